From an optimization exercise on the open Yosys and OpenROAD flow, aimed at small area, a short achievable clock period and few clock cycles; shortcuts taken in it are not production practice.
RTL that was checked went through simulation tests only; none was proved equivalent to the original.
Order is by start time. A run may have started before the one above it ended, and the first run may already hold edits.
Some runs may be left out. An edit can pass the tests and still lose a function that they never use.
Function not checked in runs 2 to 16, 20 to 23, 25, 27 to 29, 34 to 36 and 43: the RTL went through the layout flow alone.
The clock port is modelled as an ideal driver; clocking choices that lean on that would not hold on a real chip.
Power and IR drop assume default switching activity.

==> design.v <==
module counter #(parameter N=4)(input clock,input load, input en,input[N-1:0] par_load,output logic[N-1:0] count);
always @(posedge clock) begin
   if(load)begin
        count<=par_load;
   end
   else if(en)begin
         count<=count+1;
   end
end
endmodule
module n_register #(parameter N=8)(input logic clock,input logic reset, input logic enable,input logic [N-1:0] data_in,output logic [N-1:0] data_out );
    always @(posedge clock or posedge reset) begin
        if (reset)
         begin
            data_out <= 0; 
        end 
        else if (enable)
         begin
            data_out <= data_in; 
        end
    end
endmodule
module multiplier(input signed [7:0] x,input signed [7:0] y,output signed [15:0] multiplier_result);
       assign multiplier_result =x*y;
endmodule
module multiplier2 (input signed [15:0] x,input signed [7:0] y,output signed [15:0] multiplier_result);
       assign multiplier_result =x*y;
endmodule
module adder(input signed [15:0] a, input signed [15:0] b, output signed [15:0] result);
    assign result = a + b; 
endmodule
module subtractor(input signed [15:0] a, input signed [15:0] b, output signed [15:0] result);
    assign result = a - b; 
endmodule
module determinant_calculator2_2_datapath(input clock,input reset,input [1:7] en,input[7:0] data_in,input s1,
input cload,input cen ,output logic [2:0]z, output logic[15:0] out_put );
logic [7:0] a;
logic [7:0] b;
logic [7:0] c;
logic [7:0] d;
logic [15:0] ad;
logic [15:0] bc;
logic [15:0] ad_bc;
logic [7:0] x;
logic [7:0] y;
logic [15:0] multiplier_result;
counter #(3) count0to3(clock,cload,cen,3'b000,z);
n_register #(8) ra(clock,reset,en[1],data_in,a);
n_register #(8) rb(clock,reset,en[2],data_in,b);
n_register #(8) rc(clock,reset,en[3],data_in,c);
n_register #(8) rd(clock,reset,en[4],data_in,d);
n_register #(16) rad(clock,reset,en[5],multiplier_result,ad);
n_register #(16) rbc(clock,reset,en[6],multiplier_result,bc);
n_register #(16) rad_bc(clock,reset,en[7],ad_bc,out_put);
assign x= s1? b:a;
assign y= s1? c:d;
multiplier mult(x,y,multiplier_result);
subtractor subt(ad,bc,ad_bc);
endmodule
module determinant_calculator2_2_controller(input clock,input reset,input start,input [2:0]z,
output logic [1:7] en,output logic s1, output logic cload,output logic cen,output logic done );
parameter [2:0] idle=0 ,loading=1,first_multiplier=2,second_multiplier=3,subtraction=4;
logic [2:0] p_state,n_state;
always @(*)begin
    done=0;
    cload=0;
    cen=0;
    en = '0;
    s1=0;
    n_state=idle;
    case(p_state)
     idle:begin
        done=1;
        cload=1;
        n_state=(start)?loading: idle;
     end
      loading:begin
        cen=1;
        if(z<4) en[z+1]=1;
        n_state=(z==4)?first_multiplier: loading;
      end
       first_multiplier:begin
          s1=0;
          en[5]=1;
          n_state=second_multiplier;
       end
       second_multiplier:begin
         s1=1;
         en[6]=1;
         n_state=subtraction;
       end
       subtraction:begin
         en[7]=1;
         n_state=idle;
       end
       default: n_state=idle;
    endcase
end
always @( posedge clock or posedge reset)begin
  if(reset)begin
    p_state<=idle;
  end
  else begin
     p_state<=n_state;
  end
end
endmodule
 module top_module1_updated (input [7:0]data_in , input clock , input start,input reset,
  output logic [15:0] out_put,output logic done);
    logic [1:7] en;
    logic s1;
    logic [2:0]z;
    logic cload,cen;
    determinant_calculator2_2_datapath dp(clock,reset,en,data_in,s1,cload,cen,z,out_put);
    determinant_calculator2_2_controller cont(clock,reset,start,z,en,s1,cload,cen,done);
 endmodule
module determinant_calculator3_3_datapath(input clock,input reset,input [15:0] out_put_det2,input [1:13] en,input[7:0] data_in,
input[1:0] s,input[3:0] select,input [3:0] start_adress,input cload,input cen,output logic [15:0] out_put_det3,output logic[3:0] adress,
output logic [3:0]flag,output logic[7:0] k);
logic [7:0] a,b,c,d,e,f,g,h,i;
logic[15:0] multiplier_result,term1,term2,term3,sub_result,final_result;
logic [7:0] A;
counter #(4) countadresses2 (clock,cload,cen,start_adress,adress);
counter #(4) countf(clock,cload,cen,4'b0000,flag);
n_register #(8) ra(clock,reset,en[1],data_in,a);
n_register #(8) rb(clock,reset,en[2],data_in,b);
n_register #(8) rc(clock,reset,en[3],data_in,c);
n_register #(8) rd(clock,reset,en[4],data_in,d);
n_register #(8) re(clock,reset,en[5],data_in,e);
n_register #(8) rf(clock,reset,en[6],data_in,f);
n_register #(8) rg(clock,reset,en[7],data_in,g);
n_register #(8) rh(clock,reset,en[8],data_in,h);
n_register #(8) ri(clock,reset,en[9],data_in,i);
assign A= (s== 2'b00) ? a:  
        (s== 2'b01) ?b:  
        (s== 2'b10) ?c:  
        1'b0;                    
multiplier2 mult2(out_put_det2,A,multiplier_result);
n_register #(16) t1(clock,reset,en[10],multiplier_result,term1);
n_register #(16) t2(clock,reset,en[11],multiplier_result,term2);
n_register #(16) t3(clock,reset,en[12],multiplier_result,term3);
n_register #(16) t4(clock,reset,en[13],final_result,out_put_det3);
subtractor sub2(term1,term2,sub_result);
adder add(sub_result,term3,final_result);
always @(*) begin
        case (select)
            0: k =a; 
            1: k =b; 
            2: k =c; 
            3: k =d; 
            4: k =e; 
            5: k =f; 
            6: k =g; 
            7: k =h; 
            8: k =i; 
            default: k = 8'b00000000; 
        endcase
    end
endmodule
module determinant_calculator3_3_controller(input clock,input reset,input done,output logic start,input Start,input [3:0]flag,
output logic [1:13] en,output logic[1:0] s,output logic [3:0] select,output logic cload,output logic cen,output logic Done );
logic first;
parameter [2:0] idle=0 ,loading=1,det1=2, det2=3, det3=4 ,last=5;
parameter [2:0] init=0 ,E=1,F=2, H=3, I=4 ,G=5, D=6;
logic [2:0] p_state,n_state, p_state_prim , n_state_prim;
logic [1:0]x;
always @(*)begin
    Done=0;
    start=0;
    cload=0;
    cen=0;
    en = '0;
    s=2'b00;
    x=2'b00;
    n_state=idle;
    case(p_state)
     idle:begin
        Done=1;
        cload=1;
        n_state=(Start)?loading: idle;
     end
      loading:begin
        cen=1;
        if(flag<9) en[flag+1]=1;
        n_state=(flag==9)? det1: loading;
      end
       det1:begin
          s=2'b00;
          en[10]=1;
          x=2'b01;
          start=first;
          n_state=(!first && done)?det2:det1;
       end
       det2:begin
          s=2'b01;
          en[11]=1;
          x=2'b10;
          start=first;
          n_state=(!first && done)?det3:det2;
       end
       det3:begin
          s=2'b10;
          en[12]=1;
          x=2'b11;
          start=first;
          n_state=(!first && done)?last:det3;
       end
        last:begin
         en[13]=1;
         n_state=idle;
       end
       default: n_state=idle;
    endcase
end
always @(*)begin
    select=4'b0000;
    n_state_prim=init;
    case(p_state_prim)
     init:begin
         n_state_prim=(!start)?init:
           (x==2'b01)?E:
           (x==2'b10 )?D:
           (x==2'b11 )?D:
           init;
     end
      E:begin
            select=4'b0100;
            n_state_prim=(x==2'b01)?F:
           (x==2'b11 )?G:
            init;
     end
      F:begin
         select=4'b0101;
       n_state_prim=(x==2'b01)?H:
           (x==2'b10 )?G:
            init;
     end
      H:begin
          select=4'b0111;
          n_state_prim=(x==2'b01)?I:init;
     end
       I:begin
          select=4'b1000;
          n_state_prim=init;
     end
     G:begin
       select=4'b0110;
     n_state_prim=(x==2'b10)?I:
           (x==2'b11 )?H:
           init;
     end
      D:begin
          select=4'b0011;
     n_state_prim=(x==2'b10)?F:
           (x==2'b11 )?E:
           init;
     end
     default: n_state_prim=init;
    endcase
end
always @( posedge clock or posedge reset)begin
  if(reset)begin
    p_state<=idle;
    p_state_prim<=init;
    first<=0;
  end
  else begin
     p_state<=n_state;
     p_state_prim<=n_state_prim;
     first<=(n_state!=p_state) && (n_state==det1 || n_state==det2 || n_state==det3);
  end
end
endmodule
 module top_module2 (input [3:0] start_adress,input [7:0]data_in , input clock , input Start,input reset,
  output logic [15:0] out_put_det3,output logic Done,output logic [3:0] adress);
    logic [1:13] en;
    logic [1:0]s;
    logic [3:0] select,flag;
    logic cload,cen;
    logic start;
    logic [15:0] out_put_det2;
    logic [7:0] k;
    logic done;
    determinant_calculator3_3_datapath dp2(clock,reset,out_put_det2 ,en,data_in,s,select,start_adress,cload,cen,out_put_det3,adress,flag,k);
    determinant_calculator3_3_controller cont2(clock,reset,done,start,Start,flag,en,s,select,cload,cen,Done);
    top_module1_updated dc(k,clock,start,reset,out_put_det2,done);
 endmodule
==> run.sh <==
#!/bin/bash
# synth_recipe.tcl (not shown) runs the flow's synth.tcl, then flattens the netlist and writes it again
# the make line also repeats each setting of config.mk as NAME=value (left out here)
make -C /OpenROAD-flow-scripts/flow DESIGN_CONFIG=/design/flow/config.mk WORK_HOME=/design/flow/orfs CLKGATE_MAP_FILE= SYNTH_SCRIPT=/design/flow/synth_recipe.tcl finish
==> config.mk <==
export PLATFORM = sky130hd
export DESIGN_NAME = top_module2
export DESIGN_NICKNAME = top_module2
export VERILOG_FILES = /design/flow/design.v
export SDC_FILE = /design/flow/constraint.sdc
export NUM_CORES = 4
export LEC_CHECK = 0
export CAP_MARGIN = 20
export CORE_MARGIN = 2
export CORE_UTILIZATION = 40
export SLEW_MARGIN = 20
==> constraint.sdc <==
create_clock -name core_clock -period 7.0 [get_ports {clock}]
set_input_delay 1.4000 -clock core_clock [delete_from_list [all_inputs] [get_ports {clock}]]
set_output_delay 1.4000 -clock core_clock [all_outputs]
set_load 0.01 [all_outputs]
==> impl_metrics.toml, run 1 <==
[run_status]
status = "timing/DRC/antenna clean"

[sta]
period_minus_slack_ns = 6.23
fin_hold_ws_ns = 0.480
fmax_mhz = 160
drv_slew = 0
worst_pin_slew_ns = 1.04
finClkSkew_ns = 0.0171
slew_headroom_pct = 30.7
tns_ns = 0
hold_viol_final = 0
final-setup-viol-count = 0
finalCritPeriodShare_pct = 89.1
rsz0062_at_grt = "no"

[clock_tree]
clockRootBuffer = "clkbuf_16"
post_cts_buffers = 0
clock_path_buffers = 3
ctsHoldBuffers = 0
htree_num_levels = 1
cts-buffers-inserted = 28
worstSkewPairLatency_ns = 0.57
clkSlewWorstSetupHoldPaths_ns = 0.05
cts_tree = "done"
cts_resized = 0
cts_num_sinks = 237

[drt]
final_antenna_net_count = 0
drtIter0Drc = 552
wl_per_cell_um = 15.3
viasPerCell = 5.01
drc = 0
totalWireLength_um = 35900
drt-pass1-iter-count = 6
vias = 11700

[grt]
gr-total-overflow = 0
grt_max_degree = 170
gr-usage-all-layers_pct = 16.7
grt_pass1_wl_um = 62000
grt_pass1_vias = 12200
antenna_found_initial = 0

[critical_path]
r2r_cells = 19
cp.required_ns = 7.42
arrival_ns = 6.66
regToRegEndpoint = "dp2.t1.data_out[14]"
r2r_start = "cont2.p_state[2]"
worstPathMaxFanout = 16
cp-start-kind = "register"
reg2reg_slack_ns = 0.77
critical_path_class = "reg -> reg"
end_kind = "register"

[finish]
final_core_util_pct = 45.3
n_antenna_cell = 0
syn_to_final_growth_pct = 11.3
drive_above_1_share_pct = 10.4
regArea_sq_um = 5920
multiInputGateArea_sq_um = 10700
fillers = 4112
final_cell_mix = "inv_1, dfrtp_1, nand2_1"
final_common_cell = "inv_1"
fin_cells = 2343
nNetsFinal = 1995

[synth]
synth-edff-count = 4
syn-cell-area_sq_um = 17600
synth_warnings = 7
syn-num-nets = 1958
synth_area_leaders = "dfrtp_1, fa_1, ha_1"
yosys.area.top_type = "dfrtp_1"
syn_area_per_cell_sq_um = 10.3
synth_flop_cell = "dfrtp_1"
yosysSeqAreaShare_pct = 33.6
synth_cell_types = 69
synth-seq-cells = 237
syn_inst = 1701
yosys.area.top_type_share_pct = 32.1
synthArstFlopShare_pct = 95.4

[placed_design]
gp_congestion = 0.827
dp_hpwl_um = 27200
dp.cells = 2293
io_buffer_count = 35

[floorplanning]
ios = 36
chipWidth_um = 214
die_area_sq_um = 45700
core_area_sq_um = 43300
initial_utilization_pct = 40.7
die_h_um = 214
placementRows = 76

[min_path]
min_path_cells = 2
min_to = "dp2.t4.data_out[7]"
hold_path.startpoint = "dp2.t4.data_out[7]"
hp-class = "reg -> reg"

[run]
maxCapViolations = 0
sequential cells by signal, indices dropped and copies added (netlist names), 8 cells and up:
signal,count
dc.dp.ra.data_out,8
dp2.rf.data_out,8
dc.dp.rbc.data_out,16
dp2.rb.data_out,8
dp2.ra.data_out,8
dp2.rd.data_out,8
dp2.ri.data_out,8
dc.dp.rad.data_out,16
dc.dp.rad_bc.data_out,16
dp2.t4.data_out,16
dp2.rg.data_out,8
dc.dp.rb.data_out,8
dp2.rc.data_out,8
dc.dp.rd.data_out,8
dp2.t1.data_out,16
dc.dp.rc.data_out,8
dp2.re.data_out,8
dp2.t3.data_out,16
dp2.t2.data_out,16
dp2.rh.data_out,8
stage by stage:
stage                     setup WS (ns)  area (sq um)
after floorplan                    1.30         17600
after global placement            0.860         18700
after detailed placement          0.721         18700
after CTS                         0.747         19600
after global routing              0.286         19600
final                             0.765         19600
cells by family (layout without fill, tap and decap cells):
kind of cell / count (synthesis) / count (layout) / synth area share, %
compound gates: 210 / 210 / 7.87
flops: 237 / 237 / 33.6
simple gates: 456 / 456 / 12.8
xor+xnor: 64 / 64 / 3.26
buf+inv: 279 / 336 / 6.04
mux: 213 / 213 / 13.5
fa+ha+maj: 242 / 242 / 22.9
synth_stat cells (6+ instances only):
cell	n
fa_1	133
dfrtp_1	226
mux2_1	96
buf_2	7
inv_1	232
ha_1	109
a21o_1	8
nand3_1	16
xor2_1	21
and3_1	7
o21ai_0	46
a31oi_1	14
o31ai_1	11
mux2i_1	31
or2_2	23
nand2b_1	25
o21ai_1	23
nand2_1	142
nor2b_1	21
xnor2_1	42
and2_1	66
clkbuf_1	33
nor3_1	14
a221o_1	6
a22oi_1	6
a311oi_1	7
o211ai_1	7
or3_1	9
nand4_1	6
mux2_2	84
a21oi_1	39
nor2_1	103
dfxtp_1	7
routing by layer:
layer	part of all wire, %	GRT usage (%)
met1	48	22.6
met2	48	28.6
met3	2.4	2.04
met4	2.0	3.86
met5	0	0
final cells by class:
cell class              instances  share of cell area [%]
multi-input cells            1185                    54.4
flip-flops and latches        237                    30.2
inverters                     233                    4.49
clock buffers                  39                    4.15
well taps                     585                    3.74
repair buffers                 53                    2.54
clock inverters                11                   0.486
worst max-delay path by stage:
| stage | from | endpoint | slack (ns) | cells past startpoint |
|---|---|---|---|---|
| after floorplan | dc.cont.p_state[0] | dc.dp.rbc.data_out[12] | 1.30 | 22 |
| after global placement | cont2.p_state[2] | dp2.t3.data_out[15] | 0.86 | 18 |
| after detailed placement | cont2.p_state[2] | dp2.t1.data_out[14] | 0.72 | 19 |
| after CTS | cont2.p_state[2] | dp2.t1.data_out[14] | 0.75 | 19 |
| after global routing | cont2.p_state[2] | dp2.t1.data_out[14] | 0.29 | 19 |
| final | cont2.p_state[2] | dp2.t1.data_out[14] | 0.77 | 19 |
worst max-delay path: stages, from the launching register on:
cell      delay, ns
dfrtp_1        0.64
nand3b_1       0.61
nand2_1        0.32
o21a_1         0.43
and2_1         0.26
fa_1           0.41
inv_1          0.10
fa_1           0.42
fa_1           0.47
fa_1           0.54
inv_1          0.04
ha_1           0.33
nor2b_1        0.15
o21ai_1        0.16
a21boi_1       0.11
o21ai_1        0.16
a21boi_1       0.12
o211ai_1       0.31
nand2_1        0.14
o311ai_0       0.38
Testbench counts, summed over its fixed seeds: cycles 67,200.
Power of run 1 is left out: the tool's default activity adds up to more than one toggle a clock period on the data nets, which glitch-free logic cannot reach.
==> inputs of run 2 (changes only) <==
==> design.v (replaced) <==
module top_module2 (input [3:0] start_adress, input [7:0] data_in, input clock, input Start, input reset,
  output logic [15:0] out_put_det3, output logic Done, output logic [3:0] adress);
  logic [3:0] cnt;             
  logic [3:0] addr;
  logic [7:0] q0, q1, q2;      
  logic [7:0] dr;              
  logic [15:0] x2n, x3;
  wire go = Done & Start;
  wire t4 = cnt == 4'd4, t5 = cnt == 4'd5, t6 = cnt == 4'd6;
  wire t7 = cnt == 4'd7, t8 = cnt == 4'd8, t9 = cnt == 4'd9;
  assign adress = Done ? start_adress : addr;
  always @(posedge clock or posedge reset) begin
    if (reset) begin
      Done <= 1'b1;
      cnt  <= 4'd0;
    end else if (go) begin
      Done <= 1'b0;
      cnt  <= 4'd1;
    end else if (!Done) begin
      Done <= t9;
      cnt  <= t9 ? 4'd0 : cnt + 4'd1;
    end
  end
  wire signed [15:0] s_prod = $signed(q0) * $signed(dr);
  wire [15:0] s_res = (t6 ? x2n : 16'd0) - s_prod;
  wire [15:0] b_m = (t7) ? out_put_det3 : t8 ? x2n : t9 ? x3 : {{8{q1[7]}}, q1};
  wire [15:0] b_add = t5 ? x3 : (t6 | t8 | t9) ? out_put_det3 : 16'd0;
  wire signed [15:0] b_prod = $signed(b_m) * $signed(dr);
  wire [15:0] b_res = b_add + b_prod;
  always @(posedge clock) begin
    addr <= go ? start_adress + 4'd1 : addr + 4'd1;
    dr <= data_in;
    q0 <= q1;
    q1 <= q2;
    q2 <= (go || cnt == 4'd1 || cnt == 4'd2) ? data_in : q0;
    if (t4) x2n <= b_res;
    else if (t6) x2n <= s_res;
    if (t4) x3 <= s_res;
    else if (t5) x3 <= b_res;
    if (t5) out_put_det3 <= s_res;
    else if (t6 | t7 | t8 | t9) out_put_det3 <= b_res;
  end
endmodule
==> run 2 against run 1 <==
Net effect: sequential share of layout area decreased by 9.9 points; cell count decreased by 40%; global-route usage increased by 2.7 points; core utilization decreased by 0.38 points; hold slack got worse by 0.15 ns; via count decreased by 39%; critical endpoint is now out_put_det3[15].
==> impl_metrics.toml, run 2 <==
[finish]
fillers = 2426
reg.largest.list = "out_put_det3 (16), x2n (16), x3 (16)"
final_cell_mix = "fa_1, inv_1, nand2_1"
final_common_cell = "fa_1"
drive_above_1_share_pct = 7.26
fin_cells = 1404
nNetsFinal = 1293
syn_to_final_growth_pct = 10.6
n_antenna_cell = 0

[placed_design]
gp_congestion = 0.823
dp.cells = 1388
io_buffer_count = 35
dp_slack_ns = 0.583
dp_hpwl_um = 20300

[synth]
syn_inst = 1037
synth_top_family_by_area = "adder cells"
synth-edff-count = 48
synthMuxAreaShare_pct = 3.75
synth_area_leaders = "fa_1, edfxtp_1, ha_1"
yosys.area.top_type = "fa_1"
yosys.area.top_type_share_pct = 27.1
synth-seq-cells = 89
synth_flop_cell = "edfxtp_1"
yosys-top-cells-count = "fa_1, inv_1, nand2_1"
synthMostInstantiatedCell = "fa_1"
synth-adder-area-share_pct = 35.8
synthArstFlopShare_pct = 5.62
syn_area_per_cell_sq_um = 9.82
synth_xor_area_share_pct = 4.26
yosysSeqAreaShare_pct = 22.5
syn-cell-area_sq_um = 10200
synth_warnings = 1
synth_simple_gate_area_share_pct = 16.9
synth_compound_area_share_pct = 9.89
synth_cell_types = 67
syn-num-nets = 1261

[drt]
vias = 7118
totalWireLength_um = 24500
drt-pass1-iter-count = 5
drc = 0
viasPerCell = 5.07
final_antenna_net_count = 0
wl_per_cell_um = 17.4
drtIter0Drc = 445

[grt]
gr-usage-all-layers_pct = 19.4
grt_pass1_vias = 7336
gr-total-overflow = 0
grt_pass1_wl_um = 40300
grt_max_degree = 37
antenna_found_initial = 1

[floorplanning]
die_h_um = 164
ios = 36
chipWidth_um = 164
placementRows = 58
core_area_sq_um = 25100
die_area_sq_um = 26800
initial_utilization_pct = 40.6

[sta]
worst_pin_slew_ns = 0.895
timing.final.ws_setup_ns = 0.546
tns_ns = 0
slew_headroom_pct = 40.3
finClkSkew_ns = 0.0103
final-setup-viol-count = 0
drv_slew = 0
finalCritPeriodShare_pct = 92.2
fin_hold_ws_ns = 0.327
hold_viol_final = 0
period_minus_slack_ns = 6.45
rsz0062_at_grt = "no"
fmax_mhz = 155

[critical_path]
worstPathMaxFanout = 13
regToRegEndpoint = "out_put_det3[15]"
reg2reg_slack_ns = 0.55
arrival_ns = 6.52
r2r_start = "cnt[1]"
crit_start = "cnt[1]"
critical_path_class = "reg -> reg"
end_kind = "register"
cp-start-kind = "register"
r2r_cells = 20
cp.required_ns = 7.06

[clock_tree]
clkSlewWorstSetupHoldPaths_ns = 0.07
ctsHoldBuffers = 0
clockRootBuffer = "clkbuf_16"
cts_tree = "done"
cts-buffers-inserted = 9
post_cts_buffers = 0
htree_num_levels = 3
clock_path_buffers = 2
cts_num_sinks = 89
cts_resized = 0
worstSkewPairLatency_ns = 0.34

[min_path]
min_path_cells = 0
hp-class = "reg -> reg"
min_to = "q1[2]"
hold_path.startpoint = "q2[2]"

[run_status]
status = "timing/DRC/antenna clean"

[run]
maxCapViolations = 0
[run 2: critical path: stages (launching register included)]
cell	delay, ns
dfrtp_1	0.49
nor3b_4	0.53
buf_4	0.22
a211oi_1	0.06
a21oi_1	0.50
nand2b_1	0.21
fa_1	0.45
fa_1	0.51
inv_1	0.07
fa_1	0.45
fa_1	0.52
fa_1	0.42
ha_1	0.32
o21ai_0	0.09
nor2_1	0.09
o211ai_1	0.18
nand2_1	0.09
a41o_1	0.27
o41a_1	0.34
xnor3_1	0.26
mux2i_1	0.08
[run 2: cells by family after synthesis]
kind of cell,count (synthesis)
adders and majority gates,209
AOI/OAI and AO/OA,158
xor gates and xnor gates,44
and+or+nand+nor,323
muxes,36
buffers and inverters,178
DFF,89
[run 2: stage by stage]
step | utilization (%) | area [sq um]
CTS | 44.9 | 11300
global route | 44.9 | 11300
global placement | 43.8 | 11000
detailed placement | 43.8 | 11000
floorplan | - | 10200
finish | 44.9 | 11300
[run 2: how the worst max path moves through the flow]
stage,to
2_1_floorplan,x2n[15]
3_3_place_gp,out_put_det3[15]
3_5_place_dp,out_put_det3[15]
4_1_cts,out_put_det3[15]
5_1_grt,x3[15]
6_report,out_put_det3[15]
[run 2: layer usage]
layer / vias to the layer above / global-route usage [%] / part of all wire [%]
li1: 3441 / - / -
met1: 3540 / 27.5 / 48
met2: 116 / 33.3 / 48
met3: 21 / 1.19 / 3.0
met4: 0 / 3.19 / 1.1
met5: - / 0 / 0
[run 2: area by class of cell]
type / count / area, sq um / area share [%]
clock inverters: 6 / 47.5 / 0.422
well taps: 330 / 413 / 3.66
flip-flops and latches: 89 / 2290 / 20.3
clock buffers: 10 / 229 / 2.03
repair buffers: 66 / 583 / 5.17
inverters: 133 / 499 / 4.43
multi-input cells: 770 / 7210 / 64.0
Power of run 2 is left out for the same reason.
==> inputs of run 3 (changes only) <==
==> design.v (replaced) <==
module top_module2 (input [3:0] start_adress, input [7:0] data_in, input clock, input Start, input reset,
  output logic [15:0] out_put_det3, output logic Done, output logic [3:0] adress);
  logic [9:1] ph;              
  logic [3:0] addr;
  logic [7:0] q0, q1, q2;      
  logic [7:0] dr;              
  logic [15:0] x2n, x3;
  wire go = Done & Start;
  wire t4 = ph[4], t5 = ph[5], t6 = ph[6];
  wire t7 = ph[7], t8 = ph[8], t9 = ph[9];
  assign adress = Done ? start_adress : addr;
  always @(posedge clock or posedge reset) begin
    if (reset) begin
      Done <= 1'b1;
      ph   <= '0;
    end else begin
      Done <= Done ? ~Start : ph[9];
      ph   <= {ph[8:1], go};
    end
  end
  wire signed [15:0] s_prod = $signed(q0) * $signed(dr);
  wire [15:0] s_res = (t6 ? x2n : 16'd0) - s_prod;
  wire [15:0] b_m = ({16{t7}} & out_put_det3) | ({16{t8}} & x2n) | ({16{t9}} & x3)
                  | ({16{t4 | t5 | t6}} & {{8{q1[7]}}, q1});
  wire [15:0] b_add = ({16{t5}} & x3) | ({16{t6 | t8 | t9}} & out_put_det3);
  wire signed [15:0] b_prod = $signed(b_m) * $signed(dr);
  wire [15:0] b_res = b_add + b_prod;
  always @(posedge clock) begin
    addr <= go ? start_adress + 4'd1 : addr + 4'd1;
    dr <= data_in;
    q0 <= q1;
    q1 <= q2;
    q2 <= (go | ph[1] | ph[2]) ? data_in : q0;
    if (t4) x2n <= b_res;
    else if (t6) x2n <= s_res;
    if (t4) x3 <= s_res;
    else if (t5) x3 <= b_res;
    if (t5) out_put_det3 <= s_res;
    else if (t6 | t7 | t8 | t9) out_put_det3 <= b_res;
  end
endmodule
==> run 3 against run 2 <==
Net effect: still clean; critical path depth is the same; via count shrank 4.2%; hold slack gained 0.0026 ns; flip-flop and latch count grew 5; clock skew is essentially flat; maximum frequency grew 1.0%; wire length grew 4.9%; synthesized area shrank 3.5%; worst setup slack gained 0.067 ns; die area shrank 3.4%; critical path type unchanged; largest cell class unchanged.
==> impl_metrics.toml, run 3 <==
[sta]
period_minus_slack_ns = 6.39
fmax_mhz = 157
rsz0062_at_grt = "no"
slew_headroom_pct = 39.3
tns_ns = 0
finalCritPeriodShare_pct = 91.2
timing.final.ws_setup_ns = 0.613
finClkSkew_ns = 0.0102
final-setup-viol-count = 0
worst_pin_slew_ns = 0.911
hold_viol_final = 0
drv_slew = 0

[synth]
synth_warnings = 1
synth_area_leaders = "fa_1, edfxtp_1, ha_1"
syn-cell-area_sq_um = 9830
synth-edff-count = 48
syn_area_per_cell_sq_um = 10.2
yosysSeqAreaShare_pct = 24.6
yosys.area.top_type_share_pct = 27.9
synth_flop_cell = "edfxtp_1"
yosys-top-cells-count = "fa_1, inv_1, nand2_1"
synth_cell_types = 53
yosys.area.top_type = "fa_1"
syn-num-nets = 1186
synthArstFlopShare_pct = 10.6
syn_inst = 963
synth-seq-cells = 94

[drt]
viasPerCell = 5.22
totalWireLength_um = 25700
drt-pass1-iter-count = 7
vias = 6820
drtIter0Drc = 612
final_antenna_net_count = 0
wl_per_cell_um = 19.6
drc = 0

[clock_tree]
post_cts_buffers = 0
cts-buffers-inserted = 9
clockRootBuffer = "clkbuf_16"
ctsHoldBuffers = 0
cts_resized = 0
htree_num_levels = 3
clkSlewWorstSetupHoldPaths_ns = 0.08
worstSkewPairLatency_ns = 0.37
clock_path_buffers = 2
cts_num_sinks = 94
cts_tree = "done"

[min_path]
min_path_cells = 0
hold_path.startpoint = "q2[6]"
hp-class = "reg -> reg"
min_to = "q1[6]"

[critical_path]
arrival_ns = 6.50
r2r_cells = 20
cp-start-kind = "register"
end_kind = "register"
reg2reg_slack_ns = 0.61
r2r_start = "ph[9]"
worstPathMaxFanout = 18
cp.required_ns = 7.11
regToRegEndpoint = "out_put_det3[14]"
critical_path_class = "reg -> reg"

[run_status]
status = "timing/DRC/antenna clean"

[finish]
syn_to_final_growth_pct = 9.69
multiInputGateArea_sq_um = 6710
fin_cells = 1307
nNetsFinal = 1201
reg.largest.list = "out_put_det3 (16), x2n (16), x3 (16)"
final_area_sq_um = 10800
final_cell_mix = "inv_1, fa_1, nand2_1"
regArea_sq_um = 2410
fillers = 2324
n_antenna_cell = 0
drive_above_1_share_pct = 7.22

[placed_design]
io_buffer_count = 35
dp.cells = 1291
dp_hpwl_um = 20300
post_dp_cell_area_sq_um = 10500
gp_congestion = 0.862
dp_slack_ns = 0.662

[floorplanning]
core_area_sq_um = 24200
initial_utilization_pct = 40.5
die_area_sq_um = 25800
ios = 36
die_h_um = 161
placementRows = 57
chipWidth_um = 161

[grt]
grt_pass1_vias = 7039
grt_max_degree = 44
gr-total-overflow = 0
gr-usage-all-layers_pct = 21.1
antenna_found_initial = 0
grt_pass1_wl_um = 41400

[run]
maxCapViolations = 0
## run 3: worst max-delay path by stage
| stage | startpoint | to | slack (ns) | cells past startpoint |
|---|---|---|---|---|
| floorplan | ph[6] | x2n[14] | 1.13 | 23 |
| global placement | ph[6] | x3[14] | 0.82 | 20 |
| detailed placement | ph[9] | x2n[14] | 0.66 | 20 |
| CTS | ph[9] | out_put_det3[14] | 0.68 | 20 |
| global route | ph[9] | x3[14] | 0.29 | 20 |
| finish | ph[9] | out_put_det3[14] | 0.61 | 20 |
## run 3: worst max-delay path, stage by stage, from the launching register on
cell	delay, ns
dfrtp_1	0.75
or3_1	0.67
a22oi_1	0.21
fa_1	0.57
inv_1	0.05
fa_1	0.45
ha_1	0.28
inv_1	0.05
fa_1	0.48
inv_1	0.04
ha_1	0.26
ha_1	0.23
fa_1	0.47
a21o_1	0.21
a21oi_1	0.21
nor2b_1	0.07
o21a_1	0.19
o211ai_1	0.24
a2111oi_0	0.15
nand4bb_1	0.25
mux2_2	0.29
## run 3: cells by family (layout without fill, tap and decap cells)
| logic type | after synthesis | in the layout | synth area share (%) |
|---|---|---|---|
| AOI/OAI and AO/OA | 112 | 112 | 8.07 |
| xor gates and xnor gates | 48 | 48 | 4.77 |
| adders and majority gates | 208 | 208 | 36.9 |
| buffers and inverters | 179 | 199 | 7.15 |
| DFF | 94 | 94 | 24.6 |
| muxes | 39 | 39 | 4.44 |
| and+or+nand+nor | 283 | 283 | 14.1 |
## run 3: layer usage
metal / share of wire (%) / track usage, % / wire length, um / up-vias
li1: - / - / - / 3153
met1: 48 / 31.5 / 12300 / 3382
met2: 44 / 32.1 / 11300 / 254
met3: 6.2 / 4.00 / 1580 / 31
met4: 1.8 / 4.59 / 450 / 0
met5: 0 / 0 / 0 / -
## run 3: final cells by class
type	count	area share [%]
clock inverters	7	0.754
multi-input cells	690	62.3
repair buffers	45	3.95
well taps	324	3.76
inverters	138	4.80
clock buffers	9	2.09
flip-flops and latches	94	22.4
## run 3: per-stage QoR
stage                     util [%]  hold slack (ns)
after floorplan                  -            0.310
after global placement        43.2            0.311
after detailed placement      43.2            0.316
after CTS                     44.5            0.328
after global routing          44.5            0.332
final                         44.5            0.329
Power of run 3 is left out for the same reason.
==> inputs of run 4 (changes only) <==
--- a/config.mk
+++ b/config.mk
@@ -5,7 +5,9 @@
 export SDC_FILE = /design/flow/constraint.sdc
 export NUM_CORES = 4
 export LEC_CHECK = 0
+export ABC_CLOCK_PERIOD_IN_PS = 3500
 export CAP_MARGIN = 20
 export CORE_MARGIN = 2
 export CORE_UTILIZATION = 40
+export SETUP_SLACK_MARGIN = 3.0
 export SLEW_MARGIN = 20
==> run 4 against run 3 <==
Net effect: cell count increased by 2.1%; core utilization increased by 2.6 points; synthesized area unchanged; wire length increased by 0.54%; hold slack about the same; via count increased by 1.4%; flip-flop and latch count unchanged; global-route usage decreased by 0.36 points; worst setup slack improved by 0.37 ns; sequential share of layout area decreased by 1.1 points; first-iteration DRC count increased by 19%.
==> impl_metrics.toml, run 4 <==
[run_status]
status = "timing/DRC/antenna clean"

[floorplanning]
die_h_um = 161
ios = 36
die_area_sq_um = 25800
core_area_sq_um = 24200
initial_utilization_pct = 40.5
chipWidth_um = 161
placementRows = 57

[clock_tree]
cts_tree = "done"
worstSkewPairLatency_ns = 0.36
clockRootBuffer = "clkbuf_16"
cts_num_sinks = 94
cts-buffers-inserted = 9
ctsHoldBuffers = 0
clock_path_buffers = 2
htree_num_levels = 3
clkSlewWorstSetupHoldPaths_ns = 0.07

[synth]
yosys.area.top_type = "fa_1"
synth_compound_area_share_pct = 8.07
synth_cell_types = 53
synthArstFlopShare_pct = 10.6
synth_area_leaders = "fa_1, edfxtp_1, ha_1"
synth-edff-count = 48
synth_xor_area_share_pct = 4.77
yosysSeqAreaShare_pct = 24.6
syn-num-nets = 1186
syn_inst = 963
synth-seq-cells = 94
synth_flop_cell = "edfxtp_1"
syn-cell-area_sq_um = 9830
syn_area_per_cell_sq_um = 10.2
yosys.area.top_type_share_pct = 27.9
yosys-top-cells-count = "fa_1, inv_1, nand2_1"
synth_simple_gate_area_share_pct = 14.1
synthMuxAreaShare_pct = 4.44
synth_warnings = 1
synth-adder-area-share_pct = 36.9
synth_top_family_by_area = "adder cells"

[finish]
reg.largest.list = "out_put_det3 (16), x2n (16), x3 (16)"
final_cell_mix = "fa_1, inv_1, nand2_1"
final_common_cell = "fa_1"
nNetsFinal = 1228
drive_above_1_share_pct = 15.8
syn_to_final_growth_pct = 16.1
n_antenna_cell = 0

[sta]
final-setup-viol-count = 0
fin_hold_ws_ns = 0.329
slew_headroom_pct = 43.7
rsz0062_at_grt = "yes"
drv_slew = 0
finClkSkew_ns = 0.0121
worst_pin_slew_ns = 0.843
fmax_mhz = 166
finalCritPeriodShare_pct = 86.0
tns_ns = 0
period_minus_slack_ns = 6.02
hold_viol_final = 0

[drt]
drc = 0
viasPerCell = 5.18
final_antenna_net_count = 0
drt-pass1-iter-count = 7
totalWireLength_um = 25800
wl_per_cell_um = 19.3
drtIter0Drc = 727
vias = 6915

[grt]
grt_max_degree = 26
grt_pass1_vias = 7103
gr-usage-all-layers_pct = 20.8
antenna_found_initial = 0
grt_pass1_wl_um = 41000
gr-total-overflow = 0

[critical_path]
arrival_ns = 6.13
cp.required_ns = 7.11
critical_path_class = "reg -> reg"
r2r_cells = 21
cp-start-kind = "register"
worstPathMaxFanout = 8
cp_cell_sequence = "a222oi_1 -> nand2_2 -> and2_4 -> fa_1 -> inv_2 -> fa_1 -> inv_1 -> fa_1 -> fa_1 -> inv_1 -> fa_1 -> inv_2 -> ha_4 -> buf_4 -> o21ai_4 -> o21ai_2 -> o2111ai_2 -> o22ai_2 -> nor2_2 -> xnor2_2 -> mux2_4"
cp.depth = 21
worst_path_most_repeated_cell = "fa_1"
slowest_stage = "a222oi_1"
crit_path_max_incr_delay_ns = 0.60
critPathTopFamily = "adder cells"
end_kind = "register"
worst-path-buf-inv = 5

[run]
maxCapViolations = 0

[min_path]
min_path_cells = 0
hp-class = "reg -> reg"

[placed_design]
dp_hpwl_um = 20000
io_buffer_count = 35
gp_congestion = 0.893
-- run 4: worst paths after layout --
| path | startpoint | slack [ns] | endpoint |
|---|---|---|---|
| min in group asynchronous | reset | 1.36 | ph[2] |
| max in group asynchronous | reset | 5.26 | ph[8] |
| min | q2[6] | 0.33 | q1[6] |
| min reg2reg | q2[6] | 0.33 | q1[6] |
| max | ph[9] | 0.98 | out_put_det3[13] |
| max reg2reg | ph[9] | 0.98 | out_put_det3[13] |
-- run 4: layout make-up --
| cell class | count | area, sq um |
|---|---|---|
| Clock inverter | 7 | 67.6 |
| Sequential cell | 94 | 2430 |
| Fill cell | 2336 | 12800 |
| Timing Repair Buffer | 72 | 647 |
| Inverter | 138 | 518 |
| Tap cell | 324 | 405 |
| Clock buffer | 9 | 225 |
| Multi-Input combinational cell | 690 | 7120 |
-- run 4: layer usage --
layer	wire length [um]	vias up	track usage, %	share of wire (%)
li1	-	3207	-	-
met1	11700	3453	28.9	45
met2	12100	231	33.6	47
met3	1560	24	4.05	6.0
met4	465	0	5.07	1.8
met5	0	-	0	0
-- run 4: what timing repair did --
| action | 4_1_cts | 5_1_grt |
|---|---|---|
| pin swaps | 21 | 23 |
| endpoints found under the setup margin | 40 | 41 |
| gates resized for setup | 46 | 35 |
| setup buffers | 16 | 12 |
| cloned | 0 | 0 |
-- run 4: metrics by stage --
step / area, sq um / setup slack [ns] / utilization [%] / cells
6_report: 11400 / 0.979 / 47.1 / 1334
3_5_place_dp: 10600 / 0.701 / 43.7 / 1290
2_1_floorplan: 9960 / 1.29 / - / 963
5_1_grt: 11400 / 0.850 / 47.1 / 1334
4_1_cts: 11200 / 1.07 / 46.0 / 1322
3_3_place_gp: 10600 / 0.797 / 43.7 / 1290
-- run 4: cell families (layout without fill, tap and decap cells) --
logic type,Yosys count,in the layout
AOI/OAI and AO/OA,112,112
xor gates and xnor gates,48,48
adders and majority gates,208,208
buffers and inverters,179,226
DFF,94,94
muxes,39,39
and+or+nand+nor,283,283
Power of run 4 is left out for the same reason.
==> inputs of run 5 (changes only) <==
==> design.v (replaced) <==
module top_module2 (input [3:0] start_adress, input [7:0] data_in, input clock, input Start, input reset,
  output logic [15:0] out_put_det3, output logic Done, output logic [3:0] adress);
  logic [10:1] ph;             
  logic [3:0] base;            
  logic [7:0] dr, pr;          
  logic [15:0] x2n, x3;
  wire go = Done & Start;
  logic [3:0] off;
  always @(*) begin
    off = 4'd0;
    if (ph[1]) off = 4'd4;
    if (ph[2]) off = 4'd2;
    if (ph[3]) off = 4'd3;
    if (ph[4]) off = 4'd1;
    if (ph[5]) off = 4'd5;
    if (ph[7]) off = 4'd6;
    if (ph[8]) off = 4'd7;
    if (ph[9]) off = 4'd8;
  end
  assign adress = Done ? start_adress : base + off;
  always @(posedge clock or posedge reset) begin
    if (reset) begin
      Done <= 1'b1;
      ph   <= '0;
    end else begin
      Done <= Done ? ~Start : ph[10];
      ph   <= {ph[9:1], go};
    end
  end
  wire [15:0] m = ({16{ph[8]}} & out_put_det3) | ({16{ph[9] | ph[10]}} & x2n)
                | ({16{~(ph[8] | ph[9] | ph[10])}} & {{8{pr[7]}}, pr});
  wire [15:0] add = ({16{ph[5]}} & x3) | ({16{ph[7]}} & x2n)
                  | ({16{ph[6] | ph[9] | ph[10]}} & out_put_det3);
  wire sub = ph[3] | ph[5] | ph[7];
  wire signed [15:0] prod = $signed(m) * $signed(dr);
  wire [15:0] r = sub ? add - prod : add + prod;
  always @(posedge clock) begin
    if (go) base <= start_adress;
    dr <= data_in;
    pr <= dr;
    if (ph[2] | ph[5]) x3 <= r;
    if (ph[4] | ph[7]) x2n <= r;
    else if (ph[9]) x2n <= x3;
    if (ph[3] | ph[6] | ph[8] | ph[9] | ph[10]) out_put_det3 <= r;
  end
endmodule
--- a/config.mk
+++ b/config.mk
@@ -5,9 +5,7 @@
 export SDC_FILE = /design/flow/constraint.sdc
 export NUM_CORES = 4
 export LEC_CHECK = 0
-export ABC_CLOCK_PERIOD_IN_PS = 3500
 export CAP_MARGIN = 20
 export CORE_MARGIN = 2
 export CORE_UTILIZATION = 40
-export SETUP_SLACK_MARGIN = 3.0
 export SLEW_MARGIN = 20
==> run 5 against run 4 <==
Net effect: still clean on timing, DRC and antenna; cell area shrank 24%; wire length shrank 28%; non-clock buffer count grew 9; worst setup slack lost 0.83 ns; maximum frequency shrank 12%; clock skew shrank 0.0025 ns; first-iteration DRC count shrank 43%; critical path depth grew 7; critical endpoint is now x2n[15]; largest cell class unchanged.
==> impl_metrics.toml, run 5 <==
[run_status]
status = "timing/DRC/antenna clean"

[finish]
reg.largest.list = "out_put_det3 (16), x2n (16), x3 (16)"
drive_above_1_share_pct = 16.4
final_core_util_pct = 48.5
syn_to_final_growth_pct = 19.8
fin_cells = 1029
final_cell_mix = "inv_1, fa_1, and2_1"
fillers = 1685
final_common_cell = "inv_1"
n_antenna_cell = 0
nNetsFinal = 926

[floorplanning]
die_area_sq_um = 19200
placementRows = 49
core_area_sq_um = 17900
initial_utilization_pct = 40.5
die_h_um = 139
chipWidth_um = 139
ios = 36

[critical_path]
critPathTopFamily = "adder cells"
cp.required_ns = 7.10
cp-start-kind = "register"
crit_path_max_incr_delay_ns = 0.54
critical_path_class = "reg -> reg"
arrival_ns = 6.95
reg2reg_slack_ns = 0.15
end_kind = "register"
worstPathMaxFanout = 9
slowest_stage = "fa_1"
worst_path_most_repeated_cell = "buf_4"
worst-path-buf-inv = 8

[synth]
yosysSeqAreaShare_pct = 29.8
synth_warnings = 1
synth-seq-cells = 79
yosys.area.top_type = "edfxtp_1"
synthArstFlopShare_pct = 13.9
synth_cell_types = 61
yosys-top-cells-count = "inv_1, fa_1, and2_1"
synth-edff-count = 52
syn_inst = 728
synth_flop_cell = "edfxtp_1"
synthMostInstantiatedCell = "inv_1"
yosys.area.top_type_share_pct = 21.5
syn-cell-area_sq_um = 7250
synth_area_leaders = "edfxtp_1, fa_1, ha_1"
syn_area_per_cell_sq_um = 9.96
syn-num-nets = 859

[drt]
drt-pass1-iter-count = 5
wl_per_cell_um = 18.0
viasPerCell = 5.37
totalWireLength_um = 18500
final_antenna_net_count = 0
drtIter0Drc = 411
drc = 0
vias = 5528

[clock_tree]
cts-buffers-inserted = 9
worstSkewPairLatency_ns = 0.35
clkSlewWorstSetupHoldPaths_ns = 0.07
clockRootBuffer = "clkbuf_16"
htree_num_levels = 3
cts_tree = "done"
clock_path_buffers = 2
cts_num_sinks = 79

[run]
maxCapViolations = 0

[sta]
fmax_mhz = 146
slew_headroom_pct = 31.5
period_minus_slack_ns = 6.85
drv_slew = 0
hold_viol_final = 0
finClkSkew_ns = 0.00966
rsz0062_at_grt = "yes"
final-setup-viol-count = 0
worst_pin_slew_ns = 1.02
finalCritPeriodShare_pct = 97.9

[min_path]
hp-class = "reg -> reg"

[grt]
gr-total-overflow = 0
grt_max_degree = 25
antenna_found_initial = 0
grt_pass1_vias = 5501
gr-usage-all-layers_pct = 19.3
grt_pass1_wl_um = 29400

[placed_design]
dp.cells = 998
gp_congestion = 0.874
dp_hpwl_um = 14000
io_buffer_count = 35
==> run 5: cell count changes after synthesis, sizes merged, moves of 10 or more <==
cell	delta
a221o	+11
a22oi	-13
inv	-10
dfxtp	-20
a21oi	-14
nand2	-73
a31oi	+14
clkbuf	-11
mux2	-23
and2	-40
ha	-18
fa	-74
==> run 5: worst reg2reg max path, delay by kind of cell (launching register included) <==
kind                     cells  cell delay, ns
flip-flops                   1            0.40
multiplexers                 1            0.27
AND/OR/NAND/NOR              5            0.82
buffers and inverters        8            0.97
adder cells (fa/ha/maj)      6            2.57
XOR/XNOR                     2            0.36
AO/OA/AOI/OAI                6            1.21
==> run 5: metal layers <==
metal  routed length [um]  global-route usage [%]
met5                    0                       0
met4                  206                    4.89
met3                  821                    2.66
met2                 9050                    31.6
met1                 8440                    27.4
==> run 5: final cells by class <==
type	instances	area, sq um	share of cell area (%)
Clock inverter	6	68.8	0.792
Multi-Input combinational cell	497	4750	54.7
Clock buffer	10	229	2.64
Inverter	127	477	5.49
Sequential cell	79	2160	24.9
Tap cell	229	287	3.30
Timing Repair Buffer	81	716	8.24
==> run 5: what timing repair did <==
item / CTS / global route
cloned: 0 / 1
setup buffers: 0 / 14
gates resized for setup: 2 / 57
pin swaps: 0 / 24
hold buffers: 0 / 0
endpoints found under the setup margin: 1 / 13
==> run 5: through the flow <==
stage,TNS [ns],hold WS [ns],setup WS (ns),instance area (sq um)
after detailed placement,0,0.358,0.0224,8020
after global routing,-0.216,0.373,-0.128,8690
after global placement,0,0.356,0.111,8020
final,0,0.368,0.149,8690
after CTS,0,0.372,0.0358,8320
after floorplan,0,0.329,0.00890,7270
==> run 5: path summary, 6_finish.rpt <==
check                      cells after the start  endpoint   from
setup / recovery                              28   x2n[15]  ph[9]
hold / removal                                 0     ph[7]  ph[6]
setup reg to reg                              28   x2n[15]  ph[9]
hold reg to reg                                0     ph[7]  ph[6]
max in group asynchronous                      2     ph[8]  reset
min in group asynchronous                      2     ph[7]  reset
==> run 5: kinds of logic after synthesis <==
family	after synthesis	synth area share (%)
AOI/OAI and AO/OA	113	11.6
xor gates and xnor gates	48	6.38
adders and majority gates	116	26.5
buffers and inverters	153	8.26
DFF	79	29.8
muxes	15	2.31
and+or+nand+nor	204	15.1
Power of run 5 is left out for the same reason.
==> inputs of run 6 (changes only) <==
==> design.v (replaced) <==
module mac16 (input [15:0] m, input [7:0] x, input sub, input [15:0] add, output [15:0] r);
  wire p1;
  wire p2;
  wire p3;
  wire p4;
  wire p5;
  wire p6;
  wire p7;
  wire p8;
  wire p9;
  wire p10;
  wire p11;
  wire p12;
  wire p13;
  wire p14;
  wire p15;
  wire p16;
  wire p17;
  wire p18;
  wire p19;
  wire p20;
  wire p21;
  wire p22;
  wire p23;
  wire p24;
  wire p25;
  wire p26;
  wire p27;
  wire p28;
  wire p29;
  wire p30;
  wire p31;
  wire p32;
  wire p33;
  wire p34;
  wire p35;
  wire p36;
  wire p37;
  wire p38;
  wire p39;
  wire p40;
  wire p41;
  wire p42;
  wire p43;
  wire p44;
  wire p45;
  wire p46;
  wire p47;
  wire p48;
  wire p49;
  wire p50;
  wire p51;
  wire p52;
  wire s53;
  wire c54;
  wire s55;
  wire c56;
  wire s57;
  wire c58;
  wire s59;
  wire c60;
  wire s61;
  wire c62;
  wire s63;
  wire c64;
  wire s65;
  wire c66;
  wire s67;
  wire c68;
  wire s69;
  wire c70;
  wire s71;
  wire c72;
  wire s73;
  wire c74;
  wire s75;
  wire c76;
  wire s77;
  wire c78;
  wire s79;
  wire c80;
  wire s81;
  wire c82;
  wire s83;
  wire c84;
  wire s85;
  wire c86;
  wire s87;
  wire c88;
  wire s89;
  wire c90;
  wire s91;
  wire c92;
  wire s93;
  wire s94;
  wire s95;
  wire c96;
  wire s97;
  wire c98;
  wire s99;
  wire c100;
  wire s101;
  wire c102;
  wire s103;
  wire c104;
  wire s105;
  wire c106;
  wire s107;
  wire c108;
  wire s109;
  wire c110;
  wire s111;
  wire c112;
  wire s113;
  wire c114;
  wire s115;
  wire c116;
  wire s117;
  wire c118;
  wire s119;
  wire c120;
  wire s121;
  wire s122;
  wire c123;
  wire s124;
  wire c125;
  wire s126;
  wire c127;
  wire s128;
  wire c129;
  wire s130;
  wire c131;
  wire s132;
  wire c133;
  wire s134;
  wire c135;
  wire s136;
  wire c137;
  wire s138;
  wire c139;
  wire s140;
  wire c141;
  wire s142;
  wire c143;
  wire s144;
  wire c145;
  wire s146;
  wire c147;
  wire s148;
  wire c149;
  wire s150;
  wire c151;
  wire s152;
  wire one0 = x[0] ^ 1'b0;
  wire two0 = (x[1] & ~x[0] & ~1'b0) | (~x[1] & x[0] & 1'b0);
  wire neg0 = x[1] ^ sub;
  assign p1 = (one0 & m[0]) ^ neg0;
  assign p2 = ((one0 & m[1]) | (two0 & m[0])) ^ neg0;
  assign p3 = ((one0 & m[2]) | (two0 & m[1])) ^ neg0;
  assign p4 = ((one0 & m[3]) | (two0 & m[2])) ^ neg0;
  assign p5 = ((one0 & m[4]) | (two0 & m[3])) ^ neg0;
  assign p6 = ((one0 & m[5]) | (two0 & m[4])) ^ neg0;
  assign p7 = ((one0 & m[6]) | (two0 & m[5])) ^ neg0;
  assign p8 = ((one0 & m[7]) | (two0 & m[6])) ^ neg0;
  assign p9 = ((one0 & m[8]) | (two0 & m[7])) ^ neg0;
  assign p10 = ((one0 & m[9]) | (two0 & m[8])) ^ neg0;
  assign p11 = ((one0 & m[10]) | (two0 & m[9])) ^ neg0;
  assign p12 = ((one0 & m[11]) | (two0 & m[10])) ^ neg0;
  assign p13 = ((one0 & m[12]) | (two0 & m[11])) ^ neg0;
  assign p14 = ((one0 & m[13]) | (two0 & m[12])) ^ neg0;
  assign p15 = ((one0 & m[14]) | (two0 & m[13])) ^ neg0;
  assign p16 = ((one0 & m[15]) | (two0 & m[14])) ^ neg0;
  wire one1 = x[2] ^ x[1];
  wire two1 = (x[3] & ~x[2] & ~x[1]) | (~x[3] & x[2] & x[1]);
  wire neg1 = x[3] ^ sub;
  assign p17 = (one1 & m[0]) ^ neg1;
  assign p18 = ((one1 & m[1]) | (two1 & m[0])) ^ neg1;
  assign p19 = ((one1 & m[2]) | (two1 & m[1])) ^ neg1;
  assign p20 = ((one1 & m[3]) | (two1 & m[2])) ^ neg1;
  assign p21 = ((one1 & m[4]) | (two1 & m[3])) ^ neg1;
  assign p22 = ((one1 & m[5]) | (two1 & m[4])) ^ neg1;
  assign p23 = ((one1 & m[6]) | (two1 & m[5])) ^ neg1;
  assign p24 = ((one1 & m[7]) | (two1 & m[6])) ^ neg1;
  assign p25 = ((one1 & m[8]) | (two1 & m[7])) ^ neg1;
  assign p26 = ((one1 & m[9]) | (two1 & m[8])) ^ neg1;
  assign p27 = ((one1 & m[10]) | (two1 & m[9])) ^ neg1;
  assign p28 = ((one1 & m[11]) | (two1 & m[10])) ^ neg1;
  assign p29 = ((one1 & m[12]) | (two1 & m[11])) ^ neg1;
  assign p30 = ((one1 & m[13]) | (two1 & m[12])) ^ neg1;
  wire one2 = x[4] ^ x[3];
  wire two2 = (x[5] & ~x[4] & ~x[3]) | (~x[5] & x[4] & x[3]);
  wire neg2 = x[5] ^ sub;
  assign p31 = (one2 & m[0]) ^ neg2;
  assign p32 = ((one2 & m[1]) | (two2 & m[0])) ^ neg2;
  assign p33 = ((one2 & m[2]) | (two2 & m[1])) ^ neg2;
  assign p34 = ((one2 & m[3]) | (two2 & m[2])) ^ neg2;
  assign p35 = ((one2 & m[4]) | (two2 & m[3])) ^ neg2;
  assign p36 = ((one2 & m[5]) | (two2 & m[4])) ^ neg2;
  assign p37 = ((one2 & m[6]) | (two2 & m[5])) ^ neg2;
  assign p38 = ((one2 & m[7]) | (two2 & m[6])) ^ neg2;
  assign p39 = ((one2 & m[8]) | (two2 & m[7])) ^ neg2;
  assign p40 = ((one2 & m[9]) | (two2 & m[8])) ^ neg2;
  assign p41 = ((one2 & m[10]) | (two2 & m[9])) ^ neg2;
  assign p42 = ((one2 & m[11]) | (two2 & m[10])) ^ neg2;
  wire one3 = x[6] ^ x[5];
  wire two3 = (x[7] & ~x[6] & ~x[5]) | (~x[7] & x[6] & x[5]);
  wire neg3 = x[7] ^ sub;
  assign p43 = (one3 & m[0]) ^ neg3;
  assign p44 = ((one3 & m[1]) | (two3 & m[0])) ^ neg3;
  assign p45 = ((one3 & m[2]) | (two3 & m[1])) ^ neg3;
  assign p46 = ((one3 & m[3]) | (two3 & m[2])) ^ neg3;
  assign p47 = ((one3 & m[4]) | (two3 & m[3])) ^ neg3;
  assign p48 = ((one3 & m[5]) | (two3 & m[4])) ^ neg3;
  assign p49 = ((one3 & m[6]) | (two3 & m[5])) ^ neg3;
  assign p50 = ((one3 & m[7]) | (two3 & m[6])) ^ neg3;
  assign p51 = ((one3 & m[8]) | (two3 & m[7])) ^ neg3;
  assign p52 = ((one3 & m[9]) | (two3 & m[8])) ^ neg3;
  assign s53 = p5 ^ p19;
  assign c54 = p5 & p19;
  assign s55 = p6 ^ p20;
  assign c56 = p6 & p20;
  assign s57 = p7 ^ p21 ^ p33;
  assign c58 = (p7 & p21) | (p7 & p33) | (p21 & p33);
  assign s59 = p43 ^ neg3;
  assign c60 = p43 & neg3;
  assign s61 = p8 ^ p22 ^ p34;
  assign c62 = (p8 & p22) | (p8 & p34) | (p22 & p34);
  assign s63 = p44 ^ add[7];
  assign c64 = p44 & add[7];
  assign s65 = p9 ^ p23 ^ p35;
  assign c66 = (p9 & p23) | (p9 & p35) | (p23 & p35);
  assign s67 = p45 ^ add[8];
  assign c68 = p45 & add[8];
  assign s69 = p10 ^ p24 ^ p36;
  assign c70 = (p10 & p24) | (p10 & p36) | (p24 & p36);
  assign s71 = p46 ^ add[9];
  assign c72 = p46 & add[9];
  assign s73 = p11 ^ p25 ^ p37;
  assign c74 = (p11 & p25) | (p11 & p37) | (p25 & p37);
  assign s75 = p47 ^ add[10];
  assign c76 = p47 & add[10];
  assign s77 = p12 ^ p26 ^ p38;
  assign c78 = (p12 & p26) | (p12 & p38) | (p26 & p38);
  assign s79 = p48 ^ add[11];
  assign c80 = p48 & add[11];
  assign s81 = p13 ^ p27 ^ p39;
  assign c82 = (p13 & p27) | (p13 & p39) | (p27 & p39);
  assign s83 = p49 ^ add[12];
  assign c84 = p49 & add[12];
  assign s85 = p14 ^ p28 ^ p40;
  assign c86 = (p14 & p28) | (p14 & p40) | (p28 & p40);
  assign s87 = p50 ^ add[13];
  assign c88 = p50 & add[13];
  assign s89 = p15 ^ p29 ^ p41;
  assign c90 = (p15 & p29) | (p15 & p41) | (p29 & p41);
  assign s91 = p51 ^ add[14];
  assign c92 = p51 & add[14];
  assign s93 = p16 ^ p30 ^ p42;
  assign s94 = p52 ^ add[15];
  assign s95 = p3 ^ p17;
  assign c96 = p3 & p17;
  assign s97 = p4 ^ p18;
  assign c98 = p4 & p18;
  assign s99 = s53 ^ p31 ^ neg2;
  assign c100 = (s53 & p31) | (s53 & neg2) | (p31 & neg2);
  assign s101 = c54 ^ s55 ^ p32;
  assign c102 = (c54 & s55) | (c54 & p32) | (s55 & p32);
  assign s103 = c56 ^ s57 ^ s59;
  assign c104 = (c56 & s57) | (c56 & s59) | (s57 & s59);
  assign s105 = c58 ^ c60 ^ s61;
  assign c106 = (c58 & c60) | (c58 & s61) | (c60 & s61);
  assign s107 = c62 ^ c64 ^ s65;
  assign c108 = (c62 & c64) | (c62 & s65) | (c64 & s65);
  assign s109 = c66 ^ c68 ^ s69;
  assign c110 = (c66 & c68) | (c66 & s69) | (c68 & s69);
  assign s111 = c70 ^ c72 ^ s73;
  assign c112 = (c70 & c72) | (c70 & s73) | (c72 & s73);
  assign s113 = c74 ^ c76 ^ s77;
  assign c114 = (c74 & c76) | (c74 & s77) | (c76 & s77);
  assign s115 = c78 ^ c80 ^ s81;
  assign c116 = (c78 & c80) | (c78 & s81) | (c80 & s81);
  assign s117 = c82 ^ c84 ^ s85;
  assign c118 = (c82 & c84) | (c82 & s85) | (c84 & s85);
  assign s119 = c86 ^ c88 ^ s89;
  assign c120 = (c86 & c88) | (c86 & s89) | (c88 & s89);
  assign s121 = c90 ^ c92 ^ s93;
  assign s122 = p1 ^ neg0;
  assign c123 = p1 & neg0;
  assign s124 = p2 ^ add[1];
  assign c125 = p2 & add[1];
  assign s126 = s95 ^ neg1 ^ add[2];
  assign c127 = (s95 & neg1) | (s95 & add[2]) | (neg1 & add[2]);
  assign s128 = c96 ^ s97 ^ add[3];
  assign c129 = (c96 & s97) | (c96 & add[3]) | (s97 & add[3]);
  assign s130 = c98 ^ s99 ^ add[4];
  assign c131 = (c98 & s99) | (c98 & add[4]) | (s99 & add[4]);
  assign s132 = c100 ^ s101 ^ add[5];
  assign c133 = (c100 & s101) | (c100 & add[5]) | (s101 & add[5]);
  assign s134 = c102 ^ s103 ^ add[6];
  assign c135 = (c102 & s103) | (c102 & add[6]) | (s103 & add[6]);
  assign s136 = c104 ^ s105 ^ s63;
  assign c137 = (c104 & s105) | (c104 & s63) | (s105 & s63);
  assign s138 = c106 ^ s107 ^ s67;
  assign c139 = (c106 & s107) | (c106 & s67) | (s107 & s67);
  assign s140 = c108 ^ s109 ^ s71;
  assign c141 = (c108 & s109) | (c108 & s71) | (s109 & s71);
  assign s142 = c110 ^ s111 ^ s75;
  assign c143 = (c110 & s111) | (c110 & s75) | (s111 & s75);
  assign s144 = c112 ^ s113 ^ s79;
  assign c145 = (c112 & s113) | (c112 & s79) | (s113 & s79);
  assign s146 = c114 ^ s115 ^ s83;
  assign c147 = (c114 & s115) | (c114 & s83) | (s115 & s83);
  assign s148 = c116 ^ s117 ^ s87;
  assign c149 = (c116 & s117) | (c116 & s87) | (s117 & s87);
  assign s150 = c118 ^ s119 ^ s91;
  assign c151 = (c118 & s119) | (c118 & s91) | (s119 & s91);
  assign s152 = c120 ^ s121 ^ s94;
  assign r = {c151, c149, c147, c145, c143, c141, c139, c137, c135, c133, c131, c129, c127, c125, c123, s122} + {s152, s150, s148, s146, s144, s142, s140, s138, s136, s134, s132, s130, s128, s126, s124, add[0]};
endmodule
module top_module2 (input [3:0] start_adress, input [7:0] data_in, input clock, input Start, input reset,
  output logic [15:0] out_put_det3, output logic Done, output logic [3:0] adress);
  logic [10:1] ph;             
  logic [3:0] base;            
  logic [7:0] dr;              
  logic [15:0] mr;             
  logic [15:0] x2n, x3;
  wire go = Done & Start;
  logic [3:0] off;
  always @(*) begin
    off = 4'd0;
    if (ph[1]) off = 4'd4;
    if (ph[2]) off = 4'd2;
    if (ph[3]) off = 4'd3;
    if (ph[4]) off = 4'd1;
    if (ph[5]) off = 4'd5;
    if (ph[7]) off = 4'd6;
    if (ph[8]) off = 4'd7;
    if (ph[9]) off = 4'd8;
  end
  assign adress = Done ? start_adress : base + off;
  always @(posedge clock or posedge reset) begin
    if (reset) begin
      Done <= 1'b1;
      ph   <= '0;
    end else begin
      Done <= Done ? ~Start : ph[10];
      ph   <= {ph[9:1], go};
    end
  end
  wire [15:0] add = ({16{ph[5]}} & x3) | ({16{ph[7]}} & x2n)
                  | ({16{ph[6] | ph[9] | ph[10]}} & out_put_det3);
  wire sub = ph[3] | ph[5] | ph[7];
  wire [15:0] r;
  mac16 mac (.m(mr), .x(dr), .sub(sub), .add(add), .r(r));
  always @(posedge clock) begin
    if (go) base <= start_adress;
    dr <= data_in;
    mr <= ph[7] ? out_put_det3 : ph[8] ? x2n : ph[9] ? x3 : {{8{dr[7]}}, dr};
    if (ph[2] | ph[5]) x3 <= r;
    if (ph[4] | ph[7]) x2n <= r;
    if (ph[3] | ph[6] | ph[8] | ph[9] | ph[10]) out_put_det3 <= r;
  end
endmodule
==> run 6 against run 5 <==
Net effect: critical path type unchanged; clock-buffer cell count up 1; synthesized cell count down 6.7%; critical path depth down 14; wire length down 11%; flip-flop and latch count up 8; hold slack better by 0.011 ns; still clean on timing, DRC and antenna; first-iteration DRC count up 42%; synthesized area down 6.8%; maximum frequency up 19%; register-to-register slack better by 1.1 ns; cell area down 14%.
==> impl_metrics.toml, run 6 <==
[critical_path]
critical_path_class = "reg -> reg"
r2r_cells = 14
r2r_start = "dr[3]"
reg2reg_slack_ns = 1.27
regToRegEndpoint = "x2n[15]"
crit_start = "dr[3]"
arrival_ns = 5.89
cp.required_ns = 7.16
cp-start-kind = "register"
end_kind = "register"
worstPathMaxFanout = 24
crit_path_end = "x2n[15]"

[grt]
antenna_found_initial = 0
grt_max_degree = 55
grt_pass1_wl_um = 27300
gr-usage-all-layers_pct = 19.4
gr-total-overflow = 0
grt_pass1_vias = 5141

[sta]
tns_ns = 0
worst_pin_slew_ns = 0.961
timing.final.ws_setup_ns = 1.27
finalCritPeriodShare_pct = 81.9
finClkSkew_ns = 0.0110
slew_headroom_pct = 35.8
period_minus_slack_ns = 5.73
drv_slew = 0
rsz0062_at_grt = "no"
fmax_mhz = 174
final-setup-viol-count = 0
hold_viol_final = 0

[finish]
final_cell_mix = "a21oi_1, inv_1, xor2_1"
fin_cells = 899
drive_above_1_share_pct = 8.25
n_antenna_cell = 0
nNetsFinal = 754
final_common_cell = "a21oi_1"
final_area_sq_um = 7490
syn_to_final_growth_pct = 10.8

[synth]
synthArstFlopShare_pct = 12.6
yosys.area.top_type = "edfxtp_1"
synth_flop_cell = "edfxtp_1"
synth_warnings = 1
yosys.area.top_type_share_pct = 23.1
synth-seq-cells = 87
syn-cell-area_sq_um = 6760
syn-num-nets = 759
syn_inst = 679
synth_area_leaders = "edfxtp_1, fa_1, dfxtp_1"
synthMostInstantiatedCell = "a21oi_1"
synth_cell_types = 47
synth-edff-count = 52
syn_area_per_cell_sq_um = 9.96
yosysSeqAreaShare_pct = 34.3
yosys-top-cells-count = "a21oi_1, inv_1, xor2_1"

[floorplanning]
placementRows = 47
die_area_sq_um = 18000
chipWidth_um = 134
ios = 36
core_area_sq_um = 16500
die_h_um = 134
initial_utilization_pct = 40.9

[clock_tree]
cts_tree = "done"
clock_path_buffers = 2
cts-buffers-inserted = 9
clkSlewWorstSetupHoldPaths_ns = 0.07
post_cts_buffers = 0
ctsHoldBuffers = 0
clockRootBuffer = "clkbuf_16"
cts_resized = 0
cts_num_sinks = 87
htree_num_levels = 3
worstSkewPairLatency_ns = 0.35

[drt]
viasPerCell = 5.63
drc = 0
drt-pass1-iter-count = 8
totalWireLength_um = 16600
vias = 5065
final_antenna_net_count = 0
drtIter0Drc = 584
wl_per_cell_um = 18.4

[placed_design]
io_buffer_count = 35
dp_slack_ns = 1.34
dp_hpwl_um = 11800
gp_congestion = 0.843
post_dp_cell_area_sq_um = 7210
dp.cells = 883

[run_status]
status = "timing/DRC/antenna clean"

[run]
maxCapViolations = 0

[min_path]
hp-class = "reg -> reg"
==> run 6: cell count changes after synthesis, sizes merged, moves of 13 or more <==
| cell | before | now |
|---|---|---|
| a221oi | 1 | 27 |
| a21oi | 14 | 62 |
| a31oi | 16 | 3 |
| nand2 | 43 | 29 |
| clkbuf | 17 | 39 |
| mux2 | 14 | 27 |
| fa | 63 | 34 |
| and2 | 59 | 7 |
| ha | 53 | 31 |
| xnor2 | 28 | 42 |
| xor2 | 17 | 53 |
| inv | 127 | 54 |
==> run 6: logic make-up after synthesis <==
logic type                 synth area share [%]
adders and majority gates                  15.8
muxes                                      5.68
and+or+nand+nor                            8.66
buffers and inverters                      6.37
DFF                                        34.3
AOI/OAI and AO/OA                          16.8
xor gates and xnor gates                   12.4
==> run 6: worst min-delay path by stage <==
stage,from,endpoint,slack [ns],cells after the start
after global routing,ph[1],ph[2],0.39,0
final,ph[1],ph[2],0.38,0
after floorplan,ph[1],ph[2],0.35,0
after detailed placement,ph[1],ph[2],0.36,0
after global placement,ph[1],ph[2],0.36,0
after CTS,ph[1],ph[2],0.38,0
==> run 6: cell type report <==
| class | instances | area (sq um) |
|---|---|---|
| Multi-Input combinational cell | 481 | 4020 |
| Timing Repair Buffer | 41 | 395 |
| Sequential cell | 87 | 2320 |
| Inverter | 54 | 203 |
| Clock buffer | 11 | 233 |
| Tap cell | 220 | 275 |
| Clock inverter | 5 | 42.5 |
| Fill cell | 1536 | 9030 |
==> run 6: per-stage QoR <==
| step | utilization, % | hold WS (ns) |
|---|---|---|
| after global routing | 45.3 | 0.392 |
| final | 45.3 | 0.379 |
| after floorplan | - | 0.346 |
| after global placement | 43.6 | 0.356 |
| after detailed placement | 43.6 | 0.363 |
| after CTS | 45.3 | 0.378 |
==> run 6: per-layer routing <==
metal	vias to the layer above	wire length [um]	global-route usage, %	part of all wire, %
met5	-	0	0	0
met3	24	930	3.48	5.6
li1	2413	-	-	-
met4	0	276	6.43	1.7
met1	2460	8040	28.0	49
met2	168	7300	29.6	44
==> run 6: critical path, cell delays in order, from the launching register on <==
cell	delay, ns
dfxtp_1	0.95
nand2_1	0.52
mux2_2	0.35
a21oi_1	0.06
a221oi_1	0.37
xnor2_1	0.19
fa_1	0.46
fa_1	0.53
fa_1	0.43
ha_1	0.37
o21ai_0	0.10
a211o_1	0.31
o31ai_1	0.43
a31oi_1	0.17
xnor2_1	0.27
Power of run 6 is left out for the same reason.
==> inputs of run 7 (changes only) <==
--- a/design.v
+++ b/design.v
@@ -1,4 +1,4 @@
-module mac16 (input [15:0] m, input [7:0] x, input sub, input [15:0] add, output [15:0] r);
+module mac16e (input [15:0] m, input [3:0] one, input [3:0] two, input [3:0] neg, input [15:0] add, output [15:0] r);
   wire p1;
   wire p2;
   wire p3;
@@ -151,9 +151,9 @@
   wire s150;
   wire c151;
   wire s152;
-  wire one0 = x[0] ^ 1'b0;
-  wire two0 = (x[1] & ~x[0] & ~1'b0) | (~x[1] & x[0] & 1'b0);
-  wire neg0 = x[1] ^ sub;
+  wire one0 = one[0];
+  wire two0 = two[0];
+  wire neg0 = neg[0];
   assign p1 = (one0 & m[0]) ^ neg0;
   assign p2 = ((one0 & m[1]) | (two0 & m[0])) ^ neg0;
   assign p3 = ((one0 & m[2]) | (two0 & m[1])) ^ neg0;
@@ -170,9 +170,9 @@
   assign p14 = ((one0 & m[13]) | (two0 & m[12])) ^ neg0;
   assign p15 = ((one0 & m[14]) | (two0 & m[13])) ^ neg0;
   assign p16 = ((one0 & m[15]) | (two0 & m[14])) ^ neg0;
-  wire one1 = x[2] ^ x[1];
-  wire two1 = (x[3] & ~x[2] & ~x[1]) | (~x[3] & x[2] & x[1]);
-  wire neg1 = x[3] ^ sub;
+  wire one1 = one[1];
+  wire two1 = two[1];
+  wire neg1 = neg[1];
   assign p17 = (one1 & m[0]) ^ neg1;
   assign p18 = ((one1 & m[1]) | (two1 & m[0])) ^ neg1;
   assign p19 = ((one1 & m[2]) | (two1 & m[1])) ^ neg1;
@@ -187,9 +187,9 @@
   assign p28 = ((one1 & m[11]) | (two1 & m[10])) ^ neg1;
   assign p29 = ((one1 & m[12]) | (two1 & m[11])) ^ neg1;
   assign p30 = ((one1 & m[13]) | (two1 & m[12])) ^ neg1;
-  wire one2 = x[4] ^ x[3];
-  wire two2 = (x[5] & ~x[4] & ~x[3]) | (~x[5] & x[4] & x[3]);
-  wire neg2 = x[5] ^ sub;
+  wire one2 = one[2];
+  wire two2 = two[2];
+  wire neg2 = neg[2];
   assign p31 = (one2 & m[0]) ^ neg2;
   assign p32 = ((one2 & m[1]) | (two2 & m[0])) ^ neg2;
   assign p33 = ((one2 & m[2]) | (two2 & m[1])) ^ neg2;
@@ -202,9 +202,9 @@
   assign p40 = ((one2 & m[9]) | (two2 & m[8])) ^ neg2;
   assign p41 = ((one2 & m[10]) | (two2 & m[9])) ^ neg2;
   assign p42 = ((one2 & m[11]) | (two2 & m[10])) ^ neg2;
-  wire one3 = x[6] ^ x[5];
-  wire two3 = (x[7] & ~x[6] & ~x[5]) | (~x[7] & x[6] & x[5]);
-  wire neg3 = x[7] ^ sub;
+  wire one3 = one[3];
+  wire two3 = two[3];
+  wire neg3 = neg[3];
   assign p43 = (one3 & m[0]) ^ neg3;
   assign p44 = ((one3 & m[1]) | (two3 & m[0])) ^ neg3;
   assign p45 = ((one3 & m[2]) | (two3 & m[1])) ^ neg3;
@@ -324,6 +324,7 @@
   logic [7:0] dr;              
   logic [15:0] mr;             
   logic [15:0] x2n, x3;
+  logic [3:0] b_one, b_two, b_neg;   
   wire go = Done & Start;
   logic [3:0] off;
   always @(*) begin
@@ -349,12 +350,24 @@
   end
   wire [15:0] add = ({16{ph[5]}} & x3) | ({16{ph[7]}} & x2n)
                   | ({16{ph[6] | ph[9] | ph[10]}} & out_put_det3);
-  wire sub = ph[3] | ph[5] | ph[7];
   wire [15:0] r;
-  mac16 mac (.m(mr), .x(dr), .sub(sub), .add(add), .r(r));
+  mac16e mac (.m(mr), .one(b_one), .two(b_two), .neg(b_neg), .add(add), .r(r));
+  wire sub_next = ph[2] | ph[4] | ph[6];
+  wire [8:0] de = {data_in, 1'b0};
+  logic [3:0] e_one, e_two, e_neg;
+  always @(*) begin
+    for (int j = 0; j < 4; j++) begin
+      e_one[j] = de[2*j+1] ^ de[2*j];
+      e_two[j] = (de[2*j+2] & ~de[2*j+1] & ~de[2*j]) | (~de[2*j+2] & de[2*j+1] & de[2*j]);
+      e_neg[j] = de[2*j+2] ^ sub_next;
+    end
+  end
   always @(posedge clock) begin
     if (go) base <= start_adress;
     dr <= data_in;
+    b_one <= e_one;
+    b_two <= e_two;
+    b_neg <= e_neg;
     mr <= ph[7] ? out_put_det3 : ph[8] ? x2n : ph[9] ? x3 : {{8{dr[7]}}, dr};
     if (ph[2] | ph[5]) x3 <= r;
     if (ph[4] | ph[7]) x2n <= r;
==> run 7 against run 6 <==
Net effect: critical path type unchanged; still clean; flip-flop and latch count grew 11; synthesized area decreased by 9.6%; global-route usage fell by 0.80 points; wire length shrank 13%; first-iteration DRC count grew 2.2%; worst setup slack improved by 0.53 ns; largest cell class unchanged; critical path depth is 2 lower.
==> impl_metrics.toml, run 7 <==
[critical_path]
cp-start-kind = "register"
worst-path-buf-inv = 1
r2r_cells = 12
end_kind = "register"
worstPathMaxFanout = 22
critPathTopFamily = "compound AO/OA/AOI/OAI gates"
cp_cell_sequence = "or3_1 -> a222oi_1 -> inv_1 -> ha_1 -> fa_1 -> fa_1 -> ha_1 -> a211o_1 -> o32ai_1 -> o31a_1 -> o21ai_0 -> xnor2_1"
slowest_stage = "or3_1"
arrival_ns = 5.38
crit_path_max_incr_delay_ns = 0.81
cp.depth = 12
critical_path_class = "reg -> reg"
cp.required_ns = 7.17

[clock_tree]
cts-buffers-inserted = 9
cts_tree = "done"
htree_num_levels = 3
post_cts_buffers = 0
ctsHoldBuffers = 0
cts_resized = 0
worstSkewPairLatency_ns = 0.36
clockRootBuffer = "clkbuf_16"
cts_num_sinks = 98
clkSlewWorstSetupHoldPaths_ns = 0.07
clock_path_buffers = 2

[run]
maxCapViolations = 0

[finish]
final_area_sq_um = 6840
nNetsFinal = 645
fillers = 1407
n_antenna_cell = 0
final_cell_mix = "xnor2_1, inv_1, edfxtp_1"
fin_cells = 758
final_common_cell = "xnor2_1"
syn_to_final_growth_pct = 11.9
drive_above_1_share_pct = 4.21

[synth]
synthMostInstantiatedCell = "xnor2_1"
synth_cell_types = 44
synthArstFlopShare_pct = 11.2
yosysSeqAreaShare_pct = 41.5
syn-cell-area_sq_um = 6110
synth_area_leaders = "edfxtp_1, dfxtp_1, fa_1"
synth_flop_cell = "edfxtp_1"
synth-edff-count = 52
yosys.area.top_type_share_pct = 25.6
syn_inst = 558
yosys.area.top_type = "edfxtp_1"
synth_warnings = 1
synth-seq-cells = 98
syn-num-nets = 638
yosys-top-cells-count = "xnor2_1, inv_1, edfxtp_1"
syn_area_per_cell_sq_um = 11.0

[sta]
period_minus_slack_ns = 5.21
drv_slew = 0
worst_pin_slew_ns = 1.07
finalCritPeriodShare_pct = 74.4
tns_ns = 0
fmax_mhz = 192
hold_viol_final = 0
fin_hold_ws_ns = 0.395
slew_headroom_pct = 28.4
finClkSkew_ns = 0.0117
rsz0062_at_grt = "no"
final-setup-viol-count = 0

[placed_design]
dp.cells = 742
dp_hpwl_um = 10700
post_dp_cell_area_sq_um = 6550
gp_congestion = 0.880
io_buffer_count = 35

[floorplanning]
chipWidth_um = 128
ios = 36
die_area_sq_um = 16300
core_area_sq_um = 15100
die_h_um = 128
placementRows = 45
initial_utilization_pct = 40.5

[min_path]
hp-class = "reg -> reg"
min_path_cells = 0

[drt]
viasPerCell = 5.59
wl_per_cell_um = 18.9
drt-pass1-iter-count = 6
vias = 4241
totalWireLength_um = 14300
drtIter0Drc = 597
final_antenna_net_count = 0
drc = 0

[grt]
antenna_found_initial = 0
grt_pass1_vias = 4274
grt_pass1_wl_um = 23400
grt_max_degree = 34
gr-usage-all-layers_pct = 18.6
gr-total-overflow = 0

[run_status]
status = "timing/DRC/antenna clean"
run 7: cells by family (layout without fill, tap and decap cells):
group	Yosys count	after routing	share of synthesized area, %
compound gates	134	134	16.2
mux	10	10	1.68
fa+ha+maj	65	65	17.5
buf+inv	94	106	5.90
flops	98	98	41.5
xor+xnor	80	80	11.6
simple gates	77	77	5.65
run 7: worst register-to-register path, stage by stage (launching register included):
cell and delay, ns:
dfrtp_1 0.75, or3_1 0.81, a222oi_1 0.45, inv_1 0.08, ha_1 0.21, fa_1 0.55, fa_1 0.43, ha_1 0.32
a211o_1 0.30, o32ai_1 0.52, o31a_1 0.23, o21ai_0 0.12, xnor2_1 0.26
run 7: per-layer routing:
layer | track usage, % | vias up | part of all wire (%)
li1 | - | 1993 | -
met1 | 26.5 | 2102 | 48
met2 | 28.7 | 137 | 45
met3 | 4.23 | 9 | 5.9
met4 | 5.24 | 0 | 1.1
met5 | 0 | - | 0
run 7: worst paths after layout:
kind	startpoint	to	slack (ns)
max	ph[9]	out_put_det3[15]	1.79
min	ph[1]	ph[2]	0.39
max reg2reg	ph[9]	out_put_det3[15]	1.79
min reg2reg	ph[1]	ph[2]	0.39
max in group asynchronous	reset	Done	5.35
min in group asynchronous	reset	ph[1]	1.33
run 7: cell type report:
class                           instances  area [sq um]  share of cell area (%)
Clock buffer                            9           225                    3.29
Clock inverter                          7          63.8                   0.934
Inverter                               54           203                    2.97
Multi-Input combinational cell        366          3210                    47.0
Sequential cell                        98          2540                    37.1
Tap cell                              188           235                    3.44
Timing Repair Buffer                   36           358                    5.24
run 7: stage by stage:
stage | util (%) | worst slack [ns]
after CTS | 45.3 | 1.74
after global placement | 43.4 | 1.93
after global routing | 45.3 | 1.50
after detailed placement | 43.4 | 1.79
after floorplan | - | 2.76
final | 45.3 | 1.79
Power of run 7 is left out for the same reason.
==> inputs of run 8 (changes only) <==
--- a/config.mk
+++ b/config.mk
@@ -5,7 +5,9 @@
 export SDC_FILE = /design/flow/constraint.sdc
 export NUM_CORES = 4
 export LEC_CHECK = 0
+export ABC_CLOCK_PERIOD_IN_PS = 3000
 export CAP_MARGIN = 20
 export CORE_MARGIN = 2
 export CORE_UTILIZATION = 40
+export SETUP_SLACK_MARGIN = 3.7
 export SLEW_MARGIN = 20
==> run 8 against run 7 <==
Net effect: critical path depth is 1 higher; via count is 9.0% higher; clock skew is 0.0039 ns lower; non-clock buffer count is 49 higher; hold slack worse by 0.014 ns.
==> impl_metrics.toml, run 8 <==
[run_status]
status = "timing/DRC/antenna clean"

[clock_tree]
worstSkewPairLatency_ns = 0.35
clkSlewWorstSetupHoldPaths_ns = 0.07
cts-buffers-inserted = 9
htree_num_levels = 3
cts_tree = "done"
clockRootBuffer = "clkbuf_16"
clock_path_buffers = 2
cts_num_sinks = 98

[critical_path]
cp-start-kind = "register"
cp.required_ns = 7.09
cp_cell_sequence = "or3_4 -> a222oi_1 -> inv_1 -> ha_2 -> fa_1 -> fa_1 -> ha_4 -> a21o_1 -> a21o_1 -> a21oi_2 -> o31a_1 -> o21ai_2 -> xnor2_2"
end_kind = "register"
crit_path_max_incr_delay_ns = 0.58
r2r_start = "ph[9]"
worstPathMaxFanout = 5
arrival_ns = 4.13
crit_start = "ph[9]"
critical_path_class = "reg -> reg"
slowest_stage = "fa_1"

[floorplanning]
die_h_um = 128
initial_utilization_pct = 40.5
chipWidth_um = 128
ios = 36
core_area_sq_um = 15100
die_area_sq_um = 16300
placementRows = 45

[sta]
finalCritPeriodShare_pct = 57.8
fmax_mhz = 247
hold_viol_final = 0
finClkSkew_ns = 0.00785
worst_pin_slew_ns = 1.18
tns_ns = 0
slew_headroom_pct = 20.7
drv_slew = 0
final-setup-viol-count = 0
rsz0062_at_grt = "yes"
period_minus_slack_ns = 4.05

[finish]
nNetsFinal = 694
final_common_cell = "edfxtp_1"
final_cell_mix = "edfxtp_1, xnor2_1, inv_1"
drive_above_1_share_pct = 28.4
n_antenna_cell = 0
syn_to_final_growth_pct = 29.9

[drt]
drc = 0
totalWireLength_um = 16900
vias = 4621
viasPerCell = 5.73
final_antenna_net_count = 0
wl_per_cell_um = 20.9
drt-pass1-iter-count = 9
drtIter0Drc = 484

[synth]
yosys-top-cells-count = "xnor2_1, inv_1, edfxtp_1"
syn-cell-area_sq_um = 6110
synth-edff-count = 52
synthMostInstantiatedCell = "xnor2_1"
synth_cell_types = 44
synth_flop_cell = "edfxtp_1"
synth-seq-cells = 98
syn_inst = 558
syn-num-nets = 638
yosys.area.top_type = "edfxtp_1"
synth_warnings = 1
synth_area_leaders = "edfxtp_1, dfxtp_1, fa_1"
synthArstFlopShare_pct = 11.2
yosys.area.top_type_share_pct = 25.6
yosysSeqAreaShare_pct = 41.5
syn_area_per_cell_sq_um = 11.0

[placed_design]
io_buffer_count = 35
gp_congestion = 0.849
dp_hpwl_um = 10900

[grt]
grt_pass1_vias = 4742
grt_pass1_wl_um = 26200
gr-total-overflow = 0
grt_max_degree = 20
gr-usage-all-layers_pct = 21.0
antenna_found_initial = 0

[min_path]
hp-class = "reg -> reg"
hold_path.startpoint = "ph[1]"

[run]
maxCapViolations = 0
==> run 8: cell counts after synthesis <==
Identical to the previous run, type by type.
==> run 8: metrics by stage <==
stage | instance area [sq um] | instances | setup slack (ns) | util (%) | hold WS [ns]
6_report | 7940 | 807 | 2.95 | 52.6 | 0.381
3_5_place_dp | 6660 | 742 | 2.17 | 44.1 | 0.371
2_1_floorplan | 6300 | 558 | 3.05 | - | 0.346
5_1_grt | 7940 | 807 | 2.84 | 52.6 | 0.387
3_3_place_gp | 6660 | 742 | 2.23 | 44.1 | 0.362
4_1_cts | 7590 | 789 | 3.01 | 50.3 | 0.388
==> run 8: final timing paths <==
| check | slack (ns) | cells past startpoint | endpoint |
|---|---|---|---|
| worst min-delay path | 0.38 | 0 | ph[2] |
| min in group asynchronous | 1.32 | 2 | ph[2] |
| worst max-delay path | 2.95 | 13 | x2n[15] |
| worst min register to register | 0.38 | 0 | ph[2] |
| worst max register to register | 2.95 | 13 | x2n[15] |
| max in group asynchronous | 5.37 | 2 | Done |
==> run 8: final cells by class <==
| class | instances | area, sq um |
|---|---|---|
| Timing Repair Buffer | 85 | 776 |
| Clock buffer | 9 | 225 |
| Sequential cell | 98 | 2610 |
| Tap cell | 188 | 235 |
| Inverter | 54 | 203 |
| Clock inverter | 7 | 95.1 |
| Fill cell | 1285 | 7150 |
| Multi-Input combinational cell | 366 | 3790 |
==> run 8: timing repair <==
action | 4_1_cts | 5_1_grt
gates resized for setup | 110 | 42
gates cloned | 1 | 0
endpoints found under the setup margin | 46 | 37
setup buffers | 30 | 18
hold buffers | 0 | 0
pin swaps | 30 | 43
==> run 8: critical path: cells and delay by family (launching register included) <==
kind	cells	cell delay (ns)
adders and majority gates	4	1.50
AOI/OAI and AO/OA	6	1.16
DFF	1	0.47
and+or+nand+nor	1	0.38
xor gates and xnor gates	1	0.15
buffers and inverters	1	0.12
==> run 8: cell families (layout without fill, tap and decap cells) <==
| logic type | count (synthesis) | in the layout | share of synthesized area, % |
|---|---|---|---|
| mux | 10 | 10 | 1.68 |
| simple gates | 77 | 77 | 5.65 |
| buf+inv | 94 | 155 | 5.90 |
| fa+ha+maj | 65 | 65 | 17.5 |
| xor+xnor | 80 | 80 | 11.6 |
| compound gates | 134 | 134 | 16.2 |
| flops | 98 | 98 | 41.5 |
==> run 8: layer usage <==
metal  vias to the layer above  global-route usage (%)  routed length (um)
met5                         -                       0                   0
met4                         0                    6.79                 315
met3                        27                    3.64                1140
met2                       194                    33.6                8100
met1                      2318                    29.1                7310
li1                       2082                       -                   -
Power of run 8 is left out for the same reason.
==> inputs of run 9 (changes only) <==
--- a/design.v
+++ b/design.v
@@ -320,6 +320,7 @@
 module top_module2 (input [3:0] start_adress, input [7:0] data_in, input clock, input Start, input reset,
   output logic [15:0] out_put_det3, output logic Done, output logic [3:0] adress);
   logic [10:1] ph;             
+  logic add_acc;               
   logic [3:0] base;            
   logic [7:0] dr;              
   logic [15:0] mr;             
@@ -341,15 +342,17 @@
   assign adress = Done ? start_adress : base + off;
   always @(posedge clock or posedge reset) begin
     if (reset) begin
-      Done <= 1'b1;
-      ph   <= '0;
+      Done    <= 1'b1;
+      ph      <= '0;
+      add_acc <= 1'b0;
     end else begin
-      Done <= Done ? ~Start : ph[10];
-      ph   <= {ph[9:1], go};
+      Done    <= Done ? ~Start : ph[10];
+      ph      <= {ph[9:1], go};
+      add_acc <= ph[5] | ph[8] | ph[9];
     end
   end
   wire [15:0] add = ({16{ph[5]}} & x3) | ({16{ph[7]}} & x2n)
-                  | ({16{ph[6] | ph[9] | ph[10]}} & out_put_det3);
+                  | ({16{add_acc}} & out_put_det3);
   wire [15:0] r;
   mac16e mac (.m(mr), .one(b_one), .two(b_two), .neg(b_neg), .add(add), .r(r));
   wire sub_next = ph[2] | ph[4] | ph[6];
--- a/config.mk
+++ b/config.mk
@@ -5,7 +5,6 @@
 export SDC_FILE = /design/flow/constraint.sdc
 export NUM_CORES = 4
 export LEC_CHECK = 0
-export ABC_CLOCK_PERIOD_IN_PS = 3000
 export CAP_MARGIN = 20
 export CORE_MARGIN = 2
 export CORE_UTILIZATION = 40
==> run 9 against run 8 <==
Net effect: register-to-register slack improved by 0.07 ns; flip-flop and latch count increased by 1; highest routed layer unchanged; critical endpoint is now out_put_det3[13]; non-clock buffer count increased by 2; still clean.
==> impl_metrics.toml, run 9 <==
[run_status]
status = "timing/DRC/antenna clean"

[critical_path]
cp-start-kind = "register"
worstPathMaxFanout = 6
critical_path_class = "reg -> reg"
cp.required_ns = 7.10
end_kind = "register"
arrival_ns = 4.07

[drt]
drc = 0
viasPerCell = 5.63
totalWireLength_um = 16400
drt-pass1-iter-count = 6
wl_per_cell_um = 20.1
final_antenna_net_count = 0
vias = 4579
drtIter0Drc = 514

[synth]
syn_inst = 562
synth_flop_cell = "edfxtp_1"
synthMostInstantiatedCell = "xnor2_1"
yosys-top-cells-count = "xnor2_1, edfxtp_1, inv_1"
syn_area_per_cell_sq_um = 10.9
yosys.area.top_type = "edfxtp_1"
syn-cell-area_sq_um = 6150
syn-num-nets = 642
synth_warnings = 1
synth_area_leaders = "edfxtp_1, dfxtp_1, fa_1"
synth-edff-count = 52
yosysSeqAreaShare_pct = 41.7
synth-seq-cells = 99
synth_cell_types = 46
synthArstFlopShare_pct = 12.1
yosys.area.top_type_share_pct = 25.4

[floorplanning]
chipWidth_um = 128
ios = 36
die_h_um = 128
initial_utilization_pct = 40.7
placementRows = 45
core_area_sq_um = 15100
die_area_sq_um = 16400

[sta]
hold_viol_final = 0
finClkSkew_ns = 0.0107
final-setup-viol-count = 0
tns_ns = 0
rsz0062_at_grt = "yes"
worst_pin_slew_ns = 1.08
finalCritPeriodShare_pct = 56.8
drv_slew = 0
slew_headroom_pct = 27.2
fmax_mhz = 252
period_minus_slack_ns = 3.98

[clock_tree]
worstSkewPairLatency_ns = 0.36
cts_tree = "done"
clockRootBuffer = "clkbuf_16"
clkSlewWorstSetupHoldPaths_ns = 0.07
cts-buffers-inserted = 9
ctsHoldBuffers = 0
clock_path_buffers = 2
cts_num_sinks = 99
htree_num_levels = 3

[run]
maxCapViolations = 0

[grt]
grt_max_degree = 33
grt_pass1_wl_um = 25300
gr-total-overflow = 0
grt_pass1_vias = 4568
grtUsageMet2_pct = 31.7
top_usage_layer = "met2"
antenna_found_initial = 0
use_met3_pct = 3.51
use_met1_pct = 29.0
gr-usage-all-layers_pct = 20.4

[placed_design]
dp_hpwl_um = 10800
io_buffer_count = 35
gp_congestion = 0.869

[finish]
syn_to_final_growth_pct = 29.5
nNetsFinal = 700
n_antenna_cell = 0
final_cell_mix = "edfxtp_1, inv_1, xnor2_1"
drive_above_1_share_pct = 29.6
final_common_cell = "edfxtp_1"

[min_path]
hp-class = "reg -> reg"
## run 9: changes by cell type after synthesis, sizes merged, moves of 3 or more
cell   change
nor2       +4
xnor2      -4
xor2       +4
inv        -3
## run 9: cell type report
| type | instances | area, sq um |
|---|---|---|
| flip-flops and latches | 99 | 2630 |
| multi-input cells | 372 | 3830 |
| clock buffers | 11 | 243 |
| fillers | 1291 | 7130 |
| inverters | 51 | 191 |
| clock inverters | 5 | 42.5 |
| repair buffers | 87 | 792 |
| well taps | 188 | 235 |
## run 9: critical path, cell delays in order, from the launching register on
cell and delay [ns]:
dfxtp_4 0.38, buf_4 0.17, buf_4 0.16, a22oi_2 0.16, xnor2_1 0.10, ha_2 0.20, fa_1 0.55, inv_1 0.06
fa_1 0.51, inv_1 0.07, ha_4 0.31, and4_1 0.26, nand2_2 0.09, o2bb2ai_4 0.20, a41oi_2 0.17, buf_4 0.18
xnor2_2 0.14
## run 9: per-stage QoR
| stage | setup slack, ns | util, % | cell area (sq um) | std cells | hold WS (ns) |
|---|---|---|---|---|---|
| floorplan | 3.29 | - | 6390 | 562 | 0.346 |
| global placement | 2.70 | 44.7 | 6750 | 748 | 0.365 |
| detailed placement | 2.63 | 44.7 | 6750 | 748 | 0.366 |
| CTS | 3.06 | 50.4 | 7610 | 796 | 0.385 |
| global route | 2.92 | 52.7 | 7960 | 813 | 0.403 |
| finish | 3.02 | 52.7 | 7960 | 813 | 0.389 |
## run 9: final timing paths
path / start / end / slack, ns / cells after the start
min: ph[1] / ph[2] / 0.39 / 0
max: b_one[0] / out_put_det3[13] / 3.02 / 16
max in group asynchronous: reset / ph[5] / 5.30 / 2
max reg2reg: b_one[0] / out_put_det3[13] / 3.02 / 16
min reg2reg: ph[1] / ph[2] / 0.39 / 0
min in group asynchronous: reset / ph[8] / 1.35 / 2
## run 9: routing by layer
layer / routed length (um) / vias up / part of all wire (%)
met5: 0 / - / 0
met4: 331 / 0 / 2.0
met3: 944 / 26 / 5.8
met2: 7780 / 163 / 48
met1: 7320 / 2294 / 45
li1: - / 2096 / -
## run 9: cells by family after synthesis
family / after synthesis / synth area share, %
DFF: 99 / 41.7
adders and majority gates: 65 / 17.4
xor gates and xnor gates: 80 / 11.4
AOI/OAI and AO/OA: 129 / 15.3
muxes: 10 / 1.67
buffers and inverters: 91 / 5.82
and+or+nand+nor: 88 / 6.68
## run 9: what timing repair did
item / in CTS / in global routing
pin swaps: 26 / 39
endpoints found under the setup margin: 37 / 37
buffers inserted: 32 / 17
gates resized for setup: 103 / 46
Power of run 9 is left out for the same reason.
==> inputs of run 10 (changes only) <==
--- a/config.mk
+++ b/config.mk
@@ -7,6 +7,6 @@
 export LEC_CHECK = 0
 export CAP_MARGIN = 20
 export CORE_MARGIN = 2
-export CORE_UTILIZATION = 40
+export CORE_UTILIZATION = 65
 export SETUP_SLACK_MARGIN = 3.7
 export SLEW_MARGIN = 20
==> run 10 against run 9 <==
Net effect: synthesized area unchanged; critical path depth down 2; first-iteration DRC count up 40%; non-clock buffer count unchanged; die area down 37%; register-to-register slack worse by 0.05 ns; sequential share of layout area up 0.87 points; worst setup slack worse by 0.050 ns; via count up 6.7%; maximum frequency down 1.2%; core utilization up 32 points; cell count down 9.5%; highest routed layer unchanged.
==> impl_metrics.toml, run 10 <==
[drt]
viasPerCell = 6.64
drc = 0
final_antenna_net_count = 0
wl_per_cell_um = 24.4
totalWireLength_um = 18000
drtIter0Drc = 719
vias = 4884
drt-pass1-iter-count = 9

[sta]
fmax_mhz = 248
rsz0062_at_grt = "yes"
finalCritPeriodShare_pct = 57.5
drv_slew = 0
finClkSkew_ns = 0.0165
period_minus_slack_ns = 4.03
final-setup-viol-count = 0
worst_pin_slew_ns = 0.963
hold_viol_final = 0
slew_headroom_pct = 35.7
tns_ns = 0

[finish]
final_common_cell = "edfxtp_1"
n_antenna_cell = 0
drive_above_1_share_pct = 28.5
syn_to_final_growth_pct = 26.3
final_core_util_pct = 84.4
nNetsFinal = 700
final_cell_mix = "edfxtp_1, inv_1, xnor2_1"

[grt]
grtUsageMet2_pct = 58.6
grt_pass1_vias = 4964
gr-total-overflow = 0
antenna_found_initial = 0
top_usage_layer = "met2"
gr-usage-all-layers_pct = 36.1
use_met1_pct = 48.8
use_met3_pct = 7.59
grt_pass1_wl_um = 27100
grt_max_degree = 32

[floorplanning]
die_area_sq_um = 10300
die_h_um = 101
core_area_sq_um = 9200
ios = 36
chipWidth_um = 101
initial_utilization_pct = 66.8
placementRows = 35

[run]
maxCapViolations = 0

[critical_path]
worstPathMaxFanout = 8
r2r_start = "ph[7]"
critical_path_class = "reg -> reg"
end_kind = "register"
cp-start-kind = "register"
crit_start = "ph[7]"
arrival_ns = 4.28
cp.required_ns = 7.25

[synth]
synth-seq-cells = 99
synth_warnings = 1
yosys-top-cells-count = "xnor2_1, edfxtp_1, inv_1"
syn-cell-area_sq_um = 6150
synth_flop_cell = "edfxtp_1"
synthArstFlopShare_pct = 12.1
synth_cell_types = 46
synth_area_leaders = "edfxtp_1, dfxtp_1, fa_1"
yosys.area.top_type = "edfxtp_1"
syn-num-nets = 642
yosys.area.top_type_share_pct = 25.4
synth-edff-count = 52
syn_area_per_cell_sq_um = 10.9
syn_inst = 562
synthMostInstantiatedCell = "xnor2_1"
yosysSeqAreaShare_pct = 41.7

[placed_design]
dp_hpwl_um = 10800
gp_congestion = 0.889
io_buffer_count = 35

[clock_tree]
cts-buffers-inserted = 9
clock_path_buffers = 2
worstSkewPairLatency_ns = 0.39
clockRootBuffer = "clkbuf_8"
clkSlewWorstSetupHoldPaths_ns = 0.10
cts_num_sinks = 99
cts_tree = "done"
htree_num_levels = 3

[run_status]
status = "timing/DRC/antenna clean"

[min_path]
hp-class = "reg -> reg"
hold_path.startpoint = "ph[1]"
run 10: routing by layer:
layer | share of wire (%) | vias up
met5 | 0 | -
met4 | 3.6 | 0
met3 | 10 | 61
met2 | 48 | 320
met1 | 38 | 2401
li1 | - | 2102
run 10: cell families (layout without fill, tap and decap cells):
| logic type | Yosys count | in the layout | synth area share (%) |
|---|---|---|---|
| muxes | 10 | 10 | 1.67 |
| AOI/OAI and AO/OA | 129 | 129 | 15.3 |
| buffers and inverters | 91 | 154 | 5.82 |
| DFF | 99 | 99 | 41.7 |
| xor gates and xnor gates | 80 | 80 | 11.4 |
| and+or+nand+nor | 88 | 88 | 6.68 |
| adders and majority gates | 65 | 65 | 17.4 |
run 10: layout make-up:
type / instances / area, sq um
clock inverter: 5 / 82.6
inverter: 51 / 191
tap: 111 / 139
fill: 443 / 1430
timing repair buffer: 87 / 790
clock buffer: 11 / 141
multi-input combinational: 372 / 3790
sequential: 99 / 2630
run 10: metrics by stage:
stage | instance area [sq um] | worst slack [ns] | hold WS, ns | std cells
5_1_grt | 7770 | 2.88 | 0.401 | 736
2_1_floorplan | 6390 | 3.29 | 0.346 | 562
3_3_place_gp | 6670 | 2.78 | 0.356 | 673
3_5_place_dp | 6670 | 2.68 | 0.361 | 673
6_report | 7770 | 2.97 | 0.402 | 736
4_1_cts | 7510 | 3.10 | 0.386 | 722
run 10: timing repair:
item | 4_1_cts | 5_1_grt
resized for setup | 121 | 24
setup buffers | 33 | 14
hold buffers | 0 | 0
pin swaps | 36 | 23
setup endpoints to repair | 37 | 37
run 10: final timing paths:
check,end,slack (ns),cells after the start
setup / recovery,x2n[14],2.97,14
hold / removal,ph[2],0.40,0
setup reg to reg,x2n[14],2.97,14
hold reg to reg,ph[2],0.40,0
max in group asynchronous,ph[7],5.35,2
min in group asynchronous,ph[4],1.30,2
run 10: worst max-delay path: stages (launching register included):
cell and delay, ns:
dfrtp_4 0.51, buf_12 0.15, a222oi_1 0.41, inv_1 0.15, ha_2 0.21, fa_1 0.54, fa_1 0.47, ha_4 0.30
buf_4 0.14, and3_4 0.22, nand2_2 0.08, o31ai_4 0.29, buf_6 0.16, nand4_1 0.14, nand3_4 0.12
Power of run 10 is left out for the same reason.
==> inputs of run 11 (changes only) <==
==> design.v (replaced) <==
module mul16cs (input [15:0] m, input [3:0] one, input [3:0] two, input [3:0] neg, output [15:0] rs, output [15:0] rc);
  wire p1;
  wire p2;
  wire p3;
  wire p4;
  wire p5;
  wire p6;
  wire p7;
  wire p8;
  wire p9;
  wire p10;
  wire p11;
  wire p12;
  wire p13;
  wire p14;
  wire p15;
  wire p16;
  wire p17;
  wire p18;
  wire p19;
  wire p20;
  wire p21;
  wire p22;
  wire p23;
  wire p24;
  wire p25;
  wire p26;
  wire p27;
  wire p28;
  wire p29;
  wire p30;
  wire p31;
  wire p32;
  wire p33;
  wire p34;
  wire p35;
  wire p36;
  wire p37;
  wire p38;
  wire p39;
  wire p40;
  wire p41;
  wire p42;
  wire p43;
  wire p44;
  wire p45;
  wire p46;
  wire p47;
  wire p48;
  wire p49;
  wire p50;
  wire p51;
  wire p52;
  wire s53;
  wire c54;
  wire s55;
  wire c56;
  wire s57;
  wire c58;
  wire s59;
  wire c60;
  wire s61;
  wire c62;
  wire s63;
  wire c64;
  wire s65;
  wire c66;
  wire s67;
  wire c68;
  wire s69;
  wire c70;
  wire s71;
  wire s72;
  wire c73;
  wire s74;
  wire c75;
  wire s76;
  wire c77;
  wire s78;
  wire c79;
  wire s80;
  wire c81;
  wire s82;
  wire c83;
  wire s84;
  wire c85;
  wire s86;
  wire c87;
  wire s88;
  wire c89;
  wire s90;
  wire c91;
  wire s92;
  wire c93;
  wire s94;
  wire s95;
  wire c96;
  wire s97;
  wire c98;
  wire s99;
  wire c100;
  wire s101;
  wire c102;
  wire s103;
  wire c104;
  wire s105;
  wire c106;
  wire s107;
  wire c108;
  wire s109;
  wire c110;
  wire s111;
  wire c112;
  wire s113;
  wire c114;
  wire s115;
  wire c116;
  wire s117;
  wire c118;
  wire s119;
  wire c120;
  wire s121;
  wire one0 = one[0];
  wire two0 = two[0];
  wire neg0 = neg[0];
  assign p1 = (one0 & m[0]) ^ neg0;
  assign p2 = ((one0 & m[1]) | (two0 & m[0])) ^ neg0;
  assign p3 = ((one0 & m[2]) | (two0 & m[1])) ^ neg0;
  assign p4 = ((one0 & m[3]) | (two0 & m[2])) ^ neg0;
  assign p5 = ((one0 & m[4]) | (two0 & m[3])) ^ neg0;
  assign p6 = ((one0 & m[5]) | (two0 & m[4])) ^ neg0;
  assign p7 = ((one0 & m[6]) | (two0 & m[5])) ^ neg0;
  assign p8 = ((one0 & m[7]) | (two0 & m[6])) ^ neg0;
  assign p9 = ((one0 & m[8]) | (two0 & m[7])) ^ neg0;
  assign p10 = ((one0 & m[9]) | (two0 & m[8])) ^ neg0;
  assign p11 = ((one0 & m[10]) | (two0 & m[9])) ^ neg0;
  assign p12 = ((one0 & m[11]) | (two0 & m[10])) ^ neg0;
  assign p13 = ((one0 & m[12]) | (two0 & m[11])) ^ neg0;
  assign p14 = ((one0 & m[13]) | (two0 & m[12])) ^ neg0;
  assign p15 = ((one0 & m[14]) | (two0 & m[13])) ^ neg0;
  assign p16 = ((one0 & m[15]) | (two0 & m[14])) ^ neg0;
  wire one1 = one[1];
  wire two1 = two[1];
  wire neg1 = neg[1];
  assign p17 = (one1 & m[0]) ^ neg1;
  assign p18 = ((one1 & m[1]) | (two1 & m[0])) ^ neg1;
  assign p19 = ((one1 & m[2]) | (two1 & m[1])) ^ neg1;
  assign p20 = ((one1 & m[3]) | (two1 & m[2])) ^ neg1;
  assign p21 = ((one1 & m[4]) | (two1 & m[3])) ^ neg1;
  assign p22 = ((one1 & m[5]) | (two1 & m[4])) ^ neg1;
  assign p23 = ((one1 & m[6]) | (two1 & m[5])) ^ neg1;
  assign p24 = ((one1 & m[7]) | (two1 & m[6])) ^ neg1;
  assign p25 = ((one1 & m[8]) | (two1 & m[7])) ^ neg1;
  assign p26 = ((one1 & m[9]) | (two1 & m[8])) ^ neg1;
  assign p27 = ((one1 & m[10]) | (two1 & m[9])) ^ neg1;
  assign p28 = ((one1 & m[11]) | (two1 & m[10])) ^ neg1;
  assign p29 = ((one1 & m[12]) | (two1 & m[11])) ^ neg1;
  assign p30 = ((one1 & m[13]) | (two1 & m[12])) ^ neg1;
  wire one2 = one[2];
  wire two2 = two[2];
  wire neg2 = neg[2];
  assign p31 = (one2 & m[0]) ^ neg2;
  assign p32 = ((one2 & m[1]) | (two2 & m[0])) ^ neg2;
  assign p33 = ((one2 & m[2]) | (two2 & m[1])) ^ neg2;
  assign p34 = ((one2 & m[3]) | (two2 & m[2])) ^ neg2;
  assign p35 = ((one2 & m[4]) | (two2 & m[3])) ^ neg2;
  assign p36 = ((one2 & m[5]) | (two2 & m[4])) ^ neg2;
  assign p37 = ((one2 & m[6]) | (two2 & m[5])) ^ neg2;
  assign p38 = ((one2 & m[7]) | (two2 & m[6])) ^ neg2;
  assign p39 = ((one2 & m[8]) | (two2 & m[7])) ^ neg2;
  assign p40 = ((one2 & m[9]) | (two2 & m[8])) ^ neg2;
  assign p41 = ((one2 & m[10]) | (two2 & m[9])) ^ neg2;
  assign p42 = ((one2 & m[11]) | (two2 & m[10])) ^ neg2;
  wire one3 = one[3];
  wire two3 = two[3];
  wire neg3 = neg[3];
  assign p43 = (one3 & m[0]) ^ neg3;
  assign p44 = ((one3 & m[1]) | (two3 & m[0])) ^ neg3;
  assign p45 = ((one3 & m[2]) | (two3 & m[1])) ^ neg3;
  assign p46 = ((one3 & m[3]) | (two3 & m[2])) ^ neg3;
  assign p47 = ((one3 & m[4]) | (two3 & m[3])) ^ neg3;
  assign p48 = ((one3 & m[5]) | (two3 & m[4])) ^ neg3;
  assign p49 = ((one3 & m[6]) | (two3 & m[5])) ^ neg3;
  assign p50 = ((one3 & m[7]) | (two3 & m[6])) ^ neg3;
  assign p51 = ((one3 & m[8]) | (two3 & m[7])) ^ neg3;
  assign p52 = ((one3 & m[9]) | (two3 & m[8])) ^ neg3;
  assign s53 = p7 ^ p21;
  assign c54 = p7 & p21;
  assign s55 = p8 ^ p22;
  assign c56 = p8 & p22;
  assign s57 = p9 ^ p23;
  assign c58 = p9 & p23;
  assign s59 = p10 ^ p24;
  assign c60 = p10 & p24;
  assign s61 = p11 ^ p25;
  assign c62 = p11 & p25;
  assign s63 = p12 ^ p26;
  assign c64 = p12 & p26;
  assign s65 = p13 ^ p27;
  assign c66 = p13 & p27;
  assign s67 = p14 ^ p28;
  assign c68 = p14 & p28;
  assign s69 = p15 ^ p29;
  assign c70 = p15 & p29;
  assign s71 = p16 ^ p30;
  assign s72 = p5 ^ p19;
  assign c73 = p5 & p19;
  assign s74 = p6 ^ p20;
  assign c75 = p6 & p20;
  assign s76 = s53 ^ p33 ^ p43;
  assign c77 = (s53 & p33) | (s53 & p43) | (p33 & p43);
  assign s78 = c54 ^ s55 ^ p34;
  assign c79 = (c54 & s55) | (c54 & p34) | (s55 & p34);
  assign s80 = c56 ^ s57 ^ p35;
  assign c81 = (c56 & s57) | (c56 & p35) | (s57 & p35);
  assign s82 = c58 ^ s59 ^ p36;
  assign c83 = (c58 & s59) | (c58 & p36) | (s59 & p36);
  assign s84 = c60 ^ s61 ^ p37;
  assign c85 = (c60 & s61) | (c60 & p37) | (s61 & p37);
  assign s86 = c62 ^ s63 ^ p38;
  assign c87 = (c62 & s63) | (c62 & p38) | (s63 & p38);
  assign s88 = c64 ^ s65 ^ p39;
  assign c89 = (c64 & s65) | (c64 & p39) | (s65 & p39);
  assign s90 = c66 ^ s67 ^ p40;
  assign c91 = (c66 & s67) | (c66 & p40) | (s67 & p40);
  assign s92 = c68 ^ s69 ^ p41;
  assign c93 = (c68 & s69) | (c68 & p41) | (s69 & p41);
  assign s94 = c70 ^ s71 ^ p42;
  assign s95 = p3 ^ p17;
  assign c96 = p3 & p17;
  assign s97 = p4 ^ p18;
  assign c98 = p4 & p18;
  assign s99 = s72 ^ p31 ^ neg2;
  assign c100 = (s72 & p31) | (s72 & neg2) | (p31 & neg2);
  assign s101 = c73 ^ s74 ^ p32;
  assign c102 = (c73 & s74) | (c73 & p32) | (s74 & p32);
  assign s103 = c75 ^ s76 ^ neg3;
  assign c104 = (c75 & s76) | (c75 & neg3) | (s76 & neg3);
  assign s105 = c77 ^ s78 ^ p44;
  assign c106 = (c77 & s78) | (c77 & p44) | (s78 & p44);
  assign s107 = c79 ^ s80 ^ p45;
  assign c108 = (c79 & s80) | (c79 & p45) | (s80 & p45);
  assign s109 = c81 ^ s82 ^ p46;
  assign c110 = (c81 & s82) | (c81 & p46) | (s82 & p46);
  assign s111 = c83 ^ s84 ^ p47;
  assign c112 = (c83 & s84) | (c83 & p47) | (s84 & p47);
  assign s113 = c85 ^ s86 ^ p48;
  assign c114 = (c85 & s86) | (c85 & p48) | (s86 & p48);
  assign s115 = c87 ^ s88 ^ p49;
  assign c116 = (c87 & s88) | (c87 & p49) | (s88 & p49);
  assign s117 = c89 ^ s90 ^ p50;
  assign c118 = (c89 & s90) | (c89 & p50) | (s90 & p50);
  assign s119 = c91 ^ s92 ^ p51;
  assign c120 = (c91 & s92) | (c91 & p51) | (s92 & p51);
  assign s121 = c93 ^ s94 ^ p52;
  assign rs = {c120, c118, c116, c114, c112, c110, c108, c106, c104, c102, c100, c98, c96, s95, p2, p1};
  assign rc = {s121, s119, s117, s115, s113, s111, s109, s107, s105, s103, s101, s99, s97, neg1, 1'b0, neg0};
endmodule
module top_module2 (input [3:0] start_adress, input [7:0] data_in, input clock, input Start, input reset,
  output logic [15:0] out_put_det3, output logic Done, output logic [3:0] adress);
  logic [12:1] ph;             
  logic add_acc;               
  logic [3:0] addr;
  logic [7:0] dr;              
  logic [15:0] mr;             
  logic [3:0] b_one, b_two, b_neg;   
  logic [15:0] cs_s, cs_c;     
  logic [15:0] x2n, x3;
  wire go = Done & Start;
  logic [3:0] step;
  always @(*) begin
    step = 4'd0;
    if (ph[1]) step = 4'd4;
    if (ph[2]) step = 4'd14;    
    if (ph[3]) step = 4'd1;
    if (ph[4]) step = 4'd14;    
    if (ph[5]) step = 4'd4;
    if (ph[6]) step = 4'd11;    
    if (ph[7]) step = 4'd6;
    if (ph[8]) step = 4'd1;
    if (ph[9]) step = 4'd1;
  end
  assign adress = addr;
  always @(posedge clock or posedge reset) begin
    if (reset) begin
      Done    <= 1'b1;
      ph      <= '0;
      add_acc <= 1'b0;
    end else begin
      Done    <= Done ? ~Start : ph[12];
      ph      <= {ph[11:1], go};
      add_acc <= ph[7] | ph[10] | ph[11];
    end
  end
  wire sub_next = ph[3] | ph[5] | ph[7];
  wire [8:0] de = {data_in, 1'b0};
  logic [3:0] e_one, e_two, e_neg;
  always @(*) begin
    for (int j = 0; j < 4; j++) begin
      e_one[j] = de[2*j+1] ^ de[2*j];
      e_two[j] = (de[2*j+2] & ~de[2*j+1] & ~de[2*j]) | (~de[2*j+2] & de[2*j+1] & de[2*j]);
      e_neg[j] = de[2*j+2] ^ sub_next;
    end
  end
  wire [15:0] ps, pc;
  mul16cs mul (.m(mr), .one(b_one), .two(b_two), .neg(b_neg), .rs(ps), .rc(pc));
  wire [15:0] add = ({16{ph[7]}} & x3) | ({16{ph[9]}} & x2n) | ({16{add_acc}} & out_put_det3);
  wire [15:0] t_s = add ^ cs_s ^ cs_c;
  wire [15:0] t_c = (add & cs_s) | (add & cs_c) | (cs_s & cs_c);
  wire [15:0] r = t_s + {t_c[14:0], 1'b0};
  always @(posedge clock) begin
    addr <= go ? start_adress : addr + step;
    dr <= data_in;
    b_one <= e_one;
    b_two <= e_two;
    b_neg <= e_neg;
    mr <= (ph[8] | ph[9]) ? r : ph[10] ? x3 : {{8{dr[7]}}, dr};
    cs_s <= ps;
    cs_c <= pc;
    if (ph[4] | ph[7]) x3 <= r;
    if (ph[6]) x2n <= r;
    if (ph[5] | ph[8] | ph[10] | ph[11] | ph[12]) out_put_det3 <= r;
  end
endmodule
--- a/config.mk
+++ b/config.mk
@@ -7,6 +7,6 @@
 export LEC_CHECK = 0
 export CAP_MARGIN = 20
 export CORE_MARGIN = 2
-export CORE_UTILIZATION = 65
-export SETUP_SLACK_MARGIN = 3.7
+export CORE_UTILIZATION = 40
+export SETUP_SLACK_MARGIN = 4.5
 export SLEW_MARGIN = 20
==> run 11 against run 10 <==
Net effect: cell area increased by 11%; cell count increased by 25%; maximum frequency increased by 23%; wire length decreased by 7.2%.
==> impl_metrics.toml, run 11 <==
[synth]
synth_flop_cell = "dfxtp_1"
synth_area_leaders = "edfxtp_1, dfxtp_1, fa_1"
synth_cell_types = 49
yosys.area.top_type_share_pct = 20.7
synth-edff-count = 48
syn-num-nets = 712
synthArstFlopShare_pct = 10.6
syn_inst = 631
yosys-top-cells-count = "inv_1, dfxtp_1, xnor2_1"
synth-seq-cells = 132
syn-cell-area_sq_um = 6970
synthMostInstantiatedCell = "inv_1"
yosysSeqAreaShare_pct = 45.8
synth_warnings = 1
syn_area_per_cell_sq_um = 11.0
yosys.area.top_type = "edfxtp_1"

[sta]
hold_viol_final = 0
tns_ns = 0
period_minus_slack_ns = 3.26
slew_headroom_pct = 34.9
fmax_mhz = 307
worst_pin_slew_ns = 0.977
drv_slew = 0
rsz0062_at_grt = "yes"
finalCritPeriodShare_pct = 46.6
final-setup-viol-count = 0
finClkSkew_ns = 0.00927

[critical_path]
arrival_ns = 3.57
critPathTopFamily = "compound AO/OA/AOI/OAI gates"
slowest_stage = "dfrtp_4"
worst_path_most_repeated_cell = "o21a_1"
crit_path_max_incr_delay_ns = 0.51
worst-path-buf-inv = 3
cp_cell_sequence = "buf_6 -> a222oi_1 -> fa_1 -> inv_2 -> ha_4 -> o21a_1 -> o31a_1 -> o31ai_4 -> a31oi_2 -> xnor2_1 -> buf_4 -> o21a_1"
cp.required_ns = 7.31
cp-start-kind = "register"
end_kind = "register"
critical_path_class = "reg -> reg"
worstPathMaxFanout = 6

[drt]
totalWireLength_um = 16700
drc = 0
wl_per_cell_um = 18.2
final_antenna_net_count = 0
drtIter0Drc = 352
drt-pass1-iter-count = 7
vias = 4831
viasPerCell = 5.26

[finish]
nNetsFinal = 761
syn_to_final_growth_pct = 23.9
fillers = 1550
n_antenna_cell = 0
final_common_cell = "inv_1"
final_cell_mix = "inv_1, dfxtp_1, xnor2_1"
drive_above_1_share_pct = 21.4

[clock_tree]
clockRootBuffer = "clkbuf_16"
worstSkewPairLatency_ns = 0.42
cts_tree = "done"
cts_num_sinks = 132
cts-buffers-inserted = 17
ctsHoldBuffers = 0
htree_num_levels = 4
clkSlewWorstSetupHoldPaths_ns = 0.06
clock_path_buffers = 2

[placed_design]
dp_hpwl_um = 11700
io_buffer_count = 35
gp_congestion = 0.825

[run]
maxCapViolations = 0

[grt]
grt_pass1_wl_um = 26700
antenna_found_initial = 0
gr-usage-all-layers_pct = 19.4
grt_max_degree = 27
gr-total-overflow = 0
grt_pass1_vias = 4971

[floorplanning]
ios = 36
core_area_sq_um = 17200
die_area_sq_um = 18500
initial_utilization_pct = 40.6
placementRows = 48
die_h_um = 136
chipWidth_um = 136

[run_status]
status = "timing/DRC/antenna clean"

[min_path]
hp-class = "reg -> reg"
==> run 11: cell types whose count changed after synthesis, moves of 3 or more <==
cell	change
xor2_1	-3
a21oi_1	+8
o21ai_0	-5
xnor2_1	+4
inv_1	+44
a222oi_1	-8
buf_1	+3
o21a_1	+5
dfxtp_1	+35
a21o_1	+4
and2_1	-3
nor2_1	-10
clkbuf_1	-6
edfxtp_1	-4
==> run 11: per-stage QoR <==
stage	cells	util [%]	setup WS, ns	hold WS (ns)	cell area, sq um
finish	918	50.3	3.74	0.386	8640
global route	918	50.3	3.57	0.418	8640
CTS	909	49.3	3.73	0.388	8470
detailed placement	856	43.6	3.52	0.375	7490
global placement	856	43.6	3.53	0.370	7490
floorplan	631	-	3.88	0.326	7030
==> run 11: metal layers <==
| metal | global-route usage, % | vias to the layer above | wire [um] |
|---|---|---|---|
| li1 | - | 2251 | - |
| met1 | 24.2 | 2432 | 7270 |
| met2 | 32.3 | 126 | 8450 |
| met3 | 5.52 | 22 | 700 |
| met4 | 6.42 | 0 | 277 |
| met5 | 0 | - | 0 |
==> run 11: layout make-up <==
| class | instances | area [sq um] | share of cell area (%) |
|---|---|---|---|
| clock inverters | 9 | 66.3 | 0.768 |
| well taps | 225 | 282 | 3.26 |
| clock buffers | 23 | 519 | 6.01 |
| flip-flops and latches | 132 | 3220 | 37.3 |
| inverters | 95 | 357 | 4.13 |
| multi-input cells | 368 | 3590 | 41.6 |
| repair buffers | 66 | 606 | 7.01 |
==> run 11: what timing repair did <==
action / 4_1_cts / 5_1_grt
pin swaps: 19 / 14
resized for setup: 111 / 36
cloned: 0 / 0
buffers inserted: 21 / 9
setup endpoints to repair: 98 / 75
==> run 11: path summary, 6_finish.rpt <==
path,from,endpoint,slack (ns),cells past startpoint
worst max-delay path,ph[7],mr[15],3.74,12
worst min-delay path,ph[1],ph[2],0.39,0
worst max register to register,ph[7],mr[15],3.74,12
worst min register to register,ph[1],ph[2],0.39,0
max in group asynchronous,reset,ph[7],5.28,2
min in group asynchronous,reset,ph[12],1.32,2
==> run 11: cell families (layout without fill, tap and decap cells) <==
kind of cell	count (synthesis)	after routing	share of synthesized area, %
xor gates and xnor gates	81	81	10.2
DFF	132	132	45.8
AOI/OAI and AO/OA	141	141	14.7
and+or+nand+nor	70	70	4.88
muxes	10	10	1.47
buffers and inverters	131	193	7.27
adders and majority gates	66	66	15.6
==> run 11: worst reg2reg max path: cells and delay by family, from the launching register on <==
| kind | cells | cell delay [ns] |
|---|---|---|
| DFF | 1 | 0.51 |
| buffers and inverters | 3 | 0.39 |
| AOI/OAI and AO/OA | 6 | 1.35 |
| adders and majority gates | 2 | 0.72 |
| xor gates and xnor gates | 1 | 0.16 |
Power of run 11 is not shown: the default activity estimate is doubtful for this run.
==> inputs of run 12 (changes only) <==
--- a/config.mk
+++ b/config.mk
@@ -8,5 +8,5 @@
 export CAP_MARGIN = 20
 export CORE_MARGIN = 2
 export CORE_UTILIZATION = 40
-export SETUP_SLACK_MARGIN = 4.5
+export SETUP_SLACK_MARGIN = 4.0
 export SLEW_MARGIN = 20
==> run 12 against run 11 <==
Net effect: hold slack lost 0.0068 ns; via count rose by 0.14%; core utilization decreased by 0.44 points; first-iteration DRC count up 28%; synthesized area unchanged; die area unchanged; maximum frequency down 3.4%; critical path depth did not move; cell area fell by 0.87%; non-clock buffer count down 5; synthesized cell count stayed put; worst setup slack lost 0.11 ns.
==> impl_metrics.toml, run 12 <==
[run_status]
status = "timing/DRC/antenna clean"

[sta]
fmax_mhz = 296
finalCritPeriodShare_pct = 48.2
tns_ns = 0
period_minus_slack_ns = 3.38
finClkSkew_ns = 0.0131
rsz0062_at_grt = "yes"
worst_pin_slew_ns = 1.11
final-setup-viol-count = 0
drv_slew = 0
hold_viol_final = 0
slew_headroom_pct = 25.9

[finish]
final_cell_mix = "inv_1, dfxtp_1, xnor2_1"
nNetsFinal = 756
drive_above_1_share_pct = 17.2
n_antenna_cell = 0
syn_to_final_growth_pct = 22.9
fin_cells = 913
final_common_cell = "inv_1"

[critical_path]
worst-path-buf-inv = 3
critPathTopFamily = "compound AO/OA/AOI/OAI gates"
cp.required_ns = 7.31
cp_cell_sequence = "buf_12 -> a222oi_1 -> fa_1 -> buf_4 -> inv_2 -> ha_4 -> a21o_1 -> nand4_1 -> a211oi_4 -> a211oi_2 -> xnor2_2 -> o21a_1"
crit_path_max_incr_delay_ns = 0.52
regToRegEndpoint = "mr[12]"
worstPathMaxFanout = 6
slowest_stage = "fa_1"
crit_start = "ph[7]"
r2r_start = "ph[7]"
arrival_ns = 3.69
end_kind = "register"
r2r_cells = 12
cp-start-kind = "register"
reg2reg_slack_ns = 3.62
critical_path_class = "reg -> reg"

[drt]
drt-pass1-iter-count = 5
wl_per_cell_um = 18.7
vias = 4838
viasPerCell = 5.30
final_antenna_net_count = 0
totalWireLength_um = 17100
drtIter0Drc = 451
drc = 0

[synth]
syn-cell-area_sq_um = 6970
synth_cell_types = 49
synth-edff-count = 48
synthArstFlopShare_pct = 10.6
synthMuxAreaShare_pct = 1.47
synthMostInstantiatedCell = "inv_1"
syn_area_per_cell_sq_um = 11.0
synth_area_leaders = "edfxtp_1, dfxtp_1, fa_1"
syn_inst = 631
yosys.area.top_type = "edfxtp_1"
yosysSeqAreaShare_pct = 45.8
synth_flop_cell = "dfxtp_1"
yosys-top-cells-count = "inv_1, dfxtp_1, xnor2_1"
synth-adder-area-share_pct = 15.6
synth_simple_gate_area_share_pct = 4.88
synth-seq-cells = 132
syn-num-nets = 712
synth_xor_area_share_pct = 10.2
synth_compound_area_share_pct = 14.7
synth_warnings = 1
yosys.area.top_type_share_pct = 20.7
synth_top_family_by_area = "adder cells"

[grt]
antenna_found_initial = 0
gr-usage-all-layers_pct = 19.6
grt_max_degree = 27
grt_pass1_vias = 4923
gr-total-overflow = 0
grt_pass1_wl_um = 26900

[min_path]
min_path_cells = 0
min_to = "ph[2]"
hold_path.startpoint = "ph[1]"
hp-class = "reg -> reg"

[floorplanning]
core_area_sq_um = 17200
die_area_sq_um = 18500
chipWidth_um = 136
ios = 36
placementRows = 48
die_h_um = 136
initial_utilization_pct = 40.6

[placed_design]
dp_hpwl_um = 11800
gp_congestion = 0.885
dp.cells = 855
io_buffer_count = 35

[run]
maxCapViolations = 0

[clock_tree]
cts_tree = "done"
clkSlewWorstSetupHoldPaths_ns = 0.06
cts_num_sinks = 132
worstSkewPairLatency_ns = 0.43
htree_num_levels = 4
clock_path_buffers = 2
clockRootBuffer = "clkbuf_16"
cts-buffers-inserted = 17
[run 12: cell counts after synthesis]
Identical to the previous run, type by type.
[run 12: how the worst max path moves through the flow]
| stage | endpoint | slack, ns | depth (start not counted) |
|---|---|---|---|
| after floorplan | out_put_det3[13] | 3.88 | 12 |
| after global placement | out_put_det3[15] | 3.42 | 9 |
| after detailed placement | x2n[15] | 3.35 | 9 |
| after CTS | mr[15] | 3.67 | 12 |
| after global routing | mr[15] | 3.51 | 12 |
| final | mr[12] | 3.62 | 12 |
[run 12: kinds of logic (layout without fill, tap and decap cells)]
group | after synthesis | count (layout)
AOI/OAI and AO/OA | 141 | 141
DFF | 132 | 132
buffers and inverters | 131 | 188
xor gates and xnor gates | 81 | 81
and+or+nand+nor | 70 | 70
adders and majority gates | 66 | 66
muxes | 10 | 10
[run 12: per-layer routing]
metal  GRT usage (%)  share of wire, %
met1            24.9                44
met2            32.8                50
met3            3.32               4.2
met4            8.62               2.5
met5               0                 0
[run 12: area by class of cell]
| class | instances | area [sq um] |
|---|---|---|
| clock inverter | 12 | 109 |
| sequential | 132 | 3210 |
| inverter | 95 | 357 |
| clock buffer | 20 | 479 |
| multi-input combinational | 368 | 3530 |
| tap | 225 | 282 |
| timing repair buffer | 61 | 598 |
| fill | 1574 | 8610 |
[run 12: what timing repair did]
item	CTS	global route
gates cloned	0	0
gates resized for setup	37	28
setup endpoints to repair	45	42
pin swaps	26	27
setup buffers	18	8
hold buffers	0	0
[run 12: through the flow]
stage | setup slack (ns) | area [sq um] | hold slack [ns] | utilization (%)
floorplan | 3.88 | 6990 | 0.326 | -
global placement | 3.42 | 7450 | 0.367 | 43.4
detailed placement | 3.35 | 7450 | 0.368 | 43.4
CTS | 3.67 | 8380 | 0.382 | 48.8
global route | 3.51 | 8560 | 0.409 | 49.9
finish | 3.62 | 8560 | 0.380 | 49.9
[run 12: worst register-to-register path, cell delays in order (launching register included)]
cell      delay [ns]
dfrtp_4         0.51
buf_12          0.15
a222oi_1        0.50
fa_1            0.52
buf_4           0.16
inv_2           0.05
ha_4            0.12
a21o_1          0.13
nand4_1         0.23
a211oi_4        0.39
a211oi_2        0.14
xnor2_2         0.17
o21a_1          0.18
Power of run 12 is not shown: the default activity estimate is doubtful for this run.
==> inputs of run 13 (changes only) <==
--- a/design.v
+++ b/design.v
@@ -259,13 +259,13 @@
 module top_module2 (input [3:0] start_adress, input [7:0] data_in, input clock, input Start, input reset,
   output logic [15:0] out_put_det3, output logic Done, output logic [3:0] adress);
   logic [12:1] ph;             
-  logic add_acc;               
+  logic add_q0, add_q2;        
   logic [3:0] addr;
   logic [7:0] dr;              
   logic [15:0] mr;             
   logic [3:0] b_one, b_two, b_neg;   
   logic [15:0] cs_s, cs_c;     
-  logic [15:0] x2n, x3;
+  logic [15:0] q1, q0;
   wire go = Done & Start;
   logic [3:0] step;
   always @(*) begin
@@ -276,20 +276,22 @@
     if (ph[4]) step = 4'd14;    
     if (ph[5]) step = 4'd4;
     if (ph[6]) step = 4'd11;    
-    if (ph[7]) step = 4'd6;
-    if (ph[8]) step = 4'd1;
+    if (ph[7]) step = 4'd8;
+    if (ph[8]) step = 4'd14;    
     if (ph[9]) step = 4'd1;
   end
   assign adress = addr;
   always @(posedge clock or posedge reset) begin
     if (reset) begin
-      Done    <= 1'b1;
-      ph      <= '0;
-      add_acc <= 1'b0;
+      Done   <= 1'b1;
+      ph     <= '0;
+      add_q0 <= 1'b0;
+      add_q2 <= 1'b0;
     end else begin
-      Done    <= Done ? ~Start : ph[12];
-      ph      <= {ph[11:1], go};
-      add_acc <= ph[7] | ph[10] | ph[11];
+      Done   <= Done ? ~Start : ph[12];
+      ph     <= {ph[11:1], go};
+      add_q0 <= ph[6] | ph[7] | ph[8];
+      add_q2 <= ph[10] | ph[11];
     end
   end
   wire sub_next = ph[3] | ph[5] | ph[7];
@@ -304,7 +306,7 @@
   end
   wire [15:0] ps, pc;
   mul16cs mul (.m(mr), .one(b_one), .two(b_two), .neg(b_neg), .rs(ps), .rc(pc));
-  wire [15:0] add = ({16{ph[7]}} & x3) | ({16{ph[9]}} & x2n) | ({16{add_acc}} & out_put_det3);
+  wire [15:0] add = ({16{add_q0}} & q0) | ({16{add_q2}} & out_put_det3);
   wire [15:0] t_s = add ^ cs_s ^ cs_c;
   wire [15:0] t_c = (add & cs_s) | (add & cs_c) | (cs_s & cs_c);
   wire [15:0] r = t_s + {t_c[14:0], 1'b0};
@@ -314,11 +316,11 @@
     b_one <= e_one;
     b_two <= e_two;
     b_neg <= e_neg;
-    mr <= (ph[8] | ph[9]) ? r : ph[10] ? x3 : {{8{dr[7]}}, dr};
+    mr <= (ph[8] | ph[9] | ph[10]) ? out_put_det3 : {{8{dr[7]}}, dr};
     cs_s <= ps;
     cs_c <= pc;
-    if (ph[4] | ph[7]) x3 <= r;
-    if (ph[6]) x2n <= r;
-    if (ph[5] | ph[8] | ph[10] | ph[11] | ph[12]) out_put_det3 <= r;
+    if (!Done) out_put_det3 <= r;
+    q1 <= out_put_det3;
+    q0 <= q1;
   end
 endmodule
--- a/config.mk
+++ b/config.mk
@@ -8,5 +8,5 @@
 export CAP_MARGIN = 20
 export CORE_MARGIN = 2
 export CORE_UTILIZATION = 40
-export SETUP_SLACK_MARGIN = 4.0
+export SETUP_SLACK_MARGIN = 4.5
 export SLEW_MARGIN = 20
==> run 13 against run 12 <==
Net effect: highest routed layer unchanged; clock-buffer cell count rose by 4; wire length fell by 17%; first-iteration DRC count fell by 25%; cell area fell by 6.2%; core utilization rose by 1.1 points; sequential share of layout area fell by 1.2 points; largest cell class unchanged; clock skew fell by 0.0040 ns; flip-flop and latch count rose by 1; critical endpoint is now out_put_det3[13]; cell count fell by 1.4%; non-clock buffer count rose by 16; synthesized area fell by 8.2%; synthesized cell count fell by 4.0%.
==> impl_metrics.toml, run 13 <==
[run_status]
status = "timing/DRC/antenna clean"

[run]
maxCapViolations = 0

[synth]
synth_compound_area_share_pct = 13.5
synth-edff-count = 16
syn-cell-area_sq_um = 6400
synth_simple_gate_area_share_pct = 5.10
synth-seq-cells = 133
syn_inst = 606
synth_area_leaders = "dfxtp_1, fa_1, xnor2_1"
synthArstFlopShare_pct = 11.3
yosys-top-cells-count = "dfxtp_1, inv_1, xnor2_1"
yosys.area.top_type_share_pct = 31.9
syn-num-nets = 687
synth_xor_area_share_pct = 11.1
yosys.area.top_type = "dfxtp_1"
synth_flop_cell = "dfxtp_1"
synth_cell_types = 42
synthMostInstantiatedCell = "dfxtp_1"
synth_top_family_by_area = "adder cells"
syn_area_per_cell_sq_um = 10.6
synth_warnings = 1
yosysSeqAreaShare_pct = 45.3
synthMuxAreaShare_pct = 0.352
synth-adder-area-share_pct = 17.0

[sta]
drv_slew = 0
tns_ns = 0
rsz0062_at_grt = "yes"
period_minus_slack_ns = 3.00
worst_pin_slew_ns = 0.803
hold_viol_final = 0
finalCritPeriodShare_pct = 42.9
final-setup-viol-count = 0
slew_headroom_pct = 46.1
finClkSkew_ns = 0.00908
fmax_mhz = 333

[grt]
gr-total-overflow = 0
use_met3_pct = 4.23
grt_pass1_vias = 4466
grt_pass1_wl_um = 22500
grt_max_degree = 19
grtUsageMet2_pct = 28.9
use_met1_pct = 22.7
gr-usage-all-layers_pct = 17.7
antenna_found_initial = 0
top_usage_layer = "met2"

[critical_path]
slowest_stage = "or4b_4"
arrival_ns = 3.23
critical_path_class = "reg -> reg"
cp_cell_sequence = "buf_12 -> a22oi_2 -> fa_1 -> inv_2 -> ha_4 -> nor2b_4 -> o2111ai_4 -> a21oi_4 -> o211ai_2 -> or4b_4 -> o311ai_2"
critPathTopFamily = "compound AO/OA/AOI/OAI gates"
crit_path_max_incr_delay_ns = 0.49
cp-start-kind = "register"
cp.required_ns = 7.23
worstPathMaxFanout = 9
worst-path-buf-inv = 2
end_kind = "register"

[floorplanning]
ios = 36
chipWidth_um = 130
placementRows = 46
initial_utilization_pct = 40.6
die_h_um = 130
die_area_sq_um = 17000
core_area_sq_um = 15800

[drt]
vias = 4305
totalWireLength_um = 14100
viasPerCell = 4.78
drt-pass1-iter-count = 4
final_antenna_net_count = 0
drc = 0
drtIter0Drc = 337
wl_per_cell_um = 15.7

[min_path]
hp-class = "reg -> reg"

[clock_tree]
clkSlewWorstSetupHoldPaths_ns = 0.06
htree_num_levels = 4
cts_tree = "done"
worstSkewPairLatency_ns = 0.42
cts_num_sinks = 133
clock_path_buffers = 2
clockRootBuffer = "clkbuf_16"
cts-buffers-inserted = 17

[finish]
n_antenna_cell = 0
final_cell_mix = "inv_1, dfxtp_1, xnor2_1"
drive_above_1_share_pct = 19.4
syn_to_final_growth_pct = 25.5
nNetsFinal = 752

[placed_design]
gp_congestion = 0.847
io_buffer_count = 35
dp_hpwl_um = 10000
[run 13: worst reg2reg max path, cell delays in order, from the launching register on]
cell       delay (ns)
dfrtp_2          0.44
buf_12           0.15
a22oi_2          0.18
fa_1             0.47
inv_2            0.09
ha_4             0.21
nor2b_4          0.14
o2111ai_4        0.22
a21oi_4          0.11
o211ai_2         0.21
or4b_4           0.49
o311ai_2         0.09
[run 13: logic make-up after synthesis]
group,after synthesis
flip-flops,133
buffers and inverters,130
AO/OA/AOI/OAI,123
XOR/XNOR,81
AND/OR/NAND/NOR,71
adder cells (fa/ha/maj),66
multiplexers,2
[run 13: repair_timing]
| item | CTS | global route |
|---|---|---|
| hold buffers | 0 | 0 |
| pin swaps | 22 | 15 |
| gates resized for setup | 89 | 27 |
| gates cloned | 0 | 0 |
| setup endpoints to repair | 52 | 39 |
| buffers inserted | 37 | 5 |
[run 13: final timing paths]
kind / startpoint / to / slack (ns) / cells past startpoint
worst max-delay path: add_q2 / out_put_det3[13] / 4.00 / 11
worst min register to register: q1[15] / q0[15] / 0.32 / 0
worst min-delay path: q1[15] / q0[15] / 0.32 / 0
max in group asynchronous: reset / add_q0 / 5.24 / 2
min in group asynchronous: reset / add_q2 / 1.35 / 2
worst max register to register: add_q2 / out_put_det3[13] / 4.00 / 11
[run 13: through the flow]
| step | hold WS [ns] | utilization, % | worst slack (ns) | std cells | instance area (sq um) |
|---|---|---|---|---|---|
| 5_1_grt | 0.327 | 50.9 | 3.92 | 900 | 8030 |
| 6_report | 0.324 | 50.9 | 4.00 | 900 | 8030 |
| 3_3_place_gp | 0.311 | 44.2 | 3.94 | 826 | 6970 |
| 4_1_cts | 0.324 | 50.4 | 4.06 | 895 | 7950 |
| 2_1_floorplan | 0.310 | - | 4.20 | 606 | 6510 |
| 3_5_place_dp | 0.312 | 44.2 | 3.77 | 826 | 6970 |
[run 13: layer usage]
metal  share of wire [%]  wire length [um]  up-vias
met3                 4.6               648       20
met4                 2.0               284        0
li1                    -                 -     2102
met5                   0                 0        -
met2                  49              6890       93
met1                  45              6310     2090
[run 13: layout make-up]
type	instances	area [sq um]
multi-input cells	343	3170
repair buffers	77	694
flip-flops and latches	133	2910
well taps	216	270
clock buffers	24	534
inverters	99	372
fillers	1450	7740
clock inverters	8	82.6
Power of run 13 is not shown: the default activity estimate is doubtful for this run.
==> inputs of run 14 (changes only) <==
--- a/config.mk
+++ b/config.mk
@@ -8,5 +8,5 @@
 export CAP_MARGIN = 20
 export CORE_MARGIN = 2
 export CORE_UTILIZATION = 40
-export SETUP_SLACK_MARGIN = 4.5
+export SETUP_SLACK_MARGIN = 4.9
 export SLEW_MARGIN = 20
==> run 14 against run 13 <==
Net effect: clock-buffer cell count is 7 lower; maximum frequency is 3.9% higher; synthesized cell count stayed put; synthesized area stayed put; global-route usage is 0.44 points higher; register-to-register slack improved by 0.11 ns; non-clock buffer count up 20; first-iteration DRC count down 42%; cell count increased by 2.2%; worst setup slack gained 0.11 ns.
==> impl_metrics.toml, run 14 <==
[critical_path]
end_kind = "register"
worstPathMaxFanout = 8
cp-start-kind = "register"
slowest_stage = "or4b_4"
critical_path_class = "reg -> reg"
arrival_ns = 3.12
cp.required_ns = 7.23
crit_path_max_incr_delay_ns = 0.49
cp_cell_sequence = "buf_12 -> a22oi_2 -> fa_1 -> inv_2 -> ha_4 -> nor2b_4 -> o2111ai_2 -> a21oi_2 -> o211ai_2 -> or4b_4 -> o311ai_2"

[sta]
drv_slew = 0
finClkSkew_ns = 0.0104
period_minus_slack_ns = 2.89
tns_ns = 0
fmax_mhz = 346
slew_headroom_pct = 31.0
rsz0062_at_grt = "yes"
final-setup-viol-count = 0
hold_viol_final = 0
finalCritPeriodShare_pct = 41.3
worst_pin_slew_ns = 1.03

[clock_tree]
cts_tree = "done"
ctsHoldBuffers = 0
htree_num_levels = 4
clock_path_buffers = 2
worstSkewPairLatency_ns = 0.41
cts-buffers-inserted = 17
clockRootBuffer = "clkbuf_16"
clkSlewWorstSetupHoldPaths_ns = 0.06
cts_num_sinks = 133

[synth]
yosysSeqAreaShare_pct = 45.3
yosys.area.top_type_share_pct = 31.9
syn_inst = 606
yosys.area.top_type = "dfxtp_1"
synth-edff-count = 16
synth_cell_types = 42
syn-num-nets = 687
synthArstFlopShare_pct = 11.3
synth_area_leaders = "dfxtp_1, fa_1, xnor2_1"
synth_warnings = 1
syn-cell-area_sq_um = 6400
yosys-top-cells-count = "dfxtp_1, inv_1, xnor2_1"
synth_flop_cell = "dfxtp_1"
syn_area_per_cell_sq_um = 10.6
synth-seq-cells = 133
synthMostInstantiatedCell = "dfxtp_1"

[placed_design]
post_dp_cell_area_sq_um = 7050
io_buffer_count = 35
gp_congestion = 0.807
dp_hpwl_um = 10000

[finish]
fillers = 1431
syn_to_final_growth_pct = 31.6
final_common_cell = "dfxtp_1"
n_antenna_cell = 0
final_cell_mix = "dfxtp_1, inv_1, xnor2_1"
nNetsFinal = 772
final_area_sq_um = 8420
drive_above_1_share_pct = 33.4

[drt]
wl_per_cell_um = 15.8
final_antenna_net_count = 0
vias = 4471
totalWireLength_um = 14600
drt-pass1-iter-count = 4
drtIter0Drc = 194
drc = 0
viasPerCell = 4.86

[grt]
antenna_found_initial = 0
gr-total-overflow = 0
grt_max_degree = 19
grt_pass1_vias = 4759
gr-usage-all-layers_pct = 18.1
grt_pass1_wl_um = 23400

[floorplanning]
initial_utilization_pct = 40.6
die_h_um = 130
core_area_sq_um = 15800
ios = 36
chipWidth_um = 130
placementRows = 46
die_area_sq_um = 17000

[min_path]
hp-class = "reg -> reg"

[run]
maxCapViolations = 0

[run_status]
status = "timing/DRC/antenna clean"
run 14: cell types whose count changed in the layout (fill, tap and decap cells not counted), moves of 5 or more:
cell | previous run | this run
inv_2 | 3 | 20
inv_6 | 1 | 6
buf_4 | 30 | 41
buf_6 | 18 | 33
fa_2 | 3 | 13
inv_1 | 96 | 79
dfxtp_1 | 96 | 82
dfxtp_2 | 6 | 14
dfxtp_4 | 0 | 6
fa_1 | 32 | 22
a22oi_2 | 3 | 23
a22oi_1 | 58 | 38
clkbuf_2 | 5 | 0
run 14: kinds of logic (layout without fill, tap and decap cells):
group	after synthesis	count (layout)	share of synthesized area, %
XOR/XNOR	81	81	11.1
multiplexers	2	2	0.352
AND/OR/NAND/NOR	71	71	5.10
AO/OA/AOI/OAI	123	123	13.5
buffers and inverters	130	228	7.68
flip-flops	133	133	45.3
adder cells (fa/ha/maj)	66	66	17.0
run 14: cell type report:
| class | instances | area, sq um | share of cell area, % |
|---|---|---|---|
| Multi-Input combinational cell | 343 | 3360 | 39.9 |
| Sequential cell | 133 | 2940 | 34.9 |
| Clock inverter | 15 | 143 | 1.69 |
| Tap cell | 216 | 270 | 3.21 |
| Inverter | 99 | 372 | 4.41 |
| Clock buffer | 17 | 425 | 5.05 |
| Timing Repair Buffer | 97 | 910 | 10.8 |
run 14: metal layers:
| layer | part of all wire, % | vias up | GRT usage (%) |
|---|---|---|---|
| met5 | 0 | - | 0 |
| met4 | 2.5 | 0 | 7.07 |
| met3 | 3.2 | 27 | 4.11 |
| met2 | 52 | 84 | 31.8 |
| met1 | 42 | 2223 | 21.6 |
| li1 | - | 2137 | - |
run 14: path summary, 6_finish.rpt:
| kind | from | to | slack, ns | cells past startpoint |
|---|---|---|---|---|
| max in group asynchronous | reset | add_q0 | 5.30 | 2 |
| min in group asynchronous | reset | ph[1] | 1.32 | 2 |
| worst min-delay path | q1[15] | q0[15] | 0.32 | 0 |
| worst min register to register | q1[15] | q0[15] | 0.32 | 0 |
| worst max-delay path | add_q0 | out_put_det3[13] | 4.11 | 11 |
| worst max register to register | add_q0 | out_put_det3[13] | 4.11 | 11 |
run 14: stage by stage:
step	setup slack [ns]	hold WS, ns	util [%]	instances
floorplan	4.20	0.310	-	606
detailed placement	3.81	0.312	44.7	827
finish	4.11	0.324	53.4	920
global placement	3.97	0.311	44.7	827
CTS	4.09	0.325	51.9	910
global route	3.99	0.328	53.4	920
run 14: what timing repair did:
| action | 4_1_cts | 5_1_grt |
|---|---|---|
| endpoints found under the setup margin | 56 | 57 |
| gates resized for setup | 160 | 54 |
| setup buffers | 51 | 10 |
| pin swaps | 25 | 35 |
run 14: worst max-delay path: cells and delay by family, from the launching register on:
kind	cells	cell delay, ns
buffers and inverters	2	0.25
flip-flops	1	0.45
AND/OR/NAND/NOR	2	0.62
adder cells (fa/ha/maj)	2	0.66
AO/OA/AOI/OAI	5	0.73
Power of run 14 is not shown: the default activity estimate is doubtful for this run.
## Run 15: large edit since run 14, in outline
design.v: 326 -> 380 lines; modules unchanged: 0
  mac16e: new, 319 lines, shown in part
  top_module2: edited, 68 -> 61 lines, not shown
  removed: mul16cs
==> module mac16e as of run 15, first 138 of 319 lines <==
module mac16e (input [15:0] m, input [3:0] one, input [3:0] two, input [3:0] neg, input [15:0] add, output [15:0] r);
  wire p1;
  wire p2;
  wire p3;
  wire p4;
  wire p5;
  wire p6;
  wire p7;
  wire p8;
  wire p9;
  wire p10;
  wire p11;
  wire p12;
  wire p13;
  wire p14;
  wire p15;
  wire p16;
  wire p17;
  wire p18;
  wire p19;
  wire p20;
  wire p21;
  wire p22;
  wire p23;
  wire p24;
  wire p25;
  wire p26;
  wire p27;
  wire p28;
  wire p29;
  wire p30;
  wire p31;
  wire p32;
  wire p33;
  wire p34;
  wire p35;
  wire p36;
  wire p37;
  wire p38;
  wire p39;
  wire p40;
  wire p41;
  wire p42;
  wire p43;
  wire p44;
  wire p45;
  wire p46;
  wire p47;
  wire p48;
  wire p49;
  wire p50;
  wire p51;
  wire p52;
  wire s53;
  wire c54;
  wire s55;
  wire c56;
  wire s57;
  wire c58;
  wire s59;
  wire c60;
  wire s61;
  wire c62;
  wire s63;
  wire c64;
  wire s65;
  wire c66;
  wire s67;
  wire c68;
  wire s69;
  wire c70;
  wire s71;
  wire c72;
  wire s73;
  wire c74;
  wire s75;
  wire c76;
  wire s77;
  wire c78;
  wire s79;
  wire c80;
  wire s81;
  wire c82;
  wire s83;
  wire c84;
  wire s85;
  wire c86;
  wire s87;
  wire c88;
  wire s89;
  wire c90;
  wire s91;
  wire c92;
  wire s93;
  wire s94;
  wire s95;
  wire c96;
  wire s97;
  wire c98;
  wire s99;
  wire c100;
  wire s101;
  wire c102;
  wire s103;
  wire c104;
  wire s105;
  wire c106;
  wire s107;
  wire c108;
  wire s109;
  wire c110;
  wire s111;
  wire c112;
  wire s113;
  wire c114;
  wire s115;
  wire c116;
  wire s117;
  wire c118;
  wire s119;
  wire c120;
  wire s121;
  wire s122;
  wire c123;
  wire s124;
  wire c125;
  wire s126;
  wire c127;
  wire s128;
  wire c129;
  wire s130;
  wire c131;
  wire s132;
  wire c133;
  wire s134;
  wire c135;
  wire s136;
  wire c137;
--- a/config.mk
+++ b/config.mk
@@ -8,5 +8,5 @@
 export CAP_MARGIN = 20
 export CORE_MARGIN = 2
 export CORE_UTILIZATION = 40
-export SETUP_SLACK_MARGIN = 4.9
+export SETUP_SLACK_MARGIN = 3.7
 export SLEW_MARGIN = 20
==> run 15 against run 14 <==
Net effect: wire length shrank 10%; largest cell class unchanged; maximum frequency down 25%; core utilization fell by 0.66 points; sequential share of layout area is 1.7 points lower; global-route usage grew 0.75 points; still clean; synthesized area shrank 15%; via count is 16% lower; non-clock buffer count is 23 lower; cell area down 17%; clock-buffer cell count down 7; worst setup slack lost 0.95 ns.
==> impl_metrics.toml, run 15 <==
[synth]
yosys.area.top_type = "dfxtp_1"
synth_cell_types = 39
yosys.area.top_type_share_pct = 24.6
synthMostInstantiatedCell = "dfxtp_1"
synth-seq-cells = 100
synth_area_leaders = "dfxtp_1, fa_1, edfxtp_1"
synth-edff-count = 20
syn-num-nets = 571
syn-cell-area_sq_um = 5450
syn_area_per_cell_sq_um = 11.1
synthArstFlopShare_pct = 13.0
yosys-top-cells-count = "dfxtp_1, xnor2_1, a22oi_1"
syn_inst = 491
synth_flop_cell = "dfxtp_1"
synth_warnings = 1
yosysSeqAreaShare_pct = 41.6

[drt]
vias = 3771
viasPerCell = 5.19
drc = 0
wl_per_cell_um = 18.0
drt-pass1-iter-count = 4
drtIter0Drc = 174
totalWireLength_um = 13100
final_antenna_net_count = 0

[clock_tree]
cts_num_sinks = 100
worstSkewPairLatency_ns = 0.36
clkSlewWorstSetupHoldPaths_ns = 0.07
htree_num_levels = 3
clockRootBuffer = "clkbuf_16"
clock_path_buffers = 2
cts_tree = "done"
cts-buffers-inserted = 9

[grt]
antenna_found_initial = 0
grt_pass1_wl_um = 20800
gr-total-overflow = 0
grt_pass1_vias = 3889
gr-usage-all-layers_pct = 18.9
grt_max_degree = 20

[sta]
tns_ns = 0
drv_slew = 0
period_minus_slack_ns = 3.83
timing.final.ws_setup_ns = 3.17
final-setup-viol-count = 0
worst_pin_slew_ns = 0.832
hold_viol_final = 0
finalCritPeriodShare_pct = 54.8
finClkSkew_ns = 0.0105
rsz0062_at_grt = "yes"
fmax_mhz = 261
slew_headroom_pct = 44.1

[critical_path]
cp_cell_sequence = "buf_6 -> buf_4 -> a22oi_2 -> xnor2_1 -> ha_1 -> fa_1 -> inv_2 -> fa_1 -> inv_2 -> ha_4 -> nand2_2 -> nor2_1 -> a21o_1 -> a31oi_4 -> o21a_1 -> o21ai_1 -> xnor2_1"
worstPathMaxFanout = 6
cp.required_ns = 7.09
worst-path-buf-inv = 4
end_kind = "register"
crit_path_max_incr_delay_ns = 0.54
reg2reg_slack_ns = 3.17
r2r_cells = 17
regToRegEndpoint = "out_put_det3[15]"
arrival_ns = 3.92
r2r_start = "b_two[0]"
cp-start-kind = "register"
slowest_stage = "fa_1"
critical_path_class = "reg -> reg"
critPathTopFamily = "adder cells"

[finish]
fin_cells = 726
n_antenna_cell = 0
nNetsFinal = 625
final_common_cell = "xnor2_1"
drive_above_1_share_pct = 25.3
final_cell_mix = "xnor2_1, dfxtp_1, a22oi_1"
syn_to_final_growth_pct = 28.7

[floorplanning]
die_h_um = 121
chipWidth_um = 121
core_area_sq_um = 13300
ios = 36
placementRows = 42
initial_utilization_pct = 41.0
die_area_sq_um = 14600

[min_path]
hp-class = "reg -> reg"
hold_path.startpoint = "q1[9]"
min_path_cells = 0
min_to = "q0[9]"

[placed_design]
gp_congestion = 0.861
io_buffer_count = 35
dp_slack_ns = 2.73
dp_hpwl_um = 9090
dp.cells = 673

[run_status]
status = "timing/DRC/antenna clean"

[run]
maxCapViolations = 0
==> run 15: worst max-delay path by stage <==
stage | cells past startpoint | from | to
after floorplan | 16 | b_one[0] | out_put_det3[15]
after global placement | 12 | b_one[0] | out_put_det3[14]
after detailed placement | 12 | b_one[0] | out_put_det3[14]
after CTS | 13 | mr[6] | out_put_det3[14]
after global routing | 13 | mr[6] | out_put_det3[15]
final | 17 | b_two[0] | out_put_det3[15]
==> run 15: kinds of logic (layout without fill, tap and decap cells) <==
kind of cell,after synthesis,after routing,synth area share [%]
AO/OA/AOI/OAI,116,116,15.1
flip-flops,100,100,41.6
XOR/XNOR,82,82,13.2
adder cells (fa/ha/maj),65,65,19.6
buffers and inverters,64,123,4.64
AND/OR/NAND/NOR,60,60,5.01
multiplexers,4,4,0.804
==> run 15: repair_timing <==
| item | 4_1_cts | 5_1_grt |
|---|---|---|
| setup endpoints to repair | 15 | 15 |
| setup buffers | 30 | 7 |
| pin swaps | 37 | 18 |
| hold endpoints to repair | 0 | 0 |
| gates resized for setup | 100 | 34 |
| hold buffers | 0 | 0 |
| cloned | 0 | 0 |
==> run 15: per-layer routing <==
layer	vias to the layer above	GRT usage [%]	share of wire [%]
met1	1927	27.2	49
met2	44	28.6	46
met3	12	3.54	2.7
met5	-	0	0
met4	0	5.96	1.4
li1	1788	-	-
==> run 15: layout make-up <==
type / count / area, sq um
clock buffer: 10 / 250
clock inverter: 6 / 91.3
fill: 1116 / 6280
inverter: 33 / 124
multi-input combinational: 327 / 3310
sequential: 100 / 2330
tap: 176 / 220
timing repair buffer: 74 / 686
==> run 15: worst reg2reg max path, cell delays in order (launching register included) <==
cell and delay (ns):
dfxtp_4 0.38, buf_6 0.13, buf_4 0.13, a22oi_2 0.14
xnor2_1 0.15, ha_1 0.27, fa_1 0.54, inv_2 0.04
fa_1 0.51, inv_2 0.05, ha_4 0.28, nand2_2 0.06
nor2_1 0.11, a21o_1 0.21, a31oi_4 0.11, o21a_1 0.23
o21ai_1 0.16, xnor2_1 0.08
==> run 15: through the flow <==
stage / util, % / hold WS (ns) / area, sq um
4_1_cts: 51.0 / 0.353 / 6770
5_1_grt: 52.7 / 0.362 / 7010
6_report: 52.7 / 0.353 / 7010
3_3_place_gp: 44.8 / 0.335 / 5950
2_1_floorplan: - / 0.331 / 5530
3_5_place_dp: 44.8 / 0.339 / 5950
Power of run 15 is not shown: the default activity estimate is doubtful for this run.
==> inputs of run 16 (changes only) <==
--- a/config.mk
+++ b/config.mk
@@ -8,5 +8,5 @@
 export CAP_MARGIN = 20
 export CORE_MARGIN = 2
 export CORE_UTILIZATION = 40
-export SETUP_SLACK_MARGIN = 3.7
+export SETUP_SLACK_MARGIN = 3.2
 export SLEW_MARGIN = 20
==> run 16 against run 15 <==
Net effect: cell area down 6.5%; clock-buffer cell count decreased by 1; sequential share of layout area up 2.2 points; critical path type unchanged; hold slack worse by 0.00073 ns; clock skew decreased by 0.0023 ns; still clean on timing, DRC and antenna; first-iteration DRC count grew 10%.
==> impl_metrics.toml, run 16 <==
[finish]
final_common_cell = "xnor2_1"
nNetsFinal = 598
n_antenna_cell = 0
fillers = 1180
multiInputGateArea_sq_um = 3160
regArea_sq_um = 2320
drive_above_1_share_pct = 16.3
final_cell_mix = "xnor2_1, dfxtp_1, a22oi_1"
syn_to_final_growth_pct = 20.3

[sta]
fmax_mhz = 263
period_minus_slack_ns = 3.80
worst_pin_slew_ns = 0.829
drv_slew = 0
final-setup-viol-count = 0
slew_headroom_pct = 44.7
rsz0062_at_grt = "yes"
hold_viol_final = 0
finalCritPeriodShare_pct = 54.2
finClkSkew_ns = 0.00828
tns_ns = 0

[drt]
viasPerCell = 5.18
drtIter0Drc = 192
vias = 3618
totalWireLength_um = 12600
drc = 0
final_antenna_net_count = 0
drt-pass1-iter-count = 5
wl_per_cell_um = 18.1

[clock_tree]
clkSlewWorstSetupHoldPaths_ns = 0.07
ctsHoldBuffers = 0
cts-buffers-inserted = 9
cts_num_sinks = 100
clock_path_buffers = 2
cts_tree = "done"
htree_num_levels = 3
clockRootBuffer = "clkbuf_16"
worstSkewPairLatency_ns = 0.36

[synth]
yosysSeqAreaShare_pct = 41.6
synth_warnings = 1
synth_area_leaders = "dfxtp_1, fa_1, edfxtp_1"
synthArstFlopShare_pct = 13.0
synth-seq-cells = 100
syn-num-nets = 571
synth-edff-count = 20
yosys.area.top_type_share_pct = 24.6
synthMostInstantiatedCell = "dfxtp_1"
syn-cell-area_sq_um = 5450
syn_inst = 491
yosys.area.top_type = "dfxtp_1"
syn_area_per_cell_sq_um = 11.1
synth_flop_cell = "dfxtp_1"
yosys-top-cells-count = "dfxtp_1, xnor2_1, a22oi_1"
synth_cell_types = 39

[grt]
antenna_found_initial = 0
gr-total-overflow = 0
grt_max_degree = 20
gr-usage-all-layers_pct = 18.6
grt_pass1_vias = 3829
grt_pass1_wl_um = 20400

[floorplanning]
placementRows = 42
die_h_um = 121
initial_utilization_pct = 41.0
chipWidth_um = 121
ios = 36
die_area_sq_um = 14600
core_area_sq_um = 13300

[critical_path]
arrival_ns = 3.90
critical_path_class = "reg -> reg"
worstPathMaxFanout = 6
cp-start-kind = "register"
end_kind = "register"
cp.required_ns = 7.11

[placed_design]
gp_congestion = 0.876
io_buffer_count = 35
dp_hpwl_um = 9080

[run_status]
status = "timing/DRC/antenna clean"

[min_path]
hp-class = "reg -> reg"

[run]
maxCapViolations = 0
[run 16: final timing paths]
check,startpoint,endpoint,slack (ns),depth (start not counted)
setup / recovery,b_one[0],out_put_det3[14],3.20,13
hold / removal,q1[1],q0[1],0.35,0
setup reg to reg,b_one[0],out_put_det3[14],3.20,13
hold reg to reg,q1[1],q0[1],0.35,0
max in group asynchronous,reset,Done,5.32,2
min in group asynchronous,reset,ph[2],1.34,2
[run 16: cells by family (layout without fill, tap and decap cells)]
family                   after synthesis  count (layout)  synth area share [%]
AO/OA/AOI/OAI                        116             116                  15.1
XOR/XNOR                              82              82                  13.2
adder cells (fa/ha/maj)               65              65                  19.6
buffers and inverters                 64              96                  4.64
flip-flops                           100             100                  41.6
multiplexers                           4               4                 0.804
AND/OR/NAND/NOR                       60              60                  5.01
[run 16: critical path, stage by stage (launching register included)]
cell and delay, ns:
dfxtp_4 0.37, a22oi_2 0.19, xor2_1 0.24, fa_1 0.47, fa_1 0.49, inv_1 0.05, fa_1 0.49, ha_4 0.32
o21ai_0 0.09, a21oi_1 0.21, nand2_1 0.15, o311ai_2 0.27, a21oi_2 0.09, xnor2_1 0.12
[run 16: per-layer routing]
metal / routed length (um) / vias up / global-route usage (%)
met5: 0 / - / 0
met4: 247 / 0 / 7.12
met3: 743 / 19 / 4.25
met2: 5570 / 84 / 27.3
met1: 6080 / 1777 / 26.6
li1: - / 1738 / -
[run 16: through the flow]
stage / cell area, sq um / std cells / hold slack [ns] / worst slack (ns) / util [%]
final: 6550 / 699 / 0.352 / 3.20 / 49.3
after CTS: 6400 / 692 / 0.350 / 3.04 / 48.1
after detailed placement: 5940 / 672 / 0.342 / 2.74 / 44.7
after floorplan: 5520 / 491 / 0.331 / 3.19 / -
after global routing: 6550 / 699 / 0.353 / 3.06 / 49.3
after global placement: 5940 / 672 / 0.335 / 2.83 / 44.7
[run 16: final cells by class]
class | instances | share of cell area (%)
Multi-Input combinational cell | 327 | 48.1
Sequential cell | 100 | 35.4
Timing Repair Buffer | 47 | 6.61
Clock buffer | 9 | 3.44
Tap cell | 176 | 3.36
Inverter | 33 | 1.89
Clock inverter | 7 | 1.13
[run 16: repair_timing]
action	4_1_cts	5_1_grt
buffers inserted	4	7
endpoints found under the setup margin	12	8
resized for setup	48	26
pin swaps	12	10
cloned	0	0
Power of run 16 is not shown: the default activity estimate is doubtful for this run.
==> inputs of run 17 (changes only) <==
--- a/design.v
+++ b/design.v
@@ -345,25 +345,26 @@
       Done   <= 1'b1;
       ph     <= '0;
       add_q0 <= 1'b0;
-      add_q2 <= 1'b0;
+      add_q2 <= 1'b1;
     end else begin
       Done   <= Done ? ~Start : ph[10];
       ph     <= {ph[9:1], go};
       add_q0 <= ph[4] | ph[5] | ph[6];
-      add_q2 <= ph[8] | ph[9];
+      add_q2 <= ph[8] | ph[9] | ph[10] | (Done & ~Start);
     end
   end
   wire [15:0] add = ({16{add_q0}} & q0) | ({16{add_q2}} & out_put_det3);
   wire [15:0] r;
   mac16e mac (.m(mr), .one(b_one), .two(b_two), .neg(b_neg), .add(add), .r(r));
   wire sub_next = ph[2] | ph[4] | ph[6];
+  wire op_next = ~Done & ~ph[10];    
   wire [8:0] de = {data_in, 1'b0};
   logic [3:0] e_one, e_two, e_neg;
   always @(*) begin
     for (int j = 0; j < 4; j++) begin
-      e_one[j] = de[2*j+1] ^ de[2*j];
-      e_two[j] = (de[2*j+2] & ~de[2*j+1] & ~de[2*j]) | (~de[2*j+2] & de[2*j+1] & de[2*j]);
-      e_neg[j] = de[2*j+2] ^ sub_next;
+      e_one[j] = op_next & (de[2*j+1] ^ de[2*j]);
+      e_two[j] = op_next & ((de[2*j+2] & ~de[2*j+1] & ~de[2*j]) | (~de[2*j+2] & de[2*j+1] & de[2*j]));
+      e_neg[j] = op_next & (de[2*j+2] ^ sub_next);
     end
   end
   always @(posedge clock) begin
@@ -373,7 +374,7 @@
     b_two <= e_two;
     b_neg <= e_neg;
     mr <= (ph[7] | ph[8] | ph[9]) ? q1 : {{8{dr[7]}}, dr};
-    if (!Done) out_put_det3 <= r;
+    out_put_det3 <= r;
     q1 <= out_put_det3;
     q0 <= q1;
   end
==> run 17 against run 16 <==
Net effect: still clean; clock-buffer cell count up 1; via count increased by 2.0%; global-route usage decreased by 1.0 points; critical path type unchanged; critical endpoint is now out_put_det3[15].
==> impl_metrics.toml, run 17 <==
[finish]
final_common_cell = "dfxtp_1"
drive_above_1_share_pct = 13.6
n_antenna_cell = 0
syn_to_final_growth_pct = 16.9
final_cell_mix = "dfxtp_1, xnor2_1, a22oi_1"
final_area_sq_um = 6370
nNetsFinal = 612

[sta]
final-setup-viol-count = 0
worst_pin_slew_ns = 0.814
period_minus_slack_ns = 3.77
slew_headroom_pct = 45.3
fmax_mhz = 265
timing.final.ws_setup_ns = 3.23
drv_slew = 0
finClkSkew_ns = 0.00967
rsz0062_at_grt = "yes"
tns_ns = 0
finalCritPeriodShare_pct = 53.8
hold_viol_final = 0

[synth]
synth_area_leaders = "dfxtp_1, fa_1, xnor2_1"
synth-seq-cells = 101
syn-num-nets = 593
synthMostInstantiatedCell = "dfxtp_1"
syn_area_per_cell_sq_um = 10.6
synthArstFlopShare_pct = 12.9
syn_inst = 513
yosys-top-cells-count = "dfxtp_1, xnor2_1, a22oi_1"
synth_warnings = 1
synth-edff-count = 4
synth_cell_types = 47
yosys.area.top_type_share_pct = 30.9
syn-cell-area_sq_um = 5450
synth_flop_cell = "dfxtp_1"
yosys.area.top_type = "dfxtp_1"
yosysSeqAreaShare_pct = 39.1

[grt]
grtUsageMet2_pct = 27.2
grt_pass1_vias = 3616
gr-total-overflow = 0
use_met1_pct = 24.6
use_met3_pct = 3.49
antenna_found_initial = 0
gr-usage-all-layers_pct = 17.6
top_usage_layer = "met2"
grt_pass1_wl_um = 19500
grt_max_degree = 20

[critical_path]
worstPathMaxFanout = 15
r2r_start = "b_one[0]"
arrival_ns = 4.00
end_kind = "register"
cp.required_ns = 7.24
cp-start-kind = "register"
critical_path_class = "reg -> reg"
crit_start = "b_one[0]"

[placed_design]
gp_congestion = 0.900
dp_slack_ns = 2.88
io_buffer_count = 35
post_dp_cell_area_sq_um = 5870
dp_hpwl_um = 8980

[drt]
vias = 3691
final_antenna_net_count = 0
viasPerCell = 5.18
wl_per_cell_um = 17.1
drtIter0Drc = 183
totalWireLength_um = 12200
drt-pass1-iter-count = 7
drc = 0

[clock_tree]
cts_tree = "done"
cts_num_sinks = 101
htree_num_levels = 3
clock_path_buffers = 2
cts-buffers-inserted = 9
clockRootBuffer = "clkbuf_16"
ctsHoldBuffers = 0
clkSlewWorstSetupHoldPaths_ns = 0.07
worstSkewPairLatency_ns = 0.35

[floorplanning]
initial_utilization_pct = 41.0
core_area_sq_um = 13300
chipWidth_um = 121
die_h_um = 121
die_area_sq_um = 14600
ios = 36
placementRows = 42

[min_path]
hp-class = "reg -> reg"
hold_path.startpoint = "q1[1]"

[run_status]
status = "timing/DRC/antenna clean"

[run]
maxCapViolations = 0
-- run 17: cells by family (layout without fill, tap and decap cells) --
family / count (synthesis) / after routing / share of synthesized area (%)
buffers and inverters: 66 / 90 / 4.99
and+or+nand+nor: 78 / 78 / 6.52
AOI/OAI and AO/OA: 118 / 118 / 15.9
DFF: 101 / 101 / 39.1
xor gates and xnor gates: 81 / 81 / 13.0
muxes: 4 / 4 / 0.804
adders and majority gates: 65 / 65 / 19.6
-- run 17: worst paths after layout --
check	slack, ns	cells past startpoint	end
min in group asynchronous	1.37	2	ph[6]
hold / removal	0.35	0	q0[1]
max in group asynchronous	5.28	2	add_q2
hold reg to reg	0.35	0	q0[1]
setup reg to reg	3.23	13	out_put_det3[15]
setup / recovery	3.23	13	out_put_det3[15]
-- run 17: cell type report --
cell class / instances / area, sq um
repair buffers: 42 / 397
fillers: 1269 / 6930
inverters: 32 / 120
clock buffers: 10 / 229
flip-flops and latches: 101 / 2170
multi-input cells: 346 / 3170
well taps: 176 / 220
clock inverters: 6 / 53.8
-- run 17: what timing repair did --
item | 4_1_cts | 5_1_grt
buffers inserted | 1 | 5
pin swaps | 2 | 7
gates cloned | 0 | 0
endpoints found under the setup margin | 12 | 10
gates resized for setup | 31 | 31
-- run 17: per-stage QoR --
stage,hold slack (ns),instances,util (%)
finish,0.353,713,47.9
floorplan,0.331,513,-
detailed placement,0.339,691,44.2
CTS,0.354,708,46.8
global route,0.362,713,47.9
global placement,0.336,691,44.2
-- run 17: layer usage --
layer  vias up  wire [um]
met5         -          0
met4         0        180
met3        11        572
met2        91       5680
met1      1812       5790
li1       1777          -
-- run 17: critical path: stages, from the launching register on --
cell and delay, ns:
dfxtp_4 0.40, buf_4 0.15, a22oi_2 0.18, xor2_2 0.20, fa_1 0.47, fa_1 0.50
inv_1 0.05, fa_1 0.56, ha_4 0.23, and3_1 0.22, nor3b_2 0.18, a221oi_1 0.25
a31oi_1 0.14, xnor2_1 0.14
Testbench counts for the RTL of run 17, summed over its fixed seeds: cycles 17,600.
Power of run 17 is left out: the tool's default activity adds up to more than one toggle a clock period on the data nets, which glitch-free logic cannot reach.
==> inputs of run 18 (changes only) <==
==> flow/run.sh (new file) <==
#!/bin/bash
# The standard layout, with plain buffers (buf_2) on the ports instead of the
# default port buffer cell. Every port still gets its buffer.
set -euo pipefail
export BUFFER_PORTS_ARGS="-buffer_cell sky130_fd_sc_hd__buf_2"
bash standard.sh > standard.log 2>&1
==> standard.sh (new file) <==
#!/bin/bash
# synth_recipe.tcl (not shown) runs the flow's synth.tcl, then flattens the netlist and writes it again
# the make line also repeats each setting of config.mk as NAME=value (left out here)
make -C /OpenROAD-flow-scripts/flow DESIGN_CONFIG=/design/flow/config.mk WORK_HOME=/design/flow/orfs CLKGATE_MAP_FILE= SYNTH_SCRIPT=/design/flow/synth_recipe.tcl "${@:-finish}"
--- a/config.mk
+++ b/config.mk
@@ -8,5 +8,5 @@
 export CAP_MARGIN = 20
 export CORE_MARGIN = 2
 export CORE_UTILIZATION = 40
-export SETUP_SLACK_MARGIN = 3.2
+export SETUP_SLACK_MARGIN = 3.6
 export SLEW_MARGIN = 20
removed: run.sh
==> run 18 against run 17 <==
Net effect: cell area up 3.6%; flip-flop and latch count did not move; core utilization is 1.7 points higher; wire length grew 5.4%; die area unchanged; clock skew is 0.0019 ns higher; highest routed layer unchanged; critical path depth is 6 lower.
==> impl_metrics.toml, run 18 <==
[sta]
finClkSkew_ns = 0.0116
slew_headroom_pct = 33.3
fmax_mhz = 272
drv_slew = 0
finalCritPeriodShare_pct = 52.6
hold_viol_final = 0
worst_pin_slew_ns = 0.993
rsz0062_at_grt = "yes"
fin_hold_ws_ns = 0.355
tns_ns = 0
final-setup-viol-count = 0
timing.final.ws_setup_ns = 3.32
period_minus_slack_ns = 3.68

[synth]
synth-edff-count = 4
syn-cell-area_sq_um = 5450
yosys.area.top_type = "dfxtp_1"
syn_area_per_cell_sq_um = 10.6
synthArstFlopShare_pct = 12.9
syn_inst = 513
synthMostInstantiatedCell = "dfxtp_1"
synth_area_leaders = "dfxtp_1, fa_1, xnor2_1"
synth_flop_cell = "dfxtp_1"
synth_cell_types = 47
syn-num-nets = 593
yosys-top-cells-count = "dfxtp_1, xnor2_1, a22oi_1"
synth_warnings = 1
synth-seq-cells = 101
yosysSeqAreaShare_pct = 39.1
yosys.area.top_type_share_pct = 30.9

[finish]
drive_above_1_share_pct = 29.5
n_antenna_cell = 0
final_area_sq_um = 6600
nNetsFinal = 625
final_common_cell = "dfxtp_1"
final_cell_mix = "dfxtp_1, xnor2_1, buf_2"
syn_to_final_growth_pct = 21.2

[grt]
grt_pass1_wl_um = 20100
antenna_found_initial = 0
grt_pass1_vias = 3846
gr-usage-all-layers_pct = 18.1
grt_max_degree = 22
gr-total-overflow = 0

[drt]
final_antenna_net_count = 0
viasPerCell = 5.27
totalWireLength_um = 12900
drt-pass1-iter-count = 5
drtIter0Drc = 235
drc = 0
wl_per_cell_um = 17.7
vias = 3827

[clock_tree]
clkSlewWorstSetupHoldPaths_ns = 0.08
clockRootBuffer = "clkbuf_16"
clock_path_buffers = 2
htree_num_levels = 3
cts-buffers-inserted = 9
cts_num_sinks = 101
ctsHoldBuffers = 0
worstSkewPairLatency_ns = 0.36
cts_tree = "done"

[placed_design]
gp_congestion = 0.870
io_buffer_count = 35
dp_hpwl_um = 8760
dp_slack_ns = 2.96
post_dp_cell_area_sq_um = 5780

[critical_path]
critical_path_class = "reg -> out"
r2r_start = "b_one[1]"
critPathTopFamily = "compound AO/OA/AOI/OAI gates"
cp_cell_sequence = "o41ai_4 -> ha_1 -> a21o_1 -> a21oi_2 -> xnor2_1 -> mux2_2 -> buf_6"
reg2reg_slack_ns = 3.39
regToRegEndpoint = "out_put_det3[14]"
cp-start-kind = "register"
r2r_cells = 12
worstPathMaxFanout = 4
cp.required_ns = 5.60
slowest_stage = "dfrtp_2"
end_kind = "output pin"
worst-path-buf-inv = 1
crit_path_max_incr_delay_ns = 0.46
arrival_ns = 2.28

[floorplanning]
core_area_sq_um = 13300
chipWidth_um = 121
placementRows = 42
die_h_um = 121
initial_utilization_pct = 41.0
die_area_sq_um = 14600
ios = 36

[min_path]
hold_path.startpoint = "q1[7]"
min_to = "q0[7]"
min_path_cells = 0
hp-class = "reg -> reg"

[run]
maxCapViolations = 0

[run_status]
status = "timing/DRC/antenna clean"
## run 18: worst max path at each step
stage | startpoint | to | slack (ns) | cells after the start
after detailed placement | b_neg[0] | out_put_det3[14] | 2.96 | 10
after global routing | ph[2] | adress[3] | 3.22 | 8
after floorplan | b_one[2] | out_put_det3[13] | 3.56 | 14
after CTS | ph[3] | adress[3] | 3.30 | 8
final | ph[4] | adress[3] | 3.32 | 7
after global placement | b_neg[0] | out_put_det3[14] | 3.06 | 10
## run 18: repair_timing
action,CTS,global route
resized for setup,64,30
endpoints found under the setup margin,12,11
pin swaps,29,23
buffers inserted,12,8
## run 18: final cells by class
cell class,count,area (sq um)
Fill cell,1214,6700
Multi-Input combinational cell,346,3410
Inverter,32,120
Clock buffer,9,225
Clock inverter,7,88.8
Timing Repair Buffer,55,350
Tap cell,176,220
Sequential cell,101,2180
## run 18: through the flow
stage                     instances  utilization (%)
after floorplan                 513                -
final                           726             49.6
after detailed placement        690             43.5
after global routing            726             49.6
after global placement          690             43.5
after CTS                       718             48.3
## run 18: cells by family after synthesis
group | count (synthesis) | synth area share (%)
compound gates | 118 | 15.9
xor+xnor | 81 | 13.0
fa+ha+maj | 65 | 19.6
buf+inv | 66 | 4.99
flops | 101 | 39.1
mux | 4 | 0.804
simple gates | 78 | 6.52
## run 18: layer usage
metal / share of wire (%) / track usage (%)
met3: 4.4 / 4.10
met2: 49 / 28.4
met1: 45 / 24.7
met5: 0 / 0
met4: 2.0 / 6.25
Power of run 18 is left out for the same reason.
==> inputs of run 19 (changes only) <==
--- a/config.mk
+++ b/config.mk
@@ -8,5 +8,6 @@
 export CAP_MARGIN = 20
 export CORE_MARGIN = 2
 export CORE_UTILIZATION = 40
-export SETUP_SLACK_MARGIN = 3.6
+export CTS_BUF_LIST = sky130_fd_sc_hd__clkbuf_8
+export SETUP_SLACK_MARGIN = 3.2
 export SLEW_MARGIN = 20
==> run 19 against run 18 <==
Net effect: critical path depth up 5; maximum frequency down 2.1%; first-iteration DRC count down 20%; via count down 3.2%; critical path type is now reg -> reg.
==> impl_metrics.toml, run 19 <==
[floorplanning]
placementRows = 42
core_area_sq_um = 13300
ios = 36
initial_utilization_pct = 41.0
chipWidth_um = 121
die_h_um = 121
die_area_sq_um = 14600

[synth]
yosys-top-cells-count = "dfxtp_1, xnor2_1, a22oi_1"
synth-seq-cells = 101
synth_warnings = 1
syn-cell-area_sq_um = 5450
syn-num-nets = 593
synth_flop_cell = "dfxtp_1"
yosys.area.top_type_share_pct = 30.9
synth-edff-count = 4
synth_cell_types = 47
synthArstFlopShare_pct = 12.9
syn_inst = 513
syn_area_per_cell_sq_um = 10.6
yosysSeqAreaShare_pct = 39.1
synth_area_leaders = "dfxtp_1, fa_1, xnor2_1"
yosys.area.top_type = "dfxtp_1"
synthMostInstantiatedCell = "dfxtp_1"

[grt]
antenna_found_initial = 0
grt_pass1_vias = 3765
grt_pass1_wl_um = 19300
use_met1_pct = 23.8
gr-total-overflow = 0
use_met3_pct = 3.73
top_usage_layer = "met2"
grtUsageMet2_pct = 26.8
gr-usage-all-layers_pct = 17.2
grt_max_degree = 18

[sta]
rsz0062_at_grt = "no"
finClkSkew_ns = 0.0137
period_minus_slack_ns = 3.76
drv_slew = 0
slew_headroom_pct = 34.3
finalCritPeriodShare_pct = 53.7
worst_pin_slew_ns = 0.978
hold_viol_final = 0
tns_ns = 0
fin_hold_ws_ns = 0.356
fmax_mhz = 266
final-setup-viol-count = 0

[critical_path]
r2r_cells = 12
regToRegEndpoint = "out_put_det3[15]"
end_kind = "register"
critical_path_class = "reg -> reg"
cp.required_ns = 7.26
arrival_ns = 4.02
r2r_start = "mr[10]"
cp-start-kind = "register"
reg2reg_slack_ns = 3.24
worstPathMaxFanout = 6

[drt]
wl_per_cell_um = 17.1
totalWireLength_um = 12300
drc = 0
viasPerCell = 5.16
vias = 3706
drt-pass1-iter-count = 4
drtIter0Drc = 187
final_antenna_net_count = 0

[clock_tree]
cts-buffers-inserted = 9
ctsHoldBuffers = 0
clock_path_buffers = 2
cts_tree = "done"
clockRootBuffer = "clkbuf_8"
htree_num_levels = 3
worstSkewPairLatency_ns = 0.38
clkSlewWorstSetupHoldPaths_ns = 0.09
cts_num_sinks = 101

[placed_design]
dp_hpwl_um = 8770
post_dp_cell_area_sq_um = 5700
io_buffer_count = 35
dp.cells = 691
gp_congestion = 0.908

[min_path]
min_to = "q0[1]"
hold_path.startpoint = "q1[1]"
hp-class = "reg -> reg"
min_path_cells = 0

[finish]
final_cell_mix = "dfxtp_1, xnor2_1, a22oi_1"
final_area_sq_um = 6230
final_common_cell = "dfxtp_1"
nNetsFinal = 617
syn_to_final_growth_pct = 14.4
drive_above_1_share_pct = 22.3
fin_cells = 718
n_antenna_cell = 0

[run]
maxCapViolations = 0

[run_status]
status = "timing/DRC/antenna clean"
## run 19: changes by cell type in the layout (fill, tap and decap cells not counted), moves of 3 or more
cell       before  now
a21oi_1        11   14
a21oi_2         4    1
a22oi_1        31   40
a22oi_2        19   10
buf_4          15   12
buf_6           6    0
clkbuf_16       9    0
clkbuf_8        0    9
clkinv_8        3    0
fa_1           29   32
fa_2            5    2
o21ai_0         2    5
o21ai_2         4    0
## run 19: critical path, cell delays in order, from the launching register on
cell,delay (ns)
dfxtp_1,0.54
a22oi_2,0.14
xor2_1,0.25
fa_1,0.48
fa_1,0.49
inv_1,0.05
fa_1,0.55
ha_4,0.23
and3_2,0.23
nor3b_4,0.16
a221oi_1,0.22
a31oi_1,0.15
xnor2_1,0.16
## run 19: per-stage QoR
stage / utilization, % / worst slack [ns]
CTS: 44.9 / 3.19
finish: 46.9 / 3.24
detailed placement: 42.9 / 2.82
global route: 46.9 / 3.16
global placement: 42.9 / 2.95
floorplan: - / 3.29
## run 19: logic make-up after synthesis
| family | share of synthesized area, % |
|---|---|
| buffers and inverters | 4.99 |
| flip-flops | 39.1 |
| AND/OR/NAND/NOR | 6.52 |
| adder cells (fa/ha/maj) | 19.6 |
| AO/OA/AOI/OAI | 15.9 |
| multiplexers | 0.804 |
| XOR/XNOR | 13.0 |
## run 19: cell type report
class                           count  area (sq um)
Fill cell                        1263          7060
Multi-Input combinational cell    346          3250
Sequential cell                   101          2180
Timing Repair Buffer               47           265
Tap cell                          176           220
Clock buffer                        9           124
Inverter                           32           120
Clock inverter                      7          72.6
## run 19: what timing repair did
item                                   CTS  global route
pin swaps                                2            15
resized for setup                       23            46
setup buffers                            2             9
endpoints found under the hold margin    0             0
setup endpoints to repair               10             9
## run 19: worst max-delay path by stage
stage	from	endpoint	slack, ns	depth (start not counted)
2_1_floorplan	b_two[0]	out_put_det3[14]	3.29	12
3_3_place_gp	b_neg[0]	out_put_det3[15]	2.95	12
3_5_place_dp	b_neg[1]	out_put_det3[14]	2.82	11
4_1_cts	b_one[0]	out_put_det3[14]	3.19	12
5_1_grt	b_one[0]	out_put_det3[13]	3.16	12
6_report	mr[10]	out_put_det3[15]	3.24	12
## run 19: routing by layer
layer | part of all wire (%) | up-vias | wire, um
met3 | 4.6 | 12 | 568
met2 | 47 | 80 | 5830
li1 | - | 1783 | -
met1 | 46 | 1831 | 5680
met5 | 0 | - | 0
met4 | 1.7 | 0 | 203
Power of run 19 is left out for the same reason.
==> inputs of run 20 (changes only) <==
==> design.v (replaced) <==
module mul16cs (input [15:0] m, input [3:0] one, input [3:0] two, input [3:0] neg, output [15:0] rs, output [15:0] rc);
  wire p1;
  wire p2;
  wire p3;
  wire p4;
  wire p5;
  wire p6;
  wire p7;
  wire p8;
  wire p9;
  wire p10;
  wire p11;
  wire p12;
  wire p13;
  wire p14;
  wire p15;
  wire p16;
  wire p17;
  wire p18;
  wire p19;
  wire p20;
  wire p21;
  wire p22;
  wire p23;
  wire p24;
  wire p25;
  wire p26;
  wire p27;
  wire p28;
  wire p29;
  wire p30;
  wire p31;
  wire p32;
  wire p33;
  wire p34;
  wire p35;
  wire p36;
  wire p37;
  wire p38;
  wire p39;
  wire p40;
  wire p41;
  wire p42;
  wire p43;
  wire p44;
  wire p45;
  wire p46;
  wire p47;
  wire p48;
  wire p49;
  wire p50;
  wire p51;
  wire p52;
  wire s53;
  wire c54;
  wire s55;
  wire c56;
  wire s57;
  wire c58;
  wire s59;
  wire c60;
  wire s61;
  wire c62;
  wire s63;
  wire c64;
  wire s65;
  wire c66;
  wire s67;
  wire c68;
  wire s69;
  wire c70;
  wire s71;
  wire s72;
  wire c73;
  wire s74;
  wire c75;
  wire s76;
  wire c77;
  wire s78;
  wire c79;
  wire s80;
  wire c81;
  wire s82;
  wire c83;
  wire s84;
  wire c85;
  wire s86;
  wire c87;
  wire s88;
  wire c89;
  wire s90;
  wire c91;
  wire s92;
  wire c93;
  wire s94;
  wire s95;
  wire c96;
  wire s97;
  wire c98;
  wire s99;
  wire c100;
  wire s101;
  wire c102;
  wire s103;
  wire c104;
  wire s105;
  wire c106;
  wire s107;
  wire c108;
  wire s109;
  wire c110;
  wire s111;
  wire c112;
  wire s113;
  wire c114;
  wire s115;
  wire c116;
  wire s117;
  wire c118;
  wire s119;
  wire c120;
  wire s121;
  wire one0 = one[0];
  wire two0 = two[0];
  wire neg0 = neg[0];
  assign p1 = (one0 & m[0]) ^ neg0;
  assign p2 = ((one0 & m[1]) | (two0 & m[0])) ^ neg0;
  assign p3 = ((one0 & m[2]) | (two0 & m[1])) ^ neg0;
  assign p4 = ((one0 & m[3]) | (two0 & m[2])) ^ neg0;
  assign p5 = ((one0 & m[4]) | (two0 & m[3])) ^ neg0;
  assign p6 = ((one0 & m[5]) | (two0 & m[4])) ^ neg0;
  assign p7 = ((one0 & m[6]) | (two0 & m[5])) ^ neg0;
  assign p8 = ((one0 & m[7]) | (two0 & m[6])) ^ neg0;
  assign p9 = ((one0 & m[8]) | (two0 & m[7])) ^ neg0;
  assign p10 = ((one0 & m[9]) | (two0 & m[8])) ^ neg0;
  assign p11 = ((one0 & m[10]) | (two0 & m[9])) ^ neg0;
  assign p12 = ((one0 & m[11]) | (two0 & m[10])) ^ neg0;
  assign p13 = ((one0 & m[12]) | (two0 & m[11])) ^ neg0;
  assign p14 = ((one0 & m[13]) | (two0 & m[12])) ^ neg0;
  assign p15 = ((one0 & m[14]) | (two0 & m[13])) ^ neg0;
  assign p16 = ((one0 & m[15]) | (two0 & m[14])) ^ neg0;
  wire one1 = one[1];
  wire two1 = two[1];
  wire neg1 = neg[1];
  assign p17 = (one1 & m[0]) ^ neg1;
  assign p18 = ((one1 & m[1]) | (two1 & m[0])) ^ neg1;
  assign p19 = ((one1 & m[2]) | (two1 & m[1])) ^ neg1;
  assign p20 = ((one1 & m[3]) | (two1 & m[2])) ^ neg1;
  assign p21 = ((one1 & m[4]) | (two1 & m[3])) ^ neg1;
  assign p22 = ((one1 & m[5]) | (two1 & m[4])) ^ neg1;
  assign p23 = ((one1 & m[6]) | (two1 & m[5])) ^ neg1;
  assign p24 = ((one1 & m[7]) | (two1 & m[6])) ^ neg1;
  assign p25 = ((one1 & m[8]) | (two1 & m[7])) ^ neg1;
  assign p26 = ((one1 & m[9]) | (two1 & m[8])) ^ neg1;
  assign p27 = ((one1 & m[10]) | (two1 & m[9])) ^ neg1;
  assign p28 = ((one1 & m[11]) | (two1 & m[10])) ^ neg1;
  assign p29 = ((one1 & m[12]) | (two1 & m[11])) ^ neg1;
  assign p30 = ((one1 & m[13]) | (two1 & m[12])) ^ neg1;
  wire one2 = one[2];
  wire two2 = two[2];
  wire neg2 = neg[2];
  assign p31 = (one2 & m[0]) ^ neg2;
  assign p32 = ((one2 & m[1]) | (two2 & m[0])) ^ neg2;
  assign p33 = ((one2 & m[2]) | (two2 & m[1])) ^ neg2;
  assign p34 = ((one2 & m[3]) | (two2 & m[2])) ^ neg2;
  assign p35 = ((one2 & m[4]) | (two2 & m[3])) ^ neg2;
  assign p36 = ((one2 & m[5]) | (two2 & m[4])) ^ neg2;
  assign p37 = ((one2 & m[6]) | (two2 & m[5])) ^ neg2;
  assign p38 = ((one2 & m[7]) | (two2 & m[6])) ^ neg2;
  assign p39 = ((one2 & m[8]) | (two2 & m[7])) ^ neg2;
  assign p40 = ((one2 & m[9]) | (two2 & m[8])) ^ neg2;
  assign p41 = ((one2 & m[10]) | (two2 & m[9])) ^ neg2;
  assign p42 = ((one2 & m[11]) | (two2 & m[10])) ^ neg2;
  wire one3 = one[3];
  wire two3 = two[3];
  wire neg3 = neg[3];
  assign p43 = (one3 & m[0]) ^ neg3;
  assign p44 = ((one3 & m[1]) | (two3 & m[0])) ^ neg3;
  assign p45 = ((one3 & m[2]) | (two3 & m[1])) ^ neg3;
  assign p46 = ((one3 & m[3]) | (two3 & m[2])) ^ neg3;
  assign p47 = ((one3 & m[4]) | (two3 & m[3])) ^ neg3;
  assign p48 = ((one3 & m[5]) | (two3 & m[4])) ^ neg3;
  assign p49 = ((one3 & m[6]) | (two3 & m[5])) ^ neg3;
  assign p50 = ((one3 & m[7]) | (two3 & m[6])) ^ neg3;
  assign p51 = ((one3 & m[8]) | (two3 & m[7])) ^ neg3;
  assign p52 = ((one3 & m[9]) | (two3 & m[8])) ^ neg3;
  assign s53 = p7 ^ p21;
  assign c54 = p7 & p21;
  assign s55 = p8 ^ p22;
  assign c56 = p8 & p22;
  assign s57 = p9 ^ p23;
  assign c58 = p9 & p23;
  assign s59 = p10 ^ p24;
  assign c60 = p10 & p24;
  assign s61 = p11 ^ p25;
  assign c62 = p11 & p25;
  assign s63 = p12 ^ p26;
  assign c64 = p12 & p26;
  assign s65 = p13 ^ p27;
  assign c66 = p13 & p27;
  assign s67 = p14 ^ p28;
  assign c68 = p14 & p28;
  assign s69 = p15 ^ p29;
  assign c70 = p15 & p29;
  assign s71 = p16 ^ p30;
  assign s72 = p5 ^ p19;
  assign c73 = p5 & p19;
  assign s74 = p6 ^ p20;
  assign c75 = p6 & p20;
  assign s76 = s53 ^ p33 ^ p43;
  assign c77 = (s53 & p33) | (s53 & p43) | (p33 & p43);
  assign s78 = c54 ^ s55 ^ p34;
  assign c79 = (c54 & s55) | (c54 & p34) | (s55 & p34);
  assign s80 = c56 ^ s57 ^ p35;
  assign c81 = (c56 & s57) | (c56 & p35) | (s57 & p35);
  assign s82 = c58 ^ s59 ^ p36;
  assign c83 = (c58 & s59) | (c58 & p36) | (s59 & p36);
  assign s84 = c60 ^ s61 ^ p37;
  assign c85 = (c60 & s61) | (c60 & p37) | (s61 & p37);
  assign s86 = c62 ^ s63 ^ p38;
  assign c87 = (c62 & s63) | (c62 & p38) | (s63 & p38);
  assign s88 = c64 ^ s65 ^ p39;
  assign c89 = (c64 & s65) | (c64 & p39) | (s65 & p39);
  assign s90 = c66 ^ s67 ^ p40;
  assign c91 = (c66 & s67) | (c66 & p40) | (s67 & p40);
  assign s92 = c68 ^ s69 ^ p41;
  assign c93 = (c68 & s69) | (c68 & p41) | (s69 & p41);
  assign s94 = c70 ^ s71 ^ p42;
  assign s95 = p3 ^ p17;
  assign c96 = p3 & p17;
  assign s97 = p4 ^ p18;
  assign c98 = p4 & p18;
  assign s99 = s72 ^ p31 ^ neg2;
  assign c100 = (s72 & p31) | (s72 & neg2) | (p31 & neg2);
  assign s101 = c73 ^ s74 ^ p32;
  assign c102 = (c73 & s74) | (c73 & p32) | (s74 & p32);
  assign s103 = c75 ^ s76 ^ neg3;
  assign c104 = (c75 & s76) | (c75 & neg3) | (s76 & neg3);
  assign s105 = c77 ^ s78 ^ p44;
  assign c106 = (c77 & s78) | (c77 & p44) | (s78 & p44);
  assign s107 = c79 ^ s80 ^ p45;
  assign c108 = (c79 & s80) | (c79 & p45) | (s80 & p45);
  assign s109 = c81 ^ s82 ^ p46;
  assign c110 = (c81 & s82) | (c81 & p46) | (s82 & p46);
  assign s111 = c83 ^ s84 ^ p47;
  assign c112 = (c83 & s84) | (c83 & p47) | (s84 & p47);
  assign s113 = c85 ^ s86 ^ p48;
  assign c114 = (c85 & s86) | (c85 & p48) | (s86 & p48);
  assign s115 = c87 ^ s88 ^ p49;
  assign c116 = (c87 & s88) | (c87 & p49) | (s88 & p49);
  assign s117 = c89 ^ s90 ^ p50;
  assign c118 = (c89 & s90) | (c89 & p50) | (s90 & p50);
  assign s119 = c91 ^ s92 ^ p51;
  assign c120 = (c91 & s92) | (c91 & p51) | (s92 & p51);
  assign s121 = c93 ^ s94 ^ p52;
  assign rs = {c120, c118, c116, c114, c112, c110, c108, c106, c104, c102, c100, c98, c96, s95, p2, p1};
  assign rc = {s121, s119, s117, s115, s113, s111, s109, s107, s105, s103, s101, s99, s97, neg1, 1'b0, neg0};
endmodule
module top_module2 (input [3:0] start_adress, input [7:0] data_in, input clock, input Start, input reset,
  output logic [15:0] out_put_det3, output logic Done, output logic [3:0] adress);
  logic [10:1] ph;             
  logic add_q0, add_q2;        
  logic [3:0] base;            
  logic [7:0] dr;              
  logic [15:0] cs_s, cs_c;     
  logic [15:0] q1, q0;
  wire go = Done & Start;
  logic [3:0] off;
  always @(*) begin
    off = 4'd0;
    if (ph[1]) off = 4'd4;
    if (ph[2]) off = 4'd2;
    if (ph[3]) off = 4'd3;
    if (ph[4]) off = 4'd1;
    if (ph[5]) off = 4'd5;
    if (ph[7]) off = 4'd8;
    if (ph[8]) off = 4'd6;
    if (ph[9]) off = 4'd7;
  end
  assign adress = Done ? start_adress : base + off;
  always @(posedge clock or posedge reset) begin
    if (reset) begin
      Done   <= 1'b1;
      ph     <= '0;
      add_q0 <= 1'b0;
      add_q2 <= 1'b1;
    end else begin
      Done   <= Done ? ~Start : ph[10];
      ph     <= {ph[9:1], go};
      add_q0 <= ph[4] | ph[5] | ph[6];
      add_q2 <= ph[8] | ph[9] | ph[10] | (Done & ~Start);
    end
  end
  wire [15:0] m = (ph[7] | ph[8] | ph[9]) ? q1 : {{8{dr[7]}}, dr};
  wire sub_next = ph[2] | ph[4] | ph[6];
  wire op_next = ~Done & ~ph[10];
  wire [8:0] de = {data_in, 1'b0};
  logic [3:0] e_one, e_two, e_neg;
  always @(*) begin
    for (int j = 0; j < 4; j++) begin
      e_one[j] = op_next & (de[2*j+1] ^ de[2*j]);
      e_two[j] = op_next & ((de[2*j+2] & ~de[2*j+1] & ~de[2*j]) | (~de[2*j+2] & de[2*j+1] & de[2*j]));
      e_neg[j] = op_next & (de[2*j+2] ^ sub_next);
    end
  end
  wire [15:0] ps, pc;
  mul16cs mul (.m(m), .one(e_one), .two(e_two), .neg(e_neg), .rs(ps), .rc(pc));
  wire [15:0] add = ({16{add_q0}} & q0) | ({16{add_q2}} & out_put_det3);
  wire [15:0] t_s = add ^ cs_s ^ cs_c;
  wire [15:0] t_c = (add & cs_s) | (add & cs_c) | (cs_s & cs_c);
  wire [15:0] r = t_s + {t_c[14:0], 1'b0};
  always @(posedge clock) begin
    if (go) base <= start_adress;
    dr <= data_in;
    cs_s <= ps;
    cs_c <= pc;
    out_put_det3 <= r;
    q1 <= out_put_det3;
    q0 <= q1;
  end
endmodule
--- a/config.mk
+++ b/config.mk
@@ -8,6 +8,5 @@
 export CAP_MARGIN = 20
 export CORE_MARGIN = 2
 export CORE_UTILIZATION = 40
-export CTS_BUF_LIST = sky130_fd_sc_hd__clkbuf_8
-export SETUP_SLACK_MARGIN = 3.2
+export SETUP_SLACK_MARGIN = 3.6
 export SLEW_MARGIN = 20
==> run 20 against run 19 <==
Net effect: still clean on timing, DRC and antenna; non-clock buffer count rose by 19; hold slack improved by 0.011 ns; global-route usage barely moved; synthesized area rose by 8.0%; first-iteration DRC count rose by 61%; die area rose by 7.7%; flip-flop and latch count rose by 3; largest cell class unchanged.
==> impl_metrics.toml, run 20 <==
[sta]
slew_headroom_pct = 53.7
period_minus_slack_ns = 3.68
worst_pin_slew_ns = 0.693
drv_slew = 0
rsz0062_at_grt = "yes"
finClkSkew_ns = 0.00950
fmax_mhz = 272
hold_viol_final = 0
timing.final.ws_setup_ns = 3.32
final-setup-viol-count = 0
tns_ns = 0
finalCritPeriodShare_pct = 52.5

[synth]
syn_inst = 564
synth_area_leaders = "dfxtp_1, fa_1, xnor2_1"
synthMostInstantiatedCell = "dfxtp_1"
synth_warnings = 1
synth-seq-cells = 104
synth-edff-count = 4
synthArstFlopShare_pct = 12.5
synth_cell_types = 63
yosys.area.top_type = "dfxtp_1"
syn-cell-area_sq_um = 5880
synth_flop_cell = "dfxtp_1"
yosys-top-cells-count = "dfxtp_1, xnor2_1, inv_1"
syn-num-nets = 645
yosysSeqAreaShare_pct = 37.2
yosys.area.top_type_share_pct = 29.6
syn_area_per_cell_sq_um = 10.4

[grt]
gr-total-overflow = 0
grt_pass1_vias = 4285
grt_max_degree = 20
grtUsageMet2_pct = 28.1
top_usage_layer = "met2"
use_met1_pct = 22.3
gr-usage-all-layers_pct = 17.2
grt_pass1_wl_um = 21500
antenna_found_initial = 0
use_met3_pct = 4.19

[critical_path]
reg2reg_slack_ns = 3.62
slowest_stage = "dfrtp_1"
cp-start-kind = "register"
regToRegEndpoint = "cs_c[13]"
critPathTopFamily = "compound AO/OA/AOI/OAI gates"
cp.depth = 8
critical_path_class = "reg -> out"
r2r_start = "ph[7]"
arrival_ns = 2.28
cp.required_ns = 5.60
r2r_cells = 12
worst-path-buf-inv = 1
cp_cell_sequence = "nor2_2 -> o41ai_4 -> ha_1 -> a21o_1 -> a21oi_2 -> xnor2_1 -> mux2_2 -> buf_2"
worstPathMaxFanout = 3
end_kind = "output pin"
crit_path_max_incr_delay_ns = 0.40

[floorplanning]
initial_utilization_pct = 40.8
placementRows = 44
die_h_um = 125
core_area_sq_um = 14400
die_area_sq_um = 15700
ios = 36
chipWidth_um = 125

[placed_design]
gp_congestion = 0.838
post_dp_cell_area_sq_um = 6240
io_buffer_count = 35
dp_hpwl_um = 9450
dp_slack_ns = 2.68
dp.cells = 767

[clock_tree]
clockRootBuffer = "clkbuf_16"
htree_num_levels = 3
cts_num_sinks = 104
clock_path_buffers = 2
ctsHoldBuffers = 0
worstSkewPairLatency_ns = 0.37
clkSlewWorstSetupHoldPaths_ns = 0.08
cts-buffers-inserted = 9
cts_tree = "done"

[run_status]
status = "timing/DRC/antenna clean"

[finish]
final_common_cell = "dfxtp_1"
final_cell_mix = "dfxtp_1, xnor2_1, inv_1"
syn_to_final_growth_pct = 21.8
n_antenna_cell = 0
final_area_sq_um = 7160
nNetsFinal = 705
drive_above_1_share_pct = 25.9
fin_cells = 813

[drt]
drt-pass1-iter-count = 5
totalWireLength_um = 13000
viasPerCell = 5.22
final_antenna_net_count = 0
vias = 4243
wl_per_cell_um = 16.0
drc = 0
drtIter0Drc = 301

[run]
maxCapViolations = 0

[min_path]
min_to = "q1[9]"
hold_path.startpoint = "out_put_det3[9]"
hp-class = "reg -> reg"
min_path_cells = 0
## run 20: final cells by class
| cell class | instances | area, sq um |
|---|---|---|
| tap | 184 | 230 |
| inverter | 67 | 259 |
| timing repair buffer | 66 | 515 |
| clock inverter | 7 | 63.8 |
| fill | 1295 | 7260 |
| sequential | 104 | 2200 |
| clock buffer | 9 | 225 |
| multi-input combinational | 376 | 3670 |
## run 20: repair_timing
action                     in CTS  in global routing
cloned                          0                  0
setup endpoints to repair      29                 26
resized for setup              53                 30
setup buffers                  15                 15
pin swaps                      34                 21
## run 20: cell families after synthesis
| family | count (synthesis) | synth area share [%] |
|---|---|---|
| flops | 104 | 37.2 |
| simple gates | 100 | 8.51 |
| compound gates | 113 | 13.4 |
| mux | 18 | 4.40 |
| xor+xnor | 79 | 11.9 |
| fa+ha+maj | 66 | 18.5 |
| buf+inv | 84 | 6.12 |
## run 20: metal layers
layer / wire, um / up-vias
met5: 0 / -
met1: 5870 / 2075
met3: 621 / 23
li1: - / 2048
met4: 320 / 0
met2: 6220 / 97
## run 20: through the flow
step / utilization (%) / hold slack, ns
finish: 49.7 / 0.367
CTS: 47.6 / 0.371
global placement: 43.2 / 0.357
floorplan: - / 0.330
detailed placement: 43.2 / 0.360
global route: 49.7 / 0.376
## run 20: how the worst max path moves through the flow
stage / startpoint / endpoint
CTS: ph[3] / adress[3]
global route: data_in[1] / cs_c[13]
finish: ph[3] / adress[3]
global placement: data_in[1] / cs_c[15]
detailed placement: data_in[1] / cs_c[15]
floorplan: data_in[1] / cs_c[10]
Power of run 20 is left out for the same reason.
==> inputs of run 21 (changes only) <==
--- a/config.mk
+++ b/config.mk
@@ -8,5 +8,5 @@
 export CAP_MARGIN = 20
 export CORE_MARGIN = 2
 export CORE_UTILIZATION = 40
-export SETUP_SLACK_MARGIN = 3.6
+export SETUP_SLACK_MARGIN = 3.3
 export SLEW_MARGIN = 20
==> run 21 against run 20 <==
Net effect: core utilization down 2.7 points; register-to-register slack got worse by 0.19 ns; flip-flop and latch count did not move; via count fell by 2.9%; synthesized area unchanged; worst setup slack better by 0.019 ns; die area is the same; cell count down 1.6%; critical path depth up 3; first-iteration DRC count fell by 10%; synthesized cell count stayed put; maximum frequency is 0.52% higher; largest cell class unchanged.
==> impl_metrics.toml, run 21 <==
[run_status]
status = "timing/DRC/antenna clean"

[critical_path]
arrival_ns = 3.90
cp-start-kind = "primary input"
critical_path_class = "in -> reg"
end_kind = "register"
worstPathMaxFanout = 8
cp.required_ns = 7.24
reg2reg_slack_ns = 3.43

[clock_tree]
ctsHoldBuffers = 0
clock_path_buffers = 2
htree_num_levels = 3
worstSkewPairLatency_ns = 0.36
cts-buffers-inserted = 9
clockRootBuffer = "clkbuf_16"
cts_num_sinks = 104
cts_tree = "done"
clkSlewWorstSetupHoldPaths_ns = 0.07

[finish]
nNetsFinal = 692
fillers = 1346
final_common_cell = "dfxtp_1"
fin_cells = 800
syn_to_final_growth_pct = 15.2
n_antenna_cell = 0
multiInputGateArea_sq_um = 3440
final_cell_mix = "dfxtp_1, xnor2_1, inv_1"
regArea_sq_um = 2190
final_core_util_pct = 47.0
drive_above_1_share_pct = 19.5

[floorplanning]
ios = 36
die_area_sq_um = 15700
die_h_um = 125
chipWidth_um = 125
placementRows = 44
initial_utilization_pct = 40.8
core_area_sq_um = 14400

[drt]
wl_per_cell_um = 15.3
drtIter0Drc = 270
final_antenna_net_count = 0
drc = 0
viasPerCell = 5.15
totalWireLength_um = 12300
vias = 4120
drt-pass1-iter-count = 4

[placed_design]
dp.cells = 767
io_buffer_count = 35
dp_slack_ns = 2.69
dp_hpwl_um = 9220
gp_congestion = 0.843

[sta]
tns_ns = 0
fmax_mhz = 273
finalCritPeriodShare_pct = 52.3
finClkSkew_ns = 0.00471
hold_viol_final = 0
period_minus_slack_ns = 3.66
rsz0062_at_grt = "yes"
worst_pin_slew_ns = 0.760
drv_slew = 0
timing.final.ws_setup_ns = 3.34
slew_headroom_pct = 47.9
final-setup-viol-count = 0

[synth]
synthMuxAreaShare_pct = 4.40
synth_cell_types = 63
synthMostInstantiatedCell = "dfxtp_1"
synthArstFlopShare_pct = 12.5
synth-edff-count = 4
syn_inst = 564
synth_area_leaders = "dfxtp_1, fa_1, xnor2_1"
synth_simple_gate_area_share_pct = 8.51
yosys.area.top_type_share_pct = 29.6
yosys-top-cells-count = "dfxtp_1, xnor2_1, inv_1"
syn-cell-area_sq_um = 5880
syn-num-nets = 645
synth_warnings = 1
synth_flop_cell = "dfxtp_1"
syn_area_per_cell_sq_um = 10.4
yosys.area.top_type = "dfxtp_1"
synth_compound_area_share_pct = 13.4
synth-seq-cells = 104
synth_xor_area_share_pct = 11.9
synth-adder-area-share_pct = 18.5
synth_top_family_by_area = "adder cells"
yosysSeqAreaShare_pct = 37.2

[grt]
gr-usage-all-layers_pct = 15.9
antenna_found_initial = 0
grt_pass1_vias = 3851
gr-total-overflow = 0
grt_max_degree = 21
grt_pass1_wl_um = 19800

[run]
maxCapViolations = 0

[min_path]
hp-class = "reg -> reg"
[run 21: changes by cell type in the layout (fill, tap and decap cells not counted), sizes merged]
| cell | delta |
|---|---|
| clkinv | +1 |
| buf | -15 |
| inv | +1 |
| clkbuf | +2 |
| clkinvlp | -2 |
[run 21: timing repair]
action,CTS,global route
setup buffers,3,13
cloned,0,1
pin swaps,3,22
setup endpoints to repair,18,21
gates resized for setup,8,22
[run 21: cell families (layout without fill, tap and decap cells)]
kind of cell	count (synthesis)	after routing
AND/OR/NAND/NOR	100	100
multiplexers	18	18
flip-flops	104	104
XOR/XNOR	79	79
buffers and inverters	84	136
AO/OA/AOI/OAI	113	113
adder cells (fa/ha/maj)	66	66
[run 21: per-layer routing]
layer | up-vias | global-route usage [%] | share of wire (%) | wire length (um)
li1 | 2024 | - | - | -
met1 | 1982 | 22.1 | 46 | 5700
met2 | 96 | 24.2 | 47 | 5750
met3 | 18 | 3.47 | 4.7 | 580
met4 | 0 | 6.54 | 1.9 | 233
met5 | - | 0 | 0 | 0
[run 21: area by class of cell]
class | count | area share, %
timing repair buffer | 53 | 5.37
clock inverter | 7 | 1.02
multi-input combinational | 376 | 50.7
clock buffer | 9 | 3.32
tap | 184 | 3.40
inverter | 67 | 3.79
sequential | 104 | 32.4
[run 21: final timing paths]
| check | start | end | cells after the start |
|---|---|---|---|
| min in group asynchronous | reset | ph[1] | 2 |
| max | data_in[1] | cs_c[10] | 11 |
| max reg2reg | ph[7] | cs_c[10] | 11 |
| min reg2reg | out_put_det3[4] | q1[4] | 0 |
| max in group asynchronous | reset | Done | 2 |
| min | out_put_det3[4] | q1[4] | 0 |
[run 21: stage by stage]
| stage | hold slack [ns] | cell area (sq um) |
|---|---|---|
| global placement | 0.356 | 6220 |
| floorplan | 0.330 | 5920 |
| global route | 0.372 | 6780 |
| finish | 0.367 | 6780 |
| detailed placement | 0.356 | 6220 |
| CTS | 0.369 | 6570 |
[run 21: critical path: stages]
cell      delay, ns
buf_12         0.09
inv_6          0.04
or3_4          0.38
nor2_4         0.15
nor2_4         0.05
nor2_4         0.23
a221oi_1       0.11
xnor2_1        0.16
ha_1           0.31
fa_1           0.56
fa_1           0.41
Power of run 21 is left out for the same reason.
## Run 22: large edit since run 21, in outline
design.v: 321 -> 391 lines; modules unchanged: 0
  mac16b: new, 320 lines, shown in part
  top_module2: edited, 63 -> 71 lines, not shown
  removed: mul16cs
==> module mac16b as of run 22, first 135 of 320 lines <==
module mac16b (input [15:0] m, input [3:0] one, input [3:0] two, input [3:0] neg, input [15:0] add, input [2:0] addc, output [15:0] rs, output [15:0] rc);
  wire p1;
  wire p2;
  wire p3;
  wire p4;
  wire p5;
  wire p6;
  wire p7;
  wire p8;
  wire p9;
  wire p10;
  wire p11;
  wire p12;
  wire p13;
  wire p14;
  wire p15;
  wire p16;
  wire p17;
  wire p18;
  wire p19;
  wire p20;
  wire p21;
  wire p22;
  wire p23;
  wire p24;
  wire p25;
  wire p26;
  wire p27;
  wire p28;
  wire p29;
  wire p30;
  wire p31;
  wire p32;
  wire p33;
  wire p34;
  wire p35;
  wire p36;
  wire p37;
  wire p38;
  wire p39;
  wire p40;
  wire p41;
  wire p42;
  wire p43;
  wire p44;
  wire p45;
  wire p46;
  wire p47;
  wire p48;
  wire p49;
  wire p50;
  wire p51;
  wire p52;
  wire s53;
  wire c54;
  wire s55;
  wire c56;
  wire s57;
  wire c58;
  wire s59;
  wire c60;
  wire s61;
  wire c62;
  wire s63;
  wire c64;
  wire s65;
  wire c66;
  wire s67;
  wire c68;
  wire s69;
  wire c70;
  wire s71;
  wire c72;
  wire s73;
  wire c74;
  wire s75;
  wire c76;
  wire s77;
  wire c78;
  wire s79;
  wire c80;
  wire s81;
  wire c82;
  wire s83;
  wire c84;
  wire s85;
  wire c86;
  wire s87;
  wire c88;
  wire s89;
  wire c90;
  wire s91;
  wire c92;
  wire s93;
  wire s94;
  wire s95;
  wire c96;
  wire s97;
  wire c98;
  wire s99;
  wire c100;
  wire s101;
  wire c102;
  wire s103;
  wire c104;
  wire s105;
  wire c106;
  wire s107;
  wire c108;
  wire s109;
  wire c110;
  wire s111;
  wire c112;
  wire s113;
  wire c114;
  wire s115;
  wire c116;
  wire s117;
  wire c118;
  wire s119;
  wire c120;
  wire s121;
  wire s122;
  wire c123;
  wire s124;
  wire c125;
  wire s126;
  wire c127;
  wire s128;
  wire c129;
  wire s130;
  wire c131;
  wire s132;
  wire c133;
  wire s134;
==> run 22 against run 21 <==
Net effect: synthesized cell count is 3.9% lower; global-route usage is 0.98 points higher; cell count is 6.9% lower; first-iteration DRC count is 25% lower; clock-buffer cell count is 2 higher; clock skew is 0.0063 ns higher; maximum frequency is 1.4% lower; non-clock buffer count is 9 lower; critical path depth is 4 lower; register-to-register slack better by 0.09 ns; worst setup slack worse by 0.050 ns; largest cell class unchanged.
==> impl_metrics.toml, run 22 <==
[synth]
synthArstFlopShare_pct = 12.5
syn-num-nets = 630
synthMostInstantiatedCell = "dfxtp_1"
syn-cell-area_sq_um = 5700
syn_inst = 542
synth-seq-cells = 104
yosys.area.top_type_share_pct = 30.5
yosysSeqAreaShare_pct = 38.4
synth_cell_types = 40
synth-edff-count = 4
synth_warnings = 1
yosys.area.top_type = "dfxtp_1"
syn_area_per_cell_sq_um = 10.5
synth_flop_cell = "dfxtp_1"
yosys-top-cells-count = "dfxtp_1, xnor2_1, inv_1"
synth_area_leaders = "dfxtp_1, fa_1, xnor2_1"

[finish]
nNetsFinal = 648
final_cell_mix = "dfxtp_1, xnor2_1, inv_1"
n_antenna_cell = 0
final_common_cell = "dfxtp_1"
drive_above_1_share_pct = 17.5
fin_cells = 745
final_core_util_pct = 46.2
syn_to_final_growth_pct = 12.3

[critical_path]
arrival_ns = 2.31
r2r_cells = 14
cp.required_ns = 5.60
critical_path_class = "reg -> out"
reg2reg_slack_ns = 3.52
end_kind = "output pin"
cp-start-kind = "register"
r2r_start = "b_one[0]"
worstPathMaxFanout = 7
regToRegEndpoint = "ob[15]"

[run_status]
status = "timing/DRC/antenna clean"

[drt]
wl_met1_um = 5380
top_layer = "met4"
wl_per_cell_um = 15.2
drtIter0Drc = 203
totalWireLength_um = 11400
vias = 3696
drt-pass1-iter-count = 4
viasPerCell = 4.96
dr_wl_met3_um = 509
drc = 0
met2_length_um = 5290
final_antenna_net_count = 0

[sta]
fin_hold_ws_ns = 0.354
worst_pin_slew_ns = 0.768
finalCritPeriodShare_pct = 53.0
period_minus_slack_ns = 3.71
final-setup-viol-count = 0
tns_ns = 0
slew_headroom_pct = 48.4
fmax_mhz = 270
drv_slew = 0
hold_viol_final = 0
finClkSkew_ns = 0.0110
rsz0062_at_grt = "yes"

[clock_tree]
htree_num_levels = 3
cts_tree = "done"
ctsHoldBuffers = 0
clkSlewWorstSetupHoldPaths_ns = 0.07
worstSkewPairLatency_ns = 0.36
clock_path_buffers = 2
cts-buffers-inserted = 9
cts_num_sinks = 104
clockRootBuffer = "clkbuf_16"

[min_path]
hp-class = "reg -> reg"
min_to = "q0[14]"
hold_path.startpoint = "q1[14]"
min_path_cells = 0

[grt]
grt_max_degree = 20
grt_pass1_wl_um = 19400
gr-total-overflow = 0
gr-usage-all-layers_pct = 16.9
grt_pass1_vias = 3850
antenna_found_initial = 0

[floorplanning]
die_area_sq_um = 15200
placementRows = 43
initial_utilization_pct = 41.1
chipWidth_um = 123
ios = 36
core_area_sq_um = 13900
die_h_um = 123

[placed_design]
dp_hpwl_um = 8420
dp.cells = 720
gp_congestion = 0.844
io_buffer_count = 35

[run]
maxCapViolations = 0
==> run 22: cell types whose count changed in the layout (fill, tap and decap cells not counted), moves of 10 or more <==
cell / previous run / this run
o22ai_1: 26 / 0
xor2_1: 9 / 23
dfxtp_1: 87 / 69
a21o_1: 5 / 16
dfxtp_2: 0 / 10
a22oi_1: 15 / 52
==> run 22: kinds of logic (layout without fill, tap and decap cells) <==
group / count (synthesis) / count (layout) / share of synthesized area (%)
buffers and inverters: 94 / 117 / 7.08
DFF: 104 / 104 / 38.4
and+or+nand+nor: 83 / 83 / 6.54
muxes: 3 / 3 / 0.592
AOI/OAI and AO/OA: 99 / 99 / 12.7
xor gates and xnor gates: 86 / 86 / 13.3
adders and majority gates: 73 / 73 / 21.4
==> run 22: metal layers <==
metal,global-route usage (%),vias to the layer above
met4,4.83,0
li1,-,1801
met1,22.4,1807
met2,27.0,74
met5,0,-
met3,4.66,14
==> run 22: worst max path at each step <==
stage	startpoint	end	slack (ns)	cells after the start
floorplan	b_one[0]	ob[15]	3.31	15
global placement	b_neg[0]	ob[15]	3.10	13
detailed placement	b_neg[0]	ob[15]	3.07	13
CTS	ph[2]	adress[3]	3.23	8
global route	ph[7]	adress[3]	3.19	7
finish	ph[7]	adress[3]	3.29	7
==> run 22: critical path, stage by stage (launching register included) <==
cell and delay, ns:
dfrtp_2 0.48, o41ai_4 0.39, ha_1 0.28, a21o_1 0.17
a21oi_2 0.14, xnor2_1 0.10, mux2_2 0.26, buf_2 0.14
==> run 22: what timing repair did <==
item | 4_1_cts | 5_1_grt
resized for setup | 16 | 29
setup endpoints to repair | 10 | 6
setup buffers | 1 | 8
pin swaps | 2 | 5
==> run 22: final cells by class <==
| class | instances | area (sq um) |
|---|---|---|
| clock inverter | 5 | 63.8 |
| sequential | 104 | 2240 |
| timing repair buffer | 44 | 243 |
| inverter | 57 | 214 |
| fill | 1282 | 7470 |
| multi-input combinational | 344 | 3190 |
| clock buffer | 11 | 233 |
| tap | 180 | 225 |
==> run 22: stage by stage <==
step,cell area [sq um],worst slack (ns)
final,6410,3.29
after detailed placement,5910,3.07
after global routing,6410,3.19
after global placement,5910,3.10
after floorplan,5700,3.31
after CTS,6280,3.23
Power of run 22 is left out for the same reason.
==> inputs of run 23 (changes only) <==
--- a/config.mk
+++ b/config.mk
@@ -8,5 +8,5 @@
 export CAP_MARGIN = 20
 export CORE_MARGIN = 2
 export CORE_UTILIZATION = 40
-export SETUP_SLACK_MARGIN = 3.3
+export SETUP_SLACK_MARGIN = 3.6
 export SLEW_MARGIN = 20
==> run 23 against run 22 <==
Net effect: non-clock buffer count up 33; synthesized area did not move; synthesized cell count unchanged; cell area grew 8.6%; core utilization grew 4.0 points; first-iteration DRC count is 5.4% higher; clock-buffer cell count grew 1; worst setup slack better by 0.082 ns; die area unchanged; critical path depth stayed put; critical path type unchanged; critical endpoint unchanged.
==> impl_metrics.toml, run 23 <==
[drt]
drc = 0
totalWireLength_um = 12600
drt-pass1-iter-count = 6
drtIter0Drc = 214
vias = 3887
wl_per_cell_um = 16.2
final_antenna_net_count = 0
viasPerCell = 5.00

[synth]
synthMostInstantiatedCell = "dfxtp_1"
synth_warnings = 1
synthArstFlopShare_pct = 12.5
syn-cell-area_sq_um = 5700
yosys.area.top_type = "dfxtp_1"
syn_area_per_cell_sq_um = 10.5
yosysSeqAreaShare_pct = 38.4
synth_simple_gate_area_share_pct = 6.54
yosys-top-cells-count = "dfxtp_1, xnor2_1, inv_1"
synth_xor_area_share_pct = 13.3
synth_flop_cell = "dfxtp_1"
synth-seq-cells = 104
synth_area_leaders = "dfxtp_1, fa_1, xnor2_1"
synth-adder-area-share_pct = 21.4
synth_top_family_by_area = "adder cells"
syn_inst = 542
synthMuxAreaShare_pct = 0.592
synth_cell_types = 40
yosys.area.top_type_share_pct = 30.5
syn-num-nets = 630
synth_compound_area_share_pct = 12.7
synth-edff-count = 4

[floorplanning]
die_h_um = 123
chipWidth_um = 123
core_area_sq_um = 13900
placementRows = 43
die_area_sq_um = 15200
ios = 36
initial_utilization_pct = 41.1

[sta]
finClkSkew_ns = 0.00750
period_minus_slack_ns = 3.63
rsz0062_at_grt = "yes"
fmax_mhz = 276
worst_pin_slew_ns = 0.928
final-setup-viol-count = 0
finalCritPeriodShare_pct = 51.8
tns_ns = 0
drv_slew = 0
slew_headroom_pct = 37.7
hold_viol_final = 0

[placed_design]
dp_hpwl_um = 8480
gp_congestion = 0.816
io_buffer_count = 35

[grt]
gr-total-overflow = 0
grt_max_degree = 18
gr-usage-all-layers_pct = 18.0
grt_pass1_wl_um = 20600
use_met3_pct = 4.66
antenna_found_initial = 0
use_met1_pct = 22.7
top_usage_layer = "met2"
grt_pass1_vias = 4062
grtUsageMet2_pct = 30.4

[finish]
fillers = 1228
final_cell_mix = "dfxtp_1, xnor2_1, inv_1"
n_antenna_cell = 0
syn_to_final_growth_pct = 22.0
nNetsFinal = 681
final_common_cell = "dfxtp_1"
drive_above_1_share_pct = 30.6

[clock_tree]
clock_path_buffers = 2
ctsHoldBuffers = 0
cts-buffers-inserted = 9
clockRootBuffer = "clkbuf_16"
htree_num_levels = 3
clkSlewWorstSetupHoldPaths_ns = 0.07
cts_tree = "done"
worstSkewPairLatency_ns = 0.36
cts_num_sinks = 104

[critical_path]
cp-start-kind = "register"
worstPathMaxFanout = 6
end_kind = "output pin"
cp.required_ns = 5.60
reg2reg_slack_ns = 3.62
critical_path_class = "reg -> out"
arrival_ns = 2.23

[min_path]
hp-class = "reg -> reg"

[run_status]
status = "timing/DRC/antenna clean"

[run]
maxCapViolations = 0
-- run 23: cell type report --
type                       count  area, sq um  share of cell area (%)
multi-input combinational    344         3430                    49.3
sequential                   104         2260                    32.5
timing repair buffer          77          533                    7.66
clock buffer                  12          236                    3.40
tap                          180          225                    3.24
inverter                      57          214                    3.07
clock inverter                 4         55.1                   0.791
-- run 23: stage by stage --
| stage | instances | utilization [%] | setup WS, ns | hold slack [ns] | instance area [sq um] |
|---|---|---|---|---|---|
| after floorplan | 542 | - | 3.60 | 0.331 | 5740 |
| after global placement | 720 | 42.7 | 3.21 | 0.340 | 5920 |
| after detailed placement | 720 | 42.7 | 3.13 | 0.343 | 5920 |
| after CTS | 765 | 48.1 | 3.31 | 0.351 | 6670 |
| after global routing | 778 | 50.1 | 3.26 | 0.360 | 6960 |
| final | 778 | 50.1 | 3.37 | 0.354 | 6960 |
-- run 23: path summary, 6_finish.rpt --
path,depth (start not counted),end,start
worst max-delay path,7,adress[3],ph[4]
worst min-delay path,0,q0[0],q1[0]
worst max register to register,15,ob[15],b_one[0]
worst min register to register,0,q0[0],q1[0]
max in group asynchronous,2,add_q0,reset
min in group asynchronous,2,add_q0,reset
-- run 23: logic make-up after synthesis --
logic type / after synthesis
buffers and inverters: 94
DFF: 104
and+or+nand+nor: 83
xor gates and xnor gates: 86
AOI/OAI and AO/OA: 99
muxes: 3
adders and majority gates: 73
-- run 23: metal layers --
layer	vias to the layer above	wire (um)	part of all wire [%]
met4	0	188	1.5
met2	93	6320	50
met3	20	583	4.6
met1	1901	5530	44
li1	1873	-	-
met5	-	0	0
-- run 23: worst max-delay path, cell delays in order (launching register included) --
cell	delay, ns
dfrtp_2	0.46
o41ai_4	0.37
ha_1	0.28
a21o_1	0.17
a21oi_2	0.13
xnor2_1	0.08
mux2_2	0.25
buf_2	0.14
-- run 23: repair_timing --
| action | CTS | global route |
|---|---|---|
| buffers inserted | 29 | 13 |
| hold endpoints to repair | 0 | 0 |
| pin swaps | 27 | 46 |
| endpoints found under the setup margin | 20 | 17 |
| resized for setup | 65 | 53 |
Power of run 23 is left out for the same reason.
==> inputs of run 24 (changes only) <==
==> design.v: back to that of run 17 <==
==> flow/run.sh (replaced) <==
#!/bin/bash
# The standard layout, with two changes: plain buffers (buf_2) on the ports
# instead of the default port buffer cell (every port still gets its buffer),
# and no mapping of full adders to the library's fa/ha cells before ABC, so that
# ABC maps the adder trees itself. Synthesis script, registers and names are
# otherwise the standard ones.
set -euo pipefail
export BUFFER_PORTS_ARGS="-buffer_cell sky130_fd_sc_hd__buf_2"
export ADDER_MAP_FILE=
bash standard.sh > standard.log 2>&1
--- a/config.mk
+++ b/config.mk
@@ -8,5 +8,5 @@
 export CAP_MARGIN = 20
 export CORE_MARGIN = 2
 export CORE_UTILIZATION = 40
-export SETUP_SLACK_MARGIN = 3.6
+export SETUP_SLACK_MARGIN = 3.2
 export SLEW_MARGIN = 20
==> run 24 against run 23 <==
Net effect: synthesized cell count rose by 8.7%; synthesized area up 2.6%; via count grew 8.0%; highest routed layer unchanged; worst setup slack worse by 0.071 ns; core utilization shrank 2.9 points; critical endpoint is now out_put_det3[14]; clock skew is 0.0020 ns higher; non-clock buffer count is 14 lower; clock-buffer cell count shrank 2; die area is 2.5% higher; sequential share of layout area shrank 0.32 points; still clean on timing, DRC and antenna; critical path depth up 5.
==> impl_metrics.toml, run 24 <==
[synth]
syn-cell-area_sq_um = 5850
synthArstFlopShare_pct = 12.9
yosys.area.top_type_share_pct = 28.7
synth-edff-count = 4
yosys.area.top_type = "dfxtp_1"
synth_flop_cell = "dfxtp_1"
syn-num-nets = 604
syn_area_per_cell_sq_um = 9.93
yosysSeqAreaShare_pct = 36.4
synth_area_leaders = "dfxtp_1, xnor2_1, a22oi_1"
syn_inst = 589
synthMostInstantiatedCell = "xnor2_1"
synth_warnings = 1
synth_cell_types = 53
yosys-top-cells-count = "xnor2_1, dfxtp_1, a22oi_1"
synth-seq-cells = 101

[grt]
grt_pass1_wl_um = 21200
gr-total-overflow = 0
antenna_found_initial = 0
grt_max_degree = 20
grtUsageMet2_pct = 28.1
use_met1_pct = 22.8
use_met3_pct = 3.42
grt_pass1_vias = 4158
gr-usage-all-layers_pct = 17.0
top_usage_layer = "met2"

[drt]
drc = 0
totalWireLength_um = 12900
final_antenna_net_count = 0
drt-pass1-iter-count = 5
vias = 4199
viasPerCell = 5.14
wl_per_cell_um = 15.8
drtIter0Drc = 205

[finish]
final_common_cell = "xnor2_1"
n_antenna_cell = 0
syn_to_final_growth_pct = 16.6
drive_above_1_share_pct = 22.7
nNetsFinal = 643
final_cell_mix = "xnor2_1, dfxtp_1, a22oi_1"
fin_cells = 817

[placed_design]
dp.cells = 774
gp_congestion = 0.829
dp_hpwl_um = 9180
io_buffer_count = 35

[critical_path]
critPathTopFamily = "compound AO/OA/AOI/OAI gates"
slowest_stage = "dfxtp_4"
cp.required_ns = 7.27
critical_path_class = "reg -> reg"
cp_cell_sequence = "a22oi_4 -> xnor2_4 -> xor3_2 -> maj3_2 -> maj3_2 -> a211o_1 -> o211a_1 -> a211oi_4 -> a21oi_2 -> o211a_1 -> o31ai_1 -> xor2_1"
cp-start-kind = "register"
crit_path_max_incr_delay_ns = 0.39
arrival_ns = 3.97
reg2reg_slack_ns = 3.30
worst-path-buf-inv = 0
worstPathMaxFanout = 7
end_kind = "register"

[floorplanning]
core_area_sq_um = 14400
ios = 36
die_h_um = 125
placementRows = 44
die_area_sq_um = 15600
chipWidth_um = 125
initial_utilization_pct = 40.6

[run]
maxCapViolations = 0

[sta]
fin_hold_ws_ns = 0.348
tns_ns = 0
hold_viol_final = 0
slew_headroom_pct = 48.6
final-setup-viol-count = 0
worst_pin_slew_ns = 0.764
period_minus_slack_ns = 3.70
finalCritPeriodShare_pct = 52.8
rsz0062_at_grt = "yes"
drv_slew = 0
fmax_mhz = 270
finClkSkew_ns = 0.00953

[clock_tree]
cts_num_sinks = 101
clock_path_buffers = 2
htree_num_levels = 3
clkSlewWorstSetupHoldPaths_ns = 0.08
clockRootBuffer = "clkbuf_16"
cts_tree = "done"
cts-buffers-inserted = 9
worstSkewPairLatency_ns = 0.36

[run_status]
status = "timing/DRC/antenna clean"

[min_path]
hp-class = "reg -> reg"
==> run 24: what timing repair did <==
| action | in CTS | in global routing |
|---|---|---|
| setup buffers | 9 | 18 |
| gates resized for setup | 24 | 44 |
| hold endpoints to repair | 0 | 0 |
| hold buffers | 0 | 0 |
| setup endpoints to repair | 8 | 5 |
| pin swaps | 3 | 24 |
==> run 24: cells by family after synthesis <==
group,count (synthesis),share of synthesized area [%]
fa+ha+maj,34,5.88
simple gates,137,10.6
flops,101,36.4
compound gates,119,15.1
mux,2,0.364
xor+xnor,152,28.2
buf+inv,44,3.49
==> run 24: per-layer routing <==
| metal | up-vias | wire, um |
|---|---|---|
| met5 | - | 0 |
| met4 | 0 | 151 |
| met3 | 11 | 441 |
| met1 | 2012 | 6140 |
| li1 | 2103 | - |
| met2 | 73 | 6210 |
==> run 24: worst paths after layout <==
kind                            cells past startpoint                to    from
min in group asynchronous                           2             ph[1]   reset
worst min register to register                      0            q0[14]  q1[14]
worst max-delay path                               12  out_put_det3[14]   mr[4]
worst max register to register                     12  out_put_det3[14]   mr[4]
max in group asynchronous                           2            add_q2   reset
worst min-delay path                                0            q0[14]  q1[14]
==> run 24: through the flow <==
step	area (sq um)	utilization (%)	setup slack, ns
CTS	6510	45.1	3.19
detailed placement	6090	42.2	2.63
floorplan	5850	-	3.34
global route	6820	47.3	3.15
global placement	6090	42.2	2.79
finish	6820	47.3	3.30
==> run 24: area by class of cell <==
cell class                 instances  area [sq um]
fill                            1370          7600
timing repair buffer              63           405
sequential                       101          2190
clock inverter                     6          66.3
inverter                           9          33.8
tap                              184           230
multi-input combinational        444          3660
clock buffer                      10           229
Testbench counts for the RTL of run 24, summed over its fixed seeds: cycles 17,600.
Power of run 24 is left out for the same reason.
==> inputs of run 25 (changes only) <==
--- a/design.v
+++ b/design.v
@@ -319,45 +319,55 @@
 endmodule
 module top_module2 (input [3:0] start_adress, input [7:0] data_in, input clock, input Start, input reset,
   output logic [15:0] out_put_det3, output logic Done, output logic [3:0] adress);
-  logic [10:1] ph;             
+  logic [4:0] jc;
+  wire t1 = jc[0] & ~jc[1];
+  wire t2 = jc[1] & ~jc[2];
+  wire t3 = jc[2] & ~jc[3];
+  wire t4 = jc[3] & ~jc[4];
+  wire t5 = jc[4] & jc[0];
+  wire t6 = jc[1] & ~jc[0];
+  wire t7 = jc[2] & ~jc[1];
+  wire t8 = jc[3] & ~jc[2];
+  wire t9 = jc[4] & ~jc[3];
+  wire t10 = ~Done & ~jc[4] & ~jc[0];
   logic add_q0, add_q2;        
-  logic [3:0] base;            
+  logic [3:0] addr;            
   logic [7:0] dr;              
   logic [15:0] mr;             
   logic [3:0] b_one, b_two, b_neg;   
   logic [15:0] q1, q0;
   wire go = Done & Start;
-  logic [3:0] off;
+  logic [3:0] step;
   always @(*) begin
-    off = 4'd0;
-    if (ph[1]) off = 4'd4;
-    if (ph[2]) off = 4'd2;
-    if (ph[3]) off = 4'd3;
-    if (ph[4]) off = 4'd1;
-    if (ph[5]) off = 4'd5;
-    if (ph[7]) off = 4'd8;
-    if (ph[8]) off = 4'd6;
-    if (ph[9]) off = 4'd7;
+    step = 4'd0;
+    if (t1) step = 4'd14;    
+    if (t2) step = 4'd1;
+    if (t3) step = 4'd14;    
+    if (t4) step = 4'd4;
+    if (t5) step = 4'd11;    
+    if (t6) step = 4'd8;
+    if (t7) step = 4'd14;    
+    if (t8) step = 4'd1;
   end
-  assign adress = Done ? start_adress : base + off;
+  assign adress = Done ? start_adress : addr;
   always @(posedge clock or posedge reset) begin
     if (reset) begin
       Done   <= 1'b1;
-      ph     <= '0;
+      jc     <= '0;
       add_q0 <= 1'b0;
       add_q2 <= 1'b1;
     end else begin
-      Done   <= Done ? ~Start : ph[10];
-      ph     <= {ph[9:1], go};
-      add_q0 <= ph[4] | ph[5] | ph[6];
-      add_q2 <= ph[8] | ph[9] | ph[10] | (Done & ~Start);
+      Done   <= Done ? ~Start : t10;
+      jc     <= ((Done & ~Start) | t10) ? 5'd0 : {jc[3:0], ~jc[4]};
+      add_q0 <= jc[1] & jc[3];                         
+      add_q2 <= t8 | t9 | t10 | (Done & ~Start);
     end
   end
   wire [15:0] add = ({16{add_q0}} & q0) | ({16{add_q2}} & out_put_det3);
   wire [15:0] r;
   mac16e mac (.m(mr), .one(b_one), .two(b_two), .neg(b_neg), .add(add), .r(r));
-  wire sub_next = ph[2] | ph[4] | ph[6];
-  wire op_next = ~Done & ~ph[10];    
+  wire sub_next = t2 | t4 | t6;
+  wire op_next = ~Done & (jc[0] | jc[4]);    
   wire [8:0] de = {data_in, 1'b0};
   logic [3:0] e_one, e_two, e_neg;
   always @(*) begin
@@ -368,12 +378,12 @@
     end
   end
   always @(posedge clock) begin
-    if (go) base <= start_adress;
+    addr <= go ? start_adress + 4'd4 : addr + step;
     dr <= data_in;
     b_one <= e_one;
     b_two <= e_two;
     b_neg <= e_neg;
-    mr <= (ph[7] | ph[8] | ph[9]) ? q1 : {{8{dr[7]}}, dr};
+    mr <= (jc[4] & ~jc[1]) ? q1 : {{8{dr[7]}}, dr};    
     out_put_det3 <= r;
     q1 <= out_put_det3;
     q0 <= q1;
==> flow/run.sh (replaced) <==
#!/bin/bash
# The standard layout, with plain buffers (buf_2) on the ports instead of the
# default port buffer cell. Every port still gets its buffer.
set -euo pipefail
export BUFFER_PORTS_ARGS="-buffer_cell sky130_fd_sc_hd__buf_2"
bash standard.sh > standard.log 2>&1
==> run 25 against run 24 <==
Net effect: highest routed layer unchanged; first-iteration DRC count up 2.9%; core utilization down 0.062 points; clock skew up 0.0019 ns; die area down 6.1%.
==> impl_metrics.toml, run 25 <==
[run_status]
status = "timing/DRC/antenna clean"

[synth]
synthMostInstantiatedCell = "dfxtp_1"
synth_warnings = 1
synth-edff-count = 0
yosys-top-cells-count = "dfxtp_1, xnor2_1, a22oi_1"
syn_area_per_cell_sq_um = 10.5
synth-seq-cells = 96
yosysSeqAreaShare_pct = 35.8
syn-num-nets = 604
synth_cell_types = 53
yosys.area.top_type_share_pct = 32.1
syn-cell-area_sq_um = 5480
synthArstFlopShare_pct = 8.33
syn_inst = 524
synth_area_leaders = "dfxtp_1, fa_1, xnor2_1"
yosys.area.top_type = "dfxtp_1"
synth_flop_cell = "dfxtp_1"

[critical_path]
slowest_stage = "fa_1"
arrival_ns = 4.02
cp.required_ns = 7.24
worst_path_most_repeated_cell = "fa_1"
critical_path_class = "reg -> reg"
cp_cell_sequence = "a22oi_2 -> xor2_1 -> fa_1 -> fa_1 -> inv_2 -> fa_1 -> ha_4 -> a2111oi_4 -> o21ai_2 -> and3_4 -> a41oi_4 -> o21ai_1 -> xor2_1"
crit_path_max_incr_delay_ns = 0.55
worst-path-buf-inv = 1
end_kind = "register"
worstPathMaxFanout = 6
critPathTopFamily = "adder cells"
cp-start-kind = "register"

[sta]
hold_viol_final = 0
finClkSkew_ns = 0.0114
rsz0062_at_grt = "yes"
final-setup-viol-count = 0
slew_headroom_pct = 34.6
fmax_mhz = 264
drv_slew = 0
period_minus_slack_ns = 3.78
tns_ns = 0
finalCritPeriodShare_pct = 54.1
worst_pin_slew_ns = 0.979

[drt]
final_antenna_net_count = 0
drtIter0Drc = 211
viasPerCell = 5.16
drc = 0
wl_per_cell_um = 16.4
totalWireLength_um = 12000
vias = 3770
drt-pass1-iter-count = 5

[finish]
nNetsFinal = 629
final_cell_mix = "xnor2_1, dfxtp_1, a22oi_1"
regArea_sq_um = 2020
drive_above_1_share_pct = 21.1
fillers = 1254
n_antenna_cell = 0
syn_to_final_growth_pct = 14.5
multiInputGateArea_sq_um = 3300

[clock_tree]
clockRootBuffer = "clkbuf_16"
worstSkewPairLatency_ns = 0.36
clkSlewWorstSetupHoldPaths_ns = 0.07
htree_num_levels = 3
cts_num_sinks = 96
cts-buffers-inserted = 9
cts_tree = "done"
clock_path_buffers = 2

[min_path]
hp-class = "reg -> reg"

[grt]
grt_pass1_wl_um = 19800
antenna_found_initial = 0
gr-total-overflow = 0
grt_pass1_vias = 3846
grt_max_degree = 18
gr-usage-all-layers_pct = 17.6

[floorplanning]
die_area_sq_um = 14700
chipWidth_um = 121
placementRows = 42
ios = 36
core_area_sq_um = 13300
initial_utilization_pct = 41.2
die_h_um = 121

[placed_design]
dp_hpwl_um = 8490
gp_congestion = 0.852
io_buffer_count = 35

[run]
maxCapViolations = 0
## run 25: cell types whose count changed after synthesis, sizes merged, moves of 10 or more
cell	before	now
inv	9	37
xnor3	11	0
fa	0	34
a22oi	62	50
xnor2	96	71
a22o	2	14
nor2	41	30
xor3	11	0
xor2	34	12
nand2	51	22
mux2	1	11
ha	0	31
maj3	34	1
## run 25: metrics by stage
| stage | utilization (%) | hold WS (ns) | cell area, sq um | worst slack (ns) | cells |
|---|---|---|---|---|---|
| 2_1_floorplan | - | 0.327 | 5530 | 3.19 | 524 |
| 3_3_place_gp | 43.2 | 0.334 | 5740 | 2.73 | 701 |
| 3_5_place_dp | 43.2 | 0.337 | 5740 | 2.63 | 701 |
| 4_1_cts | 46.3 | 0.352 | 6160 | 3.17 | 721 |
| 5_1_grt | 47.2 | 0.359 | 6280 | 3.06 | 730 |
| 6_report | 47.2 | 0.348 | 6280 | 3.22 | 730 |
## run 25: worst reg2reg max path: stages, from the launching register on
cell	delay, ns
dfxtp_4	0.36
a22oi_2	0.20
xor2_1	0.22
fa_1	0.46
fa_1	0.53
inv_2	0.04
fa_1	0.55
ha_4	0.23
a2111oi_4	0.31
o21ai_2	0.11
and3_4	0.21
a41oi_4	0.18
o21ai_1	0.12
xor2_1	0.14
## run 25: what timing repair did
action / 4_1_cts / 5_1_grt
setup buffers: 4 / 9
resized for setup: 30 / 14
endpoints found under the setup margin: 7 / 7
endpoints found under the hold margin: 0 / 0
pin swaps: 3 / 4
hold buffers: 0 / 0
## run 25: cell families after synthesis
logic type | count (synthesis) | share of synthesized area, %
AOI/OAI and AO/OA | 124 | 17.2
xor gates and xnor gates | 83 | 13.5
adders and majority gates | 66 | 19.7
buffers and inverters | 72 | 5.45
DFF | 96 | 35.8
muxes | 12 | 2.44
and+or+nand+nor | 71 | 5.91
## run 25: final cells by class
type | instances | area share, %
flip-flops and latches | 96 | 32.2
multi-input cells | 356 | 52.5
clock buffers | 11 | 3.87
well taps | 176 | 3.51
clock inverters | 5 | 1.38
repair buffers | 49 | 4.39
inverters | 37 | 2.21
## run 25: per-layer routing
metal	routed length, um	vias to the layer above	part of all wire (%)	global-route usage, %
li1	-	1819	-	-
met1	5610	1838	47	23.8
met2	5510	98	46	27.4
met3	683	15	5.7	4.70
met4	185	0	1.5	5.96
met5	0	-	0	0
## run 25: path summary, 6_finish.rpt
kind / startpoint / to / slack, ns / cells past startpoint
max reg2reg: mr[5] / out_put_det3[13] / 3.22 / 13
min reg2reg: q1[8] / q0[8] / 0.35 / 0
min in group asynchronous: reset / jc[0] / 0.97 / 2
max in group asynchronous: reset / add_q2 / 5.75 / 2
max: mr[5] / out_put_det3[13] / 3.22 / 13
min: q1[8] / q0[8] / 0.35 / 0
Power of run 25 is left out for the same reason.
==> inputs of run 26 (changes only) <==
==> design.v: back to that of run 17 <==
==> run 26 against run 25 <==
Net effect: sequential share of layout area rose by 2.7 points; cell count is 2.7% lower; via count shrank 3.9%; cell area shrank 0.74%; global-route usage down 0.27 points; die area decreased by 0.66%; critical path depth down 2; synthesized cell count fell by 2.1%; critical path type unchanged; critical endpoint is now out_put_det3[15].
==> impl_metrics.toml, run 26 <==
[floorplanning]
die_h_um = 121
initial_utilization_pct = 41.0
ios = 36
placementRows = 42
core_area_sq_um = 13300
die_area_sq_um = 14600
chipWidth_um = 121

[synth]
yosys.area.top_type_share_pct = 30.9
yosysSeqAreaShare_pct = 39.1
syn_inst = 513
synth-seq-cells = 101
syn-cell-area_sq_um = 5450
synth_cell_types = 47
syn-num-nets = 593
synthMostInstantiatedCell = "dfxtp_1"
synthArstFlopShare_pct = 12.9
synth_area_leaders = "dfxtp_1, fa_1, xnor2_1"
syn_area_per_cell_sq_um = 10.6
synth-edff-count = 4
synth_flop_cell = "dfxtp_1"
yosys.area.top_type = "dfxtp_1"
yosys-top-cells-count = "dfxtp_1, xnor2_1, a22oi_1"
synth_warnings = 1

[grt]
grt_pass1_wl_um = 19400
gr-total-overflow = 0
gr-usage-all-layers_pct = 17.4
grt_pass1_vias = 3768
grt_max_degree = 18
antenna_found_initial = 0

[placed_design]
io_buffer_count = 35
dp_hpwl_um = 8770
gp_congestion = 0.908

[finish]
syn_to_final_growth_pct = 14.4
final_common_cell = "dfxtp_1"
regArea_sq_um = 2170
drive_above_1_share_pct = 20.4
multiInputGateArea_sq_um = 3210
final_cell_mix = "dfxtp_1, xnor2_1, a22oi_1"
n_antenna_cell = 0
fillers = 1263
nNetsFinal = 609

[clock_tree]
clkSlewWorstSetupHoldPaths_ns = 0.07
worstSkewPairLatency_ns = 0.36
cts_tree = "done"
htree_num_levels = 3
cts-buffers-inserted = 9
clockRootBuffer = "clkbuf_16"
cts_num_sinks = 101
clock_path_buffers = 2

[sta]
hold_viol_final = 0
rsz0062_at_grt = "no"
fmax_mhz = 271
slew_headroom_pct = 34.2
drv_slew = 0
period_minus_slack_ns = 3.69
worst_pin_slew_ns = 0.979
final-setup-viol-count = 0
finalCritPeriodShare_pct = 52.8
tns_ns = 0
finClkSkew_ns = 0.00941

[critical_path]
critPathTopFamily = "adder cells"
cp.required_ns = 7.23
slowest_stage = "fa_1"
crit_path_max_incr_delay_ns = 0.59
cp-start-kind = "register"
critical_path_class = "reg -> reg"
worst_path_most_repeated_cell = "fa_1"
r2r_start = "b_two[2]"
reg2reg_slack_ns = 3.31
worstPathMaxFanout = 11
end_kind = "register"
arrival_ns = 3.92
cp_cell_sequence = "a22oi_1 -> xnor2_1 -> fa_1 -> fa_1 -> fa_1 -> ha_1 -> and3_1 -> nor3b_2 -> a221oi_1 -> a31oi_1 -> xnor2_1"
worst-path-buf-inv = 0
crit_start = "b_two[2]"

[drt]
wl_per_cell_um = 17.0
vias = 3624
viasPerCell = 5.10
totalWireLength_um = 12000
drt-pass1-iter-count = 4
drtIter0Drc = 169
final_antenna_net_count = 0
drc = 0

[min_path]
hp-class = "reg -> reg"
hold_path.startpoint = "q1[1]"

[run_status]
status = "timing/DRC/antenna clean"

[run]
maxCapViolations = 0
==> run 26: cell types whose count changed after synthesis, moves of 4 or more <==
cell / change
o21ai_1: -6
edfxtp_1: +4
dfxtp_1: -4
nand2_1: +12
mux2_1: -10
nor2_1: -8
dfrtp_1: +5
xor2_1: +8
xnor2_1: -8
nor2b_1: -5
==> run 26: metrics by stage <==
| step | hold WS, ns | area, sq um | setup WS, ns | utilization (%) | std cells |
|---|---|---|---|---|---|
| 2_1_floorplan | 0.331 | 5450 | 3.29 | - | 513 |
| 3_3_place_gp | 0.336 | 5700 | 2.95 | 42.9 | 691 |
| 3_5_place_dp | 0.337 | 5700 | 2.82 | 42.9 | 691 |
| 4_1_cts | 0.352 | 6050 | 3.20 | 45.5 | 707 |
| 5_1_grt | 0.357 | 6230 | 3.19 | 46.9 | 710 |
| 6_report | 0.352 | 6230 | 3.31 | 46.9 | 710 |
==> run 26: final cells by class <==
cell class	instances	share of cell area, %
sequential	101	34.9
clock buffer	10	3.67
timing repair buffer	39	3.29
tap	176	3.53
inverter	32	1.93
clock inverter	6	1.10
multi-input combinational	346	51.6
==> run 26: path summary, 6_finish.rpt <==
check	end	cells after the start
max in group asynchronous	ph[3]	2
worst min-delay path	q0[1]	0
worst max register to register	out_put_det3[15]	11
worst max-delay path	out_put_det3[15]	11
min in group asynchronous	ph[6]	2
worst min register to register	q0[1]	0
==> run 26: repair_timing <==
item / CTS / global route
hold buffers: 0 / 0
setup endpoints to repair: 9 / 9
setup buffers: 0 / 3
resized for setup: 21 / 41
pin swaps: 1 / 12
==> run 26: layer usage <==
layer | global-route usage (%) | wire length, um | part of all wire [%]
met5 | 0 | 0 | 0
met3 | 3.58 | 451 | 3.7
met1 | 24.1 | 5660 | 47
met4 | 6.69 | 255 | 2.1
met2 | 26.6 | 5670 | 47
==> run 26: kinds of logic (layout without fill, tap and decap cells) <==
kind of cell	after synthesis	count (layout)	share of synthesized area, %
fa+ha+maj	65	65	19.6
simple gates	78	78	6.52
buf+inv	66	87	4.99
compound gates	118	118	15.9
flops	101	101	39.1
xor+xnor	81	81	13.0
mux	4	4	0.804
Testbench counts for the RTL of run 26, summed over its fixed seeds: cycles 17,600.
Power of run 26 is left out for the same reason.
==> inputs of run 27 (changes only) <==
--- a/design.v
+++ b/design.v
@@ -319,61 +319,77 @@
 endmodule
 module top_module2 (input [3:0] start_adress, input [7:0] data_in, input clock, input Start, input reset,
   output logic [15:0] out_put_det3, output logic Done, output logic [3:0] adress);
-  logic [10:1] ph;             
+  logic [4:0] jc;
+  wire t1 = jc[0] & ~jc[1];
+  wire t2 = jc[1] & ~jc[2];
+  wire t3 = jc[2] & ~jc[3];
+  wire t4 = jc[3] & ~jc[4];
+  wire t5 = jc[4] & jc[0];
+  wire t6 = jc[1] & ~jc[0];
+  wire t7 = jc[2] & ~jc[1];
+  wire t8 = jc[3] & ~jc[2];
+  wire t9 = jc[4] & ~jc[3];
+  wire t10 = ~Done & ~jc[4] & ~jc[0];
   logic add_q0, add_q2;        
-  logic [3:0] base;            
-  logic [7:0] dr;              
+  logic [3:0] addr;            
   logic [15:0] mr;             
   logic [3:0] b_one, b_two, b_neg;   
   logic [15:0] q1, q0;
   wire go = Done & Start;
-  logic [3:0] off;
+  logic [3:0] step;
   always @(*) begin
-    off = 4'd0;
-    if (ph[1]) off = 4'd4;
-    if (ph[2]) off = 4'd2;
-    if (ph[3]) off = 4'd3;
-    if (ph[4]) off = 4'd1;
-    if (ph[5]) off = 4'd5;
-    if (ph[7]) off = 4'd8;
-    if (ph[8]) off = 4'd6;
-    if (ph[9]) off = 4'd7;
+    step = 4'd0;
+    if (t1) step = 4'd14;    
+    if (t2) step = 4'd1;
+    if (t3) step = 4'd14;    
+    if (t4) step = 4'd4;
+    if (t5) step = 4'd11;    
+    if (t6) step = 4'd8;
+    if (t7) step = 4'd14;    
+    if (t8) step = 4'd1;
   end
-  assign adress = Done ? start_adress : base + off;
+  assign adress = Done ? start_adress : addr;
   always @(posedge clock or posedge reset) begin
     if (reset) begin
       Done   <= 1'b1;
-      ph     <= '0;
+      jc     <= '0;
       add_q0 <= 1'b0;
       add_q2 <= 1'b1;
     end else begin
-      Done   <= Done ? ~Start : ph[10];
-      ph     <= {ph[9:1], go};
-      add_q0 <= ph[4] | ph[5] | ph[6];
-      add_q2 <= ph[8] | ph[9] | ph[10] | (Done & ~Start);
+      Done   <= Done ? ~Start : t10;
+      jc     <= ((Done & ~Start) | t10) ? 5'd0 : {jc[3:0], ~jc[4]};
+      add_q0 <= jc[1] & jc[3];                         
+      add_q2 <= t8 | t9 | t10 | (Done & ~Start);
     end
   end
   wire [15:0] add = ({16{add_q0}} & q0) | ({16{add_q2}} & out_put_det3);
   wire [15:0] r;
   mac16e mac (.m(mr), .one(b_one), .two(b_two), .neg(b_neg), .add(add), .r(r));
-  wire sub_next = ph[2] | ph[4] | ph[6];
-  wire op_next = ~Done & ~ph[10];    
+  wire sub_next = t2 | t4 | t6;
+  wire run_next = go | (~Done & (jc[0] | jc[4]));    
   wire [8:0] de = {data_in, 1'b0};
   logic [3:0] e_one, e_two, e_neg;
   always @(*) begin
     for (int j = 0; j < 4; j++) begin
-      e_one[j] = op_next & (de[2*j+1] ^ de[2*j]);
-      e_two[j] = op_next & ((de[2*j+2] & ~de[2*j+1] & ~de[2*j]) | (~de[2*j+2] & de[2*j+1] & de[2*j]));
-      e_neg[j] = op_next & (de[2*j+2] ^ sub_next);
+      e_one[j] = run_next & (de[2*j+1] ^ de[2*j]);
+      e_two[j] = run_next & ((de[2*j+2] & ~de[2*j+1] & ~de[2*j]) | (~de[2*j+2] & de[2*j+1] & de[2*j]));
+      e_neg[j] = run_next & (de[2*j+2] ^ sub_next);
+    end
+  end
+  wire sub_now = t3 | t5 | t7;
+  logic [7:0] dr;
+  always @(*) begin
+    for (int j = 0; j < 4; j++) begin
+      dr[2*j+1] = b_neg[j] ^ sub_now;
+      dr[2*j] = b_one[j] ^ (j == 0 ? 1'b0 : b_neg[j-1] ^ sub_now);
     end
   end
   always @(posedge clock) begin
-    if (go) base <= start_adress;
-    dr <= data_in;
+    addr <= go ? start_adress + 4'd4 : addr + step;
     b_one <= e_one;
     b_two <= e_two;
     b_neg <= e_neg;
-    mr <= (ph[7] | ph[8] | ph[9]) ? q1 : {{8{dr[7]}}, dr};
+    mr <= (jc[4] & ~jc[1]) ? q1 : {{8{dr[7]}}, dr};    
     out_put_det3 <= r;
     q1 <= out_put_det3;
     q0 <= q1;
==> run 27 against run 26 <==
Net effect: still clean; cell area is 8.5% higher; core utilization is 4.0 points higher; synthesized cell count is 6.0% higher; flip-flop and latch count is 13 lower; hold slack better by 0.0051 ns; worst setup slack worse by 0.15 ns; synthesized area is 0.11% higher; maximum frequency is 3.8% lower; clock skew is 0.0031 ns higher; sequential share of layout area is 7.3 points lower; via count is 17% higher; die area is 0.11% higher; largest cell class unchanged.
==> impl_metrics.toml, run 27 <==
[synth]
syn_area_per_cell_sq_um = 10.0
yosys.area.top_type_share_pct = 29.4
syn-cell-area_sq_um = 5450
synthMostInstantiatedCell = "dfxtp_1"
yosys.area.top_type = "dfxtp_1"
synth_warnings = 1
synthArstFlopShare_pct = 9.09
synth_cell_types = 56
synth_flop_cell = "dfxtp_1"
synth-edff-count = 0
synth-seq-cells = 88
yosysSeqAreaShare_pct = 33.1
yosys-top-cells-count = "dfxtp_1, xnor2_1, a22oi_1"
synth_area_leaders = "dfxtp_1, fa_1, xnor2_1"
syn_inst = 544
syn-num-nets = 624

[drt]
drc = 0
drtIter0Drc = 236
viasPerCell = 5.39
totalWireLength_um = 13600
wl_per_cell_um = 17.3
drt-pass1-iter-count = 5
final_antenna_net_count = 0
vias = 4239

[finish]
final_common_cell = "xnor2_1"
nNetsFinal = 685
drive_above_1_share_pct = 31.5
final_cell_mix = "xnor2_1, dfxtp_1, buf_4"
syn_to_final_growth_pct = 24.0
final_core_util_pct = 50.9
n_antenna_cell = 0

[sta]
finalCritPeriodShare_pct = 54.9
drv_slew = 0
period_minus_slack_ns = 3.84
hold_viol_final = 0
worst_pin_slew_ns = 0.693
finClkSkew_ns = 0.0125
slew_headroom_pct = 53.7
rsz0062_at_grt = "yes"
tns_ns = 0
fmax_mhz = 260
final-setup-viol-count = 0

[grt]
antenna_found_initial = 0
use_met3_pct = 4.39
grtUsageMet2_pct = 29.9
top_usage_layer = "met2"
gr-usage-all-layers_pct = 19.1
use_met1_pct = 25.9
grt_max_degree = 21
grt_pass1_wl_um = 21200
grt_pass1_vias = 4132
gr-total-overflow = 0

[critical_path]
regToRegEndpoint = "out_put_det3[13]"
slowest_stage = "fa_1"
r2r_cells = 13
worst_path_most_repeated_cell = "fa_1"
worstPathMaxFanout = 5
reg2reg_slack_ns = 3.16
end_kind = "register"
r2r_start = "mr[2]"
cp_cell_sequence = "a22oi_2 -> xor2_1 -> fa_1 -> fa_1 -> inv_1 -> fa_1 -> ha_4 -> a2111oi_4 -> o21a_1 -> a211oi_4 -> a31oi_4 -> nand2b_1 -> a211o_1"
crit_path_end = "out_put_det3[13]"
cp-start-kind = "register"
critical_path_class = "reg -> reg"
crit_path_max_incr_delay_ns = 0.52
crit_start = "mr[2]"
arrival_ns = 4.08
cp.required_ns = 7.24

[floorplanning]
die_h_um = 121
die_area_sq_um = 14600
chipWidth_um = 121
placementRows = 42
ios = 36
initial_utilization_pct = 41.0
core_area_sq_um = 13300

[clock_tree]
cts_num_sinks = 88
clockRootBuffer = "clkbuf_16"
ctsHoldBuffers = 0
clkSlewWorstSetupHoldPaths_ns = 0.07
htree_num_levels = 3
cts-buffers-inserted = 9
worstSkewPairLatency_ns = 0.36
clock_path_buffers = 2
cts_tree = "done"

[placed_design]
dp_hpwl_um = 9320
io_buffer_count = 35
gp_congestion = 0.861

[run_status]
status = "timing/DRC/antenna clean"

[run]
maxCapViolations = 0

[min_path]
hold_path.startpoint = "q1[14]"
hp-class = "reg -> reg"
-- run 27: changes by cell type after synthesis, moves of 4 or more --
cell      delta
edfxtp_1     -4
nand2b_1     +4
nand2_1     -10
o21ai_0      +4
nor2_1      +15
dfxtp_1      -4
nor2b_1      +4
mux2_2       +5
dfrtp_1      -5
xnor2_1      +8
-- run 27: worst max-delay path: cells and delay by family, from the launching register on --
| family | cells | cell delay (ns) |
|---|---|---|
| flops | 1 | 0.37 |
| simple gates | 1 | 0.16 |
| compound gates | 6 | 1.12 |
| buf+inv | 1 | 0.05 |
| fa+ha+maj | 4 | 1.78 |
| xor+xnor | 1 | 0.23 |
-- run 27: cell families after synthesis --
logic type                 share of synthesized area, %
DFF                                                33.1
AOI/OAI and AO/OA                                  18.2
and+or+nand+nor                                    7.18
adders and majority gates                          19.8
muxes                                              1.84
buffers and inverters                              5.53
xor gates and xnor gates                           14.4
-- run 27: per-stage QoR --
stage | hold WS, ns | instances | worst slack, ns | instance area, sq um
6_report | 0.357 | 786 | 3.16 | 6760
5_1_grt | 0.358 | 786 | 3.01 | 6760
4_1_cts | 0.358 | 753 | 3.11 | 6300
3_5_place_dp | 0.345 | 719 | 2.38 | 5710
3_3_place_gp | 0.342 | 719 | 2.41 | 5710
2_1_floorplan | 0.326 | 544 | 3.16 | 5480
-- run 27: what timing repair did --
action | in CTS | in global routing
gates resized for setup | 47 | 44
pin swaps | 10 | 38
setup endpoints to repair | 9 | 7
setup buffers | 18 | 33
endpoints found under the hold margin | 0 | 0
-- run 27: final cells by class --
type	count	area (sq um)
clock inverter	6	97.6
timing repair buffer	88	577
clock buffer	10	239
tap	176	220
sequential	88	1860
inverter	35	131
multi-input combinational	383	3630
fill	1183	6530
-- run 27: how the worst min path moves through the flow --
stage	cells after the start	slack [ns]	endpoint
6_report	0	0.36	q0[14]
5_1_grt	0	0.36	q0[14]
4_1_cts	0	0.36	q0[14]
3_5_place_dp	0	0.35	q0[15]
3_3_place_gp	0	0.34	q0[15]
2_1_floorplan	0	0.33	q0[0]
-- run 27: metal layers --
| layer | routed length [um] | part of all wire [%] |
|---|---|---|
| met3 | 868 | 6.4 |
| met2 | 6330 | 47 |
| met5 | 0 | 0 |
| met1 | 6010 | 44 |
| met4 | 384 | 2.8 |
Power of run 27 is left out for the same reason.
==> inputs of run 28 (changes only) <==
==> design.v (replaced) <==
module mul16cs (input [15:0] m, input [3:0] one, input [3:0] two, input [3:0] neg, output [15:0] rs, output [15:0] rc);
  wire p1;
  wire p2;
  wire p3;
  wire p4;
  wire p5;
  wire p6;
  wire p7;
  wire p8;
  wire p9;
  wire p10;
  wire p11;
  wire p12;
  wire p13;
  wire p14;
  wire p15;
  wire p16;
  wire p17;
  wire p18;
  wire p19;
  wire p20;
  wire p21;
  wire p22;
  wire p23;
  wire p24;
  wire p25;
  wire p26;
  wire p27;
  wire p28;
  wire p29;
  wire p30;
  wire p31;
  wire p32;
  wire p33;
  wire p34;
  wire p35;
  wire p36;
  wire p37;
  wire p38;
  wire p39;
  wire p40;
  wire p41;
  wire p42;
  wire p43;
  wire p44;
  wire p45;
  wire p46;
  wire p47;
  wire p48;
  wire p49;
  wire p50;
  wire p51;
  wire p52;
  wire s53;
  wire c54;
  wire s55;
  wire c56;
  wire s57;
  wire c58;
  wire s59;
  wire c60;
  wire s61;
  wire c62;
  wire s63;
  wire c64;
  wire s65;
  wire c66;
  wire s67;
  wire c68;
  wire s69;
  wire c70;
  wire s71;
  wire s72;
  wire c73;
  wire s74;
  wire c75;
  wire s76;
  wire c77;
  wire s78;
  wire c79;
  wire s80;
  wire c81;
  wire s82;
  wire c83;
  wire s84;
  wire c85;
  wire s86;
  wire c87;
  wire s88;
  wire c89;
  wire s90;
  wire c91;
  wire s92;
  wire c93;
  wire s94;
  wire s95;
  wire c96;
  wire s97;
  wire c98;
  wire s99;
  wire c100;
  wire s101;
  wire c102;
  wire s103;
  wire c104;
  wire s105;
  wire c106;
  wire s107;
  wire c108;
  wire s109;
  wire c110;
  wire s111;
  wire c112;
  wire s113;
  wire c114;
  wire s115;
  wire c116;
  wire s117;
  wire c118;
  wire s119;
  wire c120;
  wire s121;
  wire one0 = one[0];
  wire two0 = two[0];
  wire neg0 = neg[0];
  assign p1 = (one0 & m[0]) ^ neg0;
  assign p2 = ((one0 & m[1]) | (two0 & m[0])) ^ neg0;
  assign p3 = ((one0 & m[2]) | (two0 & m[1])) ^ neg0;
  assign p4 = ((one0 & m[3]) | (two0 & m[2])) ^ neg0;
  assign p5 = ((one0 & m[4]) | (two0 & m[3])) ^ neg0;
  assign p6 = ((one0 & m[5]) | (two0 & m[4])) ^ neg0;
  assign p7 = ((one0 & m[6]) | (two0 & m[5])) ^ neg0;
  assign p8 = ((one0 & m[7]) | (two0 & m[6])) ^ neg0;
  assign p9 = ((one0 & m[8]) | (two0 & m[7])) ^ neg0;
  assign p10 = ((one0 & m[9]) | (two0 & m[8])) ^ neg0;
  assign p11 = ((one0 & m[10]) | (two0 & m[9])) ^ neg0;
  assign p12 = ((one0 & m[11]) | (two0 & m[10])) ^ neg0;
  assign p13 = ((one0 & m[12]) | (two0 & m[11])) ^ neg0;
  assign p14 = ((one0 & m[13]) | (two0 & m[12])) ^ neg0;
  assign p15 = ((one0 & m[14]) | (two0 & m[13])) ^ neg0;
  assign p16 = ((one0 & m[15]) | (two0 & m[14])) ^ neg0;
  wire one1 = one[1];
  wire two1 = two[1];
  wire neg1 = neg[1];
  assign p17 = (one1 & m[0]) ^ neg1;
  assign p18 = ((one1 & m[1]) | (two1 & m[0])) ^ neg1;
  assign p19 = ((one1 & m[2]) | (two1 & m[1])) ^ neg1;
  assign p20 = ((one1 & m[3]) | (two1 & m[2])) ^ neg1;
  assign p21 = ((one1 & m[4]) | (two1 & m[3])) ^ neg1;
  assign p22 = ((one1 & m[5]) | (two1 & m[4])) ^ neg1;
  assign p23 = ((one1 & m[6]) | (two1 & m[5])) ^ neg1;
  assign p24 = ((one1 & m[7]) | (two1 & m[6])) ^ neg1;
  assign p25 = ((one1 & m[8]) | (two1 & m[7])) ^ neg1;
  assign p26 = ((one1 & m[9]) | (two1 & m[8])) ^ neg1;
  assign p27 = ((one1 & m[10]) | (two1 & m[9])) ^ neg1;
  assign p28 = ((one1 & m[11]) | (two1 & m[10])) ^ neg1;
  assign p29 = ((one1 & m[12]) | (two1 & m[11])) ^ neg1;
  assign p30 = ((one1 & m[13]) | (two1 & m[12])) ^ neg1;
  wire one2 = one[2];
  wire two2 = two[2];
  wire neg2 = neg[2];
  assign p31 = (one2 & m[0]) ^ neg2;
  assign p32 = ((one2 & m[1]) | (two2 & m[0])) ^ neg2;
  assign p33 = ((one2 & m[2]) | (two2 & m[1])) ^ neg2;
  assign p34 = ((one2 & m[3]) | (two2 & m[2])) ^ neg2;
  assign p35 = ((one2 & m[4]) | (two2 & m[3])) ^ neg2;
  assign p36 = ((one2 & m[5]) | (two2 & m[4])) ^ neg2;
  assign p37 = ((one2 & m[6]) | (two2 & m[5])) ^ neg2;
  assign p38 = ((one2 & m[7]) | (two2 & m[6])) ^ neg2;
  assign p39 = ((one2 & m[8]) | (two2 & m[7])) ^ neg2;
  assign p40 = ((one2 & m[9]) | (two2 & m[8])) ^ neg2;
  assign p41 = ((one2 & m[10]) | (two2 & m[9])) ^ neg2;
  assign p42 = ((one2 & m[11]) | (two2 & m[10])) ^ neg2;
  wire one3 = one[3];
  wire two3 = two[3];
  wire neg3 = neg[3];
  assign p43 = (one3 & m[0]) ^ neg3;
  assign p44 = ((one3 & m[1]) | (two3 & m[0])) ^ neg3;
  assign p45 = ((one3 & m[2]) | (two3 & m[1])) ^ neg3;
  assign p46 = ((one3 & m[3]) | (two3 & m[2])) ^ neg3;
  assign p47 = ((one3 & m[4]) | (two3 & m[3])) ^ neg3;
  assign p48 = ((one3 & m[5]) | (two3 & m[4])) ^ neg3;
  assign p49 = ((one3 & m[6]) | (two3 & m[5])) ^ neg3;
  assign p50 = ((one3 & m[7]) | (two3 & m[6])) ^ neg3;
  assign p51 = ((one3 & m[8]) | (two3 & m[7])) ^ neg3;
  assign p52 = ((one3 & m[9]) | (two3 & m[8])) ^ neg3;
  assign s53 = p7 ^ p21;
  assign c54 = p7 & p21;
  assign s55 = p8 ^ p22;
  assign c56 = p8 & p22;
  assign s57 = p9 ^ p23;
  assign c58 = p9 & p23;
  assign s59 = p10 ^ p24;
  assign c60 = p10 & p24;
  assign s61 = p11 ^ p25;
  assign c62 = p11 & p25;
  assign s63 = p12 ^ p26;
  assign c64 = p12 & p26;
  assign s65 = p13 ^ p27;
  assign c66 = p13 & p27;
  assign s67 = p14 ^ p28;
  assign c68 = p14 & p28;
  assign s69 = p15 ^ p29;
  assign c70 = p15 & p29;
  assign s71 = p16 ^ p30;
  assign s72 = p5 ^ p19;
  assign c73 = p5 & p19;
  assign s74 = p6 ^ p20;
  assign c75 = p6 & p20;
  assign s76 = s53 ^ p33 ^ p43;
  assign c77 = (s53 & p33) | (s53 & p43) | (p33 & p43);
  assign s78 = c54 ^ s55 ^ p34;
  assign c79 = (c54 & s55) | (c54 & p34) | (s55 & p34);
  assign s80 = c56 ^ s57 ^ p35;
  assign c81 = (c56 & s57) | (c56 & p35) | (s57 & p35);
  assign s82 = c58 ^ s59 ^ p36;
  assign c83 = (c58 & s59) | (c58 & p36) | (s59 & p36);
  assign s84 = c60 ^ s61 ^ p37;
  assign c85 = (c60 & s61) | (c60 & p37) | (s61 & p37);
  assign s86 = c62 ^ s63 ^ p38;
  assign c87 = (c62 & s63) | (c62 & p38) | (s63 & p38);
  assign s88 = c64 ^ s65 ^ p39;
  assign c89 = (c64 & s65) | (c64 & p39) | (s65 & p39);
  assign s90 = c66 ^ s67 ^ p40;
  assign c91 = (c66 & s67) | (c66 & p40) | (s67 & p40);
  assign s92 = c68 ^ s69 ^ p41;
  assign c93 = (c68 & s69) | (c68 & p41) | (s69 & p41);
  assign s94 = c70 ^ s71 ^ p42;
  assign s95 = p3 ^ p17;
  assign c96 = p3 & p17;
  assign s97 = p4 ^ p18;
  assign c98 = p4 & p18;
  assign s99 = s72 ^ p31 ^ neg2;
  assign c100 = (s72 & p31) | (s72 & neg2) | (p31 & neg2);
  assign s101 = c73 ^ s74 ^ p32;
  assign c102 = (c73 & s74) | (c73 & p32) | (s74 & p32);
  assign s103 = c75 ^ s76 ^ neg3;
  assign c104 = (c75 & s76) | (c75 & neg3) | (s76 & neg3);
  assign s105 = c77 ^ s78 ^ p44;
  assign c106 = (c77 & s78) | (c77 & p44) | (s78 & p44);
  assign s107 = c79 ^ s80 ^ p45;
  assign c108 = (c79 & s80) | (c79 & p45) | (s80 & p45);
  assign s109 = c81 ^ s82 ^ p46;
  assign c110 = (c81 & s82) | (c81 & p46) | (s82 & p46);
  assign s111 = c83 ^ s84 ^ p47;
  assign c112 = (c83 & s84) | (c83 & p47) | (s84 & p47);
  assign s113 = c85 ^ s86 ^ p48;
  assign c114 = (c85 & s86) | (c85 & p48) | (s86 & p48);
  assign s115 = c87 ^ s88 ^ p49;
  assign c116 = (c87 & s88) | (c87 & p49) | (s88 & p49);
  assign s117 = c89 ^ s90 ^ p50;
  assign c118 = (c89 & s90) | (c89 & p50) | (s90 & p50);
  assign s119 = c91 ^ s92 ^ p51;
  assign c120 = (c91 & s92) | (c91 & p51) | (s92 & p51);
  assign s121 = c93 ^ s94 ^ p52;
  assign rs = {c120, c118, c116, c114, c112, c110, c108, c106, c104, c102, c100, c98, c96, s95, p2, p1};
  assign rc = {s121, s119, s117, s115, s113, s111, s109, s107, s105, s103, s101, s99, s97, neg1, 1'b0, neg0};
endmodule
module top_module2 (input [3:0] start_adress, input [7:0] data_in, input clock, input Start, input reset,
  output logic [15:0] out_put_det3, output logic Done, output logic [3:0] adress);
  logic [10:1] ph;             
  logic add_q0, add_q2;        
  logic m_a, m_q;              
  logic [3:0] base;            
  logic [7:0] ra;              
  logic [3:0] b_one, b_two, b_neg;   
  logic [15:0] cs_s, cs_c;     
  logic [15:0] q1, q0;
  wire go = Done & Start;
  logic [3:0] off;
  always @(*) begin
    off = 4'd0;
    if (ph[1]) off = 4'd4;
    if (ph[2]) off = 4'd2;
    if (ph[3]) off = 4'd3;
    if (ph[4]) off = 4'd1;
    if (ph[5]) off = 4'd5;
    if (ph[6]) off = 4'd8;
    if (ph[7]) off = 4'd6;
    if (ph[8]) off = 4'd7;
  end
  assign adress = Done ? start_adress : base + off;
  always @(posedge clock or posedge reset) begin
    if (reset) begin
      Done   <= 1'b1;
      ph     <= '0;
      add_q0 <= 1'b0;
      add_q2 <= 1'b1;
      m_a    <= 1'b0;
      m_q    <= 1'b0;
    end else begin
      Done   <= Done ? ~Start : ph[10];
      ph     <= {ph[9:1], go};
      add_q0 <= ph[4] | ph[5] | ph[6];
      add_q2 <= ph[8] | ph[9] | ph[10] | (Done & ~Start);
      m_a    <= ph[5];
      m_q    <= ph[6] | ph[7] | ph[8];
    end
  end
  wire sub_next = ph[1] | ph[3] | ph[5];
  wire run_next = go | (~Done & ~ph[9] & ~ph[10]);
  wire [8:0] de = {data_in, 1'b0};
  logic [3:0] e_one, e_two, e_neg;
  always @(*) begin
    for (int j = 0; j < 4; j++) begin
      e_one[j] = run_next & (de[2*j+1] ^ de[2*j]);
      e_two[j] = run_next & ((de[2*j+2] & ~de[2*j+1] & ~de[2*j]) | (~de[2*j+2] & de[2*j+1] & de[2*j]));
      e_neg[j] = run_next & (de[2*j+2] ^ sub_next);
    end
  end
  wire [15:0] m = m_q ? q1 : m_a ? {{8{ra[7]}}, ra} : {{8{data_in[7]}}, data_in};
  wire [15:0] ps, pc;
  mul16cs mul (.m(m), .one(b_one), .two(b_two), .neg(b_neg), .rs(ps), .rc(pc));
  wire [15:0] add = ({16{add_q0}} & q0) | ({16{add_q2}} & out_put_det3);
  wire [15:0] t_s = add ^ cs_s ^ cs_c;
  wire [15:0] t_c = (add & cs_s) | (add & cs_c) | (cs_s & cs_c);
  wire [15:0] r = t_s + {t_c[14:0], 1'b0};
  always @(posedge clock) begin
    if (go) base <= start_adress;
    if (go) ra <= data_in;
    b_one <= e_one;
    b_two <= e_two;
    b_neg <= e_neg;
    cs_s <= ps;
    cs_c <= pc;
    out_put_det3 <= r;
    q1 <= out_put_det3;
    q0 <= q1;
  end
endmodule
--- a/config.mk
+++ b/config.mk
@@ -8,5 +8,5 @@
 export CAP_MARGIN = 20
 export CORE_MARGIN = 2
 export CORE_UTILIZATION = 40
-export SETUP_SLACK_MARGIN = 3.2
+export SETUP_SLACK_MARGIN = 3.8
 export SLEW_MARGIN = 20
==> run 28 against run 27 <==
Net effect: highest routed layer unchanged; register-to-register slack better by 0.51 ns; synthesized area up 14%; still clean on timing, DRC and antenna; hold slack better by 0.0023 ns; clock skew down 0.0022 ns; first-iteration DRC count up 30%; synthesized cell count up 6.8%; cell area up 13%; wire length down 5.1%; via count down 0.73%; worst setup slack about the same; global-route usage down 2.7 points.
==> impl_metrics.toml, run 28 <==
[run_status]
status = "timing/DRC/antenna clean"

[placed_design]
io_buffer_count = 35
dp.cells = 778
dp_hpwl_um = 9060
gp_congestion = 0.839

[floorplanning]
ios = 36
die_h_um = 129
core_area_sq_um = 15200
die_area_sq_um = 16600
placementRows = 45
initial_utilization_pct = 40.9
chipWidth_um = 129

[finish]
drive_above_1_share_pct = 25.0
final_common_cell = "dfxtp_1"
syn_to_final_growth_pct = 22.9
fin_cells = 836
final_cell_mix = "dfxtp_1, inv_1, xnor2_1"
n_antenna_cell = 0
nNetsFinal = 716

[clock_tree]
cts_tree = "done"
clock_path_buffers = 2
clkSlewWorstSetupHoldPaths_ns = 0.06
htree_num_levels = 4
cts-buffers-inserted = 17
ctsHoldBuffers = 0
cts_num_sinks = 117
worstSkewPairLatency_ns = 0.42
clockRootBuffer = "clkbuf_16"

[synth]
synth_flop_cell = "dfxtp_1"
yosys.area.top_type_share_pct = 29.3
synth_cell_types = 55
syn_inst = 581
syn-cell-area_sq_um = 6220
yosys-top-cells-count = "dfxtp_1, inv_1, xnor2_1"
synthMuxAreaShare_pct = 3.10
synth-seq-cells = 117
synth_warnings = 1
syn-num-nets = 662
synth_xor_area_share_pct = 11.4
synth_simple_gate_area_share_pct = 5.94
synth-adder-area-share_pct = 17.5
yosysSeqAreaShare_pct = 40.8
synth_top_family_by_area = "adder cells"
synth_compound_area_share_pct = 15.1
yosys.area.top_type = "dfxtp_1"
synth-edff-count = 12
synth_area_leaders = "dfxtp_1, fa_1, xnor2_1"
synthMostInstantiatedCell = "dfxtp_1"
syn_area_per_cell_sq_um = 10.7
synthArstFlopShare_pct = 12.0

[critical_path]
worstPathMaxFanout = 4
cp.required_ns = 5.60
critical_path_class = "reg -> out"
end_kind = "output pin"
arrival_ns = 2.44
reg2reg_slack_ns = 3.67
cp-start-kind = "register"

[drt]
wl_per_cell_um = 15.4
drc = 0
top_layer = "met4"
viasPerCell = 5.03
drt-pass1-iter-count = 5
drtIter0Drc = 306
met2_length_um = 6290
wl_met1_um = 5940
totalWireLength_um = 12900
vias = 4208
final_antenna_net_count = 0
dr_wl_met3_um = 465

[sta]
rsz0062_at_grt = "yes"
finalCritPeriodShare_pct = 54.9
drv_slew = 0
worst_pin_slew_ns = 1.04
slew_headroom_pct = 30.9
hold_viol_final = 0
period_minus_slack_ns = 3.84
final-setup-viol-count = 0
finClkSkew_ns = 0.0103
fmax_mhz = 260
tns_ns = 0

[pwr]
p_seq_share_pct = 29.7
intPower_uw = 2390
p_sw_uw = 1490
leakagePower_uw = 0.00326
max-vdd-ir-drop_mv = 0.177
p_clk_share_pct = 23.4
swShare_pct = 38.5
p_comb_share_pct = 46.9
pwr_density_cell_nw_per_um2 = 508

[grt]
grt_pass1_vias = 4286
grt_pass1_wl_um = 21100
gr-total-overflow = 0
grt_max_degree = 31
antenna_found_initial = 0
gr-usage-all-layers_pct = 16.4

[run]
maxCapViolations = 0

[min_path]
hp-class = "reg -> reg"
## run 28: changes by cell type after synthesis, moves of 6 or more
cell      change
nor2_1        -6
mux2i_1       +7
a22o_1        -6
dfrtp_1       +6
edfxtp_1     +12
inv_1        +34
a21o_1        -9
dfxtp_1      +11
buf_2         -7
a22oi_1       +8
## run 28: area by class of cell
type | count | area [sq um]
Fill cell | 1341 | 7560
Clock inverter | 15 | 194
Timing Repair Buffer | 62 | 423
Inverter | 68 | 255
Multi-Input combinational cell | 369 | 3560
Clock buffer | 17 | 425
Tap cell | 188 | 235
Sequential cell | 117 | 2550
## run 28: metrics by stage
stage	util [%]	setup slack [ns]	power (uW)	hold WS, ns	instance area [sq um]
after floorplan	-	3.36	2480	0.326	6310
after global placement	43.3	3.06	2850	0.343	6580
after detailed placement	43.3	3.00	2900	0.349	6580
after CTS	49.1	3.13	3860	0.360	7460
after global routing	50.3	3.08	4220	0.366	7640
final	50.3	3.16	3890	0.359	7640
## run 28: what timing repair did
action,CTS,global route
setup endpoints to repair,27,27
resized for setup,33,20
buffers inserted,16,10
pin swaps,24,24
## run 28: routing by layer
metal	global-route usage [%]	vias to the layer above
met1	21.2	2035
met3	4.12	14
li1	-	2078
met4	6.52	0
met5	0	-
met2	26.5	81
## run 28: cells by family (layout without fill, tap and decap cells)
kind of cell,count (synthesis),count (layout)
muxes,15,15
DFF,117,117
AOI/OAI and AO/OA,127,127
xor gates and xnor gates,79,79
buffers and inverters,95,162
adders and majority gates,66,66
and+or+nand+nor,82,82
## run 28: critical path: stages, from the launching register on
cell and delay, ns:
dfrtp_1 0.41, or3_4 0.42, o21ai_4 0.15, ha_1 0.25
a21o_1 0.18, a21oi_2 0.14, xnor2_1 0.08, mux2_4 0.25
buf_2 0.13
## run 28: final timing paths
path                            start   endpoint  cells past startpoint
max in group asynchronous       reset      ph[6]                      2
worst min-delay path            q1[7]      q0[7]                      0
min in group asynchronous       reset     ph[10]                      2
worst max register to register  ph[6]   cs_c[15]                     14
worst max-delay path            ph[4]  adress[3]                      8
worst min register to register  q1[7]      q0[7]                      0
## run 28: power groups by stage
stage | Sequential, uW | Clock, uW | Combinational, uW
global route | 1180 | 952 | 2080
CTS | 1160 | 925 | 1780
global placement | 1160 | 0 | 1690
finish | 1150 | 908 | 1820
detailed placement | 1160 | 0 | 1740
floorplan | 1080 | 0 | 1400
==> inputs of run 29 (changes only) <==
--- a/config.mk
+++ b/config.mk
@@ -8,5 +8,5 @@
 export CAP_MARGIN = 20
 export CORE_MARGIN = 2
 export CORE_UTILIZATION = 40
-export SETUP_SLACK_MARGIN = 3.8
+export SETUP_SLACK_MARGIN = 3.6
 export SLEW_MARGIN = 20
==> run 29 against run 28 <==
Net effect: synthesized area is the same; synthesized cell count did not move; clock-buffer cell count stayed put; wire length is 0.88% lower; non-clock buffer count fell by 8; power down 1.8%; worst setup slack got worse by 0.0087 ns; critical endpoint unchanged.
==> impl_metrics.toml, run 29 <==
[sta]
tns_ns = 0
rsz0062_at_grt = "yes"
fmax_mhz = 260
finClkSkew_ns = 0.00961
final-setup-viol-count = 0
worst_pin_slew_ns = 1.03
fin_hold_ws_ns = 0.352
finalCritPeriodShare_pct = 55.0
slew_headroom_pct = 31.3
period_minus_slack_ns = 3.85
hold_viol_final = 0
drv_slew = 0

[pwr]
pwr_density_cell_nw_per_um2 = 510
p_sw_uw = 1470
power.total_uw = 3810
p_clk_share_pct = 22.8
leakagePower_uw = 0.00321
p_seq_share_pct = 30.3
max-vdd-ir-drop_mv = 0.165
p_comb_share_pct = 46.8
intPower_uw = 2350
swShare_pct = 38.5

[run_status]
status = "timing/DRC/antenna clean"

[synth]
yosys.area.top_type = "dfxtp_1"
yosysSeqAreaShare_pct = 40.8
yosys.area.top_type_share_pct = 29.3
synthArstFlopShare_pct = 12.0
synth-edff-count = 12
synth_area_leaders = "dfxtp_1, fa_1, xnor2_1"
syn-cell-area_sq_um = 6220
yosys-top-cells-count = "dfxtp_1, inv_1, xnor2_1"
synth_cell_types = 55
syn_area_per_cell_sq_um = 10.7
synth_flop_cell = "dfxtp_1"
synthMostInstantiatedCell = "dfxtp_1"
syn_inst = 581
synth_warnings = 1
syn-num-nets = 662
synth-seq-cells = 117

[finish]
final_cell_mix = "dfxtp_1, inv_1, xnor2_1"
fillers = 1381
drive_above_1_share_pct = 22.7
final_common_cell = "dfxtp_1"
n_antenna_cell = 0
nNetsFinal = 708
final_core_util_pct = 49.2
syn_to_final_growth_pct = 20.3
fin_cells = 828

[clock_tree]
cts-buffers-inserted = 17
clock_path_buffers = 2
clkSlewWorstSetupHoldPaths_ns = 0.06
cts_num_sinks = 117
ctsHoldBuffers = 0
cts_tree = "done"
htree_num_levels = 4
worstSkewPairLatency_ns = 0.41
clockRootBuffer = "clkbuf_16"

[drt]
drc = 0
drt-pass1-iter-count = 5
totalWireLength_um = 12800
wl_per_cell_um = 15.4
final_antenna_net_count = 0
vias = 4219
viasPerCell = 5.10
drtIter0Drc = 244

[floorplanning]
die_area_sq_um = 16600
placementRows = 45
initial_utilization_pct = 40.9
die_h_um = 129
ios = 36
chipWidth_um = 129
core_area_sq_um = 15200

[critical_path]
cp.required_ns = 5.60
critical_path_class = "reg -> out"
end_kind = "output pin"
arrival_ns = 2.45
cp-start-kind = "register"
r2r_cells = 9
worstPathMaxFanout = 2

[grt]
grt_max_degree = 31
antenna_found_initial = 0
gr-total-overflow = 0
gr-usage-all-layers_pct = 16.7
grt_pass1_wl_um = 21500
grt_pass1_vias = 4373

[placed_design]
gp_congestion = 0.848
dp.cells = 778
dp_hpwl_um = 9240
io_buffer_count = 35

[run]
maxCapViolations = 0

[min_path]
min_path_cells = 0
hp-class = "reg -> reg"
==> run 29: cell types whose count changed in the layout (fill, tap and decap cells not counted), moves of 3 or more <==
cell	before	now
mux2i_2	1	4
fa_1	22	27
mux2i_4	6	3
buf_4	24	17
nor3_4	0	3
fa_2	13	8
==> run 29: metrics by stage <==
stage / instance area [sq um] / worst slack (ns)
floorplan: 6310 / 3.36
global placement: 6580 / 3.06
detailed placement: 6580 / 2.98
CTS: 7310 / 3.17
global route: 7480 / 3.06
finish: 7480 / 3.15
==> run 29: kinds of logic after synthesis <==
kind of cell | Yosys count | synth area share [%]
simple gates | 82 | 5.94
xor+xnor | 79 | 11.4
buf+inv | 95 | 6.18
flops | 117 | 40.8
compound gates | 127 | 15.1
fa+ha+maj | 66 | 17.5
mux | 15 | 3.10
==> run 29: final timing paths <==
kind,slack (ns),end,from
setup / recovery,3.15,adress[3],ph[6]
hold / removal,0.35,q0[9],q1[9]
setup reg to reg,3.85,out_put_det3[11],add_q2
hold reg to reg,0.35,q0[9],q1[9]
max in group asynchronous,5.59,ph[6],reset
min in group asynchronous,1.02,ph[4],reset
==> run 29: layout make-up <==
| type | count | area (sq um) | share of cell area [%] |
|---|---|---|---|
| timing repair buffer | 54 | 334 | 4.47 |
| clock buffer | 17 | 425 | 5.69 |
| clock inverter | 15 | 180 | 2.41 |
| tap | 188 | 235 | 3.15 |
| sequential | 117 | 2540 | 34.0 |
| multi-input combinational | 369 | 3500 | 46.8 |
| inverter | 68 | 255 | 3.41 |
==> run 29: metal layers <==
layer | track usage, % | wire, um | up-vias
met1 | 21.3 | 5900 | 2048
met5 | 0 | 0 | -
li1 | - | - | 2065
met3 | 4.37 | 445 | 20
met4 | 6.20 | 192 | 0
met2 | 27.6 | 6250 | 86
==> run 29: timing repair <==
action,CTS,global route
setup buffers,9,9
pin swaps,18,18
setup endpoints to repair,19,18
resized for setup,13,23
==> run 29: power groups by stage <==
stage	clock, uW	sequential [uW]	combinational (uW)
final	870	1160	1790
after floorplan	0	1080	1400
after global placement	0	1160	1690
after CTS	891	1160	1790
after global routing	925	1190	2030
after detailed placement	0	1160	1760
==> run 29: critical path, stage by stage (launching register included) <==
cell	delay [ns]
dfrtp_4	0.48
or3_4	0.39
o21ai_4	0.14
ha_1	0.25
a21o_1	0.17
a21oi_2	0.15
xnor2_1	0.08
mux2_4	0.25
buf_2	0.14
--- run 30: outline of the changes from run 29 ---
design.v: 330 -> 381 lines; modules unchanged: 0
  mac16e: new, 319 lines, shown in part
  top_module2: edited, 72 -> 62 lines, not shown
  removed: mul16cs
==> module mac16e as of run 30, first 138 of 319 lines <==
module mac16e (input [15:0] m, input [3:0] one, input [3:0] two, input [3:0] neg, input [15:0] add, output [15:0] r);
  wire p1;
  wire p2;
  wire p3;
  wire p4;
  wire p5;
  wire p6;
  wire p7;
  wire p8;
  wire p9;
  wire p10;
  wire p11;
  wire p12;
  wire p13;
  wire p14;
  wire p15;
  wire p16;
  wire p17;
  wire p18;
  wire p19;
  wire p20;
  wire p21;
  wire p22;
  wire p23;
  wire p24;
  wire p25;
  wire p26;
  wire p27;
  wire p28;
  wire p29;
  wire p30;
  wire p31;
  wire p32;
  wire p33;
  wire p34;
  wire p35;
  wire p36;
  wire p37;
  wire p38;
  wire p39;
  wire p40;
  wire p41;
  wire p42;
  wire p43;
  wire p44;
  wire p45;
  wire p46;
  wire p47;
  wire p48;
  wire p49;
  wire p50;
  wire p51;
  wire p52;
  wire s53;
  wire c54;
  wire s55;
  wire c56;
  wire s57;
  wire c58;
  wire s59;
  wire c60;
  wire s61;
  wire c62;
  wire s63;
  wire c64;
  wire s65;
  wire c66;
  wire s67;
  wire c68;
  wire s69;
  wire c70;
  wire s71;
  wire c72;
  wire s73;
  wire c74;
  wire s75;
  wire c76;
  wire s77;
  wire c78;
  wire s79;
  wire c80;
  wire s81;
  wire c82;
  wire s83;
  wire c84;
  wire s85;
  wire c86;
  wire s87;
  wire c88;
  wire s89;
  wire c90;
  wire s91;
  wire c92;
  wire s93;
  wire s94;
  wire s95;
  wire c96;
  wire s97;
  wire c98;
  wire s99;
  wire c100;
  wire s101;
  wire c102;
  wire s103;
  wire c104;
  wire s105;
  wire c106;
  wire s107;
  wire c108;
  wire s109;
  wire c110;
  wire s111;
  wire c112;
  wire s113;
  wire c114;
  wire s115;
  wire c116;
  wire s117;
  wire c118;
  wire s119;
  wire c120;
  wire s121;
  wire s122;
  wire c123;
  wire s124;
  wire c125;
  wire s126;
  wire c127;
  wire s128;
  wire c129;
  wire s130;
  wire c131;
  wire s132;
  wire c133;
  wire s134;
  wire c135;
  wire s136;
  wire c137;
--- a/config.mk
+++ b/config.mk
@@ -8,5 +8,5 @@
 export CAP_MARGIN = 20
 export CORE_MARGIN = 2
 export CORE_UTILIZATION = 40
-export SETUP_SLACK_MARGIN = 3.6
+export SETUP_SLACK_MARGIN = 3.2
 export SLEW_MARGIN = 20
==> run 30 against run 29 <==
Net effect: combinational power decreased by 25%; clock power decreased by 44%; power decreased by 30%.
==> impl_metrics.toml, run 30 <==
[synth]
synth_flop_cell = "dfxtp_1"
syn_area_per_cell_sq_um = 10.4
syn-cell-area_sq_um = 5570
yosys.area.top_type_share_pct = 31.7
synth_cell_types = 50
yosys.area.top_type = "dfxtp_1"
synth-edff-count = 0
synth-seq-cells = 101
yosysSeqAreaShare_pct = 37.5
yosys-top-cells-count = "dfxtp_1, xnor2_1, a22oi_1"
synthMostInstantiatedCell = "dfxtp_1"
syn_inst = 533
synth_warnings = 1
synth_area_leaders = "dfxtp_1, fa_1, xnor2_1"
syn-num-nets = 613
synthArstFlopShare_pct = 12.9

[pwr]
p_clk_share_pct = 18.2
power.total_uw = 2670
intPower_uw = 1650
max-vdd-ir-drop_mv = 0.215
pwr_density_cell_nw_per_um2 = 417
p_comb_share_pct = 50.5
swShare_pct = 38.2
p_seq_share_pct = 31.3
p_sw_uw = 1020
leakagePower_uw = 0.00281

[clock_tree]
worstSkewPairLatency_ns = 0.35
cts-buffers-inserted = 9
clkSlewWorstSetupHoldPaths_ns = 0.07
ctsHoldBuffers = 0
htree_num_levels = 3
cts_num_sinks = 101
clockRootBuffer = "clkbuf_16"
cts_tree = "done"
clock_path_buffers = 2

[finish]
final_cell_mix = "dfxtp_1, xnor2_1, a22oi_1"
drive_above_1_share_pct = 21.8
multiInputGateArea_sq_um = 3320
final_common_cell = "dfxtp_1"
regArea_sq_um = 2140
fillers = 1320
nNetsFinal = 640
n_antenna_cell = 0
syn_to_final_growth_pct = 15.3
final_core_util_pct = 46.8

[critical_path]
r2r_start = "b_two[2]"
critPathTopFamily = "adder cells"
r2r_cells = 13
critical_path_class = "reg -> reg"
regToRegEndpoint = "out_put_det3[13]"
worst-path-buf-inv = 1
slowest_stage = "fa_1"
crit_path_max_incr_delay_ns = 0.54
reg2reg_slack_ns = 3.22
cp.required_ns = 7.24
cp.depth = 13
worst_path_most_repeated_cell = "fa_1"
worstPathMaxFanout = 11
cp_cell_sequence = "a22oi_2 -> xor2_2 -> fa_1 -> fa_1 -> inv_2 -> fa_1 -> ha_4 -> a2111oi_4 -> o21ai_2 -> and3_4 -> a41oi_4 -> o21ai_1 -> xor2_1"
end_kind = "register"
arrival_ns = 4.02
cp-start-kind = "register"

[floorplanning]
die_h_um = 122
placementRows = 43
initial_utilization_pct = 40.6
die_area_sq_um = 14900
chipWidth_um = 122
core_area_sq_um = 13700
ios = 36

[drt]
final_antenna_net_count = 0
drtIter0Drc = 233
vias = 3813
totalWireLength_um = 12200
drt-pass1-iter-count = 5
wl_per_cell_um = 16.4
viasPerCell = 5.12
drc = 0

[min_path]
hold_path.startpoint = "q1[1]"
hp-class = "reg -> reg"
min_path_cells = 0
min_to = "q0[1]"

[sta]
finClkSkew_ns = 0.00839
fmax_mhz = 265
fin_hold_ws_ns = 0.353
tns_ns = 0
hold_viol_final = 0
worst_pin_slew_ns = 0.927
final-setup-viol-count = 0
timing.final.ws_setup_ns = 3.22
drv_slew = 0
rsz0062_at_grt = "yes"
period_minus_slack_ns = 3.78
slew_headroom_pct = 37.7
finalCritPeriodShare_pct = 54.0

[placed_design]
io_buffer_count = 35
dp_slack_ns = 2.65
gp_congestion = 0.856
dp_hpwl_um = 8830

[grt]
gr-usage-all-layers_pct = 17.8
gr-total-overflow = 0
antenna_found_initial = 0
grt_pass1_wl_um = 20200
grt_max_degree = 20
grt_pass1_vias = 3863

[run]
maxCapViolations = 0

[run_status]
status = "timing/DRC/antenna clean"
-- run 30: cell count changes in the layout (fill, tap and decap cells not counted), sizes merged, moves of 4 or more --
cell    previous run  this run
and2               1         5
o21a               5         0
mux2i             11         1
a22oi             56        50
xnor2             67        72
a21o               7        15
a22o               8        14
inv               71        38
edfxtp            12         0
clkbuf            18         9
nand2             24        35
o21ai             16        10
-- run 30: cells by family (layout without fill, tap and decap cells) --
group | Yosys count | after routing | share of synthesized area, %
flops | 101 | 101 | 37.5
buf+inv | 69 | 101 | 5.17
compound gates | 120 | 120 | 16.5
fa+ha+maj | 65 | 65 | 19.2
xor+xnor | 83 | 83 | 13.3
mux | 5 | 5 | 0.989
simple gates | 90 | 90 | 7.28
-- run 30: layer usage --
| metal | GRT usage [%] | routed length [um] | vias up |
|---|---|---|---|
| li1 | - | - | 1849 |
| met4 | 6.61 | 181 | 0 |
| met3 | 4.26 | 399 | 10 |
| met2 | 27.8 | 5990 | 82 |
| met1 | 24.0 | 5670 | 1872 |
| met5 | 0 | 0 | - |
-- run 30: what timing repair did --
action                                  4_1_cts  5_1_grt
pin swaps                                     3        8
endpoints found under the hold margin         0        0
resized for setup                            32       21
endpoints found under the setup margin        8        7
setup buffers                                11        4
-- run 30: power by group through the flow --
stage / logic, uW / registers (uW) / clock network [uW]
6_report: 1350 / 838 / 486
5_1_grt: 1490 / 858 / 526
4_1_cts: 1260 / 839 / 500
3_5_place_dp: 1200 / 853 / 0
3_3_place_gp: 1180 / 849 / 0
2_1_floorplan: 956 / 825 / 0
-- run 30: worst register-to-register path: stages (launching register included) --
cell	delay, ns
dfxtp_2	0.40
a22oi_2	0.21
xor2_2	0.19
fa_1	0.46
fa_1	0.54
inv_2	0.04
fa_1	0.54
ha_4	0.23
a2111oi_4	0.31
o21ai_2	0.12
and3_4	0.20
a41oi_4	0.18
o21ai_1	0.11
xor2_1	0.15
-- run 30: cell type report --
cell class / instances / share of cell area [%]
tap: 180 / 3.51
clock inverter: 7 / 1.09
sequential: 101 / 33.3
multi-input combinational: 363 / 51.8
timing repair buffer: 50 / 4.68
inverter: 35 / 2.05
clock buffer: 9 / 3.51
-- run 30: worst max-delay path by stage --
stage	slack, ns	end	start
after global placement	2.76	out_put_det3[13]	b_neg[0]
after detailed placement	2.65	out_put_det3[13]	b_neg[0]
after floorplan	3.19	out_put_det3[13]	b_two[0]
final	3.22	out_put_det3[13]	b_two[2]
after global routing	3.03	out_put_det3[13]	b_two[1]
after CTS	3.19	out_put_det3[13]	b_two[1]
-- run 30: through the flow --
stage	std cells	instance area, sq um
after global placement	714	5820
after global routing	745	6410
after CTS	741	6280
after detailed placement	714	5820
final	745	6410
after floorplan	533	5610
Testbench counts for the RTL of run 30, summed over its fixed seeds: cycles 17,600.
==> inputs of run 31 (changes only) <==
==> flow/run.sh (replaced) <==
#!/bin/bash
# The standard layout, with two changes: plain buffers (buf_2) on the ports
# instead of the default port buffer cell (every port still gets its buffer),
# and, after clock tree synthesis, a later clock for the output register
# (flow/skew.tcl), which ends the multiply-accumulate paths between registers.
set -euo pipefail
export BUFFER_PORTS_ARGS="-buffer_cell sky130_fd_sc_hd__buf_2"
bash standard.sh cts > standard_cts.log 2>&1
R=orfs/results/sky130hd/top_module2/base
cp $R/4_cts.odb $R/4_cts_noskew.odb
ODB_IN=$R/4_cts_noskew.odb ODB_OUT=$R/4_cts.odb SKEW_DLY_CELL=sky130_fd_sc_hd__clkdlybuf4s15_1 \
  openroad -no_init -exit flow/skew.tcl > skew.log 2>&1
bash standard.sh > standard.log 2>&1
==> flow/skew.tcl (new file) <==
# Delays the clock of the output register (out_put_det3) by a delay buffer and a
# clock buffer inserted after its leaf clock buffer. The output register is the
# end of the multiply-accumulate paths between registers; its own paths to the
# output port only lose by this.
read_db $::env(ODB_IN)
set db [ord::get_db]
set block [ord::get_db_block]
set flops {}
foreach inst [$block getInsts] {
  if {[string match {out_put_det3*} [$inst getName]]} { lappend flops $inst }
}
puts "skew: [llength $flops] output register flip-flops"
set src [[[lindex $flops 0] findITerm CLK] getNet]
set n1 [odb::dbNet_create $block skew_net1]
set n2 [odb::dbNet_create $block skew_net2]
$n1 setSigType CLOCK
$n2 setSigType CLOCK
set b1 [odb::dbInst_create $block [$db findMaster $::env(SKEW_DLY_CELL)] skew_dly]
set b2 [odb::dbInst_create $block [$db findMaster sky130_fd_sc_hd__clkbuf_16] skew_buf]
[$b1 findITerm A] connect $src
[$b1 findITerm X] connect $n1
[$b2 findITerm A] connect $n1
[$b2 findITerm X] connect $n2
set sx 0; set sy 0
foreach f $flops {
  set it [$f findITerm CLK]
  $it disconnect
  $it connect $n2
  set bb [$f getBBox]
  set sx [expr {$sx + [$bb xMin]}]; set sy [expr {$sy + [$bb yMin]}]
}
set cx [expr {int($sx / [llength $flops])}]; set cy [expr {int($sy / [llength $flops])}]
$b1 setLocation $cx $cy
$b1 setPlacementStatus PLACED
$b2 setLocation $cx $cy
$b2 setPlacementStatus PLACED
global_connect
detailed_placement
check_placement -verbose
write_db $::env(ODB_OUT)
==> run 31 against run 30 <==
Net effect: die area is the same; still clean on timing, DRC and antenna; register-to-register slack gained 0.40 ns; largest cell class unchanged; critical endpoint unchanged; sequential power is essentially flat.
==> impl_metrics.toml, run 31 <==
[synth]
yosysSeqAreaShare_pct = 37.5
synthMuxAreaShare_pct = 0.989
synth_warnings = 1
synth_compound_area_share_pct = 16.5
yosys-top-cells-count = "dfxtp_1, xnor2_1, a22oi_1"
synth-edff-count = 0
synth_top_family_by_area = "adder cells"
synth_cell_types = 50
synthMostInstantiatedCell = "dfxtp_1"
synth-seq-cells = 101
synthArstFlopShare_pct = 12.9
synth-adder-area-share_pct = 19.2
syn-cell-area_sq_um = 5570
syn_area_per_cell_sq_um = 10.4
synth_xor_area_share_pct = 13.3
syn-num-nets = 613
synth_simple_gate_area_share_pct = 7.28
synth_flop_cell = "dfxtp_1"
synth_area_leaders = "dfxtp_1, fa_1, xnor2_1"
syn_inst = 533
yosys.area.top_type = "dfxtp_1"
yosys.area.top_type_share_pct = 31.7

[pwr]
max-vdd-ir-drop_mv = 0.188
p_sw_uw = 1010
pwr_density_cell_nw_per_um2 = 415
p_clk_share_pct = 20.5
power.total_uw = 2620
intPower_uw = 1610
swShare_pct = 38.5
leakagePower_uw = 0.00278
p_comb_share_pct = 47.6
p_seq_share_pct = 31.9

[critical_path]
cp-start-kind = "register"
critical_path_class = "reg -> reg"
end_kind = "register"
arrival_ns = 4.06
worstPathMaxFanout = 7
reg2reg_slack_ns = 3.62
cp.required_ns = 7.68

[finish]
final_area_sq_um = 6320
n_antenna_cell = 0
syn_to_final_growth_pct = 13.5
final_common_cell = "xnor2_1"
final_cell_mix = "xnor2_1, dfxtp_1, a22oi_1"
nNetsFinal = 638
drive_above_1_share_pct = 18.5

[drt]
final_antenna_net_count = 0
totalWireLength_um = 12200
vias = 3788
wl_per_cell_um = 16.4
viasPerCell = 5.10
drc = 0
drt-pass1-iter-count = 5
drtIter0Drc = 227

[placed_design]
io_buffer_count = 35
dp_hpwl_um = 8830
gp_congestion = 0.856
post_dp_cell_area_sq_um = 5820

[grt]
gr-usage-all-layers_pct = 18.1
antenna_found_initial = 0
gr-total-overflow = 0
grt_pass1_vias = 3905
grt_max_degree = 20
grt_pass1_wl_um = 20500

[sta]
worst_pin_slew_ns = 0.935
slew_headroom_pct = 37.2
final-setup-viol-count = 0
finClkSkew_ns = 0.447
fmax_mhz = 296
tns_ns = 0
finalCritPeriodShare_pct = 48.2
fin_hold_ws_ns = 0.157
period_minus_slack_ns = 3.38
hold_viol_final = 0
drv_slew = 0
rsz0062_at_grt = "no"

[floorplanning]
initial_utilization_pct = 40.6
die_h_um = 122
ios = 36
die_area_sq_um = 14900
core_area_sq_um = 13700
placementRows = 43
chipWidth_um = 122

[clock_tree]
clkSlewWorstSetupHoldPaths_ns = 0.08
clock_path_buffers = 2
cts_tree = "done"
ctsHoldBuffers = 0
worstSkewPairLatency_ns = 0.79
cts_num_sinks = 101
cts-buffers-inserted = 9
clockRootBuffer = "clkbuf_16"
htree_num_levels = 3

[min_path]
hp-class = "reg -> reg"

[run]
maxCapViolations = 0

[run_status]
status = "timing/DRC/antenna clean"
[run 31: cell counts after synthesis]
Identical to the previous run, type by type.
[run 31: path summary, 6_finish.rpt]
path / from / to / cells after the start
worst min register to register: q0[0] / out_put_det3[0] / 2
max in group asynchronous: reset / Done / 2
worst max-delay path: b_two[1] / out_put_det3[13] / 13
worst min-delay path: q0[0] / out_put_det3[0] / 2
worst max register to register: b_two[1] / out_put_det3[13] / 13
min in group asynchronous: reset / ph[3] / 2
[run 31: cell families after synthesis]
kind of cell / Yosys count
AOI/OAI and AO/OA: 120
and+or+nand+nor: 90
buffers and inverters: 69
muxes: 5
xor gates and xnor gates: 83
adders and majority gates: 65
DFF: 101
[run 31: through the flow]
step | setup slack, ns | util (%) | std cells
2_1_floorplan | 3.19 | - | 533
3_3_place_gp | 2.76 | 42.5 | 714
3_5_place_dp | 2.65 | 42.5 | 714
4_1_cts | 3.19 | 45.8 | 741
5_1_grt | 3.42 | 46.0 | 743
6_report | 3.62 | 46.0 | 743
[run 31: critical path, cell delays in order (launching register included)]
cell and delay, ns:
dfxtp_4 0.38, a22oi_2 0.19, xor2_1 0.21, fa_1 0.47, fa_1 0.52, inv_1 0.05, fa_1 0.54, ha_4 0.23
a2111oi_4 0.29, o21ai_1 0.16, and3_4 0.22, a41oi_4 0.18, o21ai_1 0.11, xor2_1 0.15
[run 31: routing by layer]
| layer | up-vias | share of wire (%) | track usage [%] |
|---|---|---|---|
| met2 | 80 | 48 | 28.6 |
| met3 | 15 | 3.6 | 4.26 |
| met4 | 0 | 2.0 | 6.90 |
| met5 | - | 0 | 0 |
| li1 | 1843 | - | - |
| met1 | 1850 | 47 | 24.2 |
[run 31: repair_timing]
item | CTS | global route
resized for setup | 32 | 0
hold endpoints to repair | 0 | 0
endpoints found under the setup margin | 8 | 0
setup buffers | 11 | 0
[run 31: power by group through the flow]
stage / combinational (uW) / clock [uW] / sequential (uW)
floorplan: 956 / 0 / 825
finish: 1250 / 539 / 837
global placement: 1180 / 0 / 849
detailed placement: 1200 / 0 / 853
CTS: 1260 / 500 / 839
global route: 1390 / 579 / 857
[run 31: cell type report]
cell class                 instances  area, sq um
tap                              180          225
buffer                             2         35.0
fill                            1322         7400
inverter                          35          131
sequential                       101         2130
clock buffer                       9          225
timing repair buffer              46          258
clock inverter                     7         70.1
multi-input combinational        363         3240
==> inputs of run 32 (changes only) <==
--- a/flow/run.sh
+++ b/flow/run.sh
@@ -8,6 +8,6 @@
 bash standard.sh cts > standard_cts.log 2>&1
 R=orfs/results/sky130hd/top_module2/base
 cp $R/4_cts.odb $R/4_cts_noskew.odb
-ODB_IN=$R/4_cts_noskew.odb ODB_OUT=$R/4_cts.odb SKEW_DLY_CELL=sky130_fd_sc_hd__clkdlybuf4s15_1 \
+ODB_IN=$R/4_cts_noskew.odb ODB_OUT=$R/4_cts.odb SKEW_DLY_CELL=sky130_fd_sc_hd__clkdlybuf4s25_1 \
   openroad -no_init -exit flow/skew.tcl > skew.log 2>&1
 bash standard.sh > standard.log 2>&1
==> run 32 against run 31 <==
Net effect: still clean; first-iteration DRC count unchanged; clock power about the same; maximum frequency increased by 1.2%; clock skew increased by 0.076 ns; hold slack got worse by 0.076 ns; cell area unchanged; largest cell class unchanged.
==> impl_metrics.toml, run 32 <==
[synth]
syn-num-nets = 613
synth_warnings = 1
synth_flop_cell = "dfxtp_1"
yosys.area.top_type = "dfxtp_1"
yosys.area.top_type_share_pct = 31.7
synth_cell_types = 50
syn_inst = 533
synthArstFlopShare_pct = 12.9
synth-edff-count = 0
synth-seq-cells = 101
syn-cell-area_sq_um = 5570
syn_area_per_cell_sq_um = 10.4
synthMostInstantiatedCell = "dfxtp_1"
yosys-top-cells-count = "dfxtp_1, xnor2_1, a22oi_1"
yosysSeqAreaShare_pct = 37.5
synth_area_leaders = "dfxtp_1, fa_1, xnor2_1"

[placed_design]
dp.cells = 714
dp_slack_ns = 2.65
gp_congestion = 0.856
io_buffer_count = 35
dp_hpwl_um = 8830

[sta]
worst_pin_slew_ns = 0.935
rsz0062_at_grt = "no"
fin_hold_ws_ns = 0.0804
drv_slew = 0
hold_viol_final = 0
timing.final.ws_setup_ns = 3.66
finalCritPeriodShare_pct = 47.6
final-setup-viol-count = 0
fmax_mhz = 300
finClkSkew_ns = 0.523
period_minus_slack_ns = 3.34
tns_ns = 0
slew_headroom_pct = 37.2

[drt]
vias = 3790
viasPerCell = 5.10
wl_per_cell_um = 16.4
drtIter0Drc = 227
final_antenna_net_count = 0
totalWireLength_um = 12200
drt-pass1-iter-count = 5
drc = 0

[critical_path]
arrival_ns = 1.94
critical_path_class = "in -> out"
crit_start = "start_adress[2]"
cp.required_ns = 5.60
r2r_start = "b_two[1]"
end_kind = "output pin"
worstPathMaxFanout = 3
r2r_cells = 13
regToRegEndpoint = "out_put_det3[13]"
cp-start-kind = "primary input"
reg2reg_slack_ns = 3.70

[finish]
drive_above_1_share_pct = 18.5
final_cell_mix = "xnor2_1, dfxtp_1, a22oi_1"
syn_to_final_growth_pct = 13.5
fin_cells = 743
n_antenna_cell = 0
final_core_util_pct = 46.0
nNetsFinal = 638
final_common_cell = "xnor2_1"

[grt]
grt_pass1_vias = 3905
grt_pass1_wl_um = 20500
grt_max_degree = 20
gr-total-overflow = 0
antenna_found_initial = 0
gr-usage-all-layers_pct = 18.1

[clock_tree]
ctsHoldBuffers = 0
cts-buffers-inserted = 9
clkSlewWorstSetupHoldPaths_ns = 0.08
htree_num_levels = 3
cts_tree = "done"
clock_path_buffers = 2
worstSkewPairLatency_ns = 0.87
clockRootBuffer = "clkbuf_16"
cts_num_sinks = 101

[floorplanning]
chipWidth_um = 122
placementRows = 43
die_area_sq_um = 14900
core_area_sq_um = 13700
die_h_um = 122
ios = 36
initial_utilization_pct = 40.6

[pwr]
max-vdd-ir-drop_mv = 0.188
pwr_density_cell_nw_per_um2 = 416
leakagePower_uw = 0.00278

[run_status]
status = "timing/DRC/antenna clean"

[min_path]
min_to = "out_put_det3[0]"
min_path_cells = 2
hold_path.startpoint = "q0[0]"
hp-class = "reg -> reg"

[run]
maxCapViolations = 0
==> run 32: changes by cell type in the layout (fill, tap and decap cells not counted), sizes merged <==
cell and delta:
clkdlybuf4s15 -1, clkdlybuf4s25 +1
==> run 32: logic make-up (layout without fill, tap and decap cells) <==
kind of cell    Yosys count  after routing  synth area share (%)
mux                       5              5                 0.989
compound gates          120            120                  16.5
xor+xnor                 83             83                  13.3
flops                   101            101                  37.5
fa+ha+maj                65             65                  19.2
buf+inv                  69             99                  5.17
simple gates             90             90                  7.28
==> run 32: metrics by stage <==
| stage | total power, uW | instance area [sq um] |
|---|---|---|
| after CTS | 2600 | 6280 |
| after global routing | 2830 | 6320 |
| after floorplan | 1780 | 5610 |
| after detailed placement | 2050 | 5820 |
| final | 2630 | 6320 |
| after global placement | 2030 | 5820 |
==> run 32: layout make-up <==
class	count	area (sq um)
fillers	1322	7400
multi-input cells	363	3240
flip-flops and latches	101	2130
repair buffers	46	258
clock buffers	9	225
well taps	180	225
inverters	35	131
clock inverters	7	70.1
plain buffers	2	35.0
==> run 32: routing by layer <==
metal	vias up	share of wire, %	track usage (%)
met5	-	0	0
met4	0	2.0	6.90
met3	15	3.7	4.26
met2	84	48	28.6
met1	1848	47	24.2
li1	1843	-	-
==> run 32: repair_timing <==
item	in CTS	in global routing
gates resized for setup	32	0
buffers inserted	11	0
endpoints found under the setup margin	8	0
==> run 32: worst max-delay path by stage <==
| stage | to | slack [ns] | cells after the start |
|---|---|---|---|
| 2_1_floorplan | out_put_det3[13] | 3.19 | 14 |
| 3_3_place_gp | out_put_det3[13] | 2.76 | 12 |
| 3_5_place_dp | out_put_det3[13] | 2.65 | 12 |
| 4_1_cts | out_put_det3[13] | 3.19 | 13 |
| 5_1_grt | out_put_det3[13] | 3.50 | 13 |
| 6_report | adress[2] | 3.66 | 3 |
==> run 32: worst max-delay path, stage by stage <==
cell and delay [ns]:
buf_2 0.12, mux2_1 0.28, buf_2 0.14
==> run 32: where the power goes <==
| part | leakage [uW] | switching (uW) | internal (uW) |
|---|---|---|---|
| sequential | 0.000917 | 98.9 | 738 |
| clock | 0.000163 | 256 | 283 |
| combinational | 0.00170 | 655 | 593 |
| total | 0.00278 | 1010 | 1610 |
==> inputs of run 33 (changes only) <==
--- a/design.v
+++ b/design.v
@@ -339,14 +339,16 @@
     if (ph[7]) step = 4'd14;    
     if (ph[8]) step = 4'd1;
   end
-  assign adress = Done ? start_adress : addr;
+  assign adress = ({4{Done}} & start_adress) | addr;
   always @(posedge clock or posedge reset) begin
     if (reset) begin
       Done   <= 1'b1;
       ph     <= '0;
       add_q0 <= 1'b0;
       add_q2 <= 1'b1;
+      addr   <= 4'd0;
     end else begin
+      addr   <= go ? start_adress + 4'd4 : (~Done & ~ph[10]) ? addr + step : 4'd0;
       Done   <= Done ? ~Start : ph[10];
       ph     <= {ph[9:1], go};
       add_q0 <= ph[4] | ph[5] | ph[6];
@@ -368,7 +370,6 @@
     end
   end
   always @(posedge clock) begin
-    addr <= go ? start_adress + 4'd4 : addr + step;
     dr <= data_in;
     b_one <= e_one;
     b_two <= e_two;
--- a/config.mk
+++ b/config.mk
@@ -8,5 +8,7 @@
 export CAP_MARGIN = 20
 export CORE_MARGIN = 2
 export CORE_UTILIZATION = 40
+export CTS_BUF_LIST = sky130_fd_sc_hd__clkbuf_8
+export HOLD_SLACK_MARGIN = 0.15
 export SETUP_SLACK_MARGIN = 3.2
 export SLEW_MARGIN = 20
==> run 33 against run 32 <==
Net effect: first-iteration DRC count grew 6.6%; clock skew up 0.013 ns; core utilization decreased by 0.23 points.
==> impl_metrics.toml, run 33 <==
[sta]
rsz0062_at_grt = "no"
final-setup-viol-count = 0
slew_headroom_pct = 44.5
drv_slew = 0
fmax_mhz = 303
worst_pin_slew_ns = 0.827
timing.final.ws_setup_ns = 3.70
finalCritPeriodShare_pct = 47.1
tns_ns = 0
hold_viol_final = 0
period_minus_slack_ns = 3.30
finClkSkew_ns = 0.536

[finish]
final_cell_mix = "xnor2_1, dfxtp_1, a22oi_1"
final_common_cell = "xnor2_1"
drive_above_1_share_pct = 16.4
final_area_sq_um = 6120
syn_to_final_growth_pct = 10.8
nNetsFinal = 618
fillers = 1283
n_antenna_cell = 0
multiInputGateArea_sq_um = 3170
regArea_sq_um = 2150

[synth]
synth_area_leaders = "dfxtp_1, fa_1, xnor2_1"
syn_inst = 522
syn-cell-area_sq_um = 5520
yosys.area.top_type_share_pct = 30.5
synth_cell_types = 48
syn-num-nets = 602
synthMostInstantiatedCell = "dfxtp_1"
synth_warnings = 1
yosysSeqAreaShare_pct = 38.2
syn_area_per_cell_sq_um = 10.6
yosys.area.top_type = "dfxtp_1"
synth-seq-cells = 101
synth_flop_cell = "dfxtp_1"
synthArstFlopShare_pct = 16.8
yosys-top-cells-count = "dfxtp_1, xnor2_1, a22oi_1"
synth-edff-count = 0

[clock_tree]
cts_tree = "done"
cts_num_sinks = 101
clockRootBuffer = "clkbuf_8"
cts-buffers-inserted = 9
worstSkewPairLatency_ns = 0.89
clkSlewWorstSetupHoldPaths_ns = 0.12
htree_num_levels = 3
clock_path_buffers = 2

[grt]
grt_pass1_wl_um = 20600
gr-usage-all-layers_pct = 18.2
top_usage_layer = "met2"
grt_max_degree = 20
antenna_found_initial = 0
use_met1_pct = 25.3
grtUsageMet2_pct = 27.8
gr-total-overflow = 0
use_met3_pct = 4.04
grt_pass1_vias = 3898

[floorplanning]
chipWidth_um = 121
core_area_sq_um = 13300
initial_utilization_pct = 41.3
die_h_um = 121
placementRows = 42
die_area_sq_um = 14800
ios = 36

[placed_design]
post_dp_cell_area_sq_um = 5770
dp_slack_ns = 2.73
dp_hpwl_um = 8940
io_buffer_count = 35
gp_congestion = 0.863

[drt]
viasPerCell = 5.33
totalWireLength_um = 12600
drc = 0
vias = 3830
drtIter0Drc = 242
wl_per_cell_um = 17.5
final_antenna_net_count = 0
drt-pass1-iter-count = 4

[critical_path]
reg2reg_slack_ns = 3.70
cp-start-kind = "register"
worstPathMaxFanout = 14
cp.required_ns = 7.83
critical_path_class = "reg -> reg"
end_kind = "register"
arrival_ns = 4.12

[min_path]
hp-class = "reg -> reg"

[run]
maxCapViolations = 0

[run_status]
status = "timing/DRC/antenna clean"
==> run 33: changes by cell type in the layout (fill, tap and decap cells not counted), sizes merged, moves of 3 or more <==
cell	before	now
buf	46	36
a21o	15	21
o21ai	10	4
nand2	35	30
dfrtp	11	15
dfxtp	88	84
mux2	4	0
a21oi	18	15
clkinv	4	1
o22ai	0	3
xnor2	72	69
==> run 33: timing repair <==
action,4_1_cts,5_1_grt
setup buffers,0,0
resized for setup,29,0
endpoints found under the setup margin,8,0
hold buffers,0,1
hold endpoints to repair,0,1
==> run 33: kinds of logic after synthesis <==
group | share of synthesized area (%)
compound gates | 17.4
xor+xnor | 13.3
fa+ha+maj | 19.4
buf+inv | 4.92
flops | 38.2
mux | 0.181
simple gates | 6.58
==> run 33: worst max-delay path, stage by stage, from the launching register on <==
cell and delay [ns]:
dfxtp_4 0.42, a22oi_1 0.20, xor2_1 0.22, fa_1 0.47, fa_1 0.52, inv_1 0.06, fa_1 0.55, ha_4 0.23
and2_1 0.17, nor3_2 0.19, a21oi_2 0.08, a31o_1 0.27, a31oi_1 0.22, xnor2_1 0.14
==> run 33: per-layer routing <==
metal	vias up	part of all wire, %	routed length, um
met5	-	0	0
met4	0	2.3	285
met3	18	4.9	619
met2	104	46	5800
met1	1907	47	5870
li1	1801	-	-
==> run 33: metrics by stage <==
| stage | cells | util (%) | hold WS (ns) |
|---|---|---|---|
| after floorplan | 522 | - | 0.331 |
| after global placement | 700 | 43.2 | 0.336 |
| after detailed placement | 700 | 43.2 | 0.336 |
| after CTS | 716 | 45.5 | 0.352 |
| after global routing | 719 | 45.8 | 0.362 |
| final | 719 | 45.8 | 0.293 |
==> run 33: final cells by class <==
class | count | share of cell area, %
plain buffers | 2 | 0.573
clock buffers | 10 | 2.25
clock inverters | 6 | 1.45
inverters | 32 | 1.96
multi-input cells | 355 | 51.9
flip-flops and latches | 101 | 35.1
well taps | 176 | 3.60
repair buffers | 37 | 3.15
==> run 33: worst paths after layout <==
kind / from / endpoint / cells past startpoint
hold reg to reg: q0[1] / out_put_det3[1] / 3
min in group asynchronous: reset / ph[4] / 2
max in group asynchronous: reset / addr[3] / 2
setup reg to reg: b_one[1] / out_put_det3[13] / 13
setup / recovery: b_one[1] / out_put_det3[13] / 13
hold / removal: q0[1] / out_put_det3[1] / 3
Testbench counts for the RTL of run 33, summed over its fixed seeds: cycles 17,600.
Power of run 33 is left out: the tool's default activity adds up to more than one toggle a clock period on the data nets, which glitch-free logic cannot reach.
==> inputs of run 34 (changes only) <==
--- a/design.v
+++ b/design.v
@@ -324,7 +324,6 @@
   logic [3:0] addr;            
   logic [7:0] dr;              
   logic [15:0] mr;             
-  logic [3:0] b_one, b_two, b_neg;   
   logic [15:0] q1, q0;
   wire go = Done & Start;
   logic [3:0] step;
@@ -358,22 +357,19 @@
   wire [15:0] add = ({16{add_q0}} & q0) | ({16{add_q2}} & out_put_det3);
   wire [15:0] r;
   mac16e mac (.m(mr), .one(b_one), .two(b_two), .neg(b_neg), .add(add), .r(r));
-  wire sub_next = ph[2] | ph[4] | ph[6];
-  wire op_next = ~Done & ~ph[10];    
-  wire [8:0] de = {data_in, 1'b0};
-  logic [3:0] e_one, e_two, e_neg;
+  wire sub = ph[3] | ph[5] | ph[7];
+  wire op = ~Done & ~ph[1];
+  wire [8:0] de = {dr, 1'b0};
+  logic [3:0] b_one, b_two, b_neg;
   always @(*) begin
     for (int j = 0; j < 4; j++) begin
-      e_one[j] = op_next & (de[2*j+1] ^ de[2*j]);
-      e_two[j] = op_next & ((de[2*j+2] & ~de[2*j+1] & ~de[2*j]) | (~de[2*j+2] & de[2*j+1] & de[2*j]));
-      e_neg[j] = op_next & (de[2*j+2] ^ sub_next);
+      b_one[j] = op & (de[2*j+1] ^ de[2*j]);
+      b_two[j] = op & ((de[2*j+2] & ~de[2*j+1] & ~de[2*j]) | (~de[2*j+2] & de[2*j+1] & de[2*j]));
+      b_neg[j] = op & (de[2*j+2] ^ sub);
     end
   end
   always @(posedge clock) begin
     dr <= data_in;
-    b_one <= e_one;
-    b_two <= e_two;
-    b_neg <= e_neg;
     mr <= (ph[7] | ph[8] | ph[9]) ? q1 : {{8{dr[7]}}, dr};
     out_put_det3 <= r;
     q1 <= out_put_det3;
--- a/flow/run.sh
+++ b/flow/run.sh
@@ -8,6 +8,6 @@
 bash standard.sh cts > standard_cts.log 2>&1
 R=orfs/results/sky130hd/top_module2/base
 cp $R/4_cts.odb $R/4_cts_noskew.odb
-ODB_IN=$R/4_cts_noskew.odb ODB_OUT=$R/4_cts.odb SKEW_DLY_CELL=sky130_fd_sc_hd__clkdlybuf4s25_1 \
+ODB_IN=$R/4_cts_noskew.odb ODB_OUT=$R/4_cts.odb SKEW_DLY_CELL=sky130_fd_sc_hd__clkdlybuf4s50_1 \
   openroad -no_init -exit flow/skew.tcl > skew.log 2>&1
 bash standard.sh > standard.log 2>&1
--- a/config.mk
+++ b/config.mk
@@ -8,7 +8,6 @@
 export CAP_MARGIN = 20
 export CORE_MARGIN = 2
 export CORE_UTILIZATION = 40
-export CTS_BUF_LIST = sky130_fd_sc_hd__clkbuf_8
 export HOLD_SLACK_MARGIN = 0.15
 export SETUP_SLACK_MARGIN = 3.2
 export SLEW_MARGIN = 20
==> run 34 against run 33 <==
Net effect: cell area up 5.8%; wire length up 0.15%; clock-buffer cell count down 1; flip-flop and latch count down 12; synthesized cell count down 4.4%; maximum frequency down 12%; die area down 4.4%; hold slack worse by 0.13 ns; global-route usage up 0.39 points.
==> impl_metrics.toml, run 34 <==
[run_status]
status = "timing/DRC/antenna clean"

[floorplanning]
die_h_um = 119
core_area_sq_um = 12700
initial_utilization_pct = 41.4
ios = 36
die_area_sq_um = 14100
placementRows = 41
chipWidth_um = 119

[clock_tree]
htree_num_levels = 3
cts-buffers-inserted = 9
clkSlewWorstSetupHoldPaths_ns = 0.09
clock_path_buffers = 2
worstSkewPairLatency_ns = 1.07
cts_num_sinks = 89
clockRootBuffer = "clkbuf_16"
cts_tree = "done"

[finish]
drive_above_1_share_pct = 27.0
final_common_cell = "dfxtp_1"
syn_to_final_growth_pct = 22.8
final_area_sq_um = 6470
n_antenna_cell = 0
nNetsFinal = 642
fillers = 1187
final_cell_mix = "dfxtp_1, a22oi_1, buf_4"

[critical_path]
cp_cell_sequence = "or3b_4 -> a21oi_4 -> buf_4 -> a22oi_2 -> xor2_2 -> fa_2 -> fa_1 -> fa_1 -> ha_2 -> or3_1 -> o22a_1 -> a41oi_2 -> buf_4 -> buf_4 -> inv_1 -> a21oi_2 -> xnor2_1"
critPathTopFamily = "adder cells"
critical_path_class = "reg -> reg"
end_kind = "register"
slowest_stage = "fa_2"
arrival_ns = 4.73
worstPathMaxFanout = 7
cp.required_ns = 8.00
cp-start-kind = "register"
worst-path-buf-inv = 4
worst_path_most_repeated_cell = "buf_4"
crit_path_max_incr_delay_ns = 0.55

[drt]
drt-pass1-iter-count = 5
wl_per_cell_um = 17.0
drtIter0Drc = 267
drc = 0
final_antenna_net_count = 0
viasPerCell = 5.26
totalWireLength_um = 12600
vias = 3886

[grt]
grt_pass1_vias = 3941
grt_pass1_wl_um = 20300
grt_max_degree = 18
gr-usage-all-layers_pct = 18.6
gr-total-overflow = 0
antenna_found_initial = 0

[sta]
fmax_mhz = 269
slew_headroom_pct = 37.5
drv_slew = 0
worst_pin_slew_ns = 0.935
rsz0062_at_grt = "yes"
period_minus_slack_ns = 3.72
hold_viol_final = 0
finalCritPeriodShare_pct = 53.2
final-setup-viol-count = 0
tns_ns = 0
finClkSkew_ns = 0.728

[synth]
synth_flop_cell = "dfxtp_1"
syn_area_per_cell_sq_um = 10.6
synthArstFlopShare_pct = 19.1
yosys-top-cells-count = "dfxtp_1, a22oi_1, xnor2_1"
yosys.area.top_type = "dfxtp_1"
syn-num-nets = 579
yosys.area.top_type_share_pct = 27.4
syn_inst = 499
synthMostInstantiatedCell = "dfxtp_1"
synth_warnings = 1
synth-edff-count = 0
yosysSeqAreaShare_pct = 35.5
synth_area_leaders = "dfxtp_1, fa_1, ha_1"
syn-cell-area_sq_um = 5270
synth-seq-cells = 89
synth_cell_types = 55

[run]
maxCapViolations = 0

[min_path]
hp-class = "reg -> reg"

[placed_design]
io_buffer_count = 35
dp_hpwl_um = 8670
post_dp_cell_area_sq_um = 5600
gp_congestion = 0.846
[run 34: changes by cell type after synthesis, sizes merged, moves of 4 or more]
cell	before	now
dfxtp	84	72
xor2	13	34
a21oi	15	21
a21o	21	17
xnor2	69	44
o21ai	4	9
inv	32	36
mux2	0	7
nand2	30	13
a22oi	50	46
nor2	29	15
[run 34: logic make-up after synthesis]
kind of cell    synth area share, %
fa+ha+maj                      20.3
mux                            1.88
compound gates                 17.6
flops                          35.5
buf+inv                        5.18
simple gates                   6.17
xor+xnor                       13.4
[run 34: timing repair]
item | CTS | global route
pin swaps | 24 | 8
endpoints found under the hold margin | 0 | 2
buffers inserted | 35 | 8
endpoints found under the setup margin | 11 | 4
hold buffers | 0 | 2
resized for setup | 44 | 8
[run 34: layout make-up]
class | count | area, sq um | area share [%]
clock buffer | 9 | 225 | 3.48
timing repair buffer | 80 | 537 | 8.30
multi-input combinational | 344 | 3360 | 52.0
inverter | 36 | 139 | 2.15
buffer | 2 | 35.0 | 0.541
clock inverter | 7 | 75.1 | 1.16
sequential | 89 | 1880 | 29.1
tap | 172 | 215 | 3.33
[run 34: path summary, 6_finish.rpt]
path / start / to / slack, ns / depth (start not counted)
max in group asynchronous: reset / ph[7] / 5.45 / 2
min in group asynchronous: reset / ph[2] / 1.11 / 2
setup / recovery: dr[3] / out_put_det3[11] / 3.28 / 17
hold reg to reg: q0[15] / out_put_det3[15] / 0.17 / 3
setup reg to reg: dr[3] / out_put_det3[11] / 3.28 / 17
hold / removal: q0[15] / out_put_det3[15] / 0.17 / 3
[run 34: routing by layer]
metal  vias up  GRT usage, %  part of all wire, %
li1       1857             -                    -
met1      1905          24.7                   47
met2       101          29.2                   46
met3        23          4.73                  5.3
met4         0          7.29                  2.3
met5         -             0                    0
[run 34: worst min-delay path, delay by kind of cell, from the launching register on]
kind	cells	cell delay, ns
AO/OA/AOI/OAI	1	0.10
XOR/XNOR	2	0.44
flip-flops	1	0.31
[run 34: stage by stage]
step	setup WS, ns	util (%)	hold slack (ns)	cells
2_1_floorplan	2.55	-	0.326	499
3_3_place_gp	2.11	44.0	0.332	676
3_5_place_dp	1.98	44.0	0.337	676
4_1_cts	2.54	49.6	0.348	727
5_1_grt	3.13	50.9	0.184	739
6_report	3.28	50.9	0.167	739
Power of run 34 is not shown: the default activity estimate is doubtful for this run.
==> run 35: too many edits to list; what changed since run 34 <==
design.v: 378 -> 370 lines; modules unchanged: 0
  mac16e: edited, 319 -> 307 lines, shown in part
  top_module2: edited, 59 -> 63 lines, not shown
==> module mac16e, changes in run 35, first 88 of 392 lines <==
@@ -92,7 +92,7 @@
   wire s91;
   wire c92;
   wire s93;
-  wire s94;
+  wire c94;
   wire s95;
   wire c96;
   wire s97;
@@ -120,200 +120,188 @@
   wire s119;
   wire c120;
   wire s121;
-  wire s122;
-  wire c123;
-  wire s124;
-  wire c125;
-  wire s126;
-  wire c127;
-  wire s128;
-  wire c129;
-  wire s130;
-  wire c131;
-  wire s132;
-  wire c133;
-  wire s134;
-  wire c135;
-  wire s136;
-  wire c137;
-  wire s138;
-  wire c139;
-  wire s140;
-  wire c141;
-  wire s142;
-  wire c143;
-  wire s144;
-  wire c145;
-  wire s146;
-  wire c147;
-  wire s148;
-  wire c149;
+  wire c122;
+  wire s123;
+  wire c124;
+  wire s125;
+  wire c126;
+  wire s127;
+  wire c128;
+  wire s129;
+  wire c130;
+  wire s131;
+  wire c132;
+  wire s133;
+  wire c134;
+  wire s135;
+  wire c136;
+  wire s137;
+  wire c138;
+  wire s139;
+  wire c140;
+  wire s141;
+  wire c142;
+  wire s143;
+  wire c144;
+  wire s145;
+  wire c146;
+  wire s147;
+  wire c148;
+  wire s149;
   wire s150;
-  wire c151;
+  wire s151;
   wire s152;
-  wire one0 = one[0];
-  wire two0 = two[0];
-  wire neg0 = neg[0];
-  assign p1 = (one0 & m[0]) ^ neg0;
-  assign p2 = ((one0 & m[1]) | (two0 & m[0])) ^ neg0;
-  assign p3 = ((one0 & m[2]) | (two0 & m[1])) ^ neg0;
-  assign p4 = ((one0 & m[3]) | (two0 & m[2])) ^ neg0;
-  assign p5 = ((one0 & m[4]) | (two0 & m[3])) ^ neg0;
-  assign p6 = ((one0 & m[5]) | (two0 & m[4])) ^ neg0;
-  assign p7 = ((one0 & m[6]) | (two0 & m[5])) ^ neg0;
-  assign p8 = ((one0 & m[7]) | (two0 & m[6])) ^ neg0;
-  assign p9 = ((one0 & m[8]) | (two0 & m[7])) ^ neg0;
-  assign p10 = ((one0 & m[9]) | (two0 & m[8])) ^ neg0;
-  assign p11 = ((one0 & m[10]) | (two0 & m[9])) ^ neg0;
-  assign p12 = ((one0 & m[11]) | (two0 & m[10])) ^ neg0;
--- a/flow/run.sh
+++ b/flow/run.sh
@@ -8,6 +8,6 @@
 bash standard.sh cts > standard_cts.log 2>&1
 R=orfs/results/sky130hd/top_module2/base
 cp $R/4_cts.odb $R/4_cts_noskew.odb
-ODB_IN=$R/4_cts_noskew.odb ODB_OUT=$R/4_cts.odb SKEW_DLY_CELL=sky130_fd_sc_hd__clkdlybuf4s50_1 \
+ODB_IN=$R/4_cts_noskew.odb ODB_OUT=$R/4_cts.odb SKEW_DLY_CELL=sky130_fd_sc_hd__clkdlybuf4s25_1 \
   openroad -no_init -exit flow/skew.tcl > skew.log 2>&1
 bash standard.sh > standard.log 2>&1
==> run 35 against run 34 <==
Net effect: synthesized cell count increased by 12%; critical path type unchanged; die area increased by 5.7%; still clean on timing, DRC and antenna; cell count increased by 3.7%; critical path depth decreased by 3; synthesized area increased by 5.9%; clock-buffer cell count increased by 2; sequential share of layout area increased by 4.7 points.
==> impl_metrics.toml, run 35 <==
[clock_tree]
cts_num_sinks = 101
clkSlewWorstSetupHoldPaths_ns = 0.09
cts-buffers-inserted = 9
clock_path_buffers = 2
htree_num_levels = 3
worstSkewPairLatency_ns = 0.86
clockRootBuffer = "clkbuf_16"
cts_tree = "done"

[drt]
drt-pass1-iter-count = 4
drc = 0
vias = 3859
viasPerCell = 5.04
wl_per_cell_um = 15.7
totalWireLength_um = 12100
drtIter0Drc = 206
final_antenna_net_count = 0

[critical_path]
r2r_start = "b_one[1]"
regToRegEndpoint = "out_put_det3[14]"
end_kind = "register"
reg2reg_slack_ns = 3.71
arrival_ns = 4.09
critical_path_class = "reg -> reg"
cp.required_ns = 7.80
cp-start-kind = "register"
worstPathMaxFanout = 14
r2r_cells = 14

[placed_design]
gp_congestion = 0.905
dp_hpwl_um = 8730
io_buffer_count = 35

[min_path]
min_to = "out_put_det3[0]"
hold_path.startpoint = "mr[0]"
min_path_cells = 2
hp-class = "reg -> reg"

[floorplanning]
die_h_um = 122
initial_utilization_pct = 40.5
chipWidth_um = 122
die_area_sq_um = 14900
ios = 36
placementRows = 43
core_area_sq_um = 13800

[synth]
synth_flop_cell = "dfxtp_1"
synth-seq-cells = 101
yosys.area.top_type = "dfxtp_1"
synth_warnings = 1
synth_cell_types = 41
synth_area_leaders = "dfxtp_1, fa_1, xnor2_1"
synthMostInstantiatedCell = "dfxtp_1"
syn-cell-area_sq_um = 5580
syn_area_per_cell_sq_um = 10.0
syn_inst = 557
yosys-top-cells-count = "dfxtp_1, xnor2_1, a22oi_1"
synth-edff-count = 0
synthArstFlopShare_pct = 16.8
yosys.area.top_type_share_pct = 30.1
syn-num-nets = 638
yosysSeqAreaShare_pct = 37.8

[sta]
fmax_mhz = 304
finalCritPeriodShare_pct = 47.0
finClkSkew_ns = 0.524
tns_ns = 0
drv_slew = 0
rsz0062_at_grt = "no"
period_minus_slack_ns = 3.29
hold_viol_final = 0
final-setup-viol-count = 0
slew_headroom_pct = 45.7
worst_pin_slew_ns = 0.815

[run_status]
status = "timing/DRC/antenna clean"

[finish]
final_cell_mix = "dfxtp_1, xnor2_1, inv_1"
drive_above_1_share_pct = 18.3
syn_to_final_growth_pct = 14.8
nNetsFinal = 662
n_antenna_cell = 0
fillers = 1330
final_common_cell = "dfxtp_1"

[grt]
gr-usage-all-layers_pct = 17.4
antenna_found_initial = 0
gr-total-overflow = 0
grt_pass1_vias = 3829
grt_max_degree = 18
grt_pass1_wl_um = 19600

[run]
maxCapViolations = 0
-- run 35: cell types whose count changed in the layout (fill, tap and decap cells not counted), sizes merged, moves of 8 or more --
cell and change:
a22oi +8, buf -34, dfxtp +12, inv +15, nand2 +23, nor2 +24, xnor2 +14, xor2 -12
-- run 35: logic make-up after synthesis --
| kind of cell | count (synthesis) | synth area share [%] |
|---|---|---|
| adder cells (fa/ha/maj) | 66 | 19.4 |
| multiplexers | 2 | 0.359 |
| flip-flops | 101 | 37.8 |
| AND/OR/NAND/NOR | 103 | 8.12 |
| buffers and inverters | 85 | 6.21 |
| AO/OA/AOI/OAI | 120 | 15.5 |
| XOR/XNOR | 80 | 12.6 |
-- run 35: layer usage --
layer	share of wire [%]	up-vias	global-route usage, %	wire length [um]
li1	-	1895	-	-
met1	47	1884	23.3	5680
met2	47	68	27.2	5670
met3	4.2	12	4.17	504
met4	1.7	0	6.97	200
met5	0	-	0	0
-- run 35: how the worst max path moves through the flow --
stage                                   to  startpoint  slack [ns]  cells after the start
final                     out_put_det3[14]    b_one[1]        3.71                     14
after global routing      out_put_det3[14]    b_two[0]        3.53                     13
after CTS                 out_put_det3[14]       mr[9]        3.20                     16
after detailed placement  out_put_det3[14]    b_neg[0]        2.54                     13
after global placement    out_put_det3[14]    b_neg[0]        2.60                     13
after floorplan           out_put_det3[15]    b_one[0]        3.17                     17
-- run 35: area by class of cell --
type                       instances  area (sq um)  area share, %
buffer                             2          35.0          0.547
clock buffer                      11           233           3.63
sequential                       101          2160           33.7
inverter                          51           191           2.99
clock inverter                     5          43.8          0.684
tap                              180           225           3.52
multi-input combinational        371          3260           50.9
timing repair buffer              45           253           3.95
-- run 35: timing repair --
action,in CTS,in global routing
setup buffers,8,0
hold buffers,0,1
gates resized for setup,48,0
endpoints found under the setup margin,9,0
endpoints found under the hold margin,0,1
-- run 35: stage by stage --
stage	area [sq um]	std cells	utilization, %	hold WS (ns)	setup slack, ns
finish	6400	766	46.5	0.325	3.71
floorplan	5670	557	-	0.331	3.17
CTS	6360	763	46.2	0.354	3.20
global placement	5870	739	42.6	0.336	2.60
detailed placement	5870	739	42.6	0.339	2.54
global route	6400	766	46.5	0.360	3.53
-- run 35: critical path: stages, from the launching register on --
cell and delay [ns]:
dfxtp_4 0.46, a22oi_2 0.11, xnor2_1 0.16, fa_2 0.38, fa_1 0.54, inv_1 0.05, fa_1 0.47, inv_1 0.04
ha_1 0.31, ha_4 0.31, nand3_2 0.12, a2111oi_4 0.39, nor3_2 0.11, a21oi_2 0.14, xor2_1 0.14
Power of run 35 is not shown: default switching activity piles up to over one toggle a cycle in this logic, so the estimate is an artifact.
==> inputs of run 36 (changes only) <==
--- a/flow/run.sh
+++ b/flow/run.sh
@@ -8,6 +8,6 @@
 bash standard.sh cts > standard_cts.log 2>&1
 R=orfs/results/sky130hd/top_module2/base
 cp $R/4_cts.odb $R/4_cts_noskew.odb
-ODB_IN=$R/4_cts_noskew.odb ODB_OUT=$R/4_cts.odb SKEW_DLY_CELL=sky130_fd_sc_hd__clkdlybuf4s25_1 \
+ODB_IN=$R/4_cts_noskew.odb ODB_OUT=$R/4_cts.odb SKEW_DLY_CELL=sky130_fd_sc_hd__clkdlybuf4s50_1 \
   openroad -no_init -exit flow/skew.tcl > skew.log 2>&1
 bash standard.sh > standard.log 2>&1
==> run 36 against run 35 <==
Net effect: die area unchanged; clock-buffer cell count unchanged; synthesized cell count unchanged; synthesized area unchanged.
==> impl_metrics.toml, run 36 <==
[floorplanning]
chipWidth_um = 122
die_area_sq_um = 14900
placementRows = 43
initial_utilization_pct = 40.5
ios = 36
die_h_um = 122
core_area_sq_um = 13800

[grt]
gr-total-overflow = 0
antenna_found_initial = 0
grt_max_degree = 18
gr-usage-all-layers_pct = 17.4
grt_pass1_vias = 3829
grt_pass1_wl_um = 19600

[finish]
fin_cells = 768
n_antenna_cell = 0
final_cell_mix = "dfxtp_1, xnor2_1, inv_1"
fillers = 1329
final_common_cell = "dfxtp_1"
multiInputGateArea_sq_um = 3260
syn_to_final_growth_pct = 15.2
final_core_util_pct = 46.6
regArea_sq_um = 2160
nNetsFinal = 664
drive_above_1_share_pct = 18.2

[drt]
totalWireLength_um = 12100
drt-pass1-iter-count = 4
wl_per_cell_um = 15.8
drc = 0
drtIter0Drc = 173
vias = 3884
viasPerCell = 5.06
final_antenna_net_count = 0

[synth]
yosysSeqAreaShare_pct = 37.8
synthMostInstantiatedCell = "dfxtp_1"
yosys-top-cells-count = "dfxtp_1, xnor2_1, a22oi_1"
synth_warnings = 1
syn_inst = 557
yosys.area.top_type = "dfxtp_1"
syn-cell-area_sq_um = 5580
synth-seq-cells = 101
synthArstFlopShare_pct = 16.8
synth_flop_cell = "dfxtp_1"
synth_cell_types = 41
syn-num-nets = 638
syn_area_per_cell_sq_um = 10.0
yosys.area.top_type_share_pct = 30.1
synth_area_leaders = "dfxtp_1, fa_1, xnor2_1"
synth-edff-count = 0

[sta]
drv_slew = 0
finalCritPeriodShare_pct = 45.9
final-setup-viol-count = 0
fmax_mhz = 311
rsz0062_at_grt = "no"
tns_ns = 0
period_minus_slack_ns = 3.21
finClkSkew_ns = 0.748
slew_headroom_pct = 46.1
hold_viol_final = 0
worst_pin_slew_ns = 0.809
timing.final.ws_setup_ns = 3.79

[critical_path]
worstPathMaxFanout = 3
cp-start-kind = "primary input"
reg2reg_slack_ns = 3.79
critical_path_class = "in -> out"
r2r_cells = 12
arrival_ns = 1.81
end_kind = "output pin"
cp.required_ns = 5.60

[clock_tree]
cts-buffers-inserted = 9
cts_num_sinks = 101
htree_num_levels = 3
clock_path_buffers = 2
clkSlewWorstSetupHoldPaths_ns = 0.09
cts_tree = "done"
clockRootBuffer = "clkbuf_16"
worstSkewPairLatency_ns = 1.09

[run]
maxCapViolations = 0

[placed_design]
dp_slack_ns = 2.54
dp.cells = 739
dp_hpwl_um = 8730
io_buffer_count = 35
gp_congestion = 0.905

[run_status]
status = "timing/DRC/antenna clean"

[min_path]
min_path_cells = 4
hp-class = "reg -> reg"
## run 36: cells by family (layout without fill, tap and decap cells)
family,count (synthesis),in the layout,share of synthesized area [%]
AO/OA/AOI/OAI,120,120,15.5
AND/OR/NAND/NOR,103,103,8.12
flip-flops,101,101,37.8
buffers and inverters,85,116,6.21
XOR/XNOR,80,80,12.6
adder cells (fa/ha/maj),66,66,19.4
multiplexers,2,2,0.359
## run 36: path summary, 6_finish.rpt
kind,startpoint,end
min in group asynchronous,reset,ph[10]
hold / removal,q0[2],out_put_det3[2]
setup / recovery,start_adress[2],adress[2]
hold reg to reg,q0[2],out_put_det3[2]
setup reg to reg,out_put_det3[10],out_put_det3[14]
max in group asynchronous,reset,ph[8]
## run 36: repair_timing
item                                   CTS  global route
hold buffers                             0             3
endpoints found under the hold margin    0             2
setup buffers                            8             0
setup endpoints to repair                9             0
resized for setup                       48             0
## run 36: metal layers
layer	up-vias	GRT usage, %	routed length [um]
li1	1902	-	-
met1	1893	23.3	5700
met2	73	27.2	5650
met3	16	4.17	502
met4	0	6.97	238
met5	-	0	0
## run 36: layout make-up
| type | instances | share of cell area, % |
|---|---|---|
| multi-input cells | 371 | 50.8 |
| flip-flops and latches | 101 | 33.6 |
| repair buffers | 47 | 4.25 |
| clock buffers | 11 | 3.62 |
| well taps | 180 | 3.51 |
| inverters | 51 | 2.98 |
| clock inverters | 5 | 0.682 |
| plain buffers | 2 | 0.545 |
## run 36: worst max-delay path, stage by stage
cell	delay, ns
buf_2	0.12
a21o_1	0.17
buf_2	0.13
## run 36: metrics by stage
| step | cell area, sq um | hold slack, ns |
|---|---|---|
| after floorplan | 5670 | 0.331 |
| after global placement | 5870 | 0.336 |
| after detailed placement | 5870 | 0.339 |
| after CTS | 6360 | 0.354 |
| after global routing | 6420 | 0.160 |
| final | 6420 | 0.118 |
Power of run 36 is left out for the same reason.
==> inputs of run 37 (changes only) <==
==> design.v: back to that of run 33 <==
--- a/flow/run.sh
+++ b/flow/run.sh
@@ -8,6 +8,6 @@
 bash standard.sh cts > standard_cts.log 2>&1
 R=orfs/results/sky130hd/top_module2/base
 cp $R/4_cts.odb $R/4_cts_noskew.odb
-ODB_IN=$R/4_cts_noskew.odb ODB_OUT=$R/4_cts.odb SKEW_DLY_CELL=sky130_fd_sc_hd__clkdlybuf4s50_1 \
+ODB_IN=$R/4_cts_noskew.odb ODB_OUT=$R/4_cts.odb SKEW_DLY_CELL=sky130_fd_sc_hd__clkdlybuf4s25_1 \
   openroad -no_init -exit flow/skew.tcl > skew.log 2>&1
 bash standard.sh > standard.log 2>&1
==> run 37 against run 36 <==
Net effect: critical path depth up 7; hold slack better by 0.19 ns; core utilization down 0.15 points; flip-flop and latch count unchanged; maximum frequency down 2.9%; cell area down 3.4%; global-route usage up 0.86 points; synthesized cell count down 6.3%; register-to-register slack worse by 0.096 ns; via count down 1.3%; sequential share of layout area up 1.0 points; worst setup slack worse by 0.096 ns.
==> impl_metrics.toml, run 37 <==
[grt]
gr-usage-all-layers_pct = 18.3
top_usage_layer = "met2"
use_met3_pct = 4.28
use_met1_pct = 25.3
grt_max_degree = 20
grt_pass1_wl_um = 20700
gr-total-overflow = 0
grt_pass1_vias = 3927
antenna_found_initial = 0
grtUsageMet2_pct = 27.7

[sta]
fmax_mhz = 302
hold_viol_final = 0
final-setup-viol-count = 0
slew_headroom_pct = 46.0
finalCritPeriodShare_pct = 47.2
finClkSkew_ns = 0.508
rsz0062_at_grt = "no"
drv_slew = 0
period_minus_slack_ns = 3.31
worst_pin_slew_ns = 0.804
tns_ns = 0

[synth]
synth_area_leaders = "dfxtp_1, fa_1, xnor2_1"
synth-edff-count = 0
yosys.area.top_type = "dfxtp_1"
synthMuxAreaShare_pct = 0.181
syn-cell-area_sq_um = 5520
yosys.area.top_type_share_pct = 30.5
synth_compound_area_share_pct = 17.4
synth_simple_gate_area_share_pct = 6.58
synth_warnings = 1
synth_xor_area_share_pct = 13.3
yosys-top-cells-count = "dfxtp_1, xnor2_1, a22oi_1"
syn_area_per_cell_sq_um = 10.6
syn_inst = 522
synthArstFlopShare_pct = 16.8
synth_flop_cell = "dfxtp_1"
synth_top_family_by_area = "adder cells"
synth_cell_types = 48
synth-adder-area-share_pct = 19.4
synth-seq-cells = 101
yosysSeqAreaShare_pct = 38.2
syn-num-nets = 602
synthMostInstantiatedCell = "dfxtp_1"

[finish]
nNetsFinal = 618
drive_above_1_share_pct = 16.2
multiInputGateArea_sq_um = 3160
final_common_cell = "xnor2_1"
n_antenna_cell = 0
final_cell_mix = "xnor2_1, dfxtp_1, a22oi_1"
syn_to_final_growth_pct = 12.4
fillers = 1270
fin_cells = 719
regArea_sq_um = 2150

[floorplanning]
die_area_sq_um = 14800
core_area_sq_um = 13300
chipWidth_um = 121
ios = 36
placementRows = 42
die_h_um = 121
initial_utilization_pct = 41.3

[run_status]
status = "timing/DRC/antenna clean"

[clock_tree]
clock_path_buffers = 2
worstSkewPairLatency_ns = 0.85
clockRootBuffer = "clkbuf_16"
post_cts_buffers = 0
cts_tree = "done"
cts_num_sinks = 101
cts-buffers-inserted = 9
clkSlewWorstSetupHoldPaths_ns = 0.08
htree_num_levels = 3

[placed_design]
dp.cells = 700
dp_hpwl_um = 8940
gp_congestion = 0.863
io_buffer_count = 35

[critical_path]
critical_path_class = "reg -> reg"
worstPathMaxFanout = 15
end_kind = "register"
cp.required_ns = 7.77
cp-start-kind = "register"
reg2reg_slack_ns = 3.69
arrival_ns = 4.08
r2r_start = "b_two[0]"
regToRegEndpoint = "out_put_det3[12]"
r2r_cells = 10

[run]
maxCapViolations = 0

[drt]
totalWireLength_um = 12600
vias = 3832
drc = 0
viasPerCell = 5.33
drt-pass1-iter-count = 5
wl_per_cell_um = 17.5
final_antenna_net_count = 0
drtIter0Drc = 257

[min_path]
hp-class = "reg -> reg"
hold_path.startpoint = "q0[1]"
min_to = "out_put_det3[1]"
min_path_cells = 3
[run 37: critical path, cell delays in order (launching register included)]
cell	delay [ns]
dfxtp_4	0.41
a22oi_1	0.22
xnor2_1	0.13
fa_1	0.46
fa_1	0.58
fa_1	0.43
ha_1	0.35
a2111o_1	0.46
a211o_1	0.32
a41oi_2	0.21
xnor2_1	0.14
[run 37: through the flow]
| stage | worst slack [ns] | util, % | cell area (sq um) | hold slack [ns] |
|---|---|---|---|---|
| floorplan | 3.21 | - | 5520 | 0.331 |
| global placement | 2.88 | 43.2 | 5770 | 0.336 |
| detailed placement | 2.73 | 43.2 | 5770 | 0.336 |
| CTS | 3.20 | 46.1 | 6160 | 0.350 |
| global route | 3.49 | 46.5 | 6200 | 0.358 |
| finish | 3.69 | 46.5 | 6200 | 0.304 |
[run 37: cell families after synthesis]
| logic type | after synthesis |
|---|---|
| adders and majority gates | 65 |
| buffers and inverters | 66 |
| DFF | 101 |
| and+or+nand+nor | 82 |
| AOI/OAI and AO/OA | 125 |
| xor gates and xnor gates | 82 |
| muxes | 1 |
[run 37: layer usage]
layer  part of all wire, %  wire length [um]
met1                    46              5830
met2                    46              5780
met3                   5.5               691
met4                   2.5               314
met5                     0                 0
[run 37: final cells by class]
cell class / count / area share (%)
buffer: 2 / 0.565
clock buffer: 10 / 3.85
clock inverter: 6 / 1.43
inverter: 32 / 1.94
multi-input combinational: 355 / 50.9
sequential: 101 / 34.6
tap: 176 / 3.55
timing repair buffer: 37 / 3.11
[run 37: how the worst max path moves through the flow]
stage               startpoint  slack, ns                to
finish                b_two[0]       3.69  out_put_det3[12]
global route          b_one[2]       3.49  out_put_det3[13]
CTS                   b_one[1]       3.20  out_put_det3[12]
detailed placement    b_neg[0]       2.73  out_put_det3[13]
global placement      b_neg[0]       2.88  out_put_det3[13]
floorplan             b_one[2]       3.21  out_put_det3[12]
[run 37: repair_timing]
item                                    CTS  global route
hold buffers                              0             1
endpoints found under the hold margin     0             1
endpoints found under the setup margin    8             0
gates resized for setup                  28             0
Testbench counts for the RTL of run 37, summed over its fixed seeds: cycles 17,600.
Power of run 37 is left out for the same reason.
==> inputs of run 38 (changes only) <==
--- a/flow/run.sh
+++ b/flow/run.sh
@@ -8,6 +8,6 @@
 bash standard.sh cts > standard_cts.log 2>&1
 R=orfs/results/sky130hd/top_module2/base
 cp $R/4_cts.odb $R/4_cts_noskew.odb
-ODB_IN=$R/4_cts_noskew.odb ODB_OUT=$R/4_cts.odb SKEW_DLY_CELL=sky130_fd_sc_hd__clkdlybuf4s25_1 \
+ODB_IN=$R/4_cts_noskew.odb ODB_OUT=$R/4_cts.odb SKEW_DLY_CELL=sky130_fd_sc_hd__clkdlybuf4s50_1 \
   openroad -no_init -exit flow/skew.tcl > skew.log 2>&1
 bash standard.sh > standard.log 2>&1
--- a/config.mk
+++ b/config.mk
@@ -9,5 +9,5 @@
 export CORE_MARGIN = 2
 export CORE_UTILIZATION = 40
 export HOLD_SLACK_MARGIN = 0.15
-export SETUP_SLACK_MARGIN = 3.2
+export SETUP_SLACK_MARGIN = 2.8
 export SLEW_MARGIN = 20
==> run 38 against run 37 <==
Net effect: flip-flop and latch count unchanged; first-iteration DRC count down 24%; worst setup slack worse by 0.15 ns; global-route usage down 0.83 points; clock skew up 0.21 ns; critical path depth unchanged; clock-buffer cell count down 1; synthesized area unchanged; cell count unchanged; core utilization down 0.52 points; maximum frequency down 4.3%; non-clock buffer count unchanged; critical path type unchanged; highest routed layer unchanged.
==> impl_metrics.toml, run 38 <==
[drt]
wl_per_cell_um = 16.9
viasPerCell = 5.22
final_antenna_net_count = 0
drt-pass1-iter-count = 5
totalWireLength_um = 12200
drc = 0
vias = 3756
drtIter0Drc = 195

[sta]
fin_hold_ws_ns = 0.135
period_minus_slack_ns = 3.46
final-setup-viol-count = 0
slew_headroom_pct = 45.1
worst_pin_slew_ns = 0.817
rsz0062_at_grt = "no"
finalCritPeriodShare_pct = 49.4
drv_slew = 0
finClkSkew_ns = 0.720
fmax_mhz = 289
tns_ns = 0
hold_viol_final = 0

[min_path]
hold_path.startpoint = "mr[0]"
min_to = "out_put_det3[0]"
hp-class = "reg -> reg"
min_path_cells = 2

[finish]
final_common_cell = "dfxtp_1"
syn_to_final_growth_pct = 11.2
fin_cells = 719
drive_above_1_share_pct = 12.5
n_antenna_cell = 0
final_area_sq_um = 6140
final_cell_mix = "dfxtp_1, xnor2_1, a22oi_1"
nNetsFinal = 618

[placed_design]
dp_hpwl_um = 8740
gp_congestion = 0.840
io_buffer_count = 35
post_dp_cell_area_sq_um = 5760
dp.cells = 699

[floorplanning]
initial_utilization_pct = 41.3
chipWidth_um = 121
die_h_um = 121
placementRows = 42
core_area_sq_um = 13300
ios = 36
die_area_sq_um = 14800

[critical_path]
r2r_cells = 10
cp.required_ns = 8.00
r2r_start = "b_two[0]"
regToRegEndpoint = "out_put_det3[12]"
end_kind = "register"
crit_start = "b_two[0]"
cp-start-kind = "register"
critical_path_class = "reg -> reg"
arrival_ns = 4.45
reg2reg_slack_ns = 3.54
worstPathMaxFanout = 15

[clock_tree]
clockRootBuffer = "clkbuf_16"
cts_tree = "done"
clkSlewWorstSetupHoldPaths_ns = 0.08
worstSkewPairLatency_ns = 1.06
cts-buffers-inserted = 9
htree_num_levels = 3
cts_num_sinks = 101
post_cts_buffers = 0
clock_path_buffers = 2

[synth]
yosys-top-cells-count = "dfxtp_1, xnor2_1, a22oi_1"
synth_area_leaders = "dfxtp_1, fa_1, xnor2_1"
synth_flop_cell = "dfxtp_1"
yosys.area.top_type_share_pct = 30.5
synthMostInstantiatedCell = "dfxtp_1"
synth_cell_types = 48
yosys.area.top_type = "dfxtp_1"
syn-num-nets = 602
yosysSeqAreaShare_pct = 38.2
synth-edff-count = 0
synthArstFlopShare_pct = 16.8
syn_inst = 522
synth_warnings = 1
syn_area_per_cell_sq_um = 10.6
synth-seq-cells = 101
syn-cell-area_sq_um = 5520

[grt]
grt_pass1_wl_um = 19500
gr-total-overflow = 0
gr-usage-all-layers_pct = 17.5
grt_max_degree = 22
antenna_found_initial = 0
grt_pass1_vias = 3719

[run]
maxCapViolations = 0

[run_status]
status = "timing/DRC/antenna clean"
## run 38: kinds of logic (layout without fill, tap and decap cells)
logic type / after synthesis / in the layout / share of synthesized area [%]
AOI/OAI and AO/OA: 125 / 125 / 17.4
DFF: 101 / 101 / 38.2
adders and majority gates: 65 / 65 / 19.4
and+or+nand+nor: 82 / 82 / 6.58
buffers and inverters: 66 / 87 / 4.92
muxes: 1 / 1 / 0.181
xor gates and xnor gates: 82 / 82 / 13.3
## run 38: critical path: stages, from the launching register on
cell and delay, ns:
dfxtp_1 0.67, a22oi_1 0.20, xnor2_1 0.18, fa_1 0.46
fa_1 0.59, fa_1 0.44, ha_1 0.35, a2111o_1 0.46
a211o_1 0.37, a41oi_2 0.23, xnor2_1 0.13
## run 38: worst max path at each step
| stage | to |
|---|---|
| 6_report | out_put_det3[12] |
| 5_1_grt | out_put_det3[13] |
| 4_1_cts | out_put_det3[13] |
| 3_5_place_dp | out_put_det3[12] |
| 3_3_place_gp | out_put_det3[13] |
| 2_1_floorplan | out_put_det3[12] |
## run 38: layer usage
layer  routed length [um]  vias up  track usage [%]  share of wire [%]
met5                    0        -                0                  0
met4                  291        0             6.68                2.4
met3                  511       20             3.85                4.2
met2                 5660       93             27.0                 46
met1                 5710     1835             23.8                 47
li1                     -     1808                -                  -
## run 38: timing repair
item / CTS / global route
hold endpoints to repair: 0 / 2
resized for setup: 2 / 0
setup endpoints to repair: 4 / 0
hold buffers: 0 / 2
## run 38: final cells by class
class	instances	area, sq um
Fill cell	1320	7210
Multi-Input combinational cell	355	3140
Sequential cell	101	2110
Clock buffer	9	225
Tap cell	176	220
Timing Repair Buffer	37	195
Inverter	32	120
Clock inverter	7	91.3
Buffer	2	35.0
## run 38: through the flow
stage | worst slack, ns | util, %
after floorplan | 3.13 | -
after global placement | 2.86 | 43.2
after detailed placement | 2.77 | 43.2
after CTS | 2.80 | 45.6
after global routing | 3.33 | 46.0
final | 3.54 | 46.0
Power of run 38 is left out for the same reason.
==> inputs of run 39 (changes only) <==
--- a/config.mk
+++ b/config.mk
@@ -8,6 +8,8 @@
 export CAP_MARGIN = 20
 export CORE_MARGIN = 2
 export CORE_UTILIZATION = 40
+export CTS_BUF_LIST = sky130_fd_sc_hd__clkbuf_8
+export CTS_CLUSTER_DIAMETER = 40
 export HOLD_SLACK_MARGIN = 0.15
-export SETUP_SLACK_MARGIN = 2.8
+export SETUP_SLACK_MARGIN = 3.2
 export SLEW_MARGIN = 20
==> run 39 against run 38 <==
Net effect: still clean; largest cell class unchanged; wire length up 3.3%; core utilization decreased by 0.075 points; critical path depth shrank 7.
==> impl_metrics.toml, run 39 <==
[grt]
grt_pass1_vias = 3898
gr-usage-all-layers_pct = 18.2
antenna_found_initial = 0
grt_max_degree = 20
gr-total-overflow = 0
grt_pass1_wl_um = 20600

[floorplanning]
chipWidth_um = 121
ios = 36
die_area_sq_um = 14800
initial_utilization_pct = 41.3
placementRows = 42
core_area_sq_um = 13300
die_h_um = 121

[synth]
yosys.area.top_type_share_pct = 30.5
synth-edff-count = 0
synthMuxAreaShare_pct = 0.181
synth-adder-area-share_pct = 19.4
syn_inst = 522
synth_flop_cell = "dfxtp_1"
yosysSeqAreaShare_pct = 38.2
yosys.area.top_type = "dfxtp_1"
synth_compound_area_share_pct = 17.4
yosys-top-cells-count = "dfxtp_1, xnor2_1, a22oi_1"
synth_cell_types = 48
synth_warnings = 1
synth-seq-cells = 101
syn_area_per_cell_sq_um = 10.6
synth_area_leaders = "dfxtp_1, fa_1, xnor2_1"
syn-num-nets = 602
synthMostInstantiatedCell = "dfxtp_1"
synth_top_family_by_area = "adder cells"
synth_xor_area_share_pct = 13.3
synthArstFlopShare_pct = 16.8
synth_simple_gate_area_share_pct = 6.58
syn-cell-area_sq_um = 5520

[finish]
final_common_cell = "xnor2_1"
fin_cells = 720
nNetsFinal = 619
final_cell_mix = "xnor2_1, dfxtp_1, a22oi_1"
n_antenna_cell = 0
syn_to_final_growth_pct = 11.0
drive_above_1_share_pct = 16.4
final_core_util_pct = 45.9

[sta]
finalCritPeriodShare_pct = 45.9
fmax_mhz = 311
hold_viol_final = 0
tns_ns = 0
final-setup-viol-count = 0
drv_slew = 0
period_minus_slack_ns = 3.21
rsz0062_at_grt = "no"
worst_pin_slew_ns = 0.829
finClkSkew_ns = 0.760
slew_headroom_pct = 44.3

[drt]
viasPerCell = 5.30
vias = 3819
drc = 0
drtIter0Drc = 243
drt-pass1-iter-count = 5
wl_per_cell_um = 17.5
totalWireLength_um = 12600
final_antenna_net_count = 0

[critical_path]
end_kind = "output pin"
critical_path_class = "in -> out"
worstPathMaxFanout = 3
arrival_ns = 1.81
cp-start-kind = "primary input"
cp.required_ns = 5.60

[min_path]
hp-class = "reg -> reg"

[placed_design]
dp.cells = 700
io_buffer_count = 35
gp_congestion = 0.863
dp_hpwl_um = 8940

[clock_tree]
htree_num_levels = 3
worstSkewPairLatency_ns = 1.12
clkSlewWorstSetupHoldPaths_ns = 0.11
clock_path_buffers = 2
cts_tree = "done"
cts-buffers-inserted = 9
clockRootBuffer = "clkbuf_8"
cts_num_sinks = 101

[run_status]
status = "timing/DRC/antenna clean"

[run]
maxCapViolations = 0
-- run 39: cell counts after synthesis --
Identical to the previous run, type by type.
-- run 39: routing by layer --
layer  global-route usage [%]  share of wire, %  up-vias
met5                        0                 0        -
met4                     6.90               2.2        0
met3                     4.04               4.6       16
met2                     27.8                46      101
met1                     25.3                47     1899
li1                         -                 -     1803
-- run 39: logic make-up after synthesis --
group / count (synthesis)
flip-flops: 101
XOR/XNOR: 82
multiplexers: 1
AO/OA/AOI/OAI: 125
buffers and inverters: 66
AND/OR/NAND/NOR: 82
adder cells (fa/ha/maj): 65
-- run 39: path summary, 6_finish.rpt --
| kind | startpoint | to | slack, ns | cells past startpoint |
|---|---|---|---|---|
| min | b_one[0] | out_put_det3[0] | 0.16 | 2 |
| min reg2reg | b_one[0] | out_put_det3[0] | 0.16 | 2 |
| max reg2reg | out_put_det3[8] | out_put_det3[12] | 3.82 | 9 |
| max | start_adress[2] | adress[2] | 3.79 | 3 |
| min in group asynchronous | reset | ph[4] | 1.07 | 2 |
| max in group asynchronous | reset | addr[3] | 5.52 | 2 |
-- run 39: critical path, stage by stage --
cell and delay [ns]:
buf_2 0.12, a21o_1 0.17, buf_2 0.13
-- run 39: metrics by stage --
step,area [sq um],worst slack (ns),hold slack [ns]
global route,6130,3.70,0.181
floorplan,5520,3.21,0.331
global placement,5770,2.88,0.336
CTS,6070,3.21,0.352
finish,6130,3.79,0.163
detailed placement,5770,2.73,0.336
-- run 39: what timing repair did --
action / CTS / global route
hold buffers: 0 / 2
buffers inserted: 0 / 0
resized for setup: 29 / 0
endpoints found under the hold margin: 0 / 2
setup endpoints to repair: 8 / 0
-- run 39: final cells by class --
type	instances	area, sq um
flip-flops and latches	101	2150
multi-input cells	355	3170
repair buffers	38	203
clock buffers	10	138
fillers	1282	7220
inverters	32	120
plain buffers	2	35.0
clock inverters	6	88.8
well taps	176	220
Power of run 39 is left out for the same reason.
==> inputs of run 40 (changes only) <==
--- a/config.mk
+++ b/config.mk
@@ -10,6 +10,7 @@
 export CORE_UTILIZATION = 40
 export CTS_BUF_LIST = sky130_fd_sc_hd__clkbuf_8
 export CTS_CLUSTER_DIAMETER = 40
+export CTS_CLUSTER_SIZE = 12
 export HOLD_SLACK_MARGIN = 0.15
 export SETUP_SLACK_MARGIN = 3.2
 export SLEW_MARGIN = 20
==> run 40 against run 39 <==
Net effect: non-clock buffer count did not move; global-route usage unchanged; flip-flop and latch count is the same; critical path type unchanged; highest routed layer unchanged.
==> impl_metrics.toml, run 40 <==
[run_status]
status = "timing/DRC/antenna clean"

[grt]
use_met1_pct = 25.3
grt_max_degree = 20
use_met3_pct = 4.04
grt_pass1_vias = 3898
grtUsageMet2_pct = 27.8
top_usage_layer = "met2"
gr-usage-all-layers_pct = 18.2
antenna_found_initial = 0
grt_pass1_wl_um = 20600
gr-total-overflow = 0

[synth]
yosysSeqAreaShare_pct = 38.2
synth-seq-cells = 101
synthMostInstantiatedCell = "dfxtp_1"
synth-edff-count = 0
synthArstFlopShare_pct = 16.8
yosys.area.top_type = "dfxtp_1"
yosys.area.top_type_share_pct = 30.5
syn_area_per_cell_sq_um = 10.6
synth_cell_types = 48
synth_warnings = 1
syn-cell-area_sq_um = 5520
synth_area_leaders = "dfxtp_1, fa_1, xnor2_1"
syn-num-nets = 602
yosys-top-cells-count = "dfxtp_1, xnor2_1, a22oi_1"
synth_flop_cell = "dfxtp_1"
syn_inst = 522

[critical_path]
reg2reg_slack_ns = 3.82
critical_path_class = "in -> out"
r2r_cells = 9
arrival_ns = 1.81
cp-start-kind = "primary input"
regToRegEndpoint = "out_put_det3[12]"
end_kind = "output pin"
cp.required_ns = 5.60
r2r_start = "out_put_det3[8]"
worstPathMaxFanout = 3

[sta]
tns_ns = 0
finalCritPeriodShare_pct = 45.9
drv_slew = 0
fmax_mhz = 311
period_minus_slack_ns = 3.21
finClkSkew_ns = 0.760
slew_headroom_pct = 44.3
hold_viol_final = 0
rsz0062_at_grt = "no"
final-setup-viol-count = 0
worst_pin_slew_ns = 0.829

[finish]
final_common_cell = "xnor2_1"
multiInputGateArea_sq_um = 3170
fillers = 1282
syn_to_final_growth_pct = 11.0
drive_above_1_share_pct = 16.4
regArea_sq_um = 2150
final_cell_mix = "xnor2_1, dfxtp_1, a22oi_1"
n_antenna_cell = 0
nNetsFinal = 619

[clock_tree]
cts_tree = "done"
clockRootBuffer = "clkbuf_8"
worstSkewPairLatency_ns = 1.12
htree_num_levels = 3
post_cts_buffers = 0
clkSlewWorstSetupHoldPaths_ns = 0.11
cts-buffers-inserted = 9
cts_num_sinks = 101
clock_path_buffers = 2

[drt]
vias = 3819
final_antenna_net_count = 0
drt-pass1-iter-count = 5
viasPerCell = 5.30
drc = 0
drtIter0Drc = 243
totalWireLength_um = 12600
wl_per_cell_um = 17.5

[min_path]
min_to = "out_put_det3[0]"
hp-class = "reg -> reg"
min_path_cells = 2
hold_path.startpoint = "b_one[0]"

[placed_design]
gp_congestion = 0.863
io_buffer_count = 35
dp_hpwl_um = 8940

[floorplanning]
die_h_um = 121
placementRows = 42
ios = 36
die_area_sq_um = 14800
core_area_sq_um = 13300
chipWidth_um = 121
initial_utilization_pct = 41.3

[run]
maxCapViolations = 0
-- run 40: cell counts after synthesis --
Identical to the previous run, type by type.
-- run 40: cells by family (layout without fill, tap and decap cells) --
logic type / count (synthesis) / after routing / share of synthesized area, %
fa+ha+maj: 65 / 65 / 19.4
flops: 101 / 101 / 38.2
mux: 1 / 1 / 0.181
compound gates: 125 / 125 / 17.4
xor+xnor: 82 / 82 / 13.3
simple gates: 82 / 82 / 6.58
buf+inv: 66 / 88 / 4.92
-- run 40: stage by stage --
stage | util, % | instance area [sq um] | std cells | setup WS, ns | hold WS [ns]
finish | 45.9 | 6130 | 720 | 3.79 | 0.163
global route | 45.9 | 6130 | 720 | 3.70 | 0.181
CTS | 45.5 | 6070 | 716 | 3.21 | 0.352
detailed placement | 43.2 | 5770 | 700 | 2.73 | 0.336
global placement | 43.2 | 5770 | 700 | 2.88 | 0.336
floorplan | - | 5520 | 522 | 3.21 | 0.331
-- run 40: worst max-delay path by stage --
stage                    startpoint                to  slack, ns  depth (start not counted)
floorplan                  b_one[2]  out_put_det3[12]       3.21                         11
global route        out_put_det3[8]  out_put_det3[12]       3.70                          9
detailed placement         b_neg[0]  out_put_det3[13]       2.73                         12
global placement           b_neg[0]  out_put_det3[13]       2.88                         12
CTS                        b_two[0]  out_put_det3[13]       3.21                         13
finish              start_adress[2]         adress[2]       3.79                          3
-- run 40: worst max-delay path: stages --
cell and delay [ns]:
buf_2 0.12, a21o_1 0.17, buf_2 0.13
-- run 40: layout make-up --
class | instances | area share (%)
inverter | 32 | 1.96
buffer | 2 | 0.572
timing repair buffer | 38 | 3.31
sequential | 101 | 35.1
tap | 176 | 3.59
multi-input combinational | 355 | 51.8
clock buffer | 10 | 2.25
clock inverter | 6 | 1.45
-- run 40: routing by layer --
layer,share of wire (%),routed length (um),vias up
li1,-,-,1803
met1,47,5920,1899
met2,46,5780,101
met3,4.6,584,16
met4,2.2,281,0
met5,0,0,-
-- run 40: what timing repair did --
item,in CTS,in global routing
endpoints found under the hold margin,0,2
hold buffers,0,2
endpoints found under the setup margin,8,0
resized for setup,29,0
Power of run 40 is left out for the same reason.
==> inputs of run 41 (changes only) <==
--- a/config.mk
+++ b/config.mk
@@ -8,9 +8,6 @@
 export CAP_MARGIN = 20
 export CORE_MARGIN = 2
 export CORE_UTILIZATION = 40
-export CTS_BUF_LIST = sky130_fd_sc_hd__clkbuf_8
-export CTS_CLUSTER_DIAMETER = 40
-export CTS_CLUSTER_SIZE = 12
 export HOLD_SLACK_MARGIN = 0.15
 export SETUP_SLACK_MARGIN = 3.2
 export SLEW_MARGIN = 20
==> run 41 against run 40 <==
Net effect: global-route usage barely moved; register-to-register slack got worse by 0.07 ns; via count rose by 0.55%.
==> impl_metrics.toml, run 41 <==
[clock_tree]
cts-buffers-inserted = 9
worstSkewPairLatency_ns = 1.07
post_cts_buffers = 0
cts_tree = "done"
clockRootBuffer = "clkbuf_16"
clkSlewWorstSetupHoldPaths_ns = 0.08
cts_num_sinks = 101
clock_path_buffers = 2
htree_num_levels = 3

[grt]
antenna_found_initial = 0
grt_pass1_vias = 3927
grt_max_degree = 20
gr-total-overflow = 0
grt_pass1_wl_um = 20700
gr-usage-all-layers_pct = 18.3

[placed_design]
dp_hpwl_um = 8940
dp_slack_ns = 2.73
io_buffer_count = 35
gp_congestion = 0.863
dp.cells = 700

[sta]
slew_headroom_pct = 46.5
period_minus_slack_ns = 3.25
worst_pin_slew_ns = 0.797
hold_viol_final = 0
finalCritPeriodShare_pct = 46.4
timing.final.ws_setup_ns = 3.75
fmax_mhz = 308
finClkSkew_ns = 0.732
tns_ns = 0
final-setup-viol-count = 0
rsz0062_at_grt = "no"
drv_slew = 0

[finish]
syn_to_final_growth_pct = 12.6
regArea_sq_um = 2150
multiInputGateArea_sq_um = 3160
fillers = 1269
nNetsFinal = 619
n_antenna_cell = 0
final_core_util_pct = 46.6
fin_cells = 720
drive_above_1_share_pct = 16.2
final_common_cell = "xnor2_1"
final_cell_mix = "xnor2_1, dfxtp_1, a22oi_1"

[critical_path]
critPathTopFamily = "adder cells"
arrival_ns = 4.24
slowest_stage = "fa_1"
worst-path-buf-inv = 0
worstPathMaxFanout = 5
end_kind = "register"
cp_cell_sequence = "a22o_1 -> ha_1 -> fa_1 -> fa_1 -> ha_1 -> a2111o_1 -> a211o_1 -> a41oi_2 -> xnor2_1"
crit_path_max_incr_delay_ns = 0.54
cp-start-kind = "register"
critical_path_class = "reg -> reg"
cp.required_ns = 8.00

[synth]
yosys.area.top_type_share_pct = 30.5
syn-num-nets = 602
syn-cell-area_sq_um = 5520
synth-edff-count = 0
yosysSeqAreaShare_pct = 38.2
yosys-top-cells-count = "dfxtp_1, xnor2_1, a22oi_1"
synth_cell_types = 48
synthMostInstantiatedCell = "dfxtp_1"
synth_warnings = 1
syn_inst = 522
synth_flop_cell = "dfxtp_1"
synthArstFlopShare_pct = 16.8
synth-seq-cells = 101
synth_area_leaders = "dfxtp_1, fa_1, xnor2_1"
syn_area_per_cell_sq_um = 10.6
yosys.area.top_type = "dfxtp_1"

[floorplanning]
die_h_um = 121
chipWidth_um = 121
core_area_sq_um = 13300
initial_utilization_pct = 41.3
die_area_sq_um = 14800
ios = 36
placementRows = 42

[drt]
final_antenna_net_count = 0
drtIter0Drc = 297
wl_per_cell_um = 17.5
top_layer = "met4"
dr_wl_met3_um = 592
met2_length_um = 5770
totalWireLength_um = 12600
drc = 0
wl_met1_um = 5920
viasPerCell = 5.33
vias = 3840
drt-pass1-iter-count = 5

[run]
maxCapViolations = 0

[run_status]
status = "timing/DRC/antenna clean"

[min_path]
hp-class = "reg -> reg"
run 41: cells by family after synthesis:
group | synth area share [%]
AOI/OAI and AO/OA | 17.4
DFF | 38.2
xor gates and xnor gates | 13.3
and+or+nand+nor | 6.58
buffers and inverters | 4.92
adders and majority gates | 19.4
muxes | 0.181
run 41: path summary, 6_finish.rpt:
path | from | endpoint | slack [ns] | cells past startpoint
max | out_put_det3[8] | out_put_det3[12] | 3.75 | 9
min | b_one[0] | out_put_det3[0] | 0.16 | 2
max reg2reg | out_put_det3[8] | out_put_det3[12] | 3.75 | 9
min reg2reg | b_one[0] | out_put_det3[0] | 0.16 | 2
max in group asynchronous | reset | ph[8] | 5.48 | 2
min in group asynchronous | reset | ph[4] | 1.11 | 2
run 41: worst min-delay path, stage by stage (launching register included):
cell and delay (ns):
dfxtp_4 0.46, and2_1 0.23, ha_1 0.15
run 41: layout make-up:
cell class,count,area share [%]
multi-input cells,355,50.8
flip-flops and latches,101,34.6
clock buffers,10,3.85
well taps,176,3.54
repair buffers,38,3.26
inverters,32,1.93
clock inverters,6,1.43
plain buffers,2,0.564
run 41: repair_timing:
action / 4_1_cts / 5_1_grt
hold buffers: 0 / 2
gates resized for setup: 28 / 0
endpoints found under the setup margin: 8 / 0
endpoints found under the hold margin: 0 / 2
run 41: per-layer routing:
metal / vias to the layer above / global-route usage, %
met5: - / 0
li1: 1809 / -
met1: 1903 / 25.3
met4: 0 / 6.97
met3: 23 / 4.28
met2: 105 / 27.7
run 41: through the flow:
| step | cell area, sq um | hold slack [ns] |
|---|---|---|
| floorplan | 5520 | 0.331 |
| global placement | 5770 | 0.336 |
| detailed placement | 5770 | 0.336 |
| CTS | 6160 | 0.350 |
| global route | 6210 | 0.183 |
| finish | 6210 | 0.162 |
Power of run 41 is left out for the same reason.
==> inputs of run 42 (changes only) <==
--- a/flow/skew.tcl
+++ b/flow/skew.tcl
@@ -1,5 +1,6 @@
 # Delays the clock of the output register (out_put_det3) by a delay buffer and a
-# clock buffer inserted after its leaf clock buffer. The output register is the
+# clock buffer inserted after its leaf clock buffer, and upsizes leaf clock buffers
+# with many flip-flops. The output register is the
 # end of the multiply-accumulate paths between registers; its own paths to the
 # output port only lose by this.
 read_db $::env(ODB_IN)
@@ -34,6 +35,21 @@
 $b1 setPlacementStatus PLACED
 $b2 setLocation $cx $cy
 $b2 setPlacementStatus PLACED
+# Clock buffers that drive many flip-flops get the strongest clock buffer, to keep
+# the slew at the flip-flop clock pins low.
+set big [$db findMaster sky130_fd_sc_hd__clkbuf_16]
+foreach inst [$block getInsts] {
+  set mname [[$inst getMaster] getName]
+  if {![string match {sky130_fd_sc_hd__clkbuf_*} $mname] || $mname eq "sky130_fd_sc_hd__clkbuf_16"} { continue }
+  set out [[$inst findITerm X] getNet]
+  if {$out eq "NULL"} { continue }
+  set sinks 0
+  foreach it [$out getITerms] { if {[[$it getMTerm] getName] eq "CLK"} { incr sinks } }
+  if {$sinks >= 13} {
+    puts "skew: [$inst getName] ($mname) drives $sinks clock pins, now clkbuf_16"
+    $inst swapMaster $big
+  }
+}
 global_connect
 detailed_placement
 check_placement -verbose
--- a/config.mk
+++ b/config.mk
@@ -8,6 +8,8 @@
 export CAP_MARGIN = 20
 export CORE_MARGIN = 2
 export CORE_UTILIZATION = 40
+export CTS_BUF_LIST = sky130_fd_sc_hd__clkbuf_8
+export CTS_CLUSTER_DIAMETER = 40
 export HOLD_SLACK_MARGIN = 0.15
 export SETUP_SLACK_MARGIN = 3.2
 export SLEW_MARGIN = 20
==> run 42 against run 41 <==
Net effect: clock-buffer cell count did not move; flip-flop and latch count stayed put; synthesized area did not move; largest cell class unchanged; maximum frequency increased by 0.97%; non-clock buffer count is 1 lower; via count fell by 0.18%; synthesized cell count unchanged; still clean.
==> impl_metrics.toml, run 42 <==
[run_status]
status = "timing/DRC/antenna clean"

[finish]
fin_cells = 719
final_cell_mix = "xnor2_1, dfxtp_1, a22oi_1"
n_antenna_cell = 0
drive_above_1_share_pct = 16.4
final_common_cell = "xnor2_1"
nNetsFinal = 618
syn_to_final_growth_pct = 11.2

[drt]
vias = 3833
viasPerCell = 5.33
wl_per_cell_um = 17.5
totalWireLength_um = 12600
drt-pass1-iter-count = 5
drtIter0Drc = 267
drc = 0
final_antenna_net_count = 0

[synth]
syn-num-nets = 602
yosys.area.top_type = "dfxtp_1"
synth_flop_cell = "dfxtp_1"
syn_inst = 522
yosysSeqAreaShare_pct = 38.2
synth_warnings = 1
synth-seq-cells = 101
synth-edff-count = 0
synthMostInstantiatedCell = "dfxtp_1"
syn_area_per_cell_sq_um = 10.6
syn-cell-area_sq_um = 5520
yosys.area.top_type_share_pct = 30.5
synthArstFlopShare_pct = 16.8
yosys-top-cells-count = "dfxtp_1, xnor2_1, a22oi_1"
synth_area_leaders = "dfxtp_1, fa_1, xnor2_1"
synth_cell_types = 48

[run]
maxCapViolations = 0

[floorplanning]
die_area_sq_um = 14800
placementRows = 42
core_area_sq_um = 13300
ios = 36
chipWidth_um = 121
initial_utilization_pct = 41.3
die_h_um = 121

[clock_tree]
cts_num_sinks = 101
worstSkewPairLatency_ns = 1.09
clockRootBuffer = "clkbuf_8"
cts-buffers-inserted = 9
post_cts_buffers = 0
cts_tree = "done"
clock_path_buffers = 2
htree_num_levels = 3
clkSlewWorstSetupHoldPaths_ns = 0.09

[placed_design]
io_buffer_count = 35
dp.cells = 700
gp_congestion = 0.863
dp_hpwl_um = 8940

[critical_path]
cp-start-kind = "primary input"
reg2reg_slack_ns = 3.82
critical_path_class = "in -> out"
cp.required_ns = 5.60
r2r_cells = 9
r2r_start = "out_put_det3[8]"
end_kind = "output pin"
worstPathMaxFanout = 3
regToRegEndpoint = "out_put_det3[12]"
arrival_ns = 1.81

[sta]
finalCritPeriodShare_pct = 45.9
hold_viol_final = 0
finClkSkew_ns = 0.722
period_minus_slack_ns = 3.21
final-setup-viol-count = 0
slew_headroom_pct = 43.9
drv_slew = 0
rsz0062_at_grt = "no"
fmax_mhz = 311
worst_pin_slew_ns = 0.834
tns_ns = 0

[grt]
gr-usage-all-layers_pct = 18.3
grt_pass1_vias = 3907
grt_max_degree = 20
gr-total-overflow = 0
grt_pass1_wl_um = 20700
antenna_found_initial = 0

[min_path]
min_to = "out_put_det3[1]"
hp-class = "reg -> reg"
hold_path.startpoint = "q0[1]"
min_path_cells = 3
==> run 42: cell counts after synthesis <==
No cell type changed its count.
==> run 42: final cells by class <==
cell class	count	area [sq um]
fillers	1281	7210
multi-input cells	355	3170
flip-flops and latches	101	2150
well taps	176	220
repair buffers	37	193
clock buffers	10	160
inverters	32	120
clock inverters	6	88.8
plain buffers	2	35.0
==> run 42: worst max path at each step <==
stage                          startpoint                to  slack (ns)
after detailed placement         b_neg[0]  out_put_det3[13]        2.73
after global placement           b_neg[0]  out_put_det3[13]        2.88
final                     start_adress[2]         adress[2]        3.79
after global routing             b_two[1]  out_put_det3[13]        3.70
after CTS                        b_two[0]  out_put_det3[13]        3.21
after floorplan                  b_one[2]  out_put_det3[12]        3.21
==> run 42: cell families (layout without fill, tap and decap cells) <==
logic type / count (synthesis) / count (layout) / share of synthesized area [%]
adder cells (fa/ha/maj): 65 / 65 / 19.4
flip-flops: 101 / 101 / 38.2
buffers and inverters: 66 / 87 / 4.92
AO/OA/AOI/OAI: 125 / 125 / 17.4
multiplexers: 1 / 1 / 0.181
AND/OR/NAND/NOR: 82 / 82 / 6.58
XOR/XNOR: 82 / 82 / 13.3
==> run 42: per-layer routing <==
layer  track usage (%)  wire length [um]
met5                 0                 0
met4              6.90               284
met3              4.04               672
met2              28.1              5790
met1              25.3              5830
==> run 42: what timing repair did <==
item	in CTS	in global routing
hold endpoints to repair	0	1
hold buffers	0	1
gates resized for setup	29	0
endpoints found under the setup margin	8	0
==> run 42: critical path: stages <==
cell and delay, ns:
buf_2 0.12, a21o_1 0.17, buf_2 0.13
==> run 42: stage by stage <==
stage / utilization, % / hold WS [ns] / instance area, sq um / setup WS [ns]
final: 46.0 / 0.107 / 6140 / 3.79
after detailed placement: 43.2 / 0.336 / 5770 / 2.73
after global placement: 43.2 / 0.336 / 5770 / 2.88
after floorplan: - / 0.331 / 5520 / 3.21
after global routing: 46.0 / 0.181 / 6140 / 3.70
after CTS: 45.5 / 0.352 / 6070 / 3.21
Power of run 42 is left out for the same reason.
==> inputs of run 43 (changes only) <==
--- a/design.v
+++ b/design.v
@@ -319,47 +319,60 @@
 endmodule
 module top_module2 (input [3:0] start_adress, input [7:0] data_in, input clock, input Start, input reset,
   output logic [15:0] out_put_det3, output logic Done, output logic [3:0] adress);
-  logic [10:1] ph;             
+  logic [4:0] jc;
+  wire t1 = jc[0] & ~jc[1];
+  wire t2 = jc[1] & ~jc[2];
+  wire t3 = jc[2] & ~jc[3];
+  wire t4 = jc[3] & ~jc[4];
+  wire t5 = jc[4] & jc[0];
+  wire t6 = jc[1] & ~jc[0];
+  wire t7 = jc[2] & ~jc[1];
+  wire t8 = jc[3] & ~jc[2];
+  wire t10 = ~Done & ~jc[4] & ~jc[0];
+  logic msel;                  
   logic add_q0, add_q2;        
   logic [3:0] addr;            
   logic [7:0] dr;              
-  logic [15:0] mr;             
+  logic [7:0] dr2;             
   logic [3:0] b_one, b_two, b_neg;   
   logic [15:0] q1, q0;
   wire go = Done & Start;
   logic [3:0] step;
   always @(*) begin
     step = 4'd0;
-    if (ph[1]) step = 4'd14;    
-    if (ph[2]) step = 4'd1;
-    if (ph[3]) step = 4'd14;    
-    if (ph[4]) step = 4'd4;
-    if (ph[5]) step = 4'd11;    
-    if (ph[6]) step = 4'd8;
-    if (ph[7]) step = 4'd14;    
-    if (ph[8]) step = 4'd1;
+    if (t1) step = 4'd14;    
+    if (t2) step = 4'd1;
+    if (t3) step = 4'd14;    
+    if (t4) step = 4'd4;
+    if (t5) step = 4'd11;    
+    if (t6) step = 4'd8;
+    if (t7) step = 4'd14;    
+    if (t8) step = 4'd1;
   end
   assign adress = ({4{Done}} & start_adress) | addr;
   always @(posedge clock or posedge reset) begin
     if (reset) begin
       Done   <= 1'b1;
-      ph     <= '0;
+      jc     <= '0;
+      msel   <= 1'b0;
       add_q0 <= 1'b0;
       add_q2 <= 1'b1;
       addr   <= 4'd0;
     end else begin
-      addr   <= go ? start_adress + 4'd4 : (~Done & ~ph[10]) ? addr + step : 4'd0;
-      Done   <= Done ? ~Start : ph[10];
-      ph     <= {ph[9:1], go};
-      add_q0 <= ph[4] | ph[5] | ph[6];
-      add_q2 <= ph[8] | ph[9] | ph[10] | (Done & ~Start);
+      addr   <= go ? start_adress + 4'd4 : (~Done & ~t10) ? addr + step : 4'd0;
+      Done   <= Done ? ~Start : t10;
+      jc     <= ((Done & ~Start) | t10) ? 5'd0 : {jc[3:0], ~jc[4]};
+      msel   <= jc[4] & ~jc[1];                               
+      add_q0 <= jc[1] & jc[3];                             
+      add_q2 <= (jc[3] & ~jc[2]) | (jc[4] & ~jc[3]) | t10 | (Done & ~Start);   
     end
   end
+  wire [15:0] m = msel ? q0 : {{8{dr2[7]}}, dr2};
   wire [15:0] add = ({16{add_q0}} & q0) | ({16{add_q2}} & out_put_det3);
   wire [15:0] r;
-  mac16e mac (.m(mr), .one(b_one), .two(b_two), .neg(b_neg), .add(add), .r(r));
-  wire sub_next = ph[2] | ph[4] | ph[6];
-  wire op_next = ~Done & ~ph[10];    
+  mac16e mac (.m(m), .one(b_one), .two(b_two), .neg(b_neg), .add(add), .r(r));
+  wire sub_next = t2 | t4 | t6;
+  wire op_next = ~Done & ~t10;    
   wire [8:0] de = {data_in, 1'b0};
   logic [3:0] e_one, e_two, e_neg;
   always @(*) begin
@@ -374,7 +387,7 @@
     b_one <= e_one;
     b_two <= e_two;
     b_neg <= e_neg;
-    mr <= (ph[7] | ph[8] | ph[9]) ? q1 : {{8{dr[7]}}, dr};
+    dr2 <= dr;
     out_put_det3 <= r;
     q1 <= out_put_det3;
     q0 <= q1;
--- a/flow/run.sh
+++ b/flow/run.sh
@@ -8,6 +8,6 @@
 bash standard.sh cts > standard_cts.log 2>&1
 R=orfs/results/sky130hd/top_module2/base
 cp $R/4_cts.odb $R/4_cts_noskew.odb
-ODB_IN=$R/4_cts_noskew.odb ODB_OUT=$R/4_cts.odb SKEW_DLY_CELL=sky130_fd_sc_hd__clkdlybuf4s50_1 \
+ODB_IN=$R/4_cts_noskew.odb ODB_OUT=$R/4_cts.odb SKEW_DLY_CELLS="sky130_fd_sc_hd__clkdlybuf4s50_1 sky130_fd_sc_hd__clkdlybuf4s15_1" \
   openroad -no_init -exit flow/skew.tcl > skew.log 2>&1
 bash standard.sh > standard.log 2>&1
--- a/flow/skew.tcl
+++ b/flow/skew.tcl
@@ -1,4 +1,4 @@
-# Delays the clock of the output register (out_put_det3) by a delay buffer and a
+# Delays the clock of the output register (out_put_det3) by delay cells and a
 # clock buffer inserted after its leaf clock buffer, and upsizes leaf clock buffers
 # with many flip-flops. The output register is the
 # end of the multiply-accumulate paths between registers; its own paths to the
@@ -12,16 +12,25 @@
 }
 puts "skew: [llength $flops] output register flip-flops"
 set src [[[lindex $flops 0] findITerm CLK] getNet]
-set n1 [odb::dbNet_create $block skew_net1]
-set n2 [odb::dbNet_create $block skew_net2]
-$n1 setSigType CLOCK
+# a chain of delay cells (SKEW_DLY_CELLS), then a clock buffer driving the flip-flops
+set prev $src
+set i 0
+foreach cell $::env(SKEW_DLY_CELLS) {
+  incr i
+  set n [odb::dbNet_create $block skew_net$i]
+  $n setSigType CLOCK
+  set b [odb::dbInst_create $block [$db findMaster $cell] skew_dly$i]
+  [$b findITerm A] connect $prev
+  [$b findITerm X] connect $n
+  lappend bufs $b
+  set prev $n
+}
+set n2 [odb::dbNet_create $block skew_net_ff]
 $n2 setSigType CLOCK
-set b1 [odb::dbInst_create $block [$db findMaster $::env(SKEW_DLY_CELL)] skew_dly]
 set b2 [odb::dbInst_create $block [$db findMaster sky130_fd_sc_hd__clkbuf_16] skew_buf]
-[$b1 findITerm A] connect $src
-[$b1 findITerm X] connect $n1
-[$b2 findITerm A] connect $n1
+[$b2 findITerm A] connect $prev
 [$b2 findITerm X] connect $n2
+lappend bufs $b2
 set sx 0; set sy 0
 foreach f $flops {
   set it [$f findITerm CLK]
@@ -31,10 +40,10 @@
   set sx [expr {$sx + [$bb xMin]}]; set sy [expr {$sy + [$bb yMin]}]
 }
 set cx [expr {int($sx / [llength $flops])}]; set cy [expr {int($sy / [llength $flops])}]
-$b1 setLocation $cx $cy
-$b1 setPlacementStatus PLACED
-$b2 setLocation $cx $cy
-$b2 setPlacementStatus PLACED
+foreach b $bufs {
+  $b setLocation $cx $cy
+  $b setPlacementStatus PLACED
+}
 # Clock buffers that drive many flip-flops get the strongest clock buffer, to keep
 # the slew at the flip-flop clock pins low.
 set big [$db findMaster sky130_fd_sc_hd__clkbuf_16]
==> run 43 against run 42 <==
Net effect: sequential share of layout area shrank 4.3 points; die area is 3.1% lower; worst setup slack got worse by 0.38 ns; flip-flop and latch count fell by 12; clock skew increased by 0.18 ns; critical path depth is 11 higher; cell area down 1.6%; synthesized cell count fell by 1.5%; core utilization hardly changed; cell count grew 0.14%; global-route usage shrank 0.92 points; critical path type is now reg -> reg; highest routed layer unchanged.
==> impl_metrics.toml, run 43 <==
[synth]
synthMuxAreaShare_pct = 2.65
synth_flop_cell = "dfxtp_1"
synth_compound_area_share_pct = 17.2
syn_inst = 514
synth_xor_area_share_pct = 13.9
syn-cell-area_sq_um = 5340
yosysSeqAreaShare_pct = 34.6
synth-seq-cells = 89
synth_cell_types = 50
synth-adder-area-share_pct = 20.7
synthMostInstantiatedCell = "dfxtp_1"
yosys.area.top_type = "dfxtp_1"
synth_top_family_by_area = "adder cells"
yosys.area.top_type_share_pct = 28.5
synth-edff-count = 0
synth_simple_gate_area_share_pct = 6.16
syn-num-nets = 596
syn_area_per_cell_sq_um = 10.4
synth_warnings = 1
synthArstFlopShare_pct = 14.6
yosys-top-cells-count = "dfxtp_1, xnor2_1, a22oi_1"
synth_area_leaders = "dfxtp_1, fa_1, xnor2_1"

[critical_path]
r2r_start = "msel"
arrival_ns = 4.76
end_kind = "register"
regToRegEndpoint = "out_put_det3[15]"
cp-start-kind = "register"
worstPathMaxFanout = 13
critical_path_class = "reg -> reg"
cp.required_ns = 8.16
r2r_cells = 14
reg2reg_slack_ns = 3.40

[placed_design]
post_dp_cell_area_sq_um = 5670
dp_hpwl_um = 8630
io_buffer_count = 35
gp_congestion = 0.836

[grt]
gr-usage-all-layers_pct = 17.4
grt_pass1_vias = 3835
grt_pass1_wl_um = 19400
grt_max_degree = 18
antenna_found_initial = 0
gr-total-overflow = 0

[run_status]
status = "timing/DRC/antenna clean"

[floorplanning]
chipWidth_um = 120
initial_utilization_pct = 40.7
die_area_sq_um = 14300
placementRows = 42
die_h_um = 120
ios = 36
core_area_sq_um = 13100

[sta]
rsz0062_at_grt = "no"
fmax_mhz = 278
drv_slew = 0
fin_hold_ws_ns = 0.131
hold_viol_final = 0
worst_pin_slew_ns = 1.03
finClkSkew_ns = 0.906
final-setup-viol-count = 0
slew_headroom_pct = 31.1
tns_ns = 0
finalCritPeriodShare_pct = 51.4
period_minus_slack_ns = 3.60

[min_path]
min_path_cells = 4
hp-class = "reg -> reg"
min_to = "out_put_det3[4]"
hold_path.startpoint = "q0[4]"

[clock_tree]
worstSkewPairLatency_ns = 1.28
clockRootBuffer = "clkbuf_8"
clkSlewWorstSetupHoldPaths_ns = 0.09
cts_tree = "done"
htree_num_levels = 3
clock_path_buffers = 2
cts-buffers-inserted = 9
cts_num_sinks = 89

[run]
maxCapViolations = 0

[drt]
totalWireLength_um = 11900
final_antenna_net_count = 0
wl_per_cell_um = 16.5
drc = 0
vias = 3824
drtIter0Drc = 270
viasPerCell = 5.31
drt-pass1-iter-count = 5

[finish]
final_area_sq_um = 6040
fillers = 1282
regArea_sq_um = 1850
reg.largest.list = "out_put_det3 (16), q0 (16), q1 (16)"
final_cell_mix = "dfxtp_1, xnor2_1, a22oi_1"
multiInputGateArea_sq_um = 3310
syn_to_final_growth_pct = 13.1
nNetsFinal = 621
drive_above_1_share_pct = 15.6
n_antenna_cell = 0
final_common_cell = "dfxtp_1"
-- run 43: changes by cell type in the layout (fill, tap and decap cells not counted), moves of 5 or more --
| cell | before | now |
|---|---|---|
| a22oi_1 | 49 | 42 |
| nand2_1 | 30 | 25 |
| mux2_2 | 0 | 6 |
| a21o_1 | 21 | 9 |
| dfxtp_2 | 11 | 0 |
| dfxtp_1 | 66 | 76 |
| mux2_4 | 0 | 5 |
| dfxtp_4 | 7 | 0 |
| dfrtp_1 | 15 | 10 |
| o21ai_0 | 1 | 9 |
-- run 43: final cells by class --
cell class              count  area share [%]
well taps                 176            3.65
clock inverters             7            1.57
plain buffers               3           0.746
repair buffers             41            3.85
inverters                  34            2.11
clock buffers               9            2.61
flip-flops and latches     89            30.7
multi-input cells         361            54.8
-- run 43: logic make-up after synthesis --
family	after synthesis
DFF	89
xor gates and xnor gates	83
AOI/OAI and AO/OA	122
and+or+nand+nor	76
buffers and inverters	64
muxes	12
adders and majority gates	68
-- run 43: per-stage QoR --
stage | util (%) | setup slack (ns) | instances
5_1_grt | 46.0 | 3.23 | 720
2_1_floorplan | - | 2.68 | 514
4_1_cts | 45.0 | 2.50 | 712
3_3_place_gp | 43.1 | 2.13 | 695
6_report | 46.0 | 3.40 | 720
3_5_place_dp | 43.1 | 2.09 | 695
-- run 43: repair_timing --
item	CTS	global route
setup endpoints to repair	10	0
hold buffers	0	5
gates resized for setup	5	0
hold endpoints to repair	0	4
setup buffers	1	0
-- run 43: critical path: stages, from the launching register on --
cell and delay [ns]:
dfrtp_4 0.57, mux2_4 0.38, a22oi_2 0.21, xor2_1 0.20, fa_1 0.46, fa_1 0.51
inv_1 0.05, fa_1 0.45, ha_2 0.19, or3_4 0.38, nor3_1 0.17, o211ai_1 0.17
o211a_4 0.21, a311oi_4 0.29, xnor2_1 0.14
-- run 43: how the worst max path moves through the flow --
stage / cells past startpoint / end / slack [ns] / start
after detailed placement: 14 / out_put_det3[15] / 2.09 / msel
after global placement: 14 / out_put_det3[15] / 2.13 / msel
after CTS: 14 / out_put_det3[15] / 2.50 / msel
after global routing: 14 / out_put_det3[13] / 3.23 / msel
final: 14 / out_put_det3[15] / 3.40 / msel
after floorplan: 15 / out_put_det3[13] / 2.68 / msel
-- run 43: layer usage --
layer  track usage (%)  vias up  wire length (um)
met5                 0        -                 0
met4              6.40        0               258
met3              4.75       27               671
met2              28.4      127              5540
met1              22.2     1858              5420
li1                  -     1812                 -
Power of run 43 is left out for the same reason.
==> inputs of run 44 (changes only) <==
==> design.v: back to that of run 33 <==
--- a/flow/run.sh
+++ b/flow/run.sh
@@ -8,6 +8,6 @@
 bash standard.sh cts > standard_cts.log 2>&1
 R=orfs/results/sky130hd/top_module2/base
 cp $R/4_cts.odb $R/4_cts_noskew.odb
-ODB_IN=$R/4_cts_noskew.odb ODB_OUT=$R/4_cts.odb SKEW_DLY_CELLS="sky130_fd_sc_hd__clkdlybuf4s50_1 sky130_fd_sc_hd__clkdlybuf4s15_1" \
+ODB_IN=$R/4_cts_noskew.odb ODB_OUT=$R/4_cts.odb SKEW_DLY_CELL=sky130_fd_sc_hd__clkdlybuf4s50_1 \
   openroad -no_init -exit flow/skew.tcl > skew.log 2>&1
 bash standard.sh > standard.log 2>&1
--- a/flow/skew.tcl
+++ b/flow/skew.tcl
@@ -1,4 +1,4 @@
-# Delays the clock of the output register (out_put_det3) by delay cells and a
+# Delays the clock of the output register (out_put_det3) by a delay buffer and a
 # clock buffer inserted after its leaf clock buffer, and upsizes leaf clock buffers
 # with many flip-flops. The output register is the
 # end of the multiply-accumulate paths between registers; its own paths to the
@@ -12,25 +12,16 @@
 }
 puts "skew: [llength $flops] output register flip-flops"
 set src [[[lindex $flops 0] findITerm CLK] getNet]
-# a chain of delay cells (SKEW_DLY_CELLS), then a clock buffer driving the flip-flops
-set prev $src
-set i 0
-foreach cell $::env(SKEW_DLY_CELLS) {
-  incr i
-  set n [odb::dbNet_create $block skew_net$i]
-  $n setSigType CLOCK
-  set b [odb::dbInst_create $block [$db findMaster $cell] skew_dly$i]
-  [$b findITerm A] connect $prev
-  [$b findITerm X] connect $n
-  lappend bufs $b
-  set prev $n
-}
-set n2 [odb::dbNet_create $block skew_net_ff]
+set n1 [odb::dbNet_create $block skew_net1]
+set n2 [odb::dbNet_create $block skew_net2]
+$n1 setSigType CLOCK
 $n2 setSigType CLOCK
+set b1 [odb::dbInst_create $block [$db findMaster $::env(SKEW_DLY_CELL)] skew_dly]
 set b2 [odb::dbInst_create $block [$db findMaster sky130_fd_sc_hd__clkbuf_16] skew_buf]
-[$b2 findITerm A] connect $prev
+[$b1 findITerm A] connect $src
+[$b1 findITerm X] connect $n1
+[$b2 findITerm A] connect $n1
 [$b2 findITerm X] connect $n2
-lappend bufs $b2
 set sx 0; set sy 0
 foreach f $flops {
   set it [$f findITerm CLK]
@@ -40,10 +31,10 @@
   set sx [expr {$sx + [$bb xMin]}]; set sy [expr {$sy + [$bb yMin]}]
 }
 set cx [expr {int($sx / [llength $flops])}]; set cy [expr {int($sy / [llength $flops])}]
-foreach b $bufs {
-  $b setLocation $cx $cy
-  $b setPlacementStatus PLACED
-}
+$b1 setLocation $cx $cy
+$b1 setPlacementStatus PLACED
+$b2 setLocation $cx $cy
+$b2 setPlacementStatus PLACED
 # Clock buffers that drive many flip-flops get the strongest clock buffer, to keep
 # the slew at the flip-flop clock pins low.
 set big [$db findMaster sky130_fd_sc_hd__clkbuf_16]
--- a/config.mk
+++ b/config.mk
@@ -7,7 +7,7 @@
 export LEC_CHECK = 0
 export CAP_MARGIN = 20
 export CORE_MARGIN = 2
-export CORE_UTILIZATION = 40
+export CORE_UTILIZATION = 55
 export CTS_BUF_LIST = sky130_fd_sc_hd__clkbuf_8
 export CTS_CLUSTER_DIAMETER = 40
 export HOLD_SLACK_MARGIN = 0.15
==> run 44 against run 43 <==
Net effect: critical path depth fell by 5; register-to-register slack improved by 0.37 ns; flip-flop and latch count rose by 12; still clean on timing, DRC and antenna; synthesized area rose by 3.3%; non-clock buffer count fell by 4; largest cell class unchanged; core utilization rose by 16 points; wire length rose by 3.1%; maximum frequency rose by 12%; first-iteration DRC count fell by 44%; clock-buffer cell count did not move.
==> impl_metrics.toml, run 44 <==
[floorplanning]
chipWidth_um = 104
die_h_um = 104
die_area_sq_um = 10800
placementRows = 36
initial_utilization_pct = 56.5
ios = 36
core_area_sq_um = 9770

[critical_path]
arrival_ns = 4.27
cp_cell_sequence = "a22o_1 -> ha_1 -> fa_1 -> fa_1 -> ha_4 -> a2111o_1 -> a211o_1 -> a41oi_2 -> xnor2_1"
cp-start-kind = "register"
worst_path_most_repeated_cell = "fa_1"
critPathTopFamily = "adder cells"
slowest_stage = "fa_1"
worst-path-buf-inv = 0
end_kind = "register"
crit_path_max_incr_delay_ns = 0.56
critical_path_class = "reg -> reg"
cp.required_ns = 8.05
worstPathMaxFanout = 5

[grt]
gr-usage-all-layers_pct = 24.6
use_met3_pct = 4.57
grt_pass1_wl_um = 20200
grtUsageMet2_pct = 39.8
use_met1_pct = 32.9
top_usage_layer = "met2"
grt_max_degree = 18
antenna_found_initial = 0
gr-total-overflow = 0
grt_pass1_vias = 3829

[drt]
vias = 3787
totalWireLength_um = 12300
final_antenna_net_count = 0
drtIter0Drc = 151
drt-pass1-iter-count = 5
drc = 0
wl_per_cell_um = 18.1
viasPerCell = 5.59

[synth]
yosys.area.top_type = "dfxtp_1"
synth_area_leaders = "dfxtp_1, fa_1, xnor2_1"
yosys.area.top_type_share_pct = 30.5
synth_cell_types = 48
yosysSeqAreaShare_pct = 38.2
syn_area_per_cell_sq_um = 10.6
synthArstFlopShare_pct = 16.8
synth_warnings = 1
synth-seq-cells = 101
syn-num-nets = 602
synth_flop_cell = "dfxtp_1"
syn-cell-area_sq_um = 5520
synthMostInstantiatedCell = "dfxtp_1"
synth-edff-count = 0
syn_inst = 522
yosys-top-cells-count = "dfxtp_1, xnor2_1, a22oi_1"

[finish]
fillers = 841
n_antenna_cell = 0
final_common_cell = "dfxtp_1"
final_cell_mix = "dfxtp_1, xnor2_1, a22oi_1"
drive_above_1_share_pct = 15.4
syn_to_final_growth_pct = 10.1
nNetsFinal = 619
final_core_util_pct = 62.1

[placed_design]
gp_congestion = 0.822
io_buffer_count = 35
dp_hpwl_um = 8750
dp_slack_ns = 2.73

[clock_tree]
clkSlewWorstSetupHoldPaths_ns = 0.09
clockRootBuffer = "clkbuf_8"
htree_num_levels = 3
cts_tree = "done"
cts_num_sinks = 101
cts-buffers-inserted = 9
clock_path_buffers = 2
worstSkewPairLatency_ns = 1.11

[run]
maxCapViolations = 0

[sta]
worst_pin_slew_ns = 0.824
hold_viol_final = 0
timing.final.ws_setup_ns = 3.78
slew_headroom_pct = 45.1
rsz0062_at_grt = "no"
drv_slew = 0
period_minus_slack_ns = 3.22
fin_hold_ws_ns = 0.128
finClkSkew_ns = 0.722
final-setup-viol-count = 0
fmax_mhz = 310
finalCritPeriodShare_pct = 46.1
tns_ns = 0

[min_path]
hp-class = "reg -> reg"

[run_status]
status = "timing/DRC/antenna clean"
==> run 44: layout make-up <==
class | instances | area [sq um] | area share (%)
clock inverters | 7 | 73.8 | 1.22
clock buffers | 9 | 158 | 2.60
well taps | 133 | 166 | 2.74
plain buffers | 2 | 35.0 | 0.577
repair buffers | 38 | 203 | 3.34
multi-input cells | 355 | 3170 | 52.2
flip-flops and latches | 101 | 2150 | 35.3
inverters | 32 | 120 | 1.98
==> run 44: layer usage <==
layer,up-vias,share of wire [%]
li1,1805,-
met1,1867,47
met2,99,47
met3,16,4.1
met4,0,1.6
met5,-,0
==> run 44: metrics by stage <==
| stage | area [sq um] | instances |
|---|---|---|
| finish | 6070 | 677 |
| global route | 6070 | 677 |
| CTS | 5980 | 673 |
| detailed placement | 5720 | 657 |
| global placement | 5720 | 657 |
| floorplan | 5520 | 522 |
==> run 44: what timing repair did <==
item / in CTS / in global routing
buffers inserted: 0 / 0
setup endpoints to repair: 8 / 0
endpoints found under the hold margin: 0 / 2
hold buffers: 0 / 2
gates resized for setup: 26 / 0
==> run 44: cell families (layout without fill, tap and decap cells) <==
| logic type | after synthesis | count (layout) | synth area share, % |
|---|---|---|---|
| compound gates | 125 | 125 | 17.4 |
| xor+xnor | 82 | 82 | 13.3 |
| fa+ha+maj | 65 | 65 | 19.4 |
| buf+inv | 66 | 88 | 4.92 |
| flops | 101 | 101 | 38.2 |
| mux | 1 | 1 | 0.181 |
| simple gates | 82 | 82 | 6.58 |
==> run 44: worst reg2reg max path, stage by stage, from the launching register on <==
cell and delay, ns:
dfxtp_1 0.35, a22o_1 0.22, ha_1 0.20, fa_1 0.48, fa_1 0.56, ha_4 0.23, a2111o_1 0.43, a211o_1 0.35
a41oi_2 0.23, xnor2_1 0.13
==> run 44: path summary, 6_finish.rpt <==
| kind | start | endpoint | slack (ns) | depth (start not counted) |
|---|---|---|---|---|
| max in group asynchronous | reset | ph[7] | 5.51 | 2 |
| min | b_one[0] | out_put_det3[0] | 0.13 | 2 |
| min reg2reg | b_one[0] | out_put_det3[0] | 0.13 | 2 |
| min in group asynchronous | reset | addr[1] | 1.06 | 2 |
| max | out_put_det3[8] | out_put_det3[12] | 3.78 | 9 |
| max reg2reg | out_put_det3[8] | out_put_det3[12] | 3.78 | 9 |
Testbench counts for the RTL of run 44, summed over its fixed seeds: cycles 17,600.
Power of run 44 is left out for the same reason.

port drivers added, routing unchanged:
In the flow no input, the clock included, has a driving cell. The finished layouts below were timed again as built, in two steps. Step 1 sets driving cells, clkbuf_16 on the clock port and buf_2 on the other inputs (assumed; they add their load-dependent delay and slew). Step 2, shift: input delay + t, output delay - t, t = (earliest + latest rising clock arrival at the registers) / 2. This alone moves slack from input paths to output paths. Slacks: no drivers / after step 1 / after step 2; pairs: no drivers / after step 1.
run | t, ns | setup slack, ns | clock arrival spread, ns | worst data-port slew with drivers (ns)
run 1 | 0.613 | 0.765 / 0.765 / 0.765 | 0.017 / 0.017 | 0.04
run 2 | 0.371 | 0.546 / 0.546 / 0.546 | 0.010 / 0.010 | 0.04
run 3 | 0.408 | 0.613 / 0.613 / 0.613 | 0.010 / 0.010 | 0.04
run 4 | 0.394 | 0.979 / 0.979 / 0.979 | 0.012 / 0.012 | 0.05
run 5 | 0.389 | 0.149 / 0.149 / 0.149 | 0.010 / 0.009 | 0.04
run 6 | 0.388 | 1.267 / 1.267 / 1.267 | 0.011 / 0.011 | 0.03
run 7 | 0.393 | 1.794 / 1.794 / 1.794 | 0.011 / 0.012 | 0.04
run 8 | 0.387 | 2.954 / 2.954 / 2.954 | 0.008 / 0.008 | 0.03
run 9 | 0.398 | 3.024 / 3.024 / 3.024 | 0.011 / 0.010 | 0.04
run 10 | 0.418 | 2.975 / 2.975 / 2.975 | 0.017 / 0.017 | 0.04
run 11 | 0.451 | 3.738 / 3.738 / 3.738 | 0.010 / 0.009 | 0.04
run 12 | 0.470 | 3.624 / 3.624 / 3.624 | 0.014 / 0.013 | 0.03
run 13 | 0.453 | 3.998 / 3.998 / 3.998 | 0.010 / 0.010 | 0.03
run 14 | 0.447 | 4.112 / 4.112 / 4.112 | 0.012 / 0.012 | 0.03
run 15 | 0.389 | 3.166 / 3.166 / 3.166 | 0.010 / 0.011 | 0.03
run 16 | 0.395 | 3.205 / 3.205 / 3.205 | 0.010 / 0.010 | 0.04
run 17 | 0.390 | 3.232 / 3.232 / 3.232 | 0.010 / 0.010 | 0.04
run 18 | 0.396 | 3.320 / 3.280 / 3.387 | 0.012 / 0.011 | 0.05
run 19 | 0.413 | 3.241 / 3.241 / 3.241 | 0.015 / 0.015 | 0.04
run 20 | 0.398 | 3.322 / 3.285 / 2.902 | 0.010 / 0.009 | 0.07
run 21 | 0.393 | 3.341 / 3.259 / 2.866 | 0.006 / 0.006 | 0.12
run 22 | 0.393 | 3.291 / 3.251 / 3.521 | 0.011 / 0.011 | 0.04
run 23 | 0.396 | 3.372 / 3.335 / 3.623 | 0.008 / 0.008 | 0.03
run 24 | 0.396 | 3.302 / 3.302 / 3.302 | 0.009 / 0.009 | 0.03
run 25 | 0.392 | 3.215 / 3.215 / 3.215 | 0.012 / 0.012 | 0.03
run 26 | 0.390 | 3.307 / 3.294 / 3.307 | 0.010 / 0.011 | 0.04
run 27 | 0.392 | 3.159 / 3.159 / 3.159 | 0.013 / 0.013 | 0.03
run 28 | 0.459 | 3.159 / 3.117 / 3.150 | 0.011 / 0.011 | 0.05
run 29 | 0.445 | 3.151 / 3.111 / 3.168 | 0.010 / 0.010 | 0.04
run 30 | 0.388 | 3.222 / 3.222 / 3.222 | 0.008 / 0.008 | 0.05
run 31 | 0.607 | 3.624 / 3.624 / 3.624 | 0.449 / 0.449 | 0.05
run 32 | 0.645 | 3.665 / 3.647 / 3.647 | 0.525 / 0.525 | 0.05
run 33 | 0.664 | 3.704 / 3.704 / 3.704 | 0.539 / 0.540 | 0.05
run 34 | 0.744 | 3.276 / 3.276 / 3.276 | 0.730 / 0.729 | 0.03
run 35 | 0.641 | 3.712 / 3.712 / 3.712 | 0.526 / 0.527 | 0.04
run 36 | 0.755 | 3.789 / 3.771 / 3.771 | 0.750 / 0.750 | 0.04
run 37 | 0.635 | 3.693 / 3.693 / 3.693 | 0.512 / 0.511 | 0.05
run 38 | 0.744 | 3.544 / 3.544 / 3.544 | 0.723 / 0.722 | 0.05
run 39 | 0.778 | 3.787 / 3.766 / 3.766 | 0.764 / 0.764 | 0.05
run 40 | 0.778 | 3.787 / 3.766 / 3.766 | 0.764 / 0.764 | 0.05
run 41 | 0.745 | 3.754 / 3.754 / 3.754 | 0.735 / 0.736 | 0.05
run 42 | 0.770 | 3.786 / 3.765 / 3.765 | 0.726 / 0.726 | 0.05
run 43 | 0.863 | 3.404 / 3.404 / 3.404 | 0.906 / 0.906 | 0.05
run 44 | 0.783 | 3.775 / 3.771 / 3.771 | 0.722 / 0.722 | 0.03
In 14 of these runs the clock reaches the registers at very different times; t lies between them, and the last value is a rough guide only. The setup slack of run 21, which loses most, moves by -0.082 ns with the drivers and by -0.475 ns with both steps.
